Source: an optimization exercise on an open RTL-to-GDS flow (aim: small area, a short achievable clock period and few clock cycles per item). Production flows keep margins and buffers that such runs may drop. Where RTL was checked, it was by simulation tests only, not by an equivalence proof against the original. Runs are listed by start time; runs that overlapped did not see each other's results, and the first one shown may already differ from the original design. Some runs may be left out. An edit can pass the tests and still lose a function that they never use. Function not checked in runs 7 and 12: the RTL went through the layout flow alone. No activity file was given, so power comes from the tool's default toggle rates.

==> design/flow/design.v <==
module CONV (
  output logic        busy,
  output logic [11:0] iaddr,      
  output logic        cwr,        
  output logic [11:0] caddr_wr,   
  output logic [19:0] cdata_wr,   
  output logic        crd,        
  output logic [11:0] caddr_rd,   
  output logic [ 2:0] csel,       
  input               clk,
  input               reset,
  input        [19:0] idata,      
  input        [19:0] cdata_rd,   
  input               ready       
);
  logic signed [19:0] KERNEL[9];
  assign KERNEL[0] = 20'h0A89E;
  assign KERNEL[1] = 20'h092D5;
  assign KERNEL[2] = 20'h06D43;
  assign KERNEL[3] = 20'h01004;
  assign KERNEL[4] = 20'hF8F71;
  assign KERNEL[5] = 20'hF6E54;
  assign KERNEL[6] = 20'hFA6D7;
  assign KERNEL[7] = 20'hFC834;
  assign KERNEL[8] = 20'hFAC19;
  logic signed [39:0] BIAS;
  assign BIAS = 40'h00_1310_0000;
  logic [5:0] row, col;   
  logic signed [19:0] idata_r;   
  logic signed [39:0] conv_mul;   
  logic signed [39:0] conv_mac;   
  logic        [19:0] conv_res;   
  logic        [ 3:0] ST_CONV_cnt;   
  logic        [ 3:0] ST_CONV_cnt_r;   
  logic signed [19:0] kernel_wire;   
  logic        [ 2:0] ST_MAXPOOL_cnt;   
  logic        [ 2:0] ST_MAXPOOL_cnt_r;   
  logic        [19:0] maxpool_res;   
  typedef enum logic [2:0] {
    ST_IDLE          = 3'b000,
    ST_CONV          = 3'b001,
    ST_WR_MEM_L0     = 3'b011,
    ST_CHECK_CONV    = 3'b010,
    ST_MAXPOOL       = 3'b110,
    ST_WR_MEM_L1     = 3'b111,
    ST_CHECK_MAXPOOL = 3'b101,
    ST_DONE          = 3'b100
  } state_t;
  state_t cs, ns;
  always_ff @(posedge clk or posedge reset) begin
    if (reset) begin
      row <= 0;
      col <= 0;
    end else if (cs == ST_WR_MEM_L0) begin
      col <= col + 1'd1;
      row <= (col == 63) ? row + 1'd1 : row;
    end else if (cs == ST_WR_MEM_L1) begin
      col <= col + 2'd2;
      row <= (col == 62) ? row + 2'd2 : row;
    end
  end
  always_ff @(posedge clk) begin
    if (ns == ST_CONV) begin
      unique case (ST_CONV_cnt)
        4'd0:    iaddr[11:0] <= {row[5:0] - 1'b1, col[5:0] - 1'b1};
        4'd1:    iaddr[11:0] <= {row[5:0] - 1'b1, col[5:0]};
        4'd2:    iaddr[11:0] <= {row[5:0] - 1'b1, col[5:0] + 1'b1};
        4'd3:    iaddr[11:0] <= {row[5:0], col[5:0] - 1'b1};
        4'd4:    iaddr[11:0] <= {row[5:0], col[5:0]};
        4'd5:    iaddr[11:0] <= {row[5:0], col[5:0] + 1'b1};
        4'd6:    iaddr[11:0] <= {row[5:0] + 1'b1, col[5:0] - 1'b1};
        4'd7:    iaddr[11:0] <= {row[5:0] + 1'b1, col[5:0]};
        4'd8:    iaddr[11:0] <= {row[5:0] + 1'b1, col[5:0] + 1'b1};
        default: iaddr[11:0] <= iaddr[11:0];
      endcase
    end
  end
  always_ff @(posedge clk or posedge reset) begin
    if (reset) ST_CONV_cnt <= 0;
    else if (ns == ST_CONV) ST_CONV_cnt <= ST_CONV_cnt + 1'b1;
    else if (ns == ST_CHECK_CONV) ST_CONV_cnt <= 0;
    else ST_CONV_cnt <= ST_CONV_cnt;
  end
  always_ff @(posedge clk) begin
    if (cs == ST_CONV) begin
      unique case (ST_CONV_cnt_r)
        4'd0:    idata_r <= (row == 0 || col == 0) ? 0 : idata;
        4'd1:    idata_r <= (row == 0) ? 0 : idata;
        4'd2:    idata_r <= (row == 0 || col == 63) ? 0 : idata;
        4'd3:    idata_r <= (col == 0) ? 0 : idata;
        4'd4:    idata_r <= idata;
        4'd5:    idata_r <= (col == 63) ? 0 : idata;
        4'd6:    idata_r <= (row == 63 || col == 0) ? 0 : idata;
        4'd7:    idata_r <= (row == 63) ? 0 : idata;
        4'd8:    idata_r <= (row == 63 || col == 63) ? 0 : idata;
        default: idata_r <= idata_r;
      endcase
    end
  end
  always_ff @(posedge clk) begin
    if (ns == ST_CONV) ST_CONV_cnt_r <= ST_CONV_cnt;
  end
  always_comb begin
    unique case (ST_CONV_cnt_r)
      4'd1:    kernel_wire = KERNEL[0];
      4'd2:    kernel_wire = KERNEL[1];
      4'd3:    kernel_wire = KERNEL[2];
      4'd4:    kernel_wire = KERNEL[3];
      4'd5:    kernel_wire = KERNEL[4];
      4'd6:    kernel_wire = KERNEL[5];
      4'd7:    kernel_wire = KERNEL[6];
      4'd8:    kernel_wire = KERNEL[7];
      4'd9:    kernel_wire = KERNEL[8];
      default: kernel_wire = 20'b0;
    endcase
  end
  assign conv_mul = idata_r * kernel_wire;
  always_ff @(posedge clk) begin
    if (cs == ST_CONV)
      if (ST_CONV_cnt_r == 0) conv_mac <= '0;
      else if (ST_CONV_cnt_r == 4'd10) conv_mac <= conv_mac + BIAS;
      else conv_mac <= conv_mac + conv_mul;
  end
  always_comb begin
    if (cs == ST_WR_MEM_L0) csel = 3'b001;   
    else if (cs == ST_MAXPOOL) csel = 3'b001;   
    else if (cs == ST_WR_MEM_L1) csel = 3'b011;   
    else csel = 0;
  end
  always_ff @(posedge clk) begin
    if (ns == ST_WR_MEM_L0) cwr <= 1;
    else if (ns == ST_WR_MEM_L1) cwr <= 1;
    else cwr <= 0;
  end
  always_ff @(posedge clk) begin
    if (ns == ST_WR_MEM_L0) caddr_wr <= {row, col};
    else if (ns == ST_WR_MEM_L1) caddr_wr <= {2'b00, {row[5:1], col[5:1]}};
  end
  assign conv_res = (conv_mac[15]) ?
                    {conv_mac[35:32],conv_mac[31:16]} + 1 :
                    {conv_mac[35:32],conv_mac[31:16]};
  always_comb begin
    if (cs == ST_WR_MEM_L0) cdata_wr = conv_mac[39] ? 0 : conv_res;
    else if (cs == ST_WR_MEM_L1) cdata_wr = maxpool_res;
    else cdata_wr = 0;
  end
  always_ff @(posedge clk) begin
    if (ns == ST_MAXPOOL) ST_MAXPOOL_cnt <= ST_MAXPOOL_cnt + 1;
    else ST_MAXPOOL_cnt <= 0;
  end
  always_ff @(posedge clk) begin
    ST_MAXPOOL_cnt_r <= ST_MAXPOOL_cnt;
  end
  always_ff @(posedge clk) begin
    if (ns == ST_MAXPOOL) crd <= 1;
    else crd <= 0;
  end
  always_ff @(posedge clk) begin
    if (ns == ST_MAXPOOL) begin
      unique case (ST_MAXPOOL_cnt)
        2'd0:    caddr_rd <= {row, col};
        2'd1:    caddr_rd <= {row, col + 1'b1};
        2'd2:    caddr_rd <= {row + 1'b1, col};
        2'd3:    caddr_rd <= {row + 1'b1, col + 1'b1};
        default: caddr_rd <= caddr_rd;
      endcase
    end
  end
  always_ff @(posedge clk) begin
    if (cs == ST_MAXPOOL) begin
      unique case (ST_MAXPOOL_cnt_r)
        2'd0:    maxpool_res <= cdata_rd;
        2'd1:    maxpool_res <= (cdata_rd > maxpool_res) ? cdata_rd : maxpool_res;
        2'd2:    maxpool_res <= (cdata_rd > maxpool_res) ? cdata_rd : maxpool_res;
        2'd3:    maxpool_res <= (cdata_rd > maxpool_res) ? cdata_rd : maxpool_res;
        default: maxpool_res <= maxpool_res;
      endcase
    end
  end
  always_ff @(posedge clk or posedge reset) begin
    if (reset) cs <= ST_IDLE;
    else cs <= ns;
  end
  always_comb begin
    case (cs)
      ST_IDLE:          ns = (ready) ? ST_CONV : ST_IDLE;
      ST_CONV:          ns = (ST_CONV_cnt_r == 4'd10) ? ST_WR_MEM_L0 : ST_CONV;
      ST_WR_MEM_L0:     ns = ST_CHECK_CONV;
      ST_CHECK_CONV:    ns = (row == 0 && col == 0) ? ST_MAXPOOL : ST_CONV;
      ST_MAXPOOL:       ns = (ST_MAXPOOL_cnt == 4) ? ST_WR_MEM_L1 : ST_MAXPOOL;
      ST_WR_MEM_L1:     ns = ST_CHECK_MAXPOOL;
      ST_CHECK_MAXPOOL: ns = (row == 0 && col == 0) ? ST_DONE : ST_MAXPOOL;
      default:          ns = ST_IDLE;
    endcase
  end
  assign busy = (cs != ST_IDLE);
endmodule
==> design/flow/run.sh <==
#!/bin/bash
# synth_recipe.tcl (not shown) runs the flow's synth.tcl, then flattens the netlist and writes it again
# the make line also repeats each setting of config.mk as NAME=value (left out here)
make -C /OpenROAD-flow-scripts/flow DESIGN_CONFIG=/design/flow/config.mk WORK_HOME=/design/flow/orfs CLKGATE_MAP_FILE= SYNTH_SCRIPT=/design/flow/synth_recipe.tcl finish
==> design/flow/config.mk <==
export PLATFORM = sky130hd
export DESIGN_NAME = CONV
export DESIGN_NICKNAME = CONV
export VERILOG_FILES = /design/flow/design.v
export SDC_FILE = /design/flow/constraint.sdc
export NUM_CORES = 4
export LEC_CHECK = 0
export CAP_MARGIN = 20
export CORE_MARGIN = 2
export CORE_UTILIZATION = 40
export PLACE_DENSITY = 0.6
export SLEW_MARGIN = 20
==> design/flow/constraint.sdc <==
create_clock -name core_clock -period 9.5 [get_ports {clk}]
set_input_delay 1.9000 -clock core_clock [delete_from_list [all_inputs] [get_ports {clk}]]
set_output_delay 1.9000 -clock core_clock [all_outputs]
set_load 0.01 [all_outputs]
==> results of run 1 <==
## flip-flops by register name, indices dropped and copies added (netlist names)
register,cells
conv_mac,40
idata_r,20
maxpool_res,20
caddr_rd,12
caddr_wr,12
iaddr,12
col,6
row,6
ST_CONV_cnt,4
ST_CONV_cnt_r,4
ST_MAXPOOL_cnt,3
ST_MAXPOOL_cnt_r,3
cs,3
crd,1
cwr,1
## worst max-delay path, stage by stage, from the launching register on
cell and delay [ns]:
edfxtp_1 0.60, nor2_1 0.19, nor2_1 0.40, mux2i_1 0.28, nor2_1 0.63, nand2_1 0.16, fa_1 0.58, inv_1 0.15
fa_1 0.85, fa_1 0.52, fa_1 0.59, fa_1 0.44, fa_1 0.49, inv_1 0.05, fa_1 0.47, inv_1 0.04
ha_1 0.38, nand3_1 0.19, nor3_2 0.32, nand3_1 0.16, a2111oi_2 0.35, nor3_2 0.13, o21ai_2 0.22, a31oi_1 0.12
xor2_1 0.15, o22ai_1 0.10
## worst max path at each step
stage	end	depth (start not counted)	from	slack, ns
after floorplan	conv_mac[38]$_SDFFCE_PP0P_	28	ST_CONV_cnt_r[2]$_DFFE_PP_	1.46
after global placement	conv_mac[37]$_SDFFCE_PP0P_	25	ST_CONV_cnt_r[1]$_DFFE_PP_	1.0
after detailed placement	conv_mac[37]$_SDFFCE_PP0P_	25	ST_CONV_cnt_r[1]$_DFFE_PP_	0.74
after CTS	conv_mac[37]$_SDFFCE_PP0P_	25	ST_CONV_cnt_r[1]$_DFFE_PP_	0.70
after global routing	conv_mac[37]$_SDFFCE_PP0P_	25	ST_CONV_cnt_r[1]$_DFFE_PP_	0.06
final	conv_mac[37]$_SDFFCE_PP0P_	25	ST_CONV_cnt_r[1]$_DFFE_PP_	0.65
## synthesized netlist by cell type (3+ instances only)
cell type  number
clkinv_1        3
dfxtp_1         8
a211oi_1       11
o21bai_1        6
a22oi_1         5
or2_2           6
o211ai_1        6
or3_1           8
mux2_2          4
nor2_1        125
a21o_1         29
xor2_1         19
ha_1          173
dfrtp_1        19
nand4_1        15
xnor2_1        76
o21ai_0        92
nor3_1         39
nor4_1          7
edfxtp_1      120
a211oi_2        4
inv_1         683
buf_1          10
o22ai_1        12
clkbuf_1       98
nand3_1        39
and2_1        107
maj3_1          4
a21oi_1       100
buf_2           6
nor2b_1        40
a31oi_1         9
nand2b_1       16
nand2_1       311
a221oi_1        6
and3_1         27
fa_1          460
o21ai_1         4
o31ai_1         6
mux2i_1         4
o21a_1         12
## stage by stage
step | instance area, um^2 | std cells
after floorplan | 25230 | 2772
final | 27830 | 3676
after CTS | 27820 | 3676
after global routing | 27830 | 3676
after detailed placement | 27190 | 3644
after global placement | 27190 | 3644
## cell families after synthesis
logic type               count (synthesis)
buffers and inverters                  803
flip-flops                             147
adder cells (fa/ha/maj)                637
XOR/XNOR                                95
other                                    1
multiplexers                             8
AO/OA/AOI/OAI                          328
AND/OR/NAND/NOR                        753
## metal layers
metal  vias to the layer above  share of wire, %  global-route usage, %
li1                       8558                 -                      -
met1                      9606                42                  27.42
met2                       416                51                  37.56
met3                        95               4.3                  3.000
met4                         0               2.2                  5.180
met5                         -                 0                      0
## layout make-up
class,instances,area [um^2]
fill,6077,34900
multi-input combinational,1822,18000
sequential,147,4239
inverter,686,2575
timing repair buffer,143,1331
tap,846,1059
clock buffer,17,425.4
clock inverter,15,201.4
==> results_dict.tcl, run 1 <==
set metrics [dict create \
    hp-class "reg -> reg" \
    cts_buffers 17 \
    initial_core_util_pct 40.21 \
    fin_ws_ns 0.6461 \
    rsz0062_at_grt "no" \
    crit_required_ns 9.70 \
    synth_flop_cell "edfxtp_1" \
    avgSynthCellArea_um2 9.101 \
    period_needed_ns 8.854 \
    layout_commonest_cell "inv_1" \
    htreeDepth 4 \
    vias 18680 \
    num_rows 92 \
    layout-drive-gt1-share_pct 3.958 \
    r2r-start "ST_CONV_cnt_r[1]$_DFFE_PP_" \
    crit_type "reg -> reg" \
    hold_depth 0 \
    fin_crit_sh_pct 93.20 \
    root_buffer "clkbuf_16" \
    grtUsageTotal_pct 21.24 \
    cts_sinks 147 \
    dr.pass1.iters 5 \
    startpoint_type "flop" \
    postCtsHoldBufs 0 \
    synth_top_family_by_area "adder cells" \
    synth-simple-area-share_pct 14.10 \
    hp-start "ST_MAXPOOL_cnt[1]$_SDFF_PN0_" \
    async_flop_share_pct 12.93 \
    routed_via_density 5.080 \
    min_to "ST_MAXPOOL_cnt_r[1]$_DFF_P_" \
    grt_max_degree 48 \
    ios 105 \
    synth_top_area_share_pct 36.50 \
    ys_ff_latch 147 \
    coreArea_mm2 0.06274 \
    area_delta_synth_final_pct 10.33 \
    synth_area_leader_cell "fa_1" \
    setup_violations 0 \
    regToRegSetupSlack_ns 0.65 \
    die_x_um 255.1 \
    antenna_left 0 \
    totalWireLength_um 65650 \
    layout.nets 3493 \
    r2r-end "conv_mac[37]$_SDFFCE_PP0P_" \
    clk_latency_ns 0.50 \
    cp_max_fo 13 \
    ys_types 77 \
    antenna_found_initial 2 \
    final_cell_mix "683 x inv_1, 460 x fa_1, 311 x nand2_1" \
    cts_max_path_buffers 2 \
    fin_hold_ws_ns 0.4332 \
    worstPathArrival_ns 9.06 \
    endpoint_kind "flop" \
    place_hpwl_um 53700 \
    synthTopCellsByArea "fa_1 37%, edfxtp_1 14%, inv_1 10%" \
    fin_setup_tns_ns 0 \
    maxCapViolCount 0 \
    finalClockSkew_ns 0.02591 \
    post-cts-setup-buffers 0 \
    die_area_mm2 0.06509 \
    fp.dieH_um 255.1 \
    yosys-mux-area-fraction_pct 0.3373 \
    io_buffers 103 \
    synthAdderAreaFrac_pct 45.24 \
    grt_pass1_wl_um 106800 \
    antennaDiodeCount 0 \
    place_ws_ns 0.7369 \
    path_clk_slew_ns 0.08 \
    synth.cell_area_mm2 0.02523 \
    synth_cells 2772 \
    drcViolationCount 0 \
    outcome "no timing/DRC/antenna violations" \
    finalMaxSlewViolations 0 \
    hold_viol_final 0 \
    grt_pass1_vias 20040 \
    reg2regPathDepth 25 \
    fmax_mhz 112.9 \
    cts.repair.resized 0 \
    wl_per_cell_um 17.86 \
    ys_warn_count 2 \
    fin_util_pct 44.36 \
    synth_edf_count 120 \
    synth_compound_area_share_pct 8.174 \
    grt_overflow 0 \
    routabilityCongestion 0.9325 \
    cts_tree "done" \
    synth_seq_area_share_pct 16.80 \
    slew_headroom_pct 25.15 \
    tightest_slew_ns 1.123 \
    dr.first_iter.drc_count 1109 \
    synthXorXnorAreaFrac_pct 3.298 \
]
Testbench counts, summed over its fixed seeds: cycles 712,716, images 12.
Power of run 1 is left out: the tool's default activity adds up to more than one toggle a clock period on the data nets, which glitch-free logic cannot reach.
==> run 2, diff against run 1 <==
==> design/flow/design.v (replaced) <==
module CONV (
  output logic        busy,
  output logic [11:0] iaddr,
  output logic        cwr,
  output logic [11:0] caddr_wr,
  output logic [19:0] cdata_wr,
  output logic        crd,
  output logic [11:0] caddr_rd,
  output logic [ 2:0] csel,
  input               clk,
  input               reset,
  input        [19:0] idata,
  input        [19:0] cdata_rd,
  input               ready
);
  logic       run;
  logic [6:0] r;
  logic [5:0] k;
  logic [1:0] q;
  logic       last;
  assign last = r[6] & (k == 6'd1) & (q == 2'd1);
  logic [6:0] r_n;
  logic [5:0] k_n;
  logic [1:0] q_n;
  always_comb begin
    r_n = r;
    k_n = k;
    q_n = q + 2'd1;
    if (q == 2'd2) begin
      q_n = 2'd0;
      k_n = k + 6'd1;
      if (k == 6'd63) r_n = r + 7'd1;
    end
  end
  always_ff @(posedge clk or posedge reset) begin
    if (reset) begin
      run <= 1'b0;
      r   <= '0;
      k   <= '0;
      q   <= '0;
    end else if (!run) begin
      run <= ready;
    end else if (last) begin
      run <= 1'b0;
      r   <= '0;
      k   <= '0;
      q   <= '0;
    end else begin
      r <= r_n;
      k <= k_n;
      q <= q_n;
    end
  end
  assign busy = run;
  logic [5:0] frow;
  always_comb begin
    case (q_n)
      2'd0:    frow = r_n[5:0] - 6'd1;
      2'd1:    frow = r_n[5:0];
      default: frow = r_n[5:0] + 6'd1;
    endcase
  end
  assign iaddr = {frow, k_n};
  logic fvalid;
  assign fvalid = run & ~last & ~r_n[6]
                & ~((r_n[5:0] == 6'd0) & (q_n == 2'd0))
                & ~((r_n[5:0] == 6'd63) & (q_n == 2'd2));
  logic signed [19:0] P;
  always_ff @(posedge clk) P <= fvalid ? idata : 20'd0;
  logic [19:0] Pb, Pb2;
  assign Pb  = {~P[19], P[18:0]};
  assign Pb2 = (k == 6'd0) ? 20'h80000 : Pb;
  logic [37:0] A0, A1, A2;
  wire [37:0] t0_0 = (q == 2'd0) ? ({18'd0, ~Pb} << 1) : (q == 2'd1) ? ({18'd0, Pb} << 2) : ({18'd0, ~Pb} << 0);
  wire [37:0] t0_1 = (q == 2'd0) ? ({18'd0, Pb} << 5) : (q == 2'd1) ? ({18'd0, Pb} << 12) : ({18'd0, ~Pb} << 3);
  wire [37:0] t0_2 = (q == 2'd0) ? ({18'd0, Pb} << 7) : (q == 2'd1) ? 38'd0 : ({18'd0, ~Pb} << 5);
  wire [37:0] t0_3 = (q == 2'd0) ? ({18'd0, Pb} << 11) : (q == 2'd1) ? 38'd0 : ({18'd0, ~Pb} << 8);
  wire [37:0] t0_4 = (q == 2'd0) ? ({18'd0, Pb} << 13) : (q == 2'd1) ? 38'd0 : ({18'd0, Pb} << 11);
  wire [37:0] t0_5 = (q == 2'd0) ? ({18'd0, Pb} << 15) : (q == 2'd1) ? 38'd0 : ({18'd0, Pb} << 13);
  wire [37:0] t0_6 = (q == 2'd0) ? 38'd0 : (q == 2'd1) ? 38'd0 : ({18'd0, ~Pb} << 15);
  wire [37:0] u0 = t0_0 + t0_1 + t0_2 + t0_3 + t0_4 + t0_5 + t0_6;
  wire [37:0] t1_0 = (q == 2'd0) ? ({18'd0, Pb} << 0) : (q == 2'd1) ? ({18'd0, Pb} << 0) : ({18'd0, Pb} << 2);
  wire [37:0] t1_1 = (q == 2'd0) ? ({18'd0, Pb} << 2) : (q == 2'd1) ? ({18'd0, ~Pb} << 4) : ({18'd0, ~Pb} << 4);
  wire [37:0] t1_2 = (q == 2'd0) ? ({18'd0, Pb} << 4) : (q == 2'd1) ? ({18'd0, ~Pb} << 7) : ({18'd0, Pb} << 6);
  wire [37:0] t1_3 = (q == 2'd0) ? ({18'd0, ~Pb} << 6) : (q == 2'd1) ? ({18'd0, Pb} << 12) : ({18'd0, Pb} << 11);
  wire [37:0] t1_4 = (q == 2'd0) ? ({18'd0, ~Pb} << 8) : (q == 2'd1) ? ({18'd0, ~Pb} << 15) : ({18'd0, ~Pb} << 14);
  wire [37:0] t1_5 = (q == 2'd0) ? ({18'd0, Pb} << 10) : (q == 2'd1) ? 38'd0 : 38'd0;
  wire [37:0] t1_6 = (q == 2'd0) ? ({18'd0, Pb} << 12) : (q == 2'd1) ? 38'd0 : 38'd0;
  wire [37:0] t1_7 = (q == 2'd0) ? ({18'd0, Pb} << 15) : (q == 2'd1) ? 38'd0 : 38'd0;
  wire [37:0] u1 = t1_0 + t1_1 + t1_2 + t1_3 + t1_4 + t1_5 + t1_6 + t1_7;
  wire [37:0] t2_0 = (q == 2'd0) ? ({18'd0, ~Pb2} << 0) : (q == 2'd1) ? ({18'd0, Pb2} << 2) : ({18'd0, Pb2} << 0);
  wire [37:0] t2_1 = (q == 2'd0) ? ({18'd0, Pb2} << 2) : (q == 2'd1) ? ({18'd0, Pb2} << 4) : ({18'd0, ~Pb2} << 3);
  wire [37:0] t2_2 = (q == 2'd0) ? ({18'd0, Pb2} << 6) : (q == 2'd1) ? ({18'd0, Pb2} << 6) : ({18'd0, Pb2} << 5);
  wire [37:0] t2_3 = (q == 2'd0) ? ({18'd0, Pb2} << 8) : (q == 2'd1) ? ({18'd0, ~Pb2} << 9) : ({18'd0, ~Pb2} << 10);
  wire [37:0] t2_4 = (q == 2'd0) ? ({18'd0, ~Pb2} << 10) : (q == 2'd1) ? ({18'd0, ~Pb2} << 12) : ({18'd0, ~Pb2} << 12);
  wire [37:0] t2_5 = (q == 2'd0) ? ({18'd0, ~Pb2} << 12) : (q == 2'd1) ? ({18'd0, ~Pb2} << 15) : ({18'd0, ~Pb2} << 14);
  wire [37:0] t2_6 = (q == 2'd0) ? ({18'd0, Pb2} << 15) : (q == 2'd1) ? 38'd0 : 38'd0;
  wire [37:0] u2 = t2_0 + t2_1 + t2_2 + t2_3 + t2_4 + t2_5 + t2_6;
  localparam logic [37:0] BIASC = 38'h1db4ba3d14;
  localparam logic [37:0] BIASC1 = 38'h28c331bbe9;
  logic [37:0] b0, b1, b2;
  always_comb begin
    if (q == 2'd0) begin
      b0 = BIASC;
      b1 = (k == 6'd0) ? BIASC1 : A0;
      b2 = A1;
    end else begin
      b0 = A0;
      b1 = A1;
      b2 = A2;
    end
  end
  always_ff @(posedge clk) begin
    A0 <= b0 + u0;
    A1 <= b1 + u1;
    A2 <= b2 + u2;
  end
  logic [5:0] ro, co;
  assign ro = (k[5:1] == 5'd0) ? r[5:0] - 6'd1 : r[5:0];
  assign co = k - 6'd2;
  logic ovalid;
  assign ovalid = run & ~((r == 7'd0) & (k[5:1] == 5'd0));
  logic [19:0] x;
  assign x = A2[37] ? 20'd0 : (A2[35:16] + {19'd0, A2[15]});
  logic [19:0] m;
  logic        podd, ceven;
  assign podd  = ovalid & ro[0];
  assign ceven = ~co[0];
  logic        l1w;
  assign l1w = podd & ~ceven & (q == 2'd1);
  logic [19:0] ma, mb;
  assign ma = ((q == 2'd0) & ceven) ? x : m;
  assign mb = ((q == 2'd0) & ~ceven) ? x : cdata_rd;
  always_ff @(posedge clk) begin
    if (podd & ((q == 2'd0) | ((q == 2'd1) & ceven))) m <= (mb > ma) ? mb : ma;
  end
  assign crd      = podd & ceven & ((q == 2'd0) | (q == 2'd1));
  assign caddr_rd = {ro[5:1], 1'b0, co[5:1], q[0]};
  assign cwr      = (ovalid & (q == 2'd0)) | l1w;
  assign csel     = {1'b0, l1w, 1'b1};
  assign caddr_wr = l1w ? {2'b00, ro[5:1], co[5:1]} : {ro, co};
  assign cdata_wr = l1w ? m : x;
endmodule
==> run 2 against run 1 <==
Compared with the run above: setup slack improved by 1.4 ns; critical path depth fell by 5; first-iteration DRC count rose by 150%; utilization fell by 0.64 points; synthesized cell count rose by 26%; sequential share of layout area fell by 3.2 points; wire length rose by 41%; hold slack improved by 0.12 ns; area after synthesis rose by 13%; global-route usage rose by 4.3 points; critical path type unchanged; highest routed layer unchanged.
==> results_dict.tcl, run 2 <==
set metrics [dict create \
    coreArea_mm2 0.07027 \
    die_x_um 270.7 \
    ir_drop_uv 205.0 \
    cts_sinks 170 \
    crit_family "adder cells" \
    p_leak_nw 15.14 \
    max_stage_delay_ns 0.85 \
    grt_pass1_vias 24510 \
    seqCellArea_mm2 0.003691 \
    routed_via_density 5.578 \
    grt_pass1_wl_um 144800 \
    area_delta_synth_final_pct 8.018 \
    ys_warn_count 1 \
    vias 24450 \
    synthTopCellsByArea "fa_1 27%, ha_1 13%, dfxtp_1 9.4%" \
    rsz0062_at_grt "no" \
    yosysMostFrequentCell "nand2_1" \
    hp-class "reg -> reg" \
    ys_types 81 \
    cts.repair.resized 0 \
    synth_seq_area_share_pct 12.95 \
    synth_common_cells "463 x nand2_1, 451 x inv_1, 380 x fa_1" \
    dp.cells 4352 \
    synth_area_leader_cell "fa_1" \
    num_rows 97 \
    finalMaxSlewViolations 0 \
    grtUsageTotal_pct 25.50 \
    layout_commonest_cell "nand2_1" \
    ios 105 \
    finalPower_mw 8.766 \
    layout.nets 4156 \
    antenna_left 0 \
    synth_edf_count 20 \
    initial_core_util_pct 40.48 \
    cp_max_fo 46 \
    fin_hold_ws_ns 0.5529 \
    final_cell_mix "461 x nand2_1, 451 x inv_1, 380 x fa_1" \
    routabilityCongestion 0.9795 \
    post-cts-setup-buffers 0 \
    path_clk_slew_ns 0.07 \
    multi_input_area_mm2 0.02225 \
    crit_type "reg -> reg" \
    worst_path_max_delay_cell "nor2_1" \
    cts_buffers 17 \
    dr.pass1.iters 7 \
    hold_viol_final 0 \
    hold_depth 3 \
    antennaDiodeCount 0 \
    dr.first_iter.drc_count 2750 \
    root_buffer "clkbuf_16" \
    outcome "no timing/DRC/antenna violations" \
    layout-drive-gt1-share_pct 3.659 \
    fin_util_pct 43.73 \
    place_hpwl_um 73510 \
    power_density_mw_per_mm2 285.3 \
    async_flop_share_pct 9.412 \
    crit_required_ns 9.89 \
    synth.cell_area_mm2 0.02845 \
    grt_overflow 0 \
    fmax_mhz 134.2 \
    clk_latency_ns 0.52 \
    period_needed_ns 7.451 \
    synth_cells 3480 \
    instances_no_fill 4384 \
    cts_max_path_buffers 2 \
    ys_ff_latch 170 \
    die_area_mm2 0.07327 \
    fp.dieH_um 270.7 \
    path_cells "inv_2, buf_4, nor2_1, a21oi_1, fa_1, fa_1, inv_1, fa_1, fa_1, inv_1, ha_1, a21oi_1, o21ai_1, a21oi_1, o21ai_0, and3_1, a221oi_1, o31ai_1, a21oi_1, a311oi_1" \
    drcViolationCount 0 \
    grt_max_degree 105 \
    postCtsHoldBufs 0 \
    synth_top_area_share_pct 26.74 \
    fin_setup_tns_ns 0 \
    critPathBufInv 4 \
    antenna_found_initial 1 \
    worst-path-stages 20 \
    fin_crit_sh_pct 78.43 \
    tightest_slew_ns 1.124 \
    endpoint_kind "flop" \
    maxCapViolCount 0 \
    worstPathArrival_ns 7.84 \
    avgSynthCellArea_um2 8.175 \
    num-fill-cells 7097 \
    io_buffers 101 \
    cts_tree "done" \
    slew_headroom_pct 25.06 \
    setup_violations 0 \
    top_regs "A0: 38 flops, A1: 38 flops, A2: 38 flops" \
    synth_flop_cell "dfxtp_1" \
    htreeDepth 4 \
    startpoint_type "flop" \
    totalWireLength_um 92440 \
    finalClockSkew_ns 0.01378 \
    wl_per_cell_um 21.09 \
    reg2regPathDepth 20 \
]
-- run 2: cell count changes in the layout (fill, tap and decap cells not counted), sizes merged, moves of 126 or more --
| cell | before | now |
|---|---|---|
| ha | 173 | 302 |
| inv | 691 | 456 |
| o21ai | 97 | 226 |
| dfxtp | 8 | 134 |
| a21oi | 102 | 255 |
| nand2 | 311 | 465 |
-- run 2: worst reg2reg max path: cells and delay by family (launching register included) --
family | cells | cell delay (ns)
DFF | 1 | 0.76
and+or+nand+nor | 2 | 1.10
AOI/OAI and AO/OA | 9 | 2.16
adders and majority gates | 5 | 2.44
buffers and inverters | 4 | 0.88
-- run 2: power by group --
| part | total, mW | switching [mW] | internal [mW] | leakage [nW] |
|---|---|---|---|---|
| Combinational | 6.77 | 3.95 | 2.82 | 13.3 |
| Clock | 0.792 | 0.361 | 0.431 | 0.293 |
| Sequential | 1.20 | 0.201 | 1.00 | 1.51 |
-- run 2: cell type report --
class | count | share of cell area (%)
inverter | 455 | 5.558
timing repair buffer | 137 | 4.170
sequential | 170 | 12.01
multi-input combinational | 2650 | 72.42
clock buffer | 20 | 1.490
clock inverter | 12 | 0.5253
tap | 940 | 3.828
-- run 2: final timing paths --
path	start	end	slack (ns)
setup / recovery	q[1]$_DFFE_PP0P_	A1[35]$_DFF_P_	2.05
hold / removal	A2[0]$_DFF_P_	A2[0]$_DFF_P_	0.55
setup reg to reg	q[1]$_DFFE_PP0P_	A1[35]$_DFF_P_	2.05
hold reg to reg	A2[0]$_DFF_P_	A2[0]$_DFF_P_	0.55
max in group asynchronous	reset	q[0]$_DFFE_PP0P_	7.19
min in group asynchronous	reset	r[1]$_DFFE_PP0P_	1.79
-- run 2: cells by family (layout without fill, tap and decap cells) --
kind of cell | count (synthesis) | after routing | synth area share [%]
AND/OR/NAND/NOR | 1028 | 1028 | 16.45
adder cells (fa/ha/maj) | 682 | 682 | 40.02
flip-flops | 170 | 170 | 12.95
buffers and inverters | 661 | 624 | 8.990
AO/OA/AOI/OAI | 770 | 770 | 16.20
other | 2 | 3 | 0.02640
XOR/XNOR | 137 | 137 | 4.271
multiplexers | 30 | 30 | 1.086
-- run 2: per-layer routing --
metal | wire length (um) | vias up | track usage, %
met3 | 7922 | 182 | 4.642
met4 | 2906 | 0 | 8.927
met5 | 0 | - | 0
met2 | 41570 | 1122 | 40.07
met1 | 40040 | 11820 | 35.17
li1 | - | 11330 | -
-- run 2: per-stage QoR --
stage          setup WS [ns]  instance area [um^2]
4_1_cts                2.170                 30730
6_report               2.049                 30730
5_1_grt                1.724                 30730
3_3_place_gp           2.263                 30110
2_1_floorplan          2.872                 28450
3_5_place_dp           2.199                 30110
Testbench counts for the RTL of run 2, summed over its fixed seeds: cycles 147,516, images 12.
==> run 3, diff against run 2 <==
==> design/flow/design.v (replaced) <==
module CONV (
  output logic        busy,
  output logic [11:0] iaddr,
  output logic        cwr,
  output logic [11:0] caddr_wr,
  output logic [19:0] cdata_wr,
  output logic        crd,
  output logic [11:0] caddr_rd,
  output logic [ 2:0] csel,
  input               clk,
  input               reset,
  input        [19:0] idata,
  input        [19:0] cdata_rd,
  input               ready
);
  logic       run;
  logic [6:0] fr;
  logic [5:0] fk;
  logic [1:0] fq;
  logic [5:0] frow;
  logic done;
  assign done = fr[6] & (fk == 6'd2);
  logic [2:0] ph;       
  logic       k0;       
  logic       ovalid;   
  logic [5:0] ro, co;   
  always_ff @(posedge clk or posedge reset) begin
    if (reset) begin
      run    <= 1'b0;
      fr     <= 7'd0;
      fk     <= 6'd0;
      fq     <= 2'd1;
      frow   <= 6'd0;
      ph     <= 3'b001;
      k0     <= 1'b1;
      ovalid <= 1'b0;
      ro     <= 6'd0;
      co     <= 6'd0;
    end else if (!run) begin
      run <= ready;
    end else if (done) begin
      run    <= 1'b0;
      fr     <= 7'd0;
      fk     <= 6'd0;
      fq     <= 2'd1;
      frow   <= 6'd0;
      ph     <= 3'b001;
      k0     <= 1'b1;
      ovalid <= 1'b0;
    end else begin
      if (fq == 2'd2) begin
        fq   <= 2'd0;
        fk   <= fk + 6'd1;
        if (fk == 6'd63) begin
          fr   <= fr + 7'd1;
          frow <= fr[5:0];
        end else begin
          frow <= fr[5:0] - 6'd1;
        end
      end else begin
        fq   <= fq + 2'd1;
        frow <= frow + 6'd1;
      end
      ph     <= {fq == 2'd2, fq == 2'd1, fq == 2'd0};
      k0     <= (fk == 6'd0);
      ovalid <= ~((fr == 7'd0) & (fk[5:1] == 5'd0));
      ro     <= (fk[5:1] == 5'd0) ? fr[5:0] - 6'd1 : fr[5:0];
      co     <= fk - 6'd2;
    end
  end
  assign busy  = run;
  assign iaddr = {frow, fk};
  logic fvalid;
  assign fvalid = run & ~fr[6]
                & ~((fr[5:0] == 6'd0) & (fq == 2'd0))
                & ~((fr[5:0] == 6'd63) & (fq == 2'd2));
  logic [19:0] P;
  always_ff @(posedge clk) P <= fvalid ? idata : 20'd0;
  logic [19:0] Pb, Pb2;
  assign Pb  = {~P[19], P[18:0]};
  assign Pb2 = k0 ? 20'h80000 : Pb;
  logic [21:0] idata3, P3;
  assign idata3 = {idata[19], idata, 1'b0} + {{2{idata[19]}}, idata};
  always_ff @(posedge clk) P3 <= fvalid ? idata3 : 22'd0;
  logic [21:0] P3b, P3b2;
  assign P3b  = {~P3[21], P3[20:0]};
  assign P3b2 = k0 ? 22'h200000 : P3b;
  localparam logic [37:0] BIASC  = 38'h17ad41b943;
  localparam logic [37:0] BIASC1 = 38'h257f799120;
  logic [37:0] S0, C0, S1, C1, S2, C2;
  logic [37:0] bs0, bc0, bs1, bc1, bs2, bc2;
  logic [37:0] ns0, nc0, ns1, nc1, ns2, nc2;
  always_comb begin
    if (ph[0]) begin
      bs0 = BIASC;
      bc0 = 38'd0;
      bs1 = k0 ? BIASC1 : S0;
      bc1 = k0 ? 38'd0 : C0;
      bs2 = S1;
      bc2 = C1;
    end else begin
      bs0 = S0;
      bc0 = C0;
      bs1 = S1;
      bc1 = C1;
      bs2 = S2;
      bc2 = C2;
    end
  end
  wire [37:0] t0_0 = ({38{ph[0]}} & ({18'd0, ~Pb} << 1))
      | ({38{ph[1]}} & ({18'd0, Pb} << 2))
      | ({38{ph[2]}} & ({18'd0, ~Pb} << 0));
  wire [37:0] t0_1 = ({38{ph[0]}} & ({18'd0, ~Pb} << 5))
      | ({38{ph[2]}} & ({16'd0, P3b} << 3));
  wire [37:0] t0_2 = ({38{ph[0]}} & ({16'd0, P3b} << 6))
      | ({38{ph[2]}} & ({16'd0, P3b} << 6));
  wire [37:0] t0_3 = ({38{ph[0]}} & ({16'd0, ~P3b} << 11))
      | ({38{ph[1]}} & ({18'd0, Pb} << 12))
      | ({38{ph[2]}} & ({16'd0, P3b} << 9));
  wire [37:0] t0_4 = ({38{ph[0]}} & ({16'd0, P3b} << 14))
      | ({38{ph[2]}} & ({16'd0, ~P3b} << 13));
  wire [37:0] s0_0_0 = t0_0 ^ t0_1 ^ t0_2;
  wire [37:0] c0_0_0_m = (t0_0 & t0_1) | (t0_0 & t0_2) | (t0_1 & t0_2);
  wire [37:0] c0_0_0 = {c0_0_0_m[36:0], 1'b0};
  wire [37:0] s0_0_1 = t0_3 ^ t0_4 ^ bs0;
  wire [37:0] c0_0_1_m = (t0_3 & t0_4) | (t0_3 & bs0) | (t0_4 & bs0);
  wire [37:0] c0_0_1 = {c0_0_1_m[36:0], 1'b0};
  wire [37:0] s0_1_0 = s0_0_0 ^ c0_0_0 ^ s0_0_1;
  wire [37:0] c0_1_0_m = (s0_0_0 & c0_0_0) | (s0_0_0 & s0_0_1) | (c0_0_0 & s0_0_1);
  wire [37:0] c0_1_0 = {c0_1_0_m[36:0], 1'b0};
  wire [37:0] s0_2_0 = s0_1_0 ^ c0_1_0 ^ c0_0_1;
  wire [37:0] c0_2_0_m = (s0_1_0 & c0_1_0) | (s0_1_0 & c0_0_1) | (c0_1_0 & c0_0_1);
  wire [37:0] c0_2_0 = {c0_2_0_m[36:0], 1'b0};
  wire [37:0] s0_3_0 = s0_2_0 ^ c0_2_0 ^ bc0;
  wire [37:0] c0_3_0_m = (s0_2_0 & c0_2_0) | (s0_2_0 & bc0) | (c0_2_0 & bc0);
  wire [37:0] c0_3_0 = {c0_3_0_m[36:0], 1'b0};
  assign ns0 = s0_3_0;
  assign nc0 = c0_3_0;
  wire [37:0] t1_0 = ({38{ph[0]}} & ({18'd0, Pb} << 0))
      | ({38{ph[1]}} & ({18'd0, Pb} << 0));
  wire [37:0] t1_1 = ({38{ph[0]}} & ({18'd0, Pb} << 2))
      | ({38{ph[2]}} & ({18'd0, Pb} << 2));
  wire [37:0] t1_2 = ({38{ph[0]}} & ({16'd0, ~P3b} << 4))
      | ({38{ph[1]}} & ({16'd0, P3b} << 4))
      | ({38{ph[2]}} & ({16'd0, P3b} << 4));
  wire [37:0] t1_3 = ({38{ph[0]}} & ({16'd0, P3b} << 8))
      | ({38{ph[1]}} & ({16'd0, ~P3b} << 6));
  wire [37:0] t1_4 = ({38{ph[0]}} & ({18'd0, Pb} << 12))
      | ({38{ph[1]}} & ({18'd0, Pb} << 12))
      | ({38{ph[2]}} & ({18'd0, Pb} << 11));
  wire [37:0] t1_5 = ({38{ph[0]}} & ({18'd0, Pb} << 15))
      | ({38{ph[1]}} & ({18'd0, ~Pb} << 15))
      | ({38{ph[2]}} & ({18'd0, ~Pb} << 14));
  wire [37:0] s1_0_0 = t1_0 ^ t1_1 ^ t1_2;
  wire [37:0] c1_0_0_m = (t1_0 & t1_1) | (t1_0 & t1_2) | (t1_1 & t1_2);
  wire [37:0] c1_0_0 = {c1_0_0_m[36:0], 1'b0};
  wire [37:0] s1_0_1 = t1_3 ^ t1_4 ^ t1_5;
  wire [37:0] c1_0_1_m = (t1_3 & t1_4) | (t1_3 & t1_5) | (t1_4 & t1_5);
  wire [37:0] c1_0_1 = {c1_0_1_m[36:0], 1'b0};
  wire [37:0] s1_1_0 = s1_0_0 ^ c1_0_0 ^ s1_0_1;
  wire [37:0] c1_1_0_m = (s1_0_0 & c1_0_0) | (s1_0_0 & s1_0_1) | (c1_0_0 & s1_0_1);
  wire [37:0] c1_1_0 = {c1_1_0_m[36:0], 1'b0};
  wire [37:0] s1_1_1 = c1_0_1 ^ bs1 ^ bc1;
  wire [37:0] c1_1_1_m = (c1_0_1 & bs1) | (c1_0_1 & bc1) | (bs1 & bc1);
  wire [37:0] c1_1_1 = {c1_1_1_m[36:0], 1'b0};
  wire [37:0] s1_2_0 = s1_1_0 ^ c1_1_0 ^ s1_1_1;
  wire [37:0] c1_2_0_m = (s1_1_0 & c1_1_0) | (s1_1_0 & s1_1_1) | (c1_1_0 & s1_1_1);
  wire [37:0] c1_2_0 = {c1_2_0_m[36:0], 1'b0};
  wire [37:0] s1_3_0 = s1_2_0 ^ c1_2_0 ^ c1_1_1;
  wire [37:0] c1_3_0_m = (s1_2_0 & c1_2_0) | (s1_2_0 & c1_1_1) | (c1_2_0 & c1_1_1);
  wire [37:0] c1_3_0 = {c1_3_0_m[36:0], 1'b0};
  assign ns1 = s1_3_0;
  assign nc1 = c1_3_0;
  wire [37:0] t2_0 = ({38{ph[0]}} & ({16'd0, P3b2} << 0))
      | ({38{ph[1]}} & ({18'd0, Pb2} << 2))
      | ({38{ph[2]}} & ({18'd0, Pb2} << 0));
  wire [37:0] t2_1 = ({38{ph[0]}} & ({18'd0, ~Pb2} << 6))
      | ({38{ph[1]}} & ({16'd0, ~P3b2} << 4))
      | ({38{ph[2]}} & ({16'd0, P3b2} << 3));
  wire [37:0] t2_2 = ({38{ph[0]}} & ({16'd0, P3b2} << 7))
      | ({38{ph[1]}} & ({16'd0, ~P3b2} << 7));
  wire [37:0] t2_3 = ({38{ph[0]}} & ({16'd0, P3b2} << 10))
      | ({38{ph[1]}} & ({16'd0, ~P3b2} << 12))
      | ({38{ph[2]}} & ({16'd0, P3b2} << 10));
  wire [37:0] t2_4 = ({38{ph[0]}} & ({16'd0, P3b2} << 13))
      | ({38{ph[1]}} & ({16'd0, ~P3b2} << 13))
      | ({38{ph[2]}} & ({16'd0, ~P3b2} << 13));
  wire [37:0] s2_0_0 = t2_0 ^ t2_1 ^ t2_2;
  wire [37:0] c2_0_0_m = (t2_0 & t2_1) | (t2_0 & t2_2) | (t2_1 & t2_2);
  wire [37:0] c2_0_0 = {c2_0_0_m[36:0], 1'b0};
  wire [37:0] s2_0_1 = t2_3 ^ t2_4 ^ bs2;
  wire [37:0] c2_0_1_m = (t2_3 & t2_4) | (t2_3 & bs2) | (t2_4 & bs2);
  wire [37:0] c2_0_1 = {c2_0_1_m[36:0], 1'b0};
  wire [37:0] s2_1_0 = s2_0_0 ^ c2_0_0 ^ s2_0_1;
  wire [37:0] c2_1_0_m = (s2_0_0 & c2_0_0) | (s2_0_0 & s2_0_1) | (c2_0_0 & s2_0_1);
  wire [37:0] c2_1_0 = {c2_1_0_m[36:0], 1'b0};
  wire [37:0] s2_2_0 = s2_1_0 ^ c2_1_0 ^ c2_0_1;
  wire [37:0] c2_2_0_m = (s2_1_0 & c2_1_0) | (s2_1_0 & c2_0_1) | (c2_1_0 & c2_0_1);
  wire [37:0] c2_2_0 = {c2_2_0_m[36:0], 1'b0};
  wire [37:0] s2_3_0 = s2_2_0 ^ c2_2_0 ^ bc2;
  wire [37:0] c2_3_0_m = (s2_2_0 & c2_2_0) | (s2_2_0 & bc2) | (c2_2_0 & bc2);
  wire [37:0] c2_3_0 = {c2_3_0_m[36:0], 1'b0};
  assign ns2 = s2_3_0;
  assign nc2 = c2_3_0;
  always_ff @(posedge clk) begin
    S0 <= ns0;
    C0 <= nc0;
    S1 <= ns1;
    C1 <= nc1;
    S2 <= ns2;
    C2 <= nc2;
  end
  logic [37:0] A2sum;
  assign A2sum = S2 + C2;
  logic [20:0] Y;
  always_ff @(posedge clk) Y <= {A2sum[37], A2sum[35:16]};
  logic [19:0] x;
  assign x = Y[20] ? 20'd0 : Y[19:0];
  logic [19:0] m;
  logic        podd, ceven;
  assign podd  = ovalid & ro[0];
  assign ceven = ~co[0];
  logic        l1w;
  assign l1w = podd & ~ceven & ph[2];
  logic [19:0] ma, mb;
  assign ma = (ph[1] & ceven) ? x : m;
  assign mb = (ph[1] & ~ceven) ? x : cdata_rd;
  always_ff @(posedge clk) begin
    if (podd & (ph[1] | (ph[2] & ceven))) m <= (mb > ma) ? mb : ma;
  end
  assign crd      = podd & ceven & (ph[1] | ph[2]);
  assign caddr_rd = {ro[5:1], 1'b0, co[5:1], ph[2]};
  assign cwr      = (ovalid & ph[1]) | l1w;
  assign csel     = {1'b0, l1w, 1'b1};
  assign caddr_wr = l1w ? {2'b00, ro[5:1], co[5:1]} : {ro, co};
  assign cdata_wr = l1w ? m : x;
endmodule
==> run 3 against run 2 <==
Compared with the run above: non-clock buffer count down 12; die area fell by 3.6%; first-iteration DRC count shrank 32%; final cell count decreased by 14%; critical path depth fell by 12; design area down 1.0%.
==> results_dict.tcl, run 3 <==
set metrics [dict create \
    outcome "no timing/DRC/antenna violations" \
    critPathBufInv 3 \
    place_hpwl_um 62990 \
    fmax_mhz 190.3 \
    postCtsHoldBufs 0 \
    yosysMostFrequentCell "fa_1" \
    ys_warn_count 1 \
    crit_type "reg -> reg" \
    slew_headroom_pct 29.36 \
    setup_violations 0 \
    htreeDepth 2 \
    post-cts-setup-buffers 0 \
    cp_max_fo 79 \
    grt_pass1_wl_um 128200 \
    cts_max_path_buffers 3 \
    synth_top_area_share_pct 25.56 \
    fin_crit_sh_pct 55.33 \
    worstPathArrival_ns 5.71 \
    root_buffer "clkbuf_16" \
    area_delta_synth_final_pct 10.96 \
    fin_setup_tns_ns 0 \
    io_buffers 101 \
    die_x_um 265.8 \
    period_needed_ns 5.256 \
    antennaDiodeCount 0 \
    synth_seq_area_share_pct 26.10 \
    ios 105 \
    avgSynthCellArea_um2 9.486 \
    initial_core_util_pct 40.61 \
    rsz0062_at_grt "no" \
    startpoint_type "flop" \
    synth_flop_cell "dfxtp_1" \
    cts_buffers 42 \
    worst_path_max_delay_cell "dfstp_4" \
    cts_tree "done" \
    dr.first_iter.drc_count 1860 \
    wl_per_cell_um 21.65 \
    path_cells "buf_4, buf_4, o21ai_0, fa_1, fa_1, inv_1, fa_1, fa_1" \
    layout_commonest_cell "fa_1" \
    hold_viol_final 0 \
    synth_edf_count 20 \
    path_clk_slew_ns 0.06 \
    coreArea_mm2 0.06751 \
    ys_types 77 \
    cts.repair.resized 0 \
    finalMaxSlewViolations 0 \
    maxCapViolCount 0 \
    synth_common_cells "350 x fa_1, 346 x inv_1, 333 x nand2_1" \
    crit_top_cell "fa_1" \
    antenna_found_initial 1 \
    crit_family "adder cells" \
    totalWireLength_um 81890 \
    endpoint_kind "flop" \
    antenna_left 0 \
    top_regs "S0: 38 flops, S1: 38 flops, S2: 38 flops" \
    drcViolationCount 0 \
    hp-class "reg -> reg" \
    grt_pass1_vias 22060 \
    routed_via_density 5.515 \
    grtUsageTotal_pct 23.52 \
    max_stage_delay_ns 1.09 \
    synth.cell_area_mm2 0.02742 \
    num_rows 95 \
    routabilityCongestion 0.9323 \
    cts_sinks 338 \
    synthTopCellsByArea "fa_1 26%, dfxtp_1 21%, ha_1 8.9%" \
    synth_area_leader_cell "fa_1" \
    fp.dieH_um 265.8 \
    final_cell_mix "350 x fa_1, 346 x inv_1, 333 x nand2_1" \
    die_area_mm2 0.07065 \
    ys_ff_latch 338 \
    clk_latency_ns 0.58 \
    layout-drive-gt1-share_pct 6.806 \
    tightest_slew_ns 1.056 \
    grt_overflow 0 \
    crit_required_ns 9.96 \
    layout.nets 3464 \
    vias 20860 \
    async_flop_share_pct 10.95 \
    synth_cells 2890 \
    finalClockSkew_ns 0.01914 \
    dr.pass1.iters 6 \
    grt_max_degree 85 \
]
run 3: worst register-to-register path, delay by kind of cell (launching register included):
kind                       cells  cell delay (ns)
adders and majority gates      4             2.09
buffers and inverters          3             1.56
DFF                            1             1.09
AOI/OAI and AO/OA              1             0.40
run 3: final timing paths:
check	start	cells past startpoint	slack (ns)	endpoint
max in group asynchronous	reset	3	7.39	ph[2]$_DFFE_PP0P_
min reg2reg	frow[5]$_DFFE_PP0P_	2	0.52	frow[5]$_DFFE_PP0P_
max	fq[0]$_DFFE_PP1P_	8	4.24	S1[9]$_DFF_P_
min	frow[5]$_DFFE_PP0P_	2	0.52	frow[5]$_DFFE_PP0P_
max reg2reg	fq[0]$_DFFE_PP1P_	8	4.24	S1[9]$_DFF_P_
min in group asynchronous	reset	3	1.74	frow[1]$_DFFE_PP0P_
run 3: through the flow:
step	std cells	utilization [%]	setup WS, ns	instance area, um^2	hold WS (ns)
after detailed placement	3705	42.91	4.256	28970	0.5090
final	3782	45.06	4.244	30420	0.5219
after global routing	3782	45.06	4.083	30420	0.5616
after floorplan	2891	-	5.585	27420	0.4649
after global placement	3705	42.91	4.311	28970	0.4982
after CTS	3782	45.04	4.274	30410	0.5261
run 3: logic make-up after synthesis:
| family | synth area share, % |
|---|---|
| buffers and inverters | 7.581 |
| adder cells (fa/ha/maj) | 34.46 |
| other | 0.02739 |
| flip-flops | 26.10 |
| AND/OR/NAND/NOR | 11.51 |
| XOR/XNOR | 1.789 |
| multiplexers | 4.272 |
| AO/OA/AOI/OAI | 14.27 |
run 3: layout make-up:
class                           instances  area (um^2)
Clock buffer                           58         1182
Clock inverter                         19        256.5
Fill cell                            6433        37100
Inverter                              350         1316
Multi-Input combinational cell       2019        18220
Sequential cell                       338         7161
Tap cell                              873         1092
Timing Repair Buffer                  125         1191
run 3: metal layers:
metal  part of all wire (%)  track usage, %
met5                      0               0
met4                    2.8           6.499
met3                    9.8           6.322
met2                     44           36.06
met1                     44           32.70
Testbench counts for the RTL of run 3, summed over its fixed seeds: cycles 147,528, images 12.
Power of run 3 is left out: the tool's default activity adds up to more than one toggle a clock period on the data nets, which glitch-free logic cannot reach.
==> run 4, diff against run 3 <==
==> design/flow/design.v (replaced) <==
module CONV (
  output logic        busy,
  output logic [11:0] iaddr,
  output logic        cwr,
  output logic [11:0] caddr_wr,
  output logic [19:0] cdata_wr,
  output logic        crd,
  output logic [11:0] caddr_rd,
  output logic [ 2:0] csel,
  input               clk,
  input               reset,
  input        [19:0] idata,
  input        [19:0] cdata_rd,
  input               ready
);
  logic       run;
  logic       done;
  logic [6:0] fr;
  logic [5:0] fk;
  logic [1:0] fq;
  logic [5:0] frow;
  always_ff @(posedge clk or posedge reset) begin
    if (reset) begin
      run  <= 1'b0;
      fr   <= 7'd0;
      fk   <= 6'd0;
      fq   <= 2'd1;
      frow <= 6'd0;
    end else if (!run) begin
      run <= ready;
    end else if (done) begin
      run  <= 1'b0;
      fr   <= 7'd0;
      fk   <= 6'd0;
      fq   <= 2'd1;
      frow <= 6'd0;
    end else begin
      if (fq == 2'd2) begin
        fq <= 2'd0;
        fk <= fk + 6'd1;
        if (fk == 6'd63) begin
          fr   <= fr + 7'd1;
          frow <= fr[5:0];
        end else begin
          frow <= fr[5:0] - 6'd1;
        end
      end else begin
        fq   <= fq + 2'd1;
        frow <= frow + 6'd1;
      end
    end
  end
  assign busy  = run;
  assign iaddr = {frow, fk};
  logic fvalid;
  assign fvalid = run & ~fr[6]
                & ~((fr[5:0] == 6'd0) & (fq == 2'd0))
                & ~((fr[5:0] == 6'd63) & (fq == 2'd2));
  logic [19:0] R;
  always_ff @(posedge clk) R <= fvalid ? idata : 20'd0;
  logic [6:0] s1r;
  logic [5:0] s1k;
  logic [1:0] s1q;
  always_ff @(posedge clk or posedge reset) begin
    if (reset) begin
      s1r <= 7'd0;
      s1k <= 6'd0;
      s1q <= 2'd0;
    end else if (run & ~done) begin
      s1r <= fr;
      s1k <= fk;
      s1q <= fq;
    end else begin
      s1r <= 7'd0;
      s1k <= 6'd0;
      s1q <= 2'd0;
    end
  end
  logic       n_ov;
  logic [5:0] n_ro, n_co;
  assign n_ov = ~((s1r == 7'd0) & (s1k[5:1] == 5'd0));
  assign n_ro = (s1k[5:1] == 5'd0) ? s1r[5:0] - 6'd1 : s1r[5:0];
  assign n_co = s1k - 6'd2;
  logic n_pool;
  assign n_pool = n_ov & n_ro[0];
  logic       crun;           
  logic [2:0] r0, r1, r2;     
  logic [2:0] pe2;            
  logic       k0, k62;        
  logic [5:0] ro, co;
  logic       cwr_r, crd_r, l1w_r, rdq2;
  logic       e1, e23, e4;    
  logic       last;
  always_ff @(posedge clk or posedge reset) begin
    if (reset) begin
      crun  <= 1'b0;
      r0    <= 3'b001;
      r1    <= 3'b001;
      r2    <= 3'b001;
      pe2   <= 3'b000;
      k0    <= 1'b0;
      k62   <= 1'b0;
      ro    <= 6'd0;
      co    <= 6'd0;
      cwr_r <= 1'b0;
      crd_r <= 1'b0;
      l1w_r <= 1'b0;
      rdq2  <= 1'b0;
      e1    <= 1'b0;
      e23   <= 1'b0;
      e4    <= 1'b0;
      last  <= 1'b0;
    end else begin
      crun  <= run & ~done;
      r0    <= crun ? {r0[1:0], r0[2]} : 3'b001;
      r1    <= crun ? {r1[1:0], r1[2]} : 3'b001;
      r2    <= crun ? {r2[1:0], r2[2]} : 3'b001;
      pe2   <= {s1q == 2'd2, s1q == 2'd1, s1q == 2'd0} & {3{s1k != 6'd0}};
      k0    <= (s1k == 6'd0);
      k62   <= (s1k == 6'd62);
      ro    <= n_ro;
      co    <= n_co;
      cwr_r <= n_ov & ((s1q == 2'd1) | (n_ro[0] & n_co[0] & (s1q == 2'd2)));
      crd_r <= n_pool & ~n_co[0] & (s1q != 2'd0);
      l1w_r <= n_pool & n_co[0] & (s1q == 2'd2);
      rdq2  <= (s1q == 2'd2);
      e1    <= n_pool & ~n_co[0] & (s1q == 2'd1);
      e23   <= n_pool & ((~n_co[0] & (s1q == 2'd2)) | (n_co[0] & (s1q == 2'd0)));
      e4    <= n_pool & n_co[0] & (s1q == 2'd1);
      last  <= s1r[6] & (s1k == 6'd1) & (s1q == 2'd2);
    end
  end
  assign done = last;
  logic [19:0] P;
  always_ff @(posedge clk) P <= R;
  logic [19:0] Pb;
  assign Pb = {~P[19], P[18:0]};
  logic [21:0] P3;
  always_ff @(posedge clk) P3 <= {R[19], R, 1'b0} + {{2{R[19]}}, R};
  logic [21:0] P3b;
  assign P3b = {~P3[21], P3[20:0]};
  localparam logic [37:0] BIASC  = 38'h17ad41b943;
  localparam logic [37:0] BIASC1 = 38'h257f799120;
  localparam logic [37:0] BIASC2 = 38'h26d2896873;
  logic [37:0] S0, C0, S1, C1, S2, C2;
  logic [37:0] bs0, bc0, bs1, bc1, bs2, bc2;
  logic [37:0] ns0, nc0, ns1, nc1, ns2, nc2;
  always_comb begin
    if (r0[0]) begin
      bs0 = k62 ? BIASC2 : BIASC;
      bc0 = 38'd0;
    end else begin
      bs0 = S0;
      bc0 = C0;
    end
    if (r1[0]) begin
      bs1 = k0 ? BIASC1 : S0;
      bc1 = k0 ? 38'd0 : C0;
    end else begin
      bs1 = S1;
      bc1 = C1;
    end
    if (r2[0]) begin
      bs2 = S1;
      bc2 = C1;
    end else begin
      bs2 = S2;
      bc2 = C2;
    end
  end
  wire [37:0] t0_0 = ({38{r0[0]}} & ({18'd0, ~Pb} << 1))
      | ({38{r0[1]}} & ({18'd0, Pb} << 2))
      | ({38{r0[2]}} & ({18'd0, ~Pb} << 0));
  wire [37:0] t0_1 = ({38{r0[0]}} & ({18'd0, ~Pb} << 5))
      | ({38{r0[2]}} & ({16'd0, P3b} << 3));
  wire [37:0] t0_2 = ({38{r0[0]}} & ({16'd0, P3b} << 6))
      | ({38{r0[2]}} & ({16'd0, P3b} << 6));
  wire [37:0] t0_3 = ({38{r0[0]}} & ({16'd0, ~P3b} << 11))
      | ({38{r0[1]}} & ({18'd0, Pb} << 12))
      | ({38{r0[2]}} & ({16'd0, P3b} << 9));
  wire [37:0] t0_4 = ({38{r0[0]}} & ({16'd0, P3b} << 14))
      | ({38{r0[2]}} & ({16'd0, ~P3b} << 13));
  wire h0_0_s = t0_0[13] ^ t0_1[13];
  wire h0_0_c = t0_0[13] & t0_1[13];
  wire f0_1_s = t0_0[14] ^ t0_1[14] ^ t0_2[14];
  wire f0_1_c = (t0_0[14] & t0_1[14]) | (t0_0[14] & t0_2[14]) | (t0_1[14] & t0_2[14]);
  wire f0_2_s = t0_0[15] ^ t0_1[15] ^ t0_2[15];
  wire f0_2_c = (t0_0[15] & t0_1[15]) | (t0_0[15] & t0_2[15]) | (t0_1[15] & t0_2[15]);
  wire f0_3_s = t0_0[16] ^ t0_1[16] ^ t0_2[16];
  wire f0_3_c = (t0_0[16] & t0_1[16]) | (t0_0[16] & t0_2[16]) | (t0_1[16] & t0_2[16]);
  wire f0_4_s = t0_0[17] ^ t0_1[17] ^ t0_2[17];
  wire f0_4_c = (t0_0[17] & t0_1[17]) | (t0_0[17] & t0_2[17]) | (t0_1[17] & t0_2[17]);
  wire f0_5_s = t0_0[18] ^ t0_1[18] ^ t0_2[18];
  wire f0_5_c = (t0_0[18] & t0_1[18]) | (t0_0[18] & t0_2[18]) | (t0_1[18] & t0_2[18]);
  wire f0_6_s = t0_0[19] ^ t0_1[19] ^ t0_2[19];
  wire f0_6_c = (t0_0[19] & t0_1[19]) | (t0_0[19] & t0_2[19]) | (t0_1[19] & t0_2[19]);
  wire f0_7_s = t0_0[20] ^ t0_1[20] ^ t0_2[20];
  wire f0_7_c = (t0_0[20] & t0_1[20]) | (t0_0[20] & t0_2[20]) | (t0_1[20] & t0_2[20]);
  wire f0_8_s = t0_0[21] ^ t0_1[21] ^ t0_2[21];
  wire f0_8_c = (t0_0[21] & t0_1[21]) | (t0_0[21] & t0_2[21]) | (t0_1[21] & t0_2[21]);
  wire h0_9_s = t0_1[22] ^ t0_2[22];
  wire h0_9_c = t0_1[22] & t0_2[22];
  wire h0_10_s = t0_1[23] ^ t0_2[23];
  wire h0_10_c = t0_1[23] & t0_2[23];
  wire h0_11_s = t0_1[24] ^ t0_2[24];
  wire h0_11_c = t0_1[24] & t0_2[24];
  wire h0_12_s = t0_0[6] ^ t0_1[6];
  wire h0_12_c = t0_0[6] & t0_1[6];
  wire f0_13_s = t0_0[7] ^ t0_1[7] ^ t0_2[7];
  wire f0_13_c = (t0_0[7] & t0_1[7]) | (t0_0[7] & t0_2[7]) | (t0_1[7] & t0_2[7]);
  wire f0_14_s = t0_0[8] ^ t0_1[8] ^ t0_2[8];
  wire f0_14_c = (t0_0[8] & t0_1[8]) | (t0_0[8] & t0_2[8]) | (t0_1[8] & t0_2[8]);
  wire f0_15_s = t0_0[9] ^ t0_1[9] ^ t0_2[9];
  wire f0_15_c = (t0_0[9] & t0_1[9]) | (t0_0[9] & t0_2[9]) | (t0_1[9] & t0_2[9]);
  wire h0_16_s = t0_3[9] ^ bs0[9];
  wire h0_16_c = t0_3[9] & bs0[9];
  wire f0_17_s = t0_0[10] ^ t0_1[10] ^ t0_2[10];
  wire f0_17_c = (t0_0[10] & t0_1[10]) | (t0_0[10] & t0_2[10]) | (t0_1[10] & t0_2[10]);
  wire f0_18_s = t0_3[10] ^ bs0[10] ^ bc0[10];
  wire f0_18_c = (t0_3[10] & bs0[10]) | (t0_3[10] & bc0[10]) | (bs0[10] & bc0[10]);
  wire f0_19_s = t0_0[11] ^ t0_1[11] ^ t0_2[11];
  wire f0_19_c = (t0_0[11] & t0_1[11]) | (t0_0[11] & t0_2[11]) | (t0_1[11] & t0_2[11]);
  wire f0_20_s = t0_3[11] ^ bs0[11] ^ bc0[11];
  wire f0_20_c = (t0_3[11] & bs0[11]) | (t0_3[11] & bc0[11]) | (bs0[11] & bc0[11]);
  wire f0_21_s = t0_0[12] ^ t0_1[12] ^ t0_2[12];
  wire f0_21_c = (t0_0[12] & t0_1[12]) | (t0_0[12] & t0_2[12]) | (t0_1[12] & t0_2[12]);
  wire f0_22_s = t0_3[12] ^ bs0[12] ^ bc0[12];
  wire f0_22_c = (t0_3[12] & bs0[12]) | (t0_3[12] & bc0[12]) | (bs0[12] & bc0[12]);
  wire f0_23_s = t0_2[13] ^ t0_3[13] ^ t0_4[13];
  wire f0_23_c = (t0_2[13] & t0_3[13]) | (t0_2[13] & t0_4[13]) | (t0_3[13] & t0_4[13]);
  wire f0_24_s = bs0[13] ^ bc0[13] ^ h0_0_s;
  wire f0_24_c = (bs0[13] & bc0[13]) | (bs0[13] & h0_0_s) | (bc0[13] & h0_0_s);
  wire f0_25_s = t0_3[14] ^ t0_4[14] ^ bs0[14];
  wire f0_25_c = (t0_3[14] & t0_4[14]) | (t0_3[14] & bs0[14]) | (t0_4[14] & bs0[14]);
  wire f0_26_s = bc0[14] ^ h0_0_c ^ f0_1_s;
  wire f0_26_c = (bc0[14] & h0_0_c) | (bc0[14] & f0_1_s) | (h0_0_c & f0_1_s);
  wire f0_27_s = t0_3[15] ^ t0_4[15] ^ bs0[15];
  wire f0_27_c = (t0_3[15] & t0_4[15]) | (t0_3[15] & bs0[15]) | (t0_4[15] & bs0[15]);
  wire f0_28_s = bc0[15] ^ f0_1_c ^ f0_2_s;
  wire f0_28_c = (bc0[15] & f0_1_c) | (bc0[15] & f0_2_s) | (f0_1_c & f0_2_s);
  wire f0_29_s = t0_3[16] ^ t0_4[16] ^ bs0[16];
  wire f0_29_c = (t0_3[16] & t0_4[16]) | (t0_3[16] & bs0[16]) | (t0_4[16] & bs0[16]);
  wire f0_30_s = bc0[16] ^ f0_2_c ^ f0_3_s;
  wire f0_30_c = (bc0[16] & f0_2_c) | (bc0[16] & f0_3_s) | (f0_2_c & f0_3_s);
  wire f0_31_s = t0_3[17] ^ t0_4[17] ^ bs0[17];
  wire f0_31_c = (t0_3[17] & t0_4[17]) | (t0_3[17] & bs0[17]) | (t0_4[17] & bs0[17]);
  wire f0_32_s = bc0[17] ^ f0_3_c ^ f0_4_s;
  wire f0_32_c = (bc0[17] & f0_3_c) | (bc0[17] & f0_4_s) | (f0_3_c & f0_4_s);
  wire f0_33_s = t0_3[18] ^ t0_4[18] ^ bs0[18];
  wire f0_33_c = (t0_3[18] & t0_4[18]) | (t0_3[18] & bs0[18]) | (t0_4[18] & bs0[18]);
  wire f0_34_s = bc0[18] ^ f0_4_c ^ f0_5_s;
  wire f0_34_c = (bc0[18] & f0_4_c) | (bc0[18] & f0_5_s) | (f0_4_c & f0_5_s);
  wire f0_35_s = t0_3[19] ^ t0_4[19] ^ bs0[19];
  wire f0_35_c = (t0_3[19] & t0_4[19]) | (t0_3[19] & bs0[19]) | (t0_4[19] & bs0[19]);
  wire f0_36_s = bc0[19] ^ f0_5_c ^ f0_6_s;
  wire f0_36_c = (bc0[19] & f0_5_c) | (bc0[19] & f0_6_s) | (f0_5_c & f0_6_s);
  wire f0_37_s = t0_3[20] ^ t0_4[20] ^ bs0[20];
  wire f0_37_c = (t0_3[20] & t0_4[20]) | (t0_3[20] & bs0[20]) | (t0_4[20] & bs0[20]);
  wire f0_38_s = bc0[20] ^ f0_6_c ^ f0_7_s;
  wire f0_38_c = (bc0[20] & f0_6_c) | (bc0[20] & f0_7_s) | (f0_6_c & f0_7_s);
  wire f0_39_s = t0_3[21] ^ t0_4[21] ^ bs0[21];
  wire f0_39_c = (t0_3[21] & t0_4[21]) | (t0_3[21] & bs0[21]) | (t0_4[21] & bs0[21]);
  wire f0_40_s = bc0[21] ^ f0_7_c ^ f0_8_s;
  wire f0_40_c = (bc0[21] & f0_7_c) | (bc0[21] & f0_8_s) | (f0_7_c & f0_8_s);
  wire f0_41_s = t0_3[22] ^ t0_4[22] ^ bs0[22];
  wire f0_41_c = (t0_3[22] & t0_4[22]) | (t0_3[22] & bs0[22]) | (t0_4[22] & bs0[22]);
  wire f0_42_s = bc0[22] ^ f0_8_c ^ h0_9_s;
  wire f0_42_c = (bc0[22] & f0_8_c) | (bc0[22] & h0_9_s) | (f0_8_c & h0_9_s);
  wire f0_43_s = t0_3[23] ^ t0_4[23] ^ bs0[23];
  wire f0_43_c = (t0_3[23] & t0_4[23]) | (t0_3[23] & bs0[23]) | (t0_4[23] & bs0[23]);
  wire f0_44_s = bc0[23] ^ h0_9_c ^ h0_10_s;
  wire f0_44_c = (bc0[23] & h0_9_c) | (bc0[23] & h0_10_s) | (h0_9_c & h0_10_s);
  wire f0_45_s = t0_3[24] ^ t0_4[24] ^ bs0[24];
  wire f0_45_c = (t0_3[24] & t0_4[24]) | (t0_3[24] & bs0[24]) | (t0_4[24] & bs0[24]);
  wire f0_46_s = bc0[24] ^ h0_10_c ^ h0_11_s;
  wire f0_46_c = (bc0[24] & h0_10_c) | (bc0[24] & h0_11_s) | (h0_10_c & h0_11_s);
  wire f0_47_s = t0_2[25] ^ t0_3[25] ^ t0_4[25];
  wire f0_47_c = (t0_2[25] & t0_3[25]) | (t0_2[25] & t0_4[25]) | (t0_3[25] & t0_4[25]);
  wire f0_48_s = bs0[25] ^ bc0[25] ^ h0_11_c;
  wire f0_48_c = (bs0[25] & bc0[25]) | (bs0[25] & h0_11_c) | (bc0[25] & h0_11_c);
  wire f0_49_s = t0_2[26] ^ t0_3[26] ^ t0_4[26];
  wire f0_49_c = (t0_2[26] & t0_3[26]) | (t0_2[26] & t0_4[26]) | (t0_3[26] & t0_4[26]);
  wire h0_50_s = bs0[26] ^ bc0[26];
  wire h0_50_c = bs0[26] & bc0[26];
  wire f0_51_s = t0_2[27] ^ t0_3[27] ^ t0_4[27];
  wire f0_51_c = (t0_2[27] & t0_3[27]) | (t0_2[27] & t0_4[27]) | (t0_3[27] & t0_4[27]);
  wire h0_52_s = bs0[27] ^ bc0[27];
  wire h0_52_c = bs0[27] & bc0[27];
  wire f0_53_s = t0_3[28] ^ t0_4[28] ^ bs0[28];
  wire f0_53_c = (t0_3[28] & t0_4[28]) | (t0_3[28] & bs0[28]) | (t0_4[28] & bs0[28]);
  wire h0_54_s = t0_3[29] ^ t0_4[29];
  wire h0_54_c = t0_3[29] & t0_4[29];
  wire h0_55_s = t0_3[30] ^ t0_4[30];
  wire h0_55_c = t0_3[30] & t0_4[30];
  wire h0_56_s = t0_3[31] ^ t0_4[31];
  wire h0_56_c = t0_3[31] & t0_4[31];
  wire h0_57_s = t0_3[32] ^ t0_4[32];
  wire h0_57_c = t0_3[32] & t0_4[32];
  wire h0_58_s = t0_0[3] ^ t0_1[3];
  wire h0_58_c = t0_0[3] & t0_1[3];
  wire f0_59_s = t0_0[4] ^ t0_1[4] ^ bs0[4];
  wire f0_59_c = (t0_0[4] & t0_1[4]) | (t0_0[4] & bs0[4]) | (t0_1[4] & bs0[4]);
  wire f0_60_s = t0_0[5] ^ t0_1[5] ^ bs0[5];
  wire f0_60_c = (t0_0[5] & t0_1[5]) | (t0_0[5] & bs0[5]) | (t0_1[5] & bs0[5]);
  wire f0_61_s = t0_2[6] ^ bs0[6] ^ bc0[6];
  wire f0_61_c = (t0_2[6] & bs0[6]) | (t0_2[6] & bc0[6]) | (bs0[6] & bc0[6]);
  wire f0_62_s = bs0[7] ^ bc0[7] ^ h0_12_c;
  wire f0_62_c = (bs0[7] & bc0[7]) | (bs0[7] & h0_12_c) | (bc0[7] & h0_12_c);
  wire f0_63_s = bs0[8] ^ bc0[8] ^ f0_13_c;
  wire f0_63_c = (bs0[8] & bc0[8]) | (bs0[8] & f0_13_c) | (bc0[8] & f0_13_c);
  wire f0_64_s = bc0[9] ^ f0_14_c ^ f0_15_s;
  wire f0_64_c = (bc0[9] & f0_14_c) | (bc0[9] & f0_15_s) | (f0_14_c & f0_15_s);
  wire f0_65_s = f0_15_c ^ h0_16_c ^ f0_17_s;
  wire f0_65_c = (f0_15_c & h0_16_c) | (f0_15_c & f0_17_s) | (h0_16_c & f0_17_s);
  wire f0_66_s = f0_17_c ^ f0_18_c ^ f0_19_s;
  wire f0_66_c = (f0_17_c & f0_18_c) | (f0_17_c & f0_19_s) | (f0_18_c & f0_19_s);
  wire f0_67_s = f0_19_c ^ f0_20_c ^ f0_21_s;
  wire f0_67_c = (f0_19_c & f0_20_c) | (f0_19_c & f0_21_s) | (f0_20_c & f0_21_s);
  wire f0_68_s = f0_21_c ^ f0_22_c ^ f0_23_s;
  wire f0_68_c = (f0_21_c & f0_22_c) | (f0_21_c & f0_23_s) | (f0_22_c & f0_23_s);
  wire f0_69_s = f0_23_c ^ f0_24_c ^ f0_25_s;
  wire f0_69_c = (f0_23_c & f0_24_c) | (f0_23_c & f0_25_s) | (f0_24_c & f0_25_s);
  wire f0_70_s = f0_25_c ^ f0_26_c ^ f0_27_s;
  wire f0_70_c = (f0_25_c & f0_26_c) | (f0_25_c & f0_27_s) | (f0_26_c & f0_27_s);
  wire f0_71_s = f0_27_c ^ f0_28_c ^ f0_29_s;
  wire f0_71_c = (f0_27_c & f0_28_c) | (f0_27_c & f0_29_s) | (f0_28_c & f0_29_s);
  wire f0_72_s = f0_29_c ^ f0_30_c ^ f0_31_s;
  wire f0_72_c = (f0_29_c & f0_30_c) | (f0_29_c & f0_31_s) | (f0_30_c & f0_31_s);
  wire f0_73_s = f0_31_c ^ f0_32_c ^ f0_33_s;
  wire f0_73_c = (f0_31_c & f0_32_c) | (f0_31_c & f0_33_s) | (f0_32_c & f0_33_s);
  wire f0_74_s = f0_33_c ^ f0_34_c ^ f0_35_s;
  wire f0_74_c = (f0_33_c & f0_34_c) | (f0_33_c & f0_35_s) | (f0_34_c & f0_35_s);
  wire f0_75_s = f0_35_c ^ f0_36_c ^ f0_37_s;
  wire f0_75_c = (f0_35_c & f0_36_c) | (f0_35_c & f0_37_s) | (f0_36_c & f0_37_s);
  wire f0_76_s = f0_37_c ^ f0_38_c ^ f0_39_s;
  wire f0_76_c = (f0_37_c & f0_38_c) | (f0_37_c & f0_39_s) | (f0_38_c & f0_39_s);
  wire f0_77_s = f0_39_c ^ f0_40_c ^ f0_41_s;
  wire f0_77_c = (f0_39_c & f0_40_c) | (f0_39_c & f0_41_s) | (f0_40_c & f0_41_s);
  wire f0_78_s = f0_41_c ^ f0_42_c ^ f0_43_s;
  wire f0_78_c = (f0_41_c & f0_42_c) | (f0_41_c & f0_43_s) | (f0_42_c & f0_43_s);
  wire f0_79_s = f0_43_c ^ f0_44_c ^ f0_45_s;
  wire f0_79_c = (f0_43_c & f0_44_c) | (f0_43_c & f0_45_s) | (f0_44_c & f0_45_s);
  wire f0_80_s = f0_45_c ^ f0_46_c ^ f0_47_s;
  wire f0_80_c = (f0_45_c & f0_46_c) | (f0_45_c & f0_47_s) | (f0_46_c & f0_47_s);
  wire f0_81_s = f0_47_c ^ f0_48_c ^ f0_49_s;
  wire f0_81_c = (f0_47_c & f0_48_c) | (f0_47_c & f0_49_s) | (f0_48_c & f0_49_s);
  wire f0_82_s = f0_49_c ^ h0_50_c ^ f0_51_s;
  wire f0_82_c = (f0_49_c & h0_50_c) | (f0_49_c & f0_51_s) | (h0_50_c & f0_51_s);
  wire f0_83_s = bc0[28] ^ f0_51_c ^ h0_52_c;
  wire f0_83_c = (bc0[28] & f0_51_c) | (bc0[28] & h0_52_c) | (f0_51_c & h0_52_c);
  wire f0_84_s = bs0[29] ^ bc0[29] ^ f0_53_c;
  wire f0_84_c = (bs0[29] & bc0[29]) | (bs0[29] & f0_53_c) | (bc0[29] & f0_53_c);
  wire f0_85_s = bs0[30] ^ bc0[30] ^ h0_54_c;
  wire f0_85_c = (bs0[30] & bc0[30]) | (bs0[30] & h0_54_c) | (bc0[30] & h0_54_c);
  wire f0_86_s = bs0[31] ^ bc0[31] ^ h0_55_c;
  wire f0_86_c = (bs0[31] & bc0[31]) | (bs0[31] & h0_55_c) | (bc0[31] & h0_55_c);
  wire f0_87_s = bs0[32] ^ bc0[32] ^ h0_56_c;
  wire f0_87_c = (bs0[32] & bc0[32]) | (bs0[32] & h0_56_c) | (bc0[32] & h0_56_c);
  wire f0_88_s = t0_4[33] ^ bs0[33] ^ bc0[33];
  wire f0_88_c = (t0_4[33] & bs0[33]) | (t0_4[33] & bc0[33]) | (bs0[33] & bc0[33]);
  wire h0_89_s = t0_4[34] ^ bs0[34];
  wire h0_89_c = t0_4[34] & bs0[34];
  wire h0_90_s = t0_4[35] ^ bs0[35];
  wire h0_90_c = t0_4[35] & bs0[35];
  wire h0_91_s = t0_0[0] ^ bs0[0];
  wire h0_91_c = t0_0[0] & bs0[0];
  wire f0_92_s = t0_0[1] ^ bs0[1] ^ bc0[1];
  wire f0_92_c = (t0_0[1] & bs0[1]) | (t0_0[1] & bc0[1]) | (bs0[1] & bc0[1]);
  wire f0_93_s = t0_0[2] ^ bs0[2] ^ bc0[2];
  wire f0_93_c = (t0_0[2] & bs0[2]) | (t0_0[2] & bc0[2]) | (bs0[2] & bc0[2]);
  wire f0_94_s = bs0[3] ^ bc0[3] ^ h0_58_s;
  wire f0_94_c = (bs0[3] & bc0[3]) | (bs0[3] & h0_58_s) | (bc0[3] & h0_58_s);
  wire f0_95_s = bc0[4] ^ h0_58_c ^ f0_59_s;
  wire f0_95_c = (bc0[4] & h0_58_c) | (bc0[4] & f0_59_s) | (h0_58_c & f0_59_s);
  wire f0_96_s = bc0[5] ^ f0_59_c ^ f0_60_s;
  wire f0_96_c = (bc0[5] & f0_59_c) | (bc0[5] & f0_60_s) | (f0_59_c & f0_60_s);
  wire f0_97_s = h0_12_s ^ f0_60_c ^ f0_61_s;
  wire f0_97_c = (h0_12_s & f0_60_c) | (h0_12_s & f0_61_s) | (f0_60_c & f0_61_s);
  wire f0_98_s = f0_13_s ^ f0_61_c ^ f0_62_s;
  wire f0_98_c = (f0_13_s & f0_61_c) | (f0_13_s & f0_62_s) | (f0_61_c & f0_62_s);
  wire f0_99_s = f0_14_s ^ f0_62_c ^ f0_63_s;
  wire f0_99_c = (f0_14_s & f0_62_c) | (f0_14_s & f0_63_s) | (f0_62_c & f0_63_s);
  wire f0_100_s = h0_16_s ^ f0_63_c ^ f0_64_s;
  wire f0_100_c = (h0_16_s & f0_63_c) | (h0_16_s & f0_64_s) | (f0_63_c & f0_64_s);
  wire f0_101_s = f0_18_s ^ f0_64_c ^ f0_65_s;
  wire f0_101_c = (f0_18_s & f0_64_c) | (f0_18_s & f0_65_s) | (f0_64_c & f0_65_s);
  wire f0_102_s = f0_20_s ^ f0_65_c ^ f0_66_s;
  wire f0_102_c = (f0_20_s & f0_65_c) | (f0_20_s & f0_66_s) | (f0_65_c & f0_66_s);
  wire f0_103_s = f0_22_s ^ f0_66_c ^ f0_67_s;
  wire f0_103_c = (f0_22_s & f0_66_c) | (f0_22_s & f0_67_s) | (f0_66_c & f0_67_s);
  wire f0_104_s = f0_24_s ^ f0_67_c ^ f0_68_s;
  wire f0_104_c = (f0_24_s & f0_67_c) | (f0_24_s & f0_68_s) | (f0_67_c & f0_68_s);
  wire f0_105_s = f0_26_s ^ f0_68_c ^ f0_69_s;
  wire f0_105_c = (f0_26_s & f0_68_c) | (f0_26_s & f0_69_s) | (f0_68_c & f0_69_s);
  wire f0_106_s = f0_28_s ^ f0_69_c ^ f0_70_s;
  wire f0_106_c = (f0_28_s & f0_69_c) | (f0_28_s & f0_70_s) | (f0_69_c & f0_70_s);
  wire f0_107_s = f0_30_s ^ f0_70_c ^ f0_71_s;
  wire f0_107_c = (f0_30_s & f0_70_c) | (f0_30_s & f0_71_s) | (f0_70_c & f0_71_s);
  wire f0_108_s = f0_32_s ^ f0_71_c ^ f0_72_s;
  wire f0_108_c = (f0_32_s & f0_71_c) | (f0_32_s & f0_72_s) | (f0_71_c & f0_72_s);
  wire f0_109_s = f0_34_s ^ f0_72_c ^ f0_73_s;
  wire f0_109_c = (f0_34_s & f0_72_c) | (f0_34_s & f0_73_s) | (f0_72_c & f0_73_s);
  wire f0_110_s = f0_36_s ^ f0_73_c ^ f0_74_s;
  wire f0_110_c = (f0_36_s & f0_73_c) | (f0_36_s & f0_74_s) | (f0_73_c & f0_74_s);
  wire f0_111_s = f0_38_s ^ f0_74_c ^ f0_75_s;
  wire f0_111_c = (f0_38_s & f0_74_c) | (f0_38_s & f0_75_s) | (f0_74_c & f0_75_s);
  wire f0_112_s = f0_40_s ^ f0_75_c ^ f0_76_s;
  wire f0_112_c = (f0_40_s & f0_75_c) | (f0_40_s & f0_76_s) | (f0_75_c & f0_76_s);
  wire f0_113_s = f0_42_s ^ f0_76_c ^ f0_77_s;
  wire f0_113_c = (f0_42_s & f0_76_c) | (f0_42_s & f0_77_s) | (f0_76_c & f0_77_s);
  wire f0_114_s = f0_44_s ^ f0_77_c ^ f0_78_s;
  wire f0_114_c = (f0_44_s & f0_77_c) | (f0_44_s & f0_78_s) | (f0_77_c & f0_78_s);
  wire f0_115_s = f0_46_s ^ f0_78_c ^ f0_79_s;
  wire f0_115_c = (f0_46_s & f0_78_c) | (f0_46_s & f0_79_s) | (f0_78_c & f0_79_s);
  wire f0_116_s = f0_48_s ^ f0_79_c ^ f0_80_s;
  wire f0_116_c = (f0_48_s & f0_79_c) | (f0_48_s & f0_80_s) | (f0_79_c & f0_80_s);
  wire f0_117_s = h0_50_s ^ f0_80_c ^ f0_81_s;
  wire f0_117_c = (h0_50_s & f0_80_c) | (h0_50_s & f0_81_s) | (f0_80_c & f0_81_s);
  wire f0_118_s = h0_52_s ^ f0_81_c ^ f0_82_s;
  wire f0_118_c = (h0_52_s & f0_81_c) | (h0_52_s & f0_82_s) | (f0_81_c & f0_82_s);
  wire f0_119_s = f0_53_s ^ f0_82_c ^ f0_83_s;
  wire f0_119_c = (f0_53_s & f0_82_c) | (f0_53_s & f0_83_s) | (f0_82_c & f0_83_s);
  wire f0_120_s = h0_54_s ^ f0_83_c ^ f0_84_s;
  wire f0_120_c = (h0_54_s & f0_83_c) | (h0_54_s & f0_84_s) | (f0_83_c & f0_84_s);
  wire f0_121_s = h0_55_s ^ f0_84_c ^ f0_85_s;
  wire f0_121_c = (h0_55_s & f0_84_c) | (h0_55_s & f0_85_s) | (f0_84_c & f0_85_s);
  wire f0_122_s = h0_56_s ^ f0_85_c ^ f0_86_s;
  wire f0_122_c = (h0_56_s & f0_85_c) | (h0_56_s & f0_86_s) | (f0_85_c & f0_86_s);
  wire f0_123_s = h0_57_s ^ f0_86_c ^ f0_87_s;
  wire f0_123_c = (h0_57_s & f0_86_c) | (h0_57_s & f0_87_s) | (f0_86_c & f0_87_s);
  wire f0_124_s = h0_57_c ^ f0_87_c ^ f0_88_s;
  wire f0_124_c = (h0_57_c & f0_87_c) | (h0_57_c & f0_88_s) | (f0_87_c & f0_88_s);
  wire f0_125_s = bc0[34] ^ f0_88_c ^ h0_89_s;
  wire f0_125_c = (bc0[34] & f0_88_c) | (bc0[34] & h0_89_s) | (f0_88_c & h0_89_s);
  wire f0_126_s = bc0[35] ^ h0_89_c ^ h0_90_s;
  wire f0_126_c = (bc0[35] & h0_89_c) | (bc0[35] & h0_90_s) | (h0_89_c & h0_90_s);
  wire f0_127_s = bs0[36] ^ bc0[36] ^ h0_90_c;
  wire f0_127_c = (bs0[36] & bc0[36]) | (bs0[36] & h0_90_c) | (bc0[36] & h0_90_c);
  wire h0_128_s = bs0[37] ^ bc0[37];
  wire h0_128_c = bs0[37] & bc0[37];
  assign ns0[0] = bc0[0];
  assign nc0[0] = h0_91_s;
  assign ns0[1] = h0_91_c;
  assign nc0[1] = f0_92_s;
  assign ns0[2] = f0_92_c;
  assign nc0[2] = f0_93_s;
  assign ns0[3] = f0_93_c;
  assign nc0[3] = f0_94_s;
  assign ns0[4] = f0_94_c;
  assign nc0[4] = f0_95_s;
  assign ns0[5] = f0_95_c;
  assign nc0[5] = f0_96_s;
  assign ns0[6] = f0_96_c;
  assign nc0[6] = f0_97_s;
  assign ns0[7] = f0_97_c;
  assign nc0[7] = f0_98_s;
  assign ns0[8] = f0_98_c;
  assign nc0[8] = f0_99_s;
  assign ns0[9] = f0_99_c;
  assign nc0[9] = f0_100_s;
  assign ns0[10] = f0_100_c;
  assign nc0[10] = f0_101_s;
  assign ns0[11] = f0_101_c;
  assign nc0[11] = f0_102_s;
  assign ns0[12] = f0_102_c;
  assign nc0[12] = f0_103_s;
  assign ns0[13] = f0_103_c;
  assign nc0[13] = f0_104_s;
  assign ns0[14] = f0_104_c;
  assign nc0[14] = f0_105_s;
  assign ns0[15] = f0_105_c;
  assign nc0[15] = f0_106_s;
  assign ns0[16] = f0_106_c;
  assign nc0[16] = f0_107_s;
  assign ns0[17] = f0_107_c;
  assign nc0[17] = f0_108_s;
  assign ns0[18] = f0_108_c;
  assign nc0[18] = f0_109_s;
  assign ns0[19] = f0_109_c;
  assign nc0[19] = f0_110_s;
  assign ns0[20] = f0_110_c;
  assign nc0[20] = f0_111_s;
  assign ns0[21] = f0_111_c;
  assign nc0[21] = f0_112_s;
  assign ns0[22] = f0_112_c;
  assign nc0[22] = f0_113_s;
  assign ns0[23] = f0_113_c;
  assign nc0[23] = f0_114_s;
  assign ns0[24] = f0_114_c;
  assign nc0[24] = f0_115_s;
  assign ns0[25] = f0_115_c;
  assign nc0[25] = f0_116_s;
  assign ns0[26] = f0_116_c;
  assign nc0[26] = f0_117_s;
  assign ns0[27] = f0_117_c;
  assign nc0[27] = f0_118_s;
  assign ns0[28] = f0_118_c;
  assign nc0[28] = f0_119_s;
  assign ns0[29] = f0_119_c;
  assign nc0[29] = f0_120_s;
  assign ns0[30] = f0_120_c;
  assign nc0[30] = f0_121_s;
  assign ns0[31] = f0_121_c;
  assign nc0[31] = f0_122_s;
  assign ns0[32] = f0_122_c;
  assign nc0[32] = f0_123_s;
  assign ns0[33] = f0_123_c;
  assign nc0[33] = f0_124_s;
  assign ns0[34] = f0_124_c;
  assign nc0[34] = f0_125_s;
  assign ns0[35] = f0_125_c;
  assign nc0[35] = f0_126_s;
  assign ns0[36] = f0_126_c;
  assign nc0[36] = f0_127_s;
  assign ns0[37] = f0_127_c;
  assign nc0[37] = h0_128_s;
  wire [37:0] t1_0 = ({38{r1[0]}} & ({18'd0, Pb} << 0))
      | ({38{r1[1]}} & ({18'd0, Pb} << 0));
  wire [37:0] t1_1 = ({38{r1[0]}} & ({18'd0, Pb} << 2))
      | ({38{r1[2]}} & ({18'd0, Pb} << 2));
  wire [37:0] t1_2 = ({38{r1[0]}} & ({16'd0, ~P3b} << 4))
      | ({38{r1[1]}} & ({16'd0, P3b} << 4))
      | ({38{r1[2]}} & ({16'd0, P3b} << 4));
  wire [37:0] t1_3 = ({38{r1[0]}} & ({16'd0, P3b} << 8))
      | ({38{r1[1]}} & ({16'd0, ~P3b} << 6));
  wire [37:0] t1_4 = ({38{r1[0]}} & ({18'd0, Pb} << 12))
      | ({38{r1[1]}} & ({18'd0, Pb} << 12))
      | ({38{r1[2]}} & ({18'd0, Pb} << 11));
  wire [37:0] t1_5 = ({38{r1[0]}} & ({18'd0, Pb} << 15))
      | ({38{r1[1]}} & ({18'd0, ~Pb} << 15))
      | ({38{r1[2]}} & ({18'd0, ~Pb} << 14));
  wire h1_0_s = t1_0[11] ^ t1_1[11];
  wire h1_0_c = t1_0[11] & t1_1[11];
  wire f1_1_s = t1_0[12] ^ t1_1[12] ^ t1_2[12];
  wire f1_1_c = (t1_0[12] & t1_1[12]) | (t1_0[12] & t1_2[12]) | (t1_1[12] & t1_2[12]);
  wire f1_2_s = t1_0[13] ^ t1_1[13] ^ t1_2[13];
  wire f1_2_c = (t1_0[13] & t1_1[13]) | (t1_0[13] & t1_2[13]) | (t1_1[13] & t1_2[13]);
  wire f1_3_s = t1_0[14] ^ t1_1[14] ^ t1_2[14];
  wire f1_3_c = (t1_0[14] & t1_1[14]) | (t1_0[14] & t1_2[14]) | (t1_1[14] & t1_2[14]);
  wire h1_4_s = t1_3[14] ^ t1_4[14];
  wire h1_4_c = t1_3[14] & t1_4[14];
  wire f1_5_s = t1_0[15] ^ t1_1[15] ^ t1_2[15];
  wire f1_5_c = (t1_0[15] & t1_1[15]) | (t1_0[15] & t1_2[15]) | (t1_1[15] & t1_2[15]);
  wire f1_6_s = t1_3[15] ^ t1_4[15] ^ t1_5[15];
  wire f1_6_c = (t1_3[15] & t1_4[15]) | (t1_3[15] & t1_5[15]) | (t1_4[15] & t1_5[15]);
  wire f1_7_s = t1_0[16] ^ t1_1[16] ^ t1_2[16];
  wire f1_7_c = (t1_0[16] & t1_1[16]) | (t1_0[16] & t1_2[16]) | (t1_1[16] & t1_2[16]);
  wire f1_8_s = t1_3[16] ^ t1_4[16] ^ t1_5[16];
  wire f1_8_c = (t1_3[16] & t1_4[16]) | (t1_3[16] & t1_5[16]) | (t1_4[16] & t1_5[16]);
  wire f1_9_s = t1_0[17] ^ t1_1[17] ^ t1_2[17];
  wire f1_9_c = (t1_0[17] & t1_1[17]) | (t1_0[17] & t1_2[17]) | (t1_1[17] & t1_2[17]);
  wire f1_10_s = t1_3[17] ^ t1_4[17] ^ t1_5[17];
  wire f1_10_c = (t1_3[17] & t1_4[17]) | (t1_3[17] & t1_5[17]) | (t1_4[17] & t1_5[17]);
  wire f1_11_s = t1_0[18] ^ t1_1[18] ^ t1_2[18];
  wire f1_11_c = (t1_0[18] & t1_1[18]) | (t1_0[18] & t1_2[18]) | (t1_1[18] & t1_2[18]);
  wire f1_12_s = t1_3[18] ^ t1_4[18] ^ t1_5[18];
  wire f1_12_c = (t1_3[18] & t1_4[18]) | (t1_3[18] & t1_5[18]) | (t1_4[18] & t1_5[18]);
  wire f1_13_s = t1_0[19] ^ t1_1[19] ^ t1_2[19];
  wire f1_13_c = (t1_0[19] & t1_1[19]) | (t1_0[19] & t1_2[19]) | (t1_1[19] & t1_2[19]);
  wire f1_14_s = t1_3[19] ^ t1_4[19] ^ t1_5[19];
  wire f1_14_c = (t1_3[19] & t1_4[19]) | (t1_3[19] & t1_5[19]) | (t1_4[19] & t1_5[19]);
  wire f1_15_s = t1_1[20] ^ t1_2[20] ^ t1_3[20];
  wire f1_15_c = (t1_1[20] & t1_2[20]) | (t1_1[20] & t1_3[20]) | (t1_2[20] & t1_3[20]);
  wire h1_16_s = t1_4[20] ^ t1_5[20];
  wire h1_16_c = t1_4[20] & t1_5[20];
  wire f1_17_s = t1_1[21] ^ t1_2[21] ^ t1_3[21];
  wire f1_17_c = (t1_1[21] & t1_2[21]) | (t1_1[21] & t1_3[21]) | (t1_2[21] & t1_3[21]);
  wire h1_18_s = t1_4[21] ^ t1_5[21];
  wire h1_18_c = t1_4[21] & t1_5[21];
  wire f1_19_s = t1_2[22] ^ t1_3[22] ^ t1_4[22];
  wire f1_19_c = (t1_2[22] & t1_3[22]) | (t1_2[22] & t1_4[22]) | (t1_3[22] & t1_4[22]);
  wire h1_20_s = t1_2[23] ^ t1_3[23];
  wire h1_20_c = t1_2[23] & t1_3[23];
  wire h1_21_s = t1_2[24] ^ t1_3[24];
  wire h1_21_c = t1_2[24] & t1_3[24];
  wire h1_22_s = t1_2[25] ^ t1_3[25];
  wire h1_22_c = t1_2[25] & t1_3[25];
  wire h1_23_s = t1_0[4] ^ t1_1[4];
  wire h1_23_c = t1_0[4] & t1_1[4];
  wire f1_24_s = t1_0[5] ^ t1_1[5] ^ t1_2[5];
  wire f1_24_c = (t1_0[5] & t1_1[5]) | (t1_0[5] & t1_2[5]) | (t1_1[5] & t1_2[5]);
  wire f1_25_s = t1_0[6] ^ t1_1[6] ^ t1_2[6];
  wire f1_25_c = (t1_0[6] & t1_1[6]) | (t1_0[6] & t1_2[6]) | (t1_1[6] & t1_2[6]);
  wire h1_26_s = t1_3[6] ^ bs1[6];
  wire h1_26_c = t1_3[6] & bs1[6];
  wire f1_27_s = t1_0[7] ^ t1_1[7] ^ t1_2[7];
  wire f1_27_c = (t1_0[7] & t1_1[7]) | (t1_0[7] & t1_2[7]) | (t1_1[7] & t1_2[7]);
  wire f1_28_s = t1_3[7] ^ bs1[7] ^ bc1[7];
  wire f1_28_c = (t1_3[7] & bs1[7]) | (t1_3[7] & bc1[7]) | (bs1[7] & bc1[7]);
  wire f1_29_s = t1_0[8] ^ t1_1[8] ^ t1_2[8];
  wire f1_29_c = (t1_0[8] & t1_1[8]) | (t1_0[8] & t1_2[8]) | (t1_1[8] & t1_2[8]);
  wire f1_30_s = t1_3[8] ^ bs1[8] ^ bc1[8];
  wire f1_30_c = (t1_3[8] & bs1[8]) | (t1_3[8] & bc1[8]) | (bs1[8] & bc1[8]);
  wire f1_31_s = t1_0[9] ^ t1_1[9] ^ t1_2[9];
  wire f1_31_c = (t1_0[9] & t1_1[9]) | (t1_0[9] & t1_2[9]) | (t1_1[9] & t1_2[9]);
  wire f1_32_s = t1_3[9] ^ bs1[9] ^ bc1[9];
  wire f1_32_c = (t1_3[9] & bs1[9]) | (t1_3[9] & bc1[9]) | (bs1[9] & bc1[9]);
  wire f1_33_s = t1_0[10] ^ t1_1[10] ^ t1_2[10];
  wire f1_33_c = (t1_0[10] & t1_1[10]) | (t1_0[10] & t1_2[10]) | (t1_1[10] & t1_2[10]);
  wire f1_34_s = t1_3[10] ^ bs1[10] ^ bc1[10];
  wire f1_34_c = (t1_3[10] & bs1[10]) | (t1_3[10] & bc1[10]) | (bs1[10] & bc1[10]);
  wire f1_35_s = t1_2[11] ^ t1_3[11] ^ t1_4[11];
  wire f1_35_c = (t1_2[11] & t1_3[11]) | (t1_2[11] & t1_4[11]) | (t1_3[11] & t1_4[11]);
  wire f1_36_s = bs1[11] ^ bc1[11] ^ h1_0_s;
  wire f1_36_c = (bs1[11] & bc1[11]) | (bs1[11] & h1_0_s) | (bc1[11] & h1_0_s);
  wire f1_37_s = t1_3[12] ^ t1_4[12] ^ bs1[12];
  wire f1_37_c = (t1_3[12] & t1_4[12]) | (t1_3[12] & bs1[12]) | (t1_4[12] & bs1[12]);
  wire f1_38_s = bc1[12] ^ h1_0_c ^ f1_1_s;
  wire f1_38_c = (bc1[12] & h1_0_c) | (bc1[12] & f1_1_s) | (h1_0_c & f1_1_s);
  wire f1_39_s = t1_3[13] ^ t1_4[13] ^ bs1[13];
  wire f1_39_c = (t1_3[13] & t1_4[13]) | (t1_3[13] & bs1[13]) | (t1_4[13] & bs1[13]);
  wire f1_40_s = bc1[13] ^ f1_1_c ^ f1_2_s;
  wire f1_40_c = (bc1[13] & f1_1_c) | (bc1[13] & f1_2_s) | (f1_1_c & f1_2_s);
  wire f1_41_s = t1_5[14] ^ bs1[14] ^ bc1[14];
  wire f1_41_c = (t1_5[14] & bs1[14]) | (t1_5[14] & bc1[14]) | (bs1[14] & bc1[14]);
  wire f1_42_s = f1_2_c ^ f1_3_s ^ h1_4_s;
  wire f1_42_c = (f1_2_c & f1_3_s) | (f1_2_c & h1_4_s) | (f1_3_s & h1_4_s);
  wire f1_43_s = bs1[15] ^ bc1[15] ^ f1_3_c;
  wire f1_43_c = (bs1[15] & bc1[15]) | (bs1[15] & f1_3_c) | (bc1[15] & f1_3_c);
  wire f1_44_s = h1_4_c ^ f1_5_s ^ f1_6_s;
  wire f1_44_c = (h1_4_c & f1_5_s) | (h1_4_c & f1_6_s) | (f1_5_s & f1_6_s);
  wire f1_45_s = bs1[16] ^ bc1[16] ^ f1_5_c;
  wire f1_45_c = (bs1[16] & bc1[16]) | (bs1[16] & f1_5_c) | (bc1[16] & f1_5_c);
  wire f1_46_s = f1_6_c ^ f1_7_s ^ f1_8_s;
  wire f1_46_c = (f1_6_c & f1_7_s) | (f1_6_c & f1_8_s) | (f1_7_s & f1_8_s);
  wire f1_47_s = bs1[17] ^ bc1[17] ^ f1_7_c;
  wire f1_47_c = (bs1[17] & bc1[17]) | (bs1[17] & f1_7_c) | (bc1[17] & f1_7_c);
  wire f1_48_s = f1_8_c ^ f1_9_s ^ f1_10_s;
  wire f1_48_c = (f1_8_c & f1_9_s) | (f1_8_c & f1_10_s) | (f1_9_s & f1_10_s);
  wire f1_49_s = bs1[18] ^ bc1[18] ^ f1_9_c;
  wire f1_49_c = (bs1[18] & bc1[18]) | (bs1[18] & f1_9_c) | (bc1[18] & f1_9_c);
  wire f1_50_s = f1_10_c ^ f1_11_s ^ f1_12_s;
  wire f1_50_c = (f1_10_c & f1_11_s) | (f1_10_c & f1_12_s) | (f1_11_s & f1_12_s);
  wire f1_51_s = bs1[19] ^ bc1[19] ^ f1_11_c;
  wire f1_51_c = (bs1[19] & bc1[19]) | (bs1[19] & f1_11_c) | (bc1[19] & f1_11_c);
  wire f1_52_s = f1_12_c ^ f1_13_s ^ f1_14_s;
  wire f1_52_c = (f1_12_c & f1_13_s) | (f1_12_c & f1_14_s) | (f1_13_s & f1_14_s);
  wire f1_53_s = bs1[20] ^ bc1[20] ^ f1_13_c;
  wire f1_53_c = (bs1[20] & bc1[20]) | (bs1[20] & f1_13_c) | (bc1[20] & f1_13_c);
  wire f1_54_s = f1_14_c ^ f1_15_s ^ h1_16_s;
  wire f1_54_c = (f1_14_c & f1_15_s) | (f1_14_c & h1_16_s) | (f1_15_s & h1_16_s);
  wire f1_55_s = bs1[21] ^ bc1[21] ^ f1_15_c;
  wire f1_55_c = (bs1[21] & bc1[21]) | (bs1[21] & f1_15_c) | (bc1[21] & f1_15_c);
  wire f1_56_s = h1_16_c ^ f1_17_s ^ h1_18_s;
  wire f1_56_c = (h1_16_c & f1_17_s) | (h1_16_c & h1_18_s) | (f1_17_s & h1_18_s);
  wire f1_57_s = t1_5[22] ^ bs1[22] ^ bc1[22];
  wire f1_57_c = (t1_5[22] & bs1[22]) | (t1_5[22] & bc1[22]) | (bs1[22] & bc1[22]);
  wire f1_58_s = f1_17_c ^ h1_18_c ^ f1_19_s;
  wire f1_58_c = (f1_17_c & h1_18_c) | (f1_17_c & f1_19_s) | (h1_18_c & f1_19_s);
  wire f1_59_s = t1_4[23] ^ t1_5[23] ^ bs1[23];
  wire f1_59_c = (t1_4[23] & t1_5[23]) | (t1_4[23] & bs1[23]) | (t1_5[23] & bs1[23]);
  wire f1_60_s = bc1[23] ^ f1_19_c ^ h1_20_s;
  wire f1_60_c = (bc1[23] & f1_19_c) | (bc1[23] & h1_20_s) | (f1_19_c & h1_20_s);
  wire f1_61_s = t1_4[24] ^ t1_5[24] ^ bs1[24];
  wire f1_61_c = (t1_4[24] & t1_5[24]) | (t1_4[24] & bs1[24]) | (t1_5[24] & bs1[24]);
  wire f1_62_s = bc1[24] ^ h1_20_c ^ h1_21_s;
  wire f1_62_c = (bc1[24] & h1_20_c) | (bc1[24] & h1_21_s) | (h1_20_c & h1_21_s);
  wire f1_63_s = t1_4[25] ^ t1_5[25] ^ bs1[25];
  wire f1_63_c = (t1_4[25] & t1_5[25]) | (t1_4[25] & bs1[25]) | (t1_5[25] & bs1[25]);
  wire f1_64_s = bc1[25] ^ h1_21_c ^ h1_22_s;
  wire f1_64_c = (bc1[25] & h1_21_c) | (bc1[25] & h1_22_s) | (h1_21_c & h1_22_s);
  wire f1_65_s = t1_3[26] ^ t1_4[26] ^ t1_5[26];
  wire f1_65_c = (t1_3[26] & t1_4[26]) | (t1_3[26] & t1_5[26]) | (t1_4[26] & t1_5[26]);
  wire f1_66_s = bs1[26] ^ bc1[26] ^ h1_22_c;
  wire f1_66_c = (bs1[26] & bc1[26]) | (bs1[26] & h1_22_c) | (bc1[26] & h1_22_c);
  wire f1_67_s = t1_3[27] ^ t1_4[27] ^ t1_5[27];
  wire f1_67_c = (t1_3[27] & t1_4[27]) | (t1_3[27] & t1_5[27]) | (t1_4[27] & t1_5[27]);
  wire h1_68_s = bs1[27] ^ bc1[27];
  wire h1_68_c = bs1[27] & bc1[27];
  wire f1_69_s = t1_3[28] ^ t1_4[28] ^ t1_5[28];
  wire f1_69_c = (t1_3[28] & t1_4[28]) | (t1_3[28] & t1_5[28]) | (t1_4[28] & t1_5[28]);
  wire h1_70_s = bs1[28] ^ bc1[28];
  wire h1_70_c = bs1[28] & bc1[28];
  wire f1_71_s = t1_3[29] ^ t1_4[29] ^ t1_5[29];
  wire f1_71_c = (t1_3[29] & t1_4[29]) | (t1_3[29] & t1_5[29]) | (t1_4[29] & t1_5[29]);
  wire h1_72_s = bs1[29] ^ bc1[29];
  wire h1_72_c = bs1[29] & bc1[29];
  wire f1_73_s = t1_4[30] ^ t1_5[30] ^ bs1[30];
  wire f1_73_c = (t1_4[30] & t1_5[30]) | (t1_4[30] & bs1[30]) | (t1_5[30] & bs1[30]);
  wire h1_74_s = t1_4[31] ^ t1_5[31];
  wire h1_74_c = t1_4[31] & t1_5[31];
  wire h1_75_s = t1_0[2] ^ t1_1[2];
  wire h1_75_c = t1_0[2] & t1_1[2];
  wire f1_76_s = t1_0[3] ^ t1_1[3] ^ bs1[3];
  wire f1_76_c = (t1_0[3] & t1_1[3]) | (t1_0[3] & bs1[3]) | (t1_1[3] & bs1[3]);
  wire f1_77_s = t1_2[4] ^ bs1[4] ^ bc1[4];
  wire f1_77_c = (t1_2[4] & bs1[4]) | (t1_2[4] & bc1[4]) | (bs1[4] & bc1[4]);
  wire f1_78_s = bs1[5] ^ bc1[5] ^ h1_23_c;
  wire f1_78_c = (bs1[5] & bc1[5]) | (bs1[5] & h1_23_c) | (bc1[5] & h1_23_c);
  wire f1_79_s = bc1[6] ^ f1_24_c ^ f1_25_s;
  wire f1_79_c = (bc1[6] & f1_24_c) | (bc1[6] & f1_25_s) | (f1_24_c & f1_25_s);
  wire f1_80_s = f1_25_c ^ h1_26_c ^ f1_27_s;
  wire f1_80_c = (f1_25_c & h1_26_c) | (f1_25_c & f1_27_s) | (h1_26_c & f1_27_s);
  wire f1_81_s = f1_27_c ^ f1_28_c ^ f1_29_s;
  wire f1_81_c = (f1_27_c & f1_28_c) | (f1_27_c & f1_29_s) | (f1_28_c & f1_29_s);
  wire f1_82_s = f1_29_c ^ f1_30_c ^ f1_31_s;
  wire f1_82_c = (f1_29_c & f1_30_c) | (f1_29_c & f1_31_s) | (f1_30_c & f1_31_s);
  wire f1_83_s = f1_31_c ^ f1_32_c ^ f1_33_s;
  wire f1_83_c = (f1_31_c & f1_32_c) | (f1_31_c & f1_33_s) | (f1_32_c & f1_33_s);
  wire f1_84_s = f1_33_c ^ f1_34_c ^ f1_35_s;
  wire f1_84_c = (f1_33_c & f1_34_c) | (f1_33_c & f1_35_s) | (f1_34_c & f1_35_s);
  wire f1_85_s = f1_35_c ^ f1_36_c ^ f1_37_s;
  wire f1_85_c = (f1_35_c & f1_36_c) | (f1_35_c & f1_37_s) | (f1_36_c & f1_37_s);
  wire f1_86_s = f1_37_c ^ f1_38_c ^ f1_39_s;
  wire f1_86_c = (f1_37_c & f1_38_c) | (f1_37_c & f1_39_s) | (f1_38_c & f1_39_s);
  wire f1_87_s = f1_39_c ^ f1_40_c ^ f1_41_s;
  wire f1_87_c = (f1_39_c & f1_40_c) | (f1_39_c & f1_41_s) | (f1_40_c & f1_41_s);
  wire f1_88_s = f1_41_c ^ f1_42_c ^ f1_43_s;
  wire f1_88_c = (f1_41_c & f1_42_c) | (f1_41_c & f1_43_s) | (f1_42_c & f1_43_s);
  wire f1_89_s = f1_43_c ^ f1_44_c ^ f1_45_s;
  wire f1_89_c = (f1_43_c & f1_44_c) | (f1_43_c & f1_45_s) | (f1_44_c & f1_45_s);
  wire f1_90_s = f1_45_c ^ f1_46_c ^ f1_47_s;
  wire f1_90_c = (f1_45_c & f1_46_c) | (f1_45_c & f1_47_s) | (f1_46_c & f1_47_s);
  wire f1_91_s = f1_47_c ^ f1_48_c ^ f1_49_s;
  wire f1_91_c = (f1_47_c & f1_48_c) | (f1_47_c & f1_49_s) | (f1_48_c & f1_49_s);
  wire f1_92_s = f1_49_c ^ f1_50_c ^ f1_51_s;
  wire f1_92_c = (f1_49_c & f1_50_c) | (f1_49_c & f1_51_s) | (f1_50_c & f1_51_s);
  wire f1_93_s = f1_51_c ^ f1_52_c ^ f1_53_s;
  wire f1_93_c = (f1_51_c & f1_52_c) | (f1_51_c & f1_53_s) | (f1_52_c & f1_53_s);
  wire f1_94_s = f1_53_c ^ f1_54_c ^ f1_55_s;
  wire f1_94_c = (f1_53_c & f1_54_c) | (f1_53_c & f1_55_s) | (f1_54_c & f1_55_s);
  wire f1_95_s = f1_55_c ^ f1_56_c ^ f1_57_s;
  wire f1_95_c = (f1_55_c & f1_56_c) | (f1_55_c & f1_57_s) | (f1_56_c & f1_57_s);
  wire f1_96_s = f1_57_c ^ f1_58_c ^ f1_59_s;
  wire f1_96_c = (f1_57_c & f1_58_c) | (f1_57_c & f1_59_s) | (f1_58_c & f1_59_s);
  wire f1_97_s = f1_59_c ^ f1_60_c ^ f1_61_s;
  wire f1_97_c = (f1_59_c & f1_60_c) | (f1_59_c & f1_61_s) | (f1_60_c & f1_61_s);
  wire f1_98_s = f1_61_c ^ f1_62_c ^ f1_63_s;
  wire f1_98_c = (f1_61_c & f1_62_c) | (f1_61_c & f1_63_s) | (f1_62_c & f1_63_s);
  wire f1_99_s = f1_63_c ^ f1_64_c ^ f1_65_s;
  wire f1_99_c = (f1_63_c & f1_64_c) | (f1_63_c & f1_65_s) | (f1_64_c & f1_65_s);
  wire f1_100_s = f1_65_c ^ f1_66_c ^ f1_67_s;
  wire f1_100_c = (f1_65_c & f1_66_c) | (f1_65_c & f1_67_s) | (f1_66_c & f1_67_s);
  wire f1_101_s = f1_67_c ^ h1_68_c ^ f1_69_s;
  wire f1_101_c = (f1_67_c & h1_68_c) | (f1_67_c & f1_69_s) | (h1_68_c & f1_69_s);
  wire f1_102_s = f1_69_c ^ h1_70_c ^ f1_71_s;
  wire f1_102_c = (f1_69_c & h1_70_c) | (f1_69_c & f1_71_s) | (h1_70_c & f1_71_s);
  wire f1_103_s = bc1[30] ^ f1_71_c ^ h1_72_c;
  wire f1_103_c = (bc1[30] & f1_71_c) | (bc1[30] & h1_72_c) | (f1_71_c & h1_72_c);
  wire f1_104_s = bs1[31] ^ bc1[31] ^ f1_73_c;
  wire f1_104_c = (bs1[31] & bc1[31]) | (bs1[31] & f1_73_c) | (bc1[31] & f1_73_c);
  wire f1_105_s = t1_5[32] ^ bs1[32] ^ bc1[32];
  wire f1_105_c = (t1_5[32] & bs1[32]) | (t1_5[32] & bc1[32]) | (bs1[32] & bc1[32]);
  wire h1_106_s = t1_5[33] ^ bs1[33];
  wire h1_106_c = t1_5[33] & bs1[33];
  wire h1_107_s = t1_5[34] ^ bs1[34];
  wire h1_107_c = t1_5[34] & bs1[34];
  wire h1_108_s = t1_0[0] ^ bs1[0];
  wire h1_108_c = t1_0[0] & bs1[0];
  wire f1_109_s = t1_0[1] ^ bs1[1] ^ bc1[1];
  wire f1_109_c = (t1_0[1] & bs1[1]) | (t1_0[1] & bc1[1]) | (bs1[1] & bc1[1]);
  wire f1_110_s = bs1[2] ^ bc1[2] ^ h1_75_s;
  wire f1_110_c = (bs1[2] & bc1[2]) | (bs1[2] & h1_75_s) | (bc1[2] & h1_75_s);
  wire f1_111_s = bc1[3] ^ h1_75_c ^ f1_76_s;
  wire f1_111_c = (bc1[3] & h1_75_c) | (bc1[3] & f1_76_s) | (h1_75_c & f1_76_s);
  wire f1_112_s = h1_23_s ^ f1_76_c ^ f1_77_s;
  wire f1_112_c = (h1_23_s & f1_76_c) | (h1_23_s & f1_77_s) | (f1_76_c & f1_77_s);
  wire f1_113_s = f1_24_s ^ f1_77_c ^ f1_78_s;
  wire f1_113_c = (f1_24_s & f1_77_c) | (f1_24_s & f1_78_s) | (f1_77_c & f1_78_s);
  wire f1_114_s = h1_26_s ^ f1_78_c ^ f1_79_s;
  wire f1_114_c = (h1_26_s & f1_78_c) | (h1_26_s & f1_79_s) | (f1_78_c & f1_79_s);
  wire f1_115_s = f1_28_s ^ f1_79_c ^ f1_80_s;
  wire f1_115_c = (f1_28_s & f1_79_c) | (f1_28_s & f1_80_s) | (f1_79_c & f1_80_s);
  wire f1_116_s = f1_30_s ^ f1_80_c ^ f1_81_s;
  wire f1_116_c = (f1_30_s & f1_80_c) | (f1_30_s & f1_81_s) | (f1_80_c & f1_81_s);
  wire f1_117_s = f1_32_s ^ f1_81_c ^ f1_82_s;
  wire f1_117_c = (f1_32_s & f1_81_c) | (f1_32_s & f1_82_s) | (f1_81_c & f1_82_s);
  wire f1_118_s = f1_34_s ^ f1_82_c ^ f1_83_s;
  wire f1_118_c = (f1_34_s & f1_82_c) | (f1_34_s & f1_83_s) | (f1_82_c & f1_83_s);
  wire f1_119_s = f1_36_s ^ f1_83_c ^ f1_84_s;
  wire f1_119_c = (f1_36_s & f1_83_c) | (f1_36_s & f1_84_s) | (f1_83_c & f1_84_s);
  wire f1_120_s = f1_38_s ^ f1_84_c ^ f1_85_s;
  wire f1_120_c = (f1_38_s & f1_84_c) | (f1_38_s & f1_85_s) | (f1_84_c & f1_85_s);
  wire f1_121_s = f1_40_s ^ f1_85_c ^ f1_86_s;
  wire f1_121_c = (f1_40_s & f1_85_c) | (f1_40_s & f1_86_s) | (f1_85_c & f1_86_s);
  wire f1_122_s = f1_42_s ^ f1_86_c ^ f1_87_s;
  wire f1_122_c = (f1_42_s & f1_86_c) | (f1_42_s & f1_87_s) | (f1_86_c & f1_87_s);
  wire f1_123_s = f1_44_s ^ f1_87_c ^ f1_88_s;
  wire f1_123_c = (f1_44_s & f1_87_c) | (f1_44_s & f1_88_s) | (f1_87_c & f1_88_s);
  wire f1_124_s = f1_46_s ^ f1_88_c ^ f1_89_s;
  wire f1_124_c = (f1_46_s & f1_88_c) | (f1_46_s & f1_89_s) | (f1_88_c & f1_89_s);
  wire f1_125_s = f1_48_s ^ f1_89_c ^ f1_90_s;
  wire f1_125_c = (f1_48_s & f1_89_c) | (f1_48_s & f1_90_s) | (f1_89_c & f1_90_s);
  wire f1_126_s = f1_50_s ^ f1_90_c ^ f1_91_s;
  wire f1_126_c = (f1_50_s & f1_90_c) | (f1_50_s & f1_91_s) | (f1_90_c & f1_91_s);
  wire f1_127_s = f1_52_s ^ f1_91_c ^ f1_92_s;
  wire f1_127_c = (f1_52_s & f1_91_c) | (f1_52_s & f1_92_s) | (f1_91_c & f1_92_s);
  wire f1_128_s = f1_54_s ^ f1_92_c ^ f1_93_s;
  wire f1_128_c = (f1_54_s & f1_92_c) | (f1_54_s & f1_93_s) | (f1_92_c & f1_93_s);
  wire f1_129_s = f1_56_s ^ f1_93_c ^ f1_94_s;
  wire f1_129_c = (f1_56_s & f1_93_c) | (f1_56_s & f1_94_s) | (f1_93_c & f1_94_s);
  wire f1_130_s = f1_58_s ^ f1_94_c ^ f1_95_s;
  wire f1_130_c = (f1_58_s & f1_94_c) | (f1_58_s & f1_95_s) | (f1_94_c & f1_95_s);
  wire f1_131_s = f1_60_s ^ f1_95_c ^ f1_96_s;
  wire f1_131_c = (f1_60_s & f1_95_c) | (f1_60_s & f1_96_s) | (f1_95_c & f1_96_s);
  wire f1_132_s = f1_62_s ^ f1_96_c ^ f1_97_s;
  wire f1_132_c = (f1_62_s & f1_96_c) | (f1_62_s & f1_97_s) | (f1_96_c & f1_97_s);
  wire f1_133_s = f1_64_s ^ f1_97_c ^ f1_98_s;
  wire f1_133_c = (f1_64_s & f1_97_c) | (f1_64_s & f1_98_s) | (f1_97_c & f1_98_s);
  wire f1_134_s = f1_66_s ^ f1_98_c ^ f1_99_s;
  wire f1_134_c = (f1_66_s & f1_98_c) | (f1_66_s & f1_99_s) | (f1_98_c & f1_99_s);
  wire f1_135_s = h1_68_s ^ f1_99_c ^ f1_100_s;
  wire f1_135_c = (h1_68_s & f1_99_c) | (h1_68_s & f1_100_s) | (f1_99_c & f1_100_s);
  wire f1_136_s = h1_70_s ^ f1_100_c ^ f1_101_s;
  wire f1_136_c = (h1_70_s & f1_100_c) | (h1_70_s & f1_101_s) | (f1_100_c & f1_101_s);
  wire f1_137_s = h1_72_s ^ f1_101_c ^ f1_102_s;
  wire f1_137_c = (h1_72_s & f1_101_c) | (h1_72_s & f1_102_s) | (f1_101_c & f1_102_s);
  wire f1_138_s = f1_73_s ^ f1_102_c ^ f1_103_s;
  wire f1_138_c = (f1_73_s & f1_102_c) | (f1_73_s & f1_103_s) | (f1_102_c & f1_103_s);
  wire f1_139_s = h1_74_s ^ f1_103_c ^ f1_104_s;
  wire f1_139_c = (h1_74_s & f1_103_c) | (h1_74_s & f1_104_s) | (f1_103_c & f1_104_s);
  wire f1_140_s = h1_74_c ^ f1_104_c ^ f1_105_s;
  wire f1_140_c = (h1_74_c & f1_104_c) | (h1_74_c & f1_105_s) | (f1_104_c & f1_105_s);
  wire f1_141_s = bc1[33] ^ f1_105_c ^ h1_106_s;
  wire f1_141_c = (bc1[33] & f1_105_c) | (bc1[33] & h1_106_s) | (f1_105_c & h1_106_s);
  wire f1_142_s = bc1[34] ^ h1_106_c ^ h1_107_s;
  wire f1_142_c = (bc1[34] & h1_106_c) | (bc1[34] & h1_107_s) | (h1_106_c & h1_107_s);
  wire f1_143_s = bs1[35] ^ bc1[35] ^ h1_107_c;
  wire f1_143_c = (bs1[35] & bc1[35]) | (bs1[35] & h1_107_c) | (bc1[35] & h1_107_c);
  wire h1_144_s = bs1[36] ^ bc1[36];
  wire h1_144_c = bs1[36] & bc1[36];
  wire h1_145_s = bs1[37] ^ bc1[37];
  wire h1_145_c = bs1[37] & bc1[37];
  assign ns1[0] = bc1[0];
  assign nc1[0] = h1_108_s;
  assign ns1[1] = h1_108_c;
  assign nc1[1] = f1_109_s;
  assign ns1[2] = f1_109_c;
  assign nc1[2] = f1_110_s;
  assign ns1[3] = f1_110_c;
  assign nc1[3] = f1_111_s;
  assign ns1[4] = f1_111_c;
  assign nc1[4] = f1_112_s;
  assign ns1[5] = f1_112_c;
  assign nc1[5] = f1_113_s;
  assign ns1[6] = f1_113_c;
  assign nc1[6] = f1_114_s;
  assign ns1[7] = f1_114_c;
  assign nc1[7] = f1_115_s;
  assign ns1[8] = f1_115_c;
  assign nc1[8] = f1_116_s;
  assign ns1[9] = f1_116_c;
  assign nc1[9] = f1_117_s;
  assign ns1[10] = f1_117_c;
  assign nc1[10] = f1_118_s;
  assign ns1[11] = f1_118_c;
  assign nc1[11] = f1_119_s;
  assign ns1[12] = f1_119_c;
  assign nc1[12] = f1_120_s;
  assign ns1[13] = f1_120_c;
  assign nc1[13] = f1_121_s;
  assign ns1[14] = f1_121_c;
  assign nc1[14] = f1_122_s;
  assign ns1[15] = f1_122_c;
  assign nc1[15] = f1_123_s;
  assign ns1[16] = f1_123_c;
  assign nc1[16] = f1_124_s;
  assign ns1[17] = f1_124_c;
  assign nc1[17] = f1_125_s;
  assign ns1[18] = f1_125_c;
  assign nc1[18] = f1_126_s;
  assign ns1[19] = f1_126_c;
  assign nc1[19] = f1_127_s;
  assign ns1[20] = f1_127_c;
  assign nc1[20] = f1_128_s;
  assign ns1[21] = f1_128_c;
  assign nc1[21] = f1_129_s;
  assign ns1[22] = f1_129_c;
  assign nc1[22] = f1_130_s;
  assign ns1[23] = f1_130_c;
  assign nc1[23] = f1_131_s;
  assign ns1[24] = f1_131_c;
  assign nc1[24] = f1_132_s;
  assign ns1[25] = f1_132_c;
  assign nc1[25] = f1_133_s;
  assign ns1[26] = f1_133_c;
  assign nc1[26] = f1_134_s;
  assign ns1[27] = f1_134_c;
  assign nc1[27] = f1_135_s;
  assign ns1[28] = f1_135_c;
  assign nc1[28] = f1_136_s;
  assign ns1[29] = f1_136_c;
  assign nc1[29] = f1_137_s;
  assign ns1[30] = f1_137_c;
  assign nc1[30] = f1_138_s;
  assign ns1[31] = f1_138_c;
  assign nc1[31] = f1_139_s;
  assign ns1[32] = f1_139_c;
  assign nc1[32] = f1_140_s;
  assign ns1[33] = f1_140_c;
  assign nc1[33] = f1_141_s;
  assign ns1[34] = f1_141_c;
  assign nc1[34] = f1_142_s;
  assign ns1[35] = f1_142_c;
  assign nc1[35] = f1_143_s;
  assign ns1[36] = f1_143_c;
  assign nc1[36] = h1_144_s;
  assign ns1[37] = h1_144_c;
  assign nc1[37] = h1_145_s;
  wire [37:0] t2_0 = ({38{pe2[0]}} & ({16'd0, P3b} << 0))
      | ({38{pe2[1]}} & ({18'd0, Pb} << 2))
      | ({38{pe2[2]}} & ({18'd0, Pb} << 0));
  wire [37:0] t2_1 = ({38{pe2[0]}} & ({18'd0, ~Pb} << 6))
      | ({38{pe2[1]}} & ({16'd0, ~P3b} << 4))
      | ({38{pe2[2]}} & ({16'd0, P3b} << 3));
  wire [37:0] t2_2 = ({38{pe2[0]}} & ({16'd0, P3b} << 7))
      | ({38{pe2[1]}} & ({16'd0, ~P3b} << 7));
  wire [37:0] t2_3 = ({38{pe2[0]}} & ({16'd0, P3b} << 10))
      | ({38{pe2[1]}} & ({16'd0, ~P3b} << 12))
      | ({38{pe2[2]}} & ({16'd0, P3b} << 10));
  wire [37:0] t2_4 = ({38{pe2[0]}} & ({16'd0, P3b} << 13))
      | ({38{pe2[1]}} & ({16'd0, ~P3b} << 13))
      | ({38{pe2[2]}} & ({16'd0, ~P3b} << 13));
  wire h2_0_s = t2_0[13] ^ t2_1[13];
  wire h2_0_c = t2_0[13] & t2_1[13];
  wire f2_1_s = t2_0[14] ^ t2_1[14] ^ t2_2[14];
  wire f2_1_c = (t2_0[14] & t2_1[14]) | (t2_0[14] & t2_2[14]) | (t2_1[14] & t2_2[14]);
  wire f2_2_s = t2_0[15] ^ t2_1[15] ^ t2_2[15];
  wire f2_2_c = (t2_0[15] & t2_1[15]) | (t2_0[15] & t2_2[15]) | (t2_1[15] & t2_2[15]);
  wire f2_3_s = t2_0[16] ^ t2_1[16] ^ t2_2[16];
  wire f2_3_c = (t2_0[16] & t2_1[16]) | (t2_0[16] & t2_2[16]) | (t2_1[16] & t2_2[16]);
  wire f2_4_s = t2_0[17] ^ t2_1[17] ^ t2_2[17];
  wire f2_4_c = (t2_0[17] & t2_1[17]) | (t2_0[17] & t2_2[17]) | (t2_1[17] & t2_2[17]);
  wire f2_5_s = t2_0[18] ^ t2_1[18] ^ t2_2[18];
  wire f2_5_c = (t2_0[18] & t2_1[18]) | (t2_0[18] & t2_2[18]) | (t2_1[18] & t2_2[18]);
  wire f2_6_s = t2_0[19] ^ t2_1[19] ^ t2_2[19];
  wire f2_6_c = (t2_0[19] & t2_1[19]) | (t2_0[19] & t2_2[19]) | (t2_1[19] & t2_2[19]);
  wire f2_7_s = t2_0[20] ^ t2_1[20] ^ t2_2[20];
  wire f2_7_c = (t2_0[20] & t2_1[20]) | (t2_0[20] & t2_2[20]) | (t2_1[20] & t2_2[20]);
  wire f2_8_s = t2_0[21] ^ t2_1[21] ^ t2_2[21];
  wire f2_8_c = (t2_0[21] & t2_1[21]) | (t2_0[21] & t2_2[21]) | (t2_1[21] & t2_2[21]);
  wire h2_9_s = t2_1[22] ^ t2_2[22];
  wire h2_9_c = t2_1[22] & t2_2[22];
  wire h2_10_s = t2_1[23] ^ t2_2[23];
  wire h2_10_c = t2_1[23] & t2_2[23];
  wire h2_11_s = t2_1[24] ^ t2_2[24];
  wire h2_11_c = t2_1[24] & t2_2[24];
  wire h2_12_s = t2_1[25] ^ t2_2[25];
  wire h2_12_c = t2_1[25] & t2_2[25];
  wire h2_13_s = t2_0[7] ^ t2_1[7];
  wire h2_13_c = t2_0[7] & t2_1[7];
  wire f2_14_s = t2_0[8] ^ t2_1[8] ^ t2_2[8];
  wire f2_14_c = (t2_0[8] & t2_1[8]) | (t2_0[8] & t2_2[8]) | (t2_1[8] & t2_2[8]);
  wire f2_15_s = t2_0[9] ^ t2_1[9] ^ t2_2[9];
  wire f2_15_c = (t2_0[9] & t2_1[9]) | (t2_0[9] & t2_2[9]) | (t2_1[9] & t2_2[9]);
  wire f2_16_s = t2_0[10] ^ t2_1[10] ^ t2_2[10];
  wire f2_16_c = (t2_0[10] & t2_1[10]) | (t2_0[10] & t2_2[10]) | (t2_1[10] & t2_2[10]);
  wire h2_17_s = t2_3[10] ^ bs2[10];
  wire h2_17_c = t2_3[10] & bs2[10];
  wire f2_18_s = t2_0[11] ^ t2_1[11] ^ t2_2[11];
  wire f2_18_c = (t2_0[11] & t2_1[11]) | (t2_0[11] & t2_2[11]) | (t2_1[11] & t2_2[11]);
  wire f2_19_s = t2_3[11] ^ bs2[11] ^ bc2[11];
  wire f2_19_c = (t2_3[11] & bs2[11]) | (t2_3[11] & bc2[11]) | (bs2[11] & bc2[11]);
  wire f2_20_s = t2_0[12] ^ t2_1[12] ^ t2_2[12];
  wire f2_20_c = (t2_0[12] & t2_1[12]) | (t2_0[12] & t2_2[12]) | (t2_1[12] & t2_2[12]);
  wire f2_21_s = t2_3[12] ^ bs2[12] ^ bc2[12];
  wire f2_21_c = (t2_3[12] & bs2[12]) | (t2_3[12] & bc2[12]) | (bs2[12] & bc2[12]);
  wire f2_22_s = t2_2[13] ^ t2_3[13] ^ t2_4[13];
  wire f2_22_c = (t2_2[13] & t2_3[13]) | (t2_2[13] & t2_4[13]) | (t2_3[13] & t2_4[13]);
  wire f2_23_s = bs2[13] ^ bc2[13] ^ h2_0_s;
  wire f2_23_c = (bs2[13] & bc2[13]) | (bs2[13] & h2_0_s) | (bc2[13] & h2_0_s);
  wire f2_24_s = t2_3[14] ^ t2_4[14] ^ bs2[14];
  wire f2_24_c = (t2_3[14] & t2_4[14]) | (t2_3[14] & bs2[14]) | (t2_4[14] & bs2[14]);
  wire f2_25_s = bc2[14] ^ h2_0_c ^ f2_1_s;
  wire f2_25_c = (bc2[14] & h2_0_c) | (bc2[14] & f2_1_s) | (h2_0_c & f2_1_s);
  wire f2_26_s = t2_3[15] ^ t2_4[15] ^ bs2[15];
  wire f2_26_c = (t2_3[15] & t2_4[15]) | (t2_3[15] & bs2[15]) | (t2_4[15] & bs2[15]);
  wire f2_27_s = bc2[15] ^ f2_1_c ^ f2_2_s;
  wire f2_27_c = (bc2[15] & f2_1_c) | (bc2[15] & f2_2_s) | (f2_1_c & f2_2_s);
  wire f2_28_s = t2_3[16] ^ t2_4[16] ^ bs2[16];
  wire f2_28_c = (t2_3[16] & t2_4[16]) | (t2_3[16] & bs2[16]) | (t2_4[16] & bs2[16]);
  wire f2_29_s = bc2[16] ^ f2_2_c ^ f2_3_s;
  wire f2_29_c = (bc2[16] & f2_2_c) | (bc2[16] & f2_3_s) | (f2_2_c & f2_3_s);
  wire f2_30_s = t2_3[17] ^ t2_4[17] ^ bs2[17];
  wire f2_30_c = (t2_3[17] & t2_4[17]) | (t2_3[17] & bs2[17]) | (t2_4[17] & bs2[17]);
  wire f2_31_s = bc2[17] ^ f2_3_c ^ f2_4_s;
  wire f2_31_c = (bc2[17] & f2_3_c) | (bc2[17] & f2_4_s) | (f2_3_c & f2_4_s);
  wire f2_32_s = t2_3[18] ^ t2_4[18] ^ bs2[18];
  wire f2_32_c = (t2_3[18] & t2_4[18]) | (t2_3[18] & bs2[18]) | (t2_4[18] & bs2[18]);
  wire f2_33_s = bc2[18] ^ f2_4_c ^ f2_5_s;
  wire f2_33_c = (bc2[18] & f2_4_c) | (bc2[18] & f2_5_s) | (f2_4_c & f2_5_s);
  wire f2_34_s = t2_3[19] ^ t2_4[19] ^ bs2[19];
  wire f2_34_c = (t2_3[19] & t2_4[19]) | (t2_3[19] & bs2[19]) | (t2_4[19] & bs2[19]);
  wire f2_35_s = bc2[19] ^ f2_5_c ^ f2_6_s;
  wire f2_35_c = (bc2[19] & f2_5_c) | (bc2[19] & f2_6_s) | (f2_5_c & f2_6_s);
  wire f2_36_s = t2_3[20] ^ t2_4[20] ^ bs2[20];
  wire f2_36_c = (t2_3[20] & t2_4[20]) | (t2_3[20] & bs2[20]) | (t2_4[20] & bs2[20]);
  wire f2_37_s = bc2[20] ^ f2_6_c ^ f2_7_s;
  wire f2_37_c = (bc2[20] & f2_6_c) | (bc2[20] & f2_7_s) | (f2_6_c & f2_7_s);
  wire f2_38_s = t2_3[21] ^ t2_4[21] ^ bs2[21];
  wire f2_38_c = (t2_3[21] & t2_4[21]) | (t2_3[21] & bs2[21]) | (t2_4[21] & bs2[21]);
  wire f2_39_s = bc2[21] ^ f2_7_c ^ f2_8_s;
  wire f2_39_c = (bc2[21] & f2_7_c) | (bc2[21] & f2_8_s) | (f2_7_c & f2_8_s);
  wire f2_40_s = t2_3[22] ^ t2_4[22] ^ bs2[22];
  wire f2_40_c = (t2_3[22] & t2_4[22]) | (t2_3[22] & bs2[22]) | (t2_4[22] & bs2[22]);
  wire f2_41_s = bc2[22] ^ f2_8_c ^ h2_9_s;
  wire f2_41_c = (bc2[22] & f2_8_c) | (bc2[22] & h2_9_s) | (f2_8_c & h2_9_s);
  wire f2_42_s = t2_3[23] ^ t2_4[23] ^ bs2[23];
  wire f2_42_c = (t2_3[23] & t2_4[23]) | (t2_3[23] & bs2[23]) | (t2_4[23] & bs2[23]);
  wire f2_43_s = bc2[23] ^ h2_9_c ^ h2_10_s;
  wire f2_43_c = (bc2[23] & h2_9_c) | (bc2[23] & h2_10_s) | (h2_9_c & h2_10_s);
  wire f2_44_s = t2_3[24] ^ t2_4[24] ^ bs2[24];
  wire f2_44_c = (t2_3[24] & t2_4[24]) | (t2_3[24] & bs2[24]) | (t2_4[24] & bs2[24]);
  wire f2_45_s = bc2[24] ^ h2_10_c ^ h2_11_s;
  wire f2_45_c = (bc2[24] & h2_10_c) | (bc2[24] & h2_11_s) | (h2_10_c & h2_11_s);
  wire f2_46_s = t2_3[25] ^ t2_4[25] ^ bs2[25];
  wire f2_46_c = (t2_3[25] & t2_4[25]) | (t2_3[25] & bs2[25]) | (t2_4[25] & bs2[25]);
  wire f2_47_s = bc2[25] ^ h2_11_c ^ h2_12_s;
  wire f2_47_c = (bc2[25] & h2_11_c) | (bc2[25] & h2_12_s) | (h2_11_c & h2_12_s);
  wire f2_48_s = t2_2[26] ^ t2_3[26] ^ t2_4[26];
  wire f2_48_c = (t2_2[26] & t2_3[26]) | (t2_2[26] & t2_4[26]) | (t2_3[26] & t2_4[26]);
  wire f2_49_s = bs2[26] ^ bc2[26] ^ h2_12_c;
  wire f2_49_c = (bs2[26] & bc2[26]) | (bs2[26] & h2_12_c) | (bc2[26] & h2_12_c);
  wire f2_50_s = t2_2[27] ^ t2_3[27] ^ t2_4[27];
  wire f2_50_c = (t2_2[27] & t2_3[27]) | (t2_2[27] & t2_4[27]) | (t2_3[27] & t2_4[27]);
  wire h2_51_s = bs2[27] ^ bc2[27];
  wire h2_51_c = bs2[27] & bc2[27];
  wire f2_52_s = t2_2[28] ^ t2_3[28] ^ t2_4[28];
  wire f2_52_c = (t2_2[28] & t2_3[28]) | (t2_2[28] & t2_4[28]) | (t2_3[28] & t2_4[28]);
  wire h2_53_s = bs2[28] ^ bc2[28];
  wire h2_53_c = bs2[28] & bc2[28];
  wire f2_54_s = t2_3[29] ^ t2_4[29] ^ bs2[29];
  wire f2_54_c = (t2_3[29] & t2_4[29]) | (t2_3[29] & bs2[29]) | (t2_4[29] & bs2[29]);
  wire h2_55_s = t2_3[30] ^ t2_4[30];
  wire h2_55_c = t2_3[30] & t2_4[30];
  wire h2_56_s = t2_3[31] ^ t2_4[31];
  wire h2_56_c = t2_3[31] & t2_4[31];
  wire h2_57_s = t2_3[32] ^ t2_4[32];
  wire h2_57_c = t2_3[32] & t2_4[32];
  wire h2_58_s = t2_3[33] ^ t2_4[33];
  wire h2_58_c = t2_3[33] & t2_4[33];
  wire h2_59_s = t2_0[3] ^ t2_1[3];
  wire h2_59_c = t2_0[3] & t2_1[3];
  wire f2_60_s = t2_0[4] ^ t2_1[4] ^ bs2[4];
  wire f2_60_c = (t2_0[4] & t2_1[4]) | (t2_0[4] & bs2[4]) | (t2_1[4] & bs2[4]);
  wire f2_61_s = t2_0[5] ^ t2_1[5] ^ bs2[5];
  wire f2_61_c = (t2_0[5] & t2_1[5]) | (t2_0[5] & bs2[5]) | (t2_1[5] & bs2[5]);
  wire f2_62_s = t2_0[6] ^ t2_1[6] ^ bs2[6];
  wire f2_62_c = (t2_0[6] & t2_1[6]) | (t2_0[6] & bs2[6]) | (t2_1[6] & bs2[6]);
  wire f2_63_s = t2_2[7] ^ bs2[7] ^ bc2[7];
  wire f2_63_c = (t2_2[7] & bs2[7]) | (t2_2[7] & bc2[7]) | (bs2[7] & bc2[7]);
  wire f2_64_s = bs2[8] ^ bc2[8] ^ h2_13_c;
  wire f2_64_c = (bs2[8] & bc2[8]) | (bs2[8] & h2_13_c) | (bc2[8] & h2_13_c);
  wire f2_65_s = bs2[9] ^ bc2[9] ^ f2_14_c;
  wire f2_65_c = (bs2[9] & bc2[9]) | (bs2[9] & f2_14_c) | (bc2[9] & f2_14_c);
  wire f2_66_s = bc2[10] ^ f2_15_c ^ f2_16_s;
  wire f2_66_c = (bc2[10] & f2_15_c) | (bc2[10] & f2_16_s) | (f2_15_c & f2_16_s);
  wire f2_67_s = f2_16_c ^ h2_17_c ^ f2_18_s;
  wire f2_67_c = (f2_16_c & h2_17_c) | (f2_16_c & f2_18_s) | (h2_17_c & f2_18_s);
  wire f2_68_s = f2_18_c ^ f2_19_c ^ f2_20_s;
  wire f2_68_c = (f2_18_c & f2_19_c) | (f2_18_c & f2_20_s) | (f2_19_c & f2_20_s);
  wire f2_69_s = f2_20_c ^ f2_21_c ^ f2_22_s;
  wire f2_69_c = (f2_20_c & f2_21_c) | (f2_20_c & f2_22_s) | (f2_21_c & f2_22_s);
  wire f2_70_s = f2_22_c ^ f2_23_c ^ f2_24_s;
  wire f2_70_c = (f2_22_c & f2_23_c) | (f2_22_c & f2_24_s) | (f2_23_c & f2_24_s);
  wire f2_71_s = f2_24_c ^ f2_25_c ^ f2_26_s;
  wire f2_71_c = (f2_24_c & f2_25_c) | (f2_24_c & f2_26_s) | (f2_25_c & f2_26_s);
  wire f2_72_s = f2_26_c ^ f2_27_c ^ f2_28_s;
  wire f2_72_c = (f2_26_c & f2_27_c) | (f2_26_c & f2_28_s) | (f2_27_c & f2_28_s);
  wire f2_73_s = f2_28_c ^ f2_29_c ^ f2_30_s;
  wire f2_73_c = (f2_28_c & f2_29_c) | (f2_28_c & f2_30_s) | (f2_29_c & f2_30_s);
  wire f2_74_s = f2_30_c ^ f2_31_c ^ f2_32_s;
  wire f2_74_c = (f2_30_c & f2_31_c) | (f2_30_c & f2_32_s) | (f2_31_c & f2_32_s);
  wire f2_75_s = f2_32_c ^ f2_33_c ^ f2_34_s;
  wire f2_75_c = (f2_32_c & f2_33_c) | (f2_32_c & f2_34_s) | (f2_33_c & f2_34_s);
  wire f2_76_s = f2_34_c ^ f2_35_c ^ f2_36_s;
  wire f2_76_c = (f2_34_c & f2_35_c) | (f2_34_c & f2_36_s) | (f2_35_c & f2_36_s);
  wire f2_77_s = f2_36_c ^ f2_37_c ^ f2_38_s;
  wire f2_77_c = (f2_36_c & f2_37_c) | (f2_36_c & f2_38_s) | (f2_37_c & f2_38_s);
  wire f2_78_s = f2_38_c ^ f2_39_c ^ f2_40_s;
  wire f2_78_c = (f2_38_c & f2_39_c) | (f2_38_c & f2_40_s) | (f2_39_c & f2_40_s);
  wire f2_79_s = f2_40_c ^ f2_41_c ^ f2_42_s;
  wire f2_79_c = (f2_40_c & f2_41_c) | (f2_40_c & f2_42_s) | (f2_41_c & f2_42_s);
  wire f2_80_s = f2_42_c ^ f2_43_c ^ f2_44_s;
  wire f2_80_c = (f2_42_c & f2_43_c) | (f2_42_c & f2_44_s) | (f2_43_c & f2_44_s);
  wire f2_81_s = f2_44_c ^ f2_45_c ^ f2_46_s;
  wire f2_81_c = (f2_44_c & f2_45_c) | (f2_44_c & f2_46_s) | (f2_45_c & f2_46_s);
  wire f2_82_s = f2_46_c ^ f2_47_c ^ f2_48_s;
  wire f2_82_c = (f2_46_c & f2_47_c) | (f2_46_c & f2_48_s) | (f2_47_c & f2_48_s);
  wire f2_83_s = f2_48_c ^ f2_49_c ^ f2_50_s;
  wire f2_83_c = (f2_48_c & f2_49_c) | (f2_48_c & f2_50_s) | (f2_49_c & f2_50_s);
  wire f2_84_s = f2_50_c ^ h2_51_c ^ f2_52_s;
  wire f2_84_c = (f2_50_c & h2_51_c) | (f2_50_c & f2_52_s) | (h2_51_c & f2_52_s);
  wire f2_85_s = bc2[29] ^ f2_52_c ^ h2_53_c;
  wire f2_85_c = (bc2[29] & f2_52_c) | (bc2[29] & h2_53_c) | (f2_52_c & h2_53_c);
  wire f2_86_s = bs2[30] ^ bc2[30] ^ f2_54_c;
  wire f2_86_c = (bs2[30] & bc2[30]) | (bs2[30] & f2_54_c) | (bc2[30] & f2_54_c);
  wire f2_87_s = bs2[31] ^ bc2[31] ^ h2_55_c;
  wire f2_87_c = (bs2[31] & bc2[31]) | (bs2[31] & h2_55_c) | (bc2[31] & h2_55_c);
  wire f2_88_s = bs2[32] ^ bc2[32] ^ h2_56_c;
  wire f2_88_c = (bs2[32] & bc2[32]) | (bs2[32] & h2_56_c) | (bc2[32] & h2_56_c);
  wire f2_89_s = bs2[33] ^ bc2[33] ^ h2_57_c;
  wire f2_89_c = (bs2[33] & bc2[33]) | (bs2[33] & h2_57_c) | (bc2[33] & h2_57_c);
  wire f2_90_s = t2_4[34] ^ bs2[34] ^ bc2[34];
  wire f2_90_c = (t2_4[34] & bs2[34]) | (t2_4[34] & bc2[34]) | (bs2[34] & bc2[34]);
  wire h2_91_s = t2_0[0] ^ bs2[0];
  wire h2_91_c = t2_0[0] & bs2[0];
  wire f2_92_s = t2_0[1] ^ bs2[1] ^ bc2[1];
  wire f2_92_c = (t2_0[1] & bs2[1]) | (t2_0[1] & bc2[1]) | (bs2[1] & bc2[1]);
  wire f2_93_s = t2_0[2] ^ bs2[2] ^ bc2[2];
  wire f2_93_c = (t2_0[2] & bs2[2]) | (t2_0[2] & bc2[2]) | (bs2[2] & bc2[2]);
  wire f2_94_s = bs2[3] ^ bc2[3] ^ h2_59_s;
  wire f2_94_c = (bs2[3] & bc2[3]) | (bs2[3] & h2_59_s) | (bc2[3] & h2_59_s);
  wire f2_95_s = bc2[4] ^ h2_59_c ^ f2_60_s;
  wire f2_95_c = (bc2[4] & h2_59_c) | (bc2[4] & f2_60_s) | (h2_59_c & f2_60_s);
  wire f2_96_s = bc2[5] ^ f2_60_c ^ f2_61_s;
  wire f2_96_c = (bc2[5] & f2_60_c) | (bc2[5] & f2_61_s) | (f2_60_c & f2_61_s);
  wire f2_97_s = bc2[6] ^ f2_61_c ^ f2_62_s;
  wire f2_97_c = (bc2[6] & f2_61_c) | (bc2[6] & f2_62_s) | (f2_61_c & f2_62_s);
  wire f2_98_s = h2_13_s ^ f2_62_c ^ f2_63_s;
  wire f2_98_c = (h2_13_s & f2_62_c) | (h2_13_s & f2_63_s) | (f2_62_c & f2_63_s);
  wire f2_99_s = f2_14_s ^ f2_63_c ^ f2_64_s;
  wire f2_99_c = (f2_14_s & f2_63_c) | (f2_14_s & f2_64_s) | (f2_63_c & f2_64_s);
  wire f2_100_s = f2_15_s ^ f2_64_c ^ f2_65_s;
  wire f2_100_c = (f2_15_s & f2_64_c) | (f2_15_s & f2_65_s) | (f2_64_c & f2_65_s);
  wire f2_101_s = h2_17_s ^ f2_65_c ^ f2_66_s;
  wire f2_101_c = (h2_17_s & f2_65_c) | (h2_17_s & f2_66_s) | (f2_65_c & f2_66_s);
  wire f2_102_s = f2_19_s ^ f2_66_c ^ f2_67_s;
  wire f2_102_c = (f2_19_s & f2_66_c) | (f2_19_s & f2_67_s) | (f2_66_c & f2_67_s);
  wire f2_103_s = f2_21_s ^ f2_67_c ^ f2_68_s;
  wire f2_103_c = (f2_21_s & f2_67_c) | (f2_21_s & f2_68_s) | (f2_67_c & f2_68_s);
  wire f2_104_s = f2_23_s ^ f2_68_c ^ f2_69_s;
  wire f2_104_c = (f2_23_s & f2_68_c) | (f2_23_s & f2_69_s) | (f2_68_c & f2_69_s);
  wire f2_105_s = f2_25_s ^ f2_69_c ^ f2_70_s;
  wire f2_105_c = (f2_25_s & f2_69_c) | (f2_25_s & f2_70_s) | (f2_69_c & f2_70_s);
  wire f2_106_s = f2_27_s ^ f2_70_c ^ f2_71_s;
  wire f2_106_c = (f2_27_s & f2_70_c) | (f2_27_s & f2_71_s) | (f2_70_c & f2_71_s);
  wire f2_107_s = f2_29_s ^ f2_71_c ^ f2_72_s;
  wire f2_107_c = (f2_29_s & f2_71_c) | (f2_29_s & f2_72_s) | (f2_71_c & f2_72_s);
  wire f2_108_s = f2_31_s ^ f2_72_c ^ f2_73_s;
  wire f2_108_c = (f2_31_s & f2_72_c) | (f2_31_s & f2_73_s) | (f2_72_c & f2_73_s);
  wire f2_109_s = f2_33_s ^ f2_73_c ^ f2_74_s;
  wire f2_109_c = (f2_33_s & f2_73_c) | (f2_33_s & f2_74_s) | (f2_73_c & f2_74_s);
  wire f2_110_s = f2_35_s ^ f2_74_c ^ f2_75_s;
  wire f2_110_c = (f2_35_s & f2_74_c) | (f2_35_s & f2_75_s) | (f2_74_c & f2_75_s);
  wire f2_111_s = f2_37_s ^ f2_75_c ^ f2_76_s;
  wire f2_111_c = (f2_37_s & f2_75_c) | (f2_37_s & f2_76_s) | (f2_75_c & f2_76_s);
  wire f2_112_s = f2_39_s ^ f2_76_c ^ f2_77_s;
  wire f2_112_c = (f2_39_s & f2_76_c) | (f2_39_s & f2_77_s) | (f2_76_c & f2_77_s);
  wire f2_113_s = f2_41_s ^ f2_77_c ^ f2_78_s;
  wire f2_113_c = (f2_41_s & f2_77_c) | (f2_41_s & f2_78_s) | (f2_77_c & f2_78_s);
  wire f2_114_s = f2_43_s ^ f2_78_c ^ f2_79_s;
  wire f2_114_c = (f2_43_s & f2_78_c) | (f2_43_s & f2_79_s) | (f2_78_c & f2_79_s);
  wire f2_115_s = f2_45_s ^ f2_79_c ^ f2_80_s;
  wire f2_115_c = (f2_45_s & f2_79_c) | (f2_45_s & f2_80_s) | (f2_79_c & f2_80_s);
  wire f2_116_s = f2_47_s ^ f2_80_c ^ f2_81_s;
  wire f2_116_c = (f2_47_s & f2_80_c) | (f2_47_s & f2_81_s) | (f2_80_c & f2_81_s);
  wire f2_117_s = f2_49_s ^ f2_81_c ^ f2_82_s;
  wire f2_117_c = (f2_49_s & f2_81_c) | (f2_49_s & f2_82_s) | (f2_81_c & f2_82_s);
  wire f2_118_s = h2_51_s ^ f2_82_c ^ f2_83_s;
  wire f2_118_c = (h2_51_s & f2_82_c) | (h2_51_s & f2_83_s) | (f2_82_c & f2_83_s);
  wire f2_119_s = h2_53_s ^ f2_83_c ^ f2_84_s;
  wire f2_119_c = (h2_53_s & f2_83_c) | (h2_53_s & f2_84_s) | (f2_83_c & f2_84_s);
  wire f2_120_s = f2_54_s ^ f2_84_c ^ f2_85_s;
  wire f2_120_c = (f2_54_s & f2_84_c) | (f2_54_s & f2_85_s) | (f2_84_c & f2_85_s);
  wire f2_121_s = h2_55_s ^ f2_85_c ^ f2_86_s;
  wire f2_121_c = (h2_55_s & f2_85_c) | (h2_55_s & f2_86_s) | (f2_85_c & f2_86_s);
  wire f2_122_s = h2_56_s ^ f2_86_c ^ f2_87_s;
  wire f2_122_c = (h2_56_s & f2_86_c) | (h2_56_s & f2_87_s) | (f2_86_c & f2_87_s);
  wire f2_123_s = h2_57_s ^ f2_87_c ^ f2_88_s;
  wire f2_123_c = (h2_57_s & f2_87_c) | (h2_57_s & f2_88_s) | (f2_87_c & f2_88_s);
  wire f2_124_s = h2_58_s ^ f2_88_c ^ f2_89_s;
  wire f2_124_c = (h2_58_s & f2_88_c) | (h2_58_s & f2_89_s) | (f2_88_c & f2_89_s);
  wire f2_125_s = h2_58_c ^ f2_89_c ^ f2_90_s;
  wire f2_125_c = (h2_58_c & f2_89_c) | (h2_58_c & f2_90_s) | (f2_89_c & f2_90_s);
  wire f2_126_s = bs2[35] ^ bc2[35] ^ f2_90_c;
  wire f2_126_c = (bs2[35] & bc2[35]) | (bs2[35] & f2_90_c) | (bc2[35] & f2_90_c);
  wire h2_127_s = bs2[36] ^ bc2[36];
  wire h2_127_c = bs2[36] & bc2[36];
  wire h2_128_s = bs2[37] ^ bc2[37];
  wire h2_128_c = bs2[37] & bc2[37];
  assign ns2[0] = bc2[0];
  assign nc2[0] = h2_91_s;
  assign ns2[1] = h2_91_c;
  assign nc2[1] = f2_92_s;
  assign ns2[2] = f2_92_c;
  assign nc2[2] = f2_93_s;
  assign ns2[3] = f2_93_c;
  assign nc2[3] = f2_94_s;
  assign ns2[4] = f2_94_c;
  assign nc2[4] = f2_95_s;
  assign ns2[5] = f2_95_c;
  assign nc2[5] = f2_96_s;
  assign ns2[6] = f2_96_c;
  assign nc2[6] = f2_97_s;
  assign ns2[7] = f2_97_c;
  assign nc2[7] = f2_98_s;
  assign ns2[8] = f2_98_c;
  assign nc2[8] = f2_99_s;
  assign ns2[9] = f2_99_c;
  assign nc2[9] = f2_100_s;
  assign ns2[10] = f2_100_c;
  assign nc2[10] = f2_101_s;
  assign ns2[11] = f2_101_c;
  assign nc2[11] = f2_102_s;
  assign ns2[12] = f2_102_c;
  assign nc2[12] = f2_103_s;
  assign ns2[13] = f2_103_c;
  assign nc2[13] = f2_104_s;
  assign ns2[14] = f2_104_c;
  assign nc2[14] = f2_105_s;
  assign ns2[15] = f2_105_c;
  assign nc2[15] = f2_106_s;
  assign ns2[16] = f2_106_c;
  assign nc2[16] = f2_107_s;
  assign ns2[17] = f2_107_c;
  assign nc2[17] = f2_108_s;
  assign ns2[18] = f2_108_c;
  assign nc2[18] = f2_109_s;
  assign ns2[19] = f2_109_c;
  assign nc2[19] = f2_110_s;
  assign ns2[20] = f2_110_c;
  assign nc2[20] = f2_111_s;
  assign ns2[21] = f2_111_c;
  assign nc2[21] = f2_112_s;
  assign ns2[22] = f2_112_c;
  assign nc2[22] = f2_113_s;
  assign ns2[23] = f2_113_c;
  assign nc2[23] = f2_114_s;
  assign ns2[24] = f2_114_c;
  assign nc2[24] = f2_115_s;
  assign ns2[25] = f2_115_c;
  assign nc2[25] = f2_116_s;
  assign ns2[26] = f2_116_c;
  assign nc2[26] = f2_117_s;
  assign ns2[27] = f2_117_c;
  assign nc2[27] = f2_118_s;
  assign ns2[28] = f2_118_c;
  assign nc2[28] = f2_119_s;
  assign ns2[29] = f2_119_c;
  assign nc2[29] = f2_120_s;
  assign ns2[30] = f2_120_c;
  assign nc2[30] = f2_121_s;
  assign ns2[31] = f2_121_c;
  assign nc2[31] = f2_122_s;
  assign ns2[32] = f2_122_c;
  assign nc2[32] = f2_123_s;
  assign ns2[33] = f2_123_c;
  assign nc2[33] = f2_124_s;
  assign ns2[34] = f2_124_c;
  assign nc2[34] = f2_125_s;
  assign ns2[35] = f2_125_c;
  assign nc2[35] = f2_126_s;
  assign ns2[36] = f2_126_c;
  assign nc2[36] = h2_127_s;
  assign ns2[37] = h2_127_c;
  assign nc2[37] = h2_128_s;
  always_ff @(posedge clk) begin
    S0 <= ns0;
    C0 <= nc0;
    S1 <= ns1;
    C1 <= nc1;
    S2 <= ns2;
    C2 <= nc2;
  end
  logic [37:0] A2sum;
  assign A2sum = S2 + C2;
  logic [19:0] Y, m, Rd;
  logic [19:0] mb, mx;
  assign mb = e4 ? Y : Rd;
  assign mx = (mb > m) ? mb : m;
  always_ff @(posedge clk) begin
    Rd <= cdata_rd;
    if (r2[0]) Y <= A2sum[37] ? 20'd0 : A2sum[35:16];
    else if (e4) Y <= mx;
    if (e1) m <= Y;
    else if (e23) m <= mx;
  end
  assign cdata_wr = Y;
  assign cwr      = cwr_r;
  assign crd      = crd_r;
  assign csel     = {1'b0, l1w_r, 1'b1};
  assign caddr_rd = {ro[5:1], 1'b0, co[5:1], rdq2};
  assign caddr_wr = l1w_r ? {2'b00, ro[5:1], co[5:1]} : {ro, co};
endmodule
==> run 4 against run 3 <==
Compared with the run above: critical endpoint is now C2[24]$_DFF_P_; area after synthesis up 4.5%; utilization down 0.15 points; hold slack worse by 0.16 ns; via count up 1.6%; non-clock buffer count down 1; sequential share of layout area up 5.2 points; largest cell class unchanged; die area up 4.4%.
==> results_dict.tcl, run 4 <==
set metrics [dict create \
    drcViolationCount 0 \
    totalWireLength_um 82090 \
    initial_core_util_pct 40.21 \
    synth-simple-area-share_pct 8.679 \
    wl_per_cell_um 21.43 \
    path_clk_slew_ns 0.06 \
    synthTopCellsByArea "fa_1 24%, dfxtp_1 22%, ha_1 6.0%" \
    ios 105 \
    grt_pass1_wl_um 128200 \
    cts_tree "done" \
    io_buffers 101 \
    postCtsHoldBufs 0 \
    grt_max_degree 75 \
    routed_via_density 5.534 \
    cts.repair.resized 0 \
    synth_flop_cell "dfxtp_1" \
    layout-drive-gt1-share_pct 7.118 \
    grt_overflow 0 \
    slew_headroom_pct 25.91 \
    grtUsageTotal_pct 22.27 \
    ys_ff_latch 420 \
    fin_hold_ws_ns 0.3587 \
    cts_sinks 420 \
    yosysMostFrequentCell "inv_1" \
    place_ws_ns 4.870 \
    synth_seq_area_share_pct 32.02 \
    layout.nets 3365 \
    hold_viol_final 0 \
    endpoint_kind "flop" \
    layout_commonest_cell "inv_1" \
    die_x_um 271.6 \
    antenna_left 0 \
    tightest_slew_ns 1.111 \
    cp_max_fo 28 \
    synth_area_leader_cell "fa_1" \
    setup_violations 0 \
    final_cell_mix "418 x inv_1, 346 x fa_1, 308 x dfxtp_1" \
    cts_max_path_buffers 3 \
    antenna_found_initial 1 \
    synthXorXnorAreaFrac_pct 1.712 \
    outcome "no timing/DRC/antenna violations" \
    crit_type "reg -> reg" \
    finalMaxSlewViolations 0 \
    root_buffer "clkbuf_16" \
    avgSynthCellArea_um2 10.08 \
    coreArea_mm2 0.07124 \
    num-fill-cells 6698 \
    dr.first_iter.drc_count 2189 \
    ys_warn_count 1 \
    crit_required_ns 9.97 \
    yosys-mux-area-fraction_pct 4.717 \
    ys_types 75 \
    routabilityCongestion 0.9384 \
    clk_latency_ns 0.62 \
    vias 21190 \
    post-cts-setup-buffers 0 \
    fmax_mhz 206.9 \
    synth_top_area_share_pct 24.18 \
    cts_buffers 50 \
    period_needed_ns 4.833 \
    async_flop_share_pct 17.14 \
    place_hpwl_um 62700 \
    dr.pass1.iters 6 \
    rsz0062_at_grt "no" \
    synth_common_cells "421 x inv_1, 346 x fa_1, 308 x dfxtp_1" \
    grt_pass1_vias 22330 \
    htreeDepth 2 \
    synth_top_family_by_area "adder cells" \
    synth_edf_count 40 \
    hp-class "reg -> reg" \
    synth.cell_area_mm2 0.02865 \
    startpoint_type "flop" \
    fin_ws_ns 4.667 \
    area_delta_synth_final_pct 11.67 \
    worstPathArrival_ns 5.31 \
    antennaDiodeCount 0 \
    die_area_mm2 0.07377 \
    synth_cells 2843 \
    synthAdderAreaFrac_pct 30.16 \
    fp.dieH_um 271.6 \
    maxCapViolCount 0 \
    fin_setup_tns_ns 0 \
    synth_compound_area_share_pct 14.51 \
    num_rows 98 \
    finalClockSkew_ns 0.02865 \
    fin_crit_sh_pct 50.88 \
]
==> run 4: kinds of logic (layout without fill, tap and decap cells) <==
group,count (synthesis),count (layout)
buf+inv,606,642
compound gates,605,605
simple gates,544,544
fa+ha+maj,483,483
flops,420,420
mux,127,127
xor+xnor,56,56
other cells,2,3
==> run 4: through the flow <==
step	utilization, %	cell area, um^2	cells
global placement	42.53	30300	3736
detailed placement	42.53	30300	3736
floorplan	-	28650	2844
CTS	44.86	31960	3829
finish	44.90	31990	3830
global route	44.90	31990	3830
==> run 4: final timing paths <==
| check | from | to | slack, ns | cells past startpoint |
|---|---|---|---|---|
| min in group asynchronous | reset | frow[3]$_DFFE_PP0P_ | 1.89 | 3 |
| setup / recovery | pe2[0]$_DFF_PP0_ | C2[24]$_DFF_P_ | 4.67 | 7 |
| hold reg to reg | R[0]$_SDFF_PN0_ | P[0]$_DFF_P_ | 0.36 | 0 |
| setup reg to reg | pe2[0]$_DFF_PP0_ | C2[24]$_DFF_P_ | 4.67 | 7 |
| hold / removal | R[0]$_SDFF_PN0_ | P[0]$_DFF_P_ | 0.36 | 0 |
| max in group asynchronous | reset | r0[2]$_DFF_PP0_ | 6.93 | 3 |
==> run 4: metal layers <==
metal / share of wire, % / vias up / global-route usage (%)
met2: 44 / 1010 / 34.12
met4: 2.1 / 2 / 5.437
li1: - / 9476 / -
met3: 9.4 / 135 / 5.228
met1: 44 / 10570 / 31.80
met5: 0.015 / - / 0
==> run 4: layout make-up <==
type                       instances  area, um^2  area share (%)
clock buffer                      71        1474           4.608
clock inverter                    22       191.4          0.5985
inverter                         425        1595           4.987
multi-input combinational       1818       17160           53.63
sequential                       420        9179           28.69
tap                              950        1189           3.716
timing repair buffer             124        1204           3.763
==> run 4: critical path, stage by stage, from the launching register on <==
cell      delay [ns]
dfrtp_1         1.01
clkinv_1        1.00
nand2_1         0.80
a21boi_0        0.29
fa_1            0.52
fa_1            0.56
inv_1           0.06
fa_1            0.46
Testbench counts for the RTL of run 4, summed over its fixed seeds: cycles 147,540, images 12.
Power of run 4 is left out for the same reason.
==> run 5, diff against run 4 <==
--- a/design/flow/design.v
+++ b/design/flow/design.v
@@ -63,8 +63,4 @@
   logic [1:0] s1q;
-  always_ff @(posedge clk or posedge reset) begin
-    if (reset) begin
-      s1r <= 7'd0;
-      s1k <= 6'd0;
-      s1q <= 2'd0;
-    end else if (run & ~done) begin
+  always_ff @(posedge clk) begin
+    if (run & ~done) begin
       s1r <= fr;
@@ -96,10 +92,2 @@
       crun  <= 1'b0;
-      r0    <= 3'b001;
-      r1    <= 3'b001;
-      r2    <= 3'b001;
-      pe2   <= 3'b000;
-      k0    <= 1'b0;
-      k62   <= 1'b0;
-      ro    <= 6'd0;
-      co    <= 6'd0;
       cwr_r <= 1'b0;
@@ -107,6 +95,2 @@
       l1w_r <= 1'b0;
-      rdq2  <= 1'b0;
-      e1    <= 1'b0;
-      e23   <= 1'b0;
-      e4    <= 1'b0;
       last  <= 1'b0;
@@ -114,10 +98,2 @@
       crun  <= run & ~done;
-      r0    <= crun ? {r0[1:0], r0[2]} : 3'b001;
-      r1    <= crun ? {r1[1:0], r1[2]} : 3'b001;
-      r2    <= crun ? {r2[1:0], r2[2]} : 3'b001;
-      pe2   <= {s1q == 2'd2, s1q == 2'd1, s1q == 2'd0} & {3{s1k != 6'd0}};
-      k0    <= (s1k == 6'd0);
-      k62   <= (s1k == 6'd62);
-      ro    <= n_ro;
-      co    <= n_co;
       cwr_r <= n_ov & ((s1q == 2'd1) | (n_ro[0] & n_co[0] & (s1q == 2'd2)));
@@ -125,6 +101,2 @@
       l1w_r <= n_pool & n_co[0] & (s1q == 2'd2);
-      rdq2  <= (s1q == 2'd2);
-      e1    <= n_pool & ~n_co[0] & (s1q == 2'd1);
-      e23   <= n_pool & ((~n_co[0] & (s1q == 2'd2)) | (n_co[0] & (s1q == 2'd0)));
-      e4    <= n_pool & n_co[0] & (s1q == 2'd1);
       last  <= s1r[6] & (s1k == 6'd1) & (s1q == 2'd2);
@@ -132,2 +104,16 @@
   end
+  always_ff @(posedge clk) begin
+    r0   <= crun ? {r0[1:0], r0[2]} : 3'b001;
+    r1   <= crun ? {r1[1:0], r1[2]} : 3'b001;
+    r2   <= crun ? {r2[1:0], r2[2]} : 3'b001;
+    pe2  <= {s1q == 2'd2, s1q == 2'd1, s1q == 2'd0} & {3{s1k != 6'd0}};
+    k0   <= (s1k == 6'd0);
+    k62  <= (s1k == 6'd62);
+    ro   <= n_ro;
+    co   <= n_co;
+    rdq2 <= (s1q == 2'd2);
+    e1   <= n_pool & ~n_co[0] & (s1q == 2'd1);
+    e23  <= n_pool & ((~n_co[0] & (s1q == 2'd2)) | (n_co[0] & (s1q == 2'd0)));
+    e4   <= n_pool & n_co[0] & (s1q == 2'd1);
+  end
   assign done = last;
--- a/design/flow/config.mk
+++ b/design/flow/config.mk
@@ -7,2 +7,3 @@
 export LEC_CHECK = 0
+export ABC_CLOCK_PERIOD_IN_PS = 3000
 export CAP_MARGIN = 20
@@ -11,2 +12,4 @@
 export PLACE_DENSITY = 0.6
+export SETUP_SLACK_MARGIN = 5
 export SLEW_MARGIN = 20
+export TNS_END_PERCENT = 100
==> run 5 against run 4 <==
Compared with the run above: still clean; design area decreased by 0.75%; wire length fell by 0.98%; critical path depth rose by 2; via count shrank 0.75%; count of clock-buffer cells in the layout is 2 lower; first-iteration DRC count up 2.6%; fmax grew 14%; sequential share of layout area is 0.50 points lower; hold slack got worse by 0.0011 ns; critical path type unchanged; largest cell class unchanged.
==> results_dict.tcl, run 5 <==
set metrics [dict create \
    initial_core_util_pct 40.44 \
    regToRegSetupSlack_ns 5.25 \
    seq_power_share_pct 33.1 \
    root_buffer "clkbuf_16" \
    area_delta_synth_final_pct 12.11 \
    max_stage_delay_ns 0.56 \
    routed_via_density 5.502 \
    synth_cells 2839 \
    ys_types 72 \
    power_frac_clock_pct 22.5 \
    coreArea_mm2 0.07003 \
    totalWireLength_um 81290 \
    crit_type "reg -> reg" \
    htreeDepth 2 \
    io_buffers 101 \
    fin_setup_tns_ns 0 \
    antenna_left 0 \
    hold_viol_final 0 \
    synth_flop_cell "dfxtp_1" \
    synth_common_cells "441 x inv_1, 353 x dfxtp_1, 346 x fa_1" \
    cts.repair.resized 0 \
    cts_sinks 420 \
    cp_max_fo 51 \
    worst_path_max_delay_cell "nand2_1" \
    pwr-share-comb_pct 44.4 \
    crit_top_cell "fa_1" \
    synth_seq_area_share_pct 31.59 \
    postCtsHoldBufs 0 \
    die_x_um 270.1 \
    synth_top_area_share_pct 24.95 \
    yosysMostFrequentCell "inv_1" \
    startpoint_type "flop" \
    synth_edf_count 40 \
    ios 105 \
    synth_area_leader_cell "dfxtp_1" \
    r2r-start "r0[0]$_SDFF_PN1_" \
    ys_warn_count 1 \
    drcViolationCount 0 \
    worstPathArrival_ns 4.75 \
    finalMaxSlewViolations 0 \
    path_cells "inv_2, buf_4, nand2_1, nand2_1, fa_1, fa_1, fa_1, inv_1, fa_1" \
    layout_commonest_cell "inv_1" \
    rsz0062_at_grt "no" \
    fin_hold_ws_ns 0.3576 \
    place_ws_ns 5.173 \
    ys_ff_latch 420 \
    p_sw_mw 3.672 \
    period_needed_ns 4.251 \
    clk_latency_ns 0.62 \
    p_int_mw 5.414 \
    finalClockSkew_ns 0.04555 \
    endpoint_kind "flop" \
    swShare_pct 40.41 \
    num_rows 97 \
    wl_per_cell_um 21.26 \
    dr.first_iter.drc_count 2247 \
    ir_drop_uv 167.6 \
    grt_pass1_vias 22200 \
    critPathLaunch "r0[0]$_SDFF_PN1_" \
    maxCapViolCount 0 \
    power_density_mw_per_mm2 286.2 \
    fmax_mhz 235.3 \
    synth.cell_area_mm2 0.02832 \
    grt_max_degree 75 \
    endpoint "C0[21]$_DFF_P_" \
    antenna_found_initial 1 \
    slew_headroom_pct 20.45 \
    grt_pass1_wl_um 128100 \
    dr.pass1.iters 9 \
    grtUsageTotal_pct 22.29 \
    outcome "no timing/DRC/antenna violations" \
    fp.dieH_um 270.1 \
    async_flop_share_pct 6.429 \
    r2r-end "C0[21]$_DFF_P_" \
    layout.nets 3367 \
    path_clk_slew_ns 0.07 \
    avgSynthCellArea_um2 9.975 \
    die_area_mm2 0.07294 \
    crit_required_ns 10.00 \
    post-cts-setup-buffers 0 \
    grt_overflow 0 \
    setup_violations 0 \
    vias 21030 \
    final_cell_mix "439 x inv_1, 349 x dfxtp_1, 346 x fa_1" \
    tightest_slew_ns 1.192 \
    cts_max_path_buffers 3 \
    hp-class "reg -> reg" \
    cts_buffers 50 \
    synthTopCellsByArea "dfxtp_1 25%, fa_1 24%, ha_1 6.1%" \
    fin_ws_ns 5.249 \
    place_hpwl_um 61830 \
    routabilityCongestion 0.9476 \
    cts_tree "done" \
    fin_crit_sh_pct 44.75 \
    reg2regPathDepth 9 \
    antennaDiodeCount 0 \
    p_leak_nw 14.54 \
    layout-drive-gt1-share_pct 7.007 \
]
-- run 5: power by group through the flow --
| stage | Clock, mW | Combinational, mW | Sequential (mW) |
|---|---|---|---|
| after global placement | 0 | 3.77 | 3.00 |
| final | 2.04 | 4.04 | 3.01 |
| after CTS | 2.09 | 4.06 | 2.97 |
| after detailed placement | 0 | 4.03 | 3.00 |
| after global routing | 2.16 | 4.76 | 3.03 |
| after floorplan | 0 | 3.13 | 2.65 |
-- run 5: cell type report --
type | count | area (um^2)
Sequential cell | 420 | 8952
Multi-Input combinational cell | 1795 | 16970
Tap cell | 940 | 1176
Clock inverter | 25 | 346.6
Fill cell | 6602 | 38280
Clock buffer | 69 | 1415
Timing Repair Buffer | 128 | 1214
Inverter | 446 | 1674
-- run 5: worst min path at each step --
stage,slack (ns),endpoint,startpoint,depth (start not counted)
after floorplan,0.33,co[0]$_DFF_P_,s1k[0]$_SDFF_PN0_,0
after global placement,0.35,P3[21]$_DFF_P_,R[19]$_SDFF_PN0_,0
after detailed placement,0.35,P3[21]$_DFF_P_,R[19]$_SDFF_PN0_,0
after CTS,0.36,P3[21]$_DFF_P_,R[19]$_SDFF_PN0_,0
after global routing,0.36,P3[21]$_DFF_P_,R[19]$_SDFF_PN0_,0
final,0.36,P3[21]$_DFF_P_,R[19]$_SDFF_PN0_,0
-- run 5: metrics by stage --
step | instances | utilization (%) | area, um^2 | total power [mW]
after floorplan | 2840 | - | 28320 | 5.772
after global placement | 3729 | 42.82 | 29990 | 6.768
after detailed placement | 3729 | 42.82 | 29990 | 7.036
after CTS | 3823 | 45.34 | 31750 | 9.113
after global routing | 3823 | 45.34 | 31750 | 9.954
final | 3823 | 45.34 | 31750 | 9.086
-- run 5: logic make-up after synthesis --
logic type	after synthesis	share of synthesized area (%)
AND/OR/NAND/NOR	537	8.819
buffers and inverters	625	8.540
multiplexers	129	4.856
other	2	0.02652
flip-flops	420	31.59
XOR/XNOR	58	1.794
AO/OA/AOI/OAI	585	13.87
adder cells (fa/ha/maj)	483	30.51
-- run 5: critical path: cells and delay by family (launching register included) --
family / cells / cell delay [ns]
fa+ha+maj: 4 / 1.91
flops: 1 / 0.32
buf+inv: 3 / 1.01
simple gates: 2 / 0.83
-- run 5: per-layer routing --
| layer | vias up | global-route usage (%) | wire [um] | share of wire (%) |
|---|---|---|---|---|
| met3 | 158 | 4.739 | 7342 | 9.0 |
| met1 | 10420 | 31.74 | 35840 | 44 |
| met5 | - | 0 | 0 | 0 |
| met2 | 1005 | 34.04 | 36070 | 44 |
| li1 | 9450 | - | - | - |
| met4 | 0 | 6.550 | 2031 | 2.5 |
Testbench counts for the RTL of run 5, summed over its fixed seeds: cycles 147,540, images 12.
==> run 6, diff against run 5 <==
--- a/design/flow/config.mk
+++ b/design/flow/config.mk
@@ -7,3 +7,2 @@
 export LEC_CHECK = 0
-export ABC_CLOCK_PERIOD_IN_PS = 3000
 export CAP_MARGIN = 20
==> run 6 against run 5 <==
Compared with the run above: critical path depth stayed put; combinational power hardly changed; clock skew stayed put; sequential share of layout area stayed put; clock power hardly changed; sequential power hardly changed; wire length stayed put; final cell count stayed put; area after synthesis stayed put.
==> results_dict.tcl, run 6 <==
set metrics [dict create \
    finalInstanceArea_mm2 0.03175 \
    r2r-start "r0[0]$_SDFF_PN1_" \
    cp_max_fo 51 \
    htreeDepth 2 \
    grt_pass1_vias 22200 \
    yosysMostFrequentCell "inv_1" \
    p_int_mw 5.414 \
    root_buffer "clkbuf_16" \
    path_clk_slew_ns 0.07 \
    dr.first_iter.drc_count 2247 \
    synth_flop_cell "dfxtp_1" \
    maxCapViolCount 0 \
    cts_max_path_buffers 3 \
    startpoint_type "flop" \
    ys_types 72 \
    fin_setup_tns_ns 0 \
    grtUsageTotal_pct 22.29 \
    finalClockSkew_ns 0.04555 \
    synth_edf_count 40 \
    cts_tree "done" \
    synth-simple-area-share_pct 8.819 \
    rsz0062_at_grt "no" \
    worstPathArrival_ns 4.75 \
    finalMaxSlewViolations 0 \
    layout_commonest_cell "inv_1" \
    yosys-mux-area-fraction_pct 4.856 \
    grt_overflow 0 \
    ios 105 \
    cts_sinks 420 \
    endpoint_kind "flop" \
    period_needed_ns 4.251 \
    routed_via_density 5.502 \
    grt_max_degree 75 \
    vias 21030 \
    slew_headroom_pct 20.45 \
    outcome "no timing/DRC/antenna violations" \
    fmax_mhz 235.3 \
    place_hpwl_um 61830 \
    hp-start "R[19]$_SDFF_PN0_" \
    cts.repair.resized 0 \
    fp.dieH_um 270.1 \
    synthAdderAreaFrac_pct 30.51 \
    synthTopCellsByArea "dfxtp_1 25%, fa_1 24%, ha_1 6.1%" \
    area_delta_synth_final_pct 12.11 \
    totalWireLength_um 81290 \
    cts_buffers 50 \
    layout-drive-gt1-share_pct 7.007 \
    hold_viol_final 0 \
    drcViolationCount 0 \
    io_buffers 101 \
    synth_cells 2839 \
    pwr-share-comb_pct 44.4 \
    synth_area_leader_cell "dfxtp_1" \
    setup_violations 0 \
    p_sw_mw 3.672 \
    swShare_pct 40.41 \
    tightest_slew_ns 1.192 \
    dr.pass1.iters 9 \
    crit_required_ns 10.00 \
    die_x_um 270.1 \
    ys_ff_latch 420 \
    num_rows 97 \
    synth_common_cells "441 x inv_1, 353 x dfxtp_1, 346 x fa_1" \
    wl_per_cell_um 21.26 \
    antenna_left 0 \
    dpl_cell_area_mm2 0.02999 \
    grt_pass1_wl_um 128100 \
    critPathLaunch "r0[0]$_SDFF_PN1_" \
    synth_compound_area_share_pct 13.87 \
    die_area_mm2 0.07294 \
    routabilityCongestion 0.9476 \
    synthXorXnorAreaFrac_pct 1.794 \
    ys_warn_count 1 \
    synth_seq_area_share_pct 31.59 \
    ir_drop_uv 167.6 \
    antenna_found_initial 1 \
    async_flop_share_pct 6.429 \
    fin_crit_sh_pct 44.75 \
    post-cts-setup-buffers 0 \
    hp-class "reg -> reg" \
    layout.nets 3367 \
    crit_type "reg -> reg" \
    antennaDiodeCount 0 \
    num-fill-cells 6602 \
    clk_latency_ns 0.62 \
    seq_power_share_pct 33.1 \
    power_frac_clock_pct 22.5 \
    synth_top_family_by_area "adder cells" \
    synth_top_area_share_pct 24.95 \
    p_leak_nw 14.54 \
    coreArea_mm2 0.07003 \
    final_cell_mix "439 x inv_1, 349 x dfxtp_1, 346 x fa_1" \
    postCtsHoldBufs 0 \
    power_density_mw_per_mm2 286.2 \
    initial_core_util_pct 40.44 \
    avgSynthCellArea_um2 9.975 \
    synth.cell_area_mm2 0.02832 \
]
==> run 6: cell counts after synthesis <==
Identical to the previous run, type by type.
==> run 6: cells by family (layout without fill, tap and decap cells) <==
group / after synthesis / count (layout)
fa+ha+maj: 483 / 483
mux: 129 / 129
compound gates: 585 / 585
buf+inv: 625 / 668
simple gates: 537 / 537
xor+xnor: 58 / 58
other cells: 2 / 3
flops: 420 / 420
==> run 6: cell type report <==
cell class / instances / area, um^2 / area share [%]
timing repair buffer: 128 / 1214 / 3.823
multi-input combinational: 1795 / 16970 / 53.45
clock inverter: 25 / 346.6 / 1.092
inverter: 446 / 1674 / 5.273
tap: 940 / 1176 / 3.705
sequential: 420 / 8952 / 28.20
clock buffer: 69 / 1415 / 4.457
==> run 6: power groups by stage <==
stage | combinational, mW | sequential, mW | clock (mW)
detailed placement | 4.03 | 3.00 | 0
global placement | 3.77 | 3.00 | 0
CTS | 4.06 | 2.97 | 2.09
finish | 4.04 | 3.01 | 2.04
global route | 4.76 | 3.03 | 2.16
floorplan | 3.13 | 2.65 | 0
==> run 6: through the flow <==
stage / std cells / power (mW) / util (%) / setup WS [ns] / hold slack, ns
3_3_place_gp: 3729 / 6.768 / 42.82 / 5.251 / 0.3496
5_1_grt: 3823 / 9.954 / 45.34 / 5.015 / 0.3640
2_1_floorplan: 2840 / 5.772 / - / 5.704 / 0.3290
3_5_place_dp: 3729 / 7.036 / 42.82 / 5.173 / 0.3482
6_report: 3823 / 9.086 / 45.34 / 5.249 / 0.3576
4_1_cts: 3823 / 9.113 / 45.34 / 5.219 / 0.3602
==> run 6: worst max-delay path, stage by stage, from the launching register on <==
cell and delay (ns):
dfxtp_2 0.32, inv_2 0.41, buf_4 0.55, nand2_1 0.56, nand2_1 0.27, fa_1 0.44
fa_1 0.47, fa_1 0.52, inv_1 0.05, fa_1 0.48
==> run 6: final timing paths <==
| kind | slack (ns) | end | cells past startpoint |
|---|---|---|---|
| hold / removal | 0.36 | P3[21]$_DFF_P_ | 0 |
| max in group asynchronous | 7.44 | frow[4]$_DFFE_PP0P_ | 2 |
| min in group asynchronous | 1.66 | crd_r$_DFF_PP0_ | 2 |
| hold reg to reg | 0.36 | P3[21]$_DFF_P_ | 0 |
| setup reg to reg | 5.25 | C0[21]$_DFF_P_ | 9 |
| setup / recovery | 5.25 | C0[21]$_DFF_P_ | 9 |
==> run 6: metal layers <==
| metal | share of wire, % | up-vias | track usage (%) |
|---|---|---|---|
| li1 | - | 9450 | - |
| met4 | 2.5 | 0 | 6.550 |
| met1 | 44 | 10420 | 31.74 |
| met5 | 0 | - | 0 |
| met2 | 44 | 1005 | 34.04 |
| met3 | 9.0 | 158 | 4.739 |
==> run 7, diff against run 6 <==
==> design/flow/design.v (replaced) <==
module CONV (
  output logic        busy,
  output logic [11:0] iaddr,
  output logic        cwr,
  output logic [11:0] caddr_wr,
  output logic [19:0] cdata_wr,
  output logic        crd,
  output logic [11:0] caddr_rd,
  output logic [ 2:0] csel,
  input               clk,
  input               reset,
  input        [19:0] idata,
  input        [19:0] cdata_rd,
  input               ready
);
  logic       run;
  logic       done;
  logic [6:0] fr;
  logic [5:0] fk;
  logic [1:0] fq;
  logic [5:0] frow;
  always_ff @(posedge clk or posedge reset) begin
    if (reset) begin
      run  <= 1'b0;
      fr   <= 7'd0;
      fk   <= 6'd0;
      fq   <= 2'd1;
      frow <= 6'd0;
    end else if (!run) begin
      run <= ready;
    end else if (done) begin
      run  <= 1'b0;
      fr   <= 7'd0;
      fk   <= 6'd0;
      fq   <= 2'd1;
      frow <= 6'd0;
    end else begin
      if (fq == 2'd2) begin
        fq <= 2'd0;
        fk <= fk + 6'd1;
        if (fk == 6'd63) begin
          fr   <= fr + 7'd1;
          frow <= fr[5:0];
        end else begin
          frow <= fr[5:0] - 6'd1;
        end
      end else begin
        fq   <= fq + 2'd1;
        frow <= frow + 6'd1;
      end
    end
  end
  assign busy  = run;
  assign iaddr = {frow, fk};
  logic fvalid;
  assign fvalid = run & ~fr[6]
                & ~((fr[5:0] == 6'd0) & (fq == 2'd0))
                & ~((fr[5:0] == 6'd63) & (fq == 2'd2));
  logic       n_ov;
  logic [5:0] n_ro, n_co;
  assign n_ov = run & ~done & ~((fr == 7'd0) & (fk[5:1] == 5'd0));
  assign n_ro = (fk[5:1] == 5'd0) ? fr[5:0] - 6'd1 : fr[5:0];
  assign n_co = fk - 6'd2;
  logic n_pool;
  assign n_pool = n_ov & n_ro[0];
  logic [2:0] r0, r1, r2;     
  logic [2:0] pe2;            
  logic       k0, k62;        
  logic [5:0] ro, co;
  logic       cwr_r, crd_r, l1w_r, rdq1;
  logic       e1, e2, e3;     
  logic       last;
  always_ff @(posedge clk or posedge reset) begin
    if (reset) begin
      cwr_r <= 1'b0;
      crd_r <= 1'b0;
      l1w_r <= 1'b0;
      last  <= 1'b0;
    end else begin
      cwr_r <= n_ov & ((fq == 2'd0) | (n_ro[0] & n_co[0] & (fq == 2'd1)));
      crd_r <= n_pool & ~n_co[0] & ~fq[1];
      l1w_r <= n_pool & n_co[0] & (fq == 2'd1);
      last  <= run & ~done & fr[6] & (fk == 6'd1) & (fq == 2'd1);
    end
  end
  always_ff @(posedge clk) begin
    r0   <= run ? {r0[1:0], r0[2]} : 3'b001;
    r1   <= run ? {r1[1:0], r1[2]} : 3'b001;
    r2   <= run ? {r2[1:0], r2[2]} : 3'b001;
    pe2  <= {fq == 2'd2, fq == 2'd1, fq == 2'd0} & {3{fk != 6'd0}};
    k0   <= (fk == 6'd0);
    k62  <= (fk == 6'd62);
    ro   <= n_ro;
    co   <= n_co;
    rdq1 <= (fq == 2'd1);
    e1   <= n_pool & ~n_co[0] & (fq == 2'd0);
    e2   <= n_pool & ~n_co[0] & (fq == 2'd1);
    e3   <= n_pool & n_co[0] & (fq == 2'd0);
  end
  assign done = last;
  logic [19:0] P;
  logic [21:0] P3;
  logic [21:0] idata3;
  assign idata3 = {idata[19], idata, 1'b0} + {{2{idata[19]}}, idata};
  always_ff @(posedge clk) begin
    P  <= fvalid ? idata : 20'd0;
    P3 <= fvalid ? idata3 : 22'd0;
  end
  logic [19:0] Pb;
  logic [21:0] P3b;
  assign Pb  = {~P[19], P[18:0]};
  assign P3b = {~P3[21], P3[20:0]};
  localparam logic [37:0] BIASC  = 38'h17ad41b943;
  localparam logic [37:0] BIASC1 = 38'h257f799120;
  localparam logic [37:0] BIASC2 = 38'h26d2896873;
  logic [37:0] A0, A1, A2;
  logic [37:0] bs0, bs1, bs2;
  logic [37:0] ns0, nc0, ns1, nc1, ns2, nc2;
  always_comb begin
    if (r0[0]) bs0 = k62 ? BIASC2 : BIASC;
    else       bs0 = A0;
    if (r1[0]) bs1 = k0 ? BIASC1 : A0;
    else       bs1 = A1;
    if (r2[0]) bs2 = A1;
    else       bs2 = A2;
  end
  wire [37:0] t0_0 = ({38{r0[0]}} & ({18'd0, ~Pb} << 1))
      | ({38{r0[1]}} & ({18'd0, Pb} << 2))
      | ({38{r0[2]}} & ({18'd0, ~Pb} << 0));
  wire [37:0] t0_1 = ({38{r0[0]}} & ({18'd0, ~Pb} << 5))
      | ({38{r0[2]}} & ({16'd0, P3b} << 3));
  wire [37:0] t0_2 = ({38{r0[0]}} & ({16'd0, P3b} << 6))
      | ({38{r0[2]}} & ({16'd0, P3b} << 6));
  wire [37:0] t0_3 = ({38{r0[0]}} & ({16'd0, ~P3b} << 11))
      | ({38{r0[1]}} & ({18'd0, Pb} << 12))
      | ({38{r0[2]}} & ({16'd0, P3b} << 9));
  wire [37:0] t0_4 = ({38{r0[0]}} & ({16'd0, P3b} << 14))
      | ({38{r0[2]}} & ({16'd0, ~P3b} << 13));
  wire h0_0_s = t0_0[9] ^ t0_1[9];
  wire h0_0_c = t0_0[9] & t0_1[9];
  wire f0_1_s = t0_0[10] ^ t0_1[10] ^ t0_2[10];
  wire f0_1_c = (t0_0[10] & t0_1[10]) | (t0_0[10] & t0_2[10]) | (t0_1[10] & t0_2[10]);
  wire f0_2_s = t0_0[11] ^ t0_1[11] ^ t0_2[11];
  wire f0_2_c = (t0_0[11] & t0_1[11]) | (t0_0[11] & t0_2[11]) | (t0_1[11] & t0_2[11]);
  wire f0_3_s = t0_0[12] ^ t0_1[12] ^ t0_2[12];
  wire f0_3_c = (t0_0[12] & t0_1[12]) | (t0_0[12] & t0_2[12]) | (t0_1[12] & t0_2[12]);
  wire f0_4_s = t0_0[13] ^ t0_1[13] ^ t0_2[13];
  wire f0_4_c = (t0_0[13] & t0_1[13]) | (t0_0[13] & t0_2[13]) | (t0_1[13] & t0_2[13]);
  wire h0_5_s = t0_3[13] ^ t0_4[13];
  wire h0_5_c = t0_3[13] & t0_4[13];
  wire f0_6_s = t0_0[14] ^ t0_1[14] ^ t0_2[14];
  wire f0_6_c = (t0_0[14] & t0_1[14]) | (t0_0[14] & t0_2[14]) | (t0_1[14] & t0_2[14]);
  wire f0_7_s = t0_3[14] ^ t0_4[14] ^ bs0[14];
  wire f0_7_c = (t0_3[14] & t0_4[14]) | (t0_3[14] & bs0[14]) | (t0_4[14] & bs0[14]);
  wire f0_8_s = t0_0[15] ^ t0_1[15] ^ t0_2[15];
  wire f0_8_c = (t0_0[15] & t0_1[15]) | (t0_0[15] & t0_2[15]) | (t0_1[15] & t0_2[15]);
  wire f0_9_s = t0_3[15] ^ t0_4[15] ^ bs0[15];
  wire f0_9_c = (t0_3[15] & t0_4[15]) | (t0_3[15] & bs0[15]) | (t0_4[15] & bs0[15]);
  wire f0_10_s = t0_0[16] ^ t0_1[16] ^ t0_2[16];
  wire f0_10_c = (t0_0[16] & t0_1[16]) | (t0_0[16] & t0_2[16]) | (t0_1[16] & t0_2[16]);
  wire f0_11_s = t0_3[16] ^ t0_4[16] ^ bs0[16];
  wire f0_11_c = (t0_3[16] & t0_4[16]) | (t0_3[16] & bs0[16]) | (t0_4[16] & bs0[16]);
  wire f0_12_s = t0_0[17] ^ t0_1[17] ^ t0_2[17];
  wire f0_12_c = (t0_0[17] & t0_1[17]) | (t0_0[17] & t0_2[17]) | (t0_1[17] & t0_2[17]);
  wire f0_13_s = t0_3[17] ^ t0_4[17] ^ bs0[17];
  wire f0_13_c = (t0_3[17] & t0_4[17]) | (t0_3[17] & bs0[17]) | (t0_4[17] & bs0[17]);
  wire f0_14_s = t0_0[18] ^ t0_1[18] ^ t0_2[18];
  wire f0_14_c = (t0_0[18] & t0_1[18]) | (t0_0[18] & t0_2[18]) | (t0_1[18] & t0_2[18]);
  wire f0_15_s = t0_3[18] ^ t0_4[18] ^ bs0[18];
  wire f0_15_c = (t0_3[18] & t0_4[18]) | (t0_3[18] & bs0[18]) | (t0_4[18] & bs0[18]);
  wire f0_16_s = t0_0[19] ^ t0_1[19] ^ t0_2[19];
  wire f0_16_c = (t0_0[19] & t0_1[19]) | (t0_0[19] & t0_2[19]) | (t0_1[19] & t0_2[19]);
  wire f0_17_s = t0_3[19] ^ t0_4[19] ^ bs0[19];
  wire f0_17_c = (t0_3[19] & t0_4[19]) | (t0_3[19] & bs0[19]) | (t0_4[19] & bs0[19]);
  wire f0_18_s = t0_0[20] ^ t0_1[20] ^ t0_2[20];
  wire f0_18_c = (t0_0[20] & t0_1[20]) | (t0_0[20] & t0_2[20]) | (t0_1[20] & t0_2[20]);
  wire f0_19_s = t0_3[20] ^ t0_4[20] ^ bs0[20];
  wire f0_19_c = (t0_3[20] & t0_4[20]) | (t0_3[20] & bs0[20]) | (t0_4[20] & bs0[20]);
  wire f0_20_s = t0_0[21] ^ t0_1[21] ^ t0_2[21];
  wire f0_20_c = (t0_0[21] & t0_1[21]) | (t0_0[21] & t0_2[21]) | (t0_1[21] & t0_2[21]);
  wire f0_21_s = t0_3[21] ^ t0_4[21] ^ bs0[21];
  wire f0_21_c = (t0_3[21] & t0_4[21]) | (t0_3[21] & bs0[21]) | (t0_4[21] & bs0[21]);
  wire f0_22_s = t0_1[22] ^ t0_2[22] ^ t0_3[22];
  wire f0_22_c = (t0_1[22] & t0_2[22]) | (t0_1[22] & t0_3[22]) | (t0_2[22] & t0_3[22]);
  wire h0_23_s = t0_4[22] ^ bs0[22];
  wire h0_23_c = t0_4[22] & bs0[22];
  wire f0_24_s = t0_1[23] ^ t0_2[23] ^ t0_3[23];
  wire f0_24_c = (t0_1[23] & t0_2[23]) | (t0_1[23] & t0_3[23]) | (t0_2[23] & t0_3[23]);
  wire h0_25_s = t0_4[23] ^ bs0[23];
  wire h0_25_c = t0_4[23] & bs0[23];
  wire f0_26_s = t0_1[24] ^ t0_2[24] ^ t0_3[24];
  wire f0_26_c = (t0_1[24] & t0_2[24]) | (t0_1[24] & t0_3[24]) | (t0_2[24] & t0_3[24]);
  wire h0_27_s = t0_4[24] ^ bs0[24];
  wire h0_27_c = t0_4[24] & bs0[24];
  wire f0_28_s = t0_2[25] ^ t0_3[25] ^ t0_4[25];
  wire f0_28_c = (t0_2[25] & t0_3[25]) | (t0_2[25] & t0_4[25]) | (t0_3[25] & t0_4[25]);
  wire h0_29_s = t0_2[26] ^ t0_3[26];
  wire h0_29_c = t0_2[26] & t0_3[26];
  wire h0_30_s = t0_2[27] ^ t0_3[27];
  wire h0_30_c = t0_2[27] & t0_3[27];
  wire h0_31_s = t0_0[6] ^ t0_1[6];
  wire h0_31_c = t0_0[6] & t0_1[6];
  wire f0_32_s = t0_0[7] ^ t0_1[7] ^ t0_2[7];
  wire f0_32_c = (t0_0[7] & t0_1[7]) | (t0_0[7] & t0_2[7]) | (t0_1[7] & t0_2[7]);
  wire f0_33_s = t0_0[8] ^ t0_1[8] ^ t0_2[8];
  wire f0_33_c = (t0_0[8] & t0_1[8]) | (t0_0[8] & t0_2[8]) | (t0_1[8] & t0_2[8]);
  wire f0_34_s = t0_2[9] ^ t0_3[9] ^ bs0[9];
  wire f0_34_c = (t0_2[9] & t0_3[9]) | (t0_2[9] & bs0[9]) | (t0_3[9] & bs0[9]);
  wire f0_35_s = t0_3[10] ^ bs0[10] ^ h0_0_c;
  wire f0_35_c = (t0_3[10] & bs0[10]) | (t0_3[10] & h0_0_c) | (bs0[10] & h0_0_c);
  wire f0_36_s = t0_3[11] ^ bs0[11] ^ f0_1_c;
  wire f0_36_c = (t0_3[11] & bs0[11]) | (t0_3[11] & f0_1_c) | (bs0[11] & f0_1_c);
  wire f0_37_s = t0_3[12] ^ bs0[12] ^ f0_2_c;
  wire f0_37_c = (t0_3[12] & bs0[12]) | (t0_3[12] & f0_2_c) | (bs0[12] & f0_2_c);
  wire f0_38_s = bs0[13] ^ f0_3_c ^ f0_4_s;
  wire f0_38_c = (bs0[13] & f0_3_c) | (bs0[13] & f0_4_s) | (f0_3_c & f0_4_s);
  wire f0_39_s = f0_4_c ^ h0_5_c ^ f0_6_s;
  wire f0_39_c = (f0_4_c & h0_5_c) | (f0_4_c & f0_6_s) | (h0_5_c & f0_6_s);
  wire f0_40_s = f0_6_c ^ f0_7_c ^ f0_8_s;
  wire f0_40_c = (f0_6_c & f0_7_c) | (f0_6_c & f0_8_s) | (f0_7_c & f0_8_s);
  wire f0_41_s = f0_8_c ^ f0_9_c ^ f0_10_s;
  wire f0_41_c = (f0_8_c & f0_9_c) | (f0_8_c & f0_10_s) | (f0_9_c & f0_10_s);
  wire f0_42_s = f0_10_c ^ f0_11_c ^ f0_12_s;
  wire f0_42_c = (f0_10_c & f0_11_c) | (f0_10_c & f0_12_s) | (f0_11_c & f0_12_s);
  wire f0_43_s = f0_12_c ^ f0_13_c ^ f0_14_s;
  wire f0_43_c = (f0_12_c & f0_13_c) | (f0_12_c & f0_14_s) | (f0_13_c & f0_14_s);
  wire f0_44_s = f0_14_c ^ f0_15_c ^ f0_16_s;
  wire f0_44_c = (f0_14_c & f0_15_c) | (f0_14_c & f0_16_s) | (f0_15_c & f0_16_s);
  wire f0_45_s = f0_16_c ^ f0_17_c ^ f0_18_s;
  wire f0_45_c = (f0_16_c & f0_17_c) | (f0_16_c & f0_18_s) | (f0_17_c & f0_18_s);
  wire f0_46_s = f0_18_c ^ f0_19_c ^ f0_20_s;
  wire f0_46_c = (f0_18_c & f0_19_c) | (f0_18_c & f0_20_s) | (f0_19_c & f0_20_s);
  wire f0_47_s = f0_20_c ^ f0_21_c ^ f0_22_s;
  wire f0_47_c = (f0_20_c & f0_21_c) | (f0_20_c & f0_22_s) | (f0_21_c & f0_22_s);
  wire f0_48_s = f0_22_c ^ h0_23_c ^ f0_24_s;
  wire f0_48_c = (f0_22_c & h0_23_c) | (f0_22_c & f0_24_s) | (h0_23_c & f0_24_s);
  wire f0_49_s = f0_24_c ^ h0_25_c ^ f0_26_s;
  wire f0_49_c = (f0_24_c & h0_25_c) | (f0_24_c & f0_26_s) | (h0_25_c & f0_26_s);
  wire f0_50_s = bs0[25] ^ f0_26_c ^ h0_27_c;
  wire f0_50_c = (bs0[25] & f0_26_c) | (bs0[25] & h0_27_c) | (f0_26_c & h0_27_c);
  wire f0_51_s = t0_4[26] ^ bs0[26] ^ f0_28_c;
  wire f0_51_c = (t0_4[26] & bs0[26]) | (t0_4[26] & f0_28_c) | (bs0[26] & f0_28_c);
  wire f0_52_s = t0_4[27] ^ bs0[27] ^ h0_29_c;
  wire f0_52_c = (t0_4[27] & bs0[27]) | (t0_4[27] & h0_29_c) | (bs0[27] & h0_29_c);
  wire f0_53_s = t0_3[28] ^ t0_4[28] ^ bs0[28];
  wire f0_53_c = (t0_3[28] & t0_4[28]) | (t0_3[28] & bs0[28]) | (t0_4[28] & bs0[28]);
  wire h0_54_s = t0_3[29] ^ t0_4[29];
  wire h0_54_c = t0_3[29] & t0_4[29];
  wire h0_55_s = t0_3[30] ^ t0_4[30];
  wire h0_55_c = t0_3[30] & t0_4[30];
  wire h0_56_s = t0_3[31] ^ t0_4[31];
  wire h0_56_c = t0_3[31] & t0_4[31];
  wire h0_57_s = t0_3[32] ^ t0_4[32];
  wire h0_57_c = t0_3[32] & t0_4[32];
  wire h0_58_s = t0_0[3] ^ t0_1[3];
  wire h0_58_c = t0_0[3] & t0_1[3];
  wire f0_59_s = t0_0[4] ^ t0_1[4] ^ bs0[4];
  wire f0_59_c = (t0_0[4] & t0_1[4]) | (t0_0[4] & bs0[4]) | (t0_1[4] & bs0[4]);
  wire f0_60_s = t0_0[5] ^ t0_1[5] ^ bs0[5];
  wire f0_60_c = (t0_0[5] & t0_1[5]) | (t0_0[5] & bs0[5]) | (t0_1[5] & bs0[5]);
  wire f0_61_s = t0_2[6] ^ bs0[6] ^ h0_31_s;
  wire f0_61_c = (t0_2[6] & bs0[6]) | (t0_2[6] & h0_31_s) | (bs0[6] & h0_31_s);
  wire f0_62_s = bs0[7] ^ h0_31_c ^ f0_32_s;
  wire f0_62_c = (bs0[7] & h0_31_c) | (bs0[7] & f0_32_s) | (h0_31_c & f0_32_s);
  wire f0_63_s = bs0[8] ^ f0_32_c ^ f0_33_s;
  wire f0_63_c = (bs0[8] & f0_32_c) | (bs0[8] & f0_33_s) | (f0_32_c & f0_33_s);
  wire f0_64_s = h0_0_s ^ f0_33_c ^ f0_34_s;
  wire f0_64_c = (h0_0_s & f0_33_c) | (h0_0_s & f0_34_s) | (f0_33_c & f0_34_s);
  wire f0_65_s = f0_1_s ^ f0_34_c ^ f0_35_s;
  wire f0_65_c = (f0_1_s & f0_34_c) | (f0_1_s & f0_35_s) | (f0_34_c & f0_35_s);
  wire f0_66_s = f0_2_s ^ f0_35_c ^ f0_36_s;
  wire f0_66_c = (f0_2_s & f0_35_c) | (f0_2_s & f0_36_s) | (f0_35_c & f0_36_s);
  wire f0_67_s = f0_3_s ^ f0_36_c ^ f0_37_s;
  wire f0_67_c = (f0_3_s & f0_36_c) | (f0_3_s & f0_37_s) | (f0_36_c & f0_37_s);
  wire f0_68_s = h0_5_s ^ f0_37_c ^ f0_38_s;
  wire f0_68_c = (h0_5_s & f0_37_c) | (h0_5_s & f0_38_s) | (f0_37_c & f0_38_s);
  wire f0_69_s = f0_7_s ^ f0_38_c ^ f0_39_s;
  wire f0_69_c = (f0_7_s & f0_38_c) | (f0_7_s & f0_39_s) | (f0_38_c & f0_39_s);
  wire f0_70_s = f0_9_s ^ f0_39_c ^ f0_40_s;
  wire f0_70_c = (f0_9_s & f0_39_c) | (f0_9_s & f0_40_s) | (f0_39_c & f0_40_s);
  wire f0_71_s = f0_11_s ^ f0_40_c ^ f0_41_s;
  wire f0_71_c = (f0_11_s & f0_40_c) | (f0_11_s & f0_41_s) | (f0_40_c & f0_41_s);
  wire f0_72_s = f0_13_s ^ f0_41_c ^ f0_42_s;
  wire f0_72_c = (f0_13_s & f0_41_c) | (f0_13_s & f0_42_s) | (f0_41_c & f0_42_s);
  wire f0_73_s = f0_15_s ^ f0_42_c ^ f0_43_s;
  wire f0_73_c = (f0_15_s & f0_42_c) | (f0_15_s & f0_43_s) | (f0_42_c & f0_43_s);
  wire f0_74_s = f0_17_s ^ f0_43_c ^ f0_44_s;
  wire f0_74_c = (f0_17_s & f0_43_c) | (f0_17_s & f0_44_s) | (f0_43_c & f0_44_s);
  wire f0_75_s = f0_19_s ^ f0_44_c ^ f0_45_s;
  wire f0_75_c = (f0_19_s & f0_44_c) | (f0_19_s & f0_45_s) | (f0_44_c & f0_45_s);
  wire f0_76_s = f0_21_s ^ f0_45_c ^ f0_46_s;
  wire f0_76_c = (f0_21_s & f0_45_c) | (f0_21_s & f0_46_s) | (f0_45_c & f0_46_s);
  wire f0_77_s = h0_23_s ^ f0_46_c ^ f0_47_s;
  wire f0_77_c = (h0_23_s & f0_46_c) | (h0_23_s & f0_47_s) | (f0_46_c & f0_47_s);
  wire f0_78_s = h0_25_s ^ f0_47_c ^ f0_48_s;
  wire f0_78_c = (h0_25_s & f0_47_c) | (h0_25_s & f0_48_s) | (f0_47_c & f0_48_s);
  wire f0_79_s = h0_27_s ^ f0_48_c ^ f0_49_s;
  wire f0_79_c = (h0_27_s & f0_48_c) | (h0_27_s & f0_49_s) | (f0_48_c & f0_49_s);
  wire f0_80_s = f0_28_s ^ f0_49_c ^ f0_50_s;
  wire f0_80_c = (f0_28_s & f0_49_c) | (f0_28_s & f0_50_s) | (f0_49_c & f0_50_s);
  wire f0_81_s = h0_29_s ^ f0_50_c ^ f0_51_s;
  wire f0_81_c = (h0_29_s & f0_50_c) | (h0_29_s & f0_51_s) | (f0_50_c & f0_51_s);
  wire f0_82_s = h0_30_s ^ f0_51_c ^ f0_52_s;
  wire f0_82_c = (h0_30_s & f0_51_c) | (h0_30_s & f0_52_s) | (f0_51_c & f0_52_s);
  wire f0_83_s = h0_30_c ^ f0_52_c ^ f0_53_s;
  wire f0_83_c = (h0_30_c & f0_52_c) | (h0_30_c & f0_53_s) | (f0_52_c & f0_53_s);
  wire f0_84_s = bs0[29] ^ f0_53_c ^ h0_54_s;
  wire f0_84_c = (bs0[29] & f0_53_c) | (bs0[29] & h0_54_s) | (f0_53_c & h0_54_s);
  wire f0_85_s = bs0[30] ^ h0_54_c ^ h0_55_s;
  wire f0_85_c = (bs0[30] & h0_54_c) | (bs0[30] & h0_55_s) | (h0_54_c & h0_55_s);
  wire f0_86_s = bs0[31] ^ h0_55_c ^ h0_56_s;
  wire f0_86_c = (bs0[31] & h0_55_c) | (bs0[31] & h0_56_s) | (h0_55_c & h0_56_s);
  wire f0_87_s = bs0[32] ^ h0_56_c ^ h0_57_s;
  wire f0_87_c = (bs0[32] & h0_56_c) | (bs0[32] & h0_57_s) | (h0_56_c & h0_57_s);
  wire f0_88_s = t0_4[33] ^ bs0[33] ^ h0_57_c;
  wire f0_88_c = (t0_4[33] & bs0[33]) | (t0_4[33] & h0_57_c) | (bs0[33] & h0_57_c);
  wire h0_89_s = t0_4[34] ^ bs0[34];
  wire h0_89_c = t0_4[34] & bs0[34];
  wire h0_90_s = t0_4[35] ^ bs0[35];
  wire h0_90_c = t0_4[35] & bs0[35];
  assign ns0[0] = t0_0[0];
  assign nc0[0] = bs0[0];
  assign ns0[1] = t0_0[1];
  assign nc0[1] = bs0[1];
  assign ns0[2] = t0_0[2];
  assign nc0[2] = bs0[2];
  assign ns0[3] = bs0[3];
  assign nc0[3] = h0_58_s;
  assign ns0[4] = h0_58_c;
  assign nc0[4] = f0_59_s;
  assign ns0[5] = f0_59_c;
  assign nc0[5] = f0_60_s;
  assign ns0[6] = f0_60_c;
  assign nc0[6] = f0_61_s;
  assign ns0[7] = f0_61_c;
  assign nc0[7] = f0_62_s;
  assign ns0[8] = f0_62_c;
  assign nc0[8] = f0_63_s;
  assign ns0[9] = f0_63_c;
  assign nc0[9] = f0_64_s;
  assign ns0[10] = f0_64_c;
  assign nc0[10] = f0_65_s;
  assign ns0[11] = f0_65_c;
  assign nc0[11] = f0_66_s;
  assign ns0[12] = f0_66_c;
  assign nc0[12] = f0_67_s;
  assign ns0[13] = f0_67_c;
  assign nc0[13] = f0_68_s;
  assign ns0[14] = f0_68_c;
  assign nc0[14] = f0_69_s;
  assign ns0[15] = f0_69_c;
  assign nc0[15] = f0_70_s;
  assign ns0[16] = f0_70_c;
  assign nc0[16] = f0_71_s;
  assign ns0[17] = f0_71_c;
  assign nc0[17] = f0_72_s;
  assign ns0[18] = f0_72_c;
  assign nc0[18] = f0_73_s;
  assign ns0[19] = f0_73_c;
  assign nc0[19] = f0_74_s;
  assign ns0[20] = f0_74_c;
  assign nc0[20] = f0_75_s;
  assign ns0[21] = f0_75_c;
  assign nc0[21] = f0_76_s;
  assign ns0[22] = f0_76_c;
  assign nc0[22] = f0_77_s;
  assign ns0[23] = f0_77_c;
  assign nc0[23] = f0_78_s;
  assign ns0[24] = f0_78_c;
  assign nc0[24] = f0_79_s;
  assign ns0[25] = f0_79_c;
  assign nc0[25] = f0_80_s;
  assign ns0[26] = f0_80_c;
  assign nc0[26] = f0_81_s;
  assign ns0[27] = f0_81_c;
  assign nc0[27] = f0_82_s;
  assign ns0[28] = f0_82_c;
  assign nc0[28] = f0_83_s;
  assign ns0[29] = f0_83_c;
  assign nc0[29] = f0_84_s;
  assign ns0[30] = f0_84_c;
  assign nc0[30] = f0_85_s;
  assign ns0[31] = f0_85_c;
  assign nc0[31] = f0_86_s;
  assign ns0[32] = f0_86_c;
  assign nc0[32] = f0_87_s;
  assign ns0[33] = f0_87_c;
  assign nc0[33] = f0_88_s;
  assign ns0[34] = f0_88_c;
  assign nc0[34] = h0_89_s;
  assign ns0[35] = h0_89_c;
  assign nc0[35] = h0_90_s;
  assign ns0[36] = bs0[36];
  assign nc0[36] = h0_90_c;
  assign ns0[37] = bs0[37];
  assign nc0[37] = 1'b0;
  wire [37:0] t1_0 = ({38{r1[0]}} & ({18'd0, Pb} << 0))
      | ({38{r1[1]}} & ({18'd0, Pb} << 0));
  wire [37:0] t1_1 = ({38{r1[0]}} & ({18'd0, Pb} << 2))
      | ({38{r1[2]}} & ({18'd0, Pb} << 2));
  wire [37:0] t1_2 = ({38{r1[0]}} & ({16'd0, ~P3b} << 4))
      | ({38{r1[1]}} & ({16'd0, P3b} << 4))
      | ({38{r1[2]}} & ({16'd0, P3b} << 4));
  wire [37:0] t1_3 = ({38{r1[0]}} & ({16'd0, P3b} << 8))
      | ({38{r1[1]}} & ({16'd0, ~P3b} << 6));
  wire [37:0] t1_4 = ({38{r1[0]}} & ({18'd0, Pb} << 12))
      | ({38{r1[1]}} & ({18'd0, Pb} << 12))
      | ({38{r1[2]}} & ({18'd0, Pb} << 11));
  wire [37:0] t1_5 = ({38{r1[0]}} & ({18'd0, Pb} << 15))
      | ({38{r1[1]}} & ({18'd0, ~Pb} << 15))
      | ({38{r1[2]}} & ({18'd0, ~Pb} << 14));
  wire h1_0_s = t1_0[14] ^ t1_1[14];
  wire h1_0_c = t1_0[14] & t1_1[14];
  wire f1_1_s = t1_0[15] ^ t1_1[15] ^ t1_2[15];
  wire f1_1_c = (t1_0[15] & t1_1[15]) | (t1_0[15] & t1_2[15]) | (t1_1[15] & t1_2[15]);
  wire f1_2_s = t1_0[16] ^ t1_1[16] ^ t1_2[16];
  wire f1_2_c = (t1_0[16] & t1_1[16]) | (t1_0[16] & t1_2[16]) | (t1_1[16] & t1_2[16]);
  wire f1_3_s = t1_0[17] ^ t1_1[17] ^ t1_2[17];
  wire f1_3_c = (t1_0[17] & t1_1[17]) | (t1_0[17] & t1_2[17]) | (t1_1[17] & t1_2[17]);
  wire f1_4_s = t1_0[18] ^ t1_1[18] ^ t1_2[18];
  wire f1_4_c = (t1_0[18] & t1_1[18]) | (t1_0[18] & t1_2[18]) | (t1_1[18] & t1_2[18]);
  wire f1_5_s = t1_0[19] ^ t1_1[19] ^ t1_2[19];
  wire f1_5_c = (t1_0[19] & t1_1[19]) | (t1_0[19] & t1_2[19]) | (t1_1[19] & t1_2[19]);
  wire h1_6_s = t1_1[20] ^ t1_2[20];
  wire h1_6_c = t1_1[20] & t1_2[20];
  wire h1_7_s = t1_1[21] ^ t1_2[21];
  wire h1_7_c = t1_1[21] & t1_2[21];
  wire h1_8_s = t1_0[6] ^ t1_1[6];
  wire h1_8_c = t1_0[6] & t1_1[6];
  wire f1_9_s = t1_0[7] ^ t1_1[7] ^ t1_2[7];
  wire f1_9_c = (t1_0[7] & t1_1[7]) | (t1_0[7] & t1_2[7]) | (t1_1[7] & t1_2[7]);
  wire f1_10_s = t1_0[8] ^ t1_1[8] ^ t1_2[8];
  wire f1_10_c = (t1_0[8] & t1_1[8]) | (t1_0[8] & t1_2[8]) | (t1_1[8] & t1_2[8]);
  wire f1_11_s = t1_0[9] ^ t1_1[9] ^ t1_2[9];
  wire f1_11_c = (t1_0[9] & t1_1[9]) | (t1_0[9] & t1_2[9]) | (t1_1[9] & t1_2[9]);
  wire f1_12_s = t1_0[10] ^ t1_1[10] ^ t1_2[10];
  wire f1_12_c = (t1_0[10] & t1_1[10]) | (t1_0[10] & t1_2[10]) | (t1_1[10] & t1_2[10]);
  wire f1_13_s = t1_0[11] ^ t1_1[11] ^ t1_2[11];
  wire f1_13_c = (t1_0[11] & t1_1[11]) | (t1_0[11] & t1_2[11]) | (t1_1[11] & t1_2[11]);
  wire h1_14_s = t1_3[11] ^ t1_4[11];
  wire h1_14_c = t1_3[11] & t1_4[11];
  wire f1_15_s = t1_0[12] ^ t1_1[12] ^ t1_2[12];
  wire f1_15_c = (t1_0[12] & t1_1[12]) | (t1_0[12] & t1_2[12]) | (t1_1[12] & t1_2[12]);
  wire f1_16_s = t1_3[12] ^ t1_4[12] ^ bs1[12];
  wire f1_16_c = (t1_3[12] & t1_4[12]) | (t1_3[12] & bs1[12]) | (t1_4[12] & bs1[12]);
  wire f1_17_s = t1_0[13] ^ t1_1[13] ^ t1_2[13];
  wire f1_17_c = (t1_0[13] & t1_1[13]) | (t1_0[13] & t1_2[13]) | (t1_1[13] & t1_2[13]);
  wire f1_18_s = t1_3[13] ^ t1_4[13] ^ bs1[13];
  wire f1_18_c = (t1_3[13] & t1_4[13]) | (t1_3[13] & bs1[13]) | (t1_4[13] & bs1[13]);
  wire f1_19_s = t1_2[14] ^ t1_3[14] ^ t1_4[14];
  wire f1_19_c = (t1_2[14] & t1_3[14]) | (t1_2[14] & t1_4[14]) | (t1_3[14] & t1_4[14]);
  wire f1_20_s = t1_5[14] ^ bs1[14] ^ h1_0_s;
  wire f1_20_c = (t1_5[14] & bs1[14]) | (t1_5[14] & h1_0_s) | (bs1[14] & h1_0_s);
  wire f1_21_s = t1_3[15] ^ t1_4[15] ^ t1_5[15];
  wire f1_21_c = (t1_3[15] & t1_4[15]) | (t1_3[15] & t1_5[15]) | (t1_4[15] & t1_5[15]);
  wire f1_22_s = bs1[15] ^ h1_0_c ^ f1_1_s;
  wire f1_22_c = (bs1[15] & h1_0_c) | (bs1[15] & f1_1_s) | (h1_0_c & f1_1_s);
  wire f1_23_s = t1_3[16] ^ t1_4[16] ^ t1_5[16];
  wire f1_23_c = (t1_3[16] & t1_4[16]) | (t1_3[16] & t1_5[16]) | (t1_4[16] & t1_5[16]);
  wire f1_24_s = bs1[16] ^ f1_1_c ^ f1_2_s;
  wire f1_24_c = (bs1[16] & f1_1_c) | (bs1[16] & f1_2_s) | (f1_1_c & f1_2_s);
  wire f1_25_s = t1_3[17] ^ t1_4[17] ^ t1_5[17];
  wire f1_25_c = (t1_3[17] & t1_4[17]) | (t1_3[17] & t1_5[17]) | (t1_4[17] & t1_5[17]);
  wire f1_26_s = bs1[17] ^ f1_2_c ^ f1_3_s;
  wire f1_26_c = (bs1[17] & f1_2_c) | (bs1[17] & f1_3_s) | (f1_2_c & f1_3_s);
  wire f1_27_s = t1_3[18] ^ t1_4[18] ^ t1_5[18];
  wire f1_27_c = (t1_3[18] & t1_4[18]) | (t1_3[18] & t1_5[18]) | (t1_4[18] & t1_5[18]);
  wire f1_28_s = bs1[18] ^ f1_3_c ^ f1_4_s;
  wire f1_28_c = (bs1[18] & f1_3_c) | (bs1[18] & f1_4_s) | (f1_3_c & f1_4_s);
  wire f1_29_s = t1_3[19] ^ t1_4[19] ^ t1_5[19];
  wire f1_29_c = (t1_3[19] & t1_4[19]) | (t1_3[19] & t1_5[19]) | (t1_4[19] & t1_5[19]);
  wire f1_30_s = bs1[19] ^ f1_4_c ^ f1_5_s;
  wire f1_30_c = (bs1[19] & f1_4_c) | (bs1[19] & f1_5_s) | (f1_4_c & f1_5_s);
  wire f1_31_s = t1_3[20] ^ t1_4[20] ^ t1_5[20];
  wire f1_31_c = (t1_3[20] & t1_4[20]) | (t1_3[20] & t1_5[20]) | (t1_4[20] & t1_5[20]);
  wire f1_32_s = bs1[20] ^ f1_5_c ^ h1_6_s;
  wire f1_32_c = (bs1[20] & f1_5_c) | (bs1[20] & h1_6_s) | (f1_5_c & h1_6_s);
  wire f1_33_s = t1_3[21] ^ t1_4[21] ^ t1_5[21];
  wire f1_33_c = (t1_3[21] & t1_4[21]) | (t1_3[21] & t1_5[21]) | (t1_4[21] & t1_5[21]);
  wire f1_34_s = bs1[21] ^ h1_6_c ^ h1_7_s;
  wire f1_34_c = (bs1[21] & h1_6_c) | (bs1[21] & h1_7_s) | (h1_6_c & h1_7_s);
  wire f1_35_s = t1_2[22] ^ t1_3[22] ^ t1_4[22];
  wire f1_35_c = (t1_2[22] & t1_3[22]) | (t1_2[22] & t1_4[22]) | (t1_3[22] & t1_4[22]);
  wire f1_36_s = t1_5[22] ^ bs1[22] ^ h1_7_c;
  wire f1_36_c = (t1_5[22] & bs1[22]) | (t1_5[22] & h1_7_c) | (bs1[22] & h1_7_c);
  wire f1_37_s = t1_2[23] ^ t1_3[23] ^ t1_4[23];
  wire f1_37_c = (t1_2[23] & t1_3[23]) | (t1_2[23] & t1_4[23]) | (t1_3[23] & t1_4[23]);
  wire h1_38_s = t1_5[23] ^ bs1[23];
  wire h1_38_c = t1_5[23] & bs1[23];
  wire f1_39_s = t1_2[24] ^ t1_3[24] ^ t1_4[24];
  wire f1_39_c = (t1_2[24] & t1_3[24]) | (t1_2[24] & t1_4[24]) | (t1_3[24] & t1_4[24]);
  wire h1_40_s = t1_5[24] ^ bs1[24];
  wire h1_40_c = t1_5[24] & bs1[24];
  wire f1_41_s = t1_2[25] ^ t1_3[25] ^ t1_4[25];
  wire f1_41_c = (t1_2[25] & t1_3[25]) | (t1_2[25] & t1_4[25]) | (t1_3[25] & t1_4[25]);
  wire h1_42_s = t1_5[25] ^ bs1[25];
  wire h1_42_c = t1_5[25] & bs1[25];
  wire f1_43_s = t1_3[26] ^ t1_4[26] ^ t1_5[26];
  wire f1_43_c = (t1_3[26] & t1_4[26]) | (t1_3[26] & t1_5[26]) | (t1_4[26] & t1_5[26]);
  wire h1_44_s = t1_3[27] ^ t1_4[27];
  wire h1_44_c = t1_3[27] & t1_4[27];
  wire h1_45_s = t1_3[28] ^ t1_4[28];
  wire h1_45_c = t1_3[28] & t1_4[28];
  wire h1_46_s = t1_3[29] ^ t1_4[29];
  wire h1_46_c = t1_3[29] & t1_4[29];
  wire h1_47_s = t1_0[4] ^ t1_1[4];
  wire h1_47_c = t1_0[4] & t1_1[4];
  wire f1_48_s = t1_0[5] ^ t1_1[5] ^ t1_2[5];
  wire f1_48_c = (t1_0[5] & t1_1[5]) | (t1_0[5] & t1_2[5]) | (t1_1[5] & t1_2[5]);
  wire f1_49_s = t1_2[6] ^ t1_3[6] ^ bs1[6];
  wire f1_49_c = (t1_2[6] & t1_3[6]) | (t1_2[6] & bs1[6]) | (t1_3[6] & bs1[6]);
  wire f1_50_s = t1_3[7] ^ bs1[7] ^ h1_8_c;
  wire f1_50_c = (t1_3[7] & bs1[7]) | (t1_3[7] & h1_8_c) | (bs1[7] & h1_8_c);
  wire f1_51_s = t1_3[8] ^ bs1[8] ^ f1_9_c;
  wire f1_51_c = (t1_3[8] & bs1[8]) | (t1_3[8] & f1_9_c) | (bs1[8] & f1_9_c);
  wire f1_52_s = t1_3[9] ^ bs1[9] ^ f1_10_c;
  wire f1_52_c = (t1_3[9] & bs1[9]) | (t1_3[9] & f1_10_c) | (bs1[9] & f1_10_c);
  wire f1_53_s = t1_3[10] ^ bs1[10] ^ f1_11_c;
  wire f1_53_c = (t1_3[10] & bs1[10]) | (t1_3[10] & f1_11_c) | (bs1[10] & f1_11_c);
  wire f1_54_s = bs1[11] ^ f1_12_c ^ f1_13_s;
  wire f1_54_c = (bs1[11] & f1_12_c) | (bs1[11] & f1_13_s) | (f1_12_c & f1_13_s);
  wire f1_55_s = f1_13_c ^ h1_14_c ^ f1_15_s;
  wire f1_55_c = (f1_13_c & h1_14_c) | (f1_13_c & f1_15_s) | (h1_14_c & f1_15_s);
  wire f1_56_s = f1_15_c ^ f1_16_c ^ f1_17_s;
  wire f1_56_c = (f1_15_c & f1_16_c) | (f1_15_c & f1_17_s) | (f1_16_c & f1_17_s);
  wire f1_57_s = f1_17_c ^ f1_18_c ^ f1_19_s;
  wire f1_57_c = (f1_17_c & f1_18_c) | (f1_17_c & f1_19_s) | (f1_18_c & f1_19_s);
  wire f1_58_s = f1_19_c ^ f1_20_c ^ f1_21_s;
  wire f1_58_c = (f1_19_c & f1_20_c) | (f1_19_c & f1_21_s) | (f1_20_c & f1_21_s);
  wire f1_59_s = f1_21_c ^ f1_22_c ^ f1_23_s;
  wire f1_59_c = (f1_21_c & f1_22_c) | (f1_21_c & f1_23_s) | (f1_22_c & f1_23_s);
  wire f1_60_s = f1_23_c ^ f1_24_c ^ f1_25_s;
  wire f1_60_c = (f1_23_c & f1_24_c) | (f1_23_c & f1_25_s) | (f1_24_c & f1_25_s);
  wire f1_61_s = f1_25_c ^ f1_26_c ^ f1_27_s;
  wire f1_61_c = (f1_25_c & f1_26_c) | (f1_25_c & f1_27_s) | (f1_26_c & f1_27_s);
  wire f1_62_s = f1_27_c ^ f1_28_c ^ f1_29_s;
  wire f1_62_c = (f1_27_c & f1_28_c) | (f1_27_c & f1_29_s) | (f1_28_c & f1_29_s);
  wire f1_63_s = f1_29_c ^ f1_30_c ^ f1_31_s;
  wire f1_63_c = (f1_29_c & f1_30_c) | (f1_29_c & f1_31_s) | (f1_30_c & f1_31_s);
  wire f1_64_s = f1_31_c ^ f1_32_c ^ f1_33_s;
  wire f1_64_c = (f1_31_c & f1_32_c) | (f1_31_c & f1_33_s) | (f1_32_c & f1_33_s);
  wire f1_65_s = f1_33_c ^ f1_34_c ^ f1_35_s;
  wire f1_65_c = (f1_33_c & f1_34_c) | (f1_33_c & f1_35_s) | (f1_34_c & f1_35_s);
  wire f1_66_s = f1_35_c ^ f1_36_c ^ f1_37_s;
  wire f1_66_c = (f1_35_c & f1_36_c) | (f1_35_c & f1_37_s) | (f1_36_c & f1_37_s);
  wire f1_67_s = f1_37_c ^ h1_38_c ^ f1_39_s;
  wire f1_67_c = (f1_37_c & h1_38_c) | (f1_37_c & f1_39_s) | (h1_38_c & f1_39_s);
  wire f1_68_s = f1_39_c ^ h1_40_c ^ f1_41_s;
  wire f1_68_c = (f1_39_c & h1_40_c) | (f1_39_c & f1_41_s) | (h1_40_c & f1_41_s);
  wire f1_69_s = bs1[26] ^ f1_41_c ^ h1_42_c;
  wire f1_69_c = (bs1[26] & f1_41_c) | (bs1[26] & h1_42_c) | (f1_41_c & h1_42_c);
  wire f1_70_s = t1_5[27] ^ bs1[27] ^ f1_43_c;
  wire f1_70_c = (t1_5[27] & bs1[27]) | (t1_5[27] & f1_43_c) | (bs1[27] & f1_43_c);
  wire f1_71_s = t1_5[28] ^ bs1[28] ^ h1_44_c;
  wire f1_71_c = (t1_5[28] & bs1[28]) | (t1_5[28] & h1_44_c) | (bs1[28] & h1_44_c);
  wire f1_72_s = t1_5[29] ^ bs1[29] ^ h1_45_c;
  wire f1_72_c = (t1_5[29] & bs1[29]) | (t1_5[29] & h1_45_c) | (bs1[29] & h1_45_c);
  wire f1_73_s = t1_4[30] ^ t1_5[30] ^ bs1[30];
  wire f1_73_c = (t1_4[30] & t1_5[30]) | (t1_4[30] & bs1[30]) | (t1_5[30] & bs1[30]);
  wire h1_74_s = t1_4[31] ^ t1_5[31];
  wire h1_74_c = t1_4[31] & t1_5[31];
  wire h1_75_s = t1_0[2] ^ t1_1[2];
  wire h1_75_c = t1_0[2] & t1_1[2];
  wire f1_76_s = t1_0[3] ^ t1_1[3] ^ bs1[3];
  wire f1_76_c = (t1_0[3] & t1_1[3]) | (t1_0[3] & bs1[3]) | (t1_1[3] & bs1[3]);
  wire f1_77_s = t1_2[4] ^ bs1[4] ^ h1_47_s;
  wire f1_77_c = (t1_2[4] & bs1[4]) | (t1_2[4] & h1_47_s) | (bs1[4] & h1_47_s);
  wire f1_78_s = bs1[5] ^ h1_47_c ^ f1_48_s;
  wire f1_78_c = (bs1[5] & h1_47_c) | (bs1[5] & f1_48_s) | (h1_47_c & f1_48_s);
  wire f1_79_s = h1_8_s ^ f1_48_c ^ f1_49_s;
  wire f1_79_c = (h1_8_s & f1_48_c) | (h1_8_s & f1_49_s) | (f1_48_c & f1_49_s);
  wire f1_80_s = f1_9_s ^ f1_49_c ^ f1_50_s;
  wire f1_80_c = (f1_9_s & f1_49_c) | (f1_9_s & f1_50_s) | (f1_49_c & f1_50_s);
  wire f1_81_s = f1_10_s ^ f1_50_c ^ f1_51_s;
  wire f1_81_c = (f1_10_s & f1_50_c) | (f1_10_s & f1_51_s) | (f1_50_c & f1_51_s);
  wire f1_82_s = f1_11_s ^ f1_51_c ^ f1_52_s;
  wire f1_82_c = (f1_11_s & f1_51_c) | (f1_11_s & f1_52_s) | (f1_51_c & f1_52_s);
  wire f1_83_s = f1_12_s ^ f1_52_c ^ f1_53_s;
  wire f1_83_c = (f1_12_s & f1_52_c) | (f1_12_s & f1_53_s) | (f1_52_c & f1_53_s);
  wire f1_84_s = h1_14_s ^ f1_53_c ^ f1_54_s;
  wire f1_84_c = (h1_14_s & f1_53_c) | (h1_14_s & f1_54_s) | (f1_53_c & f1_54_s);
  wire f1_85_s = f1_16_s ^ f1_54_c ^ f1_55_s;
  wire f1_85_c = (f1_16_s & f1_54_c) | (f1_16_s & f1_55_s) | (f1_54_c & f1_55_s);
  wire f1_86_s = f1_18_s ^ f1_55_c ^ f1_56_s;
  wire f1_86_c = (f1_18_s & f1_55_c) | (f1_18_s & f1_56_s) | (f1_55_c & f1_56_s);
  wire f1_87_s = f1_20_s ^ f1_56_c ^ f1_57_s;
  wire f1_87_c = (f1_20_s & f1_56_c) | (f1_20_s & f1_57_s) | (f1_56_c & f1_57_s);
  wire f1_88_s = f1_22_s ^ f1_57_c ^ f1_58_s;
  wire f1_88_c = (f1_22_s & f1_57_c) | (f1_22_s & f1_58_s) | (f1_57_c & f1_58_s);
  wire f1_89_s = f1_24_s ^ f1_58_c ^ f1_59_s;
  wire f1_89_c = (f1_24_s & f1_58_c) | (f1_24_s & f1_59_s) | (f1_58_c & f1_59_s);
  wire f1_90_s = f1_26_s ^ f1_59_c ^ f1_60_s;
  wire f1_90_c = (f1_26_s & f1_59_c) | (f1_26_s & f1_60_s) | (f1_59_c & f1_60_s);
  wire f1_91_s = f1_28_s ^ f1_60_c ^ f1_61_s;
  wire f1_91_c = (f1_28_s & f1_60_c) | (f1_28_s & f1_61_s) | (f1_60_c & f1_61_s);
  wire f1_92_s = f1_30_s ^ f1_61_c ^ f1_62_s;
  wire f1_92_c = (f1_30_s & f1_61_c) | (f1_30_s & f1_62_s) | (f1_61_c & f1_62_s);
  wire f1_93_s = f1_32_s ^ f1_62_c ^ f1_63_s;
  wire f1_93_c = (f1_32_s & f1_62_c) | (f1_32_s & f1_63_s) | (f1_62_c & f1_63_s);
  wire f1_94_s = f1_34_s ^ f1_63_c ^ f1_64_s;
  wire f1_94_c = (f1_34_s & f1_63_c) | (f1_34_s & f1_64_s) | (f1_63_c & f1_64_s);
  wire f1_95_s = f1_36_s ^ f1_64_c ^ f1_65_s;
  wire f1_95_c = (f1_36_s & f1_64_c) | (f1_36_s & f1_65_s) | (f1_64_c & f1_65_s);
  wire f1_96_s = h1_38_s ^ f1_65_c ^ f1_66_s;
  wire f1_96_c = (h1_38_s & f1_65_c) | (h1_38_s & f1_66_s) | (f1_65_c & f1_66_s);
  wire f1_97_s = h1_40_s ^ f1_66_c ^ f1_67_s;
  wire f1_97_c = (h1_40_s & f1_66_c) | (h1_40_s & f1_67_s) | (f1_66_c & f1_67_s);
  wire f1_98_s = h1_42_s ^ f1_67_c ^ f1_68_s;
  wire f1_98_c = (h1_42_s & f1_67_c) | (h1_42_s & f1_68_s) | (f1_67_c & f1_68_s);
  wire f1_99_s = f1_43_s ^ f1_68_c ^ f1_69_s;
  wire f1_99_c = (f1_43_s & f1_68_c) | (f1_43_s & f1_69_s) | (f1_68_c & f1_69_s);
  wire f1_100_s = h1_44_s ^ f1_69_c ^ f1_70_s;
  wire f1_100_c = (h1_44_s & f1_69_c) | (h1_44_s & f1_70_s) | (f1_69_c & f1_70_s);
  wire f1_101_s = h1_45_s ^ f1_70_c ^ f1_71_s;
  wire f1_101_c = (h1_45_s & f1_70_c) | (h1_45_s & f1_71_s) | (f1_70_c & f1_71_s);
  wire f1_102_s = h1_46_s ^ f1_71_c ^ f1_72_s;
  wire f1_102_c = (h1_46_s & f1_71_c) | (h1_46_s & f1_72_s) | (f1_71_c & f1_72_s);
  wire f1_103_s = h1_46_c ^ f1_72_c ^ f1_73_s;
  wire f1_103_c = (h1_46_c & f1_72_c) | (h1_46_c & f1_73_s) | (f1_72_c & f1_73_s);
  wire f1_104_s = bs1[31] ^ f1_73_c ^ h1_74_s;
  wire f1_104_c = (bs1[31] & f1_73_c) | (bs1[31] & h1_74_s) | (f1_73_c & h1_74_s);
  wire f1_105_s = t1_5[32] ^ bs1[32] ^ h1_74_c;
  wire f1_105_c = (t1_5[32] & bs1[32]) | (t1_5[32] & h1_74_c) | (bs1[32] & h1_74_c);
  wire h1_106_s = t1_5[33] ^ bs1[33];
  wire h1_106_c = t1_5[33] & bs1[33];
  wire h1_107_s = t1_5[34] ^ bs1[34];
  wire h1_107_c = t1_5[34] & bs1[34];
  assign ns1[0] = t1_0[0];
  assign nc1[0] = bs1[0];
  assign ns1[1] = t1_0[1];
  assign nc1[1] = bs1[1];
  assign ns1[2] = bs1[2];
  assign nc1[2] = h1_75_s;
  assign ns1[3] = h1_75_c;
  assign nc1[3] = f1_76_s;
  assign ns1[4] = f1_76_c;
  assign nc1[4] = f1_77_s;
  assign ns1[5] = f1_77_c;
  assign nc1[5] = f1_78_s;
  assign ns1[6] = f1_78_c;
  assign nc1[6] = f1_79_s;
  assign ns1[7] = f1_79_c;
  assign nc1[7] = f1_80_s;
  assign ns1[8] = f1_80_c;
  assign nc1[8] = f1_81_s;
  assign ns1[9] = f1_81_c;
  assign nc1[9] = f1_82_s;
  assign ns1[10] = f1_82_c;
  assign nc1[10] = f1_83_s;
  assign ns1[11] = f1_83_c;
  assign nc1[11] = f1_84_s;
  assign ns1[12] = f1_84_c;
  assign nc1[12] = f1_85_s;
  assign ns1[13] = f1_85_c;
  assign nc1[13] = f1_86_s;
  assign ns1[14] = f1_86_c;
  assign nc1[14] = f1_87_s;
  assign ns1[15] = f1_87_c;
  assign nc1[15] = f1_88_s;
  assign ns1[16] = f1_88_c;
  assign nc1[16] = f1_89_s;
  assign ns1[17] = f1_89_c;
  assign nc1[17] = f1_90_s;
  assign ns1[18] = f1_90_c;
  assign nc1[18] = f1_91_s;
  assign ns1[19] = f1_91_c;
  assign nc1[19] = f1_92_s;
  assign ns1[20] = f1_92_c;
  assign nc1[20] = f1_93_s;
  assign ns1[21] = f1_93_c;
  assign nc1[21] = f1_94_s;
  assign ns1[22] = f1_94_c;
  assign nc1[22] = f1_95_s;
  assign ns1[23] = f1_95_c;
  assign nc1[23] = f1_96_s;
  assign ns1[24] = f1_96_c;
  assign nc1[24] = f1_97_s;
  assign ns1[25] = f1_97_c;
  assign nc1[25] = f1_98_s;
  assign ns1[26] = f1_98_c;
  assign nc1[26] = f1_99_s;
  assign ns1[27] = f1_99_c;
  assign nc1[27] = f1_100_s;
  assign ns1[28] = f1_100_c;
  assign nc1[28] = f1_101_s;
  assign ns1[29] = f1_101_c;
  assign nc1[29] = f1_102_s;
  assign ns1[30] = f1_102_c;
  assign nc1[30] = f1_103_s;
  assign ns1[31] = f1_103_c;
  assign nc1[31] = f1_104_s;
  assign ns1[32] = f1_104_c;
  assign nc1[32] = f1_105_s;
  assign ns1[33] = f1_105_c;
  assign nc1[33] = h1_106_s;
  assign ns1[34] = h1_106_c;
  assign nc1[34] = h1_107_s;
  assign ns1[35] = bs1[35];
  assign nc1[35] = h1_107_c;
  assign ns1[36] = bs1[36];
  assign nc1[36] = 1'b0;
  assign ns1[37] = bs1[37];
  assign nc1[37] = 1'b0;
  wire [37:0] t2_0 = ({38{pe2[0]}} & ({16'd0, P3b} << 0))
      | ({38{pe2[1]}} & ({18'd0, Pb} << 2))
      | ({38{pe2[2]}} & ({18'd0, Pb} << 0));
  wire [37:0] t2_1 = ({38{pe2[0]}} & ({18'd0, ~Pb} << 6))
      | ({38{pe2[1]}} & ({16'd0, ~P3b} << 4))
      | ({38{pe2[2]}} & ({16'd0, P3b} << 3));
  wire [37:0] t2_2 = ({38{pe2[0]}} & ({16'd0, P3b} << 7))
      | ({38{pe2[1]}} & ({16'd0, ~P3b} << 7));
  wire [37:0] t2_3 = ({38{pe2[0]}} & ({16'd0, P3b} << 10))
      | ({38{pe2[1]}} & ({16'd0, ~P3b} << 12))
      | ({38{pe2[2]}} & ({16'd0, P3b} << 10));
  wire [37:0] t2_4 = ({38{pe2[0]}} & ({16'd0, P3b} << 13))
      | ({38{pe2[1]}} & ({16'd0, ~P3b} << 13))
      | ({38{pe2[2]}} & ({16'd0, ~P3b} << 13));
  wire h2_0_s = t2_0[10] ^ t2_1[10];
  wire h2_0_c = t2_0[10] & t2_1[10];
  wire f2_1_s = t2_0[11] ^ t2_1[11] ^ t2_2[11];
  wire f2_1_c = (t2_0[11] & t2_1[11]) | (t2_0[11] & t2_2[11]) | (t2_1[11] & t2_2[11]);
  wire f2_2_s = t2_0[12] ^ t2_1[12] ^ t2_2[12];
  wire f2_2_c = (t2_0[12] & t2_1[12]) | (t2_0[12] & t2_2[12]) | (t2_1[12] & t2_2[12]);
  wire f2_3_s = t2_0[13] ^ t2_1[13] ^ t2_2[13];
  wire f2_3_c = (t2_0[13] & t2_1[13]) | (t2_0[13] & t2_2[13]) | (t2_1[13] & t2_2[13]);
  wire h2_4_s = t2_3[13] ^ t2_4[13];
  wire h2_4_c = t2_3[13] & t2_4[13];
  wire f2_5_s = t2_0[14] ^ t2_1[14] ^ t2_2[14];
  wire f2_5_c = (t2_0[14] & t2_1[14]) | (t2_0[14] & t2_2[14]) | (t2_1[14] & t2_2[14]);
  wire f2_6_s = t2_3[14] ^ t2_4[14] ^ bs2[14];
  wire f2_6_c = (t2_3[14] & t2_4[14]) | (t2_3[14] & bs2[14]) | (t2_4[14] & bs2[14]);
  wire f2_7_s = t2_0[15] ^ t2_1[15] ^ t2_2[15];
  wire f2_7_c = (t2_0[15] & t2_1[15]) | (t2_0[15] & t2_2[15]) | (t2_1[15] & t2_2[15]);
  wire f2_8_s = t2_3[15] ^ t2_4[15] ^ bs2[15];
  wire f2_8_c = (t2_3[15] & t2_4[15]) | (t2_3[15] & bs2[15]) | (t2_4[15] & bs2[15]);
  wire f2_9_s = t2_0[16] ^ t2_1[16] ^ t2_2[16];
  wire f2_9_c = (t2_0[16] & t2_1[16]) | (t2_0[16] & t2_2[16]) | (t2_1[16] & t2_2[16]);
  wire f2_10_s = t2_3[16] ^ t2_4[16] ^ bs2[16];
  wire f2_10_c = (t2_3[16] & t2_4[16]) | (t2_3[16] & bs2[16]) | (t2_4[16] & bs2[16]);
  wire f2_11_s = t2_0[17] ^ t2_1[17] ^ t2_2[17];
  wire f2_11_c = (t2_0[17] & t2_1[17]) | (t2_0[17] & t2_2[17]) | (t2_1[17] & t2_2[17]);
  wire f2_12_s = t2_3[17] ^ t2_4[17] ^ bs2[17];
  wire f2_12_c = (t2_3[17] & t2_4[17]) | (t2_3[17] & bs2[17]) | (t2_4[17] & bs2[17]);
  wire f2_13_s = t2_0[18] ^ t2_1[18] ^ t2_2[18];
  wire f2_13_c = (t2_0[18] & t2_1[18]) | (t2_0[18] & t2_2[18]) | (t2_1[18] & t2_2[18]);
  wire f2_14_s = t2_3[18] ^ t2_4[18] ^ bs2[18];
  wire f2_14_c = (t2_3[18] & t2_4[18]) | (t2_3[18] & bs2[18]) | (t2_4[18] & bs2[18]);
  wire f2_15_s = t2_0[19] ^ t2_1[19] ^ t2_2[19];
  wire f2_15_c = (t2_0[19] & t2_1[19]) | (t2_0[19] & t2_2[19]) | (t2_1[19] & t2_2[19]);
  wire f2_16_s = t2_3[19] ^ t2_4[19] ^ bs2[19];
  wire f2_16_c = (t2_3[19] & t2_4[19]) | (t2_3[19] & bs2[19]) | (t2_4[19] & bs2[19]);
  wire f2_17_s = t2_0[20] ^ t2_1[20] ^ t2_2[20];
  wire f2_17_c = (t2_0[20] & t2_1[20]) | (t2_0[20] & t2_2[20]) | (t2_1[20] & t2_2[20]);
  wire f2_18_s = t2_3[20] ^ t2_4[20] ^ bs2[20];
  wire f2_18_c = (t2_3[20] & t2_4[20]) | (t2_3[20] & bs2[20]) | (t2_4[20] & bs2[20]);
  wire f2_19_s = t2_0[21] ^ t2_1[21] ^ t2_2[21];
  wire f2_19_c = (t2_0[21] & t2_1[21]) | (t2_0[21] & t2_2[21]) | (t2_1[21] & t2_2[21]);
  wire f2_20_s = t2_3[21] ^ t2_4[21] ^ bs2[21];
  wire f2_20_c = (t2_3[21] & t2_4[21]) | (t2_3[21] & bs2[21]) | (t2_4[21] & bs2[21]);
  wire f2_21_s = t2_1[22] ^ t2_2[22] ^ t2_3[22];
  wire f2_21_c = (t2_1[22] & t2_2[22]) | (t2_1[22] & t2_3[22]) | (t2_2[22] & t2_3[22]);
  wire h2_22_s = t2_4[22] ^ bs2[22];
  wire h2_22_c = t2_4[22] & bs2[22];
  wire f2_23_s = t2_1[23] ^ t2_2[23] ^ t2_3[23];
  wire f2_23_c = (t2_1[23] & t2_2[23]) | (t2_1[23] & t2_3[23]) | (t2_2[23] & t2_3[23]);
  wire h2_24_s = t2_4[23] ^ bs2[23];
  wire h2_24_c = t2_4[23] & bs2[23];
  wire f2_25_s = t2_1[24] ^ t2_2[24] ^ t2_3[24];
  wire f2_25_c = (t2_1[24] & t2_2[24]) | (t2_1[24] & t2_3[24]) | (t2_2[24] & t2_3[24]);
  wire h2_26_s = t2_4[24] ^ bs2[24];
  wire h2_26_c = t2_4[24] & bs2[24];
  wire f2_27_s = t2_1[25] ^ t2_2[25] ^ t2_3[25];
  wire f2_27_c = (t2_1[25] & t2_2[25]) | (t2_1[25] & t2_3[25]) | (t2_2[25] & t2_3[25]);
  wire h2_28_s = t2_4[25] ^ bs2[25];
  wire h2_28_c = t2_4[25] & bs2[25];
  wire f2_29_s = t2_2[26] ^ t2_3[26] ^ t2_4[26];
  wire f2_29_c = (t2_2[26] & t2_3[26]) | (t2_2[26] & t2_4[26]) | (t2_3[26] & t2_4[26]);
  wire h2_30_s = t2_2[27] ^ t2_3[27];
  wire h2_30_c = t2_2[27] & t2_3[27];
  wire h2_31_s = t2_2[28] ^ t2_3[28];
  wire h2_31_c = t2_2[28] & t2_3[28];
  wire h2_32_s = t2_0[7] ^ t2_1[7];
  wire h2_32_c = t2_0[7] & t2_1[7];
  wire f2_33_s = t2_0[8] ^ t2_1[8] ^ t2_2[8];
  wire f2_33_c = (t2_0[8] & t2_1[8]) | (t2_0[8] & t2_2[8]) | (t2_1[8] & t2_2[8]);
  wire f2_34_s = t2_0[9] ^ t2_1[9] ^ t2_2[9];
  wire f2_34_c = (t2_0[9] & t2_1[9]) | (t2_0[9] & t2_2[9]) | (t2_1[9] & t2_2[9]);
  wire f2_35_s = t2_2[10] ^ t2_3[10] ^ bs2[10];
  wire f2_35_c = (t2_2[10] & t2_3[10]) | (t2_2[10] & bs2[10]) | (t2_3[10] & bs2[10]);
  wire f2_36_s = t2_3[11] ^ bs2[11] ^ h2_0_c;
  wire f2_36_c = (t2_3[11] & bs2[11]) | (t2_3[11] & h2_0_c) | (bs2[11] & h2_0_c);
  wire f2_37_s = t2_3[12] ^ bs2[12] ^ f2_1_c;
  wire f2_37_c = (t2_3[12] & bs2[12]) | (t2_3[12] & f2_1_c) | (bs2[12] & f2_1_c);
  wire f2_38_s = bs2[13] ^ f2_2_c ^ f2_3_s;
  wire f2_38_c = (bs2[13] & f2_2_c) | (bs2[13] & f2_3_s) | (f2_2_c & f2_3_s);
  wire f2_39_s = f2_3_c ^ h2_4_c ^ f2_5_s;
  wire f2_39_c = (f2_3_c & h2_4_c) | (f2_3_c & f2_5_s) | (h2_4_c & f2_5_s);
  wire f2_40_s = f2_5_c ^ f2_6_c ^ f2_7_s;
  wire f2_40_c = (f2_5_c & f2_6_c) | (f2_5_c & f2_7_s) | (f2_6_c & f2_7_s);
  wire f2_41_s = f2_7_c ^ f2_8_c ^ f2_9_s;
  wire f2_41_c = (f2_7_c & f2_8_c) | (f2_7_c & f2_9_s) | (f2_8_c & f2_9_s);
  wire f2_42_s = f2_9_c ^ f2_10_c ^ f2_11_s;
  wire f2_42_c = (f2_9_c & f2_10_c) | (f2_9_c & f2_11_s) | (f2_10_c & f2_11_s);
  wire f2_43_s = f2_11_c ^ f2_12_c ^ f2_13_s;
  wire f2_43_c = (f2_11_c & f2_12_c) | (f2_11_c & f2_13_s) | (f2_12_c & f2_13_s);
  wire f2_44_s = f2_13_c ^ f2_14_c ^ f2_15_s;
  wire f2_44_c = (f2_13_c & f2_14_c) | (f2_13_c & f2_15_s) | (f2_14_c & f2_15_s);
  wire f2_45_s = f2_15_c ^ f2_16_c ^ f2_17_s;
  wire f2_45_c = (f2_15_c & f2_16_c) | (f2_15_c & f2_17_s) | (f2_16_c & f2_17_s);
  wire f2_46_s = f2_17_c ^ f2_18_c ^ f2_19_s;
  wire f2_46_c = (f2_17_c & f2_18_c) | (f2_17_c & f2_19_s) | (f2_18_c & f2_19_s);
  wire f2_47_s = f2_19_c ^ f2_20_c ^ f2_21_s;
  wire f2_47_c = (f2_19_c & f2_20_c) | (f2_19_c & f2_21_s) | (f2_20_c & f2_21_s);
  wire f2_48_s = f2_21_c ^ h2_22_c ^ f2_23_s;
  wire f2_48_c = (f2_21_c & h2_22_c) | (f2_21_c & f2_23_s) | (h2_22_c & f2_23_s);
  wire f2_49_s = f2_23_c ^ h2_24_c ^ f2_25_s;
  wire f2_49_c = (f2_23_c & h2_24_c) | (f2_23_c & f2_25_s) | (h2_24_c & f2_25_s);
  wire f2_50_s = f2_25_c ^ h2_26_c ^ f2_27_s;
  wire f2_50_c = (f2_25_c & h2_26_c) | (f2_25_c & f2_27_s) | (h2_26_c & f2_27_s);
  wire f2_51_s = bs2[26] ^ f2_27_c ^ h2_28_c;
  wire f2_51_c = (bs2[26] & f2_27_c) | (bs2[26] & h2_28_c) | (f2_27_c & h2_28_c);
  wire f2_52_s = t2_4[27] ^ bs2[27] ^ f2_29_c;
  wire f2_52_c = (t2_4[27] & bs2[27]) | (t2_4[27] & f2_29_c) | (bs2[27] & f2_29_c);
  wire f2_53_s = t2_4[28] ^ bs2[28] ^ h2_30_c;
  wire f2_53_c = (t2_4[28] & bs2[28]) | (t2_4[28] & h2_30_c) | (bs2[28] & h2_30_c);
  wire f2_54_s = t2_3[29] ^ t2_4[29] ^ bs2[29];
  wire f2_54_c = (t2_3[29] & t2_4[29]) | (t2_3[29] & bs2[29]) | (t2_4[29] & bs2[29]);
  wire h2_55_s = t2_3[30] ^ t2_4[30];
  wire h2_55_c = t2_3[30] & t2_4[30];
  wire h2_56_s = t2_3[31] ^ t2_4[31];
  wire h2_56_c = t2_3[31] & t2_4[31];
  wire h2_57_s = t2_3[32] ^ t2_4[32];
  wire h2_57_c = t2_3[32] & t2_4[32];
  wire h2_58_s = t2_3[33] ^ t2_4[33];
  wire h2_58_c = t2_3[33] & t2_4[33];
  wire h2_59_s = t2_0[3] ^ t2_1[3];
  wire h2_59_c = t2_0[3] & t2_1[3];
  wire f2_60_s = t2_0[4] ^ t2_1[4] ^ bs2[4];
  wire f2_60_c = (t2_0[4] & t2_1[4]) | (t2_0[4] & bs2[4]) | (t2_1[4] & bs2[4]);
  wire f2_61_s = t2_0[5] ^ t2_1[5] ^ bs2[5];
  wire f2_61_c = (t2_0[5] & t2_1[5]) | (t2_0[5] & bs2[5]) | (t2_1[5] & bs2[5]);
  wire f2_62_s = t2_0[6] ^ t2_1[6] ^ bs2[6];
  wire f2_62_c = (t2_0[6] & t2_1[6]) | (t2_0[6] & bs2[6]) | (t2_1[6] & bs2[6]);
  wire f2_63_s = t2_2[7] ^ bs2[7] ^ h2_32_s;
  wire f2_63_c = (t2_2[7] & bs2[7]) | (t2_2[7] & h2_32_s) | (bs2[7] & h2_32_s);
  wire f2_64_s = bs2[8] ^ h2_32_c ^ f2_33_s;
  wire f2_64_c = (bs2[8] & h2_32_c) | (bs2[8] & f2_33_s) | (h2_32_c & f2_33_s);
  wire f2_65_s = bs2[9] ^ f2_33_c ^ f2_34_s;
  wire f2_65_c = (bs2[9] & f2_33_c) | (bs2[9] & f2_34_s) | (f2_33_c & f2_34_s);
  wire f2_66_s = h2_0_s ^ f2_34_c ^ f2_35_s;
  wire f2_66_c = (h2_0_s & f2_34_c) | (h2_0_s & f2_35_s) | (f2_34_c & f2_35_s);
  wire f2_67_s = f2_1_s ^ f2_35_c ^ f2_36_s;
  wire f2_67_c = (f2_1_s & f2_35_c) | (f2_1_s & f2_36_s) | (f2_35_c & f2_36_s);
  wire f2_68_s = f2_2_s ^ f2_36_c ^ f2_37_s;
  wire f2_68_c = (f2_2_s & f2_36_c) | (f2_2_s & f2_37_s) | (f2_36_c & f2_37_s);
  wire f2_69_s = h2_4_s ^ f2_37_c ^ f2_38_s;
  wire f2_69_c = (h2_4_s & f2_37_c) | (h2_4_s & f2_38_s) | (f2_37_c & f2_38_s);
  wire f2_70_s = f2_6_s ^ f2_38_c ^ f2_39_s;
  wire f2_70_c = (f2_6_s & f2_38_c) | (f2_6_s & f2_39_s) | (f2_38_c & f2_39_s);
  wire f2_71_s = f2_8_s ^ f2_39_c ^ f2_40_s;
  wire f2_71_c = (f2_8_s & f2_39_c) | (f2_8_s & f2_40_s) | (f2_39_c & f2_40_s);
  wire f2_72_s = f2_10_s ^ f2_40_c ^ f2_41_s;
  wire f2_72_c = (f2_10_s & f2_40_c) | (f2_10_s & f2_41_s) | (f2_40_c & f2_41_s);
  wire f2_73_s = f2_12_s ^ f2_41_c ^ f2_42_s;
  wire f2_73_c = (f2_12_s & f2_41_c) | (f2_12_s & f2_42_s) | (f2_41_c & f2_42_s);
  wire f2_74_s = f2_14_s ^ f2_42_c ^ f2_43_s;
  wire f2_74_c = (f2_14_s & f2_42_c) | (f2_14_s & f2_43_s) | (f2_42_c & f2_43_s);
  wire f2_75_s = f2_16_s ^ f2_43_c ^ f2_44_s;
  wire f2_75_c = (f2_16_s & f2_43_c) | (f2_16_s & f2_44_s) | (f2_43_c & f2_44_s);
  wire f2_76_s = f2_18_s ^ f2_44_c ^ f2_45_s;
  wire f2_76_c = (f2_18_s & f2_44_c) | (f2_18_s & f2_45_s) | (f2_44_c & f2_45_s);
  wire f2_77_s = f2_20_s ^ f2_45_c ^ f2_46_s;
  wire f2_77_c = (f2_20_s & f2_45_c) | (f2_20_s & f2_46_s) | (f2_45_c & f2_46_s);
  wire f2_78_s = h2_22_s ^ f2_46_c ^ f2_47_s;
  wire f2_78_c = (h2_22_s & f2_46_c) | (h2_22_s & f2_47_s) | (f2_46_c & f2_47_s);
  wire f2_79_s = h2_24_s ^ f2_47_c ^ f2_48_s;
  wire f2_79_c = (h2_24_s & f2_47_c) | (h2_24_s & f2_48_s) | (f2_47_c & f2_48_s);
  wire f2_80_s = h2_26_s ^ f2_48_c ^ f2_49_s;
  wire f2_80_c = (h2_26_s & f2_48_c) | (h2_26_s & f2_49_s) | (f2_48_c & f2_49_s);
  wire f2_81_s = h2_28_s ^ f2_49_c ^ f2_50_s;
  wire f2_81_c = (h2_28_s & f2_49_c) | (h2_28_s & f2_50_s) | (f2_49_c & f2_50_s);
  wire f2_82_s = f2_29_s ^ f2_50_c ^ f2_51_s;
  wire f2_82_c = (f2_29_s & f2_50_c) | (f2_29_s & f2_51_s) | (f2_50_c & f2_51_s);
  wire f2_83_s = h2_30_s ^ f2_51_c ^ f2_52_s;
  wire f2_83_c = (h2_30_s & f2_51_c) | (h2_30_s & f2_52_s) | (f2_51_c & f2_52_s);
  wire f2_84_s = h2_31_s ^ f2_52_c ^ f2_53_s;
  wire f2_84_c = (h2_31_s & f2_52_c) | (h2_31_s & f2_53_s) | (f2_52_c & f2_53_s);
  wire f2_85_s = h2_31_c ^ f2_53_c ^ f2_54_s;
  wire f2_85_c = (h2_31_c & f2_53_c) | (h2_31_c & f2_54_s) | (f2_53_c & f2_54_s);
  wire f2_86_s = bs2[30] ^ f2_54_c ^ h2_55_s;
  wire f2_86_c = (bs2[30] & f2_54_c) | (bs2[30] & h2_55_s) | (f2_54_c & h2_55_s);
  wire f2_87_s = bs2[31] ^ h2_55_c ^ h2_56_s;
  wire f2_87_c = (bs2[31] & h2_55_c) | (bs2[31] & h2_56_s) | (h2_55_c & h2_56_s);
  wire f2_88_s = bs2[32] ^ h2_56_c ^ h2_57_s;
  wire f2_88_c = (bs2[32] & h2_56_c) | (bs2[32] & h2_57_s) | (h2_56_c & h2_57_s);
  wire f2_89_s = bs2[33] ^ h2_57_c ^ h2_58_s;
  wire f2_89_c = (bs2[33] & h2_57_c) | (bs2[33] & h2_58_s) | (h2_57_c & h2_58_s);
  wire f2_90_s = t2_4[34] ^ bs2[34] ^ h2_58_c;
  wire f2_90_c = (t2_4[34] & bs2[34]) | (t2_4[34] & h2_58_c) | (bs2[34] & h2_58_c);
  assign ns2[0] = t2_0[0];
  assign nc2[0] = bs2[0];
  assign ns2[1] = t2_0[1];
  assign nc2[1] = bs2[1];
  assign ns2[2] = t2_0[2];
  assign nc2[2] = bs2[2];
  assign ns2[3] = bs2[3];
  assign nc2[3] = h2_59_s;
  assign ns2[4] = h2_59_c;
  assign nc2[4] = f2_60_s;
  assign ns2[5] = f2_60_c;
  assign nc2[5] = f2_61_s;
  assign ns2[6] = f2_61_c;
  assign nc2[6] = f2_62_s;
  assign ns2[7] = f2_62_c;
  assign nc2[7] = f2_63_s;
  assign ns2[8] = f2_63_c;
  assign nc2[8] = f2_64_s;
  assign ns2[9] = f2_64_c;
  assign nc2[9] = f2_65_s;
  assign ns2[10] = f2_65_c;
  assign nc2[10] = f2_66_s;
  assign ns2[11] = f2_66_c;
  assign nc2[11] = f2_67_s;
  assign ns2[12] = f2_67_c;
  assign nc2[12] = f2_68_s;
  assign ns2[13] = f2_68_c;
  assign nc2[13] = f2_69_s;
  assign ns2[14] = f2_69_c;
  assign nc2[14] = f2_70_s;
  assign ns2[15] = f2_70_c;
  assign nc2[15] = f2_71_s;
  assign ns2[16] = f2_71_c;
  assign nc2[16] = f2_72_s;
  assign ns2[17] = f2_72_c;
  assign nc2[17] = f2_73_s;
  assign ns2[18] = f2_73_c;
  assign nc2[18] = f2_74_s;
  assign ns2[19] = f2_74_c;
  assign nc2[19] = f2_75_s;
  assign ns2[20] = f2_75_c;
  assign nc2[20] = f2_76_s;
  assign ns2[21] = f2_76_c;
  assign nc2[21] = f2_77_s;
  assign ns2[22] = f2_77_c;
  assign nc2[22] = f2_78_s;
  assign ns2[23] = f2_78_c;
  assign nc2[23] = f2_79_s;
  assign ns2[24] = f2_79_c;
  assign nc2[24] = f2_80_s;
  assign ns2[25] = f2_80_c;
  assign nc2[25] = f2_81_s;
  assign ns2[26] = f2_81_c;
  assign nc2[26] = f2_82_s;
  assign ns2[27] = f2_82_c;
  assign nc2[27] = f2_83_s;
  assign ns2[28] = f2_83_c;
  assign nc2[28] = f2_84_s;
  assign ns2[29] = f2_84_c;
  assign nc2[29] = f2_85_s;
  assign ns2[30] = f2_85_c;
  assign nc2[30] = f2_86_s;
  assign ns2[31] = f2_86_c;
  assign nc2[31] = f2_87_s;
  assign ns2[32] = f2_87_c;
  assign nc2[32] = f2_88_s;
  assign ns2[33] = f2_88_c;
  assign nc2[33] = f2_89_s;
  assign ns2[34] = f2_89_c;
  assign nc2[34] = f2_90_s;
  assign ns2[35] = bs2[35];
  assign nc2[35] = f2_90_c;
  assign ns2[36] = bs2[36];
  assign nc2[36] = 1'b0;
  assign ns2[37] = bs2[37];
  assign nc2[37] = 1'b0;
  always_ff @(posedge clk) begin
    A0 <= ns0 + nc0;
    A1 <= ns1 + nc1;
    A2 <= ns2 + nc2;
  end
  logic [19:0] x, m;
  assign x = A2[37] ? 20'd0 : A2[35:16];
  logic [19:0] ma, mb;
  assign ma = e1 ? x : m;
  assign mb = e3 ? x : cdata_rd;
  always_ff @(posedge clk) begin
    if (e1 | e2 | e3) m <= (mb > ma) ? mb : ma;
  end
  assign cdata_wr = l1w_r ? m : x;
  assign cwr      = cwr_r;
  assign crd      = crd_r;
  assign csel     = {1'b0, l1w_r, 1'b1};
  assign caddr_rd = {ro[5:1], 1'b0, co[5:1], rdq1};
  assign caddr_wr = l1w_r ? {2'b00, ro[5:1], co[5:1]} : {ro, co};
endmodule
==> run 7 against run 6 <==
Compared with the run above: fmax down 9.9%; design area grew 5.2%; register-to-register slack got worse by 0.47 ns; critical path depth rose by 9; critical endpoint is now A2[35]$_DFF_P_; hold slack improved by 0.050 ns; still clean on timing, DRC and antenna; power down 27%; synthesized cell count grew 10%; highest routed layer is now met5.
==> results_dict.tcl, run 7 <==
set metrics [dict create \
    wl_per_cell_um 21.83 \
    grt_overflow 0 \
    grt_pass1_vias 23820 \
    crit_required_ns 10.04 \
    startpoint_type "flop" \
    finalPower_mw 6.607 \
    io_buffers 101 \
    ios 105 \
    routabilityCongestion 0.9467 \
    drcViolationCount 0 \
    path_cells "buf_8, clkinvlp_4, nand2_2, o221ai_2, fa_1, fa_1, inv_1, fa_1, inv_1, ha_4, and3_4, and3_4, a221o_1, a221o_1, o21ai_4, o2111ai_2, a21oi_2, xnor2_1" \
    yosysMostFrequentCell "inv_1" \
    worst_path_max_delay_cell "fa_1" \
    endpoint "A2[35]$_DFF_P_" \
    period_needed_ns 4.716 \
    dpl_cell_area_mm2 0.02801 \
    place_ws_ns 3.379 \
    setup_violations 0 \
    num_rows 93 \
    coreArea_mm2 0.06470 \
    htreeDepth 1 \
    finalMaxSlewViolations 0 \
    fp.dieH_um 260.4 \
    cts_sinks 230 \
    endpoint_kind "flop" \
    die_x_um 260.4 \
    synth.cell_area_mm2 0.02629 \
    vias 24270 \
    synth_common_cells "462 x inv_1, 263 x nand2_1, 249 x fa_1" \
    num-fill-cells 5913 \
    p_leak_nw 14.67 \
    initial_core_util_pct 40.63 \
    layout.nets 3820 \
    cts_max_path_buffers 3 \
    synth_seq_area_share_pct 18.78 \
    critPathLaunch "P3[13]$_SDFF_PN0_" \
    synth_edf_count 20 \
    path_clk_slew_ns 0.06 \
    tightest_slew_ns 0.9563 \
    crit_type "reg -> reg" \
    power_density_mw_per_mm2 197.8 \
    fmax_mhz 212.0 \
    ys_warn_count 1 \
    layout-drive-gt1-share_pct 22.35 \
    max_stage_delay_ns 0.56 \
    ir_drop_uv 157.7 \
    grt_pass1_wl_um 139300 \
    final_cell_mix "418 x inv_1, 236 x nand2_1, 234 x fa_1" \
    async_flop_share_pct 11.30 \
    rsz0062_at_grt "yes" \
    avgSynthCellArea_um2 8.382 \
    maxCapViolCount 0 \
    outcome "no timing/DRC/antenna violations" \
    r2r-start "P3[13]$_SDFF_PN0_" \
    cts_buffers 29 \
    ys_ff_latch 230 \
    ys_types 88 \
    hold_viol_final 0 \
    dr.first_iter.drc_count 2365 \
    antenna_found_initial 2 \
    clk_latency_ns 0.61 \
    place_hpwl_um 63640 \
    totalWireLength_um 91770 \
    grtUsageTotal_pct 26.38 \
    fin_crit_sh_pct 49.64 \
    die_area_mm2 0.06778 \
    worstPathArrival_ns 5.25 \
    routed_via_density 5.774 \
    reg2regPathDepth 18 \
    synth_area_leader_cell "fa_1" \
    finalInstanceArea_mm2 0.03340 \
    fin_setup_tns_ns 0 \
    hp-class "reg -> reg" \
    layout_commonest_cell "inv_1" \
    synth_flop_cell "dfxtp_1" \
    grt_max_degree 40 \
    r2r-end "A2[35]$_DFF_P_" \
    regToRegSetupSlack_ns 4.78 \
    cp_max_fo 10 \
    antenna_left 0 \
    slew_headroom_pct 36.25 \
    area_delta_synth_final_pct 27.07 \
    crit_top_cell "fa_1" \
    finalClockSkew_ns 0.02714 \
    synthTopCellsByArea "fa_1 19%, dfxtp_1 14%, ha_1 9.7%" \
    dp.cells 3929 \
    root_buffer "clkbuf_16" \
    fin_ws_ns 4.784 \
    instances_no_fill 4204 \
    top_regs "A0: 38 flops, A1: 38 flops, A2: 38 flops" \
    synth_cells 3136 \
    cts_tree "done" \
    synth_top_area_share_pct 18.96 \
    dr.pass1.iters 6 \
]
-- run 7: cell count changes after synthesis, moves of 30 or more --
| cell | delta |
|---|---|
| a21oi_1 | +59 |
| nand2_1 | +37 |
| o21a_1 | +30 |
| ha_1 | +67 |
| o21ai_0 | +65 |
| dfxtp_1 | -169 |
| xnor2_1 | +34 |
| a21o_1 | +46 |
| nor2_1 | +42 |
| fa_1 | -97 |
-- run 7: worst min path at each step --
stage	start	endpoint	slack, ns	depth (start not counted)
global placement	r2[2]$_SDFF_PN0_	r2[0]$_SDFF_PN1_	0.39	1
floorplan	r2[2]$_SDFF_PN0_	r2[0]$_SDFF_PN1_	0.39	1
CTS	r2[2]$_SDFF_PN0_	r2[0]$_SDFF_PN1_	0.41	1
detailed placement	r2[2]$_SDFF_PN0_	r2[0]$_SDFF_PN1_	0.39	1
global route	r2[2]$_SDFF_PN0_	r2[0]$_SDFF_PN1_	0.44	1
finish	r2[2]$_SDFF_PN0_	r2[0]$_SDFF_PN1_	0.41	1
-- run 7: cell families after synthesis --
kind of cell,Yosys count,synth area share (%)
mux,136,5.431
xor+xnor,115,3.832
compound gates,807,20.39
simple gates,727,13.08
fa+ha+maj,453,28.67
other cells,2,0.02857
flops,230,18.78
buf+inv,666,9.786
-- run 7: metrics by stage --
step	utilization, %	hold WS, ns
after detailed placement	43.29	0.3924
after floorplan	-	0.3863
after CTS	49.78	0.4118
after global routing	51.62	0.4367
after global placement	43.29	0.3894
final	51.63	0.4075
-- run 7: what timing repair did --
item | 4_1_cts | 5_1_grt
gates resized for setup | 415 | 169
buffers inserted | 144 | 54
gates cloned | 18 | 3
hold endpoints to repair | 0 | 0
hold buffers | 0 | 0
setup endpoints to repair | 88 | 48
pin swaps | 144 | 98
-- run 7: cell type report --
type	count	area, um^2	share of cell area (%)
multi-input cells	2243	20800	62.27
flip-flops and latches	230	5027	15.05
repair buffers	352	3659	10.95
inverters	465	1868	5.592
well taps	855	1070	3.203
clock buffers	35	799.5	2.394
clock inverters	19	150.1	0.4495
repair inverters	3	25.02	0.07491
diodes	2	5.005	0.01498
-- run 7: layer usage --
| metal | track usage, % | part of all wire (%) | wire, um | vias to the layer above |
|---|---|---|---|---|
| li1 | - | - | - | 11020 |
| met3 | 7.294 | 10 | 9417 | 371 |
| met4 | 10.17 | 5.2 | 4809 | 2 |
| met5 | 0 | 0.017 | 16 | - |
| met1 | 34.18 | 41 | 37820 | 11580 |
| met2 | 41.75 | 43 | 39710 | 1301 |
-- run 7: power breakdown --
| part | internal (mW) | total (mW) | switching [mW] |
|---|---|---|---|
| logic | 1.91 | 3.97 | 2.06 |
| registers | 1.25 | 1.52 | 0.275 |
| clock network | 0.630 | 1.11 | 0.482 |
-- run 7: worst max-delay path: cells and delay by family, from the launching register on --
kind            cells  cell delay, ns
compound gates      6            1.33
xor+xnor            1            0.12
fa+ha+maj           4            1.86
buf+inv             4            0.51
flops               1            0.34
simple gates        3            0.47
## Run 8: large edit since run 7, in outline
design/flow/design.v: 995 -> 1245 lines; modules unchanged: 0
  CONV: edited, 995 -> 1245 lines, shown in part
==> module CONV, changes in run 8, first 53 of 1867 lines <==
@@ -69,3 +69,3 @@
   logic [5:0] ro, co;
-  logic       cwr_r, crd_r, l1w_r, rdq1;
+  logic       cwr_r, crd_r, l1w_r, rdq2;
   logic       e1, e2, e3;     
@@ -79,6 +79,6 @@
     end else begin
-      cwr_r <= n_ov & ((fq == 2'd0) | (n_ro[0] & n_co[0] & (fq == 2'd1)));
-      crd_r <= n_pool & ~n_co[0] & ~fq[1];
-      l1w_r <= n_pool & n_co[0] & (fq == 2'd1);
-      last  <= run & ~done & fr[6] & (fk == 6'd1) & (fq == 2'd1);
+      cwr_r <= n_ov & ((fq == 2'd1) | (n_ro[0] & n_co[0] & (fq == 2'd2)));
+      crd_r <= n_pool & ~n_co[0] & (fq != 2'd0);
+      l1w_r <= n_pool & n_co[0] & (fq == 2'd2);
+      last  <= run & ~done & fr[6] & (fk == 6'd1) & (fq == 2'd2);
     end
@@ -94,6 +94,6 @@
     co   <= n_co;
-    rdq1 <= (fq == 2'd1);
-    e1   <= n_pool & ~n_co[0] & (fq == 2'd0);
-    e2   <= n_pool & ~n_co[0] & (fq == 2'd1);
-    e3   <= n_pool & n_co[0] & (fq == 2'd0);
+    rdq2 <= (fq == 2'd2);
+    e1   <= n_pool & ~n_co[0] & (fq == 2'd1);
+    e2   <= n_pool & ~n_co[0] & (fq == 2'd2);
+    e3   <= n_pool & n_co[0] & (fq == 2'd1);
   end
@@ -115,12 +115,27 @@
   localparam logic [37:0] BIASC2 = 38'h26d2896873;
-  logic [37:0] A0, A1, A2;
-  logic [37:0] bs0, bs1, bs2;
+  logic [37:0] S0, C0, S1, C1, S2, C2;
+  logic [37:0] bs0, bc0, bs1, bc1, bs2, bc2;
   logic [37:0] ns0, nc0, ns1, nc1, ns2, nc2;
   always_comb begin
-    if (r0[0]) bs0 = k62 ? BIASC2 : BIASC;
-    else       bs0 = A0;
-    if (r1[0]) bs1 = k0 ? BIASC1 : A0;
-    else       bs1 = A1;
-    if (r2[0]) bs2 = A1;
-    else       bs2 = A2;
+    if (r0[0]) begin
+      bs0 = k62 ? BIASC2 : BIASC;
+      bc0 = 38'd0;
+    end else begin
+      bs0 = S0;
+      bc0 = C0;
+    end
+    if (r1[0]) begin
+      bs1 = k0 ? BIASC1 : S0;
+      bc1 = k0 ? 38'd0 : C0;
+    end else begin
+      bs1 = S1;
==> run 8 against run 7 <==
Compared with the run above: highest routed layer is now met4; critical path type unchanged; flip-flop and latch count increased by 134; largest cell class unchanged; critical path depth decreased by 8; final cell count decreased by 13%; synthesized cell count decreased by 12%; register-to-register slack improved by 0.43 ns.
==> results_dict.tcl, run 8 <==
set metrics [dict create \
    synth_area_leader_cell "fa_1" \
    fmax_mhz 233.4 \
    crit_required_ns 9.96 \
    startpoint_type "flop" \
    layout-drive-gt1-share_pct 6.784 \
    layout_commonest_cell "inv_1" \
    grt_pass1_wl_um 125700 \
    fin_setup_tns_ns 0 \
    grt_overflow 0 \
    hp-class "reg -> reg" \
    ys_ff_latch 364 \
    maxCapViolCount 0 \
    worst_path_max_delay_cell "nand2_1" \
    p_leak_nw 13.07 \
    setup_violations 0 \
    synth_edf_count 40 \
    regToRegSetupSlack_ns 5.22 \
    antenna_left 0 \
    path_clk_slew_ns 0.06 \
    synth_common_cells "432 x inv_1, 346 x fa_1, 298 x dfxtp_1" \
    drcViolationCount 0 \
    routabilityCongestion 0.9292 \
    grtUsageTotal_pct 23.12 \
    grt_max_degree 63 \
    fin_crit_sh_pct 45.09 \
    fp.dieH_um 264.9 \
    final_cell_mix "429 x inv_1, 346 x fa_1, 293 x dfxtp_1" \
    vias 20760 \
    ios 105 \
    ys_warn_count 1 \
    swShare_pct 38.51 \
    finalInstanceArea_mm2 0.03026 \
    dpl_cell_area_mm2 0.02884 \
    clk_latency_ns 0.60 \
    synth.cell_area_mm2 0.02723 \
    finalPower_mw 6.582 \
    antenna_found_initial 1 \
    async_flop_share_pct 7.143 \
    fin_ws_ns 5.216 \
    yosysMostFrequentCell "inv_1" \
    max_stage_delay_ns 0.65 \
    power_density_mw_per_mm2 217.5 \
    synthTopCellsByArea "fa_1 25%, dfxtp_1 22%, ha_1 6.4%" \
    cts_sinks 364 \
    power_frac_clock_pct 25.2 \
    synth_cells 2758 \
    synth_flop_cell "dfxtp_1" \
    initial_core_util_pct 40.47 \
    finalMaxSlewViolations 0 \
    totalWireLength_um 81050 \
    synth_compound_area_share_pct 14.62 \
    synthXorXnorAreaFrac_pct 1.866 \
    cts_tree "done" \
    crit_family "adder cells" \
    period_needed_ns 4.284 \
    place_hpwl_um 61480 \
    dr.pass1.iters 9 \
    layout.nets 3282 \
    dr.first_iter.drc_count 2001 \
    synth_top_family_by_area "adder cells" \
    ys_types 71 \
    io_buffers 101 \
    crit_type "reg -> reg" \
    coreArea_mm2 0.06728 \
    synthAdderAreaFrac_pct 31.87 \
    ir_drop_uv 120.5 \
    path_cells "buf_4, inv_1, buf_4, nand2_1, nand2_1, fa_1, fa_1, fa_1, inv_1, fa_1" \
    routed_via_density 5.672 \
    die_area_mm2 0.07017 \
    num_rows 95 \
    synth-simple-area-share_pct 8.478 \
    synth_seq_area_share_pct 28.72 \
    cp_max_fo 62 \
    seq_power_share_pct 37.4 \
    p_sw_mw 2.535 \
    avgSynthCellArea_um2 9.873 \
    hold_viol_final 0 \
    area_delta_synth_final_pct 11.14 \
    worstPathArrival_ns 4.74 \
    place_ws_ns 4.343 \
    critPathBufInv 4 \
    cts_buffers 42 \
    crit_top_cell "fa_1" \
    yosys-mux-area-fraction_pct 5.569 \
    tightest_slew_ns 1.098 \
    p_int_mw 4.047 \
    outcome "no timing/DRC/antenna violations" \
    die_x_um 264.9 \
    pwr-share-comb_pct 37.4 \
    htreeDepth 2 \
    endpoint_kind "flop" \
    grt_pass1_vias 21540 \
    wl_per_cell_um 22.14 \
    synth_top_area_share_pct 25.44 \
    rsz0062_at_grt "no" \
    root_buffer "clkbuf_16" \
    finalClockSkew_ns 0.02913 \
    slew_headroom_pct 26.73 \
    cts_max_path_buffers 3 \
]
-- run 8: cell types whose count changed in the layout (fill, tap and decap cells not counted), sizes merged, moves of 25 or more --
cell   previous run  this run
buf             237        34
a21o             88        42
o21ai           161        75
nor2            159       126
nor3             50        25
a21oi           196       150
fa              249       346
nand2           265       193
xnor2            75        36
o21a             33         4
dfxtp           184       298
ha              204       140
-- run 8: cell families (layout without fill, tap and decap cells) --
logic type / after synthesis / in the layout
AND/OR/NAND/NOR: 501 / 501
flip-flops: 364 / 364
adder cells (fa/ha/maj): 486 / 486
XOR/XNOR: 58 / 58
buffers and inverters: 621 / 648
other: 2 / 4
AO/OA/AOI/OAI: 580 / 580
multiplexers: 146 / 146
-- run 8: repair_timing --
item / CTS / global route
setup buffers: 0 / 1
gates cloned: 1 / 0
hold endpoints to repair: 0 / 0
pin swaps: 0 / 1
endpoints found under the setup margin: 10 / 30
hold buffers: 0 / 0
resized for setup: 2 / 2
-- run 8: final timing paths --
path	to	start	cells past startpoint
setup reg to reg	C0[21]$_DFF_P_	r0[2]$_SDFF_PN0_	10
hold / removal	r2[0]$_SDFF_PN1_	r2[2]$_SDFF_PN0_	1
max in group asynchronous	crd_r$_DFF_PP0_	reset	2
hold reg to reg	r2[0]$_SDFF_PN1_	r2[2]$_SDFF_PN0_	1
setup / recovery	C0[21]$_DFF_P_	r0[2]$_SDFF_PN0_	10
min in group asynchronous	frow[4]$_DFFE_PP0P_	reset	2
-- run 8: per-layer routing --
metal | wire, um | track usage, %
met4 | 2044 | 6.215
met5 | 0 | 0
met3 | 8596 | 6.224
met1 | 35310 | 32.86
met2 | 35100 | 34.73
-- run 8: through the flow --
| stage | cells | util, % | hold WS (ns) |
|---|---|---|---|
| 2_1_floorplan | 2759 | - | 0.3863 |
| 3_3_place_gp | 3580 | 42.86 | 0.3951 |
| 3_5_place_dp | 3580 | 42.86 | 0.3990 |
| 4_1_cts | 3658 | 44.96 | 0.4111 |
| 5_1_grt | 3659 | 44.98 | 0.4330 |
| 6_report | 3660 | 44.98 | 0.4120 |
-- run 8: cell type report --
type / instances / area [um^2]
fill: 6290 / 37020
multi-input combinational: 1774 / 17040
sequential: 364 / 7828
inverter: 435 / 1637
timing repair buffer: 135 / 1266
clock buffer: 54 / 1147
tap: 873 / 1092
clock inverter: 23 / 245.2
timing repair inverter: 1 / 5.005
antenna: 1 / 2.502
-- run 8: power groups by stage --
stage / Clock [mW] / Combinational (mW) / Sequential [mW]
2_1_floorplan: 0 / 1.87 / 2.22
3_3_place_gp: 0 / 2.31 / 2.46
3_5_place_dp: 0 / 2.44 / 2.46
4_1_cts: 1.68 / 2.47 / 2.43
5_1_grt: 1.74 / 2.85 / 2.49
6_report: 1.66 / 2.46 / 2.46
Testbench counts for the RTL of run 8, summed over its fixed seeds: cycles 147,528, images 12.
==> run 9, diff against run 8 <==
==> design/flow/flow/run.sh (new file) <==
#!/bin/bash
set -euo pipefail
MARGIN=6
sed "s/SETUP_SLACK_MARGIN=[0-9.]*/SETUP_SLACK_MARGIN=$MARGIN/" standard.sh > standard_margin.sh
bash standard_margin.sh > flow.log 2>&1
==> design/flow/standard.sh (new file) <==
#!/bin/bash
# synth_recipe.tcl (not shown) runs the flow's synth.tcl, then flattens the netlist and writes it again
# the make line also repeats each setting of config.mk as NAME=value (left out here)
make -C /OpenROAD-flow-scripts/flow DESIGN_CONFIG=/design/flow/config.mk WORK_HOME=/design/flow/orfs CLKGATE_MAP_FILE= SYNTH_SCRIPT=/design/flow/synth_recipe.tcl "${@:-finish}"
removed: design/flow/run.sh
==> run 9 against run 8 <==
Compared with the run above: register-to-register slack improved by 0.75 ns; largest cell class unchanged; count of clock-buffer cells in the layout fell by 2; sequential share of layout area fell by 1.3 points; critical path type is now in -> reg.
==> results_dict.tcl, run 9 <==
set metrics [dict create \
    outcome "no timing/DRC/antenna violations" \
    p_int_mw 4.181 \
    synth_edf_count 40 \
    synth_top_area_share_pct 25.44 \
    die_area_mm2 0.07017 \
    layout.nets 3386 \
    period_needed_ns 3.842 \
    grt_pass1_wl_um 132500 \
    synthTopCellsByArea "fa_1 25%, dfxtp_1 22%, ha_1 6.4%" \
    wl_per_cell_um 23.20 \
    synth_area_leader_cell "fa_1" \
    swShare_pct 38.73 \
    crit_top_cell "a21o_1" \
    cts_buffers 42 \
    synth.cell_area_mm2 0.02723 \
    fp.dieH_um 264.9 \
    antennaDiodeCount 0 \
    cp_max_fo 4 \
    ys_ff_latch 364 \
    place_hpwl_um 62900 \
    ys_types 71 \
    fin_crit_sh_pct 40.44 \
    crit_family "compound AO/OA/AOI/OAI gates" \
    area_delta_synth_final_pct 17.66 \
    async_flop_share_pct 7.143 \
    path_clk_slew_ns 0.06 \
    finalClockSkew_ns 0.02555 \
    ys_warn_count 1 \
    maxCapViolCount 0 \
    hp-class "reg -> reg" \
    totalWireLength_um 87310 \
    dr.pass1.iters 10 \
    htreeDepth 2 \
    endpoint "Y[6]$_DFFE_PP_" \
    endpoint_kind "flop" \
    layout-drive-gt1-share_pct 15.29 \
    p_sw_mw 2.643 \
    fin_util_pct 47.62 \
    max_stage_delay_ns 0.30 \
    pwr-share-comb_pct 38.5 \
    place_ws_ns 4.281 \
    fin_ws_ns 5.658 \
    postCtsHoldBufs 0 \
    cts_max_path_buffers 3 \
    grt_pass1_vias 22350 \
    crit_type "in -> reg" \
    reg2regPathDepth 10 \
    drcViolationCount 0 \
    fmax_mhz 260.3 \
    root_buffer "clkbuf_16" \
    routabilityCongestion 0.9228 \
    rsz0062_at_grt "yes" \
    worst-path-stages 15 \
    synth_common_cells "432 x inv_1, 346 x fa_1, 298 x dfxtp_1" \
    path_cells "buf_6, mux2i_4, inv_2, ha_4, a21o_1, a21o_1, a21oi_2, o21ai_1, nand3_1, o211ai_1, o22ai_4, buf_12, buf_16, mux2i_2, o2bb2ai_2" \
    initial_core_util_pct 40.47 \
    synth_cells 2758 \
    grt_max_degree 62 \
    coreArea_mm2 0.06728 \
    ios 105 \
    cts_sinks 364 \
    power_frac_clock_pct 25.9 \
    vias 21450 \
    power_density_mw_per_mm2 213.0 \
    regToRegSetupSlack_ns 5.97 \
    ir_drop_uv 136.5 \
    num_rows 95 \
    cts_tree "done" \
    layout_commonest_cell "inv_1" \
    fin_setup_tns_ns 0 \
    final_cell_mix "420 x inv_1, 345 x fa_1, 277 x dfxtp_1" \
    die_x_um 264.9 \
    dr.first_iter.drc_count 2363 \
    grt_overflow 0 \
    worst_path_max_delay_cell "o22ai_4" \
    clk_latency_ns 0.60 \
    synth_seq_area_share_pct 28.72 \
    avgSynthCellArea_um2 9.873 \
    critPathLaunch "cdata_rd[5]" \
    io_buffers 101 \
    slew_headroom_pct 27.56 \
    hold_viol_final 0 \
    r2r-start "S2[7]$_DFF_P_" \
    routed_via_density 5.699 \
    grtUsageTotal_pct 24.53 \
    setup_violations 0 \
    finalMaxSlewViolations 0 \
    antenna_found_initial 1 \
    tightest_slew_ns 1.087 \
    synth_flop_cell "dfxtp_1" \
    antenna_left 0 \
    yosysMostFrequentCell "inv_1" \
    startpoint_type "input port" \
    seq_power_share_pct 35.5 \
    critPathBufInv 4 \
    crit_required_ns 9.95 \
    r2r-end "Y[0]$_DFFE_PP_" \
    worstPathArrival_ns 4.29 \
    p_leak_nw 13.85 \
]
-- run 9: per-stage QoR --
step                hold WS [ns]  power [mW]  instance area, um^2  instances
floorplan                 0.3863       4.096                27360       2759
global placement          0.3972       4.892                28920       3576
detailed placement        0.3981       5.006                28920       3576
CTS                       0.4124       6.822                31520       3730
global route              0.4182       7.310                32040       3763
finish                    0.4061       6.824                32040       3763
-- run 9: what timing repair did --
item	in CTS	in global routing
setup buffers	73	31
cloned	4	2
gates resized for setup	198	116
setup endpoints to repair	199	110
pin swaps	49	44
-- run 9: worst register-to-register path: cells and delay by family, from the launching register on --
family,cells,cell delay [ns]
AO/OA/AOI/OAI,5,1.35
adder cells (fa/ha/maj),1,0.35
flip-flops,1,0.32
AND/OR/NAND/NOR,4,1.24
-- run 9: worst min-delay path by stage --
stage,start,end,slack (ns),cells past startpoint
floorplan,r2[2]$_SDFF_PN0_,r2[0]$_SDFF_PN1_,0.39,1
global placement,r2[2]$_SDFF_PN0_,r2[0]$_SDFF_PN1_,0.40,1
detailed placement,r2[2]$_SDFF_PN0_,r2[0]$_SDFF_PN1_,0.40,1
CTS,r2[2]$_SDFF_PN0_,r2[0]$_SDFF_PN1_,0.41,1
global route,r2[2]$_SDFF_PN0_,r2[0]$_SDFF_PN1_,0.42,1
finish,r2[2]$_SDFF_PN0_,r2[0]$_SDFF_PN1_,0.41,1
-- run 9: logic make-up (layout without fill, tap and decap cells) --
logic type | count (synthesis) | in the layout | synth area share, %
xor+xnor | 58 | 58 | 1.866
fa+ha+maj | 486 | 486 | 31.87
compound gates | 580 | 580 | 14.62
buf+inv | 621 | 752 | 8.850
mux | 146 | 146 | 5.569
other cells | 2 | 3 | 0.02758
flops | 364 | 364 | 28.72
simple gates | 501 | 501 | 8.478
-- run 9: area by class of cell --
| cell class | instances | area, um^2 |
|---|---|---|
| clock buffers | 52 | 1140 |
| clock inverters | 25 | 331.6 |
| fillers | 6236 | 35240 |
| inverters | 435 | 1669 |
| multi-input cells | 1774 | 17790 |
| flip-flops and latches | 364 | 7865 |
| well taps | 873 | 1092 |
| repair buffers | 237 | 2127 |
| repair inverters | 3 | 18.77 |
-- run 9: power groups by stage --
stage | registers (mW) | clock network [mW] | logic (mW)
finish | 2.42 | 1.77 | 2.63
global route | 2.45 | 1.85 | 3.00
CTS | 2.41 | 1.79 | 2.62
detailed placement | 2.44 | 0 | 2.57
global placement | 2.43 | 0 | 2.46
floorplan | 2.22 | 0 | 1.88
-- run 9: per-layer routing --
metal	part of all wire (%)	vias to the layer above	wire, um	GRT usage, %
li1	-	9400	-	-
met1	42	10720	36860	34.20
met2	45	1088	39400	37.98
met3	9.1	241	7909	5.072
met4	3.6	2	3137	8.337
met5	0.0092	-	8	0
==> run 10, diff against run 9 <==
--- a/design/flow/design.v
+++ b/design/flow/design.v
@@ -70,3 +70,3 @@
   logic       cwr_r, crd_r, l1w_r, rdq2;
-  logic       e1, e2, e3;     
+  logic       e1, e23, e4;    
   logic       last;
@@ -96,4 +96,4 @@
     e1   <= n_pool & ~n_co[0] & (fq == 2'd1);
-    e2   <= n_pool & ~n_co[0] & (fq == 2'd2);
-    e3   <= n_pool & n_co[0] & (fq == 2'd1);
+    e23  <= n_pool & ((~n_co[0] & (fq == 2'd2)) | (n_co[0] & (fq == 2'd0)));
+    e4   <= n_pool & n_co[0] & (fq == 2'd1);
   end
@@ -1228,11 +1228,12 @@
   assign A2sum = S2 + C2;
-  logic [19:0] Y, m;
-  logic [19:0] ma, mb, mx;
-  assign ma = e1 ? Y : m;
-  assign mb = e3 ? Y : cdata_rd;
-  assign mx = (mb > ma) ? mb : ma;
+  logic [19:0] Y, m, Rd;
+  logic [19:0] mb, mx;
+  assign mb = e4 ? Y : Rd;
+  assign mx = (mb > m) ? mb : m;
   always_ff @(posedge clk) begin
+    Rd <= cdata_rd;
     if (r2[0]) Y <= A2sum[37] ? 20'd0 : A2sum[35:16];
-    else if (e3) Y <= mx;
-    if (e1 | e2) m <= mx;
+    else if (e4) Y <= mx;
+    if (e1) m <= Y;
+    else if (e23) m <= mx;
   end
==> design/flow/flow/run.sh (replaced) <==
#!/bin/bash
set -euo pipefail
MARGIN=6.5
sed "s/SETUP_SLACK_MARGIN=[0-9.]*/SETUP_SLACK_MARGIN=$MARGIN/" standard.sh > standard_margin.sh
bash standard_margin.sh > flow.log 2>&1
==> run 10 against run 9 <==
Compared with the run above: still clean on timing, DRC and antenna; power is 5.1% higher; synthesized cell count is 1.5% higher; wire length is 5.4% higher; hold slack better by 0.010 ns; fmax is 8.8% higher; final cell count is 3.7% higher; via count is 3.3% higher; critical path type is now reg -> out; largest power group unchanged.
==> results_dict.tcl, run 10 <==
set metrics [dict create \
    outcome "no timing/DRC/antenna violations" \
    dp.cells 3620 \
    synth_flop_cell "dfxtp_1" \
    fp.dieH_um 266.9 \
    fin_util_pct 50.33 \
    worstPathArrival_ns 1.63 \
    synth_top_family_by_area "adder cells" \
    async_flop_share_pct 6.771 \
    fin_setup_tns_ns 0 \
    fmax_mhz 283.3 \
    dpl_cell_area_mm2 0.02931 \
    fin_crit_sh_pct 37.16 \
    yosys-mux-area-fraction_pct 4.822 \
    cts_sinks 384 \
    power_density_mw_per_mm2 208.2 \
    maxCapViolCount 0 \
    hp-start "r2[2]$_SDFF_PN0_" \
    totalWireLength_um 92060 \
    hold_viol_final 0 \
    io_buffers 101 \
    cp_max_fo 6 \
    ys_ff_latch 384 \
    grt_overflow 0 \
    drcViolationCount 0 \
    hp-class "reg -> reg" \
    ir_drop_uv 155.8 \
    vias 22160 \
    p_int_mw 4.424 \
    r2r-start "P[15]$_SDFF_PN0_" \
    dr.first_iter.drc_count 2298 \
    area_delta_synth_final_pct 24.69 \
    synth.cell_area_mm2 0.02764 \
    finalMaxSlewViolations 0 \
    final_cell_mix "391 x inv_1, 315 x fa_1, 265 x dfxtp_1" \
    pwr-share-comb_pct 38.0 \
    avgSynthCellArea_um2 9.874 \
    setup_violations 0 \
    slew_headroom_pct 53.62 \
    synth_seq_area_share_pct 29.74 \
    antenna_found_initial 2 \
    startpoint_type "flop" \
    synth_compound_area_share_pct 14.88 \
    instances_no_fill 3901 \
    dr.pass1.iters 6 \
    p_leak_nw 14.99 \
    fin_hold_ws_ns 0.4161 \
    grtUsageTotal_pct 25.71 \
    num_rows 96 \
    synthXorXnorAreaFrac_pct 1.929 \
    antenna_left 0 \
    power_frac_clock_pct 26.3 \
    wl_per_cell_um 23.60 \
    root_buffer "clkbuf_16" \
    htreeDepth 2 \
    synthAdderAreaFrac_pct 31.40 \
    p_sw_mw 2.750 \
    crit_required_ns 7.60 \
    layout_commonest_cell "inv_1" \
    coreArea_mm2 0.06847 \
    synth_edf_count 40 \
    synthTopCellsByArea "fa_1 25%, dfxtp_1 23%, ha_1 6.3%" \
    synth-simple-area-share_pct 8.552 \
    grt_max_degree 73 \
    grt_pass1_vias 22970 \
    path_clk_slew_ns 0.06 \
    synth_area_leader_cell "fa_1" \
    yosysMostFrequentCell "inv_1" \
    grt_pass1_wl_um 138700 \
    rsz0062_at_grt "yes" \
    ios 105 \
    endpoint_kind "output pin" \
    cts_max_path_buffers 3 \
    place_hpwl_um 61750 \
    synth_top_area_share_pct 25.06 \
    crit_type "reg -> out" \
    regToRegSetupSlack_ns 6.13 \
    period_needed_ns 3.530 \
    r2r-end "C0[16]$_DFF_P_" \
    ys_warn_count 1 \
    routed_via_density 5.681 \
    clk_latency_ns 0.62 \
    swShare_pct 38.34 \
    min_to "r2[0]$_SDFF_PN1_" \
    cts_tree "done" \
    reg2regPathDepth 7 \
    layout-drive-gt1-share_pct 23.89 \
    hold_depth 1 \
    layout.nets 3511 \
    initial_core_util_pct 40.37 \
    routabilityCongestion 0.9503 \
    critPathLaunch "l1w_r$_DFF_PP0_" \
    ys_types 79 \
    tightest_slew_ns 0.6957 \
    seq_power_share_pct 35.7 \
    die_area_mm2 0.07121 \
    cts_buffers 46 \
    synth_cells 2799 \
    finalInstanceArea_mm2 0.03446 \
    synth_common_cells "428 x inv_1, 346 x fa_1, 318 x dfxtp_1" \
    finalClockSkew_ns 0.03648 \
    die_x_um 266.9 \
]
[run 10: changes by cell type in the layout (fill, tap and decap cells not counted), moves of 20 or more]
| cell | previous run | this run |
|---|---|---|
| buf_6 | 11 | 54 |
| buf_4 | 116 | 152 |
| mux2i_1 | 74 | 41 |
| a21oi_1 | 141 | 110 |
| fa_1 | 345 | 315 |
| fa_2 | 1 | 31 |
| inv_1 | 420 | 391 |
| o21ai_1 | 6 | 34 |
| buf_2 | 6 | 30 |
| clkdlybuf4s50_1 | 50 | 30 |
[run 10: timing repair]
action / CTS / global route
endpoints found under the setup margin: 276 / 180
gates resized for setup: 606 / 159
pin swaps: 58 / 58
setup buffers: 120 / 55
cloned: 20 / 1
hold buffers: 0 / 0
[run 10: how the worst max path moves through the flow]
stage,to,depth (start not counted)
final,caddr_wr[0],3
after global routing,P3[19]$_SDFF_PN0_,13
after CTS,P3[19]$_SDFF_PN0_,13
after detailed placement,P3[19]$_SDFF_PN0_,13
after global placement,P3[19]$_SDFF_PN0_,13
after floorplan,P3[19]$_SDFF_PN0_,12
[run 10: power groups by stage]
stage                     clock network, mW  registers, mW  logic, mW
after global placement                    0           2.55       2.37
after global routing                   1.98           2.58       3.12
after detailed placement                  0           2.56       2.51
after floorplan                           0           2.31       1.95
after CTS                              1.92           2.53       2.62
final                                  1.89           2.56       2.72
[run 10: worst max-delay path, cell delays in order (launching register included)]
cell and delay [ns]:
dfrtp_2 0.43, buf_6 0.15, mux2_4 0.30, buf_6 0.12
[run 10: final cells by class]
cell class	instances	area, um^2
antenna	1	2.502
clock buffer	64	1333
clock inverter	20	282.8
fill	6051	34010
inverter	430	1739
multi-input combinational	1798	18240
sequential	384	8342
tap	882	1104
timing repair buffer	319	3398
timing repair inverter	3	23.77
[run 10: through the flow]
stage,worst slack (ns),power (mW)
after global routing,5.848,7.686
after global placement,4.829,4.923
after CTS,5.882,7.066
after detailed placement,4.798,5.070
after floorplan,5.603,4.257
final,5.970,7.174
[run 10: per-layer routing]
| layer | GRT usage, % | share of wire (%) |
|---|---|---|
| met2 | 39.17 | 44 |
| met3 | 7.067 | 11 |
| met5 | 0 | 0.012 |
| met4 | 9.566 | 4.5 |
| met1 | 34.86 | 41 |
[run 10: logic make-up after synthesis]
kind of cell             after synthesis
XOR/XNOR                              60
buffers and inverters                619
other                                  2
adder cells (fa/ha/maj)              486
flip-flops                           384
multiplexers                         125
AO/OA/AOI/OAI                        602
AND/OR/NAND/NOR                      521
Testbench counts for the RTL of run 10, summed over its fixed seeds: cycles 147,528, images 12.
==> run 11, diff against run 10 <==
==> design/flow/flow/run.sh (replaced) <==
#!/bin/bash
set -euo pipefail
MARGIN=6
sed "s/SETUP_SLACK_MARGIN=[0-9.]*/SETUP_SLACK_MARGIN=$MARGIN/" standard.sh > standard_margin.sh
bash standard_margin.sh > flow.log 2>&1
==> run 11 against run 10 <==
Compared with the run above: first-iteration DRC count decreased by 2.6%; die area unchanged; utilization decreased by 4.1 points; setup slack got worse by 0.044 ns; largest power group unchanged.
==> results_dict.tcl, run 11 <==
set metrics [dict create \
    outcome "no timing/DRC/antenna violations" \
    pwr-share-comb_pct 37.2 \
    num-fill-cells 6436 \
    finalPower_mw 6.932 \
    regToRegSetupSlack_ns 6.06 \
    ys_warn_count 1 \
    layout-drive-gt1-share_pct 12.40 \
    grt_max_degree 64 \
    synth_common_cells "428 x inv_1, 346 x fa_1, 318 x dfxtp_1" \
    layout_commonest_cell "inv_1" \
    coreArea_mm2 0.06847 \
    swShare_pct 38.48 \
    die_x_um 266.9 \
    grtUsageTotal_pct 23.47 \
    grt_pass1_vias 21970 \
    power_density_mw_per_mm2 219.2 \
    clk_latency_ns 0.59 \
    seq_power_share_pct 37.1 \
    multi_input_area_mm2 0.01728 \
    synth_top_area_share_pct 25.06 \
    routed_via_density 5.648 \
    dr.first_iter.drc_count 2239 \
    root_buffer "clkbuf_16" \
    cts_buffers 47 \
    layout.nets 3379 \
    antenna_found_initial 2 \
    startpoint_type "flop" \
    area_delta_synth_final_pct 14.46 \
    vias 21290 \
    htreeDepth 2 \
    cp_max_fo 4 \
    fin_setup_tns_ns 0 \
    wl_per_cell_um 22.34 \
    p_leak_nw 13.82 \
    synth_edf_count 40 \
    dr.pass1.iters 8 \
    worstPathArrival_ns 1.67 \
    setup_violations 0 \
    tightest_slew_ns 1.130 \
    grt_overflow 0 \
    final_cell_mix "416 x inv_1, 345 x fa_1, 293 x dfxtp_1" \
    hold_depth 1 \
    place_hpwl_um 63290 \
    ios 105 \
    synth_cells 2799 \
    synth_flop_cell "dfxtp_1" \
    crit_type "reg -> out" \
    finalMaxSlewViolations 0 \
    hp-start "r2[2]$_SDFF_PN0_" \
    ys_ff_latch 384 \
    rsz0062_at_grt "yes" \
    p_int_mw 4.265 \
    finalClockSkew_ns 0.02768 \
    reg2regPathDepth 9 \
    avgSynthCellArea_um2 9.874 \
    antenna_left 0 \
    routabilityCongestion 0.9595 \
    maxCapViolCount 0 \
    synth_area_leader_cell "fa_1" \
    yosysMostFrequentCell "inv_1" \
    worst_path_max_delay_cell "dfrtp_2" \
    hold_viol_final 0 \
    path_clk_slew_ns 0.06 \
    slew_headroom_pct 24.65 \
    totalWireLength_um 84200 \
    path_cells "buf_6, buf_4, buf_4, dlygate4sd2_1" \
    async_flop_share_pct 6.771 \
    fin_crit_sh_pct 37.62 \
    power_frac_clock_pct 25.6 \
    r2r-start "r1[0]$_SDFF_PN1_" \
    die_area_mm2 0.07121 \
    fp.dieH_um 266.9 \
    num_rows 96 \
    cts_sinks 384 \
    synth_seq_area_share_pct 29.74 \
    seqCellArea_mm2 0.008277 \
    crit_top_cell "buf_4" \
    cts_max_path_buffers 3 \
    hp-class "reg -> reg" \
    max_stage_delay_ns 0.43 \
    p_sw_mw 2.667 \
    synth.cell_area_mm2 0.02764 \
    endpoint_kind "output pin" \
    period_needed_ns 3.574 \
    crit_required_ns 7.60 \
    io_buffers 101 \
    fmax_mhz 279.8 \
    initial_core_util_pct 40.37 \
    ys_types 79 \
    synthTopCellsByArea "fa_1 25%, dfxtp_1 23%, ha_1 6.3%" \
    critPathLaunch "l1w_r$_DFF_PP0_" \
    postCtsHoldBufs 0 \
    cts_tree "done" \
    drcViolationCount 0 \
    ir_drop_uv 138.7 \
    grt_pass1_wl_um 128100 \
]
## run 11: cell counts after synthesis
No cell type changed its count.
## run 11: path summary, 6_finish.rpt
path                                      to
hold reg to reg             r2[0]$_SDFF_PN1_
setup / recovery                     csel[1]
max in group asynchronous  fk[0]$_DFFE_PP0P_
hold / removal              r2[0]$_SDFF_PN1_
setup reg to reg              C1[22]$_DFF_P_
min in group asynchronous    crd_r$_DFF_PP0_
## run 11: per-stage QoR
stage / area (um^2) / hold slack [ns] / util (%) / setup WS, ns / instances
2_1_floorplan: 27720 / 0.3863 / - / 5.603 / 2800
3_3_place_gp: 29270 / 0.3947 / 42.75 / 4.857 / 3620
3_5_place_dp: 29270 / 0.3975 / 42.75 / 4.816 / 3620
4_1_cts: 31140 / 0.4122 / 45.48 / 5.851 / 3734
5_1_grt: 31630 / 0.4423 / 46.20 / 5.795 / 3768
6_report: 31630 / 0.4066 / 46.20 / 5.926 / 3769
## run 11: area by class of cell
type | count | share of cell area, %
antenna | 1 | 0.007911
clock inverter | 20 | 0.5142
timing repair buffer | 186 | 5.534
sequential | 384 | 26.17
clock buffer | 65 | 4.300
multi-input combinational | 1797 | 54.63
tap | 882 | 3.489
inverter | 430 | 5.269
timing repair inverter | 4 | 0.08702
## run 11: worst max-delay path: cells and delay by family, from the launching register on
kind / cells / cell delay [ns]
DFF: 1 / 0.43
buffers and inverters: 4 / 0.66
## run 11: timing repair
action / in CTS / in global routing
setup buffers: 25 / 32
endpoints found under the hold margin: 0 / 0
pin swaps: 18 / 25
gates cloned: 4 / 2
resized for setup: 143 / 63
endpoints found under the setup margin: 209 / 103
## run 11: cell families (layout without fill, tap and decap cells)
group | after synthesis | count (layout) | share of synthesized area, %
XOR/XNOR | 60 | 60 | 1.929
other | 2 | 4 | 0.02717
buffers and inverters | 619 | 705 | 8.652
AND/OR/NAND/NOR | 521 | 521 | 8.552
multiplexers | 125 | 125 | 4.822
flip-flops | 384 | 384 | 29.74
adder cells (fa/ha/maj) | 486 | 486 | 31.40
AO/OA/AOI/OAI | 602 | 602 | 14.88
## run 11: power groups by stage
stage	clock [mW]	sequential [mW]	combinational (mW)
after floorplan	0	2.31	1.95
after global placement	0	2.57	2.39
after detailed placement	0	2.58	2.53
after CTS	1.81	2.55	2.57
after global routing	1.87	2.60	2.97
final	1.78	2.57	2.58
## run 11: metal layers
metal  up-vias  share of wire, %  global-route usage, %  routed length (um)
met5         -                 0                      0                   0
met3       176                11                  6.154                9317
li1       9437                 -                      -                   -
met1     10530                43                  33.37               36120
met2      1140                43                  34.94               36260
met4         0               3.0                  6.985                2505
==> run 12, diff against run 11 <==
--- a/design/flow/design.v
+++ b/design/flow/design.v
@@ -70,2 +70,3 @@
   logic       cwr_r, crd_r, l1w_r, rdq2;
+  logic [11:0] waddr;
   logic       e1, e23, e4;    
@@ -95,2 +96,3 @@
     rdq2 <= (fq == 2'd2);
+    waddr <= (n_pool & n_co[0] & (fq == 2'd2)) ? {2'b00, n_ro[5:1], n_co[5:1]} : {n_ro, n_co};
     e1   <= n_pool & ~n_co[0] & (fq == 2'd1);
@@ -1226,4 +1228,177 @@
   end
-  logic [37:0] A2sum;
-  assign A2sum = S2 + C2;
+  wire [37:0] A2sum_g0 = S2 & C2;
+  wire [37:0] A2sum_p0 = S2 ^ C2;
+  wire A2sum_cg0 = A2sum_g0[1] | (A2sum_p0[1] & A2sum_g0[0]);
+  wire A2sum_cp0 = A2sum_p0[1] & A2sum_p0[0];
+  wire A2sum_cg1 = A2sum_g0[3] | (A2sum_p0[3] & A2sum_g0[2]);
+  wire A2sum_cp1 = A2sum_p0[3] & A2sum_p0[2];
+  wire A2sum_cg2 = A2sum_g0[5] | (A2sum_p0[5] & A2sum_g0[4]);
+  wire A2sum_cp2 = A2sum_p0[5] & A2sum_p0[4];
+  wire A2sum_cg3 = A2sum_g0[7] | (A2sum_p0[7] & A2sum_g0[6]);
+  wire A2sum_cp3 = A2sum_p0[7] & A2sum_p0[6];
+  wire A2sum_cg4 = A2sum_g0[9] | (A2sum_p0[9] & A2sum_g0[8]);
+  wire A2sum_cp4 = A2sum_p0[9] & A2sum_p0[8];
+  wire A2sum_cg5 = A2sum_g0[11] | (A2sum_p0[11] & A2sum_g0[10]);
+  wire A2sum_cp5 = A2sum_p0[11] & A2sum_p0[10];
+  wire A2sum_cg6 = A2sum_g0[13] | (A2sum_p0[13] & A2sum_g0[12]);
+  wire A2sum_cp6 = A2sum_p0[13] & A2sum_p0[12];
+  wire A2sum_cg7 = A2sum_g0[15] | (A2sum_p0[15] & A2sum_g0[14]);
+  wire A2sum_cp7 = A2sum_p0[15] & A2sum_p0[14];
+  wire A2sum_cg8 = A2sum_g0[17] | (A2sum_p0[17] & A2sum_g0[16]);
+  wire A2sum_cp8 = A2sum_p0[17] & A2sum_p0[16];
+  wire A2sum_cg9 = A2sum_g0[19] | (A2sum_p0[19] & A2sum_g0[18]);
+  wire A2sum_cp9 = A2sum_p0[19] & A2sum_p0[18];
+  wire A2sum_cg10 = A2sum_g0[21] | (A2sum_p0[21] & A2sum_g0[20]);
+  wire A2sum_cp10 = A2sum_p0[21] & A2sum_p0[20];
+  wire A2sum_cg11 = A2sum_g0[23] | (A2sum_p0[23] & A2sum_g0[22]);
+  wire A2sum_cp11 = A2sum_p0[23] & A2sum_p0[22];
+  wire A2sum_cg12 = A2sum_g0[25] | (A2sum_p0[25] & A2sum_g0[24]);
+  wire A2sum_cp12 = A2sum_p0[25] & A2sum_p0[24];
+  wire A2sum_cg13 = A2sum_g0[27] | (A2sum_p0[27] & A2sum_g0[26]);
+  wire A2sum_cp13 = A2sum_p0[27] & A2sum_p0[26];
+  wire A2sum_cg14 = A2sum_g0[29] | (A2sum_p0[29] & A2sum_g0[28]);
+  wire A2sum_cp14 = A2sum_p0[29] & A2sum_p0[28];
+  wire A2sum_cg15 = A2sum_g0[31] | (A2sum_p0[31] & A2sum_g0[30]);
+  wire A2sum_cp15 = A2sum_p0[31] & A2sum_p0[30];
+  wire A2sum_cg16 = A2sum_g0[33] | (A2sum_p0[33] & A2sum_g0[32]);
+  wire A2sum_cp16 = A2sum_p0[33] & A2sum_p0[32];
+  wire A2sum_cg17 = A2sum_g0[35] | (A2sum_p0[35] & A2sum_g0[34]);
+  wire A2sum_cp17 = A2sum_p0[35] & A2sum_p0[34];
+  wire A2sum_cg18 = A2sum_g0[37] | (A2sum_p0[37] & A2sum_g0[36]);
+  wire A2sum_cp18 = A2sum_p0[37] & A2sum_p0[36];
+  wire A2sum_cg19 = A2sum_cg1 | (A2sum_cp1 & A2sum_cg0);
+  wire A2sum_cp19 = A2sum_cp1 & A2sum_cp0;
+  wire A2sum_cg20 = A2sum_cg3 | (A2sum_cp3 & A2sum_cg2);
+  wire A2sum_cp20 = A2sum_cp3 & A2sum_cp2;
+  wire A2sum_cg21 = A2sum_cg5 | (A2sum_cp5 & A2sum_cg4);
+  wire A2sum_cp21 = A2sum_cp5 & A2sum_cp4;
+  wire A2sum_cg22 = A2sum_cg7 | (A2sum_cp7 & A2sum_cg6);
+  wire A2sum_cp22 = A2sum_cp7 & A2sum_cp6;
+  wire A2sum_cg23 = A2sum_cg9 | (A2sum_cp9 & A2sum_cg8);
+  wire A2sum_cp23 = A2sum_cp9 & A2sum_cp8;
+  wire A2sum_cg24 = A2sum_cg11 | (A2sum_cp11 & A2sum_cg10);
+  wire A2sum_cp24 = A2sum_cp11 & A2sum_cp10;
+  wire A2sum_cg25 = A2sum_cg13 | (A2sum_cp13 & A2sum_cg12);
+  wire A2sum_cp25 = A2sum_cp13 & A2sum_cp12;
+  wire A2sum_cg26 = A2sum_cg15 | (A2sum_cp15 & A2sum_cg14);
+  wire A2sum_cp26 = A2sum_cp15 & A2sum_cp14;
+  wire A2sum_cg27 = A2sum_cg17 | (A2sum_cp17 & A2sum_cg16);
+  wire A2sum_cp27 = A2sum_cp17 & A2sum_cp16;
+  wire A2sum_cg28 = A2sum_cg20 | (A2sum_cp20 & A2sum_cg19);
+  wire A2sum_cp28 = A2sum_cp20 & A2sum_cp19;
+  wire A2sum_cg29 = A2sum_cg22 | (A2sum_cp22 & A2sum_cg21);
+  wire A2sum_cp29 = A2sum_cp22 & A2sum_cp21;
+  wire A2sum_cg30 = A2sum_cg24 | (A2sum_cp24 & A2sum_cg23);
+  wire A2sum_cp30 = A2sum_cp24 & A2sum_cp23;
+  wire A2sum_cg31 = A2sum_cg26 | (A2sum_cp26 & A2sum_cg25);
+  wire A2sum_cp31 = A2sum_cp26 & A2sum_cp25;
+  wire A2sum_cg32 = A2sum_cg29 | (A2sum_cp29 & A2sum_cg28);
+  wire A2sum_cp32 = A2sum_cp29 & A2sum_cp28;
+  wire A2sum_cg33 = A2sum_cg31 | (A2sum_cp31 & A2sum_cg30);
+  wire A2sum_cp33 = A2sum_cp31 & A2sum_cp30;
+  wire A2sum_cg34 = A2sum_cg33 | (A2sum_cp33 & A2sum_cg32);
+  wire A2sum_cp34 = A2sum_cp33 & A2sum_cp32;
+  wire A2sum_cg35 = A2sum_cg30 | (A2sum_cp30 & A2sum_cg32);
+  wire A2sum_cp35 = A2sum_cp30 & A2sum_cp32;
+  wire A2sum_cg36 = A2sum_cg21 | (A2sum_cp21 & A2sum_cg28);
+  wire A2sum_cp36 = A2sum_cp21 & A2sum_cp28;
+  wire A2sum_cg37 = A2sum_cg23 | (A2sum_cp23 & A2sum_cg32);
+  wire A2sum_cp37 = A2sum_cp23 & A2sum_cp32;
+  wire A2sum_cg38 = A2sum_cg25 | (A2sum_cp25 & A2sum_cg35);
+  wire A2sum_cp38 = A2sum_cp25 & A2sum_cp35;
+  wire A2sum_cg39 = A2sum_cg27 | (A2sum_cp27 & A2sum_cg34);
+  wire A2sum_cp39 = A2sum_cp27 & A2sum_cp34;
+  wire A2sum_cg40 = A2sum_cg2 | (A2sum_cp2 & A2sum_cg19);
+  wire A2sum_cp40 = A2sum_cp2 & A2sum_cp19;
+  wire A2sum_cg41 = A2sum_cg4 | (A2sum_cp4 & A2sum_cg28);
+  wire A2sum_cp41 = A2sum_cp4 & A2sum_cp28;
+  wire A2sum_cg42 = A2sum_cg6 | (A2sum_cp6 & A2sum_cg36);
+  wire A2sum_cp42 = A2sum_cp6 & A2sum_cp36;
+  wire A2sum_cg43 = A2sum_cg8 | (A2sum_cp8 & A2sum_cg32);
+  wire A2sum_cp43 = A2sum_cp8 & A2sum_cp32;
+  wire A2sum_cg44 = A2sum_cg10 | (A2sum_cp10 & A2sum_cg37);
+  wire A2sum_cp44 = A2sum_cp10 & A2sum_cp37;
+  wire A2sum_cg45 = A2sum_cg12 | (A2sum_cp12 & A2sum_cg35);
+  wire A2sum_cp45 = A2sum_cp12 & A2sum_cp35;
+  wire A2sum_cg46 = A2sum_cg14 | (A2sum_cp14 & A2sum_cg38);
+  wire A2sum_cp46 = A2sum_cp14 & A2sum_cp38;
+  wire A2sum_cg47 = A2sum_cg16 | (A2sum_cp16 & A2sum_cg34);
+  wire A2sum_cp47 = A2sum_cp16 & A2sum_cp34;
+  wire A2sum_cg48 = A2sum_cg18 | (A2sum_cp18 & A2sum_cg39);
+  wire A2sum_cp48 = A2sum_cp18 & A2sum_cp39;
+  wire A2sum_cg49 = A2sum_g0[2] | (A2sum_p0[2] & A2sum_cg0);
+  wire A2sum_cp49 = A2sum_p0[2] & A2sum_cp0;
+  wire A2sum_cg50 = A2sum_g0[4] | (A2sum_p0[4] & A2sum_cg19);
+  wire A2sum_cp50 = A2sum_p0[4] & A2sum_cp19;
+  wire A2sum_cg51 = A2sum_g0[6] | (A2sum_p0[6] & A2sum_cg40);
+  wire A2sum_cp51 = A2sum_p0[6] & A2sum_cp40;
+  wire A2sum_cg52 = A2sum_g0[8] | (A2sum_p0[8] & A2sum_cg28);
+  wire A2sum_cp52 = A2sum_p0[8] & A2sum_cp28;
+  wire A2sum_cg53 = A2sum_g0[10] | (A2sum_p0[10] & A2sum_cg41);
+  wire A2sum_cp53 = A2sum_p0[10] & A2sum_cp41;
+  wire A2sum_cg54 = A2sum_g0[12] | (A2sum_p0[12] & A2sum_cg36);
+  wire A2sum_cp54 = A2sum_p0[12] & A2sum_cp36;
+  wire A2sum_cg55 = A2sum_g0[14] | (A2sum_p0[14] & A2sum_cg42);
+  wire A2sum_cp55 = A2sum_p0[14] & A2sum_cp42;
+  wire A2sum_cg56 = A2sum_g0[16] | (A2sum_p0[16] & A2sum_cg32);
+  wire A2sum_cp56 = A2sum_p0[16] & A2sum_cp32;
+  wire A2sum_cg57 = A2sum_g0[18] | (A2sum_p0[18] & A2sum_cg43);
+  wire A2sum_cp57 = A2sum_p0[18] & A2sum_cp43;
+  wire A2sum_cg58 = A2sum_g0[20] | (A2sum_p0[20] & A2sum_cg37);
+  wire A2sum_cp58 = A2sum_p0[20] & A2sum_cp37;
+  wire A2sum_cg59 = A2sum_g0[22] | (A2sum_p0[22] & A2sum_cg44);
+  wire A2sum_cp59 = A2sum_p0[22] & A2sum_cp44;
+  wire A2sum_cg60 = A2sum_g0[24] | (A2sum_p0[24] & A2sum_cg35);
+  wire A2sum_cp60 = A2sum_p0[24] & A2sum_cp35;
+  wire A2sum_cg61 = A2sum_g0[26] | (A2sum_p0[26] & A2sum_cg45);
+  wire A2sum_cp61 = A2sum_p0[26] & A2sum_cp45;
+  wire A2sum_cg62 = A2sum_g0[28] | (A2sum_p0[28] & A2sum_cg38);
+  wire A2sum_cp62 = A2sum_p0[28] & A2sum_cp38;
+  wire A2sum_cg63 = A2sum_g0[30] | (A2sum_p0[30] & A2sum_cg46);
+  wire A2sum_cp63 = A2sum_p0[30] & A2sum_cp46;
+  wire A2sum_cg64 = A2sum_g0[32] | (A2sum_p0[32] & A2sum_cg34);
+  wire A2sum_cp64 = A2sum_p0[32] & A2sum_cp34;
+  wire A2sum_cg65 = A2sum_g0[34] | (A2sum_p0[34] & A2sum_cg47);
+  wire A2sum_cp65 = A2sum_p0[34] & A2sum_cp47;
+  wire A2sum_cg66 = A2sum_g0[36] | (A2sum_p0[36] & A2sum_cg39);
+  wire A2sum_cp66 = A2sum_p0[36] & A2sum_cp39;
+  wire [37:0] A2sum;
+  assign A2sum[0] = A2sum_p0[0];
+  assign A2sum[1] = A2sum_p0[1] ^ A2sum_g0[0];
+  assign A2sum[2] = A2sum_p0[2] ^ A2sum_cg0;
+  assign A2sum[3] = A2sum_p0[3] ^ A2sum_cg49;
+  assign A2sum[4] = A2sum_p0[4] ^ A2sum_cg19;
+  assign A2sum[5] = A2sum_p0[5] ^ A2sum_cg50;
+  assign A2sum[6] = A2sum_p0[6] ^ A2sum_cg40;
+  assign A2sum[7] = A2sum_p0[7] ^ A2sum_cg51;
+  assign A2sum[8] = A2sum_p0[8] ^ A2sum_cg28;
+  assign A2sum[9] = A2sum_p0[9] ^ A2sum_cg52;
+  assign A2sum[10] = A2sum_p0[10] ^ A2sum_cg41;
+  assign A2sum[11] = A2sum_p0[11] ^ A2sum_cg53;
+  assign A2sum[12] = A2sum_p0[12] ^ A2sum_cg36;
+  assign A2sum[13] = A2sum_p0[13] ^ A2sum_cg54;
+  assign A2sum[14] = A2sum_p0[14] ^ A2sum_cg42;
+  assign A2sum[15] = A2sum_p0[15] ^ A2sum_cg55;
+  assign A2sum[16] = A2sum_p0[16] ^ A2sum_cg32;
+  assign A2sum[17] = A2sum_p0[17] ^ A2sum_cg56;
+  assign A2sum[18] = A2sum_p0[18] ^ A2sum_cg43;
+  assign A2sum[19] = A2sum_p0[19] ^ A2sum_cg57;
+  assign A2sum[20] = A2sum_p0[20] ^ A2sum_cg37;
+  assign A2sum[21] = A2sum_p0[21] ^ A2sum_cg58;
+  assign A2sum[22] = A2sum_p0[22] ^ A2sum_cg44;
+  assign A2sum[23] = A2sum_p0[23] ^ A2sum_cg59;
+  assign A2sum[24] = A2sum_p0[24] ^ A2sum_cg35;
+  assign A2sum[25] = A2sum_p0[25] ^ A2sum_cg60;
+  assign A2sum[26] = A2sum_p0[26] ^ A2sum_cg45;
+  assign A2sum[27] = A2sum_p0[27] ^ A2sum_cg61;
+  assign A2sum[28] = A2sum_p0[28] ^ A2sum_cg38;
+  assign A2sum[29] = A2sum_p0[29] ^ A2sum_cg62;
+  assign A2sum[30] = A2sum_p0[30] ^ A2sum_cg46;
+  assign A2sum[31] = A2sum_p0[31] ^ A2sum_cg63;
+  assign A2sum[32] = A2sum_p0[32] ^ A2sum_cg34;
+  assign A2sum[33] = A2sum_p0[33] ^ A2sum_cg64;
+  assign A2sum[34] = A2sum_p0[34] ^ A2sum_cg47;
+  assign A2sum[35] = A2sum_p0[35] ^ A2sum_cg65;
+  assign A2sum[36] = A2sum_p0[36] ^ A2sum_cg39;
+  assign A2sum[37] = A2sum_p0[37] ^ A2sum_cg66;
   logic [19:0] Y, m, Rd;
@@ -1244,3 +1419,3 @@
   assign caddr_rd = {ro[5:1], 1'b0, co[5:1], rdq2};
-  assign caddr_wr = l1w_r ? {2'b00, ro[5:1], co[5:1]} : {ro, co};
+  assign caddr_wr = waddr;
 endmodule
--- a/design/flow/config.mk
+++ b/design/flow/config.mk
@@ -9,4 +9,4 @@
 export CORE_MARGIN = 2
-export CORE_UTILIZATION = 40
-export PLACE_DENSITY = 0.6
+export CORE_UTILIZATION = 55
+export PLACE_DENSITY = 0.72
 export SETUP_SLACK_MARGIN = 5
==> run 12 against run 11 <==
Compared with the run above: setup slack improved by 0.057 ns; critical path type is now in -> reg; utilization is 18 points higher; global-route usage rose by 7.6 points; sequential share of layout area increased by 0.31 points; clock power hardly changed; fmax up 1.6%; area after synthesis grew 0.98%; sequential power about the same; clock skew increased by 0.0048 ns; via count grew 2.0%; synthesized cell count rose by 0.18%; flip-flop and latch count grew 10.
==> results_dict.tcl, run 12 <==
set metrics [dict create \
    worstPathArrival_ns 3.99 \
    use_met2_pct 48.70 \
    crit_required_ns 9.97 \
    place_hpwl_um 59340 \
    outcome "no timing/DRC/antenna violations" \
    num_rows 82 \
    dp.cells 3423 \
    worst_path_max_delay_cell "ha_4" \
    avgSynthCellArea_um2 9.952 \
    synthTopCellsByArea "fa_1 26%, dfxtp_1 24%, ha_1 6.1%" \
    synth_seq_area_share_pct 30.17 \
    regToRegSetupSlack_ns 5.98 \
    grt_overflow 0 \
    ys_types 70 \
    htreeDepth 2 \
    io_buffers 101 \
    synth_flop_cell "dfxtp_1" \
    finalPower_mw 6.957 \
    yosysMostFrequentCell "inv_1" \
    power_density_mw_per_mm2 217.6 \
    endpoint_kind "flop" \
    fmax_mhz 284.4 \
    cts_sinks 394 \
    synth_area_leader_cell "fa_1" \
    fin_crit_sh_pct 37.02 \
    ys_ff_latch 394 \
    finalClockSkew_ns 0.03246 \
    totalWireLength_um 82000 \
    dr.first_iter.drc_count 2427 \
    ys_warn_count 1 \
    die_area_mm2 0.05256 \
    slew_headroom_pct 34.82 \
    synth.cell_area_mm2 0.02791 \
    synth_edf_count 40 \
    synth_top_area_share_pct 25.97 \
    cts_tree "done" \
    max_stage_delay_ns 0.27 \
    synth_common_cells "431 x inv_1, 362 x fa_1, 328 x dfxtp_1" \
    dr.pass1.iters 9 \
    setup_violations 0 \
    crit_top_cell "buf_6" \
    routed_via_density 6.093 \
    grt_pass1_vias 22530 \
    area_delta_synth_final_pct 14.58 \
    vias 21710 \
    p_leak_nw 14.08 \
    initial_core_util_pct 55.62 \
    synth_cells 2804 \
    ir_drop_uv 154.1 \
    maxCapViolCount 0 \
    clk_latency_ns 0.59 \
    final_cell_mix "426 x inv_1, 358 x fa_1, 306 x dfxtp_1" \
    cts_buffers 45 \
    hold_viol_final 0 \
    layout_commonest_cell "inv_1" \
    startpoint_type "input port" \
    num-fill-cells 3908 \
    layout.nets 3394 \
    die_x_um 229.3 \
    crit_type "in -> reg" \
    postCtsHoldBufs 0 \
    instances_no_fill 3562 \
    ios 105 \
    async_flop_share_pct 6.599 \
    seqCellArea_mm2 0.008464 \
    grt.met3_usage_pct 6.648 \
    grt_max_degree 72 \
    wl_per_cell_um 23.02 \
    hp-class "reg -> reg" \
    finalMaxSlewViolations 0 \
    multi_input_area_mm2 0.01760 \
    path_clk_slew_ns 0.06 \
    drcViolationCount 0 \
    grtUsageTotal_pct 31.02 \
    cp_max_fo 3 \
    coreArea_mm2 0.05017 \
    period_needed_ns 3.516 \
    routabilityCongestion 0.9860 \
    fin_setup_tns_ns 0 \
    cts_max_path_buffers 3 \
    fp.dieH_um 229.3 \
    tightest_slew_ns 0.9717 \
    grt_pass1_wl_um 127100 \
    antenna_left 0 \
    layout-drive-gt1-share_pct 12.18 \
    antenna_found_initial 2 \
    top_usage_layer "met2" \
    path_cells "buf_8, buf_4, ha_4, a211oi_2, o21ai_2, a31oi_4, buf_6, buf_6, buf_6, buf_6, buf_6, nor3_4, a21oi_2, xor2_1, nor2_1" \
    root_buffer "clkbuf_16" \
    rsz0062_at_grt "yes" \
    met1_usage_pct 42.71 \
]
==> run 12: metal layers <==
metal,vias up,wire length [um]
li1,9452,-
met1,10780,33340
met2,1217,37170
met3,252,8411
met4,0,3073
met5,-,0
==> run 12: kinds of logic after synthesis <==
logic type | after synthesis | synth area share [%]
AOI/OAI and AO/OA | 596 | 14.68
xor gates and xnor gates | 44 | 1.381
and+or+nand+nor | 534 | 8.900
DFF | 394 | 30.17
adders and majority gates | 497 | 32.02
buffers and inverters | 627 | 8.635
muxes | 110 | 4.188
other | 2 | 0.02691
==> run 12: worst paths after layout <==
check / startpoint / to / cells past startpoint
min reg2reg: r2[2]$_SDFF_PN0_ / r2[0]$_SDFF_PN1_ / 1
min in group asynchronous: reset / fk[3]$_DFFE_PP0P_ / 2
max reg2reg: r1[1]$_SDFF_PN0_ / C1[15]$_DFF_P_ / 10
min: r2[2]$_SDFF_PN0_ / r2[0]$_SDFF_PN1_ / 1
max in group asynchronous: reset / fk[2]$_DFFE_PP0P_ / 2
max: idata[1] / P3[12]$_SDFF_PN0_ / 15
==> run 12: layout make-up <==
type | count | share of cell area (%)
diodes | 1 | 0.007826
inverters | 437 | 5.275
well taps | 672 | 2.630
multi-input cells | 1786 | 55.06
repair inverters | 1 | 0.01565
clock buffers | 62 | 3.972
clock inverters | 20 | 0.7122
flip-flops and latches | 394 | 26.47
repair buffers | 189 | 5.858
==> run 12: through the flow <==
step	util (%)	setup WS (ns)	area, um^2	hold WS [ns]
floorplan	-	5.658	27980	0.3863
global placement	58.49	4.900	29350	0.3916
detailed placement	58.52	4.681	29360	0.4051
CTS	62.59	5.918	31400	0.4214
global route	63.73	5.863	31970	0.4572
finish	63.73	5.984	31970	0.4163
==> run 12: worst max-delay path: cells and delay by family <==
family	cells	cell delay [ns]
buf+inv	7	0.78
xor+xnor	1	0.18
fa+ha+maj	1	0.27
compound gates	4	0.56
simple gates	2	0.27
==> run 12: where the power goes <==
| part | switching [mW] | leakage, nW | internal (mW) | total (mW) |
|---|---|---|---|---|
| clock network | 0.741 | 0.733 | 1.05 | 1.79 |
| registers | 0.426 | 3.46 | 2.16 | 2.58 |
| logic | 1.44 | 9.89 | 1.15 | 2.59 |
| total | 2.61 | 14.1 | 4.35 | 6.96 |
==> run 12: repair_timing <==
action | CTS | global route
setup buffers | 35 | 15
hold endpoints to repair | 0 | 0
setup endpoints to repair | 169 | 110
cloned | 2 | 4
pin swaps | 36 | 23
resized for setup | 117 | 96
==> run 13, diff against run 12 <==
--- a/design/flow/design.v
+++ b/design/flow/design.v
@@ -1228,177 +1228,4 @@
   end
-  wire [37:0] A2sum_g0 = S2 & C2;
-  wire [37:0] A2sum_p0 = S2 ^ C2;
-  wire A2sum_cg0 = A2sum_g0[1] | (A2sum_p0[1] & A2sum_g0[0]);
-  wire A2sum_cp0 = A2sum_p0[1] & A2sum_p0[0];
-  wire A2sum_cg1 = A2sum_g0[3] | (A2sum_p0[3] & A2sum_g0[2]);
-  wire A2sum_cp1 = A2sum_p0[3] & A2sum_p0[2];
-  wire A2sum_cg2 = A2sum_g0[5] | (A2sum_p0[5] & A2sum_g0[4]);
-  wire A2sum_cp2 = A2sum_p0[5] & A2sum_p0[4];
-  wire A2sum_cg3 = A2sum_g0[7] | (A2sum_p0[7] & A2sum_g0[6]);
-  wire A2sum_cp3 = A2sum_p0[7] & A2sum_p0[6];
-  wire A2sum_cg4 = A2sum_g0[9] | (A2sum_p0[9] & A2sum_g0[8]);
-  wire A2sum_cp4 = A2sum_p0[9] & A2sum_p0[8];
-  wire A2sum_cg5 = A2sum_g0[11] | (A2sum_p0[11] & A2sum_g0[10]);
-  wire A2sum_cp5 = A2sum_p0[11] & A2sum_p0[10];
-  wire A2sum_cg6 = A2sum_g0[13] | (A2sum_p0[13] & A2sum_g0[12]);
-  wire A2sum_cp6 = A2sum_p0[13] & A2sum_p0[12];
-  wire A2sum_cg7 = A2sum_g0[15] | (A2sum_p0[15] & A2sum_g0[14]);
-  wire A2sum_cp7 = A2sum_p0[15] & A2sum_p0[14];
-  wire A2sum_cg8 = A2sum_g0[17] | (A2sum_p0[17] & A2sum_g0[16]);
-  wire A2sum_cp8 = A2sum_p0[17] & A2sum_p0[16];
-  wire A2sum_cg9 = A2sum_g0[19] | (A2sum_p0[19] & A2sum_g0[18]);
-  wire A2sum_cp9 = A2sum_p0[19] & A2sum_p0[18];
-  wire A2sum_cg10 = A2sum_g0[21] | (A2sum_p0[21] & A2sum_g0[20]);
-  wire A2sum_cp10 = A2sum_p0[21] & A2sum_p0[20];
-  wire A2sum_cg11 = A2sum_g0[23] | (A2sum_p0[23] & A2sum_g0[22]);
-  wire A2sum_cp11 = A2sum_p0[23] & A2sum_p0[22];
-  wire A2sum_cg12 = A2sum_g0[25] | (A2sum_p0[25] & A2sum_g0[24]);
-  wire A2sum_cp12 = A2sum_p0[25] & A2sum_p0[24];
-  wire A2sum_cg13 = A2sum_g0[27] | (A2sum_p0[27] & A2sum_g0[26]);
-  wire A2sum_cp13 = A2sum_p0[27] & A2sum_p0[26];
-  wire A2sum_cg14 = A2sum_g0[29] | (A2sum_p0[29] & A2sum_g0[28]);
-  wire A2sum_cp14 = A2sum_p0[29] & A2sum_p0[28];
-  wire A2sum_cg15 = A2sum_g0[31] | (A2sum_p0[31] & A2sum_g0[30]);
-  wire A2sum_cp15 = A2sum_p0[31] & A2sum_p0[30];
-  wire A2sum_cg16 = A2sum_g0[33] | (A2sum_p0[33] & A2sum_g0[32]);
-  wire A2sum_cp16 = A2sum_p0[33] & A2sum_p0[32];
-  wire A2sum_cg17 = A2sum_g0[35] | (A2sum_p0[35] & A2sum_g0[34]);
-  wire A2sum_cp17 = A2sum_p0[35] & A2sum_p0[34];
-  wire A2sum_cg18 = A2sum_g0[37] | (A2sum_p0[37] & A2sum_g0[36]);
-  wire A2sum_cp18 = A2sum_p0[37] & A2sum_p0[36];
-  wire A2sum_cg19 = A2sum_cg1 | (A2sum_cp1 & A2sum_cg0);
-  wire A2sum_cp19 = A2sum_cp1 & A2sum_cp0;
-  wire A2sum_cg20 = A2sum_cg3 | (A2sum_cp3 & A2sum_cg2);
-  wire A2sum_cp20 = A2sum_cp3 & A2sum_cp2;
-  wire A2sum_cg21 = A2sum_cg5 | (A2sum_cp5 & A2sum_cg4);
-  wire A2sum_cp21 = A2sum_cp5 & A2sum_cp4;
-  wire A2sum_cg22 = A2sum_cg7 | (A2sum_cp7 & A2sum_cg6);
-  wire A2sum_cp22 = A2sum_cp7 & A2sum_cp6;
-  wire A2sum_cg23 = A2sum_cg9 | (A2sum_cp9 & A2sum_cg8);
-  wire A2sum_cp23 = A2sum_cp9 & A2sum_cp8;
-  wire A2sum_cg24 = A2sum_cg11 | (A2sum_cp11 & A2sum_cg10);
-  wire A2sum_cp24 = A2sum_cp11 & A2sum_cp10;
-  wire A2sum_cg25 = A2sum_cg13 | (A2sum_cp13 & A2sum_cg12);
-  wire A2sum_cp25 = A2sum_cp13 & A2sum_cp12;
-  wire A2sum_cg26 = A2sum_cg15 | (A2sum_cp15 & A2sum_cg14);
-  wire A2sum_cp26 = A2sum_cp15 & A2sum_cp14;
-  wire A2sum_cg27 = A2sum_cg17 | (A2sum_cp17 & A2sum_cg16);
-  wire A2sum_cp27 = A2sum_cp17 & A2sum_cp16;
-  wire A2sum_cg28 = A2sum_cg20 | (A2sum_cp20 & A2sum_cg19);
-  wire A2sum_cp28 = A2sum_cp20 & A2sum_cp19;
-  wire A2sum_cg29 = A2sum_cg22 | (A2sum_cp22 & A2sum_cg21);
-  wire A2sum_cp29 = A2sum_cp22 & A2sum_cp21;
-  wire A2sum_cg30 = A2sum_cg24 | (A2sum_cp24 & A2sum_cg23);
-  wire A2sum_cp30 = A2sum_cp24 & A2sum_cp23;
-  wire A2sum_cg31 = A2sum_cg26 | (A2sum_cp26 & A2sum_cg25);
-  wire A2sum_cp31 = A2sum_cp26 & A2sum_cp25;
-  wire A2sum_cg32 = A2sum_cg29 | (A2sum_cp29 & A2sum_cg28);
-  wire A2sum_cp32 = A2sum_cp29 & A2sum_cp28;
-  wire A2sum_cg33 = A2sum_cg31 | (A2sum_cp31 & A2sum_cg30);
-  wire A2sum_cp33 = A2sum_cp31 & A2sum_cp30;
-  wire A2sum_cg34 = A2sum_cg33 | (A2sum_cp33 & A2sum_cg32);
-  wire A2sum_cp34 = A2sum_cp33 & A2sum_cp32;
-  wire A2sum_cg35 = A2sum_cg30 | (A2sum_cp30 & A2sum_cg32);
-  wire A2sum_cp35 = A2sum_cp30 & A2sum_cp32;
-  wire A2sum_cg36 = A2sum_cg21 | (A2sum_cp21 & A2sum_cg28);
-  wire A2sum_cp36 = A2sum_cp21 & A2sum_cp28;
-  wire A2sum_cg37 = A2sum_cg23 | (A2sum_cp23 & A2sum_cg32);
-  wire A2sum_cp37 = A2sum_cp23 & A2sum_cp32;
-  wire A2sum_cg38 = A2sum_cg25 | (A2sum_cp25 & A2sum_cg35);
-  wire A2sum_cp38 = A2sum_cp25 & A2sum_cp35;
-  wire A2sum_cg39 = A2sum_cg27 | (A2sum_cp27 & A2sum_cg34);
-  wire A2sum_cp39 = A2sum_cp27 & A2sum_cp34;
-  wire A2sum_cg40 = A2sum_cg2 | (A2sum_cp2 & A2sum_cg19);
-  wire A2sum_cp40 = A2sum_cp2 & A2sum_cp19;
-  wire A2sum_cg41 = A2sum_cg4 | (A2sum_cp4 & A2sum_cg28);
-  wire A2sum_cp41 = A2sum_cp4 & A2sum_cp28;
-  wire A2sum_cg42 = A2sum_cg6 | (A2sum_cp6 & A2sum_cg36);
-  wire A2sum_cp42 = A2sum_cp6 & A2sum_cp36;
-  wire A2sum_cg43 = A2sum_cg8 | (A2sum_cp8 & A2sum_cg32);
-  wire A2sum_cp43 = A2sum_cp8 & A2sum_cp32;
-  wire A2sum_cg44 = A2sum_cg10 | (A2sum_cp10 & A2sum_cg37);
-  wire A2sum_cp44 = A2sum_cp10 & A2sum_cp37;
-  wire A2sum_cg45 = A2sum_cg12 | (A2sum_cp12 & A2sum_cg35);
-  wire A2sum_cp45 = A2sum_cp12 & A2sum_cp35;
-  wire A2sum_cg46 = A2sum_cg14 | (A2sum_cp14 & A2sum_cg38);
-  wire A2sum_cp46 = A2sum_cp14 & A2sum_cp38;
-  wire A2sum_cg47 = A2sum_cg16 | (A2sum_cp16 & A2sum_cg34);
-  wire A2sum_cp47 = A2sum_cp16 & A2sum_cp34;
-  wire A2sum_cg48 = A2sum_cg18 | (A2sum_cp18 & A2sum_cg39);
-  wire A2sum_cp48 = A2sum_cp18 & A2sum_cp39;
-  wire A2sum_cg49 = A2sum_g0[2] | (A2sum_p0[2] & A2sum_cg0);
-  wire A2sum_cp49 = A2sum_p0[2] & A2sum_cp0;
-  wire A2sum_cg50 = A2sum_g0[4] | (A2sum_p0[4] & A2sum_cg19);
-  wire A2sum_cp50 = A2sum_p0[4] & A2sum_cp19;
-  wire A2sum_cg51 = A2sum_g0[6] | (A2sum_p0[6] & A2sum_cg40);
-  wire A2sum_cp51 = A2sum_p0[6] & A2sum_cp40;
-  wire A2sum_cg52 = A2sum_g0[8] | (A2sum_p0[8] & A2sum_cg28);
-  wire A2sum_cp52 = A2sum_p0[8] & A2sum_cp28;
-  wire A2sum_cg53 = A2sum_g0[10] | (A2sum_p0[10] & A2sum_cg41);
-  wire A2sum_cp53 = A2sum_p0[10] & A2sum_cp41;
-  wire A2sum_cg54 = A2sum_g0[12] | (A2sum_p0[12] & A2sum_cg36);
-  wire A2sum_cp54 = A2sum_p0[12] & A2sum_cp36;
-  wire A2sum_cg55 = A2sum_g0[14] | (A2sum_p0[14] & A2sum_cg42);
-  wire A2sum_cp55 = A2sum_p0[14] & A2sum_cp42;
-  wire A2sum_cg56 = A2sum_g0[16] | (A2sum_p0[16] & A2sum_cg32);
-  wire A2sum_cp56 = A2sum_p0[16] & A2sum_cp32;
-  wire A2sum_cg57 = A2sum_g0[18] | (A2sum_p0[18] & A2sum_cg43);
-  wire A2sum_cp57 = A2sum_p0[18] & A2sum_cp43;
-  wire A2sum_cg58 = A2sum_g0[20] | (A2sum_p0[20] & A2sum_cg37);
-  wire A2sum_cp58 = A2sum_p0[20] & A2sum_cp37;
-  wire A2sum_cg59 = A2sum_g0[22] | (A2sum_p0[22] & A2sum_cg44);
-  wire A2sum_cp59 = A2sum_p0[22] & A2sum_cp44;
-  wire A2sum_cg60 = A2sum_g0[24] | (A2sum_p0[24] & A2sum_cg35);
-  wire A2sum_cp60 = A2sum_p0[24] & A2sum_cp35;
-  wire A2sum_cg61 = A2sum_g0[26] | (A2sum_p0[26] & A2sum_cg45);
-  wire A2sum_cp61 = A2sum_p0[26] & A2sum_cp45;
-  wire A2sum_cg62 = A2sum_g0[28] | (A2sum_p0[28] & A2sum_cg38);
-  wire A2sum_cp62 = A2sum_p0[28] & A2sum_cp38;
-  wire A2sum_cg63 = A2sum_g0[30] | (A2sum_p0[30] & A2sum_cg46);
-  wire A2sum_cp63 = A2sum_p0[30] & A2sum_cp46;
-  wire A2sum_cg64 = A2sum_g0[32] | (A2sum_p0[32] & A2sum_cg34);
-  wire A2sum_cp64 = A2sum_p0[32] & A2sum_cp34;
-  wire A2sum_cg65 = A2sum_g0[34] | (A2sum_p0[34] & A2sum_cg47);
-  wire A2sum_cp65 = A2sum_p0[34] & A2sum_cp47;
-  wire A2sum_cg66 = A2sum_g0[36] | (A2sum_p0[36] & A2sum_cg39);
-  wire A2sum_cp66 = A2sum_p0[36] & A2sum_cp39;
-  wire [37:0] A2sum;
-  assign A2sum[0] = A2sum_p0[0];
-  assign A2sum[1] = A2sum_p0[1] ^ A2sum_g0[0];
-  assign A2sum[2] = A2sum_p0[2] ^ A2sum_cg0;
-  assign A2sum[3] = A2sum_p0[3] ^ A2sum_cg49;
-  assign A2sum[4] = A2sum_p0[4] ^ A2sum_cg19;
-  assign A2sum[5] = A2sum_p0[5] ^ A2sum_cg50;
-  assign A2sum[6] = A2sum_p0[6] ^ A2sum_cg40;
-  assign A2sum[7] = A2sum_p0[7] ^ A2sum_cg51;
-  assign A2sum[8] = A2sum_p0[8] ^ A2sum_cg28;
-  assign A2sum[9] = A2sum_p0[9] ^ A2sum_cg52;
-  assign A2sum[10] = A2sum_p0[10] ^ A2sum_cg41;
-  assign A2sum[11] = A2sum_p0[11] ^ A2sum_cg53;
-  assign A2sum[12] = A2sum_p0[12] ^ A2sum_cg36;
-  assign A2sum[13] = A2sum_p0[13] ^ A2sum_cg54;
-  assign A2sum[14] = A2sum_p0[14] ^ A2sum_cg42;
-  assign A2sum[15] = A2sum_p0[15] ^ A2sum_cg55;
-  assign A2sum[16] = A2sum_p0[16] ^ A2sum_cg32;
-  assign A2sum[17] = A2sum_p0[17] ^ A2sum_cg56;
-  assign A2sum[18] = A2sum_p0[18] ^ A2sum_cg43;
-  assign A2sum[19] = A2sum_p0[19] ^ A2sum_cg57;
-  assign A2sum[20] = A2sum_p0[20] ^ A2sum_cg37;
-  assign A2sum[21] = A2sum_p0[21] ^ A2sum_cg58;
-  assign A2sum[22] = A2sum_p0[22] ^ A2sum_cg44;
-  assign A2sum[23] = A2sum_p0[23] ^ A2sum_cg59;
-  assign A2sum[24] = A2sum_p0[24] ^ A2sum_cg35;
-  assign A2sum[25] = A2sum_p0[25] ^ A2sum_cg60;
-  assign A2sum[26] = A2sum_p0[26] ^ A2sum_cg45;
-  assign A2sum[27] = A2sum_p0[27] ^ A2sum_cg61;
-  assign A2sum[28] = A2sum_p0[28] ^ A2sum_cg38;
-  assign A2sum[29] = A2sum_p0[29] ^ A2sum_cg62;
-  assign A2sum[30] = A2sum_p0[30] ^ A2sum_cg46;
-  assign A2sum[31] = A2sum_p0[31] ^ A2sum_cg63;
-  assign A2sum[32] = A2sum_p0[32] ^ A2sum_cg34;
-  assign A2sum[33] = A2sum_p0[33] ^ A2sum_cg64;
-  assign A2sum[34] = A2sum_p0[34] ^ A2sum_cg47;
-  assign A2sum[35] = A2sum_p0[35] ^ A2sum_cg65;
-  assign A2sum[36] = A2sum_p0[36] ^ A2sum_cg39;
-  assign A2sum[37] = A2sum_p0[37] ^ A2sum_cg66;
+  logic [37:0] A2sum;
+  assign A2sum = S2 + C2;
   logic [19:0] Y, m, Rd;
==> run 13 against run 12 <==
Compared with the run above: setup slack better by 0.064 ns; critical path depth down 5; power shrank 0.80%; non-clock buffer count shrank 35; sequential share of layout area increased by 0.42 points; register-to-register slack improved by 0.06 ns; sequential power about the same; count of clock-buffer cells in the layout up 1; area after synthesis fell by 0.50%; critical path type unchanged; largest cell class unchanged; largest power group is now registers.
==> results_dict.tcl, run 13 <==
set metrics [dict create \
    seq_power_share_pct 37.4 \
    use_met2_pct 46.71 \
    crit_required_ns 9.99 \
    htreeDepth 2 \
    io_buffers 101 \
    cts_tree "done" \
    postCtsHoldBufs 0 \
    maxCapViolCount 0 \
    ios 105 \
    area_delta_synth_final_pct 13.37 \
    pwr-share-comb_pct 35.6 \
    fmax_mhz 289.6 \
    grt_pass1_vias 22260 \
    layout-drive-gt1-share_pct 10.52 \
    synth_common_cells "445 x inv_1, 346 x fa_1, 328 x dfxtp_1" \
    grt_max_degree 84 \
    finalMaxSlewViolations 0 \
    final_cell_mix "435 x inv_1, 345 x fa_1, 305 x dfxtp_1" \
    finalClockSkew_ns 0.03442 \
    synth_area_leader_cell "fa_1" \
    dp.cells 3424 \
    slew_headroom_pct 17.26 \
    path_cells "buf_8, ha_4, a21o_1, a21o_1, a2111oi_4, o31ai_4, o41ai_4, buf_4, xor2_2, nor2_1" \
    coreArea_mm2 0.04997 \
    routed_via_density 6.057 \
    yosysMostFrequentCell "inv_1" \
    tightest_slew_ns 1.232 \
    synth_top_area_share_pct 24.95 \
    ys_warn_count 1 \
    ys_ff_latch 394 \
    fin_setup_tns_ns 0 \
    met1_usage_pct 41.02 \
    totalWireLength_um 79360 \
    routabilityCongestion 0.9539 \
    drcViolationCount 0 \
    cts_sinks 394 \
    crit_top_cell "a21o_1" \
    p_sw_mw 2.569 \
    grt_pass1_wl_um 123600 \
    root_buffer "clkbuf_16" \
    die_area_mm2 0.05230 \
    synth_seq_area_share_pct 30.32 \
    synth_flop_cell "dfxtp_1" \
    synthTopCellsByArea "fa_1 25%, dfxtp_1 24%, ha_1 6.3%" \
    grt_overflow 0 \
    hold_viol_final 0 \
    power_frac_clock_pct 27.0 \
    vias 21450 \
    top_usage_layer "met2" \
    fin_crit_sh_pct 36.34 \
    dr.first_iter.drc_count 2412 \
    dr.pass1.iters 9 \
    ir_drop_uv 133.8 \
    rsz0062_at_grt "yes" \
    place_hpwl_um 58420 \
    wl_per_cell_um 22.40 \
    crit_type "in -> reg" \
    swShare_pct 37.22 \
    initial_core_util_pct 55.57 \
    num-fill-cells 4066 \
    worstPathArrival_ns 3.94 \
    instances_no_fill 3542 \
    p_int_mw 4.333 \
    grtUsageTotal_pct 30.19 \
    antennaDiodeCount 0 \
    avgSynthCellArea_um2 9.899 \
    grt.met3_usage_pct 8.558 \
    max_stage_delay_ns 0.43 \
    power_density_mw_per_mm2 219.2 \
    layout_commonest_cell "inv_1" \
    endpoint_kind "flop" \
    hp-class "reg -> reg" \
    path_clk_slew_ns 0.06 \
    worst_path_max_delay_cell "o41ai_4" \
    p_leak_nw 13.82 \
    period_needed_ns 3.452 \
    synth.cell_area_mm2 0.02777 \
    setup_violations 0 \
    cts_max_path_buffers 3 \
    antenna_found_initial 1 \
    fp.dieH_um 228.7 \
    synth_edf_count 40 \
    antenna_left 0 \
    ys_types 80 \
    clk_latency_ns 0.62 \
    async_flop_share_pct 6.599 \
    outcome "no timing/DRC/antenna violations" \
    die_x_um 228.7 \
    cts_buffers 46 \
    synth_cells 2805 \
    startpoint_type "input port" \
    cp_max_fo 4 \
    layout.nets 3361 \
    num_rows 82 \
]
run 13: changes by cell type in the layout (fill, tap and decap cells not counted), moves of 14 or more:
cell	delta
o22ai_1	+37
buf_4	-25
nand2_1	+19
o311ai_0	-18
and3_1	-15
nor2_1	-14
nor2b_1	-14
nor3_1	+14
run 13: cells by family (layout without fill, tap and decap cells):
family,count (synthesis),in the layout,share of synthesized area [%]
AOI/OAI and AO/OA,609,609,14.89
and+or+nand+nor,516,516,8.625
DFF,394,394,30.32
other,2,3,0.02705
muxes,124,124,4.722
xor gates and xnor gates,49,49,1.546
adders and majority gates,486,486,31.25
buffers and inverters,625,689,8.616
run 13: through the flow:
step	setup slack, ns	instance area, um^2	hold WS [ns]	power (mW)	util [%]
floorplan	5.753	27820	0.3863	4.225	-
global placement	4.928	29150	0.3937	4.828	58.35
detailed placement	4.880	29160	0.3983	4.985	58.35
CTS	5.974	31080	0.4197	6.867	62.20
global route	5.959	31480	0.4600	7.399	63.00
finish	6.048	31480	0.4138	6.902	63.00
run 13: path summary, 6_finish.rpt:
check	from	end	slack (ns)	cells after the start
min in group asynchronous	reset	l1w_r$_DFF_PP0_	1.67	2
hold / removal	r2[2]$_SDFF_PN0_	r2[0]$_SDFF_PN1_	0.41	1
setup / recovery	idata[2]	P3[14]$_SDFF_PN0_	6.05	10
hold reg to reg	r2[2]$_SDFF_PN0_	r2[0]$_SDFF_PN1_	0.41	1
setup reg to reg	P3[0]$_SDFF_PN0_	C2[13]$_DFF_P_	6.05	7
max in group asynchronous	reset	fk[2]$_DFFE_PP0P_	7.41	2
run 13: what timing repair did:
action | CTS | global route
setup endpoints to repair | 193 | 90
gates resized for setup | 65 | 85
gates cloned | 2 | 2
setup buffers | 16 | 12
pin swaps | 8 | 17
run 13: layout make-up:
class | instances | area (um^2) | area share (%)
multi-input cells | 1787 | 17300 | 54.96
flip-flops and latches | 394 | 8464 | 26.89
inverters | 447 | 1715 | 5.449
repair buffers | 154 | 1539 | 4.889
clock buffers | 63 | 1349 | 4.285
well taps | 672 | 840.8 | 2.671
clock inverters | 23 | 257.7 | 0.8188
repair inverters | 2 | 12.51 | 0.03975
run 13: worst max-delay path: cells and delay by family:
kind	cells	cell delay [ns]
adders and majority gates	1	0.22
buffers and inverters	2	0.31
and+or+nand+nor	1	0.06
xor gates and xnor gates	1	0.13
AOI/OAI and AO/OA	5	1.32
run 13: power groups by stage:
stage                     logic [mW]  clock network, mW  registers (mW)
after global routing            2.84               1.95            2.60
after global placement          2.26                  0            2.57
after detailed placement        2.41                  0            2.58
after CTS                       2.43               1.89            2.55
after floorplan                 1.88                  0            2.35
final                           2.46               1.86            2.58
run 13: routing by layer:
| metal | part of all wire (%) | vias to the layer above |
|---|---|---|
| li1 | - | 9408 |
| met5 | 0 | - |
| met2 | 45 | 1215 |
| met1 | 41 | 10580 |
| met4 | 3.7 | 0 |
| met3 | 11 | 252 |
Testbench counts for the RTL of run 13, summed over its fixed seeds: cycles 147,528, images 12.
==> run 14, diff against run 13 <==
--- a/design/flow/config.mk
+++ b/design/flow/config.mk
@@ -9,4 +9,4 @@
 export CORE_MARGIN = 2
-export CORE_UTILIZATION = 55
-export PLACE_DENSITY = 0.72
+export CORE_UTILIZATION = 65
+export PLACE_DENSITY = 0.85
 export SETUP_SLACK_MARGIN = 5
==> run 14 against run 13 <==
Compared with the run above: still clean on timing, DRC and antenna; flip-flop and latch count did not move; clock skew rose by 0.0053 ns; setup slack got worse by 0.18 ns; final cell count fell by 3.7%; fmax fell by 4.9%; clock power barely moved; critical path depth rose by 3; critical path type unchanged; critical endpoint is now P3[13]$_SDFF_PN0_; largest power group unchanged; highest routed layer is now met5.
==> results_dict.tcl, run 14 <==
set metrics [dict create \
    outcome "no timing/DRC/antenna violations" \
    num_rows 75 \
    wl_per_cell_um 24.41 \
    synth_edf_count 40 \
    rsz0062_at_grt "yes" \
    cts_buffers 44 \
    synth_top_area_share_pct 24.95 \
    maxCapViolCount 0 \
    die_area_mm2 0.04439 \
    synth_area_leader_cell "fa_1" \
    startpoint_type "input port" \
    routed_via_density 6.575 \
    grt_pass1_vias 22930 \
    place_hpwl_um 57900 \
    root_buffer "clkbuf_16" \
    final_cell_mix "433 x inv_1, 345 x fa_1, 305 x dfxtp_1" \
    area_delta_synth_final_pct 13.11 \
    totalWireLength_um 83270 \
    fin_setup_tns_ns 0 \
    regToRegSetupSlack_ns 6.03 \
    cp_max_fo 3 \
    antenna_left 0 \
    yosysMostFrequentCell "inv_1" \
    period_needed_ns 3.630 \
    power_density_mw_per_mm2 223.9 \
    fin_hold_ws_ns 0.4104 \
    ios 105 \
    dr.pass1.iters 10 \
    ir_drop_uv 173.4 \
    postCtsHoldBufs 0 \
    synth_cells 2805 \
    antennaDiodeCount 0 \
    htreeDepth 2 \
    grt_pass1_wl_um 125700 \
    endpoint_kind "flop" \
    grt_overflow 0 \
    hold_viol_final 0 \
    ys_ff_latch 394 \
    crit_required_ns 9.97 \
    finalMaxSlewViolations 0 \
    dr.first_iter.drc_count 3277 \
    cts_sinks 394 \
    avgSynthCellArea_um2 9.899 \
    synth_seq_area_share_pct 30.32 \
    crit_type "in -> reg" \
    grt_max_degree 84 \
    instances_no_fill 3412 \
    routabilityCongestion 1.020 \
    initial_core_util_pct 66.05 \
    finalClockSkew_ns 0.03971 \
    layout-drive-gt1-share_pct 10.79 \
    drcViolationCount 0 \
    ys_warn_count 1 \
    io_buffers 101 \
    antenna_found_initial 2 \
    path_clk_slew_ns 0.06 \
    cts_max_path_buffers 3 \
    p_leak_nw 13.87 \
    worstPathArrival_ns 4.10 \
    ys_types 80 \
    die_x_um 210.7 \
    fmax_mhz 275.5 \
    async_flop_share_pct 6.599 \
    tightest_slew_ns 0.9499 \
    vias 22430 \
    dp.cells 3292 \
    setup_violations 0 \
    cts_tree "done" \
    layout_commonest_cell "inv_1" \
    synth_flop_cell "dfxtp_1" \
    hp-class "reg -> reg" \
    grtUsageTotal_pct 36.87 \
    layout.nets 3366 \
    synthTopCellsByArea "fa_1 25%, dfxtp_1 24%, ha_1 6.3%" \
    slew_headroom_pct 36.19 \
    coreArea_mm2 0.04204 \
    fp.dieH_um 210.7 \
    fin_crit_sh_pct 38.21 \
    synth_common_cells "445 x inv_1, 346 x fa_1, 328 x dfxtp_1" \
    synth.cell_area_mm2 0.02777 \
    clk_latency_ns 0.61 \
]
==> run 14: changes by cell type in the layout (fill, tap and decap cells not counted), moves of 3 or more <==
| cell | change |
|---|---|
| buf_12 | +4 |
| clkbuf_16 | -3 |
| buf_4 | +4 |
| buf_8 | -3 |
| a21oi_1 | -3 |
| inv_2 | +4 |
| a21oi_2 | +3 |
| clkinvlp_4 | -3 |
==> run 14: layout make-up <==
| cell class | count | area (um^2) |
|---|---|---|
| Fill cell | 2662 | 10630 |
| Timing Repair inverter | 2 | 15.01 |
| Clock inverter | 22 | 306.5 |
| Inverter | 447 | 1703 |
| Sequential cell | 394 | 8462 |
| Multi-Input combinational cell | 1787 | 17320 |
| Timing Repair Buffer | 161 | 1643 |
| Tap cell | 539 | 674.4 |
| Clock buffer | 60 | 1282 |
==> run 14: logic make-up (layout without fill, tap and decap cells) <==
kind of cell | Yosys count | count (layout) | share of synthesized area [%]
AND/OR/NAND/NOR | 516 | 516 | 8.625
AO/OA/AOI/OAI | 609 | 609 | 14.89
flip-flops | 394 | 394 | 30.32
XOR/XNOR | 49 | 49 | 1.546
multiplexers | 124 | 124 | 4.722
other | 2 | 3 | 0.02705
buffers and inverters | 625 | 692 | 8.616
adder cells (fa/ha/maj) | 486 | 486 | 31.25
==> run 14: final timing paths <==
check,start,endpoint,depth (start not counted)
setup reg to reg,P[14]$_SDFF_PN0_,C2[15]$_DFF_P_,8
hold / removal,r2[2]$_SDFF_PN0_,r2[0]$_SDFF_PN1_,1
min in group asynchronous,reset,l1w_r$_DFF_PP0_,2
hold reg to reg,r2[2]$_SDFF_PN0_,r2[0]$_SDFF_PN1_,1
max in group asynchronous,reset,fk[4]$_DFFE_PP0P_,2
setup / recovery,idata[0],P3[13]$_SDFF_PN0_,13
==> run 14: per-layer routing <==
metal  share of wire, %  up-vias  wire length (um)  track usage (%)
li1                   -     9446                 -                -
met1                 36    10860             30110            47.46
met2                 46     1734             38320            59.55
met3                 13      390             10810            10.48
met4                4.8        4              4010            14.04
met5              0.029        -                24                0
==> run 14: stage by stage <==
| step | utilization (%) | power (mW) | instance area, um^2 | setup WS, ns |
|---|---|---|---|---|
| 5_1_grt | 74.71 | 7.436 | 31410 | 5.831 |
| 3_3_place_gp | 68.98 | 4.772 | 29000 | 4.945 |
| 2_1_floorplan | - | 4.225 | 27820 | 5.753 |
| 4_1_cts | 73.78 | 6.915 | 31020 | 5.967 |
| 3_5_place_dp | 68.98 | 4.999 | 29000 | 4.798 |
| 6_report | 74.71 | 7.030 | 31410 | 5.870 |
==> run 14: worst max-delay path, cell delays in order <==
cell	delay (ns)
buf_2	0.11
ha_4	0.13
inv_2	0.04
fa_2	0.38
nor2b_4	0.16
o21ai_4	0.10
a21boi_4	0.20
o21ai_4	0.11
buf_4	0.14
buf_4	0.14
a21oi_1	0.22
a311oi_1	0.13
nor4_1	0.33
==> run 14: timing repair <==
action                                  in CTS  in global routing
endpoints found under the setup margin     148                 78
setup buffers                               20                 12
gates resized for setup                     81                 76
pin swaps                                   11                 18
cloned                                       3                  3
==> run 14: power by group <==
part / internal [mW] / switching, mW / leakage (nW)
logic: 1.12 / 1.45 / 9.63
clock network: 1.10 / 0.765 / 0.772
registers: 2.16 / 0.435 / 3.47
==> run 15, diff against run 14 <==
==> design/flow/flow/run.sh (replaced) <==
#!/bin/bash
set -euo pipefail
MARGIN=6.25
sed "s/SETUP_SLACK_MARGIN=[0-9.]*/SETUP_SLACK_MARGIN=$MARGIN/" standard.sh > standard_margin.sh
bash standard_margin.sh > flow.log 2>&1
--- a/design/flow/config.mk
+++ b/design/flow/config.mk
@@ -9,4 +9,4 @@
 export CORE_MARGIN = 2
-export CORE_UTILIZATION = 65
-export PLACE_DENSITY = 0.85
+export CORE_UTILIZATION = 55
+export PLACE_DENSITY = 0.72
 export SETUP_SLACK_MARGIN = 5
==> run 15 against run 14 <==
Compared with the run above: still clean; via count fell by 0.65%; utilization is 9.8 points lower; sequential power about the same; count of clock-buffer cells in the layout increased by 4; flip-flop and latch count stayed put; combinational power is 3% lower; setup slack improved by 0.21 ns; first-iteration DRC count down 15%; register-to-register slack better by 0.12 ns; critical path type unchanged; largest cell class unchanged.
==> results_dict.tcl, run 15 <==
set metrics [dict create \
    outcome "no timing/DRC/antenna violations" \
    finalMaxSlewViolations 0 \
    postCtsHoldBufs 0 \
    synth_flop_cell "dfxtp_1" \
    synth_top_area_share_pct 24.95 \
    maxCapViolCount 0 \
    min_to "r2[0]$_SDFF_PN1_" \
    place_hpwl_um 58690 \
    grt_max_degree 77 \
    power_density_mw_per_mm2 211.4 \
    totalWireLength_um 84090 \
    fmax_mhz 292.3 \
    crit_type "in -> reg" \
    routed_via_density 6.165 \
    layout.nets 3437 \
    r2r-end "C1[13]$_DFF_P_" \
    ys_ff_latch 394 \
    num-fill-cells 3912 \
    ys_types 80 \
    fin_crit_sh_pct 36.02 \
    regToRegSetupSlack_ns 6.15 \
    endpoint_kind "flop" \
    finalClockSkew_ns 0.02829 \
    setup_violations 0 \
    async_flop_share_pct 6.599 \
    rsz0062_at_grt "yes" \
    layout-drive-gt1-share_pct 14.27 \
    crit_required_ns 9.98 \
    fin_setup_tns_ns 0 \
    die_area_mm2 0.05230 \
    wl_per_cell_um 23.26 \
    p_leak_nw 14.37 \
    synth_common_cells "445 x inv_1, 346 x fa_1, 328 x dfxtp_1" \
    slew_headroom_pct 35.39 \
    dr.first_iter.drc_count 2798 \
    cp_max_fo 4 \
    cts_buffers 46 \
    synth_cells 2805 \
    reg2regPathDepth 10 \
    vias 22290 \
    htreeDepth 2 \
    synth.cell_area_mm2 0.02777 \
    root_buffer "clkbuf_16" \
    area_delta_synth_final_pct 16.86 \
    grt_pass1_wl_um 127500 \
    ir_drop_uv 151.8 \
    tightest_slew_ns 0.9617 \
    grt_pass1_vias 22970 \
    worstPathArrival_ns 3.90 \
    coreArea_mm2 0.04997 \
    startpoint_type "input port" \
    hp-start "r2[2]$_SDFF_PN0_" \
    cts_tree "done" \
    final_cell_mix "420 x inv_1, 336 x fa_1, 292 x dfxtp_1" \
    synth_area_leader_cell "fa_1" \
    layout_commonest_cell "inv_1" \
    grt_overflow 0 \
    routabilityCongestion 0.9730 \
    ys_warn_count 1 \
    drcViolationCount 0 \
    synth_edf_count 40 \
    fin_hold_ws_ns 0.4061 \
    r2r-start "r1[1]$_SDFF_PN0_" \
    synthTopCellsByArea "fa_1 25%, dfxtp_1 24%, ha_1 6.3%" \
    hp-class "reg -> reg" \
    fp.dieH_um 228.7 \
    yosysMostFrequentCell "inv_1" \
    cts_max_path_buffers 3 \
    antennaDiodeCount 0 \
    antenna_left 0 \
    path_clk_slew_ns 0.06 \
    cts_sinks 394 \
    clk_latency_ns 0.62 \
    hold_viol_final 0 \
    avgSynthCellArea_um2 9.899 \
    grtUsageTotal_pct 31.06 \
    die_x_um 228.7 \
    period_needed_ns 3.421 \
    ios 105 \
    initial_core_util_pct 55.57 \
    antenna_found_initial 2 \
    hold_depth 1 \
    num_rows 82 \
    io_buffers 101 \
    dr.pass1.iters 9 \
    synth_seq_area_share_pct 30.32 \
]
## run 15: cell counts after synthesis
No cell type changed its count.
## run 15: timing repair
action,4_1_cts,5_1_grt
endpoints found under the setup margin,251,101
buffers inserted,48,43
gates resized for setup,233,88
gates cloned,8,9
pin swaps,34,31
## run 15: worst max path at each step
stage,from,to,cells after the start
after global routing,idata[2],P3[14]$_SDFF_PN0_,10
after floorplan,idata[1],P3[20]$_SDFF_PN0_,9
after CTS,idata[2],P3[18]$_SDFF_PN0_,10
after global placement,idata[1],P3[17]$_SDFF_PN0_,12
final,idata[2],P3[18]$_SDFF_PN0_,10
after detailed placement,idata[1],P3[20]$_SDFF_PN0_,10
## run 15: final cells by class
| class | instances | area (um^2) | share of cell area (%) |
|---|---|---|---|
| Timing Repair inverter | 2 | 15.01 | 0.04627 |
| Tap cell | 672 | 840.8 | 2.591 |
| Timing Repair Buffer | 229 | 2416 | 7.446 |
| Inverter | 447 | 1750 | 5.394 |
| Multi-Input combinational cell | 1788 | 17430 | 53.71 |
| Clock inverter | 19 | 195.2 | 0.6015 |
| Sequential cell | 394 | 8511 | 26.23 |
| Clock buffer | 64 | 1291 | 3.979 |
## run 15: cell families (layout without fill, tap and decap cells)
kind of cell,after synthesis,in the layout,synth area share [%]
AO/OA/AOI/OAI,609,609,14.89
XOR/XNOR,49,49,1.546
adder cells (fa/ha/maj),486,486,31.25
buffers and inverters,625,761,8.616
flip-flops,394,394,30.32
multiplexers,124,124,4.722
other,2,3,0.02705
AND/OR/NAND/NOR,516,517,8.625
## run 15: worst max-delay path, stage by stage
cell and delay (ns):
buf_8 0.10, ha_4 0.22, a21o_1 0.15, a21o_1 0.19, a2111oi_4 0.39, o31ai_2 0.13
o41ai_4 0.42, a21oi_1 0.11, nor3_1 0.20, nor3_1 0.09
## run 15: per-stage QoR
stage / cell area (um^2) / power (mW) / instances / setup slack, ns / util, %
after floorplan: 27840 / 4.225 / 2806 / 5.753 / -
after global placement: 29160 / 4.824 / 3424 / 4.947 / 58.36
after global routing: 32450 / 7.330 / 3615 / 6.032 / 64.94
after detailed placement: 29160 / 5.013 / 3424 / 4.875 / 58.36
after CTS: 31600 / 6.801 / 3563 / 6.054 / 63.25
final: 32450 / 6.861 / 3615 / 6.079 / 64.94
## run 15: power breakdown
| group | internal, mW | switching (mW) |
|---|---|---|
| combinational | 1.11 | 1.39 |
| clock | 1.01 | 0.761 |
| sequential | 2.16 | 0.434 |
## run 15: metal layers
layer	vias up	track usage (%)	wire, um	share of wire (%)
met5	-	0	13	0.015
met4	2	10.87	3740	4.4
met3	317	9.119	10630	13
met2	1522	48.48	37720	45
met1	10880	41.38	31980	38
li1	9569	-	-	-
==> run 16, diff against run 15 <==
==> design/flow/run.sh (new file) <==
#!/bin/bash
# synth_recipe.tcl (not shown) runs the flow's synth.tcl, then flattens the netlist and writes it again
# the make line also repeats each setting of config.mk as NAME=value (left out here)
make -C /OpenROAD-flow-scripts/flow DESIGN_CONFIG=/design/flow/config.mk WORK_HOME=/design/flow/orfs CLKGATE_MAP_FILE= SYNTH_SCRIPT=/design/flow/synth_recipe.tcl finish
removed: design/flow/flow/run.sh
removed: design/flow/standard.sh
==> run 16 against run 15 <==
Compared with the run above: still clean on timing, DRC and antenna; fmax is 21% lower; register-to-register slack worse by 0.97 ns; clock power is 3% higher; first-iteration DRC count is 15% lower; sequential share of layout area is 1.2 points higher; sequential power hardly changed.
==> results_dict.tcl, run 16 <==
set metrics [dict create \
    outcome "no timing/DRC/antenna violations" \
    crit_type "reg -> reg" \
    path_cells "inv_2, buf_6, nand2_1, nand2_1, o21ai_0, fa_1, inv_1, fa_1, fa_1, inv_1, fa_1" \
    ys_ff_latch 394 \
    synth_seq_area_share_pct 30.32 \
    slew_headroom_pct 19.62 \
    layout.nets 3330 \
    crit_required_ns 9.96 \
    vias 21210 \
    dr.pass1.iters 6 \
    path_clk_slew_ns 0.06 \
    endpoint_kind "flop" \
    area_delta_synth_final_pct 10.54 \
    final_cell_mix "442 x inv_1, 346 x fa_1, 324 x dfxtp_1" \
    die_x_um 228.7 \
    cts_sinks 394 \
    grtUsageTotal_pct 29.85 \
    layout-drive-gt1-share_pct 6.911 \
    synth_cells 2805 \
    crit_top_cell "fa_1" \
    finalInstanceArea_mm2 0.03069 \
    dr.first_iter.drc_count 2392 \
    grt_overflow 0 \
    fp.dieH_um 228.7 \
    p_leak_nw 13.45 \
    period_needed_ns 4.317 \
    routabilityCongestion 0.9455 \
    hold_viol_final 0 \
    routed_via_density 6.046 \
    seqCellArea_mm2 0.008427 \
    synthTopCellsByArea "fa_1 25%, dfxtp_1 24%, ha_1 6.3%" \
    place_hpwl_um 58760 \
    synth_area_leader_cell "fa_1" \
    rsz0062_at_grt "no" \
    wl_per_cell_um 22.21 \
    critPathBufInv 4 \
    ir_drop_uv 138.1 \
    cts_buffers 46 \
    worstPathArrival_ns 4.78 \
    startpoint_type "flop" \
    cp_max_fo 58 \
    crit_family "adder cells" \
    cts_max_path_buffers 3 \
    grt_max_degree 83 \
    grt_pass1_wl_um 122000 \
    tightest_slew_ns 1.206 \
    yosysMostFrequentCell "inv_1" \
    num-fill-cells 4093 \
    die_area_mm2 0.05230 \
    hp-class "reg -> reg" \
    synth_edf_count 40 \
    synth.cell_area_mm2 0.02777 \
    io_buffers 101 \
    maxCapViolCount 0 \
    antenna_left 0 \
    finalClockSkew_ns 0.01840 \
    synth_flop_cell "dfxtp_1" \
    worst_path_max_delay_cell "fa_1" \
    drcViolationCount 0 \
    fmax_mhz 231.6 \
    antenna_found_initial 2 \
    fin_util_pct 61.43 \
    avgSynthCellArea_um2 9.899 \
    htreeDepth 2 \
    synth_common_cells "445 x inv_1, 346 x fa_1, 328 x dfxtp_1" \
    coreArea_mm2 0.04997 \
    ys_types 80 \
    ios 105 \
    layout_commonest_cell "inv_1" \
    fin_crit_sh_pct 45.45 \
    multi_input_area_mm2 0.01699 \
    clk_latency_ns 0.61 \
    cts_tree "done" \
    fin_setup_tns_ns 0 \
    post-cts-setup-buffers 0 \
    synth_top_area_share_pct 24.95 \
    power_density_mw_per_mm2 223.3 \
    initial_core_util_pct 55.57 \
    grt_pass1_vias 22210 \
    async_flop_share_pct 6.599 \
    setup_violations 0 \
    max_stage_delay_ns 0.56 \
    finalMaxSlewViolations 0 \
    dpl_cell_area_mm2 0.02911 \
    totalWireLength_um 77950 \
    ys_warn_count 1 \
    num_rows 82 \
    root_buffer "clkbuf_16" \
]
run 16: cell families (layout without fill, tap and decap cells):
kind of cell / after synthesis / count (layout) / synth area share, %
buf+inv: 625 / 655 / 8.616
compound gates: 609 / 609 / 14.89
xor+xnor: 49 / 49 / 1.546
flops: 394 / 394 / 30.32
other cells: 2 / 4 / 0.02705
simple gates: 516 / 516 / 8.625
mux: 124 / 124 / 4.722
fa+ha+maj: 486 / 486 / 31.25
run 16: what timing repair did:
item                                    CTS  global route
hold buffers                              0             0
resized for setup                         0             2
endpoints found under the setup margin    0             6
endpoints found under the hold margin     0             0
run 16: metal layers:
metal	vias to the layer above	global-route usage (%)	part of all wire (%)
li1	9366	-	-
met1	10470	40.32	41
met2	1135	46.51	45
met3	240	7.360	11
met4	4	11.54	3.8
met5	-	0	0.035
run 16: worst reg2reg max path, stage by stage (launching register included):
cell and delay [ns]:
dfxtp_2 0.45, inv_2 0.33, buf_6 0.45, nand2_1 0.52, nand2_1 0.26, o21ai_0 0.17, fa_1 0.56, inv_1 0.05
fa_1 0.38, fa_1 0.51, inv_1 0.05, fa_1 0.44
run 16: final timing paths:
path,startpoint,endpoint,slack [ns],depth (start not counted)
hold reg to reg,r2[2]$_SDFF_PN0_,r2[0]$_SDFF_PN1_,0.43,1
hold / removal,r2[2]$_SDFF_PN0_,r2[0]$_SDFF_PN1_,0.43,1
max in group asynchronous,reset,frow[0]$_DFFE_PP0P_,7.43,2
min in group asynchronous,reset,l1w_r$_DFF_PP0_,1.67,2
setup / recovery,r1[0]$_SDFF_PN1_,C1[19]$_DFF_P_,5.18,11
setup reg to reg,r1[0]$_SDFF_PN1_,C1[19]$_DFF_P_,5.18,11
run 16: through the flow:
stage	hold slack, ns	power, mW	worst slack [ns]	cells
floorplan	0.3863	4.222	5.597	2806
global placement	0.3949	4.818	4.784	3425
detailed placement	0.4089	4.997	4.699	3425
CTS	0.4359	6.856	5.041	3508
global route	0.4640	7.328	5.009	3508
finish	0.4311	6.855	5.183	3509
run 16: cell type report:
| cell class | instances | area share [%] |
|---|---|---|
| multi-input cells | 1787 | 55.34 |
| flip-flops and latches | 394 | 27.45 |
| inverters | 447 | 5.466 |
| clock buffers | 61 | 4.264 |
| repair buffers | 125 | 3.893 |
| well taps | 672 | 2.739 |
| clock inverters | 22 | 0.8397 |
| diodes | 1 | 0.008153 |
run 16: report_power, final:
part / total [mW] / internal (mW) / switching (mW)
clock: 1.83 / 1.06 / 0.762
sequential: 2.58 / 2.16 / 0.421
combinational: 2.45 / 1.08 / 1.37
==> run 17: too many edits to list; what changed since run 16 <==
design/flow/design.v: 1248 -> 1214 lines; modules unchanged: 0
  CONV: edited, 1248 -> 1214 lines, shown in part
==> module CONV, changes in run 17, first 43 of 2130 lines <==
@@ -103,16 +103,16 @@
   logic [19:0] P;
-  logic [21:0] P3;
-  logic [21:0] idata3;
-  assign idata3 = {idata[19], idata, 1'b0} + {{2{idata[19]}}, idata};
+  logic [22:0] P5;
+  logic [22:0] idata5;
+  assign idata5 = {idata[19], idata, 2'b00} + {{3{idata[19]}}, idata};
   always_ff @(posedge clk) begin
     P  <= fvalid ? idata : 20'd0;
-    P3 <= fvalid ? idata3 : 22'd0;
+    P5 <= fvalid ? idata5 : 23'd0;
   end
   logic [19:0] Pb;
-  logic [21:0] P3b;
+  logic [22:0] P5b;
   assign Pb  = {~P[19], P[18:0]};
-  assign P3b = {~P3[21], P3[20:0]};
-  localparam logic [37:0] BIASC  = 38'h17ad41b943;
-  localparam logic [37:0] BIASC1 = 38'h257f799120;
-  localparam logic [37:0] BIASC2 = 38'h26d2896873;
+  assign P5b = {~P5[22], P5[21:0]};
+  localparam logic [37:0] BIASC  = 38'h1aaa9a6590;
+  localparam logic [37:0] BIASC1 = 38'h273cd1e485;
+  localparam logic [37:0] BIASC2 = 38'h27d559998f;
   logic [37:0] S0, C0, S1, C1, S2, C2;
@@ -146,988 +146,950 @@
       | ({38{r0[2]}} & ({18'd0, ~Pb} << 0));
-  wire [37:0] t0_1 = ({38{r0[0]}} & ({18'd0, ~Pb} << 5))
-      | ({38{r0[2]}} & ({16'd0, P3b} << 3));
-  wire [37:0] t0_2 = ({38{r0[0]}} & ({16'd0, P3b} << 6))
-      | ({38{r0[2]}} & ({16'd0, P3b} << 6));
-  wire [37:0] t0_3 = ({38{r0[0]}} & ({16'd0, ~P3b} << 11))
+  wire [37:0] t0_1 = ({38{r0[0]}} & ({15'd0, P5b} << 5))
+      | ({38{r0[2]}} & ({15'd0, ~P5b} << 3));
+  wire [37:0] t0_2 = ({38{r0[2]}} & ({18'd0, ~Pb} << 8));
+  wire [37:0] t0_3 = ({38{r0[0]}} & ({15'd0, P5b} << 11))
       | ({38{r0[1]}} & ({18'd0, Pb} << 12))
-      | ({38{r0[2]}} & ({16'd0, P3b} << 9));
-  wire [37:0] t0_4 = ({38{r0[0]}} & ({16'd0, P3b} << 14))
-      | ({38{r0[2]}} & ({16'd0, ~P3b} << 13));
-  wire h0_0_s = t0_0[13] ^ t0_1[13];
-  wire h0_0_c = t0_0[13] & t0_1[13];
removed: design/flow/run.sh
==> design/flow/flow/run.sh (new file) <==
#!/bin/bash
set -euo pipefail
MARGIN=6
sed "s/SETUP_SLACK_MARGIN=[0-9.]*/SETUP_SLACK_MARGIN=$MARGIN/" standard.sh > standard_margin.sh
bash standard_margin.sh > flow.log 2>&1
==> design/flow/standard.sh (new file) <==
#!/bin/bash
# synth_recipe.tcl (not shown) runs the flow's synth.tcl, then flattens the netlist and writes it again
# the make line also repeats each setting of config.mk as NAME=value (left out here)
make -C /OpenROAD-flow-scripts/flow DESIGN_CONFIG=/design/flow/config.mk WORK_HOME=/design/flow/orfs CLKGATE_MAP_FILE= SYNTH_SCRIPT=/design/flow/synth_recipe.tcl "${@:-finish}"
--- a/design/flow/config.mk
+++ b/design/flow/config.mk
@@ -10,2 +10,3 @@
 export CORE_UTILIZATION = 55
+export CTS_BUF_LIST = sky130_fd_sc_hd__clkbuf_4 sky130_fd_sc_hd__clkbuf_8
 export PLACE_DENSITY = 0.72
==> run 17 against run 16 <==
Compared with the run above: still clean on timing, DRC and antenna; final cell count increased by 0.57%; combinational power barely moved; wire length shrank 2.8%; area after synthesis is 1.1% lower; critical path depth stayed put; count of clock-buffer cells in the layout rose by 44; via count shrank 1.2%; critical path type is now in -> reg; critical endpoint is now P5[20]$_SDFF_PN0_; largest power group unchanged; highest routed layer unchanged.
==> results_dict.tcl, run 17 <==
set metrics [dict create \
    outcome "no timing/DRC/antenna violations" \
    fin_util_pct 62.83 \
    layout_commonest_cell "inv_1" \
    cp_max_fo 4 \
    antenna_found_initial 2 \
    worst_path_max_delay_cell "o41ai_4" \
    power_density_mw_per_mm2 223.0 \
    coreArea_mm2 0.04915 \
    ys_ff_latch 394 \
    p_int_mw 4.335 \
    rsz0062_at_grt "yes" \
    grt_max_degree 81 \
    startpoint_type "input port" \
    slew_headroom_pct 34.30 \
    synth_top_area_share_pct 24.94 \
    ys_types 87 \
    hp-class "reg -> reg" \
    max_stage_delay_ns 0.37 \
    use_met2_pct 44.36 \
    synth_flop_cell "dfxtp_1" \
    avgSynthCellArea_um2 9.974 \
    cts_buffers 72 \
    fin_setup_tns_ns 0 \
    endpoint_kind "flop" \
    grt_pass1_vias 21200 \
    power_frac_clock_pct 26.4 \
    synth_cells 2752 \
    layout-drive-gt1-share_pct 11.43 \
    grt_overflow 0 \
    setup_violations 0 \
    place_hpwl_um 55280 \
    grt_pass1_wl_um 118200 \
    ir_drop_uv 143.2 \
    path_clk_slew_ns 0.06 \
    dr.first_iter.drc_count 2542 \
    pwr-share-comb_pct 35.9 \
    critPathBufInv 1 \
    synth_seq_area_share_pct 30.67 \
    synth_common_cells "414 x inv_1, 342 x fa_1, 328 x dfxtp_1" \
    wl_per_cell_um 21.47 \
    hold_viol_final 0 \
    maxCapViolCount 0 \
    top_usage_layer "met2" \
    cts_tree "done" \
    synthTopCellsByArea "fa_1 25%, dfxtp_1 24%, ha_1 5.7%" \
    crit_top_cell "a21oi_2" \
    synth.cell_area_mm2 0.02745 \
    crit_family "compound AO/OA/AOI/OAI gates" \
    synth_edf_count 40 \
    ios 105 \
    htreeDepth 3 \
    final_cell_mix "404 x inv_1, 341 x fa_1, 314 x dfxtp_1" \
    die_area_mm2 0.05171 \
    yosysMostFrequentCell "inv_1" \
    met1_usage_pct 42.15 \
    fmax_mhz 284.3 \
    async_flop_share_pct 6.599 \
    finalMaxSlewViolations 0 \
    cts_sinks 394 \
    crit_required_ns 10.08 \
    layout.nets 3320 \
    finalClockSkew_ns 0.04560 \
    num_rows 81 \
    antenna_left 0 \
    p_leak_nw 13.32 \
    fp.dieH_um 227.4 \
    drcViolationCount 0 \
    vias 20950 \
    totalWireLength_um 75760 \
    p_sw_mw 2.551 \
    io_buffers 101 \
    routed_via_density 5.937 \
    fin_crit_sh_pct 37.03 \
    tightest_slew_ns 0.9855 \
    initial_core_util_pct 55.84 \
    swShare_pct 37.05 \
    path_cells "dlygate4sd2_1, ha_4, a21o_1, a21oi_2, nor2_1, a21oi_2, o31ai_4, o41ai_4, o21ai_1, a21oi_2, mux2i_1" \
    crit_type "in -> reg" \
    postCtsHoldBufs 0 \
    dr.pass1.iters 7 \
    seq_power_share_pct 37.7 \
    synth_area_leader_cell "fa_1" \
    area_delta_synth_final_pct 12.51 \
    cts_max_path_buffers 3 \
    clk_latency_ns 0.68 \
    root_buffer "clkbuf_8" \
    die_x_um 227.4 \
    period_needed_ns 3.517 \
    grt.met3_usage_pct 8.454 \
    routabilityCongestion 0.9124 \
    worstPathArrival_ns 4.10 \
    ys_warn_count 1 \
    grtUsageTotal_pct 29.84 \
]
-- run 17: changes by cell type in the layout (fill, tap and decap cells not counted), moves of 38 or more --
cell	previous run	this run
clkdlybuf4s50_1	101	58
inv_1	442	404
a221oi_1	11	51
clkbuf_8	8	83
o21ai_0	87	132
clkbuf_16	47	0
-- run 17: worst register-to-register path: cells and delay by family (launching register included) --
| kind | cells | cell delay (ns) |
|---|---|---|
| AO/OA/AOI/OAI | 2 | 0.27 |
| buffers and inverters | 3 | 0.72 |
| adder cells (fa/ha/maj) | 4 | 1.95 |
| flip-flops | 1 | 0.33 |
-- run 17: worst paths after layout --
check                               endpoint        startpoint  cells past startpoint  slack (ns)
setup / recovery           P5[20]$_SDFF_PN0_          idata[8]                     11        5.98
hold / removal              r2[0]$_SDFF_PN1_  r2[2]$_SDFF_PN0_                      1        0.41
setup reg to reg              C2[17]$_DFF_P_    pe2[1]$_DFF_P_                      9        6.08
hold reg to reg             r2[0]$_SDFF_PN1_  r2[2]$_SDFF_PN0_                      1        0.41
max in group asynchronous  fk[2]$_DFFE_PP0P_             reset                      2        7.44
min in group asynchronous  fk[5]$_DFFE_PP0P_             reset                      2        1.63
-- run 17: layout make-up --
| class | instances | area (um^2) |
|---|---|---|
| antenna | 3 | 7.507 |
| clock buffer | 105 | 1308 |
| clock inverter | 22 | 296.5 |
| fill | 3936 | 18270 |
| inverter | 415 | 1574 |
| multi-input combinational | 1769 | 16960 |
| sequential | 394 | 8451 |
| tap | 664 | 830.8 |
| timing repair buffer | 153 | 1435 |
| timing repair inverter | 4 | 25.02 |
-- run 17: cell families after synthesis --
family	share of synthesized area, %
AO/OA/AOI/OAI	14.78
adder cells (fa/ha/maj)	30.69
buffers and inverters	8.369
XOR/XNOR	1.495
flip-flops	30.67
other	0.02736
multiplexers	5.114
AND/OR/NAND/NOR	8.857
-- run 17: power by group through the flow --
stage / Sequential [mW] / Clock [mW] / Combinational, mW
floorplan: 2.35 / 0 / 1.92
global placement: 2.58 / 0 / 2.29
detailed placement: 2.59 / 0 / 2.45
CTS: 2.56 / 1.85 / 2.46
global route: 2.62 / 1.92 / 2.85
finish: 2.59 / 1.82 / 2.47
-- run 17: timing repair --
item,in CTS,in global routing
gates cloned,5,0
hold endpoints to repair,0,0
buffers inserted,12,17
gates resized for setup,73,45
pin swaps,7,11
setup endpoints to repair,161,87
-- run 17: per-layer routing --
metal  part of all wire [%]  vias up
li1                       -     9312
met3                     11      206
met2                     44     1162
met1                     42    10270
met4                    3.1        2
met5                  0.017        -
-- run 17: metrics by stage --
| step | power [mW] | std cells | cell area (um^2) | setup WS, ns | hold slack (ns) |
|---|---|---|---|---|---|
| finish | 6.886 | 3529 | 30880 | 5.983 | 0.4067 |
| global route | 7.391 | 3527 | 30880 | 5.907 | 0.4408 |
| CTS | 6.866 | 3509 | 30620 | 6.003 | 0.4113 |
| detailed placement | 5.040 | 3365 | 28820 | 4.895 | 0.3961 |
| global placement | 4.868 | 3365 | 28820 | 4.969 | 0.3922 |
| floorplan | 4.270 | 2754 | 27530 | 5.772 | 0.3863 |
Testbench counts for the RTL of run 17, summed over its fixed seeds: cycles 147,528, images 12.
==> run 18, diff against run 17 <==
==> design/flow/design.v: back to that of run 13 <==
==> run 18 against run 17 <==
Compared with the run above: still clean; clock power fell by 7%; flip-flop and latch count stayed put; sequential share of layout area down 0.35 points; final cell count grew 1.4%; combinational power about the same; design area up 1.4%; setup slack improved by 0.069 ns; first-iteration DRC count grew 3.1%.
==> results_dict.tcl, run 18 <==
set metrics [dict create \
    fin_crit_sh_pct 36.30 \
    maxCapViolCount 0 \
    tightest_slew_ns 0.9788 \
    endpoint_kind "flop" \
    hold_depth 1 \
    drcViolationCount 0 \
    ir_drop_uv 97.61 \
    synth_seq_area_share_pct 30.32 \
    crit_type "reg -> reg" \
    synth.cell_area_mm2 0.02777 \
    die_x_um 228.7 \
    totalWireLength_um 79600 \
    fin_setup_tns_ns 0 \
    vias 21590 \
    outcome "no timing/DRC/antenna violations" \
    avgSynthCellArea_um2 9.899 \
    grt_pass1_wl_um 123800 \
    routabilityCongestion 0.9539 \
    die_area_mm2 0.05230 \
    fin_ws_ns 6.051 \
    cts_max_path_buffers 3 \
    num-fill-cells 4106 \
    io_buffers 101 \
    layout-drive-gt1-share_pct 11.77 \
    htreeDepth 3 \
    reg2regPathDepth 7 \
    rsz0062_at_grt "yes" \
    hp-class "reg -> reg" \
    num_rows 82 \
    cts_buffers 72 \
    layout.nets 3385 \
    clk_latency_ns 0.68 \
    synth_area_leader_cell "fa_1" \
    finalClockSkew_ns 0.05334 \
    setup_violations 0 \
    instances_no_fill 3580 \
    place_ws_ns 4.880 \
    initial_core_util_pct 55.57 \
    dr.first_iter.drc_count 2620 \
    grt_max_degree 84 \
    layout_commonest_cell "inv_1" \
    ys_warn_count 1 \
    synth_common_cells "445 x inv_1, 346 x fa_1, 328 x dfxtp_1" \
    area_delta_synth_final_pct 12.78 \
    crit_required_ns 10.00 \
    routed_via_density 6.032 \
    synth_top_area_share_pct 24.95 \
    cp_max_fo 14 \
    antenna_found_initial 4 \
    grtUsageTotal_pct 30.37 \
    ios 105 \
    cts_sinks 394 \
    grt_pass1_vias 22430 \
    root_buffer "clkbuf_8" \
    period_needed_ns 3.449 \
    final_cell_mix "435 x inv_1, 345 x fa_1, 307 x dfxtp_1" \
    synth_cells 2805 \
    regToRegSetupSlack_ns 6.05 \
    grt_overflow 0 \
    place_hpwl_um 58420 \
    hold_viol_final 0 \
    synthTopCellsByArea "fa_1 25%, dfxtp_1 24%, ha_1 6.3%" \
    power_density_mw_per_mm2 215.0 \
    synth_edf_count 40 \
    cts_tree "done" \
    p_leak_nw 13.85 \
    startpoint_type "flop" \
    synth_flop_cell "dfxtp_1" \
    fp.dieH_um 228.7 \
    async_flop_share_pct 6.599 \
    ys_types 80 \
    fmax_mhz 290.0 \
    dp.cells 3424 \
    wl_per_cell_um 22.23 \
    worstPathArrival_ns 3.95 \
    antenna_left 0 \
    finalMaxSlewViolations 0 \
    ys_ff_latch 394 \
    yosysMostFrequentCell "inv_1" \
    path_clk_slew_ns 0.06 \
    dr.pass1.iters 9 \
    slew_headroom_pct 34.25 \
    coreArea_mm2 0.04997 \
]
[run 18: cell count changes in the layout (fill, tap and decap cells not counted), sizes merged, moves of 12 or more]
cell and change:
a221oi -40, a21o +24, a21oi +15, a222oi +13, mux2i -16, nor2b -24
o221ai +32, o22ai +12, o21ai -43, nand2 +29, inv +32, ha +14
[run 18: layout make-up]
class	instances	area, um^2	area share (%)
diodes	2	5.005	0.01598
repair buffers	152	1493	4.766
multi-input cells	1787	17300	55.23
flip-flops and latches	394	8459	27.01
clock inverters	15	153.9	0.4914
clock buffers	109	1344	4.291
repair inverters	2	10.01	0.03196
inverters	447	1715	5.478
well taps	672	840.8	2.685
[run 18: routing by layer]
metal | track usage (%) | wire length (um) | vias up | share of wire [%]
li1 | - | - | 9455 | -
met1 | 40.71 | 31910 | 10550 | 40
met2 | 46.37 | 35220 | 1310 | 44
met3 | 9.157 | 9027 | 276 | 11
met4 | 11.87 | 3294 | 6 | 4.1
met5 | 0 | 142 | - | 0.18
[run 18: where the power goes]
part,internal [mW],switching (mW)
registers,2.16,0.415
logic,1.08,1.37
clock network,0.959,0.743
total,4.20,2.53
[run 18: path summary, 6_finish.rpt]
path,startpoint,endpoint
max reg2reg,P3[0]$_SDFF_PN0_,C2[13]$_DFF_P_
min in group asynchronous,reset,fk[5]$_DFFE_PP0P_
min reg2reg,r2[2]$_SDFF_PN0_,r2[0]$_SDFF_PN1_
max in group asynchronous,reset,fk[1]$_DFFE_PP0P_
min,r2[2]$_SDFF_PN0_,r2[0]$_SDFF_PN1_
max,P3[0]$_SDFF_PN0_,C2[13]$_DFF_P_
[run 18: cells by family (layout without fill, tap and decap cells)]
logic type               count (synthesis)  count (layout)  share of synthesized area (%)
AND/OR/NAND/NOR                        516             516                          8.625
adder cells (fa/ha/maj)                486             486                          31.25
other                                    2               5                        0.02705
AO/OA/AOI/OAI                          609             609                          14.89
multiplexers                           124             124                          4.722
flip-flops                             394             394                          30.32
XOR/XNOR                                49              49                          1.546
buffers and inverters                  625             725                          8.616
[run 18: through the flow]
| stage | power, mW | instance area (um^2) | hold WS, ns | utilization [%] |
|---|---|---|---|---|
| floorplan | 4.225 | 27820 | 0.3863 | - |
| global placement | 4.828 | 29150 | 0.3937 | 58.35 |
| detailed placement | 4.985 | 29160 | 0.3983 | 58.35 |
| CTS | 6.697 | 30920 | 0.4169 | 61.87 |
| global route | 7.243 | 31310 | 0.4585 | 62.67 |
| finish | 6.732 | 31320 | 0.4154 | 62.68 |
[run 18: what timing repair did]
| action | 4_1_cts | 5_1_grt |
|---|---|---|
| endpoints found under the setup margin | 207 | 93 |
| hold buffers | 0 | 0 |
| gates cloned | 2 | 2 |
| pin swaps | 6 | 16 |
| gates resized for setup | 85 | 81 |
| buffers inserted | 14 | 11 |
[run 18: worst max-delay path, stage by stage (launching register included)]
cell and delay (ns):
dfxtp_1 0.84, inv_1 0.48, a21o_1 0.33, fa_1 0.54, inv_1 0.06, fa_1 0.53, inv_1 0.05, fa_1 0.46
Testbench counts for the RTL of run 18, summed over its fixed seeds: cycles 147,528, images 12.
==> run 19, diff against run 18 <==
==> design/flow/design.v: back to that of run 17 <==
--- a/design/flow/config.mk
+++ b/design/flow/config.mk
@@ -11,2 +11,4 @@
 export CTS_BUF_LIST = sky130_fd_sc_hd__clkbuf_4 sky130_fd_sc_hd__clkbuf_8
+export CTS_CLUSTER_DIAMETER = 60
+export CTS_CLUSTER_SIZE = 15
 export PLACE_DENSITY = 0.72
==> run 19 against run 18 <==
Compared with the run above: power decreased by 7.1%; fmax decreased by 0.54%; synthesized cell count decreased by 1.9%; utilization decreased by 1.3 points; area after synthesis decreased by 1.1%; critical path depth increased by 4; die area decreased by 1.1%; flip-flop and latch count unchanged; non-clock buffer count increased by 3; via count decreased by 3.7%; design area decreased by 3.7%; final cell count decreased by 3.0%; critical path type is now in -> reg; largest cell class unchanged; largest power group unchanged; highest routed layer is now met4.
==> results_dict.tcl, run 19 <==
set metrics [dict create \
    synth_edf_count 40 \
    grtUsageTotal_pct 29.30 \
    synth_top_area_share_pct 24.94 \
    htreeDepth 2 \
    ys_warn_count 1 \
    grt_pass1_wl_um 116600 \
    endpoint_kind "flop" \
    critPathLaunch "idata[4]" \
    cts_buffers 40 \
    swShare_pct 39.69 \
    synth-simple-area-share_pct 8.857 \
    power_frac_clock_pct 19.1 \
    fmax_mhz 288.4 \
    pwr-share-comb_pct 39.5 \
    ir_drop_uv 104.9 \
    startpoint_type "input port" \
    synth_top_family_by_area "adder cells" \
    hp-class "reg -> reg" \
    ys_ff_latch 394 \
    regToRegSetupSlack_ns 6.04 \
    endpoint "P5[20]$_SDFF_PN0_" \
    fin_setup_tns_ns 0 \
    clk_latency_ns 0.67 \
    synthTopCellsByArea "fa_1 25%, dfxtp_1 24%, ha_1 5.7%" \
    synth_flop_cell "dfxtp_1" \
    antenna_found_initial 0 \
    grt_pass1_vias 20940 \
    yosysMostFrequentCell "inv_1" \
    die_area_mm2 0.05171 \
    postCtsHoldBufs 0 \
    fp.dieH_um 227.4 \
    totalWireLength_um 74790 \
    path_cells "clkdlybuf4s15_1, ha_4, nor2b_2, o21a_1, o21ai_2, a21o_1, o31ai_4, o41ai_4, o21ai_1, a21oi_2, mux2i_1" \
    synth_area_leader_cell "fa_1" \
    ys_types 87 \
    synth.cell_area_mm2 0.02745 \
    synth_seq_area_share_pct 30.67 \
    cts_tree "done" \
    crit_required_ns 10.08 \
    setup_violations 0 \
    path_clk_slew_ns 0.09 \
    place_hpwl_um 55280 \
    dr.first_iter.drc_count 2611 \
    num-fill-cells 3996 \
    place_ws_ns 4.895 \
    p_sw_mw 2.482 \
    grt_max_degree 81 \
    fin_ws_ns 6.032 \
    synth_compound_area_share_pct 14.78 \
    vias 20800 \
    synthXorXnorAreaFrac_pct 1.495 \
    layout-drive-gt1-share_pct 9.722 \
    slew_headroom_pct 33.94 \
    ios 105 \
    r2r-start "P5[13]$_SDFF_PN0_" \
    cts_sinks 394 \
    hp-start "r2[2]$_SDFF_PN0_" \
    r2r-end "C2[16]$_DFF_P_" \
    die_x_um 227.4 \
    finalMaxSlewViolations 0 \
    tightest_slew_ns 0.9909 \
    dr.pass1.iters 9 \
    fin_crit_sh_pct 36.50 \
    period_needed_ns 3.468 \
    routabilityCongestion 0.9124 \
    crit_type "in -> reg" \
    maxCapViolCount 0 \
    worst_path_max_delay_cell "o41ai_4" \
    cts_max_path_buffers 3 \
    p_leak_nw 12.95 \
    reg2regPathDepth 10 \
    area_delta_synth_final_pct 9.869 \
    routed_via_density 5.988 \
    worstPathArrival_ns 4.05 \
    seq_power_share_pct 41.4 \
    final_cell_mix "405 x inv_1, 341 x fa_1, 315 x dfxtp_1" \
    root_buffer "clkbuf_8" \
    grt_overflow 0 \
    antenna_left 0 \
    synth_cells 2752 \
    drcViolationCount 0 \
    yosys-mux-area-fraction_pct 5.114 \
    max_stage_delay_ns 0.38 \
    layout.nets 3290 \
    layout_commonest_cell "inv_1" \
    num_rows 81 \
    synthAdderAreaFrac_pct 30.69 \
    outcome "no timing/DRC/antenna violations" \
    avgSynthCellArea_um2 9.974 \
    power_density_mw_per_mm2 207.4 \
    wl_per_cell_um 21.53 \
    async_flop_share_pct 6.599 \
    hold_viol_final 0 \
    rsz0062_at_grt "yes" \
    p_int_mw 3.771 \
    finalClockSkew_ns 0.03856 \
    initial_core_util_pct 55.84 \
    io_buffers 101 \
    cp_max_fo 3 \
    synth_common_cells "414 x inv_1, 342 x fa_1, 328 x dfxtp_1" \
    coreArea_mm2 0.04915 \
]
[run 19: cell types whose count changed in the layout (fill, tap and decap cells not counted), moves of 15 or more]
| cell | delta |
|---|---|
| a21oi_1 | -16 |
| a21o_1 | -23 |
| a221oi_1 | +40 |
| o21ai_0 | +47 |
| clkbuf_4 | -20 |
| clkbuf_8 | -38 |
| o221ai_1 | -32 |
| mux2i_1 | +15 |
| nand2_1 | -29 |
| nor2b_1 | +24 |
| inv_1 | -30 |
[run 19: kinds of logic (layout without fill, tap and decap cells)]
group / after synthesis / count (layout)
buffers and inverters: 592 / 645
AO/OA/AOI/OAI: 605 / 605
adder cells (fa/ha/maj): 468 / 468
multiplexers: 134 / 134
XOR/XNOR: 46 / 46
flip-flops: 394 / 394
AND/OR/NAND/NOR: 511 / 512
other: 2 / 6
[run 19: final cells by class]
class	count	area [um^2]	area share, %
clock inverters	20	192.7	0.6389
clock buffers	51	670.6	2.224
diodes	2	5.005	0.01660
repair buffers	155	1465	4.858
repair inverters	4	27.53	0.09127
flip-flops and latches	394	8447	28.01
multi-input cells	1769	16950	56.20
inverters	415	1570	5.207
well taps	664	830.8	2.755
[run 19: through the flow]
step	std cells	cell area, um^2	hold slack, ns	total power [mW]	util (%)
after detailed placement	3365	28820	0.3961	5.040	58.64
after global placement	3365	28820	0.3922	4.868	58.63
final	3474	30160	0.4127	6.253	61.35
after CTS	3458	29930	0.4166	6.231	60.88
after global routing	3472	30150	0.4472	6.733	61.34
after floorplan	2754	27530	0.3863	4.270	-
[run 19: how the worst min path moves through the flow]
stage,end,slack (ns),cells past startpoint
CTS,r2[0]$_SDFF_PN1_,0.42,1
global route,r2[0]$_SDFF_PN1_,0.45,1
floorplan,r2[0]$_SDFF_PN1_,0.39,1
finish,r2[0]$_SDFF_PN1_,0.41,1
detailed placement,r2[0]$_SDFF_PN1_,0.40,1
global placement,r2[0]$_SDFF_PN1_,0.39,1
[run 19: per-layer routing]
metal / GRT usage, % / up-vias / share of wire (%)
li1: - / 9247 / -
met1: 42.29 / 10220 / 43
met2: 43.71 / 1136 / 44
met3: 6.724 / 201 / 9.9
met4: 9.677 / 0 / 3.2
met5: 0 / - / 0
[run 19: repair_timing]
action | 4_1_cts | 5_1_grt
setup buffers | 17 | 14
gates resized for setup | 77 | 39
gates cloned | 5 | 0
endpoints found under the setup margin | 160 | 80
pin swaps | 8 | 8
[run 19: power groups by stage]
stage	logic [mW]	registers, mW	clock network, mW
final	2.47	2.59	1.20
after CTS	2.46	2.56	1.22
after global routing	2.85	2.61	1.27
after global placement	2.29	2.58	0
after detailed placement	2.45	2.59	0
after floorplan	1.92	2.35	0
[run 19: worst max-delay path, delay by kind of cell]
family | cells | cell delay (ns)
AND/OR/NAND/NOR | 1 | 0.15
AO/OA/AOI/OAI | 7 | 1.34
buffers and inverters | 1 | 0.23
multiplexers | 1 | 0.19
adder cells (fa/ha/maj) | 1 | 0.24
Testbench counts for the RTL of run 19, summed over its fixed seeds: cycles 147,528, images 12.
==> run 20, diff against run 19 <==
--- a/design/flow/config.mk
+++ b/design/flow/config.mk
@@ -11,4 +11,4 @@
 export CTS_BUF_LIST = sky130_fd_sc_hd__clkbuf_4 sky130_fd_sc_hd__clkbuf_8
-export CTS_CLUSTER_DIAMETER = 60
-export CTS_CLUSTER_SIZE = 15
+export CTS_CLUSTER_DIAMETER = 50
+export CTS_CLUSTER_SIZE = 12
 export PLACE_DENSITY = 0.72
==> run 20 against run 19 <==
Compared with the run above: still clean; count of clock-buffer cells in the layout rose by 11; global-route usage rose by 0.092 points; area after synthesis unchanged; die area is the same; via count about the same; sequential power is essentially flat; critical path type unchanged; largest cell class unchanged.
==> results_dict.tcl, run 20 <==
set metrics [dict create \
    routed_via_density 5.976 \
    clk_latency_ns 0.66 \
    die_area_mm2 0.05171 \
    r2r-start "P5[13]$_SDFF_PN0_" \
    worstPathArrival_ns 4.07 \
    rsz0062_at_grt "yes" \
    io_buffers 101 \
    synth_seq_area_share_pct 30.67 \
    hp-class "reg -> reg" \
    coreArea_mm2 0.04915 \
    synth_top_area_share_pct 24.94 \
    htreeDepth 2 \
    finalMaxSlewViolations 0 \
    synth_common_cells "414 x inv_1, 342 x fa_1, 328 x dfxtp_1" \
    cp_max_fo 4 \
    seqCellArea_mm2 0.008452 \
    ys_warn_count 1 \
    multi_input_area_mm2 0.01696 \
    maxCapViolCount 0 \
    path_clk_slew_ns 0.08 \
    ys_ff_latch 394 \
    num-fill-cells 3988 \
    grt_pass1_wl_um 116700 \
    antenna_left 0 \
    routabilityCongestion 0.9124 \
    synth_cells 2752 \
    dpl_cell_area_mm2 0.02882 \
    fmax_mhz 287.3 \
    power_density_mw_per_mm2 210.0 \
    initial_core_util_pct 55.84 \
    fp.dieH_um 227.4 \
    yosysMostFrequentCell "inv_1" \
    finalClockSkew_ns 0.03949 \
    layout.nets 3296 \
    hold_viol_final 0 \
    ys_types 87 \
    synth.cell_area_mm2 0.02745 \
    synthTopCellsByArea "fa_1 25%, dfxtp_1 24%, ha_1 5.7%" \
    synth_area_leader_cell "fa_1" \
    antennaDiodeCount 0 \
    setup_violations 0 \
    ir_drop_uv 112.6 \
    crit_required_ns 10.09 \
    crit_type "in -> reg" \
    dr.first_iter.drc_count 2599 \
    layout_commonest_cell "inv_1" \
    area_delta_synth_final_pct 10.34 \
    wl_per_cell_um 21.58 \
    postCtsHoldBufs 0 \
    hp-start "r2[2]$_SDFF_PN0_" \
    async_flop_share_pct 6.599 \
    vias 20820 \
    grt_max_degree 81 \
    cts_sinks 394 \
    critPathLaunch "idata[8]" \
    tightest_slew_ns 0.9783 \
    drcViolationCount 0 \
    grt_pass1_vias 20950 \
    final_cell_mix "405 x inv_1, 341 x fa_1, 313 x dfxtp_1" \
    startpoint_type "input port" \
    endpoint_kind "flop" \
    cts_tree "done" \
    outcome "no timing/DRC/antenna violations" \
    synth_flop_cell "dfxtp_1" \
    cts_buffers 47 \
    antenna_found_initial 1 \
    dr.pass1.iters 8 \
    period_needed_ns 3.481 \
    place_hpwl_um 55280 \
    layout-drive-gt1-share_pct 10.35 \
    cts_max_path_buffers 3 \
    die_x_um 227.4 \
    finalPower_mw 6.360 \
    num_rows 81 \
    finalInstanceArea_mm2 0.03029 \
    synth_edf_count 40 \
    avgSynthCellArea_um2 9.974 \
    root_buffer "clkbuf_8" \
    grtUsageTotal_pct 29.40 \
    totalWireLength_um 75200 \
    fin_crit_sh_pct 36.64 \
    p_leak_nw 13.03 \
    grt_overflow 0 \
    slew_headroom_pct 34.78 \
    fin_setup_tns_ns 0 \
    ios 105 \
]
-- run 20: layout make-up --
cell class	count	area share (%)
Sequential cell	394	27.91
Inverter	415	5.184
Clock inverter	22	0.6568
Tap cell	664	2.743
Clock buffer	62	2.631
Multi-Input combinational cell	1769	56.00
Timing Repair Buffer	154	4.792
Timing Repair inverter	4	0.09088
-- run 20: per-layer routing --
metal | part of all wire (%) | track usage (%) | vias to the layer above | wire, um
li1 | - | - | 9243 | -
met1 | 42 | 41.85 | 10250 | 31430
met2 | 44 | 44.22 | 1152 | 33180
met3 | 11 | 7.383 | 176 | 8355
met4 | 3.0 | 9.277 | 2 | 2227
met5 | 0.017 | 0 | - | 13
-- run 20: worst paths after layout --
path	to	slack, ns	cells after the start
max in group asynchronous	fk[1]$_DFFE_PP0P_	7.47	2
min in group asynchronous	fr[6]$_DFFE_PP0P_	1.61	2
worst min-delay path	r2[0]$_SDFF_PN1_	0.41	1
worst min register to register	r2[0]$_SDFF_PN1_	0.41	1
worst max-delay path	P5[20]$_SDFF_PN0_	6.02	11
worst max register to register	C2[16]$_DFF_P_	6.04	10
-- run 20: power by group --
group	switching [mW]	leakage (nW)	internal [mW]	total, mW
clock	0.683	0.522	0.617	1.30
sequential	0.430	3.46	2.16	2.59
combinational	1.37	9.05	1.10	2.47
-- run 20: repair_timing --
item | in CTS | in global routing
setup endpoints to repair | 163 | 86
buffers inserted | 15 | 15
gates resized for setup | 75 | 52
cloned | 5 | 0
pin swaps | 7 | 11
-- run 20: worst max-delay path, stage by stage --
cell	delay, ns
clkdlybuf4s15_1	0.28
ha_4	0.31
a21o_1	0.17
a21oi_2	0.16
nor2_1	0.08
a21oi_2	0.19
o31ai_4	0.12
o41ai_4	0.37
o21ai_1	0.14
a21oi_2	0.16
mux2i_1	0.19
-- run 20: stage by stage --
step | utilization, % | std cells | worst slack [ns] | hold slack [ns]
final | 61.62 | 3484 | 6.019 | 0.4110
after global routing | 61.62 | 3484 | 5.907 | 0.4463
after CTS | 61.13 | 3469 | 5.982 | 0.4156
after detailed placement | 58.64 | 3365 | 4.895 | 0.3961
after global placement | 58.63 | 3365 | 4.969 | 0.3922
after floorplan | - | 2754 | 5.772 | 0.3863
-- run 20: cells by family (layout without fill, tap and decap cells) --
kind of cell / Yosys count / in the layout / share of synthesized area [%]
AO/OA/AOI/OAI: 605 / 605 / 14.78
XOR/XNOR: 46 / 46 / 1.495
adder cells (fa/ha/maj): 468 / 468 / 30.69
buffers and inverters: 592 / 657 / 8.369
flip-flops: 394 / 394 / 30.67
multiplexers: 134 / 134 / 5.114
other: 2 / 4 / 0.02736
AND/OR/NAND/NOR: 511 / 512 / 8.857

[afterwards: timing with drivers on the ports]
The results above use ideal ports. As a check the final layouts listed here were re-extracted and re-timed, cells and wires unchanged.
Step 1: set_driving_cell puts a clkbuf_16 on clk and a buf_2 on each other input, an assumption about the parent block.
Step 2 times the ports against the registers' clock, not the clock port: input delays grow and output delays shrink by t, the midpoint of the rising clock arrivals with the driver on.
Three values: no drivers, after step 1, after step 2; two values: the first two.
run	shift t [ns]	slack for setup (ns)	worst setup path at the end	worst slew at a driven data input, ns	cell pins on the clock port's net
run 1	0.534	0.646 / 0.646 / 0.646	register to register	0.04	1
run 2	0.579	2.049 / 2.049 / 2.049	register to register	0.06	1
run 3	0.630	4.244 / 4.244 / 4.244	register to register	0.04	1
run 4	0.667	4.667 / 4.667 / 4.667	register to register	0.04	1
run 5	0.665	5.249 / 5.249 / 5.249	register to register	0.04	1
run 6	0.665	5.249 / 5.249 / 5.249	register to register	0.04	1
run 7	0.659	4.784 / 4.784 / 4.501	input to register	0.04	1
run 8	0.641	5.216 / 5.216 / 4.700	input to register	0.04	1
run 9	0.643	5.658 / 5.681 / 5.038	input to register	0.06	1
run 10	0.667	5.970 / 5.906 / 5.346	input to register	0.05	1
run 11	0.643	5.926 / 5.861 / 5.320	input to register	0.05	1
run 12	0.637	5.983 / 5.959 / 5.367	input to register	0.05	1
run 13	0.655	6.048 / 5.998 / 5.411	input to register	0.05	1
run 14	0.651	5.870 / 5.892 / 5.241	input to register	0.04	1
run 15	0.665	6.079 / 6.100 / 5.435	input to register	0.05	1
run 16	0.657	5.183 / 5.183 / 4.595	input to register	0.04	1
run 17	0.710	5.983 / 5.998 / 5.310	input to register	0.05	1
run 18	0.705	6.051 / 6.002 / 5.388	input to register	0.04	1
run 19	0.699	6.032 / 5.990 / 5.365	input to register	0.05	1
run 20	0.693	6.019 / 6.004 / 5.355	input to register	0.05	1
After both steps setup and hold are still met in every run listed. For run 17, which loses most, drivers alone change the setup slack by +0.015 ns; drivers and shift together by -0.673 ns.
